Source: an optimization exercise on an open RTL-to-GDS flow (aim: small area and a short achievable clock period). Production flows keep margins and buffers that such runs may drop. Where RTL was checked, it was by simulation tests only, not by an equivalence proof against the original. Order is by start time. A run may have started before the one above it ended, and the first run may already hold edits. Not every run is shown, and edits may drop behaviour that the tests do not exercise. No functional check of the RTL was part of runs 2 to 7, 14 to 16, 24, 25, 29, 33 and 34. The clock cells of runs 11 to 36 come from the design's own scripts or RTL, not from TritonCTS. The clock input has no modelled driver; a real chip could not lean on it and would need a root buffer or a full tree. Power is estimated from default activity; no workload was simulated.

==> flow/design.v <==
module ram16x8 (data_out, clk, w_mem, address, data_in);
input[3:0] address;
input[7:0] data_in;
input w_mem, clk;
output[7:0] data_out;
reg[7:0] ram_data[15:0];
reg[7:0] data_out;
always@(posedge clk)begin
	if (w_mem == 1'b0)
		data_out <= ram_data[address];
	else
		ram_data[address] <= data_in;
end
endmodule
module cpu(out, in, clk, reset);
parameter DATA_IN=0, REG_C_O=1, ALU_OUT=2, MEM_OUT=3;
input[7:0] in;
input clk, reset;
output[7:0] out;
reg[7:0] reg_a, reg_b, reg_c, instr, write_data, out;
wire[7:0] in, mem_out, alu_out;
wire clk, reset;
wire [3:0] addr;
wire [1:0] sel;
wire ready, w_out, w_reg_a, w_reg_b, w_reg_c, w_mem;
always@(alu_out or in or mem_out or reg_c or sel)begin
	if (sel == DATA_IN)
		write_data = in;
	else if (sel == ALU_OUT)
		write_data = alu_out;
    else if (sel == MEM_OUT)
        write_data = mem_out;
    else
        write_data = reg_c;
end   
always@(posedge clk)begin
	if(reset)begin
		instr <= 0;
		reg_a <= 0;
		reg_b <= 0;
		reg_c <= 0;
		out <= 0;
	end
	else begin
	    instr <= in;
		if(ready | w_reg_c | w_out)begin
			if (w_reg_c)
				reg_c <= write_data;
			else if (w_reg_a)
				reg_a <= write_data;
			else if (w_reg_b)
				reg_b <= write_data;
			else 
				out <= write_data;
		end
	end
end
ram16x8 r1(
	.data_out	(mem_out[7:0]),
	.address	(addr[3:0]),
	.data_in	(write_data[7:0]),
	.w_mem		(w_mem),
	.clk		(clk));
ALU a1(
	.alu_out	(alu_out[7:0]),
	.reg_a		(reg_a[7:0]),
	.reg_b		(reg_b[7:0]),
	.sel_fun	(instr[6:4]));
Control c1(
	.addr		(addr[3:0]),
	.sel		(sel[1:0]),
	.ready		(ready),
	.w_out		(w_out),
	.w_reg_a	(w_reg_a),
	.w_reg_b	(w_reg_b),
	.w_reg_c	(w_reg_c),
	.w_mem		(w_mem),
	.opcode		(instr[7:0]),
	.clk		(clk),
	.reset		(reset));
endmodule
module Control(opcode, clk, reset, addr, sel, ready,
		w_out, w_reg_a, w_reg_b, w_reg_c, w_mem) ;
parameter DATA_IN=0, REG_C_O=1, ALU_OUT=2, MEM_OUT=3;
parameter ST_0=0, ST_1=1, ST_2=2, ST_3=3;
input[7:0] opcode;
input clk, reset;
output[3:0] addr;
output[1:0] sel;
output ready, w_out, w_reg_a, w_reg_b, w_reg_c, w_mem;
reg[3:0] addr;
reg[1:0] sel;
reg ready, w_mem, w_out, w_reg_a, w_reg_b, w_reg_c;
reg[1:0] current_state, next_state;
always@(posedge clk)begin
	if (!reset)
		current_state <= next_state;
	else
		current_state <= ST_1;
	end
always@(current_state or opcode)begin
	case(current_state)
	ST_0:begin
		ready = 1;
		addr = opcode[3:0];
		case (opcode[7:4])
		4'b0000:begin  
				w_out=0; w_reg_a=0; w_reg_b=0; w_reg_c=1; w_mem=0;
				sel=ALU_OUT; next_state=ST_0; 
				end
		4'b0001:begin  
				w_out=0; w_reg_a=0; w_reg_b=0; w_reg_c=1; w_mem=0; 
				sel=ALU_OUT; next_state=ST_0;
				end
		4'b0010:begin  
				w_out=0; w_reg_a=0; w_reg_b=0; w_reg_c=1; w_mem=0; 
				sel=ALU_OUT; next_state=ST_0;
				end
		4'b0011:begin  
				w_out=0; w_reg_a=0; w_reg_b=0; w_reg_c=1; w_mem=0; 
				sel=ALU_OUT; next_state=ST_0;
				end
		4'b0100:begin  
				w_out=0; w_reg_a=0; w_reg_b=0; w_reg_c=1; w_mem=0;
				sel=ALU_OUT; next_state=ST_0;
				end
		4'b0101:begin  
				w_out=0; w_reg_a=0; w_reg_b=0; w_reg_c=1; w_mem=0;
				sel=ALU_OUT; next_state=ST_0;
				end
		4'b0110:begin  
				w_out=0; w_reg_a=1; w_reg_b=0; w_reg_c=0; w_mem=0;
				sel=DATA_IN; next_state=ST_1;
				end
		4'b0111:begin  
				w_out=0; w_reg_a=0; w_reg_b=1; w_reg_c=0; w_mem=0; 
				sel=DATA_IN; next_state=ST_1;
				end
		4'b1000:begin  
				w_out=0; w_reg_a=0; w_reg_b=0; w_reg_c=0; w_mem=1; 
				sel=DATA_IN; next_state=ST_1;
				end
		4'b1001:begin  
				w_out=0; w_reg_a=0; w_reg_b=0; w_reg_c=0; w_mem=1; 
				sel=REG_C_O; next_state=ST_0;
				end
		4'b1010:begin  
				w_out=0; w_reg_a=0; w_reg_b=0; w_reg_c=0; w_mem=0; 
				sel=MEM_OUT; next_state=ST_2;  
				end
		4'b1011:begin  
				w_out=1; w_reg_a=0; w_reg_b=0; w_reg_c=0; w_mem=0;
				sel=REG_C_O; next_state=ST_0;
				end
		4'b1100:begin  
				w_out=1; w_reg_a=0; w_reg_b=0; w_reg_c=0; w_mem=0; 
				sel=MEM_OUT; next_state=ST_3; 
				end
		4'b1101:begin  
				w_out=0; w_reg_a=1; w_reg_b=0; w_reg_c=0; w_mem=0;
				sel=REG_C_O; next_state=ST_0; 
				end
		4'b1110:begin  
				w_out=0; w_reg_a=0; w_reg_b=1; w_reg_c=0; w_mem=0;
				sel=REG_C_O; next_state=ST_0;
				end
		default:begin
				w_out=0; w_reg_a=0; w_reg_b=0; w_reg_c=0; w_mem=1;
				sel=ALU_OUT; next_state=ST_0;
				end
		endcase
	end
	ST_1 : begin
			ready = 0; addr = 0;
			w_out = 0; w_reg_a = 0; w_reg_b = 0; w_reg_c = 0; w_mem = 0;
			sel = DATA_IN; next_state = ST_0;
			end
	ST_2 : begin
			ready = 0; addr = 0;
			w_out = 0; w_reg_a = 0; w_reg_b = 0; w_reg_c = 1; w_mem = 0;
			sel = MEM_OUT; next_state = ST_0;
			end
	ST_3 : begin
			ready = 0; addr = 0;
			w_out = 1; w_reg_a = 0; w_reg_b = 0; w_reg_c = 0; w_mem = 0;
			sel = MEM_OUT; next_state = ST_0;
			end       
	default : begin
			ready = 0; addr = 0;
			w_out = 0; w_reg_a = 0; w_reg_b = 0; w_reg_c = 0; w_mem = 0;
			sel = DATA_IN; next_state = ST_0;
			end
	endcase 
end
endmodule
module ALU(alu_out, reg_a, reg_b, sel_fun) ;
input[7:0]  reg_a, reg_b;
input[2:0] 	sel_fun;
output[7:0] alu_out;
reg[7:0] 	alu_out;
always@(reg_a or reg_b or sel_fun)begin
	case (sel_fun) 
	3'b000 : alu_out = reg_a + reg_b;
	3'b001 : alu_out = reg_a - reg_b;
	3'b010 : alu_out = reg_a + 1;
	3'b011 : alu_out = reg_a - 1;
	3'b100 : alu_out = reg_a + reg_b + 1;
	3'b101 : alu_out = -reg_a;
	default: alu_out = 8'h00;
	endcase
end
endmodule
==> flow/run.sh <==
#!/bin/bash
# synth_recipe.tcl (not shown) runs the flow's synth.tcl, then flattens the netlist and writes it again
# the make line also repeats each setting of config.mk as NAME=value (left out here)
make -C /OpenROAD-flow-scripts/flow DESIGN_CONFIG=/design/flow/config.mk WORK_HOME=/design/flow/orfs CLKGATE_MAP_FILE= SYNTH_SCRIPT=/design/flow/synth_recipe.tcl finish
==> flow/config.mk <==
export PLATFORM = sky130hd
export DESIGN_NAME = cpu
export DESIGN_NICKNAME = cpu
export VERILOG_FILES = /design/flow/design.v
export SDC_FILE = /design/flow/constraint.sdc
export NUM_CORES = 4
export LEC_CHECK = 0
export CAP_MARGIN = 20
export CORE_MARGIN = 2
export CORE_UTILIZATION = 40
export SLEW_MARGIN = 20
==> flow/constraint.sdc <==
create_clock -name core_clock -period 4.0 [get_ports {clk}]
set_input_delay 0.8000 -clock core_clock [delete_from_list [all_inputs] [get_ports {clk}]]
set_output_delay 0.8000 -clock core_clock [all_outputs]
set_load 0.01 [all_outputs]
==> summary.txt, run 1 <==
# nets final=855; fin crit period=3.55 ns; vias per cell=5.60; Synth Net Count=836; CP Launch Type=flip-flop; GRT Util Overall=0.201; Iter 0 DRT Violations=543; # setup viols final=0; deepest clock path buffer count=2; Hold Path End=c1.current_state[0]; Int Pwr=3.18 mW; routed wl met2=10800 um; Synth warnings=4; dpl hpwl=15300 um; Simple-Gate Fraction of Synth Area=0.148; root buffer cell=clkbuf_16; max-slew violations=0; standard-cell rows=54; Post-Syn Area=8890 sq um; initial antenna violation count=0; power share of the combinational group=0.108; residual DRC count=0; post-CTS setup buffers=0; Fin. Hold Viols=0; Critical Path AT=3.68 ns; Synth area leader=edfxtp_1; htree depth=4; Clk pwr share=0.383; Area growth syn-to-layout=12.5%; multiplexer share of the synthesized area=0.0670; WP data required=4.13 ns; critical path type=flip-flop to flip-flop; # resized after CTS=0; Post-synth ARST share=0; worst-case reg-to-reg path depth=12; RSZ-0062 raised after global routing=no; GPL Wtd Cong=0.912; cts bufs inserted=17; RR Startpoint=instr[6]; largest family of logic cells by synthesized area=simple AND/OR/NAND/NOR gates; Non-Filler Instances=1113; Post-synth EDFFs=136; Max-Cap Viols=0; DR top layer=met4; Crit Path Max Fanout=16; drt total wl=22600 um; met1 WL=10400 um; Rel. slew slack=0.368; dpl cells=1081; peak supply drop=0.290 mV; commonest non-fill, non-tap cell in the layout=edfxtp_1; cts-stage hold buffer count=0; initial core utilization=0.408; switching share of power=0.253; grt total ovfl=0; Setup TNS Final=0 ns; Worst-Margin Slew=0.946 ns; sequential fraction of the synthesis area=0.569; Cells after Synth=801; PD cells=426 nW/um^2; Die Footprint=23400 sq um; post-synthesis adder-cell area fraction=0.0369; Die Wd=153 um; Max Freq=282 MHz; CTS tree=built; metal3 WL=1130 um; Clk pin slew, worst setup/hold paths=0.07 ns; HP Class=flip-flop to flip-flop; Clk Latency, worst-skew pair=0.44 ns; Hold WS=0.426 ns; FF/Latch Area=5070 sq um; Synth Register Bits=185; sw power=1.08 mW; largest net degree at the start of global routing=47; num ports=18; ANT nets after route=0; most frequent cells in the layout=edfxtp_1, nor2_1, a21oi_1, nand2_1, dfxtp_1; Critical Path Sink Type=flip-flop; via count=6236; hold depth=1; Netlist cell types=63; r2r setup slk=0.45 ns; syn avg cell area=11.1 sq um; global-route wire length before repair=36000 um; number of global-route vias before repair=6113; drt pass-1 iters=5; top cells by area, synth=edfxtp_1, dfxtp_1, nor2_1; part of the cycle the worst path needs=0.886; Multi-input gate area=3610 sq um; Port-buffer cells=17; Flop pwr share=0.509; Synth Flop Type=edfxtp_1; Synth Area in Compound Gates=0.138; ANT cells=0; number of fill cells=2015; area share of the leading cell type in the synthesized netlist=0.459; XOR/XNOR Fraction of Synth Area=0.0138; P_leak=3.51 nW; share of cells above drive strength 1=0.102; Core Box Area=21800 sq um; r2r endpoint=r1.ram_data[4][7]; Num Clock Sinks=185; Die Span Y=153 um; wire per inst=20.3 um; status=complete, no violations; skew final=0.0131 ns
power by group through the flow:
stage          Sequential (mW)  Clock, mW  Combinational (mW)
3_5_place_dp              2.21          0               0.460
6_report                  2.17       1.63               0.461
5_1_grt                   2.17       1.73               0.508
3_3_place_gp              2.21          0               0.458
4_1_cts                   2.17       1.66               0.462
2_1_floorplan             2.20          0               0.296
critical path, cell delays in order, from the launching register on:
cell	delay, ns
dfxtp_1	0.55
nor2b_1	0.19
a21oi_1	0.15
nor2_1	0.05
a221o_1	0.29
ha_1	0.33
and2_1	0.15
o211ai_1	0.12
a21o_1	0.21
a21bo_2	0.19
o311ai_1	0.32
nor2_1	0.09
nor2_2	0.58
stage by stage:
stage                     setup slack, ns  area, sq um   util  power, mW
after floorplan                     0.581         8890      -       2.49
after CTS                           0.183        10000  0.459       4.29
after detailed placement            0.211         9450  0.433       2.67
after global routing                0.227        10000  0.459       4.42
final                               0.455        10000  0.459       4.26
after global placement              0.339         9450  0.433       2.67
registers in the layout (all words and copies together), names as in the netlist, named ones only:
name,flops
r1.ram_data,128
out,8
r1.data_out,8
reg_a,8
reg_b,8
reg_c,8
instr,7
c1.current_state,2
how the worst max path moves through the flow:
stage          startpoint  depth (start not counted)  slack (ns)                end
6_report         instr[6]                         12        0.45  r1.ram_data[4][7]
3_3_place_gp     instr[6]                         12        0.34  r1.ram_data[0][7]
4_1_cts          instr[6]                         12        0.18  r1.ram_data[4][7]
2_1_floorplan    instr[5]                         13        0.58  r1.ram_data[0][7]
3_5_place_dp     instr[6]                         12        0.21  r1.ram_data[0][7]
5_1_grt          instr[6]                         12        0.23  r1.ram_data[4][7]
cell type report:
| type | count | area share |
|---|---|---|
| sequential | 185 | 0.506 |
| multi-input combinational | 557 | 0.360 |
| clock buffer | 21 | 0.0450 |
| timing repair buffer | 44 | 0.0367 |
| tap | 280 | 0.0350 |
| clock inverter | 11 | 0.0112 |
| inverter | 15 | 0.00562 |
cells by family after synthesis:
group,Yosys count
and+or+nand+nor,273
xor gates and xnor gates,14
DFF,185
muxes,47
buffers and inverters,59
AOI/OAI and AO/OA,198
adders and majority gates,25
cell usage after synthesis (2+ instances only):
master	instances
edfxtp_1	136
nor2_1	120
a21oi_1	82
nand2_1	52
dfxtp_1	49
mux2i_1	37
clkbuf_1	30
o21ai_0	25
nor2b_1	24
ha_1	23
o21ai_1	17
nand3b_1	15
nand2b_1	13
o22ai_1	13
inv_1	12
mux4_2	10
o31ai_1	10
or3_1	10
buf_2	9
nor3_1	8
xor2_1	8
nand3_1	7
xnor2_1	6
a211o_1	5
a311oi_1	5
nand4_1	5
o211ai_1	5
a211oi_1	4
a31oi_1	4
buf_1	4
o21a_1	4
a21o_1	3
a32oi_1	3
and2_1	3
inv_2	3
nor3b_1	3
o221ai_1	3
or2_1	3
a211oi_2	2
and2b_1	2
fa_1	2
metal layers:
layer | vias up | global-route usage
met5 | - | 0
met4 | 0 | 0.0586
met3 | 24 | 0.0369
met2 | 156 | 0.321
met1 | 3066 | 0.281
li1 | 2990 | -
==> run 2: changes to the inputs <==
==> flow/design.v (replaced) <==
module cpu(out, in, clk, reset);
input  [7:0] in;
input        clk, reset;
output [7:0] out;
reg [7:0] out;
reg [7:0] instr, reg_a, reg_b, reg_c, mem_d;
reg [1:0] state;                        
reg [7:0] ram_data [0:15];
wire [3:0] op = instr[7:4];
wire [3:0] a  = instr[3:0];
wire s0 = (state == 2'd0);
wire s2 = (state == 2'd2);
wire s3 = (state == 2'd3);
wire inv_a = (op[2:0] == 3'd5);
wire use_b = ~op[1];                    
wire inv_b = (op[2:0] == 3'd1) | (op[2:0] == 3'd3);
wire cin   = (op[2:0] == 3'd1) | (op[2:0] == 3'd2) | (op[2:0] == 3'd4) | (op[2:0] == 3'd5);
wire [7:0] alu_x = inv_a ? ~reg_a : reg_a;
wire [7:0] alu_y = ({8{use_b & ~inv_a}} & reg_b) ^ {8{inv_b}};
wire [7:0] alu_out = alu_x + alu_y + {7'd0, cin};
wire       mem_we = s0 & op[3] & (op[1:0] == 2'b00 ? ~op[2] : (op[1:0] == 2'b01 ? ~op[2] : (op[2] & op[1] & op[0])));
wire [7:0] mem_wd = ~op[0] ? in : (reg_c & {8{~op[1]}});
wire [3:0] mem_ra = s0 ? a : 4'd0;
integer i;
always @(posedge clk) begin
	for (i = 0; i < 16; i = i + 1)
		if (mem_we && a == i)
			ram_data[i] <= mem_wd;
	if (!mem_we)
		mem_d <= ram_data[mem_ra];
end
always @(posedge clk) begin
	instr <= in;
	if (reset) begin
		reg_a <= 8'd0;
		reg_b <= 8'd0;
		reg_c <= 8'd0;
		out   <= 8'd0;
		state <= 2'd1;
	end else begin
		if (s0) begin
			case (op)
			4'h0, 4'h1, 4'h2, 4'h3, 4'h4, 4'h5: reg_c <= alu_out;
			4'h6: reg_a <= in;
			4'h7: reg_b <= in;
			4'h8: out <= in;
			4'h9: out <= reg_c;
			4'hA: out <= mem_d;
			4'hB: out <= reg_c;
			4'hC: out <= mem_d;
			4'hD: reg_a <= reg_c;
			4'hE: reg_b <= reg_c;
			4'hF: out <= 8'd0;
			endcase
			case (op)
			4'h6, 4'h7, 4'h8: state <= 2'd1;
			4'hA: state <= 2'd2;
			4'hC: state <= 2'd3;
			default: state <= 2'd0;
			endcase
		end else begin
			state <= 2'd0;
			if (s2) reg_c <= mem_d;
			if (s3) out <= mem_d;
		end
	end
end
endmodule
==> summary.txt, run 2 <==
largest net degree at the start of global routing=29 (was 47); Max Freq=304 MHz (was 282 MHz); syn avg cell area=12.3 sq um (was 11.1 sq um); peak supply drop=0.398 mV (was 0.290 mV); area share of the leading cell type in the synthesized netlist=0.507 (was 0.459); Synth area leader=edfxtp_1 (unchanged); max reg flops=128 (unchanged); GRT Util Overall=0.205 (was 0.201); deepest clock path buffer count=2 (unchanged); Hold WS=0.503 ns (was 0.426 ns); Post-Syn Area=8060 sq um (was 8890 sq um); dpl cell area=8390 sq um (was 9450 sq um); wire per inst=22.6 um (was 20.3 um); Worst-Margin Slew=1.02 ns (was 0.946 ns); commonest non-fill, non-tap cell in the layout=edfxtp_1 (unchanged); # nets final=679 (was 855); Cells after Synth=653 (was 801); CP Launch Type=flip-flop (unchanged); drt pass-1 iters=5 (unchanged); drt total wl=21200 um (was 22600 um); global-route wire length before repair=32600 um (was 36000 um); ANT nets after route=0 (unchanged); Rel. slew slack=0.319 (was 0.368); grt total ovfl=0 (unchanged); largest register by flop count=ram_data (was r1.ram_data); Post-synth EDFFs=136 (unchanged); most frequent cells in the layout=edfxtp_1, nor2_1, nand2_1, dfxtp_1, a211oi_1 (was edfxtp_1, nor2_1, a21oi_1, nand2_1, dfxtp_1); Synth Net Count=673 (was 836); Critical Path Sink Type=flip-flop (unchanged); fin crit period=3.29 ns (was 3.55 ns); Iter 0 DRT Violations=594 (was 543); initial antenna violation count=0 (unchanged); Clk Latency, worst-skew pair=0.45 ns (was 0.44 ns); hold depth=2 (was 1); share of cells above drive strength 1=0.112 (was 0.102); status=complete, no violations (unchanged); # setup viols final=0 (unchanged); Die Wd=146 um (was 153 um); CTS tree=built (unchanged); skew final=0.0166 ns (was 0.0131 ns); post-CTS setup buffers=0 (unchanged); post-route cell area=9020 sq um (was 10000 sq um); # resized after CTS=0 (unchanged); P_leak=3.06 nW (was 3.51 nW); r2r endpoint=reg_c[6] (was r1.ram_data[4][7]); worst-case reg-to-reg path depth=9 (was 12); Hold Crit Start=out[1]; WP data required=4.37 ns (was 4.13 ns); residual DRC count=0 (unchanged); Die Span Y=146 um (was 153 um); ANT cells=0 (unchanged); num ports=18 (unchanged); Num Clock Sinks=178 (was 185); top-count cell post-synth=edfxtp_1 (unchanged); worst setup margin=0.707 ns (was 0.455 ns); initial core utilization=0.411 (was 0.408); vias per cell=5.89 (was 5.60); critical path type=flip-flop to flip-flop (unchanged); number of global-route vias before repair=5353 (was 6113); standard-cell rows=51 (was 54); Critical Path AT=3.66 ns (was 3.68 ns); Post-synth ARST share=0 (unchanged); dpl hpwl=14500 um (was 15300 um); Synth Register Bits=178 (was 185); Place WS=0.710 ns (was 0.211 ns); PD cells=466 nW/um^2 (was 426 nW/um^2); root buffer cell=clkbuf_16 (unchanged); part of the cycle the worst path needs=0.823 (was 0.886); max-slew violations=0 (unchanged); Hold Path End=out[1] (was c1.current_state[0]); Setup TNS Final=0 ns (unchanged); r2r setup slk=0.71 ns (was 0.45 ns); Synth Flop Type=edfxtp_1 (unchanged); sequential fraction of the synthesis area=0.611 (was 0.569); Pwr Total=4.20 mW (was 4.26 mW); cts-stage hold buffer count=0 (unchanged); commonest cells in the netlist=edfxtp_1, nor2_1, dfxtp_1, nand2_1, a211oi_1 (was edfxtp_1, nor2_1, a21oi_1); htree depth=4 (unchanged); via count=5523 (was 6236); Crit Path Max Fanout=18 (was 16); Core Box Area=19600 sq um (was 21800 sq um); HP Class=flip-flop to flip-flop (unchanged); Fin. Hold Viols=0 (unchanged); RSZ-0062 raised after global routing=no (unchanged); GPL Wtd Cong=0.941 (was 0.912); Netlist cell types=76 (was 63); top cells by area, synth=edfxtp_1, dfxtp_1, nor2_1 (unchanged); Port-buffer cells=17 (unchanged); RR Startpoint=instr[4] (was instr[6]); Clk pin slew, worst setup/hold paths=0.08 ns (was 0.07 ns); cts bufs inserted=17 (unchanged); Max-Cap Viols=0 (unchanged); Synth warnings=2 (was 4); Area growth syn-to-layout=11.9% (was 12.5%); Die Footprint=21300 sq um (was 23400 sq um)
[run 2: worst max-delay path, cell delays in order, from the launching register on]
cell and delay, ns:
dfxtp_1 0.69, nand3b_1 0.53, xor2_1 0.30, fa_1 0.44, fa_1 0.49, nor2b_4 0.14, o31a_1 0.16, o211ai_1 0.09
a31o_1 0.21, a211oi_1 0.18
[run 2: metrics by stage]
step,instances,util
finish,937,0.460
global route,937,0.460
CTS,937,0.460
detailed placement,905,0.428
global placement,905,0.428
floorplan,653,-
[run 2: cell families after synthesis]
logic type,share of synthesized area
compound gates,0.150
xor+xnor,0.0172
fa+ha+maj,0.0174
buf+inv,0.0374
flops,0.611
mux,0.0354
simple gates,0.132
[run 2: worst max-delay path by stage]
stage                          end     start  slack (ns)  cells past startpoint
after floorplan           reg_c[6]  instr[4]        1.10                     13
after global placement    reg_c[6]  instr[4]        0.81                      9
after detailed placement  reg_c[6]  instr[4]        0.71                      9
after CTS                 reg_c[6]  instr[4]        0.70                      9
after global routing      reg_c[6]  instr[4]        0.47                      9
final                     reg_c[6]  instr[4]        0.71                      9
[run 2: layout make-up]
type,count,area [sq um]
fill,1779,10600
inverter,14,52.6
multi-input combinational,420,2830
timing repair buffer,28,253
clock buffer,17,425
tap,265,332
sequential,178,4920
clock inverter,15,200
[run 2: per-layer routing]
| metal | share of wire | track usage | vias up | wire [um] |
|---|---|---|---|---|
| li1 | - | - | 2542 | - |
| met1 | 0.42 | 0.270 | 2684 | 8830 |
| met2 | 0.47 | 0.321 | 246 | 9930 |
| met3 | 0.074 | 0.0508 | 51 | 1570 |
| met4 | 0.040 | 0.0902 | 0 | 852 |
| met5 | 0 | 0 | - | 0 |
[run 2: where the power goes]
| part | switching [mW] | internal [mW] | leakage [nW] | total [mW] |
|---|---|---|---|---|
| logic | 0.239 | 0.141 | 1.16 | 0.381 |
| clock network | 0.826 | 0.911 | 0.305 | 1.74 |
| registers | 0.0500 | 2.03 | 1.60 | 2.08 |
==> run 3: changes to the inputs <==
--- a/flow/design.v
+++ b/flow/design.v
@@ -3,8 +3,8 @@
 input        clk, reset;
 output [7:0] out;
-reg [7:0] out;
-reg [7:0] instr, reg_a, reg_b, reg_c, mem_d;
-reg [1:0] state;                        
-reg [7:0] ram_data [0:15];
+reg [7:0]   out;
+reg [7:0]   instr, reg_a, reg_b, reg_c, mem_d;
+reg [1:0]   state;                      
+reg [127:0] mem;                        
 wire [3:0] op = instr[7:4];
 wire [3:0] a  = instr[3:0];
@@ -13,20 +13,27 @@
 wire s3 = (state == 2'd3);
 wire inv_a = (op[2:0] == 3'd5);
-wire use_b = ~op[1];                    
-wire inv_b = (op[2:0] == 3'd1) | (op[2:0] == 3'd3);
+wire use_b = ~op[1] & ~inv_a;           
+wire inv_b = op[0] & ~op[2];            
 wire cin   = (op[2:0] == 3'd1) | (op[2:0] == 3'd2) | (op[2:0] == 3'd4) | (op[2:0] == 3'd5);
-wire [7:0] alu_x = inv_a ? ~reg_a : reg_a;
-wire [7:0] alu_y = ({8{use_b & ~inv_a}} & reg_b) ^ {8{inv_b}};
-wire [7:0] alu_out = alu_x + alu_y + {7'd0, cin};
-wire       mem_we = s0 & op[3] & (op[1:0] == 2'b00 ? ~op[2] : (op[1:0] == 2'b01 ? ~op[2] : (op[2] & op[1] & op[0])));
+wire [7:0] alu_x = reg_a ^ {8{inv_a}};
+wire [7:0] alu_y = (reg_b & {8{use_b}}) ^ {8{inv_b}};
+wire [8:0] alu_s = {alu_x, 1'b1} + {alu_y, cin};
+wire [7:0] alu_out = alu_s[8:1];
+wire       mem_wr = s0 & op[3] & ((~op[2] & ~op[1]) | (op[2] & op[1] & op[0]));
 wire [7:0] mem_wd = ~op[0] ? in : (reg_c & {8{~op[1]}});
 wire [3:0] mem_ra = s0 ? a : 4'd0;
+wire [15:0] wsel = {15'd0, mem_wr} << a;
+wire [15:0] rsel = 16'd1 << mem_ra;
+reg [7:0] rd;
 integer i;
+always @(*) begin
+	rd = 8'd0;
+	for (i = 0; i < 16; i = i + 1)
+		rd = rd | (mem[8*i +: 8] & {8{rsel[i]}});
+end
 always @(posedge clk) begin
 	for (i = 0; i < 16; i = i + 1)
-		if (mem_we && a == i)
-			ram_data[i] <= mem_wd;
-	if (!mem_we)
-		mem_d <= ram_data[mem_ra];
+		mem[8*i +: 8] <= (mem_wd & {8{wsel[i]}}) | (mem[8*i +: 8] & {8{~wsel[i]}});
+	mem_d <= (rd & {8{~mem_wr}}) | (mem_d & {8{mem_wr}});
 end
 always @(posedge clk) begin
--- a/flow/config.mk
+++ b/flow/config.mk
@@ -6,6 +6,8 @@
 export NUM_CORES = 4
 export LEC_CHECK = 0
+export ABC_CLOCK_PERIOD_IN_PS = 1500
 export CAP_MARGIN = 20
 export CORE_MARGIN = 2
-export CORE_UTILIZATION = 40
+export CORE_UTILIZATION = 60
+export SETUP_SLACK_MARGIN = 2.2
 export SLEW_MARGIN = 20
==> summary.txt, run 3 <==
grt total ovfl=0 (unchanged); cts-stage hold buffer count=0 (unchanged); WP data required=4.15 ns (was 4.37 ns); commonest non-fill, non-tap cell in the layout=edfxtp_1 (unchanged); status=complete, no violations (unchanged); fin crit period=2.24 ns (was 3.29 ns); met1 WL=8680 um (was 8830 um); dpl hpwl=14000 um (was 14500 um); deepest clock path buffer count=2 (unchanged); commonest cells in the netlist=edfxtp_1, nor2_1, a22oi_1 (was edfxtp_1, nor2_1, dfxtp_1, nand2_1, a211oi_1); Crit Path Max Fanout=7 (was 18); sequential fraction of the synthesis area=0.634 (was 0.611); CP max stage cell=a222oi_1 (was dfxtp_1); Synth Net Count=640 (was 673); ANT nets after route=0 (unchanged); top-count cell post-synth=edfxtp_1 (unchanged); GRT Util Overall=0.340 (was 0.205); r2r setup slk=1.76 ns (was 0.71 ns); residual DRC count=0 (unchanged); Post-synth EDFFs=136 (unchanged); ANT cells=0 (unchanged); Fin. Hold Viols=0 (unchanged); root buffer cell=clkbuf_16 (unchanged); Area growth syn-to-layout=34.3% (was 11.9%); Synth Flop Type=edfxtp_1 (unchanged); Die Span Y=118 um (was 146 um); cts bufs inserted=17 (unchanged); Post-Syn Area=7770 sq um (was 8060 sq um); P_leak=3.80 nW (was 3.06 nW); Synth Register Bits=178 (unchanged); Worst-Margin Slew=0.629 ns (was 1.02 ns); Hold Path End=out[6] (was out[1]); Post-Route Utilization=0.826 (was 0.460); DR top layer=met4 (unchanged); Pwr Total=4.28 mW (was 4.20 mW); wire per inst=27.1 um (was 22.6 um); Crit path buffers/inverters=1 (was 0); Netlist cell types=61 (was 76); largest net degree at the start of global routing=23 (was 29); Clk pin slew, worst setup/hold paths=0.08 ns (about the same); HP Class=flip-flop to flip-flop (unchanged); initial core utilization=0.616 (was 0.411); htree depth=4 (unchanged); Hold WS=0.477 ns (was 0.503 ns); CTS tree=built (unchanged); Rel. slew slack=0.579 (was 0.319); GPL Wtd Cong=0.954 (was 0.941); vias per cell=6.65 (was 5.89); worst-case reg-to-reg path depth=7 (was 9); critical path type=flip-flop to flip-flop (unchanged); dpl cells=789 (was 905); CP Launch Type=flip-flop (unchanged); peak supply drop=0.448 mV (was 0.398 mV); Setup TNS Final=0 ns (unchanged); crit-path cells=inv_2, ha_4, or3b_4, nor2_4, a222oi_1, o2111a_1, nand4_1 (was nand3b_1, xor2_1, fa_1, fa_1, nor2b_4, o31a_1, o211ai_1, a31o_1, a211oi_1); RR Startpoint=state[1] (was instr[4]); syn avg cell area=12.5 sq um (was 12.3 sq um); via count=6146 (was 5523); initial antenna violation count=0 (unchanged); Num Clock Sinks=178 (unchanged); Critical Path Sink Type=flip-flop (unchanged); number of global-route vias before repair=5815 (was 5353); routed wl met2=12500 um (was 9930 um); Port-buffer cells=17 (unchanged); Max Freq=446 MHz (was 304 MHz); Die Wd=118 um (was 146 um); Post-synth ARST share=0 (unchanged); PD cells=411 nW/um^2 (was 466 nW/um^2); Hold Crit Start=out[6] (was out[1]); critical path's largest stage delay=0.58 ns (was 0.69 ns); Synth warnings=1 (was 2); skew final=0.0126 ns (was 0.0166 ns); share of cells above drive strength 1=0.374 (was 0.112); Die Footprint=13900 sq um (was 21300 sq um); num ports=18 (unchanged); Critical Path AT=2.39 ns (was 3.66 ns); drt total wl=25000 um (was 21200 um); Iter 0 DRT Violations=766 (was 594); hold depth=2 (unchanged); # setup viols final=0 (unchanged); RSZ-0062 raised after global routing=yes (was no); Largest delay share family, worst path=compound AO/OA/AOI/OAI gates (was adder cells); global-route wire length before repair=34600 um (was 32600 um); part of the cycle the worst path needs=0.560 (was 0.823); top cells by area, synth=edfxtp_1, dfxtp_1, a22oi_1 (was edfxtp_1, dfxtp_1, nor2_1); metal3 WL=2020 um (was 1570 um); standard-cell rows=41 (was 51); Cells after Synth=620 (was 653); Clk Latency, worst-skew pair=0.44 ns (was 0.45 ns); Non-Filler Instances=924 (was 937); drt pass-1 iters=5 (unchanged); Synth area leader=edfxtp_1 (unchanged); # nets final=759 (was 679); Max-Cap Viols=0 (unchanged); area share of the leading cell type in the synthesized netlist=0.526 (was 0.507); Core Box Area=12600 sq um (was 19600 sq um); most frequent cells in the layout=edfxtp_1, buf_4, nor2_1, a22oi_1, nand2_1 (was edfxtp_1, nor2_1, nand2_1, dfxtp_1, a211oi_1); max-slew violations=0 (unchanged)
[run 3: kinds of logic after synthesis]
group / count (synthesis) / synth area share
compound gates: 154 / 0.144
flops: 178 / 0.634
xor+xnor: 15 / 0.0169
fa+ha+maj: 10 / 0.0171
simple gates: 186 / 0.117
buf+inv: 46 / 0.0287
mux: 31 / 0.0419
[run 3: cell type report]
class / count / area, sq um
Tap cell: 172 / 215
Clock inverter: 14 / 145
Fill cell: 663 / 2190
Clock buffer: 18 / 429
Sequential cell: 178 / 4960
Multi-Input combinational cell: 396 / 3270
Inverter: 16 / 60.1
Timing Repair Buffer: 130 / 1350
[run 3: tightest hold or removal path, stage by stage, from the launching register on]
cell and delay, ns:
dfxtp_2 0.32, nand2b_1 0.06, a21oi_1 0.06
[run 3: per-layer routing]
layer  GRT usage  vias to the layer above
met5           0                        -
met4       0.216                        0
met3      0.0770                      132
met2       0.570                      421
met1       0.394                     2994
li1            -                     2599
[run 3: worst max-delay path by stage]
stage	startpoint	endpoint	slack, ns	depth (start not counted)
2_1_floorplan	state[0]	flip-flop	1.87	7
3_5_place_dp	instr[4]	reg_c[6]	1.20	8
4_1_cts	instr[5]	reg_c[3]	1.87	9
3_3_place_gp	instr[4]	reg_c[6]	1.29	8
5_1_grt	state[1]	flip-flop	1.68	7
6_report	state[1]	flip-flop	1.76	7
[run 3: metrics by stage]
stage	setup slack, ns	cell area (sq um)
detailed placement	1.20	8250
finish	1.76	10400
CTS	1.87	9830
global route	1.68	10400
floorplan	1.87	7980
global placement	1.29	8250
[run 3: power breakdown]
| group | leakage [nW] | total, mW | switching (mW) | internal (mW) |
|---|---|---|---|---|
| Combinational | 1.91 | 0.566 | 0.309 | 0.257 |
| Clock | 0.278 | 1.63 | 0.756 | 0.878 |
| Sequential | 1.61 | 2.08 | 0.0481 | 2.03 |
[run 3: what timing repair did]
action	4_1_cts	5_1_grt
endpoints found under the setup margin	296	190
gates resized for setup	138	53
pin swaps	52	49
setup buffers	62	38
cloned	0	3
==> run 4: changes to the inputs <==
--- a/flow/config.mk
+++ b/flow/config.mk
@@ -6,8 +6,7 @@
 export NUM_CORES = 4
 export LEC_CHECK = 0
-export ABC_CLOCK_PERIOD_IN_PS = 1500
 export CAP_MARGIN = 20
 export CORE_MARGIN = 2
-export CORE_UTILIZATION = 60
+export CORE_UTILIZATION = 40
 export SETUP_SLACK_MARGIN = 2.2
 export SLEW_MARGIN = 20
==> summary.txt, run 4 <==
status=complete, no violations (unchanged); number of fill cells=1525 (was 663); Area growth syn-to-layout=34.2% (was 34.3%); # setup viols final=0 (unchanged); # nets final=751 (was 759); ANT cells=0 (unchanged); Post-synth ARST share=0 (unchanged); PD cells=413 nW/um^2 (was 411 nW/um^2); Die Wd=143 um (was 118 um); Max-Cap Viols=0 (unchanged); Non-Filler Instances=1004 (was 924); GPL Wtd Cong=0.900 (was 0.954); Setup TNS Final=0 ns (unchanged); Synth Register Bits=178 (unchanged); via count=5805 (was 6146); dpl hpwl=14100 um (was 14000 um); Post-synth EDFFs=136 (unchanged); Worst-Margin Slew=0.617 ns (was 0.629 ns); Synth area leader=edfxtp_1 (unchanged); Fin. Hold Viols=0 (unchanged); initial core utilization=0.411 (was 0.616); deepest clock path buffer count=2 (unchanged); number of global-route vias before repair=5847 (was 5815); RR Startpoint=instr[5] (was state[1]); share of cells above drive strength 1=0.378 (was 0.374); commonest cells in the netlist=edfxtp_1, nor2_1, a22oi_1 (unchanged); hold depth=2 (unchanged); cts bufs inserted=17 (unchanged); Iter 0 DRT Violations=639 (was 766); HP Class=flip-flop to flip-flop (unchanged); Clk Latency, worst-skew pair=0.43 ns (was 0.44 ns); top cells by area, synth=edfxtp_1, dfxtp_1, a22oi_1 (unchanged); area share of the leading cell type in the synthesized netlist=0.526 (unchanged); dpl cells=877 (was 789); critical path type=flip-flop to flip-flop (unchanged); Rel. slew slack=0.589 (was 0.579); post-route cell area=10400 sq um (about the same); most frequent cells in the layout=edfxtp_1, buf_4, nor2_1, nand2_1, dfxtp_1 (was edfxtp_1, buf_4, nor2_1, a22oi_1, nand2_1); Hold Crit Start=out[6] (unchanged); peak supply drop=0.315 mV (was 0.448 mV); wire per inst=23.5 um (was 27.1 um); worst-case reg-to-reg path depth=10 (was 7); residual DRC count=0 (unchanged); WP data required=4.36 ns (was 4.15 ns); P_leak=3.71 nW (was 3.80 nW); max-slew violations=0 (unchanged); global-route wire length before repair=35700 um (was 34600 um); Synth Flop Type=edfxtp_1 (unchanged); fin crit period=2.18 ns (was 2.24 ns); dpl cell area=8360 sq um (was 8250 sq um); syn avg cell area=12.5 sq um (unchanged); commonest non-fill, non-tap cell in the layout=edfxtp_1 (unchanged); Port-buffer cells=17 (unchanged); cts-stage hold buffer count=0 (unchanged); CTS tree=built (unchanged); part of the cycle the worst path needs=0.545 (was 0.560); RSZ-0062 raised after global routing=yes (unchanged); htree depth=4 (unchanged); largest net degree at the start of global routing=21 (was 23); CP Launch Point=instr[5] (was state[1]); Die Span Y=143 um (was 118 um); Die Footprint=20500 sq um (was 13900 sq um); Max Freq=459 MHz (was 446 MHz); drt total wl=23600 um (was 25000 um); root buffer cell=clkbuf_16 (unchanged); Critical Path AT=2.54 ns (was 2.39 ns); Core Box Area=18900 sq um (was 12600 sq um); ANT nets after route=0 (unchanged); Crit Path Max Fanout=8 (was 7); Critical Path Sink Type=flip-flop (unchanged); Synth Net Count=640 (unchanged); Post-Syn Area=7770 sq um (unchanged); grt total ovfl=0 (unchanged); CP Launch Type=flip-flop (unchanged); standard-cell rows=50 (was 41); Num Clock Sinks=178 (unchanged); Cells after Synth=620 (unchanged); GRT Util Overall=0.240 (was 0.340); vias per cell=5.78 (was 6.65); top-count cell post-synth=edfxtp_1 (unchanged); Synth warnings=1 (unchanged); Clk pin slew, worst setup/hold paths=0.07 ns (was 0.08 ns); Netlist cell types=61 (unchanged); sequential fraction of the synthesis area=0.634 (unchanged); skew final=0.00967 ns (was 0.0126 ns); initial antenna violation count=0 (unchanged); num ports=18 (unchanged); drt pass-1 iters=5 (unchanged)
-- run 4: cell families (layout without fill, tap and decap cells) --
logic type,Yosys count,after routing,synth area share
buffers and inverters,46,170,0.0287
and+or+nand+nor,186,186,0.117
muxes,31,31,0.0419
AOI/OAI and AO/OA,154,154,0.144
xor gates and xnor gates,15,15,0.0169
DFF,178,178,0.634
adders and majority gates,10,10,0.0171
-- run 4: metal layers --
layer  vias up  share of wire  track usage
met1      2850           0.40        0.307
met2       282           0.48        0.395
met4         0          0.040        0.112
met5         -              0            0
met3        80          0.081       0.0460
li1       2593              -            -
-- run 4: metrics by stage --
stage / util / power, mW / setup WS, ns / hold slack (ns)
2_1_floorplan: - / 2.37 / 1.87 / 0.478
3_3_place_gp: 0.442 / 2.50 / 1.21 / 0.466
3_5_place_dp: 0.442 / 2.50 / 1.17 / 0.494
4_1_cts: 0.540 / 4.27 / 1.83 / 0.500
5_1_grt: 0.552 / 4.44 / 1.74 / 0.505
6_report: 0.552 / 4.30 / 1.82 / 0.496
-- run 4: worst max-delay path: stages (launching register included) --
cell and delay (ns):
dfxtp_4 0.38, nand3b_1 0.20, buf_6 0.17, buf_4 0.14, xnor2_2 0.12, ha_2 0.39
o21ai_1 0.09, nand2b_1 0.07, a21oi_1 0.08, or3_1 0.35, a31oi_1 0.12
-- run 4: final cells by class --
cell class                 instances  area, sq um  share of cell area
sequential                       178         4960               0.476
multi-input combinational        396         3290               0.316
timing repair buffer             122         1180               0.113
clock inverter                    15          178              0.0170
tap                              260          325              0.0312
inverter                          16         60.1             0.00576
clock buffer                      17          425              0.0408
-- run 4: where the power goes --
| group | internal, mW | switching, mW | total (mW) |
|---|---|---|---|
| logic | 0.233 | 0.288 | 0.521 |
| clock network | 0.901 | 0.797 | 1.70 |
| registers | 2.03 | 0.0517 | 2.09 |
-- run 4: path summary, 6_finish.rpt --
| check | slack (ns) | endpoint |
|---|---|---|
| max | 1.82 | reg_c[6] |
| min | 0.50 | out[6] |
| max reg2reg | 1.82 | reg_c[6] |
| min reg2reg | 0.50 | out[6] |
-- run 4: what timing repair did --
item | CTS | global route
gates resized for setup | 141 | 41
setup endpoints to repair | 296 | 168
pin swaps | 50 | 38
setup buffers | 83 | 12
==> run 5: changes to the inputs <==
==> flow/design.v (replaced) <==
module cpu(out, in, clk, reset);
input  [7:0] in;
input        clk, reset;
output [7:0] out;
reg [7:0]   out;
reg [7:0]   reg_a, reg_b, reg_c, mem_d;
reg [127:0] mem;                        
reg [3:0]   op;                         
reg [3:0]   addr;                       
reg         st0, st2, st3;              
reg         mem_wr;                     
reg         inv_a, use_b, inv_b, cin;   
wire go_s1 = st0 & (op == 4'h6 || op == 4'h7 || op == 4'h8);
wire go_s2 = st0 & (op == 4'hA);
wire go_s3 = st0 & (op == 4'hC);
wire nx_s0 = ~reset & ~(go_s1 | go_s2 | go_s3);
wire [2:0] in_f = in[6:4];
always @(posedge clk) begin
	op     <= in[7:4];
	addr   <= in[3:0] & {4{nx_s0}};
	st0    <= nx_s0;
	st2    <= ~reset & go_s2;
	st3    <= ~reset & go_s3;
	mem_wr <= nx_s0 & in[7] & ((~in[6] & ~in[5]) | (in[6] & in[5] & in[4]));
	inv_a  <= (in_f == 3'd5);
	use_b  <= (in_f == 3'd0) | (in_f == 3'd1) | (in_f == 3'd4);
	inv_b  <= (in_f == 3'd1) | (in_f == 3'd3);
	cin    <= (in_f == 3'd1) | (in_f == 3'd2) | (in_f == 3'd4) | (in_f == 3'd5);
end
wire [7:0] alu_x = reg_a ^ {8{inv_a}};
wire [7:0] alu_y = (reg_b & {8{use_b}}) ^ {8{inv_b}};
wire [8:0] alu_s = {alu_x, 1'b1} + {alu_y, cin};
wire [7:0] alu_out = alu_s[8:1];
wire [7:0] mem_wd = ~op[0] ? in : (reg_c & {8{~op[1]}});
wire [15:0] wsel = {15'd0, mem_wr} << addr;
wire [15:0] rsel = 16'd1 << addr;
reg [7:0] rd;
integer i;
always @(*) begin
	rd = 8'd0;
	for (i = 0; i < 16; i = i + 1)
		rd = rd | (mem[8*i +: 8] & {8{rsel[i]}});
end
always @(posedge clk) begin
	for (i = 0; i < 16; i = i + 1)
		if (wsel[i])
			mem[8*i +: 8] <= mem_wd;
	if (!mem_wr)
		mem_d <= rd;
end
always @(posedge clk) begin
	if (reset) begin
		reg_a <= 8'd0;
		reg_b <= 8'd0;
		reg_c <= 8'd0;
		out   <= 8'd0;
	end else begin
		if (st0) begin
			case (op)
			4'h0, 4'h1, 4'h2, 4'h3, 4'h4, 4'h5: reg_c <= alu_out;
			4'h6: reg_a <= in;
			4'h7: reg_b <= in;
			4'h8: out <= in;
			4'h9: out <= reg_c;
			4'hA: out <= mem_d;
			4'hB: out <= reg_c;
			4'hC: out <= mem_d;
			4'hD: reg_a <= reg_c;
			4'hE: reg_b <= reg_c;
			4'hF: out <= 8'd0;
			endcase
		end
		if (st2) reg_c <= mem_d;
		if (st3) out <= mem_d;
	end
end
endmodule
--- a/flow/config.mk
+++ b/flow/config.mk
@@ -9,4 +9,6 @@
 export CORE_MARGIN = 2
 export CORE_UTILIZATION = 40
-export SETUP_SLACK_MARGIN = 2.2
+export CTS_CLUSTER_DIAMETER = 100
+export CTS_CLUSTER_SIZE = 50
+export SETUP_SLACK_MARGIN = 2.3
 export SLEW_MARGIN = 20
==> summary.txt, run 5 <==
power share of the combinational group=0.133 (was 0.121); CP Launch Point=inv_a (was instr[5]); Clk pwr share=0.386 (was 0.394); sw power=1.19 mW (was 1.14 mW); CP endpoint=reg_c[6] (unchanged); worst setup margin=1.79 ns (was 1.82 ns); hold depth=2 (unchanged); Critical Path AT=2.56 ns (was 2.54 ns); grt total ovfl=0 (unchanged); initial core utilization=0.408 (was 0.411); max-slew violations=0 (unchanged); Area growth syn-to-layout=33.5% (was 34.2%); Worst-Margin Slew=0.536 ns (was 0.617 ns); GRT Util Overall=0.232 (was 0.240); Post-synth EDFFs=136 (unchanged); Die Span Y=148 um (was 143 um); Setup TNS Final=0 ns (unchanged); Synth Net Count=702 (was 640); PD cells=408 nW/um^2 (was 413 nW/um^2); num ports=18 (unchanged); global-route wire length before repair=37500 um (was 35700 um); commonest non-fill, non-tap cell in the layout=edfxtp_1 (unchanged); Synth Register Bits=184 (was 178); Rel. slew slack=0.642 (was 0.589); status=complete, no violations (unchanged); dpl cells=947 (was 877); most frequent cells in the layout=edfxtp_1, buf_4, nand2_1, nor2_1, dfxtp_1 (was edfxtp_1, buf_4, nor2_1, nand2_1, dfxtp_1); CTS tree=built (unchanged); drt pass-1 iters=5 (unchanged); CP max stage cell=dfxtp_4 (was ha_2); Die Wd=148 um (was 143 um); r2r endpoint=reg_c[6] (unchanged); ANT nets after route=0 (unchanged); Synth area leader=edfxtp_1 (unchanged); largest register by flop count=mem; Post-synth ARST share=0 (unchanged); drt total wl=26300 um (was 23600 um); Max-Cap Viols=0 (unchanged); most used cell, CP=xor2_1; Die Footprint=21900 sq um (was 20500 sq um); # nets final=794 (was 751); dpl cell area=8760 sq um (was 8360 sq um); share of cells above drive strength 1=0.375 (was 0.378); Post-Route Utilization=0.545 (was 0.552); Netlist cell types=69 (was 61); RSZ-0062 raised after global routing=yes (unchanged); Max Freq=452 MHz (was 459 MHz); Num Clock Sinks=184 (was 178); Pwr Total=4.51 mW (was 4.30 mW); Iter 0 DRT Violations=897 (was 639); Flop pwr share=0.481 (was 0.485); # setup viols final=0 (unchanged); CP Launch Type=flip-flop (unchanged); Post-Syn Area=8280 sq um (was 7770 sq um); Port-buffer cells=17 (unchanged); htree depth=4 (unchanged); switching share of power=0.264 (about the same); dpl hpwl=15600 um (was 14100 um); WP data required=4.34 ns (was 4.36 ns); P_leak=3.96 nW (was 3.71 nW); largest net degree at the start of global routing=29 (was 21); skew final=0.0184 ns (was 0.00967 ns); max reg flops=128; sequential fraction of the synthesis area=0.609 (was 0.634); cts bufs inserted=17 (unchanged); root buffer cell=clkbuf_16 (unchanged); RR Startpoint=inv_a (was instr[5]); Non-Filler Instances=1060 (was 1004); vias per cell=6.17 (was 5.78); commonest cells in the netlist=edfxtp_1, nor2_1, dfxtp_1, nand2_1, a22oi_1 (was edfxtp_1, nor2_1, a22oi_1); Fin. Hold Viols=0 (unchanged); Largest delay share family, worst path=compound AO/OA/AOI/OAI gates (was simple AND/OR/NAND/NOR gates); residual DRC count=0 (unchanged); Hold Crit Start=reg_b[4] (was out[6]); number of global-route vias before repair=6168 (was 5847); worst-case reg-to-reg path depth=7 (was 10); HP Class=flip-flop to flip-flop (unchanged); deepest clock path buffer count=2 (unchanged); fin crit period=2.21 ns (was 2.18 ns); critical path's largest stage delay=0.46 ns (was 0.39 ns); part of the cycle the worst path needs=0.553 (was 0.545); top cells by area, synth=edfxtp_1, dfxtp_1, a22oi_1 (unchanged); peak supply drop=0.273 mV (was 0.315 mV); area share of the leading cell type in the synthesized netlist=0.493 (was 0.526); Crit Path Max Fanout=8 (unchanged); r2r setup slk=1.79 ns (was 1.82 ns); via count=6544 (was 5805); top-count cell post-synth=edfxtp_1 (unchanged); wire per inst=24.8 um (was 23.5 um); Int Pwr=3.32 mW (was 3.17 mW); Crit. path cell count=7 (was 10); Clk Latency, worst-skew pair=0.45 ns (was 0.43 ns); critical path type=flip-flop to flip-flop (unchanged); Cells after Synth=684 (was 620); Core Box Area=20300 sq um (was 18900 sq um); Synth Flop Type=edfxtp_1 (unchanged); crit-path cells=xor2_1, ha_4, nand3_1, o211ai_1, a311oi_2, xor2_1, a2111oi_2 (was nand3b_1, buf_6, buf_4, xnor2_2, ha_2, o21ai_1, nand2b_1, a21oi_1, or3_1, a31oi_1); Crit path buffers/inverters=0 (was 2); Clk pin slew, worst setup/hold paths=0.07 ns (about the same); Place WS=1.20 ns (was 1.17 ns); GPL Wtd Cong=0.931 (was 0.900); Synth warnings=1 (unchanged); post-route cell area=11100 sq um (was 10400 sq um); Critical Path Sink Type=flip-flop (unchanged); Hold WS=0.502 ns (was 0.496 ns); syn avg cell area=12.1 sq um (was 12.5 sq um); initial antenna violation count=1 (was 0); standard-cell rows=52 (was 50)
## run 5: worst reg2reg max path: stages, from the launching register on
cell	delay, ns
dfxtp_4	0.46
xor2_1	0.32
ha_4	0.27
nand3_1	0.08
o211ai_1	0.18
a311oi_2	0.38
xor2_1	0.14
a2111oi_2	0.29
## run 5: logic make-up (layout without fill, tap and decap cells)
logic type	after synthesis	count (layout)	synth area share
AND/OR/NAND/NOR	188	188	0.113
flip-flops	184	184	0.609
AO/OA/AOI/OAI	176	176	0.151
buffers and inverters	65	170	0.0387
multiplexers	39	39	0.0509
XOR/XNOR	24	24	0.0254
adder cells (fa/ha/maj)	8	8	0.0130
other	0	1	0
## run 5: layout make-up
type | instances | area, sq um
Clock buffer | 17 | 425
Timing Repair Buffer | 120 | 1290
Antenna cell | 1 | 2.50
Clock inverter | 15 | 186
Sequential cell | 184 | 5090
Tap cell | 270 | 338
Fill cell | 1625 | 9240
Multi-Input combinational cell | 435 | 3640
Inverter | 18 | 75.1
## run 5: timing repair
item,in CTS,in global routing
setup buffers,49,28
resized for setup,200,72
pin swaps,35,37
cloned,2,1
hold endpoints to repair,0,0
hold buffers,0,0
endpoints found under the setup margin,311,140
## run 5: worst min-delay path by stage
stage                     endpoint  slack [ns]
after floorplan           reg_b[3]        0.48
after global placement    reg_b[4]        0.49
after detailed placement  reg_b[4]        0.49
after CTS                 reg_b[4]        0.50
after global routing      reg_b[4]        0.54
final                     reg_b[4]        0.50
## run 5: routing by layer
| metal | wire length [um] | track usage |
|---|---|---|
| met1 | 10300 | 0.311 |
| met2 | 12100 | 0.357 |
| met3 | 2890 | 0.0648 |
| met4 | 1080 | 0.0943 |
| met5 | 0 | 0 |
## run 5: power groups by stage
stage | clock network [mW] | registers, mW | logic [mW]
final | 1.74 | 2.17 | 0.599
after global routing | 1.83 | 2.17 | 0.629
after CTS | 1.75 | 2.17 | 0.515
after detailed placement | 0 | 2.21 | 0.381
after global placement | 0 | 2.21 | 0.377
after floorplan | 0 | 2.17 | 0.285
==> run 6: changes to the inputs <==
--- a/flow/config.mk
+++ b/flow/config.mk
@@ -9,6 +9,4 @@
 export CORE_MARGIN = 2
 export CORE_UTILIZATION = 40
-export CTS_CLUSTER_DIAMETER = 100
-export CTS_CLUSTER_SIZE = 50
-export SETUP_SLACK_MARGIN = 2.3
+export SETUP_SLACK_MARGIN = 1.5
 export SLEW_MARGIN = 20
==> summary.txt, run 6 <==
status=complete, no violations (unchanged); Post-Syn Area=8280 sq um (unchanged); switching share of power=0.263 (was 0.264); number of fill cells=1825 (was 1625); Cells after Synth=684 (unchanged); peak supply drop=0.252 mV (was 0.273 mV); Setup TNS Final=0 ns (unchanged); HP Class=flip-flop to flip-flop (unchanged); Worst-Margin Slew=1.04 ns (was 0.536 ns); Port-buffer cells=17 (unchanged); Multi-input gate area=2950 sq um (was 3640 sq um); # nets final=717 (was 794); Synth Flop Type=edfxtp_1 (unchanged); fin crit period=2.44 ns (was 2.21 ns); Die Span Y=148 um (unchanged); syn avg cell area=12.1 sq um (unchanged); largest net degree at the start of global routing=26 (was 29); initial antenna violation count=0 (was 1); Max-Cap Viols=0 (unchanged); number of global-route vias before repair=5765 (was 6168); wire per inst=23.2 um (was 24.8 um); most frequent cells in the layout=edfxtp_1, nor2_1, nand2_1, dfxtp_1, a22oi_1 (was edfxtp_1, buf_4, nand2_1, nor2_1, dfxtp_1); GRT Util Overall=0.214 (was 0.232); via count=5945 (was 6544); Core Box Area=20300 sq um (unchanged); Netlist cell types=69 (unchanged); sw power=1.15 mW (was 1.19 mW); Synth area leader=edfxtp_1 (unchanged); max reg flops=128 (unchanged); power share of the combinational group=0.087 (was 0.133); part of the cycle the worst path needs=0.610 (was 0.553); Int Pwr=3.21 mW (was 3.32 mW); RSZ-0062 raised after global routing=yes (unchanged); Flop pwr share=0.499 (was 0.481); Post-synth EDFFs=136 (unchanged); top-count cell post-synth=edfxtp_1 (unchanged); commonest non-fill, non-tap cell in the layout=edfxtp_1 (unchanged); Pwr Total=4.36 mW (was 4.51 mW); Die Wd=148 um (unchanged); Rel. slew slack=0.299 (was 0.642); residual DRC count=0 (unchanged); Max Freq=410 MHz (was 452 MHz); sequential fraction of the synthesis area=0.609 (unchanged); Synth Net Count=702 (unchanged); skew final=0.00940 ns (was 0.0184 ns); GPL Wtd Cong=0.949 (was 0.931); WP data required=4.34 ns (about the same); critical path type=flip-flop to flip-flop (unchanged); post-route cell area=9410 sq um (was 11100 sq um); htree depth=4 (unchanged); Post-synth ARST share=0 (unchanged); Clk pin slew, worst setup/hold paths=0.07 ns (about the same); FF/Latch Area=5050 sq um (was 5090 sq um); Synth warnings=1 (unchanged); share of cells above drive strength 1=0.140 (was 0.375); num ports=18 (unchanged); Num Clock Sinks=184 (unchanged); P_leak=3.23 nW (was 3.96 nW); dpl cell area=8730 sq um (was 8760 sq um); cts bufs inserted=17 (unchanged); Critical Path Sink Type=flip-flop (unchanged); drt pass-1 iters=6 (was 5); commonest cells in the netlist=edfxtp_1, nor2_1, dfxtp_1, nand2_1, a22oi_1 (unchanged); deepest clock path buffer count=2 (unchanged); Synth Register Bits=184 (unchanged); Crit Path Max Fanout=8 (unchanged); root buffer cell=clkbuf_16 (unchanged); Iter 0 DRT Violations=767 (was 897); Critical Path AT=2.78 ns (was 2.56 ns); CTS tree=built (unchanged); global-route wire length before repair=34900 um (was 37500 um); # setup viols final=0 (unchanged); max-slew violations=0 (unchanged); standard-cell rows=52 (unchanged); ANT nets after route=0 (unchanged); vias per cell=6.05 (was 6.17); dpl hpwl=15500 um (was 15600 um); cts-stage hold buffer count=0 (unchanged); Die Footprint=21900 sq um (unchanged); Clk pwr share=0.414 (was 0.386); Clk Latency, worst-skew pair=0.45 ns (about the same); top cells by area, synth=edfxtp_1, dfxtp_1, a22oi_1 (unchanged); Hold WS=0.510 ns (was 0.502 ns); largest register by flop count=mem (unchanged); Fin. Hold Viols=0 (unchanged); ANT cells=0 (was 1); initial core utilization=0.408 (unchanged); drt total wl=22800 um (was 26300 um); Post-Route Utilization=0.463 (was 0.545); PD cells=464 nW/um^2 (was 408 nW/um^2); grt total ovfl=0 (unchanged); area share of the leading cell type in the synthesized netlist=0.493 (unchanged); CP Launch Type=flip-flop (unchanged); Area growth syn-to-layout=13.6% (was 33.5%)
-- run 6: cell counts after synthesis --
Identical to the previous run, type by type.
-- run 6: layer usage --
layer,vias to the layer above,global-route usage,part of all wire
met5,-,0,0
met4,0,0.0857,0.036
met3,70,0.0580,0.095
met2,337,0.329,0.46
met1,2915,0.291,0.41
li1,2623,-,-
-- run 6: path summary, 6_finish.rpt --
check                              start  endpoint  slack, ns  cells after the start
worst max register to register     inv_b  reg_c[6]       1.56                      7
worst max-delay path               inv_b  reg_c[6]       1.56                      7
worst min register to register  reg_b[2]  reg_b[2]       0.51                      2
worst min-delay path            reg_b[2]  reg_b[2]       0.51                      2
-- run 6: metrics by stage --
| stage | setup WS (ns) | cells |
|---|---|---|
| floorplan | 1.80 | 684 |
| global placement | 1.26 | 950 |
| detailed placement | 1.20 | 950 |
| CTS | 1.52 | 982 |
| global route | 1.39 | 982 |
| finish | 1.56 | 982 |
-- run 6: critical path, cell delays in order, from the launching register on --
cell and delay [ns]:
dfxtp_1 0.61, xnor2_1 0.17, ha_1 0.31, a21oi_1 0.23, o211ai_1 0.19, a311oi_1 0.35
xor2_1 0.17, a2111oi_2 0.30
-- run 6: logic make-up after synthesis --
kind of cell	synth area share
and+or+nand+nor	0.113
DFF	0.609
AOI/OAI and AO/OA	0.151
buffers and inverters	0.0387
muxes	0.0509
xor gates and xnor gates	0.0254
adders and majority gates	0.0130
-- run 6: timing repair --
item	CTS	global route
cloned	0	0
setup buffers	0	0
gates resized for setup	1	8
setup endpoints to repair	7	38
-- run 6: power groups by stage --
stage / logic [mW] / registers (mW) / clock network (mW)
2_1_floorplan: 0.277 / 2.17 / 0
3_3_place_gp: 0.364 / 2.21 / 0
3_5_place_dp: 0.371 / 2.22 / 0
4_1_cts: 0.373 / 2.17 / 1.82
5_1_grt: 0.412 / 2.18 / 1.91
6_report: 0.380 / 2.18 / 1.80
-- run 6: cell type report --
cell class                      count  area share
Clock buffer                       17      0.0452
Inverter                           18     0.00718
Timing Repair Buffer               43      0.0388
Sequential cell                   184       0.537
Tap cell                          270      0.0359
Clock inverter                     15      0.0230
Multi-Input combinational cell    435       0.313
==> run 7: changes to the inputs <==
==> flow/design.v (replaced) <==
module cpu(out, in, clk, reset);
input  [7:0] in;
input        clk, reset;
output [7:0] out;
reg [7:0]   out;
reg [7:0]   reg_a, reg_b, reg_c, mem_d;
reg [127:0] mem;                        
reg [3:0]   op;                         
reg [3:0]   addr;                       
reg         st0, st2, st3;              
reg         mem_wr;                     
reg         inv_a, use_b, inv_b, cin;   
wire op_alu = st0 & ~op[3] & ~(op[2] & op[1]);       
wire op_6   = st0 & (op == 4'h6);
wire op_7   = st0 & (op == 4'h7);
wire op_8   = st0 & (op == 4'h8);
wire op_9b  = st0 & (op == 4'h9 || op == 4'hB);
wire op_ac  = st0 & (op == 4'hA || op == 4'hC);
wire op_a   = st0 & (op == 4'hA);
wire op_c   = st0 & (op == 4'hC);
wire op_d   = st0 & (op == 4'hD);
wire op_e   = st0 & (op == 4'hE);
wire nx_s0 = ~reset & ~(op_6 | op_7 | op_8 | op_ac);
wire [2:0] in_f = in[6:4];
always @(posedge clk) begin
	op     <= in[7:4];
	addr   <= in[3:0] & {4{nx_s0}};
	st0    <= nx_s0;
	st2    <= ~reset & op_a;
	st3    <= ~reset & op_c;
	mem_wr <= nx_s0 & in[7] & ((~in[6] & ~in[5]) | (in[6] & in[5] & in[4]));
	inv_a  <= (in_f == 3'd5);
	use_b  <= (in_f == 3'd0) | (in_f == 3'd1) | (in_f == 3'd4);
	inv_b  <= (in_f == 3'd1) | (in_f == 3'd3);
	cin    <= (in_f == 3'd1) | (in_f == 3'd2) | (in_f == 3'd4) | (in_f == 3'd5);
end
wire [7:0] alu_x = reg_a ^ {8{inv_a}};
wire [7:0] alu_y = (reg_b & {8{use_b}}) ^ {8{inv_b}};
reg  [8:0] cg, cp, cgn, cpn;
reg  [7:0] alu_out;
integer k, s;
always @(*) begin
	cg = {alu_x & alu_y, cin};
	cp = {alu_x ^ alu_y, 1'b0};
	for (s = 1; s < 9; s = s * 2) begin
		cgn = cg; cpn = cp;
		for (k = s; k < 9; k = k + 1) begin
			cgn[k] = cg[k] | (cp[k] & cg[k-s]);
			cpn[k] = cp[k] & cp[k-s];
		end
		cg = cgn; cp = cpn;
	end
	alu_out = alu_x ^ alu_y ^ cg[7:0];
end
wire [7:0] mem_wd = (in & {8{~op[0]}}) | (reg_c & {8{op[0] & ~op[1]}});
reg [15:0] wsel, rsel;
reg [7:0]  rd;
integer i;
always @(*) begin
	rd = 8'd0;
	for (i = 0; i < 16; i = i + 1) begin
		rsel[i] = (addr == i);
		wsel[i] = mem_wr & rsel[i];
		rd = rd | (mem[8*i +: 8] & {8{rsel[i]}});
	end
end
always @(posedge clk) begin
	for (i = 0; i < 16; i = i + 1)
		if (wsel[i])
			mem[8*i +: 8] <= mem_wd;
	if (!mem_wr)
		mem_d <= rd;
end
wire nr = ~reset;
wire a_in = nr & op_6, a_c = nr & op_d, a_h = nr & ~(op_6 | op_d);
wire b_in = nr & op_7, b_c = nr & op_e, b_h = nr & ~(op_7 | op_e);
wire c_alu = nr & op_alu, c_d = nr & st2, c_h = nr & ~(op_alu | st2);
wire o_in = nr & op_8, o_c = nr & op_9b, o_d = nr & (op_ac | st3);
wire o_h  = nr & ~(op_8 | op_9b | op_ac | st3 | (st0 & op == 4'hF));
always @(posedge clk) begin
	reg_a <= (in & {8{a_in}}) | (reg_c & {8{a_c}}) | (reg_a & {8{a_h}});
	reg_b <= (in & {8{b_in}}) | (reg_c & {8{b_c}}) | (reg_b & {8{b_h}});
	reg_c <= (alu_out & {8{c_alu}}) | (mem_d & {8{c_d}}) | (reg_c & {8{c_h}});
	out   <= (in & {8{o_in}}) | (reg_c & {8{o_c}}) | (mem_d & {8{o_d}}) | (out & {8{o_h}});
end
endmodule
--- a/flow/config.mk
+++ b/flow/config.mk
@@ -9,4 +9,4 @@
 export CORE_MARGIN = 2
 export CORE_UTILIZATION = 40
-export SETUP_SLACK_MARGIN = 1.5
+export SETUP_SLACK_MARGIN = 2.3
 export SLEW_MARGIN = 20
==> summary.txt, run 7 <==
status=complete, no violations (unchanged); Port-buffer cells=17 (unchanged); drt total wl=25700 um (was 22800 um); Core Box Area=19400 sq um (was 20300 sq um); cts bufs inserted=17 (unchanged); Die Span Y=145 um (was 148 um); residual DRC count=0 (unchanged); CTS tree=built (unchanged); Max-Cap Viols=0 (unchanged); number of fill cells=1475 (was 1825); htree depth=4 (unchanged); Post-Syn Area=7900 sq um (was 8280 sq um); Die Wd=145 um (was 148 um); standard-cell rows=51 (was 52); fin crit period=2.25 ns (was 2.44 ns); critical path type=flip-flop to flip-flop (unchanged); commonest non-fill, non-tap cell in the layout=edfxtp_1 (unchanged); Setup TNS Final=0 ns (unchanged); post-route cell area=11000 sq um (was 9410 sq um); GRT Util Overall=0.234 (was 0.214); deepest clock path buffer count=2 (unchanged); dpl hpwl=14400 um (was 15500 um); Iter 0 DRT Violations=870 (was 767); number of global-route vias before repair=5628 (was 5765); cts-stage hold buffer count=0 (unchanged); r2r setup slk=1.75 ns (was 1.56 ns); P_leak=4.03 nW (was 3.23 nW); Synth Flop Type=edfxtp_1 (unchanged); Num Clock Sinks=184 (unchanged); # nets final=747 (was 717); top-count cell post-synth=edfxtp_1 (unchanged); top cells by area, synth=edfxtp_1, dfxtp_1, a22oi_1 (unchanged); skew final=0.0118 ns (was 0.00940 ns); ANT cells=0 (unchanged); max reg flops=128 (unchanged); Cells after Synth=612 (was 684); Netlist cell types=69 (unchanged); part of the cycle the worst path needs=0.563 (was 0.610); Worst-Margin Slew=0.698 ns (was 1.04 ns); Critical Path AT=2.57 ns (was 2.78 ns); global-route wire length before repair=35400 um (was 34900 um); sequential fraction of the synthesis area=0.639 (was 0.609); via count=6138 (was 5945); Post-synth EDFFs=136 (unchanged); WP data required=4.32 ns (was 4.34 ns); ANT nets after route=0 (unchanged); Critical Path Sink Type=flip-flop (unchanged); GPL Wtd Cong=0.878 (was 0.949); RSZ-0062 raised after global routing=yes (unchanged); grt total ovfl=0 (unchanged); syn avg cell area=12.9 sq um (was 12.1 sq um); drt pass-1 iters=10 (was 6); peak supply drop=0.334 mV (was 0.252 mV); Synth Register Bits=184 (unchanged); area share of the leading cell type in the synthesized netlist=0.517 (was 0.493); max-slew violations=0 (unchanged); share of cells above drive strength 1=0.412 (was 0.140); Crit Path Max Fanout=7 (was 8); commonest cells in the netlist=edfxtp_1, nand2_1, nor2_1 (was edfxtp_1, nor2_1, dfxtp_1, nand2_1, a22oi_1); initial antenna violation count=0 (unchanged); Pwr Total=4.42 mW (was 4.36 mW); largest net degree at the start of global routing=21 (was 26); Max Freq=444 MHz (was 410 MHz); PD cells=403 nW/um^2 (was 464 nW/um^2); largest register by flop count=mem (unchanged); initial core utilization=0.407 (was 0.408); Die Footprint=20900 sq um (was 21900 sq um); Synth Net Count=630 (was 702); Clk Latency, worst-skew pair=0.44 ns (was 0.45 ns); critical path's largest stage delay=0.40 ns (was 0.61 ns); num ports=18 (unchanged); root buffer cell=clkbuf_16 (unchanged); Post-synth ARST share=0 (unchanged); Synth area leader=edfxtp_1 (unchanged); Rel. slew slack=0.534 (was 0.299); Clk pin slew, worst setup/hold paths=0.08 ns (was 0.07 ns); Fin. Hold Viols=0 (unchanged); Synth warnings=1 (unchanged); vias per cell=6.10 (was 6.05); CP max stage cell=dfxtp_4 (was dfxtp_1); dpl cell area=8340 sq um (was 8730 sq um); Area growth syn-to-layout=39.0% (was 13.6%); most frequent cells in the layout=edfxtp_1, buf_4, nand2_1, dfxtp_1, buf_6 (was edfxtp_1, nor2_1, nand2_1, dfxtp_1, a22oi_1); crit-path cells=nand2_4, xnor2_4, fa_2, a21o_1, a221o_1, o41a_1, xnor2_1, o21ai_1 (was xnor2_1, ha_1, a21oi_1, o211ai_1, a311oi_1, xor2_1, a2111oi_2); # setup viols final=0 (unchanged); HP Class=flip-flop to flip-flop (unchanged); wire per inst=25.5 um (was 23.2 um); CP Launch Type=flip-flop (unchanged)
[run 7: cell count changes after synthesis, moves of 6 or more]
cell / delta
a211oi_1: -15
a21oi_1: -8
a221o_1: +8
a222oi_1: +10
a31oi_1: -7
and3_1: +6
clkbuf_1: -6
mux2_2: -8
mux2i_1: -7
nand3b_1: -8
nor2_1: -7
o211ai_1: -14
o21ai_0: -11
[run 7: worst max-delay path: cells and delay by family (launching register included)]
family / cells / cell delay [ns]
simple gates: 1 / 0.08
xor+xnor: 2 / 0.32
fa+ha+maj: 1 / 0.38
flops: 1 / 0.40
compound gates: 4 / 0.95
[run 7: kinds of logic after synthesis]
family | Yosys count | synth area share
DFF | 184 | 0.639
xor gates and xnor gates | 23 | 0.0255
muxes | 25 | 0.0360
AOI/OAI and AO/OA | 145 | 0.146
and+or+nand+nor | 175 | 0.109
buffers and inverters | 52 | 0.0318
adders and majority gates | 8 | 0.0136
[run 7: stage by stage]
stage | util | setup slack, ns | hold WS, ns | instances
3_5_place_dp | 0.430 | 1.17 | 0.467 | 867
5_1_grt | 0.566 | 1.68 | 0.502 | 1007
2_1_floorplan | - | 1.86 | 0.446 | 612
3_3_place_gp | 0.430 | 1.28 | 0.460 | 867
6_report | 0.566 | 1.75 | 0.489 | 1007
4_1_cts | 0.521 | 1.77 | 0.476 | 960
[run 7: final timing paths]
path / end / cells after the start / startpoint
min: out[2] / 1 / out[2]
max: reg_c[7] / 8 / use_b
max reg2reg: reg_c[7] / 8 / use_b
min reg2reg: out[2] / 1 / out[2]
[run 7: power breakdown]
group	switching [mW]	internal, mW
combinational	0.291	0.252
sequential	0.0643	2.09
clock	0.829	0.898
total	1.18	3.24
[run 7: repair_timing]
item / in CTS / in global routing
gates resized for setup: 192 / 95
pin swaps: 35 / 35
buffers inserted: 61 / 44
cloned: 0 / 3
endpoints found under the setup margin: 311 / 225
[run 7: routing by layer]
layer,wire (um),GRT usage
met5,0,0
met4,1010,0.0736
met3,2680,0.0530
met2,12000,0.370
met1,10000,0.322
[run 7: layout make-up]
class                   instances  area (sq um)  share of cell area
multi-input cells             376          3430               0.313
flip-flops and latches        184          5100               0.464
clock buffers                  17           425              0.0387
repair buffers                134          1450               0.132
clock inverters                15           174              0.0158
inverters                      16          68.8             0.00627
well taps                     265           332              0.0302
==> run 8: changes to the inputs <==
==> flow/design.v (replaced) <==
module cpu(out, in, clk, reset);
input  [7:0] in;
input        clk, reset;
output [7:0] out;
reg [7:0]   out;
reg [7:0]   reg_a, reg_b, reg_c, mem_d;
reg [7:0]   alu_p, alu_g;               
reg         alu_c;                      
reg [127:0] mem;                        
reg [3:0]   op;                         
reg [3:0]   addr;                       
reg         st0, st2, st3;              
reg         mem_wr;                     
wire op_alu = st0 & ~op[3] & ~(op[2] & op[1]);       
wire op_6   = st0 & (op == 4'h6);
wire op_7   = st0 & (op == 4'h7);
wire op_8   = st0 & (op == 4'h8);
wire op_9b  = st0 & (op == 4'h9 || op == 4'hB);
wire op_ac  = st0 & (op == 4'hA || op == 4'hC);
wire op_a   = st0 & (op == 4'hA);
wire op_c   = st0 & (op == 4'hC);
wire op_d   = st0 & (op == 4'hD);
wire op_e   = st0 & (op == 4'hE);
wire op_f   = st0 & (op == 4'hF);
wire nx_s0 = ~reset & ~(op_6 | op_7 | op_8 | op_ac);
always @(posedge clk) begin
	op     <= in[7:4];
	addr   <= in[3:0] & {4{nx_s0}};
	st0    <= nx_s0;
	st2    <= ~reset & op_a;
	st3    <= ~reset & op_c;
	mem_wr <= nx_s0 & in[7] & ((~in[6] & ~in[5]) | (in[6] & in[5] & in[4]));
end
wire nr = ~reset;
wire a_in = nr & op_6, a_c = nr & op_d, a_h = nr & ~(op_6 | op_d);
wire b_in = nr & op_7, b_c = nr & op_e, b_h = nr & ~(op_7 | op_e);
wire c_alu = nr & op_alu, c_d = nr & st2, c_h = nr & ~(op_alu | st2);
wire o_in = nr & op_8, o_c = nr & op_9b, o_d = nr & (op_ac | st3);
wire o_h  = nr & ~(op_8 | op_9b | op_ac | st3 | op_f);
wire [7:0] a_nx = (in & {8{a_in}}) | (reg_c & {8{a_c}}) | (reg_a & {8{a_h}});
wire [7:0] b_nx = (in & {8{b_in}}) | (reg_c & {8{b_c}}) | (reg_b & {8{b_h}});
wire [2:0] f = in[6:4];
wire inv_a = f[2] & f[0];
wire use_b = ~f[1] & ~(f[2] & f[0]);
wire inv_b = f[0] & ~f[2];
wire [7:0] a_sel = op_d ? reg_c : reg_a;
wire [7:0] b_sel = op_e ? reg_c : reg_b;
wire [7:0] alu_x = a_sel ^ {8{inv_a}};
wire [7:0] alu_y = (b_sel & {8{use_b}}) ^ {8{inv_b}};
always @(posedge clk) begin
	alu_p <= alu_x ^ alu_y;
	alu_g <= alu_x & alu_y;
	alu_c <= f[2] | (f[1] ^ f[0]);
end
reg  [8:0] cg, cp, cgn, cpn;
integer k, s;
always @(*) begin
	cg = {alu_g, alu_c};
	cp = {alu_p, 1'b0};
	for (s = 1; s < 9; s = s * 2) begin
		cgn = cg; cpn = cp;
		for (k = s; k < 9; k = k + 1) begin
			cgn[k] = cg[k] | (cp[k] & cg[k-s]);
			cpn[k] = cp[k] & cp[k-s];
		end
		cg = cgn; cp = cpn;
	end
end
wire [7:0] alu_out = alu_p ^ cg[7:0];
wire [7:0] mem_wd = (in & {8{~op[0]}}) | (reg_c & {8{op[0] & ~op[1]}});
reg [15:0] wsel, rsel;
reg [7:0]  rd;
integer i;
always @(*) begin
	rd = 8'd0;
	for (i = 0; i < 16; i = i + 1) begin
		rsel[i] = (addr == i);
		wsel[i] = mem_wr & rsel[i];
		rd = rd | (mem[8*i +: 8] & {8{rsel[i]}});
	end
end
always @(posedge clk) begin
	for (i = 0; i < 16; i = i + 1)
		if (wsel[i])
			mem[8*i +: 8] <= mem_wd;
	if (!mem_wr)
		mem_d <= rd;
end
always @(posedge clk) begin
	reg_a <= a_nx;
	reg_b <= b_nx;
	reg_c <= (alu_out & {8{c_alu}}) | (mem_d & {8{c_d}}) | (reg_c & {8{c_h}});
	out   <= (in & {8{o_in}}) | (reg_c & {8{o_c}}) | (mem_d & {8{o_d}}) | (out & {8{o_h}});
end
endmodule
--- a/flow/config.mk
+++ b/flow/config.mk
@@ -9,4 +9,4 @@
 export CORE_MARGIN = 2
 export CORE_UTILIZATION = 40
-export SETUP_SLACK_MARGIN = 2.3
+export SETUP_SLACK_MARGIN = 1.8
 export SLEW_MARGIN = 20
==> summary.txt, run 8 <==
Synth area leader=edfxtp_1 (unchanged); wire per inst=23.4 um (was 25.5 um); share of cells above drive strength 1=0.152 (was 0.412); Netlist cell types=77 (was 69); HP Class=flip-flop to flip-flop (unchanged); Iter 0 DRT Violations=637 (was 870); PD cells=453 nW/um^2 (was 403 nW/um^2); Synth Flop Type=edfxtp_1 (unchanged); peak supply drop=0.307 mV (was 0.334 mV); Hold Path End=reg_a[7] (was out[2]); max reg flops=128 (unchanged); vias per cell=5.99 (was 6.10); hold depth=2 (was 1); max-slew violations=0 (unchanged); commonest non-fill, non-tap cell in the layout=edfxtp_1 (unchanged); standard-cell rows=53 (was 51); deepest clock path buffer count=2 (unchanged); residual DRC count=0 (unchanged); # setup viols final=0 (unchanged); Post-Syn Area=8500 sq um (was 7900 sq um); CP max stage cell=clkdlybuf4s50_1 (was dfxtp_4); Die Footprint=22400 sq um (was 20900 sq um); Post-synth ARST share=0 (unchanged); syn avg cell area=12.7 sq um (was 12.9 sq um); CTS tree=built (unchanged); GRT Util Overall=0.211 (was 0.234); Worst-Margin Slew=0.926 ns (was 0.698 ns); initial antenna violation count=0 (unchanged); P_leak=3.30 nW (was 4.03 nW); Max Freq=459 MHz (was 444 MHz); Clk pin slew, worst setup/hold paths=0.08 ns (about the same); Fin. Hold Viols=0 (unchanged); RSZ-0062 raised after global routing=no (was yes); root buffer cell=clkbuf_16 (unchanged); CP Launch Type=flip-flop (unchanged); Die Wd=150 um (was 145 um); cts bufs inserted=17 (unchanged); Place WS=1.23 ns (was 1.17 ns); Critical Path Sink Type=output pin (was flip-flop); Die Span Y=150 um (was 145 um); via count=5892 (was 6138); Clk Latency, worst-skew pair=0.44 ns (about the same); WP data required=3.20 ns (was 4.32 ns); skew final=0.0181 ns (was 0.0118 ns); Synth Net Count=686 (was 630); critical path's largest stage delay=0.56 ns (was 0.40 ns); RR Startpoint=addr[3] (was use_b); cts-stage hold buffer count=0 (unchanged); area share of the leading cell type in the synthesized netlist=0.481 (was 0.517); Crit Path Max Fanout=2 (was 7); Post-synth EDFFs=136 (unchanged); # nets final=714 (was 747); Critical Path AT=1.38 ns (was 2.57 ns); htree depth=4 (unchanged); Synth warnings=1 (unchanged); Flop pwr share=0.519 (was 0.487); most frequent cells in the layout=edfxtp_1, dfxtp_1, nand2_1, nand3_1, buf_4 (was edfxtp_1, buf_4, nand2_1, dfxtp_1, buf_6); Synth Register Bits=196 (was 184); part of the cycle the worst path needs=0.545 (was 0.563); sequential fraction of the synthesis area=0.622 (was 0.639); worst setup margin=1.82 ns (was 1.75 ns); ANT nets after route=0 (unchanged); power share of the combinational group=0.077 (was 0.123); drt total wl=23000 um (was 25700 um); largest register by flop count=mem (unchanged); Num Clock Sinks=196 (was 184); Cells after Synth=668 (was 612); critical path type=flip-flop to output pin (was flip-flop to flip-flop); sw power=1.19 mW (was 1.18 mW); Largest delay share family, worst path=buffers and inverters (was compound AO/OA/AOI/OAI gates); initial core utilization=0.405 (was 0.407); drt pass-1 iters=5 (was 10); r2r setup slk=1.86 ns (was 1.75 ns); r2r endpoint=mem_d[7] (was reg_c[7]); GPL Wtd Cong=0.878 (about the same); commonest cells in the netlist=edfxtp_1, dfxtp_1, nand2_1 (was edfxtp_1, nand2_1, nor2_1); num ports=18 (unchanged); grt total ovfl=0 (unchanged); number of global-route vias before repair=5662 (was 5628); Hold Crit Start=reg_a[7] (was out[2]); Core Box Area=21000 sq um (was 19400 sq um); Crit path buffers/inverters=1 (was 0); worst-case reg-to-reg path depth=5 (was 8); ANT cells=0 (unchanged); Rel. slew slack=0.380 (was 0.534); Area growth syn-to-layout=14.8% (was 39.0%); Clk pwr share=0.404 (was 0.391); crit-path cells=clkdlybuf4s50_1 (was nand2_4, xnor2_4, fa_2, a21o_1, a221o_1, o41a_1, xnor2_1, o21ai_1); Max-Cap Viols=0 (unchanged); top-count cell post-synth=edfxtp_1 (unchanged); Int Pwr=3.22 mW (was 3.24 mW); switching share of power=0.270 (was 0.268); global-route wire length before repair=35000 um (was 35400 um); fin crit period=2.18 ns (was 2.25 ns); Port-buffer cells=17 (unchanged); Setup TNS Final=0 ns (unchanged); largest net degree at the start of global routing=30 (was 21); status=complete, no violations (unchanged); top cells by area, synth=edfxtp_1, dfxtp_1, mux2i_1 (was edfxtp_1, dfxtp_1, a22oi_1); dpl hpwl=15600 um (was 14400 um)
## run 8: changes by cell type after synthesis, sizes merged, moves of 9 or more
cell / delta
xnor2: -11
nor3: -9
a22o: -9
mux2i: +10
nand2: -11
dfxtp: +12
nor2: -14
nand3: +22
a31oi: +10
a21oi: +15
a222oi: -10
o21ai: +10
## run 8: cell families after synthesis
group,synth area share
and+or+nand+nor,0.122
AOI/OAI and AO/OA,0.142
buffers and inverters,0.0333
xor gates and xnor gates,0.0130
muxes,0.0558
adders and majority gates,0.0118
DFF,0.622
## run 8: worst max-delay path by stage
stage                     slack (ns)  endpoint  cells past startpoint    start
final                           1.82    out[7]                      1   out[7]
after global routing            1.77   mem[67]                      3  addr[3]
after CTS                       1.66  mem_d[7]                      5  addr[3]
after detailed placement        1.23  alu_p[2]                      4    in[4]
after global placement          1.30  alu_p[1]                      4    in[4]
after floorplan                 1.85  mem[101]                      3    in[5]
## run 8: power groups by stage
stage / combinational [mW] / clock, mW / sequential (mW)
4_1_cts: 0.325 / 1.80 / 2.29
5_1_grt: 0.368 / 1.88 / 2.30
3_5_place_dp: 0.317 / 0 / 2.34
3_3_place_gp: 0.313 / 0 / 2.34
2_1_floorplan: 0.224 / 0 / 2.30
6_report: 0.340 / 1.78 / 2.29
## run 8: final cells by class
type	instances	area [sq um]
clock buffer	17	425
clock inverter	15	215
fill	1923	11200
inverter	13	48.8
multi-input combinational	417	2970
sequential	196	5300
tap	275	344
timing repair buffer	51	444
## run 8: what timing repair did
action,in CTS,in global routing
resized for setup,21,12
setup endpoints to repair,204,52
buffers inserted,1,8
## run 8: metal layers
metal | routed length (um) | GRT usage | vias up
li1 | - | - | 2647
met1 | 9980 | 0.284 | 2937
met2 | 10800 | 0.339 | 266
met3 | 1610 | 0.0494 | 42
met4 | 583 | 0.0689 | 0
met5 | 0 | 0 | -
## run 8: per-stage QoR
step | power, mW | util | cell area, sq um | cells | hold slack, ns
floorplan | 2.52 | - | 8500 | 668 | 0.443
global placement | 2.65 | 0.428 | 8970 | 943 | 0.454
global route | 4.55 | 0.465 | 9750 | 984 | 0.484
detailed placement | 2.66 | 0.428 | 8970 | 943 | 0.455
finish | 4.42 | 0.465 | 9750 | 984 | 0.469
CTS | 4.41 | 0.461 | 9650 | 976 | 0.465
==> run 9: changes to the inputs <==
--- a/flow/config.mk
+++ b/flow/config.mk
@@ -9,4 +9,4 @@
 export CORE_MARGIN = 2
 export CORE_UTILIZATION = 40
-export SETUP_SLACK_MARGIN = 1.8
+export SETUP_SLACK_MARGIN = 2.2
 export SLEW_MARGIN = 20
==> summary.txt, run 9 <==
Num Clock Sinks=196 (unchanged); Synth Register Bits=196 (unchanged); RSZ-0062 raised after global routing=yes (was no); cts-stage hold buffer count=0 (unchanged); commonest cells in the netlist=edfxtp_1, dfxtp_1, nand2_1 (unchanged); critical path type=flip-flop to flip-flop (was flip-flop to output pin); Clk Latency, worst-skew pair=0.44 ns (about the same); grt total ovfl=0 (unchanged); global-route wire length before repair=37100 um (was 35000 um); drt total wl=25000 um (was 23000 um); residual DRC count=0 (unchanged); ANT cells=0 (unchanged); status=complete, no violations (unchanged); syn avg cell area=12.7 sq um (unchanged); critical path's largest stage delay=0.54 ns (was 0.56 ns); Cells after Synth=668 (unchanged); Area growth syn-to-layout=22.5% (was 14.8%); initial antenna violation count=0 (unchanged); num ports=18 (unchanged); WP data required=4.17 ns (was 3.20 ns); Netlist cell types=77 (unchanged); Setup TNS Final=0 ns (unchanged); HP Class=flip-flop to flip-flop (unchanged); Die Footprint=22400 sq um (unchanged); Synth area leader=edfxtp_1 (unchanged); largest register by flop count=mem (unchanged); Post-synth ARST share=0 (unchanged); number of fill cells=1811 (was 1923); # nets final=745 (was 714); CP Launch Type=flip-flop (unchanged); most frequent cells in the layout=edfxtp_1, buf_4, dfxtp_1, nand2_1, nand3_1 (was edfxtp_1, dfxtp_1, nand2_1, nand3_1, buf_4); max-slew violations=0 (unchanged); cts bufs inserted=17 (unchanged); Synth Net Count=686 (unchanged); deepest clock path buffer count=2 (unchanged); max reg flops=128 (unchanged); area share of the leading cell type in the synthesized netlist=0.481 (unchanged); share of cells above drive strength 1=0.276 (was 0.152); top cells by area, synth=edfxtp_1, dfxtp_1, mux2i_1 (unchanged); Crit Path Max Fanout=6 (was 2); Rel. slew slack=0.612 (was 0.380); Worst-Margin Slew=0.579 ns (was 0.926 ns); Fin. Hold Viols=0 (unchanged); skew final=0.00867 ns (was 0.0181 ns); PD cells=422 nW/um^2 (was 453 nW/um^2); GRT Util Overall=0.225 (was 0.211); commonest non-fill, non-tap cell in the layout=edfxtp_1 (unchanged); Core Box Area=21000 sq um (unchanged); largest net degree at the start of global routing=35 (was 30); CTS tree=built (unchanged); vias per cell=6.09 (was 5.99); Synth warnings=1 (unchanged); initial core utilization=0.405 (unchanged); wire per inst=24.7 um (was 23.4 um); crit-path cells=buf_6, buf_4, inv_2, a32oi_1, o22ai_1, or4_4 (was clkdlybuf4s50_1); dpl cell area=8950 sq um (was 8970 sq um); root buffer cell=clkbuf_16 (unchanged); dpl hpwl=15300 um (was 15600 um); peak supply drop=0.294 mV (was 0.307 mV); Pwr Total=4.39 mW (was 4.42 mW); Max-Cap Viols=0 (unchanged); Synth Flop Type=edfxtp_1 (unchanged); Clk pin slew, worst setup/hold paths=0.07 ns (was 0.08 ns); Largest delay share family, worst path=simple AND/OR/NAND/NOR gates (was buffers and inverters); # setup viols final=0 (unchanged); standard-cell rows=53 (unchanged); drt pass-1 iters=5 (unchanged); Die Wd=150 um (unchanged); via count=6171 (was 5892); Iter 0 DRT Violations=731 (was 637); post-route cell area=10400 sq um (was 9750 sq um); part of the cycle the worst path needs=0.504 (was 0.545); Post-synth EDFFs=136 (unchanged); Port-buffer cells=17 (unchanged); htree depth=4 (unchanged); Die Span Y=150 um (unchanged); Max Freq=496 MHz (was 459 MHz); Crit path buffers/inverters=3 (was 1); Post-Syn Area=8500 sq um (unchanged); Critical Path AT=2.19 ns (was 1.38 ns); GPL Wtd Cong=0.871 (was 0.878); ANT nets after route=0 (unchanged); number of global-route vias before repair=5984 (was 5662); top-count cell post-synth=edfxtp_1 (unchanged); sequential fraction of the synthesis area=0.622 (unchanged); fin crit period=2.02 ns (was 2.18 ns); P_leak=3.54 nW (was 3.30 nW); Critical Path Sink Type=flip-flop (was output pin); CP max stage cell=or4_4 (was clkdlybuf4s50_1)
## run 9: metal layers
| metal | wire [um] | part of all wire | GRT usage | up-vias |
|---|---|---|---|---|
| li1 | - | - | - | 2722 |
| met5 | 0 | 0 | 0 | - |
| met4 | 734 | 0.029 | 0.0623 | 0 |
| met1 | 10000 | 0.40 | 0.303 | 3022 |
| met2 | 12100 | 0.48 | 0.375 | 371 |
| met3 | 2180 | 0.087 | 0.0424 | 56 |
## run 9: worst paths after layout
kind,from,end,slack [ns],depth (start not counted)
worst max-delay path,addr[2],mem_d[3],1.98,6
worst min-delay path,reg_a[6],reg_a[6],0.47,2
worst max register to register,addr[2],mem_d[3],1.98,6
worst min register to register,reg_a[6],reg_a[6],0.47,2
## run 9: cell families (layout without fill, tap and decap cells)
kind of cell | count (synthesis) | after routing | share of synthesized area
and+or+nand+nor | 191 | 192 | 0.122
AOI/OAI and AO/OA | 168 | 168 | 0.142
adders and majority gates | 8 | 8 | 0.0118
buffers and inverters | 55 | 125 | 0.0333
muxes | 39 | 39 | 0.0558
xor gates and xnor gates | 11 | 11 | 0.0130
DFF | 196 | 196 | 0.622
## run 9: cell type report
class | instances | area [sq um] | area share
Sequential cell | 196 | 5330 | 0.511
Multi-Input combinational cell | 418 | 3300 | 0.317
Inverter | 13 | 52.6 | 0.00505
Tap cell | 275 | 344 | 0.0330
Clock inverter | 13 | 145 | 0.0139
Timing Repair Buffer | 81 | 818 | 0.0786
Clock buffer | 18 | 429 | 0.0412
## run 9: what timing repair did
item | CTS | global route
setup buffers | 23 | 17
setup endpoints to repair | 308 | 110
gates cloned | 3 | 2
pin swaps | 13 | 16
gates resized for setup | 141 | 38
## run 9: stage by stage
step	std cells	util	worst slack, ns	hold slack, ns
finish	1014	0.497	1.98	0.468
global route	1014	0.497	1.97	0.488
CTS	995	0.482	2.05	0.470
detailed placement	938	0.427	1.14	0.460
global placement	938	0.427	1.21	0.451
floorplan	668	-	2.22	0.443
## run 9: worst register-to-register path: cells and delay by family, from the launching register on
family | cells | cell delay (ns)
AND/OR/NAND/NOR | 1 | 0.54
flip-flops | 1 | 0.45
buffers and inverters | 3 | 0.42
AO/OA/AOI/OAI | 2 | 0.35
## run 9: power breakdown
part	leakage, nW	internal, mW	switching, mW
Clock	0.275	0.879	0.801
Sequential	1.75	2.22	0.0671
Combinational	1.51	0.176	0.249
==> run 10: changes to the inputs <==
--- a/flow/design.v
+++ b/flow/design.v
@@ -9,5 +9,5 @@
 reg [127:0] mem;                        
 reg [3:0]   op;                         
-reg [3:0]   addr;                       
+reg [3:0]   a_lo, a_hi;                 
 reg         st0, st2, st3;              
 reg         mem_wr;                     
@@ -26,5 +26,6 @@
 always @(posedge clk) begin
 	op     <= in[7:4];
-	addr   <= in[3:0] & {4{nx_s0}};
+	a_lo   <= nx_s0 ? (4'b0001 << in[1:0]) : 4'b0001;
+	a_hi   <= nx_s0 ? (4'b0001 << in[3:2]) : 4'b0001;
 	st0    <= nx_s0;
 	st2    <= ~reset & op_a;
@@ -75,5 +76,5 @@
 	rd = 8'd0;
 	for (i = 0; i < 16; i = i + 1) begin
-		rsel[i] = (addr == i);
+		rsel[i] = a_hi[i / 4] & a_lo[i % 4];
 		wsel[i] = mem_wr & rsel[i];
 		rd = rd | (mem[8*i +: 8] & {8{rsel[i]}});
==> summary.txt, run 10 <==
WP data required=4.12 ns (was 4.17 ns); Cells after Synth=623 (was 668); cts-stage hold buffer count=0 (unchanged); crit-path cells=buf_12, a222oi_1, inv_1, a222oi_1, o211ai_1 (was buf_6, buf_4, inv_2, a32oi_1, o22ai_1, or4_4); critical path's largest stage delay=0.45 ns (was 0.54 ns); met1 WL=9330 um (was 10000 um); Critical Path Sink Type=flip-flop (unchanged); part of the cycle the worst path needs=0.482 (was 0.504); Netlist cell types=59 (was 77); DR top layer=met4 (unchanged); r2r setup slk=2.07 ns (was 1.98 ns); grt total ovfl=0 (unchanged); Place WS=1.21 ns (was 1.14 ns); number of fill cells=1719 (was 1811); drt total wl=21700 um (was 25000 um); CTS tree=built (unchanged); fin crit period=1.93 ns (was 2.02 ns); Hold Crit Start=out[3] (was reg_a[6]); standard-cell rows=52 (was 53); top-count cell post-synth=edfxtp_1 (unchanged); drt pass-1 iters=6 (was 5); Max-Cap Viols=0 (unchanged); worst-case reg-to-reg path depth=5 (was 6); residual DRC count=0 (unchanged); Crit Path Max Fanout=6 (unchanged); CP Launch Point=a_hi[1] (was addr[2]); cts bufs inserted=17 (unchanged); HP Class=flip-flop to flip-flop (unchanged); most used cell, CP=a222oi_1; Die Span Y=147 um (was 150 um); CP Launch Type=flip-flop (unchanged); CP endpoint=mem_d[4] (was mem_d[3]); RR Startpoint=a_hi[1] (was addr[2]); Post-Syn Area=8150 sq um (was 8500 sq um); most frequent cells in the layout=edfxtp_1, a22oi_1, dfxtp_1, nand2_1, buf_4 (was edfxtp_1, buf_4, dfxtp_1, nand2_1, nand3_1); CP max stage cell=a222oi_1 (was or4_4); initial antenna violation count=0 (unchanged); commonest cells in the netlist=edfxtp_1, dfxtp_1, a22oi_1 (was edfxtp_1, dfxtp_1, nand2_1); metal3 WL=1890 um (was 2180 um); Synth Register Bits=200 (was 196); Synth Net Count=641 (was 686); Rel. slew slack=0.489 (was 0.612); peak supply drop=0.323 mV (was 0.294 mV); Post-synth EDFFs=136 (unchanged); GPL Wtd Cong=0.849 (was 0.871); Critical Path AT=2.05 ns (was 2.19 ns); critical path type=flip-flop to flip-flop (unchanged); sequential fraction of the synthesis area=0.659 (was 0.622); # setup viols final=0 (unchanged); Clk Latency, worst-skew pair=0.44 ns (about the same); dpl cells=874 (was 938); Max Freq=519 MHz (was 496 MHz); number of global-route vias before repair=5378 (was 5984); Clk pin slew, worst setup/hold paths=0.07 ns (about the same); vias per cell=6.04 (was 6.09); Port-buffer cells=17 (unchanged); share of cells above drive strength 1=0.226 (was 0.276); r2r endpoint=mem_d[4] (was mem_d[3]); Non-Filler Instances=938 (was 1014); htree depth=4 (unchanged); via count=5662 (was 6171); Post-synth ARST share=0 (unchanged); Post-Route Utilization=0.487 (was 0.497); num ports=18 (unchanged); status=complete, no violations (unchanged); skew final=0.0118 ns (was 0.00867 ns); Synth Flop Type=edfxtp_1 (unchanged); largest net degree at the start of global routing=30 (was 35); Setup TNS Final=0 ns (unchanged); global-route wire length before repair=32500 um (was 37100 um); routed wl met2=10100 um (was 12100 um); dpl hpwl=13100 um (was 15300 um); Synth warnings=1 (unchanged); Core Box Area=20100 sq um (was 21000 sq um); top cells by area, synth=edfxtp_1, dfxtp_1, a22oi_1 (was edfxtp_1, dfxtp_1, mux2i_1); area share of the leading cell type in the synthesized netlist=0.501 (was 0.481); root buffer cell=clkbuf_16 (unchanged); P_leak=3.43 nW (was 3.54 nW); Worst-Margin Slew=0.766 ns (was 0.579 ns); syn avg cell area=13.1 sq um (was 12.7 sq um); ANT nets after route=0 (unchanged); worst setup margin=2.07 ns (was 1.98 ns); max-slew violations=0 (unchanged); Iter 0 DRT Violations=800 (was 731); Die Footprint=21500 sq um (was 22400 sq um); PD cells=440 nW/um^2 (was 422 nW/um^2); Synth area leader=edfxtp_1 (unchanged); largest register by flop count=mem (unchanged); RSZ-0062 raised after global routing=yes (unchanged); # nets final=673 (was 745); GRT Util Overall=0.202 (was 0.225); initial core utilization=0.405 (about the same); Num Clock Sinks=200 (was 196); commonest non-fill, non-tap cell in the layout=edfxtp_1 (unchanged); Area growth syn-to-layout=20.2% (was 22.5%); wire per inst=23.1 um (was 24.7 um); Fin. Hold Viols=0 (unchanged); max reg flops=128 (unchanged); ANT cells=0 (unchanged); Die Wd=147 um (was 150 um); deepest clock path buffer count=2 (unchanged)
==> run 10: cell types whose count changed after synthesis, moves of 10 or more <==
cell	previous run	this run
a222oi_1	1	20
a22o_1	1	13
mux2i_1	26	16
clkbuf_1	12	31
a22oi_1	29	51
buf_2	15	4
nor2b_1	13	0
and3_1	8	22
nor2_1	36	12
==> run 10: per-layer routing <==
layer	GRT usage	vias to the layer above
li1	-	2547
met1	0.298	2837
met2	0.301	247
met3	0.0360	31
met4	0.0694	0
met5	0	-
==> run 10: where the power goes <==
part / internal, mW / switching (mW)
logic: 0.128 / 0.190
clock network: 0.831 / 0.822
registers: 2.26 / 0.0746
==> run 10: cells by family after synthesis <==
| family | synth area share |
|---|---|
| and+or+nand+nor | 0.0952 |
| AOI/OAI and AO/OA | 0.168 |
| muxes | 0.0197 |
| xor gates and xnor gates | 0.0146 |
| adders and majority gates | 0.0123 |
| buffers and inverters | 0.0319 |
| DFF | 0.659 |
==> run 10: timing repair <==
action,4_1_cts,5_1_grt
endpoints found under the hold margin,0,0
pin swaps,17,27
gates resized for setup,94,51
gates cloned,3,0
setup buffers,10,19
endpoints found under the setup margin,297,113
==> run 10: critical path: cells and delay by family, from the launching register on <==
kind	cells	cell delay (ns)
AO/OA/AOI/OAI	3	1.03
buffers and inverters	2	0.23
flip-flops	1	0.35
==> run 10: how the worst min path moves through the flow <==
stage	endpoint	slack, ns	cells after the start
final	out[3]	0.48	1
after global routing	reg_a[3]	0.49	2
after CTS	reg_a[3]	0.47	2
after detailed placement	reg_a[3]	0.46	2
after global placement	reg_a[2]	0.45	2
after floorplan	reg_a[0]	0.44	2
==> run 10: cell type report <==
class | instances | area, sq um | share of cell area
clock buffer | 17 | 425 | 0.0435
clock inverter | 15 | 156 | 0.0160
inverter | 17 | 63.8 | 0.00652
multi-input combinational | 364 | 2840 | 0.291
sequential | 200 | 5400 | 0.552
tap | 270 | 338 | 0.0345
timing repair buffer | 55 | 562 | 0.0574
==> run 10: per-stage QoR <==
| stage | hold WS [ns] | cell area (sq um) | power, mW |
|---|---|---|---|
| after CTS | 0.472 | 9440 | 4.29 |
| after detailed placement | 0.462 | 8540 | 2.64 |
| final | 0.475 | 9790 | 4.31 |
| after global routing | 0.494 | 9790 | 4.43 |
| after global placement | 0.454 | 8540 | 2.64 |
| after floorplan | 0.443 | 8180 | 2.53 |
==> run 11: changes to the inputs <==
==> flow/flow/run.sh (new file) <==
#!/bin/bash
# Own layout flow: the standard flow (standard.sh) with two changes:
#  - the port buffers are sky130_fd_sc_hd__buf_4 (buffer_ports' default pick
#    is a delay cell);
#  - the clock tree step is flow/cts.tcl: the clock port drives 4 clkbuf_8,
#    which drive 8 clkbuf_16 placed at the centres of k-means clusters of the
#    registers, instead of TritonCTS's H-tree.
# Each step's output goes to a log file of its own in the work folder.
set -euo pipefail
R=$(pwd)/orfs/results/$FLOW_PLATFORM/cpu/base
PB="BUFFER_PORTS_ARGS=-buffer_cell sky130_fd_sc_hd__buf_4"
bash standard.sh "$PB" place > log_1_place.txt 2>&1
RESULTS=$R CTS_NTOP=4 CTS_NLEAF=8 CTS_TOPBUF=sky130_fd_sc_hd__clkbuf_8 \
  CTS_LEAFBUF=sky130_fd_sc_hd__clkbuf_16 SETUP_MARGIN=2.2 \
  openroad -no_init -exit flow/cts.tcl > log_2_cts.txt 2>&1
cp "$R/4_1_cts.odb" "$R/4_cts.odb"
touch "$R/4_cts.sdc"
bash standard.sh "$PB" finish > log_3_finish.txt 2>&1
==> flow/flow/cts.tcl (new file) <==
# Clock tree step of the own flow, in place of ORFS's cts.tcl: the same
# steps, but a shallow two-level clock tree (see mytree.tcl) instead of
# TritonCTS's H-tree.
set P $::env(FLOW_HOME)/platforms/sky130hd
set R $::env(RESULTS)
read_liberty $P/lib/sky130_fd_sc_hd__tt_025C_1v80.lib
read_db $R/3_place.odb
read_sdc $R/3_place.sdc
source $P/setRC.tcl
set_dont_use {sky130_fd_sc_hd__probe_p_8 sky130_fd_sc_hd__probec_p_8 sky130_fd_sc_hd__lpflow_*}

source [file dirname [info script]]/mytree.tcl
build_clock_tree $::env(CTS_NTOP) $::env(CTS_NLEAF) $::env(CTS_TOPBUF) $::env(CTS_LEAFBUF)

set_placement_padding -global -left 0 -right 0
detailed_placement
set_propagated_clock [all_clocks]
estimate_parasitics -placement
report_clock_latency -clock core_clock

repair_timing -setup_margin $::env(SETUP_MARGIN) -verbose
detailed_placement
check_placement -verbose
estimate_parasitics -placement
report_checks -path_delay max -format end -group_path_count 10
report_worst_slack -max
report_worst_slack -min

write_db $R/4_1_cts.odb
write_sdc -no_timestamp $R/4_cts.sdc
==> flow/flow/mytree.tcl (new file) <==
# Build a one-level clock tree: the clock port drives NBUF clock buffers, each
# placed at the centre of a k-means cluster of the clock sinks it drives.
proc kmeans { xs ys nbuf } {
  set n [llength $xs]
  # k-means, seeded by spreading over the sink list sorted by angle around the centre
  set cx 0.0; set cy 0.0
  foreach x $xs y $ys { set cx [expr {$cx + $x}]; set cy [expr {$cy + $y}] }
  set cx [expr {$cx / $n}]; set cy [expr {$cy / $n}]
  set ang {}
  for {set i 0} {$i < $n} {incr i} {
    lappend ang [list $i [expr {atan2([lindex $ys $i] - $cy, [lindex $xs $i] - $cx)}]]
  }
  set ang [lsort -real -index 1 $ang]
  set kx {}; set ky {}
  for {set k 0} {$k < $nbuf} {incr k} {
    set i [lindex [lindex $ang [expr {int(($k + 0.5) * $n / $nbuf)}]] 0]
    lappend kx [expr {($cx + [lindex $xs $i]) / 2.0}]
    lappend ky [expr {($cy + [lindex $ys $i]) / 2.0}]
  }
  set cap [expr {int(ceil(1.15 * $n / $nbuf))}]
  for {set iter 0} {$iter < 30} {incr iter} {
    # balanced assignment: sinks in order of their best distance, capped cluster size
    set cand {}
    for {set i 0} {$i < $n} {incr i} {
      for {set k 0} {$k < $nbuf} {incr k} {
        set d [expr {abs([lindex $xs $i] - [lindex $kx $k]) + abs([lindex $ys $i] - [lindex $ky $k])}]
        lappend cand [list $i $k $d]
      }
    }
    set cand [lsort -real -index 2 $cand]
    set asg [lrepeat $n -1]
    set cnt [lrepeat $nbuf 0]
    foreach c $cand {
      lassign $c i k d
      if {[lindex $asg $i] >= 0} continue
      if {[lindex $cnt $k] >= $cap} continue
      lset asg $i $k
      lset cnt $k [expr {[lindex $cnt $k] + 1}]
    }
    set sx [lrepeat $nbuf 0.0]; set sy [lrepeat $nbuf 0.0]
    for {set i 0} {$i < $n} {incr i} {
      set k [lindex $asg $i]
      lset sx $k [expr {[lindex $sx $k] + [lindex $xs $i]}]
      lset sy $k [expr {[lindex $sy $k] + [lindex $ys $i]}]
    }
    for {set k 0} {$k < $nbuf} {incr k} {
      if {[lindex $cnt $k] > 0} {
        lset kx $k [expr {[lindex $sx $k] / [lindex $cnt $k]}]
        lset ky $k [expr {[lindex $sy $k] / [lindex $cnt $k]}]
      }
    }
  }
  puts "kmeans: $n points, cluster sizes $cnt"
  return [list $asg $kx $ky]
}

# Insert a buffer per cluster of the loads (iterms) of net src.
proc split_net { src loads nbuf bufname prefix } {
  set block [ord::get_db_block]
  set master [[ord::get_db] findMaster $bufname]
  set xs {}; set ys {}
  foreach it $loads {
    set bb [[$it getInst] getBBox]
    lappend xs [expr {([$bb xMin] + [$bb xMax]) / 2.0}]
    lappend ys [expr {([$bb yMin] + [$bb yMax]) / 2.0}]
  }
  lassign [kmeans $xs $ys $nbuf] asg kx ky
  set nets {}; set bufs {}
  for {set k 0} {$k < $nbuf} {incr k} {
    set buf [odb::dbInst_create $block $master "${prefix}_$k"]
    set w [$master getWidth]
    set h [$master getHeight]
    $buf setLocation [expr {int([lindex $kx $k] - $w / 2)}] [expr {int([lindex $ky $k] - $h / 2)}]
    $buf setPlacementStatus PLACED
    set net [odb::dbNet_create $block "${prefix}_net_$k"]
    $net setSigType CLOCK
    [$buf findITerm X] connect $net
    lappend nets $net
    lappend bufs $buf
  }
  set i 0
  foreach it $loads {
    $it disconnect
    $it connect [lindex $nets [lindex $asg $i]]
    incr i
  }
  foreach buf $bufs { [$buf findITerm A] connect $src }
  return $bufs
}

# Clock tree: the clock port drives ntop buffers, which drive nleaf leaf
# buffers in all, which drive the clock sinks (nleaf 0: tops drive the sinks).
proc build_clock_tree { ntop nleaf topbuf leafbuf } {
  set block [ord::get_db_block]
  set clknet [$block findNet clk]
  set sinks [$clknet getITerms]
  if {$nleaf == 0} {
    split_net $clknet $sinks $ntop $topbuf clkbuf_top
    return
  }
  set leaves [split_net $clknet $sinks $nleaf $leafbuf clkbuf_leaf]
  set ins {}
  foreach b $leaves { lappend ins [$b findITerm A] }
  foreach it $ins { $it disconnect }
  set tmp [odb::dbNet_create $block "clk_tmp"]
  foreach it $ins { $it connect $tmp }
  set tops [split_net $clknet $ins $ntop $topbuf clkbuf_top]
  odb::dbNet_destroy $tmp
}
==> flow/standard.sh (new file) <==
#!/bin/bash
# synth_recipe.tcl (not shown) runs the flow's synth.tcl, then flattens the netlist and writes it again
# the make line also repeats each setting of config.mk as NAME=value (left out here)
make -C /OpenROAD-flow-scripts/flow DESIGN_CONFIG=/design/flow/config.mk WORK_HOME=/design/flow/orfs CLKGATE_MAP_FILE= SYNTH_SCRIPT=/design/flow/synth_recipe.tcl "${@:-finish}"
removed: flow/run.sh
==> summary.txt, run 11 <==
status=complete, no violations (unchanged); Synth area leader=edfxtp_1 (unchanged); fin crit period=1.81 ns (was 1.93 ns); # nets final=655 (was 673); Fin. Hold Viols=0 (unchanged); sequential fraction of the synthesis area=0.659 (unchanged); P_leak=3.15 nW (was 3.43 nW); CP max stage cell=dfxtp_4 (was a222oi_1); Post-synth EDFFs=136 (unchanged); Synth Net Count=641 (unchanged); global-route wire length before repair=31700 um (was 32500 um); Synth Register Bits=200 (unchanged); grt total ovfl=0 (unchanged); Die Span Y=147 um (unchanged); Cells after Synth=623 (unchanged); Clk pin slew, worst setup/hold paths=0.11 ns (was 0.07 ns); RSZ-0062 raised after global routing=yes (unchanged); Multi-input gate area=2660 sq um (was 2840 sq um); num ports=18 (unchanged); Synth Flop Type=edfxtp_1 (unchanged); Core Box Area=20100 sq um (unchanged); top cells by area, synth=edfxtp_1, dfxtp_1, a22oi_1 (unchanged); CP Launch Type=flip-flop (unchanged); dpl cells=875 (was 874); # setup viols final=0 (unchanged); Non-Filler Instances=905 (was 938); Setup TNS Final=0 ns (unchanged); Place WS=1.76 ns (was 1.21 ns); Post-Syn Area=8150 sq um (unchanged); skew final=0.0510 ns (was 0.0118 ns); Post-Route Utilization=0.452 (was 0.487); critical path type=flip-flop to flip-flop (unchanged); Synth warnings=1 (unchanged); PD cells=401 nW/um^2 (was 440 nW/um^2); GPL Wtd Cong=0.803 (was 0.849); Area growth syn-to-layout=11.6% (was 20.2%); crit-path cells=buf_12, buf_4, a222oi_1, o22ai_1, a21oi_1, nand3_1 (was buf_12, a222oi_1, inv_1, a222oi_1, o211ai_1); ANT cells=0 (unchanged); FF/Latch Area=5400 sq um (about the same); r2r endpoint=mem_d[2] (was mem_d[4]); Hold Crit Start=reg_a[6] (was out[3]); Worst-Margin Slew=0.709 ns (was 0.766 ns); dpl hpwl=13100 um (about the same); drt total wl=20700 um (was 21700 um); via count=5554 (was 5662); wire per inst=22.9 um (was 23.1 um); residual DRC count=0 (unchanged); syn avg cell area=13.1 sq um (unchanged); vias per cell=6.14 (was 6.04); HP Class=flip-flop to flip-flop (unchanged); Crit Path Max Fanout=5 (was 6); Rel. slew slack=0.527 (was 0.489); worst-case reg-to-reg path depth=6 (was 5); max reg flops=128 (unchanged); Port-buffer cells=17 (unchanged); post-route cell area=9090 sq um (was 9790 sq um); r2r setup slk=2.19 ns (was 2.07 ns); RR Startpoint=a_hi[0] (was a_hi[1]); critical path's largest stage delay=0.37 ns (was 0.45 ns); peak supply drop=0.189 mV (was 0.323 mV); initial core utilization=0.405 (unchanged); worst setup margin=2.19 ns (was 2.07 ns); share of cells above drive strength 1=0.157 (was 0.226); Netlist cell types=59 (unchanged); part of the cycle the worst path needs=0.452 (was 0.482); Critical Path AT=1.82 ns (was 2.05 ns); GRT Util Overall=0.187 (was 0.202); drt pass-1 iters=6 (unchanged); ANT nets after route=0 (unchanged); initial antenna violation count=0 (unchanged); Die Footprint=21500 sq um (unchanged); max-slew violations=0 (unchanged); Die Wd=147 um (unchanged); area share of the leading cell type in the synthesized netlist=0.501 (unchanged); Post-synth ARST share=0 (unchanged); most frequent cells in the layout=edfxtp_1, dfxtp_1, a22oi_1, nand2_1, buf_4 (was edfxtp_1, a22oi_1, dfxtp_1, nand2_1, buf_4); commonest non-fill, non-tap cell in the layout=edfxtp_1 (unchanged); Max-Cap Viols=0 (unchanged); largest register by flop count=mem (unchanged); Max Freq=553 MHz (was 519 MHz); commonest cells in the netlist=edfxtp_1, dfxtp_1, a22oi_1 (unchanged); Critical Path Sink Type=flip-flop (unchanged); number of fill cells=1767 (was 1719); top-count cell post-synth=edfxtp_1 (unchanged); Hold Path End=reg_a[6] (was out[3]); largest net degree at the start of global routing=39 (was 30); standard-cell rows=52 (unchanged); Iter 0 DRT Violations=803 (was 800); dpl cell area=8500 sq um (was 8540 sq um); number of global-route vias before repair=5104 (was 5378); Pwr Total=3.65 mW (was 4.31 mW); Clk Latency, worst-skew pair=0.33 ns (was 0.44 ns); WP data required=4.01 ns (was 4.12 ns); Hold WS=0.476 ns (was 0.475 ns); hold depth=2 (was 1)
==> run 11: cell counts after synthesis <==
No cell type changed its count.
==> run 11: cells by family (layout without fill, tap and decap cells) <==
family / count (synthesis) / after routing / share of synthesized area
flip-flops: 200 / 200 / 0.659
AO/OA/AOI/OAI: 186 / 186 / 0.168
AND/OR/NAND/NOR: 141 / 143 / 0.0952
buffers and inverters: 60 / 70 / 0.0319
multiplexers: 16 / 16 / 0.0197
XOR/XNOR: 12 / 12 / 0.0146
adder cells (fa/ha/maj): 8 / 8 / 0.0123
==> run 11: worst max-delay path: cells and delay by family, from the launching register on <==
kind / cells / cell delay [ns]
AND/OR/NAND/NOR: 1 / 0.18
flip-flops: 1 / 0.37
buffers and inverters: 2 / 0.29
AO/OA/AOI/OAI: 3 / 0.66
==> run 11: layout make-up <==
class	instances	area share
multi-input cells	365	0.292
inverters	17	0.00702
repair buffers	41	0.0420
well taps	270	0.0372
flip-flops and latches	200	0.594
plain buffers	12	0.0281
==> run 11: metal layers <==
| layer | share of wire | track usage | up-vias |
|---|---|---|---|
| met2 | 0.44 | 0.281 | 272 |
| met1 | 0.45 | 0.296 | 2764 |
| met5 | 0 | 0 | - |
| met3 | 0.086 | 0.0177 | 36 |
| met4 | 0.025 | 0.0388 | 0 |
| li1 | - | - | 2482 |
==> run 11: power by group <==
part / switching (mW) / internal, mW / leakage [nW] / total, mW
clock: 0.567 / 0.453 / 0.127 / 1.02
combinational: 0.178 / 0.115 / 1.24 / 0.293
sequential: 0.0730 / 2.26 / 1.78 / 2.33
==> run 11: how the worst max path moves through the flow <==
stage	startpoint	end	slack [ns]	cells past startpoint
floorplan	a_hi[1]	mem[40]	2.07	4
global placement	mem_wr	mem[41]	1.61	2
detailed placement	in[2]	mem[82]	1.76	3
global route	a_hi[0]	mem_d[2]	2.12	6
finish	a_hi[0]	mem_d[2]	2.19	6
==> run 12: changes to the inputs <==
--- a/flow/flow/run.sh
+++ b/flow/flow/run.sh
@@ -12,5 +12,5 @@
 bash standard.sh "$PB" place > log_1_place.txt 2>&1
 RESULTS=$R CTS_NTOP=4 CTS_NLEAF=8 CTS_TOPBUF=sky130_fd_sc_hd__clkbuf_8 \
-  CTS_LEAFBUF=sky130_fd_sc_hd__clkbuf_16 SETUP_MARGIN=2.2 \
+  CTS_LEAFBUF=sky130_fd_sc_hd__clkbuf_16 SETUP_MARGIN=2.5 \
   openroad -no_init -exit flow/cts.tcl > log_2_cts.txt 2>&1
 cp "$R/4_1_cts.odb" "$R/4_cts.odb"
--- a/flow/flow/mytree.tcl
+++ b/flow/flow/mytree.tcl
@@ -1,5 +1,5 @@
 # Build a one-level clock tree: the clock port drives NBUF clock buffers, each
 # placed at the centre of a k-means cluster of the clock sinks it drives.
-proc kmeans { xs ys nbuf } {
+proc kmeans { xs ys nbuf {slack 1.15} } {
   set n [llength $xs]
   # k-means, seeded by spreading over the sink list sorted by angle around the centre
@@ -18,5 +18,5 @@
     lappend ky [expr {($cy + [lindex $ys $i]) / 2.0}]
   }
-  set cap [expr {int(ceil(1.15 * $n / $nbuf))}]
+  set cap [expr {int(ceil($slack * $n / $nbuf))}]
   for {set iter 0} {$iter < 30} {incr iter} {
     # balanced assignment: sinks in order of their best distance, capped cluster size
@@ -56,5 +56,5 @@
 
 # Insert a buffer per cluster of the loads (iterms) of net src.
-proc split_net { src loads nbuf bufname prefix } {
+proc split_net { src loads nbuf bufname prefix {slack 1.15} } {
   set block [ord::get_db_block]
   set master [[ord::get_db] findMaster $bufname]
@@ -65,5 +65,5 @@
     lappend ys [expr {([$bb yMin] + [$bb yMax]) / 2.0}]
   }
-  lassign [kmeans $xs $ys $nbuf] asg kx ky
+  lassign [kmeans $xs $ys $nbuf $slack] asg kx ky
   set nets {}; set bufs {}
   for {set k 0} {$k < $nbuf} {incr k} {
@@ -99,5 +99,5 @@
     return
   }
-  set leaves [split_net $clknet $sinks $nleaf $leafbuf clkbuf_leaf]
+  set leaves [split_net $clknet $sinks $nleaf $leafbuf clkbuf_leaf 1.05]
   set ins {}
   foreach b $leaves { lappend ins [$b findITerm A] }
@@ -105,5 +105,5 @@
   set tmp [odb::dbNet_create $block "clk_tmp"]
   foreach it $ins { $it connect $tmp }
-  set tops [split_net $clknet $ins $ntop $topbuf clkbuf_top]
+  set tops [split_net $clknet $ins $ntop $topbuf clkbuf_top 1.0]
   odb::dbNet_destroy $tmp
 }
--- a/flow/config.mk
+++ b/flow/config.mk
@@ -9,4 +9,4 @@
 export CORE_MARGIN = 2
 export CORE_UTILIZATION = 40
-export SETUP_SLACK_MARGIN = 2.2
+export SETUP_SLACK_MARGIN = 2.5
 export SLEW_MARGIN = 20
==> summary.txt, run 12 <==
status=complete, no violations (unchanged); part of the cycle the worst path needs=0.495 (was 0.452); GPL Wtd Cong=0.795 (was 0.803); standard-cell rows=52 (unchanged); top cells by area, synth=edfxtp_1, dfxtp_1, a22oi_1 (unchanged); max-slew violations=0 (unchanged); CP Launch Point=a_hi[1] (was a_hi[0]); power share of the combinational group=0.101 (was 0.080); sw power=877 uW (was 817 uW); Synth area leader=edfxtp_1 (unchanged); Critical Path AT=2.01 ns (was 1.82 ns); Synth Register Bits=200 (unchanged); top-count cell post-synth=edfxtp_1 (unchanged); WP data required=4.03 ns (was 4.01 ns); Post-synth ARST share=0 (unchanged); Synth warnings=1 (unchanged); RR Startpoint=a_hi[1] (was a_hi[0]); drt pass-1 iters=6 (unchanged); fin crit period=1.98 ns (was 1.81 ns); max reg flops=128 (unchanged); RSZ-0062 raised after global routing=yes (unchanged); Core Box Area=20100 sq um (unchanged); GRT Util Overall=0.190 (was 0.187); residual DRC count=0 (unchanged); worst-case reg-to-reg path depth=5 (was 6); Iter 0 DRT Violations=779 (was 803); vias per cell=6.09 (was 6.14); most used cell, CP=a222oi_1; critical path type=flip-flop to flip-flop (unchanged); global-route wire length before repair=32200 um (was 31700 um); critical path's largest stage delay=0.59 ns (was 0.37 ns); num ports=18 (unchanged); CP max stage cell=a222oi_1 (was dfxtp_4); crit-path cells=buf_12, a222oi_1, inv_1, a222oi_1, o211ai_1 (was buf_12, buf_4, a222oi_1, o22ai_1, a21oi_1, nand3_1); number of global-route vias before repair=5338 (was 5104); Int Pwr=2.88 mW (was 2.83 mW); Crit. path cell count=5 (was 6); Synth Flop Type=edfxtp_1 (unchanged); Hold Crit Start=reg_a[5] (was reg_a[6]); Max Freq=505 MHz (was 553 MHz); r2r setup slk=2.02 ns (was 2.19 ns); commonest non-fill, non-tap cell in the layout=edfxtp_1 (unchanged); Clk pin slew, worst setup/hold paths=0.10 ns (was 0.11 ns); CP Launch Type=flip-flop (unchanged); # nets final=692 (was 655); # setup viols final=0 (unchanged); commonest cells in the netlist=edfxtp_1, dfxtp_1, a22oi_1 (unchanged); Area growth syn-to-layout=20.8% (was 11.6%); Max-Cap Viols=0 (unchanged); grt total ovfl=0 (unchanged); initial antenna violation count=0 (unchanged); Crit Path Max Fanout=6 (was 5); Critical Path Sink Type=flip-flop (unchanged); ANT nets after route=0 (unchanged); skew final=0.0215 ns (was 0.0510 ns); Clk Latency, worst-skew pair=0.31 ns (was 0.33 ns); Synth Net Count=641 (unchanged); Die Footprint=21500 sq um (unchanged); area share of the leading cell type in the synthesized netlist=0.501 (unchanged); sequential fraction of the synthesis area=0.659 (unchanged); syn avg cell area=13.1 sq um (unchanged); Die Span Y=147 um (unchanged); Rel. slew slack=0.555 (was 0.527); peak supply drop=0.272 mV (was 0.189 mV); Flop pwr share=0.622 (was 0.640); wire per inst=23.0 um (was 22.9 um); Die Wd=147 um (unchanged); ANT cells=0 (unchanged); largest net degree at the start of global routing=39 (unchanged); dpl hpwl=13200 um (was 13100 um); Worst-Margin Slew=0.668 ns (was 0.709 ns); P_leak=3.39 nW (was 3.15 nW); Post-synth EDFFs=136 (unchanged); hold depth=2 (unchanged); Netlist cell types=59 (unchanged); Crit path buffers/inverters=2 (unchanged); Setup TNS Final=0 ns (unchanged); Cells after Synth=623 (unchanged); PD cells=382 nW/um^2 (was 401 nW/um^2); initial core utilization=0.405 (unchanged); drt total wl=21600 um (was 20700 um); Clk pwr share=0.277 (was 0.280); Post-Syn Area=8150 sq um (unchanged); HP Class=flip-flop to flip-flop (unchanged); switching share of power=0.233 (was 0.224); Fin. Hold Viols=0 (unchanged); Port-buffer cells=17 (unchanged); Largest delay share family, worst path=compound AO/OA/AOI/OAI gates (unchanged); via count=5736 (was 5554); Post-Route Utilization=0.489 (was 0.452); most frequent cells in the layout=edfxtp_1, buf_4, a22oi_1, dfxtp_1, nand2_1 (was edfxtp_1, dfxtp_1, a22oi_1, nand2_1, buf_4); largest register by flop count=mem (unchanged); share of cells above drive strength 1=0.289 (was 0.157)
## run 12: cell counts after synthesis
No cell type changed its count.
## run 12: cells by family after synthesis
logic type | synth area share
and+or+nand+nor | 0.0952
buffers and inverters | 0.0319
adders and majority gates | 0.0123
DFF | 0.659
xor gates and xnor gates | 0.0146
muxes | 0.0197
AOI/OAI and AO/OA | 0.168
## run 12: layer usage
metal	vias up	GRT usage	wire, um
met3	40	0.0230	1780
met5	-	0	0
met4	0	0.0374	412
met2	295	0.300	10100
li1	2564	-	-
met1	2837	0.285	9380
## run 12: through the flow
| stage | hold WS [ns] | area, sq um | power, mW | std cells | worst slack (ns) |
|---|---|---|---|---|---|
| finish | 0.480 | 9840 | 3.76 | 942 | 2.02 |
| global route | 0.497 | 9840 | 3.88 | 942 | 1.96 |
| detailed placement | 0.459 | 8590 | 2.65 | 872 | 1.77 |
| floorplan | 0.443 | 8400 | 2.55 | 623 | 2.25 |
| global placement | 0.451 | 8590 | 2.65 | 872 | 1.79 |
## run 12: final cells by class
class | count | area (sq um)
fillers | 1737 | 10300
flip-flops and latches | 200 | 5420
multi-input cells | 366 | 2960
repair buffers | 77 | 802
well taps | 270 | 338
plain buffers | 12 | 255
inverters | 17 | 70.1
## run 12: worst paths after layout
kind                            endpoint
worst max register to register  mem_d[7]
worst min register to register  reg_a[5]
worst min-delay path            reg_a[5]
worst max-delay path            mem_d[7]
## run 12: power groups by stage
stage	logic (mW)	clock network, mW	registers, mW
after global routing	0.408	1.13	2.34
after global placement	0.264	0	2.39
final	0.380	1.04	2.34
after floorplan	0.206	0	2.34
after detailed placement	0.268	0	2.39
## run 12: worst register-to-register path, stage by stage, from the launching register on
cell,delay [ns]
dfxtp_4,0.37
buf_12,0.14
a222oi_1,0.37
inv_1,0.08
a222oi_1,0.59
o211ai_1,0.18
==> run 13: changes to the inputs <==
--- a/flow/flow/run.sh
+++ b/flow/flow/run.sh
@@ -12,5 +12,5 @@
 bash standard.sh "$PB" place > log_1_place.txt 2>&1
 RESULTS=$R CTS_NTOP=4 CTS_NLEAF=8 CTS_TOPBUF=sky130_fd_sc_hd__clkbuf_8 \
-  CTS_LEAFBUF=sky130_fd_sc_hd__clkbuf_16 SETUP_MARGIN=2.5 \
+  CTS_LEAFBUF=sky130_fd_sc_hd__clkbuf_16 SETUP_MARGIN=2.8 \
   openroad -no_init -exit flow/cts.tcl > log_2_cts.txt 2>&1
 cp "$R/4_1_cts.odb" "$R/4_cts.odb"
--- a/flow/config.mk
+++ b/flow/config.mk
@@ -9,4 +9,4 @@
 export CORE_MARGIN = 2
 export CORE_UTILIZATION = 40
-export SETUP_SLACK_MARGIN = 2.5
+export SETUP_SLACK_MARGIN = 2.8
 export SLEW_MARGIN = 20
==> summary.txt, run 13 <==
status=complete, no violations (unchanged); Die Wd=147 um (unchanged); Post-synth EDFFs=136 (unchanged); HP Class=flip-flop to flip-flop (unchanged); Die Span Y=147 um (unchanged); RSZ-0062 raised after global routing=yes (unchanged); Clk pin slew, worst setup/hold paths=0.10 ns (about the same); skew final=0.0340 ns (was 0.0215 ns); grt total ovfl=0 (unchanged); met2 usage=0.333 (was 0.300); Core Box Area=20100 sq um (unchanged); max-slew violations=0 (unchanged); Synth warnings=1 (unchanged); largest register by flop count=mem (unchanged); Place WS=1.74 ns (was 1.77 ns); sequential fraction of the synthesis area=0.659 (unchanged); switching share of power=0.239 (was 0.233); wire per inst=25.0 um (was 23.0 um); global-route wire length before repair=35000 um (was 32200 um); num ports=18 (unchanged); peak supply drop=0.344 mV (was 0.272 mV); Critical Path Sink Type=flip-flop (unchanged); # setup viols final=0 (unchanged); power share of the combinational group=0.132 (was 0.101); ANT cells=0 (unchanged); initial core utilization=0.405 (unchanged); Clk pwr share=0.267 (was 0.277); post-route cell area=11000 sq um (was 9840 sq um); Rel. slew slack=0.626 (was 0.555); Hold WS=0.494 ns (was 0.480 ns); top-count cell post-synth=edfxtp_1 (unchanged); sw power=929 uW (was 877 uW); Post-Route Utilization=0.548 (was 0.489); Clk Latency, worst-skew pair=0.32 ns (was 0.31 ns); Netlist cell types=59 (unchanged); Most Crowded Layer GR=met2 (unchanged); GRT Util Overall=0.208 (was 0.190); Synth area leader=edfxtp_1 (unchanged); drt total wl=24700 um (was 21600 um); commonest cells in the netlist=edfxtp_1, dfxtp_1, a22oi_1 (unchanged); Flop pwr share=0.602 (was 0.622); Fin. Hold Viols=0 (unchanged); Synth Flop Type=edfxtp_1 (unchanged); Post-Syn Area=8150 sq um (unchanged); part of the cycle the worst path needs=0.475 (was 0.495); P_leak=3.75 nW (was 3.39 nW); vias per cell=6.19 (was 6.09); Crit Path Max Fanout=6 (unchanged); ANT nets after route=0 (unchanged); CP Launch Type=flip-flop (unchanged); Cells after Synth=623 (unchanged); via count=6124 (was 5736); Port-buffer cells=17 (unchanged); fin crit period=1.90 ns (was 1.98 ns); worst setup margin=2.10 ns (was 2.02 ns); share of cells above drive strength 1=0.435 (was 0.289); Die Footprint=21500 sq um (unchanged); number of global-route vias before repair=5840 (was 5338); dpl cells=871 (was 872); Max-Cap Viols=0 (unchanged); dpl cell area=8780 sq um (was 8590 sq um); Synth Register Bits=200 (unchanged); GPL Wtd Cong=0.857 (was 0.795); syn avg cell area=13.1 sq um (unchanged); top cells by area, synth=edfxtp_1, dfxtp_1, a22oi_1 (unchanged); number of fill cells=1528 (was 1737); met1 Usage GRT=0.294 (was 0.285); initial antenna violation count=0 (unchanged); Setup TNS Final=0 ns (unchanged); drt pass-1 iters=5 (was 6); Area growth syn-to-layout=35.3% (was 20.8%); residual DRC count=0 (unchanged); Synth Net Count=641 (unchanged); PD cells=353 nW/um^2 (was 382 nW/um^2); Post-synth ARST share=0 (unchanged); area share of the leading cell type in the synthesized netlist=0.501 (unchanged); commonest non-fill, non-tap cell in the layout=edfxtp_1 (unchanged); Worst-Margin Slew=0.562 ns (was 0.668 ns); most frequent cells in the layout=edfxtp_1, buf_4, buf_6, a22oi_1, dfxtp_1 (was edfxtp_1, buf_4, a22oi_1, dfxtp_1, nand2_1); Non-Filler Instances=990 (was 942); WP data required=4.04 ns (was 4.03 ns); # nets final=740 (was 692); largest net degree at the start of global routing=28 (was 39); standard-cell rows=52 (unchanged); met3 Use GR=0.0413 (was 0.0230); Critical Path AT=1.94 ns (was 2.01 ns); Int Pwr=2.96 mW (was 2.88 mW); critical path type=flip-flop to flip-flop (unchanged); Max Freq=526 MHz (was 505 MHz); Pwr Total=3.89 mW (was 3.76 mW); max reg flops=128 (unchanged); dpl hpwl=13600 um (was 13200 um); Iter 0 DRT Violations=817 (was 779); r2r setup slk=2.10 ns (was 2.02 ns)
run 13: critical path, cell delays in order, from the launching register on:
cell	delay, ns
dfxtp_4	0.36
buf_12	0.13
buf_8	0.13
a22oi_2	0.18
nand2_2	0.10
a222oi_1	0.57
o21ai_1	0.16
run 13: routing by layer:
metal | up-vias | wire length [um]
met1 | 3076 | 9990
met4 | 0 | 753
li1 | 2662 | -
met2 | 328 | 11700
met5 | - | 0
met3 | 58 | 2270
run 13: path summary, 6_finish.rpt:
| path | from | to | depth (start not counted) |
|---|---|---|---|
| min | reg_a[4] | reg_a[4] | 2 |
| max reg2reg | a_hi[0] | mem_d[1] | 6 |
| max | a_hi[0] | mem_d[1] | 6 |
| min reg2reg | reg_a[4] | reg_a[4] | 2 |
run 13: cells by family after synthesis:
logic type / synth area share
fa+ha+maj: 0.0123
compound gates: 0.168
mux: 0.0197
xor+xnor: 0.0146
flops: 0.659
simple gates: 0.0952
buf+inv: 0.0319
run 13: layout make-up:
type,instances,area (sq um),area share
Inverter,17,134,0.0121
Multi-Input combinational cell,366,3340,0.303
Buffer,12,255,0.0232
Sequential cell,200,5440,0.494
Timing Repair Buffer,125,1520,0.138
Tap cell,270,338,0.0307
run 13: power by group through the flow:
stage / Sequential, mW / Clock, mW / Combinational, mW
after floorplan: 2.34 / 0 / 0.227
after global placement: 2.39 / 0 / 0.283
after detailed placement: 2.39 / 0 / 0.286
after global routing: 2.34 / 1.11 / 0.540
final: 2.34 / 1.04 / 0.513
==> run 14: changes to the inputs <==
==> flow/design.v (replaced) <==
module cpu(out, in, clk, reset);
input  [7:0] in;
input        clk, reset;
output [7:0] out;
reg [7:0]   out;
reg [7:0]   reg_a, reg_b, reg_c, mem_d;
reg [7:0]   alu_p, alu_g;               
reg         alu_c;                      
reg [127:0] mem;                        
reg [3:0]   a_lo, a_hi;                 
reg         c_alu;                      
reg         a_in, b_in, o_in;           
reg         o_c;                        
reg         ld_a, ld_c;                 
reg         a_c, b_c;                   
reg         o_z;                        
reg         mem_wr;                     
reg         st2, st3;                   
wire nx_s0 = ~reset & ~(a_in | b_in | o_in | ld_a | ld_c);
wire [15:0] nop = {15'd0, nx_s0} << in[7:4];
always @(posedge clk) begin
	c_alu  <= nop[0] | nop[1] | nop[2] | nop[3] | nop[4] | nop[5];
	a_in   <= nop[6];
	b_in   <= nop[7];
	o_in   <= nop[8];
	o_c    <= nop[9] | nop[11];
	ld_a   <= nop[10];
	ld_c   <= nop[12];
	a_c    <= nop[13];
	b_c    <= nop[14];
	o_z    <= nop[15];
	mem_wr <= nop[8] | nop[9] | nop[15];
	st2    <= ~reset & ld_a;
	st3    <= ~reset & ld_c;
	a_lo   <= nx_s0 ? (4'b0001 << in[1:0]) : 4'b0001;
	a_hi   <= nx_s0 ? (4'b0001 << in[3:2]) : 4'b0001;
end
wire [2:0] f = in[6:4];
wire inv_a = f[2] & f[0];
wire use_b = ~f[1] & ~(f[2] & f[0]);
wire inv_b = f[0] & ~f[2];
wire [7:0] a_sel = a_c ? reg_c : reg_a;
wire [7:0] b_sel = b_c ? reg_c : reg_b;
wire [7:0] alu_x = a_sel ^ {8{inv_a}};
wire [7:0] alu_y = (b_sel & {8{use_b}}) ^ {8{inv_b}};
always @(posedge clk) begin
	alu_p <= alu_x ^ alu_y;
	alu_g <= alu_x & alu_y;
	alu_c <= f[2] | (f[1] ^ f[0]);
end
reg  [8:0] cg, cp, cgn, cpn;
integer k, s;
always @(*) begin
	cg = {alu_g, alu_c};
	cp = {alu_p, 1'b0};
	for (s = 1; s < 9; s = s * 2) begin
		cgn = cg; cpn = cp;
		for (k = s; k < 9; k = k + 1) begin
			cgn[k] = cg[k] | (cp[k] & cg[k-s]);
			cpn[k] = cp[k] & cp[k-s];
		end
		cg = cgn; cp = cpn;
	end
end
wire [7:0] alu_out = alu_p ^ cg[7:0];
wire [7:0] mem_wd = (in & {8{o_in}}) | (reg_c & {8{o_c}});
reg [15:0] wsel, rsel;
reg [7:0]  rd;
integer i;
always @(*) begin
	rd = 8'd0;
	for (i = 0; i < 16; i = i + 1) begin
		rsel[i] = a_hi[i / 4] & a_lo[i % 4];
		wsel[i] = mem_wr & rsel[i];
		rd = rd | (mem[8*i +: 8] & {8{rsel[i]}});
	end
end
always @(posedge clk) begin
	for (i = 0; i < 16; i = i + 1)
		if (wsel[i])
			mem[8*i +: 8] <= mem_wd;
	if (!mem_wr)
		mem_d <= rd;
end
wire o_d = ld_a | ld_c | st3;
wire a_h = ~(a_in | a_c);
wire b_h = ~(b_in | b_c);
wire c_h = ~(c_alu | st2);
wire o_h = ~(o_in | o_c | o_d | o_z);
always @(posedge clk) begin
	if (reset) begin
		reg_a <= 8'd0;
		reg_b <= 8'd0;
		reg_c <= 8'd0;
		out   <= 8'd0;
	end else begin
		reg_a <= (in & {8{a_in}}) | (reg_c & {8{a_c}}) | (reg_a & {8{a_h}});
		reg_b <= (in & {8{b_in}}) | (reg_c & {8{b_c}}) | (reg_b & {8{b_h}});
		reg_c <= (alu_out & {8{c_alu}}) | (mem_d & {8{st2}}) | (reg_c & {8{c_h}});
		out   <= (in & {8{o_in}}) | (reg_c & {8{o_c}}) | (mem_d & {8{o_d}}) | (out & {8{o_h}});
	end
end
endmodule
--- a/flow/flow/run.sh
+++ b/flow/flow/run.sh
@@ -12,5 +12,5 @@
 bash standard.sh "$PB" place > log_1_place.txt 2>&1
 RESULTS=$R CTS_NTOP=4 CTS_NLEAF=8 CTS_TOPBUF=sky130_fd_sc_hd__clkbuf_8 \
-  CTS_LEAFBUF=sky130_fd_sc_hd__clkbuf_16 SETUP_MARGIN=2.8 \
+  CTS_LEAFBUF=sky130_fd_sc_hd__clkbuf_16 SETUP_MARGIN=2.5 \
   openroad -no_init -exit flow/cts.tcl > log_2_cts.txt 2>&1
 cp "$R/4_1_cts.odb" "$R/4_cts.odb"
--- a/flow/config.mk
+++ b/flow/config.mk
@@ -9,4 +9,4 @@
 export CORE_MARGIN = 2
 export CORE_UTILIZATION = 40
-export SETUP_SLACK_MARGIN = 2.8
+export SETUP_SLACK_MARGIN = 2.5
 export SLEW_MARGIN = 20
==> summary.txt, run 14 <==
Netlist cell types=50 (was 59); Port-buffer cells=17 (unchanged); Hold WS=0.486 ns (was 0.494 ns); top cells by area, synth=edfxtp_1, dfxtp_1, a221oi_1 (was edfxtp_1, dfxtp_1, a22oi_1); Die Footprint=21200 sq um (was 21500 sq um); CP Launch Point=a_hi[1] (was a_hi[0]); Post-Syn Area=8030 sq um (was 8150 sq um); largest register by flop count=mem (unchanged); Critical Path Sink Type=flip-flop (unchanged); wire per inst=24.4 um (was 25.0 um); Setup TNS Final=0 ns (unchanged); Fin. Hold Viols=0 (unchanged); Area growth syn-to-layout=20.2% (was 35.3%); RR Startpoint=a_hi[1] (was a_hi[0]); dpl cells=837 (was 871); sequential fraction of the synthesis area=0.680 (was 0.659); commonest cells in the netlist=edfxtp_1, dfxtp_1, nor2_1 (was edfxtp_1, dfxtp_1, a22oi_1); Synth Register Bits=205 (was 200); Die Span Y=146 um (was 147 um); post-route cell area=9660 sq um (was 11000 sq um); Core Box Area=19600 sq um (was 20100 sq um); standard-cell rows=51 (was 52); max-slew violations=0 (unchanged); worst-case reg-to-reg path depth=5 (was 6); global-route wire length before repair=33000 um (was 35000 um); Rel. slew slack=0.543 (was 0.626); r2r setup slk=2.02 ns (was 2.10 ns); initial core utilization=0.410 (was 0.405); dpl hpwl=13300 um (was 13600 um); Cells after Synth=595 (was 623); # nets final=658 (was 740); PD cells=383 nW/um^2 (was 353 nW/um^2); WP data required=4.04 ns (about the same); share of cells above drive strength 1=0.277 (was 0.435); syn avg cell area=13.5 sq um (was 13.1 sq um); via count=5533 (was 6124); Non-Filler Instances=903 (was 990); status=complete, no violations (unchanged); Post-synth ARST share=0 (unchanged); top-count cell post-synth=edfxtp_1 (unchanged); Synth area leader=edfxtp_1 (unchanged); GRT Util Overall=0.199 (was 0.208); Clk pin slew, worst setup/hold paths=0.10 ns (about the same); ANT nets after route=0 (unchanged); # setup viols final=0 (unchanged); initial antenna violation count=0 (unchanged); max reg flops=128 (unchanged); vias per cell=6.13 (was 6.19); worst setup margin=2.02 ns (was 2.10 ns); Crit Path Max Fanout=6 (unchanged); Max Freq=504 MHz (was 526 MHz); Max-Cap Viols=0 (unchanged); number of global-route vias before repair=5344 (was 5840); Pwr Total=3.70 mW (was 3.89 mW); Post-synth EDFFs=136 (unchanged); grt total ovfl=0 (unchanged); skew final=0.0213 ns (was 0.0340 ns); CP Launch Type=flip-flop (unchanged); RSZ-0062 raised after global routing=yes (unchanged); ANT cells=0 (unchanged); most frequent cells in the layout=edfxtp_1, nor2_1, buf_4, dfxtp_1, a221oi_1 (was edfxtp_1, buf_4, buf_6, a22oi_1, dfxtp_1); r2r endpoint=mem_d[1] (unchanged); peak supply drop=0.213 mV (was 0.344 mV); Clk Latency, worst-skew pair=0.31 ns (was 0.32 ns); fin crit period=1.98 ns (was 1.90 ns); drt total wl=22000 um (was 24700 um); CP max stage cell=or4_1 (was a222oi_1); critical path's largest stage delay=0.48 ns (was 0.57 ns); Iter 0 DRT Violations=750 (was 817); largest net degree at the start of global routing=41 (was 28); Worst-Margin Slew=0.686 ns (was 0.562 ns); Synth Flop Type=edfxtp_1 (unchanged); Critical Path AT=2.03 ns (was 1.94 ns); Synth Net Count=613 (was 641); GPL Wtd Cong=0.870 (was 0.857); Place WS=1.83 ns (was 1.74 ns); CP endpoint=mem_d[1] (unchanged); Synth warnings=1 (unchanged); crit-path cells=buf_4, clkbuf_16, a222oi_1, nor2_1, or4_1 (was buf_12, buf_8, a22oi_2, nand2_2, a222oi_1, o21ai_1); HP Class=flip-flop to flip-flop (unchanged); commonest non-fill, non-tap cell in the layout=edfxtp_1 (unchanged); num ports=18 (unchanged); critical path type=flip-flop to flip-flop (unchanged); P_leak=3.29 nW (was 3.75 nW); dpl cell area=8520 sq um (was 8780 sq um); area share of the leading cell type in the synthesized netlist=0.508 (was 0.501); Post-Route Utilization=0.493 (was 0.548); drt pass-1 iters=5 (unchanged); residual DRC count=0 (unchanged); part of the cycle the worst path needs=0.496 (was 0.475); Die Wd=146 um (was 147 um)
[run 14: cells by family (layout without fill, tap and decap cells)]
group,count (synthesis),in the layout,share of synthesized area
AOI/OAI and AO/OA,153,153,0.147
xor gates and xnor gates,10,10,0.0109
adders and majority gates,8,8,0.0125
buffers and inverters,54,97,0.0262
DFF,205,205,0.680
muxes,16,16,0.0199
and+or+nand+nor,149,149,0.103
[run 14: worst min-delay path by stage]
stage | slack [ns] | to | startpoint | depth (start not counted)
finish | 0.49 | st2 | ld_a | 1
global route | 0.50 | st3 | ld_c | 1
detailed placement | 0.48 | st2 | ld_a | 1
global placement | 0.47 | st2 | ld_a | 1
floorplan | 0.45 | st3 | ld_c | 1
[run 14: layer usage]
layer | vias to the layer above | track usage | routed length, um
met5 | - | 0 | 0
met4 | 0 | 0.0466 | 566
met3 | 40 | 0.0364 | 1870
met2 | 267 | 0.318 | 10300
met1 | 2794 | 0.285 | 9260
li1 | 2432 | - | -
[run 14: critical path: cells and delay by family, from the launching register on]
family / cells / cell delay (ns)
AOI/OAI and AO/OA: 1 / 0.45
buffers and inverters: 2 / 0.31
DFF: 1 / 0.37
and+or+nand+nor: 2 / 0.58
[run 14: layout make-up]
type,instances,area [sq um]
plain buffers,12,255
inverters,12,68.8
well taps,265,332
fillers,1642,9930
flip-flops and latches,205,5540
repair buffers,73,786
multi-input cells,336,2680
[run 14: report_power, final]
part	total [mW]	leakage, nW	switching (mW)	internal, mW
combinational	0.301	1.32	0.168	0.133
sequential	2.36	1.85	0.0792	2.28
clock	1.04	0.127	0.583	0.454
total	3.70	3.29	0.830	2.87
==> run 15: changes to the inputs <==
--- a/flow/flow/run.sh
+++ b/flow/flow/run.sh
@@ -12,5 +12,5 @@
 bash standard.sh "$PB" place > log_1_place.txt 2>&1
 RESULTS=$R CTS_NTOP=4 CTS_NLEAF=8 CTS_TOPBUF=sky130_fd_sc_hd__clkbuf_8 \
-  CTS_LEAFBUF=sky130_fd_sc_hd__clkbuf_16 SETUP_MARGIN=2.5 \
+  CTS_LEAFBUF=sky130_fd_sc_hd__clkbuf_16 SETUP_MARGIN=2.0 \
   openroad -no_init -exit flow/cts.tcl > log_2_cts.txt 2>&1
 cp "$R/4_1_cts.odb" "$R/4_cts.odb"
--- a/flow/config.mk
+++ b/flow/config.mk
@@ -9,4 +9,4 @@
 export CORE_MARGIN = 2
 export CORE_UTILIZATION = 40
-export SETUP_SLACK_MARGIN = 2.5
+export SETUP_SLACK_MARGIN = 2.0
 export SLEW_MARGIN = 20
==> summary.txt, run 15 <==
standard-cell rows=51 (unchanged); Synth area leader=edfxtp_1 (unchanged); Rel. slew slack=0.395 (was 0.543); FF/Latch Area=5470 sq um (was 5540 sq um); max-slew violations=0 (unchanged); Worst-Margin Slew=0.908 ns (was 0.686 ns); top-count cell post-synth=edfxtp_1 (unchanged); Synth Area in Compound Gates=0.147 (unchanged); Netlist cell types=50 (unchanged); Die Wd=146 um (unchanged); # nets final=608 (was 658); most frequent cells in the layout=edfxtp_1, dfxtp_1, nor2_1, a221oi_1 (was edfxtp_1, nor2_1, buf_4, dfxtp_1, a221oi_1); largest family of logic cells by synthesized area=compound AO/OA/AOI/OAI gates (unchanged); Crit path buffers/inverters=1 (was 2); Iter 0 DRT Violations=644 (was 750); Critical Path Sink Type=flip-flop (unchanged); Area growth syn-to-layout=8.93% (was 20.2%); share of cells above drive strength 1=0.100 (was 0.277); critical path type=flip-flop to flip-flop (unchanged); post-synthesis adder-cell area fraction=0.0125 (unchanged); Synth Flop Type=edfxtp_1 (unchanged); Cells after Synth=595 (unchanged); Simple-Gate Fraction of Synth Area=0.103 (unchanged); Synth Net Count=613 (unchanged); dpl cell area=8360 sq um (was 8520 sq um); dpl cells=839 (was 837); drt total wl=19700 um (was 22000 um); ANT nets after route=0 (unchanged); Die Span Y=146 um (unchanged); status=complete, no violations (unchanged); WP data required=4.04 ns (about the same); Post-synth ARST share=0 (unchanged); number of global-route vias before repair=4967 (was 5344); PD cells=414 nW/um^2 (was 383 nW/um^2); Die Footprint=21200 sq um (unchanged); via count=5201 (was 5533); global-route wire length before repair=30300 um (was 33000 um); Max Freq=499 MHz (was 504 MHz); Pwr Total=3.62 mW (was 3.70 mW); largest register by flop count=mem (unchanged); XOR/XNOR Fraction of Synth Area=0.0109 (unchanged); initial antenna violation count=0 (unchanged); dpl hpwl=12900 um (was 13300 um); Post-Syn Area=8030 sq um (unchanged); Port-buffer cells=17 (unchanged); fin crit period=2.00 ns (was 1.98 ns); Max-Cap Viols=0 (unchanged); commonest non-fill, non-tap cell in the layout=edfxtp_1 (unchanged); P_leak=2.86 nW (was 3.29 nW); initial core utilization=0.410 (unchanged); largest net degree at the start of global routing=41 (unchanged); Core Box Area=19600 sq um (unchanged); part of the cycle the worst path needs=0.501 (was 0.496); crit-path cells=buf_8, a222oi_1, o221ai_1, or3_1 (was buf_4, clkbuf_16, a222oi_1, nor2_1, or4_1); Fin. Hold Viols=0 (unchanged); peak supply drop=0.217 mV (was 0.213 mV); drt pass-1 iters=7 (was 5); Hold WS=0.489 ns (was 0.486 ns); multiplexer share of the synthesized area=0.0199 (unchanged); Critical Path AT=2.05 ns (was 2.03 ns); CP Launch Type=flip-flop (unchanged); grt total ovfl=0 (unchanged); commonest cells in the netlist=edfxtp_1, dfxtp_1, nor2_1 (unchanged); max reg flops=128 (unchanged); RSZ-0062 raised after global routing=no (was yes); ANT cells=0 (unchanged); GPL Wtd Cong=0.956 (was 0.870); GRT Util Overall=0.180 (was 0.199); Synth Register Bits=205 (unchanged); # setup viols final=0 (unchanged); skew final=0.0176 ns (was 0.0213 ns); Setup TNS Final=0 ns (unchanged); residual DRC count=0 (unchanged); num ports=18 (unchanged); CP max stage cell=a222oi_1 (was or4_1); Crit Path Max Fanout=34 (was 6); HP Class=flip-flop to flip-flop (unchanged); number of fill cells=1714 (was 1642); Clk Latency, worst-skew pair=0.31 ns (about the same); critical path's largest stage delay=0.58 ns (was 0.48 ns); Synth warnings=1 (unchanged); Largest delay share family, worst path=compound AO/OA/AOI/OAI gates (was simple AND/OR/NAND/NOR gates); Clk pin slew, worst setup/hold paths=0.10 ns (about the same); wire per inst=23.1 um (was 24.4 um); Post-synth EDFFs=136 (unchanged); Multi-input gate area=2440 sq um (was 2680 sq um); syn avg cell area=13.5 sq um (unchanged); post-route cell area=8750 sq um (was 9660 sq um); Non-Filler Instances=853 (was 903); sequential fraction of the synthesis area=0.680 (unchanged); vias per cell=6.10 (was 6.13); area share of the leading cell type in the synthesized netlist=0.508 (unchanged); top cells by area, synth=edfxtp_1, dfxtp_1, a221oi_1 (unchanged)
## run 15: cell count changes in the layout (fill, tap and decap cells not counted), moves of 10 or more
cell | before | now
buf_6 | 20 | 1
dfxtp_4 | 15 | 0
dfxtp_1 | 39 | 64
buf_4 | 40 | 20
dfxtp_2 | 15 | 5
## run 15: power breakdown
part	leakage, nW	total, mW	switching [mW]	internal, mW
registers	1.83	2.35	0.0652	2.29
logic	0.901	0.233	0.145	0.0884
clock network	0.127	1.04	0.583	0.454
total	2.86	3.62	0.793	2.83
## run 15: kinds of logic after synthesis
kind of cell | after synthesis
AOI/OAI and AO/OA | 153
xor gates and xnor gates | 10
adders and majority gates | 8
buffers and inverters | 54
DFF | 205
muxes | 16
and+or+nand+nor | 149
## run 15: layer usage
metal | part of all wire | routed length (um) | vias up | global-route usage
met3 | 0.073 | 1430 | 17 | 0.0213
met1 | 0.44 | 8760 | 2636 | 0.268
met5 | 0 | 0 | - | 0
met2 | 0.47 | 9350 | 223 | 0.294
met4 | 0.0097 | 192 | 0 | 0.0216
li1 | - | - | 2325 | -
## run 15: final cells by class
cell class / instances / share of cell area
sequential: 205 / 0.625
multi-input combinational: 336 / 0.279
tap: 265 / 0.0379
buffer: 12 / 0.0292
timing repair buffer: 23 / 0.0225
inverter: 12 / 0.00644
## run 15: through the flow
stage / utilization / setup slack (ns)
floorplan: - / 2.09
detailed placement: 0.427 / 1.22
global route: 0.447 / 2.00
global placement: 0.427 / 1.52
finish: 0.447 / 2.00
## run 15: final timing paths
check,from,endpoint,slack [ns],cells past startpoint
worst max register to register,a_hi[1],mem_d[5],2.00,4
worst min-delay path,ld_a,st2,0.49,1
worst min register to register,ld_a,st2,0.49,1
worst max-delay path,a_hi[1],mem_d[5],2.00,4
==> run 16: changes to the inputs <==
--- a/flow/flow/run.sh
+++ b/flow/flow/run.sh
@@ -12,5 +12,5 @@
 bash standard.sh "$PB" place > log_1_place.txt 2>&1
 RESULTS=$R CTS_NTOP=4 CTS_NLEAF=8 CTS_TOPBUF=sky130_fd_sc_hd__clkbuf_8 \
-  CTS_LEAFBUF=sky130_fd_sc_hd__clkbuf_16 SETUP_MARGIN=2.0 \
+  CTS_LEAFBUF=sky130_fd_sc_hd__clkbuf_16 SETUP_MARGIN=2.2 \
   openroad -no_init -exit flow/cts.tcl > log_2_cts.txt 2>&1
 cp "$R/4_1_cts.odb" "$R/4_cts.odb"
--- a/flow/config.mk
+++ b/flow/config.mk
@@ -9,4 +9,4 @@
 export CORE_MARGIN = 2
 export CORE_UTILIZATION = 40
-export SETUP_SLACK_MARGIN = 2.0
+export SETUP_SLACK_MARGIN = 2.2
 export SLEW_MARGIN = 20
==> summary.txt, run 16 <==
RR Startpoint=a_hi[1] (unchanged); status=complete, no violations (unchanged); grt total ovfl=0 (unchanged); Most Crowded Layer GR=met2 (unchanged); Die Wd=146 um (unchanged); multiplexer share of the synthesized area=0.0199 (unchanged); Hold Path End=st2 (unchanged); Critical Path Sink Type=flip-flop (unchanged); Setup TNS Final=0 ns (unchanged); num ports=18 (unchanged); most frequent cells in the layout=edfxtp_1, dfxtp_1, nor2_1, a221oi_1, buf_4 (was edfxtp_1, dfxtp_1, nor2_1, a221oi_1); standard-cell rows=51 (unchanged); dpl cell area=8370 sq um (was 8360 sq um); post-synthesis adder-cell area fraction=0.0125 (unchanged); number of fill cells=1756 (was 1714); Non-Filler Instances=863 (was 853); commonest cells in the netlist=edfxtp_1, dfxtp_1, nor2_1 (unchanged); number of global-route vias before repair=5076 (was 4967); # setup viols final=0 (unchanged); Synth Area in Compound Gates=0.147 (unchanged); commonest non-fill, non-tap cell in the layout=edfxtp_1 (unchanged); Fin. Hold Viols=0 (unchanged); Cells after Synth=595 (unchanged); met3 Use GR=0.0213 (unchanged); r2r setup slk=2.09 ns (was 2.00 ns); Synth Flop Type=edfxtp_1 (unchanged); vias per cell=6.08 (was 6.10); Synth area leader=edfxtp_1 (unchanged); XOR/XNOR Fraction of Synth Area=0.0109 (unchanged); met2 usage=0.298 (was 0.294); peak supply drop=0.213 mV (was 0.217 mV); Post-synth EDFFs=136 (unchanged); max reg flops=128 (unchanged); skew final=0.0436 ns (was 0.0176 ns); Clk Latency, worst-skew pair=0.34 ns (was 0.31 ns); GRT Util Overall=0.187 (was 0.180); RSZ-0062 raised after global routing=yes (was no); max-slew violations=0 (unchanged); HP Class=flip-flop to flip-flop (unchanged); # nets final=618 (was 608); met1 Usage GRT=0.281 (was 0.268); Core Box Area=19600 sq um (unchanged); Hold WS=0.485 ns (was 0.489 ns); initial antenna violation count=0 (unchanged); Simple-Gate Fraction of Synth Area=0.103 (unchanged); Port-buffer cells=17 (unchanged); Max Freq=523 MHz (was 499 MHz); Iter 0 DRT Violations=811 (was 644); Area growth syn-to-layout=11.0% (was 8.93%); r2r endpoint=mem_d[5] (unchanged); WP data required=4.05 ns (was 4.04 ns); Crit Path Max Fanout=15 (was 34); sequential fraction of the synthesis area=0.680 (unchanged); top cells by area, synth=edfxtp_1, dfxtp_1, a221oi_1 (unchanged); residual DRC count=0 (unchanged); via count=5248 (was 5201); Max-Cap Viols=0 (unchanged); Hold Crit Start=ld_a (unchanged); initial core utilization=0.410 (unchanged); Worst-Margin Slew=0.846 ns (was 0.908 ns); Netlist cell types=50 (unchanged); drt pass-1 iters=5 (was 7); part of the cycle the worst path needs=0.478 (was 0.501); worst setup margin=2.09 ns (was 2.00 ns); CP Launch Type=flip-flop (unchanged); ANT nets after route=0 (unchanged); Rel. slew slack=0.436 (was 0.395); share of cells above drive strength 1=0.137 (was 0.100); GPL Wtd Cong=0.897 (was 0.956); Die Span Y=146 um (unchanged); PD cells=410 nW/um^2 (was 414 nW/um^2); dpl cells=837 (was 839); largest net degree at the start of global routing=41 (unchanged); wire per inst=23.9 um (was 23.1 um); ANT cells=0 (unchanged); syn avg cell area=13.5 sq um (unchanged); Post-Syn Area=8030 sq um (unchanged); largest register by flop count=mem (unchanged); post-route cell area=8910 sq um (was 8750 sq um); dpl hpwl=13000 um (was 12900 um); drt total wl=20600 um (was 19700 um); top-count cell post-synth=edfxtp_1 (unchanged); hold depth=1 (unchanged); Synth Net Count=613 (unchanged); global-route wire length before repair=31200 um (was 30300 um); FF/Latch Area=5490 sq um (was 5470 sq um); Synth Register Bits=205 (unchanged); Synth warnings=1 (unchanged); Multi-input gate area=2460 sq um (was 2440 sq um); Post-synth ARST share=0 (unchanged); largest family of logic cells by synthesized area=compound AO/OA/AOI/OAI gates (unchanged); Die Footprint=21200 sq um (unchanged); worst-case reg-to-reg path depth=4 (unchanged); fin crit period=1.91 ns (was 2.00 ns); Clk pin slew, worst setup/hold paths=0.10 ns (about the same); Critical Path AT=1.97 ns (was 2.05 ns); area share of the leading cell type in the synthesized netlist=0.508 (unchanged); P_leak=2.93 nW (was 2.86 nW); Place WS=1.38 ns (was 1.22 ns); critical path type=flip-flop to flip-flop (unchanged)
-- run 16: cell counts after synthesis --
Identical to the previous run, type by type.
-- run 16: cell type report --
class,count,area share
Inverter,12,0.00674
Sequential cell,205,0.616
Buffer,12,0.0286
Timing Repair inverter,1,0.000561
Multi-Input combinational cell,336,0.276
Timing Repair Buffer,32,0.0352
Tap cell,265,0.0372
-- run 16: layer usage --
layer	vias up	part of all wire
met5	-	0
li1	2353	-
met1	2621	0.44
met4	0	0.022
met3	32	0.082
met2	242	0.46
-- run 16: worst max-delay path by stage --
stage / start / to / slack (ns) / depth (start not counted)
after floorplan: a_lo[0] / mem[0] / 2.14 / 3
after global placement: a_hi[0] / mem[3] / 1.50 / 2
after detailed placement: a_hi[0] / mem[3] / 1.38 / 2
after global routing: a_hi[1] / mem_d[5] / 2.10 / 4
final: a_hi[1] / mem_d[5] / 2.09 / 4
-- run 16: worst max-delay path, cell delays in order, from the launching register on --
cell and delay [ns]:
dfxtp_4 0.36, buf_12 0.15, a222oi_1 0.53, o22ai_1 0.18, or3_1 0.43
-- run 16: cells by family after synthesis --
group,count (synthesis)
DFF,205
and+or+nand+nor,149
xor gates and xnor gates,10
muxes,16
AOI/OAI and AO/OA,153
adders and majority gates,8
buffers and inverters,54
-- run 16: through the flow --
stage / total power [mW] / util
finish: 3.66 / 0.455
global route: 3.76 / 0.455
detailed placement: 2.62 / 0.427
global placement: 2.61 / 0.427
floorplan: 2.53 / -
-- run 16: report_power, final --
part           internal, mW  total [mW]  switching (mW)  leakage (nW)
combinational        0.0976       0.237           0.140         0.967
sequential             2.29        2.36          0.0764          1.83
clock                 0.454        1.06           0.601         0.127
total                  2.84        3.66           0.818          2.93
==> run 17: changes to the inputs <==
--- a/flow/design.v
+++ b/flow/design.v
@@ -66,14 +66,26 @@
 wire [7:0] mem_wd = (in & {8{o_in}}) | (reg_c & {8{o_c}});
 reg [15:0] wsel, rsel;
-reg [7:0]  rd;
 integer i;
 always @(*) begin
-	rd = 8'd0;
 	for (i = 0; i < 16; i = i + 1) begin
 		rsel[i] = a_hi[i / 4] & a_lo[i % 4];
 		wsel[i] = mem_wr & rsel[i];
-		rd = rd | (mem[8*i +: 8] & {8{rsel[i]}});
 	end
 end
+wire [7:0] rd;
+genvar gb, gp;
+generate
+	for (gb = 0; gb < 8; gb = gb + 1) begin : rdb
+		wire [7:0] u;
+		wire [1:0] v;
+		for (gp = 0; gp < 8; gp = gp + 1) begin : rdp
+			rd_aoi22 t (.y(u[gp]), .a1(rsel[2*gp]), .a2(mem[16*gp + gb]),
+			            .b1(rsel[2*gp+1]), .b2(mem[16*gp + 8 + gb]));
+		end
+		rd_nand4 n0 (.y(v[0]), .a(u[0]), .b(u[1]), .c(u[2]), .d(u[3]));
+		rd_nand4 n1 (.y(v[1]), .a(u[4]), .b(u[5]), .c(u[6]), .d(u[7]));
+		rd_or2   o  (.y(rd[gb]), .a(v[0]), .b(v[1]));
+	end
+endgenerate
 always @(posedge clk) begin
 	for (i = 0; i < 16; i = i + 1)
@@ -102,2 +114,17 @@
 end
 endmodule
+module rd_aoi22(y, a1, a2, b1, b2);
+input  a1, a2, b1, b2;
+output y;
+assign y = ~((a1 & a2) | (b1 & b2));
+endmodule
+module rd_nand4(y, a, b, c, d);
+input  a, b, c, d;
+output y;
+assign y = ~(a & b & c & d);
+endmodule
+module rd_or2(y, a, b);
+input  a, b;
+output y;
+assign y = a | b;
+endmodule
--- a/flow/config.mk
+++ b/flow/config.mk
@@ -11,2 +11,3 @@
 export SETUP_SLACK_MARGIN = 2.2
 export SLEW_MARGIN = 20
+export SYNTH_HIERARCHICAL = 1
==> summary.txt, run 17 <==
status=complete, no violations (unchanged); Rel. slew slack=0.515 (was 0.436); part of the cycle the worst path needs=0.436 (was 0.478); Post-synth EDFFs=136 (unchanged); top cells by area, synth=edfxtp_1, dfxtp_1, a22oi_2 (was edfxtp_1, dfxtp_1, a221oi_1); GRT Util Overall=0.165 (was 0.187); # setup viols final=0 (unchanged); largest net degree at the start of global routing=37 (was 41); commonest cells in the netlist=edfxtp_1, dfxtp_1, a22oi_2 (was edfxtp_1, dfxtp_1, nor2_1); fin crit period=1.74 ns (was 1.91 ns); Fin. Hold Viols=0 (unchanged); RR Startpoint=a_lo[2] (was a_hi[1]); via count=4995 (was 5248); RSZ-0062 raised after global routing=yes (unchanged); dpl cells=848 (was 837); Die Footprint=21900 sq um (was 21200 sq um); CP max stage cell=and3_2 (was a222oi_1); number of global-route vias before repair=4684 (was 5076); drt total wl=18500 um (was 20600 um); GPL Wtd Cong=0.796 (was 0.897); commonest non-fill, non-tap cell in the layout=edfxtp_1 (unchanged); Pwr Total=3.60 mW (was 3.66 mW); Cells after Synth=587 (was 595); initial core utilization=0.408 (was 0.410); ANT cells=0 (unchanged); most frequent cells in the layout=edfxtp_1, dfxtp_1, a22oi_2, nor2_1, a221oi_1 (was edfxtp_1, dfxtp_1, nor2_1, a221oi_1, buf_4); drt pass-1 iters=5 (unchanged); crit-path cells=buf_4, nor2_1, and3_2, nand2_2, nor4b_1 (was buf_12, a222oi_1, o22ai_1, or3_1); Crit Path Max Fanout=36 (was 15); Worst-Margin Slew=0.726 ns (was 0.846 ns); CP Launch Point=reset (was a_hi[1]); Synth warnings=7 (was 1); peak supply drop=0.218 mV (was 0.213 mV); worst-case reg-to-reg path depth=4 (unchanged); Iter 0 DRT Violations=478 (was 811); Port-buffer cells=17 (unchanged); share of cells above drive strength 1=0.177 (was 0.137); Die Span Y=148 um (was 146 um); grt total ovfl=0 (unchanged); P_leak=2.78 nW (was 2.93 nW); Largest delay share family, worst path=simple AND/OR/NAND/NOR gates (was compound AO/OA/AOI/OAI gates); critical path's largest stage delay=0.29 ns (was 0.53 ns); area share of the leading cell type in the synthesized netlist=0.493 (was 0.508); critical path type=input port to flip-flop (was flip-flop to flip-flop); initial antenna violation count=0 (unchanged); Non-Filler Instances=862 (was 863); Synth Register Bits=205 (unchanged); Crit path buffers/inverters=1 (unchanged); Critical Path AT=1.95 ns (was 1.97 ns); CP endpoint=ld_c (was mem_d[5]); WP data required=4.21 ns (was 4.05 ns); Synth Flop Type=edfxtp_1 (unchanged); Max-Cap Viols=0 (unchanged); Setup TNS Final=0 ns (unchanged); top-count cell post-synth=edfxtp_1 (unchanged); max reg flops=128 (unchanged); Die Wd=148 um (was 146 um); Critical Path Sink Type=flip-flop (unchanged); CP Launch Type=input port (was flip-flop); ANT nets after route=0 (unchanged); global-route wire length before repair=28400 um (was 31200 um); Hold Crit Start=ld_a (unchanged); r2r setup slk=2.28 ns (was 2.09 ns); Crit. path cell count=5 (was 4); Area growth syn-to-layout=7.76% (was 11.0%); Max Freq=574 MHz (was 523 MHz); standard-cell rows=52 (was 51); HP Class=flip-flop to flip-flop (unchanged); vias per cell=5.79 (was 6.08); r2r endpoint=mem_d[1] (was mem_d[5]); Synth Net Count=605 (was 613); sequential fraction of the synthesis area=0.659 (was 0.680); Hold WS=0.476 ns (was 0.485 ns); dpl hpwl=12700 um (was 13000 um); Post-synth ARST share=0 (unchanged); Netlist cell types=46 (was 50); skew final=0.0208 ns (was 0.0436 ns); # nets final=612 (was 618); num ports=18 (unchanged); PD cells=403 nW/um^2 (was 410 nW/um^2); wire per inst=21.5 um (was 23.9 um); Core Box Area=20300 sq um (was 19600 sq um); residual DRC count=0 (unchanged); Clk Latency, worst-skew pair=0.31 ns (was 0.34 ns); Post-Syn Area=8290 sq um (was 8030 sq um); largest register by flop count=mem (unchanged); number of fill cells=1842 (was 1756); Clk pin slew, worst setup/hold paths=0.11 ns (was 0.10 ns); Synth area leader=edfxtp_1 (unchanged); syn avg cell area=14.1 sq um (was 13.5 sq um); max-slew violations=0 (unchanged)
run 17: cell count changes in the layout (fill, tap and decap cells not counted), moves of 9 or more:
cell / change
a22oi_1: -21
a22oi_2: +63
o22ai_1: -9
and2_1: +16
nand4_1: +14
a222oi_1: -22
run 17: logic make-up (layout without fill, tap and decap cells):
logic type | after synthesis | after routing | synth area share
compound gates | 146 | 146 | 0.168
xor+xnor | 10 | 10 | 0.0106
fa+ha+maj | 8 | 8 | 0.0121
buf+inv | 31 | 36 | 0.0155
flops | 205 | 205 | 0.659
mux | 16 | 16 | 0.0193
simple gates | 171 | 171 | 0.115
run 17: routing by layer:
metal | wire length [um] | global-route usage | vias to the layer above
met5 | 0 | 0 | -
met4 | 337 | 0.0257 | 0
li1 | - | - | 2295
met3 | 902 | 0.0120 | 19
met1 | 9230 | 0.269 | 2537
met2 | 8020 | 0.246 | 144
run 17: power breakdown:
group	total (mW)	internal (mW)	leakage, nW	switching (mW)
sequential	2.35	2.29	1.71	0.0601
combinational	0.212	0.0903	0.943	0.122
clock	1.04	0.454	0.127	0.586
run 17: worst reg2reg max path, delay by kind of cell, from the launching register on:
| family | cells | cell delay (ns) |
|---|---|---|
| simple gates | 3 | 0.81 |
| compound gates | 1 | 0.28 |
| flops | 1 | 0.39 |
run 17: per-stage QoR:
stage                     instance area [sq um]  utilization  worst slack [ns]
final                                      8930        0.440              2.26
after global routing                       8930        0.440              2.13
after detailed placement                   8660        0.427              1.89
after global placement                     8660        0.427              1.96
after floorplan                            8320            -              2.21
run 17: layout make-up:
cell class	count	area, sq um	area share
Timing Repair Buffer	19	143	0.0160
Tap cell	270	338	0.0378
Multi-Input combinational cell	351	2710	0.304
Sequential cell	205	5470	0.612
Inverter	5	18.8	0.00210
Buffer	12	255	0.0286
run 17: worst min path at each step:
stage                     endpoint  slack, ns  cells after the start
after global placement         st3       0.47                      1
final                          st2       0.48                      1
after floorplan                st3       0.45                      1
after detailed placement       st3       0.48                      1
after global routing           st3       0.51                      1
run 17: Yosys stat by module, one instance, submodules excluded:
| module | cells inside | cell area [sq um] | times used |
|---|---|---|---|
| rd_nand4 | 1 | 6.26 | 16 |
| cpu | 499 | 7340 | 1 |
| rd_or2 | 1 | 6.26 | 8 |
| rd_aoi22 | 1 | 12.5 | 64 |
==> run 18: changes to the inputs <==
--- a/flow/flow/run.sh
+++ b/flow/flow/run.sh
@@ -12,5 +12,5 @@
 bash standard.sh "$PB" place > log_1_place.txt 2>&1
 RESULTS=$R CTS_NTOP=4 CTS_NLEAF=8 CTS_TOPBUF=sky130_fd_sc_hd__clkbuf_8 \
-  CTS_LEAFBUF=sky130_fd_sc_hd__clkbuf_16 SETUP_MARGIN=2.2 \
+  CTS_LEAFBUF=sky130_fd_sc_hd__clkbuf_16 SETUP_MARGIN=2.0 \
   openroad -no_init -exit flow/cts.tcl > log_2_cts.txt 2>&1
 cp "$R/4_1_cts.odb" "$R/4_cts.odb"
--- a/flow/config.mk
+++ b/flow/config.mk
@@ -9,5 +9,5 @@
 export CORE_MARGIN = 2
 export CORE_UTILIZATION = 40
-export SETUP_SLACK_MARGIN = 2.2
+export SETUP_SLACK_MARGIN = 2.0
 export SLEW_MARGIN = 20
 export SYNTH_HIERARCHICAL = 1
==> summary.txt, run 18 <==
GPL Wtd Cong=0.842 (was 0.796); Die Span Y=148 um (unchanged); Place WS=1.91 ns (was 1.89 ns); Pwr Total=3.61 mW (was 3.60 mW); WP data required=4.21 ns (about the same); share of cells above drive strength 1=0.163 (was 0.177); critical path type=input port to flip-flop (unchanged); num ports=18 (unchanged); residual DRC count=0 (unchanged); HP Class=flip-flop to flip-flop (unchanged); worst setup margin=2.18 ns (was 2.26 ns); commonest non-fill, non-tap cell in the layout=edfxtp_1 (unchanged); grt total ovfl=0 (unchanged); Clk pin slew, worst setup/hold paths=0.10 ns (was 0.11 ns); Post-Route Utilization=0.439 (was 0.440); CP Launch Type=input port (unchanged); worst-case reg-to-reg path depth=3 (was 4); Hold Crit Start=ld_c (was ld_a); drt pass-1 iters=5 (unchanged); Max Freq=550 MHz (was 574 MHz); max reg flops=128 (unchanged); wire per inst=21.1 um (was 21.5 um); top cells by area, synth=edfxtp_1, dfxtp_1, a22oi_2 (unchanged); Synth Flop Type=edfxtp_1 (unchanged); Synth warnings=7 (unchanged); Port-buffer cells=17 (unchanged); Area growth syn-to-layout=7.36% (was 7.76%); Synth area leader=edfxtp_1 (unchanged); Rel. slew slack=0.348 (was 0.515); status=complete, no violations (unchanged); commonest cells in the netlist=edfxtp_1, dfxtp_1, a22oi_2 (unchanged); Crit Path Max Fanout=36 (unchanged); initial core utilization=0.408 (unchanged); Critical Path AT=2.03 ns (was 1.95 ns); r2r setup slk=2.18 ns (was 2.28 ns); Synth Register Bits=205 (unchanged); Setup TNS Final=0 ns (unchanged); GRT Util Overall=0.166 (was 0.165); P_leak=2.77 nW (was 2.78 nW); peak supply drop=0.315 mV (was 0.218 mV); top-count cell post-synth=edfxtp_1 (unchanged); area share of the leading cell type in the synthesized netlist=0.493 (unchanged); post-route cell area=8900 sq um (was 8930 sq um); Die Wd=148 um (unchanged); vias per cell=5.73 (was 5.79); sequential fraction of the synthesis area=0.659 (unchanged); part of the cycle the worst path needs=0.455 (was 0.436); Max-Cap Viols=0 (unchanged); Post-synth ARST share=0 (unchanged); max-slew violations=0 (unchanged); largest register by flop count=mem (unchanged); drt total wl=18200 um (was 18500 um); skew final=0.0135 ns (was 0.0208 ns); Post-synth EDFFs=136 (unchanged); syn avg cell area=14.1 sq um (unchanged); standard-cell rows=52 (unchanged); Synth Net Count=605 (unchanged); Post-Syn Area=8290 sq um (unchanged); PD cells=406 nW/um^2 (was 403 nW/um^2); dpl hpwl=12400 um (was 12700 um); number of fill cells=1832 (was 1842); RR Startpoint=a_c (was a_lo[2]); # nets final=610 (was 612); Critical Path Sink Type=flip-flop (unchanged); Cells after Synth=587 (unchanged); most frequent cells in the layout=edfxtp_1, dfxtp_1, a22oi_2, nor2_1, a221oi_1 (unchanged); number of global-route vias before repair=4902 (was 4684); # setup viols final=0 (unchanged); largest net degree at the start of global routing=37 (unchanged); RSZ-0062 raised after global routing=no (was yes); Core Box Area=20300 sq um (unchanged); Clk Latency, worst-skew pair=0.31 ns (about the same); ANT nets after route=0 (unchanged); CP endpoint=ld_c (unchanged); Die Footprint=21900 sq um (unchanged); ANT cells=0 (unchanged); Fin. Hold Viols=0 (unchanged); initial antenna violation count=0 (unchanged); Worst-Margin Slew=0.976 ns (was 0.726 ns); Iter 0 DRT Violations=474 (was 478); r2r endpoint=alu_p[2] (was mem_d[1]); via count=4926 (was 4995); fin crit period=1.82 ns (was 1.74 ns); CP Launch Point=reset (unchanged); dpl cell area=8650 sq um (was 8660 sq um); Netlist cell types=46 (unchanged); global-route wire length before repair=28400 um (unchanged)
[run 18: cell counts after synthesis]
No cell type changed its count.
[run 18: critical path, stage by stage]
cell     delay (ns)
buf_4          0.23
nor2_1         0.17
and3_1         0.33
nand2_2        0.17
nor4b_1        0.30
[run 18: stage by stage]
step,instances,hold slack (ns)
after floorplan,587,0.454
after global placement,848,0.475
after detailed placement,848,0.476
after global routing,860,0.521
final,860,0.495
[run 18: where the power goes]
| part | switching [mW] | total, mW | internal [mW] | leakage (nW) |
|---|---|---|---|---|
| Sequential | 0.0614 | 2.35 | 2.29 | 1.71 |
| Clock | 0.592 | 1.05 | 0.455 | 0.127 |
| Combinational | 0.127 | 0.215 | 0.0887 | 0.935 |
[run 18: worst min-delay path by stage]
stage / to / slack, ns / depth (start not counted)
2_1_floorplan: st3 / 0.45 / 1
3_3_place_gp: st3 / 0.47 / 1
3_5_place_dp: st3 / 0.48 / 1
5_1_grt: st3 / 0.52 / 1
6_report: st3 / 0.49 / 1
[run 18: final cells by class]
type | count | area, sq um | area share
tap | 270 | 338 | 0.0379
buffer | 12 | 255 | 0.0287
inverter | 5 | 18.8 | 0.00211
multi-input combinational | 351 | 2700 | 0.303
sequential | 205 | 5470 | 0.614
timing repair buffer | 17 | 128 | 0.0143
[run 18: logic make-up (layout without fill, tap and decap cells)]
kind of cell	Yosys count	after routing	share of synthesized area
buffers and inverters	31	34	0.0155
adders and majority gates	8	8	0.0121
and+or+nand+nor	171	171	0.115
DFF	205	205	0.659
AOI/OAI and AO/OA	146	146	0.168
xor gates and xnor gates	10	10	0.0106
muxes	16	16	0.0193
[run 18: per-layer routing]
layer	vias up	GRT usage	part of all wire
li1	2295	-	-
met3	40	0.0142	0.047
met5	-	0	0
met1	2454	0.231	0.44
met2	137	0.279	0.48
met4	0	0.0476	0.033
[run 18: modules after synthesis (local to each module, per instance)]
module    copies in the design  cell area, sq um
cpu                          1              7340
rd_or2                       8              6.26
rd_aoi22                    64              12.5
rd_nand4                    16              6.26
==> run 19: changes to the inputs <==
--- a/flow/flow/run.sh
+++ b/flow/flow/run.sh
@@ -12,5 +12,5 @@
 bash standard.sh "$PB" place > log_1_place.txt 2>&1
 RESULTS=$R CTS_NTOP=4 CTS_NLEAF=8 CTS_TOPBUF=sky130_fd_sc_hd__clkbuf_8 \
-  CTS_LEAFBUF=sky130_fd_sc_hd__clkbuf_16 SETUP_MARGIN=2.0 \
+  CTS_LEAFBUF=sky130_fd_sc_hd__clkbuf_16 SETUP_MARGIN=2.4 \
   openroad -no_init -exit flow/cts.tcl > log_2_cts.txt 2>&1
 cp "$R/4_1_cts.odb" "$R/4_cts.odb"
--- a/flow/config.mk
+++ b/flow/config.mk
@@ -9,5 +9,5 @@
 export CORE_MARGIN = 2
 export CORE_UTILIZATION = 40
-export SETUP_SLACK_MARGIN = 2.0
+export SETUP_SLACK_MARGIN = 2.4
 export SLEW_MARGIN = 20
 export SYNTH_HIERARCHICAL = 1
==> summary.txt, run 19 <==
Crit Path Max Fanout=3 (was 36); Synth warnings=7 (unchanged); max reg flops=128 (unchanged); Synth Register Bits=205 (unchanged); share of cells above drive strength 1=0.278 (was 0.163); Post-synth EDFFs=136 (unchanged); commonest non-fill, non-tap cell in the layout=edfxtp_1 (unchanged); area share of the leading cell type in the synthesized netlist=0.493 (unchanged); max-slew violations=0 (unchanged); drt total wl=19000 um (was 18200 um); Worst-Margin Slew=0.725 ns (was 0.976 ns); Setup TNS Final=0 ns (unchanged); Cells after Synth=587 (unchanged); Post-synth ARST share=0 (unchanged); Synth Flop Type=edfxtp_1 (unchanged); status=complete, no violations (unchanged); ANT cells=0 (unchanged); number of fill cells=1836 (was 1832); vias per cell=5.81 (was 5.73); top cells by area, synth=edfxtp_1, dfxtp_1, a22oi_2 (unchanged); Core Box Area=20300 sq um (unchanged); initial core utilization=0.408 (unchanged); FF/Latch Area=5490 sq um (was 5470 sq um); Clk pwr share=0.286 (was 0.290); Int Pwr=2.85 mW (was 2.83 mW); wire per inst=21.9 um (was 21.1 um); Post-Syn Area=8290 sq um (unchanged); drt pass-1 iters=5 (unchanged); Critical Path Sink Type=flip-flop (unchanged); peak supply drop=0.191 mV (was 0.315 mV); Critical Path AT=1.80 ns (was 2.03 ns); sw power=771 uW (was 781 uW); residual DRC count=0 (unchanged); most frequent cells in the layout=edfxtp_1, a22oi_2, dfxtp_1, nor2_1, a221oi_1 (was edfxtp_1, dfxtp_1, a22oi_2, nor2_1, a221oi_1); met1 WL=9620 um (was 8000 um); Die Footprint=21900 sq um (unchanged); fin crit period=1.59 ns (was 1.82 ns); ANT nets after route=0 (unchanged); RSZ-0062 raised after global routing=yes (was no); commonest cells in the netlist=edfxtp_1, dfxtp_1, a22oi_2 (unchanged); largest register by flop count=mem (unchanged); # setup viols final=0 (unchanged); Rel. slew slack=0.516 (was 0.348); Iter 0 DRT Violations=583 (was 474); sequential fraction of the synthesis area=0.659 (unchanged); number of global-route vias before repair=4849 (was 4902); Synth Net Count=605 (unchanged); Clk Latency, worst-skew pair=0.31 ns (about the same); HP Class=flip-flop to flip-flop (unchanged); PD cells=395 nW/um^2 (was 406 nW/um^2); Max-Cap Viols=0 (unchanged); Synth area leader=edfxtp_1 (unchanged); num ports=18 (unchanged); dpl hpwl=12900 um (was 12400 um); critical path's largest stage delay=0.35 ns (was 0.33 ns); DR top layer=met4 (unchanged); skew final=0.0231 ns (was 0.0135 ns); Die Wd=148 um (unchanged); Clk pin slew, worst setup/hold paths=0.10 ns (about the same); Die Span Y=148 um (unchanged); CP max stage cell=dfxtp_2 (was and3_1); Max Freq=629 MHz (was 550 MHz); # nets final=617 (was 610); standard-cell rows=52 (unchanged); WP data required=4.21 ns (about the same); largest net degree at the start of global routing=37 (unchanged); grt total ovfl=0 (unchanged); initial antenna violation count=0 (unchanged); switching share of power=0.213 (was 0.216); Multi-input gate area=2840 sq um (was 2700 sq um); critical path type=flip-flop to flip-flop (was input port to flip-flop); crit-path cells=ha_1, o211ai_1, buf_4, nand3_1, and3b_1, o21a_1 (was buf_4, nor2_1, and3_1, nand2_2, nor4b_1); via count=5041 (was 4926); P_leak=2.86 nW (was 2.77 nW); syn avg cell area=14.1 sq um (unchanged); global-route wire length before repair=29300 um (was 28400 um); metal3 WL=950 um (was 859 um); Area growth syn-to-layout=10.3% (was 7.36%); Flop pwr share=0.651 (about the same); Fin. Hold Viols=0 (unchanged); part of the cycle the worst path needs=0.398 (was 0.455); routed wl met2=8060 um (was 8720 um); Port-buffer cells=17 (unchanged); top-count cell post-synth=edfxtp_1 (unchanged); GRT Util Overall=0.171 (was 0.166); Netlist cell types=46 (unchanged); CP Launch Type=flip-flop (was input port); GPL Wtd Cong=0.748 (was 0.842); Post-Route Utilization=0.450 (was 0.439); power share of the combinational group=0.064 (was 0.060)
-- run 19: final timing paths --
check,from,end,slack [ns],cells after the start
max,alu_p[0],reg_c[3],2.41,6
min reg2reg,ld_c,st3,0.51,1
min,ld_c,st3,0.51,1
max reg2reg,alu_p[0],reg_c[3],2.41,6
-- run 19: cell families (layout without fill, tap and decap cells) --
| group | after synthesis | count (layout) | share of synthesized area |
|---|---|---|---|
| muxes | 16 | 16 | 0.0193 |
| xor gates and xnor gates | 10 | 10 | 0.0106 |
| buffers and inverters | 31 | 41 | 0.0155 |
| AOI/OAI and AO/OA | 146 | 146 | 0.168 |
| DFF | 205 | 205 | 0.659 |
| and+or+nand+nor | 171 | 171 | 0.115 |
| adders and majority gates | 8 | 8 | 0.0121 |
-- run 19: cell type report --
class | count | share of cell area
Sequential cell | 205 | 0.600
Inverter | 5 | 0.00205
Timing Repair Buffer | 24 | 0.0226
Multi-Input combinational cell | 351 | 0.310
Buffer | 12 | 0.0279
Tap cell | 270 | 0.0369
-- run 19: per-stage QoR --
| step | hold WS, ns | instance area, sq um | cells | setup WS [ns] | total power, mW |
|---|---|---|---|---|---|
| final | 0.510 | 9140 | 867 | 2.41 | 3.62 |
| after global placement | 0.478 | 8700 | 848 | 2.04 | 2.61 |
| after global routing | 0.512 | 9140 | 867 | 2.36 | 3.74 |
| after detailed placement | 0.479 | 8700 | 848 | 1.99 | 2.61 |
| after floorplan | 0.454 | 8420 | 587 | 2.27 | 2.53 |
-- run 19: routing by layer --
| layer | track usage | up-vias |
|---|---|---|
| met5 | 0 | - |
| met4 | 0.0290 | 0 |
| met3 | 0.00864 | 21 |
| li1 | - | 2308 |
| met1 | 0.291 | 2569 |
| met2 | 0.243 | 143 |
-- run 19: modules after synthesis (local to each module, per instance) --
module	area, sq um	times used
rd_aoi22	12.5	64
rd_nand4	6.26	16
cpu	7340	1
rd_or2	6.26	8
-- run 19: worst max-delay path, delay by kind of cell, from the launching register on --
family | cells | cell delay [ns]
compound gates | 2 | 0.49
fa+ha+maj | 1 | 0.22
simple gates | 2 | 0.26
flops | 1 | 0.35
buf+inv | 1 | 0.19
-- run 19: power groups by stage --
stage | logic (mW) | registers, mW | clock network, mW
global placement | 0.210 | 2.40 | 0
global route | 0.253 | 2.36 | 1.13
detailed placement | 0.216 | 2.40 | 0
finish | 0.230 | 2.35 | 1.03
floorplan | 0.164 | 2.37 | 0
==> run 20: changes to the inputs <==
--- a/flow/flow/run.sh
+++ b/flow/flow/run.sh
@@ -5,5 +5,6 @@
 #  - the clock tree step is flow/cts.tcl: the clock port drives 4 clkbuf_8,
 #    which drive 8 clkbuf_16 placed at the centres of k-means clusters of the
-#    registers, instead of TritonCTS's H-tree.
+#    registers, instead of TritonCTS's H-tree, followed by the timing repair
+#    and a greedy downsizing pass that keeps the worst slack.
 # Each step's output goes to a log file of its own in the work folder.
 set -euo pipefail
@@ -12,5 +13,5 @@
 bash standard.sh "$PB" place > log_1_place.txt 2>&1
 RESULTS=$R CTS_NTOP=4 CTS_NLEAF=8 CTS_TOPBUF=sky130_fd_sc_hd__clkbuf_8 \
-  CTS_LEAFBUF=sky130_fd_sc_hd__clkbuf_16 SETUP_MARGIN=2.4 \
+  CTS_LEAFBUF=sky130_fd_sc_hd__clkbuf_16 SETUP_MARGIN=2.2 \
   openroad -no_init -exit flow/cts.tcl > log_2_cts.txt 2>&1
 cp "$R/4_1_cts.odb" "$R/4_cts.odb"
--- a/flow/flow/cts.tcl
+++ b/flow/flow/cts.tcl
@@ -1,5 +1,6 @@
 # Clock tree step of the own flow, in place of ORFS's cts.tcl: the same
 # steps, but a shallow two-level clock tree (see mytree.tcl) instead of
-# TritonCTS's H-tree.
+# TritonCTS's H-tree, and a greedy downsizing pass (see downsize.tcl) after
+# the timing repair.
 set P $::env(FLOW_HOME)/platforms/sky130hd
 set R $::env(RESULTS)
@@ -21,4 +22,11 @@
 repair_timing -setup_margin $::env(SETUP_MARGIN) -verbose
 detailed_placement
+estimate_parasitics -placement
+
+# area recovery: smaller drive strengths wherever the worst slack allows
+source [file dirname [info script]]/downsize.tcl
+set ws0 [sta::worst_slack_cmd max]
+downsize_cells [expr {$ws0 - 0.002e-9}] 0.1e-9
+detailed_placement
 check_placement -verbose
 estimate_parasitics -placement
==> flow/flow/downsize.tcl (new file) <==
# Greedy area recovery: try each instance in its family's smallest drive
# strengths, keeping a change only if the worst setup slack stays at or above
# the target and the worst hold slack stays above hold_min.
proc downsize_cells { target hold_min } {
  set block [ord::get_db_block]
  set tried 0; set kept 0; set saved 0.0
  set cands {}
  foreach inst [$block getInsts] {
    set m [[$inst getMaster] getName]
    if {![regexp {^(sky130_fd_sc_hd__\w+?)_(\d+)$} $m -> base drive]} continue
    if {[string match "*clkbuf*" $base] || [string match "*tap*" $base] || [string match "*fill*" $base] || [string match "*decap*" $base] || [string match "*conb*" $base]} continue
    if {[string match "clkbuf_*" [$inst getName]]} continue
    lappend cands [list $inst $base $drive]
  }
  foreach c $cands {
    lassign $c inst base drive
    set name [$inst getName]
    set cur [[$inst getMaster] getName]
    set curarea [expr {[[$inst getMaster] getWidth] * [[$inst getMaster] getHeight]}]
    set opts {}
    foreach lc [get_lib_cells ${base}_*] {
      set ln [get_name $lc]
      if {![regexp {_(\d+)$} $ln -> d]} continue
      if {$ln eq $cur} continue
      set mm [[ord::get_db] findMaster $ln]
      if {$mm eq "NULL"} continue
      set a [expr {[$mm getWidth] * [$mm getHeight]}]
      if {$a < $curarea} { lappend opts [list $ln $a] }
    }
    set opts [lsort -real -index 1 $opts]
    foreach o $opts {
      lassign $o ln a
      incr tried
      replace_cell $name $ln
      set ws [sta::worst_slack_cmd max]
      set hs [sta::worst_slack_cmd min]
      if {$ws >= $target && $hs >= $hold_min} {
        incr kept
        set saved [expr {$saved + ($curarea - $a) / 1e6}]
        break
      } else {
        replace_cell $name $cur
      }
    }
  }
  puts "downsize: tried $tried, kept $kept, saved $saved um2"
}
--- a/flow/config.mk
+++ b/flow/config.mk
@@ -9,5 +9,5 @@
 export CORE_MARGIN = 2
 export CORE_UTILIZATION = 40
-export SETUP_SLACK_MARGIN = 2.4
+export SETUP_SLACK_MARGIN = 2.2
 export SLEW_MARGIN = 20
 export SYNTH_HIERARCHICAL = 1
==> summary.txt, run 20 <==
status=complete, no violations (unchanged); Hold WS=0.479 ns (was 0.510 ns); dpl cells=848 (unchanged); Post-Syn Area=8290 sq um (unchanged); commonest cells in the netlist=edfxtp_1, dfxtp_1, a22oi_2 (unchanged); dpl hpwl=12700 um (was 12900 um); power share of the combinational group=0.054 (was 0.064); skew final=0.0215 ns (was 0.0231 ns); Critical Path Sink Type=flip-flop (unchanged); Iter 0 DRT Violations=466 (was 583); Clk pin slew, worst setup/hold paths=0.11 ns (was 0.10 ns); ANT cells=0 (unchanged); Netlist cell types=46 (unchanged); sw power=765 uW (was 771 uW); Cells after Synth=587 (unchanged); Int Pwr=2.82 mW (was 2.85 mW); Post-Route Utilization=0.422 (was 0.450); grt total ovfl=0 (unchanged); Die Footprint=21900 sq um (unchanged); global-route wire length before repair=28400 um (was 29300 um); via count=5014 (was 5041); Synth Register Bits=205 (unchanged); part of the cycle the worst path needs=0.432 (was 0.398); Post-synth ARST share=0 (unchanged); Synth Net Count=605 (unchanged); Max Freq=579 MHz (was 629 MHz); met1 Usage GRT=0.273 (was 0.291); post-route cell area=8570 sq um (was 9140 sq um); GRT Util Overall=0.166 (was 0.171); Max-Cap Viols=0 (unchanged); Place WS=1.89 ns (was 1.99 ns); most frequent cells in the layout=edfxtp_1, a22oi_1, dfxtp_1, nor2_1, a221oi_1 (was edfxtp_1, a22oi_2, dfxtp_1, nor2_1, a221oi_1); RSZ-0062 raised after global routing=yes (unchanged); # nets final=612 (was 617); Pwr Total=3.58 mW (was 3.62 mW); PD cells=418 nW/um^2 (was 395 nW/um^2); drt pass-1 iters=5 (unchanged); CP Launch Type=input port (was flip-flop); met3 Use GR=0.0120 (was 0.00864); Core Box Area=20300 sq um (unchanged); wire per inst=21.5 um (was 21.9 um); top cells by area, synth=edfxtp_1, dfxtp_1, a22oi_2 (unchanged); commonest non-fill, non-tap cell in the layout=edfxtp_1 (unchanged); Area growth syn-to-layout=3.37% (was 10.3%); Crit Path Max Fanout=18 (was 3); switching share of power=0.213 (about the same); drt total wl=18600 um (was 19000 um); critical path type=input port to flip-flop (was flip-flop to flip-flop); number of global-route vias before repair=4663 (was 4849); HP Class=flip-flop to flip-flop (unchanged); residual DRC count=0 (unchanged); sequential fraction of the synthesis area=0.659 (unchanged); largest net degree at the start of global routing=37 (unchanged); # setup viols final=0 (unchanged); peak supply drop=0.218 mV (was 0.191 mV); share of cells above drive strength 1=0.0507 (was 0.278); Post-synth EDFFs=136 (unchanged); Clk Latency, worst-skew pair=0.31 ns (about the same); worst setup margin=2.27 ns (was 2.41 ns); Die Wd=148 um (unchanged); Non-Filler Instances=862 (was 867); syn avg cell area=14.1 sq um (unchanged); Fin. Hold Viols=0 (unchanged); Flop pwr share=0.655 (was 0.651); vias per cell=5.82 (was 5.81); Synth warnings=7 (unchanged); Die Span Y=148 um (unchanged); initial core utilization=0.408 (unchanged); area share of the leading cell type in the synthesized netlist=0.493 (unchanged); GPL Wtd Cong=0.796 (was 0.748); P_leak=2.70 nW (was 2.86 nW); Most Crowded Layer GR=met1 (unchanged); Port-buffer cells=17 (unchanged); ANT nets after route=0 (unchanged); largest register by flop count=mem (unchanged); initial antenna violation count=0 (unchanged); fin crit period=1.73 ns (was 1.59 ns); Setup TNS Final=0 ns (unchanged); max-slew violations=0 (unchanged); dpl cell area=8660 sq um (was 8700 sq um); Clk pwr share=0.291 (was 0.286); Critical Path AT=1.92 ns (was 1.80 ns); top-count cell post-synth=edfxtp_1 (unchanged); met2 usage=0.245 (was 0.243); standard-cell rows=52 (unchanged); Rel. slew slack=0.501 (was 0.516); num ports=18 (unchanged); max reg flops=128 (unchanged); Synth Flop Type=edfxtp_1 (unchanged); Worst-Margin Slew=0.747 ns (was 0.725 ns); WP data required=4.19 ns (was 4.21 ns); Synth area leader=edfxtp_1 (unchanged)
## run 20: cell counts after synthesis
Identical to the previous run, type by type.
## run 20: power groups by stage
stage | Clock (mW) | Combinational, mW | Sequential [mW]
after floorplan | 0 | 0.153 | 2.37
final | 1.04 | 0.194 | 2.35
after detailed placement | 0 | 0.211 | 2.40
after global placement | 0 | 0.207 | 2.39
after global routing | 1.14 | 0.215 | 2.36
## run 20: cell families (layout without fill, tap and decap cells)
group,Yosys count,after routing,synth area share
flip-flops,205,205,0.659
XOR/XNOR,10,10,0.0106
multiplexers,16,16,0.0193
buffers and inverters,31,36,0.0155
adder cells (fa/ha/maj),8,8,0.0121
AND/OR/NAND/NOR,171,171,0.115
AO/OA/AOI/OAI,146,146,0.168
## run 20: routing by layer
metal	part of all wire	up-vias
met5	0	-
met4	0.016	0
met3	0.057	17
met2	0.43	170
met1	0.49	2535
li1	-	2292
## run 20: layout make-up
cell class                 count  area (sq um)
sequential                   205          5470
inverter                       5          18.8
timing repair buffer          19          90.1
tap                          270           338
multi-input combinational    351          2400
fill                        1895         11700
buffer                        12           255
## run 20: per-module statistics from Yosys, one instance, submodules excluded
| module | flops+latches | area, sq um |
|---|---|---|
| cpu | 205 | 7340 |
| rd_or2 | 0 | 6.26 |
| rd_aoi22 | 0 | 12.5 |
| rd_nand4 | 0 | 6.26 |
## run 20: path summary, 6_finish.rpt
path,to,depth (start not counted),slack [ns],from
setup / recovery,out[5],4,2.27,in[5]
hold / removal,st2,1,0.48,ld_a
setup reg to reg,mem_d[7],4,2.32,a_lo[0]
hold reg to reg,st2,1,0.48,ld_a
## run 20: worst max-delay path, stage by stage
cell and delay [ns]:
clkbuf_2 0.27, a22o_1 0.50, a221oi_1 0.27, nor2_1 0.06
==> run 21: changes to the inputs <==
--- a/flow/flow/run.sh
+++ b/flow/flow/run.sh
@@ -13,5 +13,5 @@
 bash standard.sh "$PB" place > log_1_place.txt 2>&1
 RESULTS=$R CTS_NTOP=4 CTS_NLEAF=8 CTS_TOPBUF=sky130_fd_sc_hd__clkbuf_8 \
-  CTS_LEAFBUF=sky130_fd_sc_hd__clkbuf_16 SETUP_MARGIN=2.2 \
+  CTS_LEAFBUF=sky130_fd_sc_hd__clkbuf_16 SETUP_MARGIN=2.6 \
   openroad -no_init -exit flow/cts.tcl > log_2_cts.txt 2>&1
 cp "$R/4_1_cts.odb" "$R/4_cts.odb"
--- a/flow/config.mk
+++ b/flow/config.mk
@@ -9,5 +9,5 @@
 export CORE_MARGIN = 2
 export CORE_UTILIZATION = 40
-export SETUP_SLACK_MARGIN = 2.2
+export SETUP_SLACK_MARGIN = 2.6
 export SLEW_MARGIN = 20
 export SYNTH_HIERARCHICAL = 1
==> summary.txt, run 21 <==
GRT Util Overall=0.174 (was 0.166); wire per inst=21.7 um (was 21.5 um); status=complete, no violations (unchanged); area share of the leading cell type in the synthesized netlist=0.493 (unchanged); Flop pwr share=0.643 (was 0.655); ANT nets after route=0 (unchanged); Largest delay share family, worst path=simple AND/OR/NAND/NOR gates (was compound AO/OA/AOI/OAI gates); Setup TNS Final=0 ns (unchanged); r2r endpoint=mem_d[2] (was mem_d[7]); Post-Syn Area=8290 sq um (unchanged); Crit. path cell count=4 (unchanged); max reg flops=128 (unchanged); GPL Wtd Cong=0.799 (was 0.796); CP max stage cell=dfxtp_4 (was a22o_1); CP Launch Point=a_hi[0] (was in[5]); Synth area leader=edfxtp_1 (unchanged); vias per cell=5.71 (was 5.82); sw power=794 uW (was 765 uW); Hold WS=0.512 ns (was 0.479 ns); critical path type=flip-flop to flip-flop (was input port to flip-flop); commonest non-fill, non-tap cell in the layout=edfxtp_1 (unchanged); Synth Register Bits=205 (unchanged); Max Freq=625 MHz (was 579 MHz); Max-Cap Viols=0 (unchanged); Fin. Hold Viols=0 (unchanged); r2r setup slk=2.40 ns (was 2.32 ns); P_leak=3.10 nW (was 2.70 nW); crit-path cells=and2_4, a22oi_2, nand4_1, or2_1 (was clkbuf_2, a22o_1, a221oi_1, nor2_1); Synth warnings=7 (unchanged); Core Box Area=20300 sq um (unchanged); Crit path buffers/inverters=0 (was 1); Post-synth EDFFs=136 (unchanged); Die Span Y=148 um (unchanged); Netlist cell types=46 (unchanged); Rel. slew slack=0.625 (was 0.501); Clk Latency, worst-skew pair=0.31 ns (about the same); global-route wire length before repair=29700 um (was 28400 um); RSZ-0062 raised after global routing=yes (unchanged); syn avg cell area=14.1 sq um (unchanged); PD cells=383 nW/um^2 (was 418 nW/um^2); Clk pwr share=0.283 (was 0.291); dpl cell area=8820 sq um (was 8660 sq um); initial antenna violation count=1 (was 0); Non-Filler Instances=905 (was 862); CP endpoint=mem_d[2] (was out[5]); HP Class=flip-flop to flip-flop (unchanged); max-slew violations=0 (unchanged); Critical Path Sink Type=flip-flop (unchanged); Clk pin slew, worst setup/hold paths=0.10 ns (was 0.11 ns); post-route cell area=9560 sq um (was 8570 sq um); switching share of power=0.217 (was 0.213); initial core utilization=0.408 (unchanged); commonest cells in the netlist=edfxtp_1, dfxtp_1, a22oi_2 (unchanged); drt pass-1 iters=5 (unchanged); Die Footprint=21900 sq um (unchanged); number of fill cells=1770 (was 1895); sequential fraction of the synthesis area=0.659 (unchanged); Worst-Margin Slew=0.563 ns (was 0.747 ns); Iter 0 DRT Violations=415 (was 466); drt total wl=19600 um (was 18600 um); # setup viols final=0 (unchanged); grt total ovfl=0 (unchanged); top cells by area, synth=edfxtp_1, dfxtp_1, a22oi_2 (unchanged); RR Startpoint=a_hi[0] (was a_lo[0]); skew final=0.0156 ns (was 0.0215 ns); residual DRC count=0 (unchanged); Crit Path Max Fanout=8 (was 18); share of cells above drive strength 1=0.287 (was 0.0507); peak supply drop=0.219 mV (was 0.218 mV); Int Pwr=2.87 mW (was 2.82 mW); # nets final=655 (was 612); part of the cycle the worst path needs=0.400 (was 0.432); WP data required=4.05 ns (was 4.19 ns); critical path's largest stage delay=0.39 ns (was 0.50 ns); standard-cell rows=52 (unchanged); largest register by flop count=mem (unchanged); num ports=18 (unchanged); fin crit period=1.60 ns (was 1.73 ns); dpl hpwl=12600 um (was 12700 um); number of global-route vias before repair=4967 (was 4663); ANT cells=0 (unchanged); Critical Path AT=1.65 ns (was 1.92 ns); CP Launch Type=flip-flop (was input port); power share of the combinational group=0.074 (was 0.054); top-count cell post-synth=edfxtp_1 (unchanged); worst-case reg-to-reg path depth=4 (unchanged); via count=5166 (was 5014); largest net degree at the start of global routing=28 (was 37); Cells after Synth=587 (unchanged); dpl cells=848 (unchanged); Synth Net Count=605 (unchanged); Synth Flop Type=edfxtp_1 (unchanged); most frequent cells in the layout=edfxtp_1, a22oi_1, nor2_1, dfxtp_1, dfxtp_2 (was edfxtp_1, a22oi_1, dfxtp_1, nor2_1, a221oi_1); Post-synth ARST share=0 (unchanged); Die Wd=148 um (unchanged); Port-buffer cells=17 (unchanged); Area growth syn-to-layout=15.3% (was 3.37%)
==> run 21: how the worst min path moves through the flow <==
| stage | cells after the start | end | start | slack [ns] |
|---|---|---|---|---|
| after floorplan | 1 | st3 | ld_c | 0.45 |
| after global routing | 1 | st3 | ld_c | 0.51 |
| after detailed placement | 1 | st3 | ld_c | 0.49 |
| final | 1 | st3 | ld_c | 0.51 |
| after global placement | 1 | st3 | ld_c | 0.48 |
==> run 21: logic make-up (layout without fill, tap and decap cells) <==
| logic type | Yosys count | count (layout) | synth area share |
|---|---|---|---|
| adders and majority gates | 8 | 8 | 0.0121 |
| xor gates and xnor gates | 10 | 10 | 0.0106 |
| AOI/OAI and AO/OA | 146 | 146 | 0.168 |
| buffers and inverters | 31 | 79 | 0.0155 |
| DFF | 205 | 205 | 0.659 |
| and+or+nand+nor | 171 | 171 | 0.115 |
| muxes | 16 | 16 | 0.0193 |
==> run 21: power by group through the flow <==
| stage | Sequential, mW | Combinational [mW] | Clock, mW |
|---|---|---|---|
| floorplan | 2.37 | 0.174 | 0 |
| global placement | 2.40 | 0.225 | 0 |
| detailed placement | 2.40 | 0.230 | 0 |
| global route | 2.36 | 0.294 | 1.15 |
| finish | 2.36 | 0.271 | 1.04 |
==> run 21: area by class of cell <==
class / count / area, sq um / share of cell area
Sequential cell: 205 / 5520 / 0.578
Buffer: 12 / 255 / 0.0267
Inverter: 5 / 18.8 / 0.00196
Multi-Input combinational cell: 351 / 2840 / 0.297
Timing Repair Buffer: 62 / 592 / 0.0619
Tap cell: 270 / 338 / 0.0353
==> run 21: layer usage <==
layer	share of wire	vias up	GRT usage
met5	0	-	0
met4	0.016	0	0.0271
met3	0.050	19	0.0102
met2	0.49	135	0.290
met1	0.45	2624	0.257
li1	-	2388	-
==> run 21: per-module statistics from Yosys, one instance, submodules excluded <==
module | flip-flops and latches | area [sq um]
cpu | 205 | 7340
rd_aoi22 | 0 | 12.5
rd_or2 | 0 | 6.26
rd_nand4 | 0 | 6.26
==> run 21: per-stage QoR <==
step | setup slack (ns) | total power, mW | utilization
final | 2.40 | 3.66 | 0.471
after detailed placement | 2.02 | 2.63 | 0.434
after floorplan | 2.27 | 2.54 | -
after global routing | 2.36 | 3.81 | 0.471
after global placement | 2.06 | 2.62 | 0.434
==> run 22: changes to the inputs <==
--- a/flow/flow/run.sh
+++ b/flow/flow/run.sh
@@ -13,5 +13,5 @@
 bash standard.sh "$PB" place > log_1_place.txt 2>&1
 RESULTS=$R CTS_NTOP=4 CTS_NLEAF=8 CTS_TOPBUF=sky130_fd_sc_hd__clkbuf_8 \
-  CTS_LEAFBUF=sky130_fd_sc_hd__clkbuf_16 SETUP_MARGIN=2.6 \
+  CTS_LEAFBUF=sky130_fd_sc_hd__clkbuf_16 SETUP_MARGIN=2.4 \
   openroad -no_init -exit flow/cts.tcl > log_2_cts.txt 2>&1
 cp "$R/4_1_cts.odb" "$R/4_cts.odb"
--- a/flow/config.mk
+++ b/flow/config.mk
@@ -9,5 +9,5 @@
 export CORE_MARGIN = 2
 export CORE_UTILIZATION = 40
-export SETUP_SLACK_MARGIN = 2.6
+export SETUP_SLACK_MARGIN = 2.4
 export SLEW_MARGIN = 20
 export SYNTH_HIERARCHICAL = 1
==> summary.txt, run 22 <==
Synth Flop Type=edfxtp_1 (unchanged); area share of the leading cell type in the synthesized netlist=0.493 (unchanged); Clk pin slew, worst setup/hold paths=0.10 ns (about the same); Cells after Synth=587 (unchanged); Netlist cell types=46 (unchanged); critical path's largest stage delay=0.36 ns (was 0.39 ns); peak supply drop=0.191 mV (was 0.219 mV); part of the cycle the worst path needs=0.397 (was 0.400); post-route cell area=8870 sq um (was 9560 sq um); Crit Path Max Fanout=3 (was 8); drt total wl=19100 um (was 19600 um); Crit. path cell count=6 (was 4); Synth Net Count=605 (unchanged); grt total ovfl=0 (unchanged); GPL Wtd Cong=0.748 (was 0.799); Pwr Total=3.60 mW (was 3.66 mW); Iter 0 DRT Violations=592 (was 415); GRT Util Overall=0.172 (was 0.174); Setup TNS Final=0 ns (unchanged); syn avg cell area=14.1 sq um (unchanged); initial antenna violation count=0 (was 1); top cells by area, synth=edfxtp_1, dfxtp_1, a22oi_2 (unchanged); Post-synth EDFFs=136 (unchanged); Max Freq=630 MHz (was 625 MHz); Clk Latency, worst-skew pair=0.31 ns (about the same); CP max stage cell=dfxtp_2 (was dfxtp_4); number of global-route vias before repair=4805 (was 4967); Most Crowded Layer GR=met1 (was met2); num ports=18 (unchanged); Crit path buffers/inverters=1 (was 0); top-count cell post-synth=edfxtp_1 (unchanged); WP data required=4.21 ns (was 4.05 ns); fin crit period=1.59 ns (was 1.60 ns); crit-path cells=ha_1, o211ai_1, buf_4, nand3_1, and3b_1, o21a_1 (was and2_4, a22oi_2, nand4_1, or2_1); vias per cell=5.88 (was 5.71); Rel. slew slack=0.543 (was 0.625); max-slew violations=0 (unchanged); residual DRC count=0 (unchanged); Synth warnings=7 (unchanged); drt pass-1 iters=5 (unchanged); Max-Cap Viols=0 (unchanged); wire per inst=21.9 um (was 21.7 um); status=complete, no violations (unchanged); Worst-Margin Slew=0.685 ns (was 0.563 ns); critical path type=flip-flop to flip-flop (unchanged); commonest non-fill, non-tap cell in the layout=edfxtp_1 (unchanged); RSZ-0062 raised after global routing=yes (unchanged); commonest cells in the netlist=edfxtp_1, dfxtp_1, a22oi_2 (unchanged); dpl cell area=8700 sq um (was 8820 sq um); # setup viols final=0 (unchanged); Post-Syn Area=8290 sq um (unchanged); Synth Register Bits=205 (unchanged); worst-case reg-to-reg path depth=6 (was 4); via count=5114 (was 5166); skew final=0.0259 ns (was 0.0156 ns); Die Span Y=148 um (unchanged); dpl hpwl=12900 um (was 12600 um); Die Wd=148 um (unchanged); global-route wire length before repair=29400 um (was 29700 um); most frequent cells in the layout=edfxtp_1, a22oi_1, dfxtp_1, nor2_1, a221oi_1 (was edfxtp_1, a22oi_1, nor2_1, dfxtp_1, dfxtp_2); PD cells=406 nW/um^2 (was 383 nW/um^2); max reg flops=128 (unchanged); hold depth=1 (unchanged); sequential fraction of the synthesis area=0.659 (unchanged); P_leak=2.85 nW (was 3.10 nW); Port-buffer cells=17 (unchanged); Synth area leader=edfxtp_1 (unchanged); largest net degree at the start of global routing=37 (was 28); ANT cells=0 (unchanged); Post-synth ARST share=0 (unchanged); Core Box Area=20300 sq um (unchanged); Critical Path AT=1.80 ns (was 1.65 ns); Hold WS=0.503 ns (was 0.512 ns); CP Launch Type=flip-flop (unchanged); ANT nets after route=0 (unchanged); Die Footprint=21900 sq um (unchanged); Critical Path Sink Type=flip-flop (unchanged); share of cells above drive strength 1=0.187 (was 0.287); Fin. Hold Viols=0 (unchanged); initial core utilization=0.408 (unchanged); HP Class=flip-flop to flip-flop (unchanged); largest register by flop count=mem (unchanged); standard-cell rows=52 (unchanged); met2 usage=0.240 (was 0.290); met3 Use GR=0.0117 (was 0.0102); # nets final=620 (was 655); Largest delay share family, worst path=compound AO/OA/AOI/OAI gates (was simple AND/OR/NAND/NOR gates); met1 Usage GRT=0.293 (was 0.257); Area growth syn-to-layout=6.99% (was 15.3%)
run 22: cell families (layout without fill, tap and decap cells):
| kind of cell | count (synthesis) | in the layout | share of synthesized area |
|---|---|---|---|
| flip-flops | 205 | 205 | 0.659 |
| AND/OR/NAND/NOR | 171 | 171 | 0.115 |
| AO/OA/AOI/OAI | 146 | 146 | 0.168 |
| buffers and inverters | 31 | 44 | 0.0155 |
| multiplexers | 16 | 16 | 0.0193 |
| XOR/XNOR | 10 | 10 | 0.0106 |
| adder cells (fa/ha/maj) | 8 | 8 | 0.0121 |
run 22: layout make-up:
cell class	count	area, sq um
Buffer	12	255
Sequential cell	205	5490
Multi-Input combinational cell	351	2540
Fill cell	1878	11400
Tap cell	270	338
Timing Repair Buffer	27	225
Inverter	5	18.8
run 22: worst paths after layout:
kind / slack (ns) / endpoint / start
max: 2.41 / reg_c[3] / alu_p[0]
max reg2reg: 2.41 / reg_c[3] / alu_p[0]
min: 0.50 / st3 / ld_c
min reg2reg: 0.50 / st3 / ld_c
run 22: power breakdown:
part | switching [mW] | internal, mW
clock network | 0.573 | 0.454
registers | 0.0639 | 2.29
logic | 0.124 | 0.0938
total | 0.761 | 2.84
run 22: per-module statistics from Yosys (local to each module, per instance):
module | cells inside | cell area, sq um | copies in the design | flip-flops and latches
cpu | 499 | 7340 | 1 | 205
rd_aoi22 | 1 | 12.5 | 64 | 0
rd_nand4 | 1 | 6.26 | 16 | 0
rd_or2 | 1 | 6.26 | 8 | 0
run 22: through the flow:
stage,std cells,utilization,setup WS [ns]
after global placement,848,0.428,2.04
after global routing,870,0.437,2.36
final,870,0.437,2.41
after floorplan,587,-,2.27
after detailed placement,848,0.428,1.99
run 22: metal layers:
| metal | vias to the layer above | part of all wire | wire, um |
|---|---|---|---|
| met5 | - | 0 | 0 |
| met4 | 0 | 0.019 | 356 |
| met3 | 24 | 0.049 | 935 |
| met2 | 155 | 0.43 | 8150 |
| met1 | 2624 | 0.51 | 9660 |
| li1 | 2311 | - | - |
==> run 23: changes to the inputs <==
--- a/flow/design.v
+++ b/flow/design.v
@@ -49,19 +49,44 @@
 	alu_c <= f[2] | (f[1] ^ f[0]);
 end
-reg  [8:0] cg, cp, cgn, cpn;
-integer k, s;
-always @(*) begin
-	cg = {alu_g, alu_c};
-	cp = {alu_p, 1'b0};
-	for (s = 1; s < 9; s = s * 2) begin
-		cgn = cg; cpn = cp;
-		for (k = s; k < 9; k = k + 1) begin
-			cgn[k] = cg[k] | (cp[k] & cg[k-s]);
-			cpn[k] = cp[k] & cp[k-s];
-		end
-		cg = cgn; cp = cpn;
+wire [7:0] g1n, p1n, g2, p2, g3n;
+wire [7:0] alu_out;
+assign g1n[0] = 1'b0;                   
+alu_aoi21 l1g1 (.y(g1n[1]), .a1(alu_p[0]), .a2(alu_c), .b1(alu_g[0]));
+genvar gk;
+generate
+	for (gk = 2; gk < 8; gk = gk + 1) begin : l1
+		alu_aoi21 g (.y(g1n[gk]), .a1(alu_p[gk-1]), .a2(alu_g[gk-2]), .b1(alu_g[gk-1]));
+		alu_nand2 p (.y(p1n[gk]), .a(alu_p[gk-1]), .b(alu_p[gk-2]));
 	end
-end
-wire [7:0] alu_out = alu_p ^ cg[7:0];
+endgenerate
+assign p1n[1:0] = 2'b11;                
+wire alu_c_n;
+alu_inv   l1c  (.y(alu_c_n), .a(alu_c));
+alu_inv   l2g1 (.y(g2[1]), .a(g1n[1]));
+alu_oai21 l2g2 (.y(g2[2]), .a1(p1n[2]), .a2(alu_c_n), .b1(g1n[2]));
+alu_oai21 l2g3 (.y(g2[3]), .a1(p1n[3]), .a2(g1n[1]), .b1(g1n[3]));
+generate
+	for (gk = 4; gk < 8; gk = gk + 1) begin : l2
+		alu_oai21 g (.y(g2[gk]), .a1(p1n[gk]), .a2(g1n[gk-2]), .b1(g1n[gk]));
+		alu_nor2  p (.y(p2[gk]), .a(p1n[gk]), .b(p1n[gk-2]));
+	end
+endgenerate
+assign g2[0] = alu_c;
+assign p2[3:0] = 4'd0;                  
+generate
+	for (gk = 4; gk < 8; gk = gk + 1) begin : l3
+		alu_aoi21 g (.y(g3n[gk]), .a1(p2[gk]), .a2(g2[gk-4]), .b1(g2[gk]));
+	end
+endgenerate
+assign g3n[3:0] = 4'd0;                 
+alu_xor2  s0 (.y(alu_out[0]), .a(alu_p[0]), .b(alu_c));
+alu_xnor2 s1 (.y(alu_out[1]), .a(alu_p[1]), .b(g1n[1]));
+alu_xor2  s2 (.y(alu_out[2]), .a(alu_p[2]), .b(g2[2]));
+alu_xor2  s3 (.y(alu_out[3]), .a(alu_p[3]), .b(g2[3]));
+generate
+	for (gk = 4; gk < 8; gk = gk + 1) begin : sh
+		alu_xnor2 s (.y(alu_out[gk]), .a(alu_p[gk]), .b(g3n[gk]));
+	end
+endgenerate
 wire [7:0] mem_wd = (in & {8{o_in}}) | (reg_c & {8{o_c}});
 reg [15:0] wsel, rsel;
@@ -129,2 +154,37 @@
 assign y = a | b;
 endmodule
+module alu_aoi21(y, a1, a2, b1);
+input  a1, a2, b1;
+output y;
+assign y = ~((a1 & a2) | b1);
+endmodule
+module alu_oai21(y, a1, a2, b1);
+input  a1, a2, b1;
+output y;
+assign y = ~((a1 | a2) & b1);
+endmodule
+module alu_nand2(y, a, b);
+input  a, b;
+output y;
+assign y = ~(a & b);
+endmodule
+module alu_nor2(y, a, b);
+input  a, b;
+output y;
+assign y = ~(a | b);
+endmodule
+module alu_inv(y, a);
+input  a;
+output y;
+assign y = ~a;
+endmodule
+module alu_xor2(y, a, b);
+input  a, b;
+output y;
+assign y = a ^ b;
+endmodule
+module alu_xnor2(y, a, b);
+input  a, b;
+output y;
+assign y = ~(a ^ b);
+endmodule
==> summary.txt, run 23 <==
status=complete, no violations (unchanged); Max-Cap Viols=0 (unchanged); Cells after Synth=580 (was 587); initial core utilization=0.410 (was 0.408); Synth warnings=7 (unchanged); Netlist cell types=40 (was 46); Post-Route Utilization=0.428 (was 0.437); Die Wd=148 um (about the same); top-count cell post-synth=edfxtp_1 (unchanged); Clk pin slew, worst setup/hold paths=0.10 ns (about the same); # nets final=604 (was 620); dpl hpwl=12500 um (was 12900 um); Core Box Area=20400 sq um (was 20300 sq um); Critical Path AT=0.78 ns (was 1.80 ns); critical path's largest stage delay=0.37 ns (was 0.36 ns); Flop pwr share=0.654 (about the same); largest register by flop count=mem (unchanged); worst-case reg-to-reg path depth=4 (was 6); part of the cycle the worst path needs=0.396 (was 0.397); WP data required=3.20 ns (was 4.21 ns); wire per inst=21.6 um (was 21.9 um); top cells by area, synth=edfxtp_1, dfxtp_1, a22oi_2 (unchanged); via count=4820 (was 5114); Critical Path Sink Type=output pin (was flip-flop); residual DRC count=0 (unchanged); Port-buffer cells=17 (unchanged); Crit path buffers/inverters=1 (unchanged); Crit. path cell count=1 (was 6); syn avg cell area=14.4 sq um (was 14.1 sq um); CP Launch Type=flip-flop (unchanged); PD cells=413 nW/um^2 (was 406 nW/um^2); share of cells above drive strength 1=0.164 (was 0.187); drt total wl=18500 um (was 19100 um); number of global-route vias before repair=4820 (was 4805); # setup viols final=0 (unchanged); ANT nets after route=0 (unchanged); commonest cells in the netlist=edfxtp_1, dfxtp_1, a22oi_2 (unchanged); Worst-Margin Slew=0.697 ns (was 0.685 ns); Pwr Total=3.60 mW (about the same); HP Class=flip-flop to flip-flop (unchanged); Die Span Y=148 um (about the same); skew final=0.0155 ns (was 0.0259 ns); Clk pwr share=0.286 (was 0.285); Crit Path Max Fanout=2 (was 3); critical path type=flip-flop to output pin (was flip-flop to flip-flop); Clk Latency, worst-skew pair=0.31 ns (about the same); Synth Net Count=597 (was 605); max reg flops=128 (unchanged); Post-Syn Area=8350 sq um (was 8290 sq um); area share of the leading cell type in the synthesized netlist=0.489 (was 0.493); peak supply drop=0.237 mV (was 0.191 mV); drt pass-1 iters=5 (unchanged); commonest non-fill, non-tap cell in the layout=edfxtp_1 (unchanged); CP max stage cell=dfxtp_4 (was dfxtp_2); hold depth=2 (was 1); initial antenna violation count=0 (unchanged); num ports=18 (unchanged); fin crit period=1.58 ns (was 1.59 ns); grt total ovfl=0 (unchanged); crit-path cells=buf_6 (was ha_1, o211ai_1, buf_4, nand3_1, and3b_1, o21a_1); Rel. slew slack=0.535 (was 0.543); P_leak=2.66 nW (was 2.85 nW); vias per cell=5.64 (was 5.88); Hold WS=0.477 ns (was 0.503 ns); Synth area leader=edfxtp_1 (unchanged); Largest delay share family, worst path=flip-flops (was compound AO/OA/AOI/OAI gates); power share of the combinational group=0.060 (about the same); Fin. Hold Viols=0 (unchanged); ANT cells=0 (unchanged); largest net degree at the start of global routing=36 (was 37); Die Footprint=22000 sq um (was 21900 sq um); Setup TNS Final=0 ns (unchanged); sw power=767 uW (was 761 uW); r2r setup slk=2.44 ns (was 2.41 ns); Area growth syn-to-layout=4.50% (was 6.99%); Synth Register Bits=205 (unchanged); Iter 0 DRT Violations=420 (was 592); switching share of power=0.213 (was 0.211); post-route cell area=8730 sq um (was 8870 sq um); GPL Wtd Cong=0.792 (was 0.748); dpl cell area=8710 sq um (was 8700 sq um); Max Freq=631 MHz (was 630 MHz); RSZ-0062 raised after global routing=yes (unchanged); Post-synth ARST share=0 (unchanged); Synth Flop Type=edfxtp_1 (unchanged); most frequent cells in the layout=edfxtp_1, a22oi_1, dfxtp_1, a21oi_1, nor2_1 (was edfxtp_1, a22oi_1, dfxtp_1, nor2_1, a221oi_1); sequential fraction of the synthesis area=0.654 (was 0.659); standard-cell rows=52 (unchanged); global-route wire length before repair=28900 um (was 29400 um); GRT Util Overall=0.168 (was 0.172); Post-synth EDFFs=136 (unchanged); Int Pwr=2.84 mW (about the same); max-slew violations=0 (unchanged)
[run 23: through the flow]
| stage | setup slack (ns) | std cells |
|---|---|---|
| finish | 2.42 | 855 |
| global route | 2.32 | 855 |
| detailed placement | 2.01 | 840 |
| global placement | 2.06 | 840 |
| floorplan | 2.35 | 580 |
[run 23: kinds of logic after synthesis]
group                      synth area share
AOI/OAI and AO/OA                     0.162
xor gates and xnor gates             0.0178
adders and majority gates            0.0105
buffers and inverters                0.0196
DFF                                   0.654
muxes                                0.0264
and+or+nand+nor                       0.109
[run 23: worst register-to-register path: cells and delay by family, from the launching register on]
kind	cells	cell delay [ns]
flops	1	0.38
compound gates	1	0.24
simple gates	3	0.71
[run 23: routing by layer]
layer	share of wire	GRT usage	vias up
li1	-	-	2255
met1	0.46	0.249	2445
met2	0.48	0.277	99
met3	0.036	0.0117	21
met4	0.022	0.0305	0
met5	0	0	-
[run 23: cell type report]
class                   instances  area, sq um
fillers                      1876        11600
plain buffers                  12          255
repair buffers                 20          159
multi-input cells             344         2470
flip-flops and latches        205         5490
well taps                     270          338
inverters                       4         15.0
[run 23: path summary, 6_finish.rpt]
kind | startpoint | endpoint
max | out[1] | out[1]
min | out[2] | out[2]
min reg2reg | out[2] | out[2]
max reg2reg | a_hi[0] | mem_d[6]
[run 23: modules after synthesis, one instance, submodules excluded]
module / cells inside / cell area [sq um]
alu_oai21: 1 / 5.00
alu_xor2: 1 / 8.76
alu_inv: 1 / 3.75
alu_aoi21: 1 / 8.76
alu_nand2: 1 / 3.75
rd_nand4: 1 / 6.26
alu_xnor2: 1 / 8.76
alu_nor2: 1 / 3.75
rd_aoi22: 1 / 12.5
rd_or2: 1 / 6.26
cpu: 455 / 7160
[run 23: power groups by stage]
stage / combinational (mW) / sequential [mW] / clock [mW]
after floorplan: 0.172 / 2.37 / 0
after detailed placement: 0.229 / 2.40 / 0
final: 0.217 / 2.36 / 1.03
after global routing: 0.240 / 2.37 / 1.13
after global placement: 0.225 / 2.40 / 0
==> run 24: changes to the inputs <==
==> flow/design.v (replaced) <==
module cpu(out, in, clk, reset);
input  [7:0] in;
input        clk, reset;
output [7:0] out;
reg [7:0]   out;
reg [7:0]   reg_a, reg_b, reg_c, mem_d;
reg [7:0]   alu_p, alu_g;               
reg         alu_c;                      
reg [127:0] mem;                        
reg [3:0]   a_lo, a_hi;                 
reg         c_alu;                      
reg         a_in, b_in, o_in;           
reg         o_c;                        
reg         ld_a, ld_c;                 
reg         a_c, b_c;                   
reg         o_z;                        
reg         mem_wr;                     
reg         st2, st3;                   
wire busy = a_in | b_in | o_in | ld_a | ld_c;    
wire [3:0] ih = in[7:4];
wire [15:0] dec = 16'd1 << ih;
wire [10:0] x_nd = ~{dec[0] | dec[1] | dec[2] | dec[3] | dec[4] | dec[5],
                     dec[6], dec[7], dec[8], dec[9] | dec[11], dec[10],
                     dec[12], dec[13], dec[14], dec[15],
                     dec[8] | dec[9] | dec[15]};
wire [10:0] x_nx;
wire [1:0]  st_nx;
wire [3:0]  lo_nd = {~(in[1:0] == 2'd3), ~(in[1:0] == 2'd2), ~(in[1:0] == 2'd1), (in[1:0] == 2'd0)};
wire [3:0]  hi_nd = {~(in[3:2] == 2'd3), ~(in[3:2] == 2'd2), ~(in[3:2] == 2'd1), (in[3:2] == 2'd0)};
wire [3:0]  lo_nx, hi_nx;
genvar gi;
generate
	for (gi = 0; gi < 11; gi = gi + 1) begin : xn
		g_nor3 n (.y(x_nx[gi]), .a(reset), .b(busy), .c(x_nd[gi]));
	end
	for (gi = 0; gi < 4; gi = gi + 1) begin : an
		g_nor3 l (.y(lo_nx[gi]), .a(reset), .b(busy), .c(lo_nd[gi]));
		g_nor3 h (.y(hi_nx[gi]), .a(reset), .b(busy), .c(hi_nd[gi]));
	end
endgenerate
g_nor2 s2n (.y(st_nx[0]), .a(reset), .b(~ld_a));
g_nor2 s3n (.y(st_nx[1]), .a(reset), .b(~ld_c));
always @(posedge clk) begin
	{c_alu, a_in, b_in, o_in, o_c, ld_a, ld_c, a_c, b_c, o_z, mem_wr} <= x_nx;
	{st3, st2} <= st_nx;
	a_lo <= lo_nx;
	a_hi <= hi_nx;
end
wire [2:0] f = in[6:4];
wire sel_t  = ~f[1] & ~f[0];                
wire sel_nt = ~f[2] & ~f[1] & f[0];         
wire sel_a  = f[1] & ~f[0];                 
wire sel_na = f[0] & (f[1] | f[2]);         
wire sel_3  = f[1] & f[0];                  
wire [7:0] a_sel = a_c ? reg_c : reg_a;
wire [7:0] b_sel = b_c ? reg_c : reg_b;
wire [7:0] c_t   = a_sel ^ b_sel;
wire [7:0] c_nt  = ~c_t;
wire [7:0] c_na  = ~a_sel;
wire [7:0] c_ab  = a_sel & b_sel;
wire [7:0] c_anb = a_sel & ~b_sel;
wire [7:0] p_nx, g_nx;
generate
	for (gi = 0; gi < 8; gi = gi + 1) begin : pg
		wire u1, u2, v1, v2;
		g_aoi22 pu1 (.y(u1), .a1(sel_t), .a2(c_t[gi]), .b1(sel_nt), .b2(c_nt[gi]));
		g_aoi22 pu2 (.y(u2), .a1(sel_a), .a2(a_sel[gi]), .b1(sel_na), .b2(c_na[gi]));
		g_nand2 pp  (.y(p_nx[gi]), .a(u1), .b(u2));
		g_aoi22 gv1 (.y(v1), .a1(sel_t), .a2(c_ab[gi]), .b1(sel_nt), .b2(c_anb[gi]));
		g_nand2 gv2 (.y(v2), .a(sel_3), .b(a_sel[gi]));
		g_nand2 gg  (.y(g_nx[gi]), .a(v1), .b(v2));
	end
endgenerate
always @(posedge clk) begin
	alu_p <= p_nx;
	alu_g <= g_nx;
	alu_c <= f[2] | (f[1] ^ f[0]);
end
wire [7:0] g1n, p1n, g2, p2, g3n;
wire [7:0] alu_out;
assign g1n[0] = 1'b0;                   
g_aoi21 l1g1 (.y(g1n[1]), .a1(alu_p[0]), .a2(alu_c), .b1(alu_g[0]));
genvar gk;
generate
	for (gk = 2; gk < 8; gk = gk + 1) begin : l1
		g_aoi21 g (.y(g1n[gk]), .a1(alu_p[gk-1]), .a2(alu_g[gk-2]), .b1(alu_g[gk-1]));
		g_nand2 p (.y(p1n[gk]), .a(alu_p[gk-1]), .b(alu_p[gk-2]));
	end
endgenerate
assign p1n[1:0] = 2'b11;                
wire alu_c_n;
g_inv   l1c  (.y(alu_c_n), .a(alu_c));
g_inv   l2g1 (.y(g2[1]), .a(g1n[1]));
g_oai21 l2g2 (.y(g2[2]), .a1(p1n[2]), .a2(alu_c_n), .b1(g1n[2]));
g_oai21 l2g3 (.y(g2[3]), .a1(p1n[3]), .a2(g1n[1]), .b1(g1n[3]));
generate
	for (gk = 4; gk < 8; gk = gk + 1) begin : l2
		g_oai21 g (.y(g2[gk]), .a1(p1n[gk]), .a2(g1n[gk-2]), .b1(g1n[gk]));
		g_nor2  p (.y(p2[gk]), .a(p1n[gk]), .b(p1n[gk-2]));
	end
endgenerate
assign g2[0] = alu_c;
assign p2[3:0] = 4'd0;                  
generate
	for (gk = 4; gk < 8; gk = gk + 1) begin : l3
		g_aoi21 g (.y(g3n[gk]), .a1(p2[gk]), .a2(g2[gk-4]), .b1(g2[gk]));
	end
endgenerate
assign g3n[3:0] = 4'd0;                 
g_xor2  s0 (.y(alu_out[0]), .a(alu_p[0]), .b(alu_c));
g_xnor2 s1 (.y(alu_out[1]), .a(alu_p[1]), .b(g1n[1]));
g_xor2  s2 (.y(alu_out[2]), .a(alu_p[2]), .b(g2[2]));
g_xor2  s3 (.y(alu_out[3]), .a(alu_p[3]), .b(g2[3]));
generate
	for (gk = 4; gk < 8; gk = gk + 1) begin : sh
		g_xnor2 s (.y(alu_out[gk]), .a(alu_p[gk]), .b(g3n[gk]));
	end
endgenerate
wire [3:0] lo = {a_lo[3:1], ~a_lo[0]};
wire [3:0] hi = {a_hi[3:1], ~a_hi[0]};
wire [7:0] mem_wd = (in & {8{o_in}}) | (reg_c & {8{o_c}});
reg [15:0] wsel, rsel;
integer i;
always @(*) begin
	for (i = 0; i < 16; i = i + 1) begin
		rsel[i] = hi[i / 4] & lo[i % 4];
		wsel[i] = mem_wr & rsel[i];
	end
end
wire [7:0] rd;
genvar gb, gp;
generate
	for (gb = 0; gb < 8; gb = gb + 1) begin : rdb
		wire [7:0] u;
		wire [1:0] v;
		for (gp = 0; gp < 8; gp = gp + 1) begin : rdp
			g_aoi22 t (.y(u[gp]), .a1(rsel[2*gp]), .a2(mem[16*gp + gb]),
			           .b1(rsel[2*gp+1]), .b2(mem[16*gp + 8 + gb]));
		end
		g_nand4 n0 (.y(v[0]), .a(u[0]), .b(u[1]), .c(u[2]), .d(u[3]));
		g_nand4 n1 (.y(v[1]), .a(u[4]), .b(u[5]), .c(u[6]), .d(u[7]));
		g_or2   o  (.y(rd[gb]), .a(v[0]), .b(v[1]));
	end
endgenerate
always @(posedge clk) begin
	for (i = 0; i < 16; i = i + 1)
		if (wsel[i])
			mem[8*i +: 8] <= mem_wd;
	if (!mem_wr)
		mem_d <= rd;
end
wire o_d = ld_a | ld_c | st3;
wire a_h = ~(a_in | a_c);
wire b_h = ~(b_in | b_c);
wire c_h = ~(c_alu | st2);
wire o_h = ~(o_in | o_c | o_d | o_z);
wire [7:0] a_nx, b_nx, c_nx, o_nx;
generate
	for (gi = 0; gi < 8; gi = gi + 1) begin : rw
		wire au, ah, bu, bh, cu, ch, ou, oh;
		g_aoi22 a1 (.y(au), .a1(a_in), .a2(in[gi]), .b1(a_c), .b2(reg_c[gi]));
		g_nand2 a2 (.y(ah), .a(a_h), .b(reg_a[gi]));
		g_aoi21 a3 (.y(a_nx[gi]), .a1(au), .a2(ah), .b1(reset));
		g_aoi22 b1 (.y(bu), .a1(b_in), .a2(in[gi]), .b1(b_c), .b2(reg_c[gi]));
		g_nand2 b2 (.y(bh), .a(b_h), .b(reg_b[gi]));
		g_aoi21 b3 (.y(b_nx[gi]), .a1(bu), .a2(bh), .b1(reset));
		g_aoi22 c1 (.y(cu), .a1(c_alu), .a2(alu_out[gi]), .b1(st2), .b2(mem_d[gi]));
		g_nand2 c2 (.y(ch), .a(c_h), .b(reg_c[gi]));
		g_aoi21 c3 (.y(c_nx[gi]), .a1(cu), .a2(ch), .b1(reset));
		g_aoi22 o1 (.y(ou), .a1(o_in), .a2(in[gi]), .b1(o_c), .b2(reg_c[gi]));
		g_aoi22 o2 (.y(oh), .a1(o_d), .a2(mem_d[gi]), .b1(o_h), .b2(out[gi]));
		g_aoi21 o3 (.y(o_nx[gi]), .a1(ou), .a2(oh), .b1(reset));
	end
endgenerate
always @(posedge clk) begin
	reg_a <= a_nx;
	reg_b <= b_nx;
	reg_c <= c_nx;
	out   <= o_nx;
end
endmodule
module g_aoi22(y, a1, a2, b1, b2);
input  a1, a2, b1, b2;
output y;
assign y = ~((a1 & a2) | (b1 & b2));
endmodule
module g_aoi21(y, a1, a2, b1);
input  a1, a2, b1;
output y;
assign y = ~((a1 & a2) | b1);
endmodule
module g_oai21(y, a1, a2, b1);
input  a1, a2, b1;
output y;
assign y = ~((a1 | a2) & b1);
endmodule
module g_nand2(y, a, b);
input  a, b;
output y;
assign y = ~(a & b);
endmodule
module g_nand4(y, a, b, c, d);
input  a, b, c, d;
output y;
assign y = ~(a & b & c & d);
endmodule
module g_nor2(y, a, b);
input  a, b;
output y;
assign y = ~(a | b);
endmodule
module g_nor3(y, a, b, c);
input  a, b, c;
output y;
assign y = ~(a | b | c);
endmodule
module g_or2(y, a, b);
input  a, b;
output y;
assign y = a | b;
endmodule
module g_inv(y, a);
input  a;
output y;
assign y = ~a;
endmodule
module g_xor2(y, a, b);
input  a, b;
output y;
assign y = a ^ b;
endmodule
module g_xnor2(y, a, b);
input  a, b;
output y;
assign y = ~(a ^ b);
endmodule
--- a/flow/flow/mytree.tcl
+++ b/flow/flow/mytree.tcl
@@ -75,5 +75,7 @@
     set net [odb::dbNet_create $block "${prefix}_net_$k"]
     $net setSigType CLOCK
-    [$buf findITerm X] connect $net
+    set o [$buf findITerm X]
+    if {$o eq "NULL"} { set o [$buf findITerm Y] }
+    $o connect $net
     lappend nets $net
     lappend bufs $buf
==> summary.txt, run 24 <==
commonest cells in the netlist=edfxtp_1, a22oi_2, dfxtp_1 (was edfxtp_1, dfxtp_1, a22oi_2); WP data required=4.19 ns (was 3.20 ns); drt total wl=21800 um (was 18500 um); Rel. slew slack=0.514 (was 0.535); dpl cells=942 (was 840); fin crit period=1.62 ns (was 1.58 ns); Clk Latency, worst-skew pair=0.31 ns (about the same); max reg flops=128 (unchanged); # setup viols final=0 (unchanged); critical path type=flip-flop to flip-flop (was flip-flop to output pin); via count=5580 (was 4820); syn avg cell area=14.1 sq um (was 14.4 sq um); skew final=0.0196 ns (was 0.0155 ns); Cells after Synth=647 (was 580); Post-synth ARST share=0 (unchanged); CP max stage cell=dfxtp_2 (was dfxtp_4); ANT nets after route=0 (unchanged); Synth area leader=edfxtp_1 (unchanged); Crit Path Max Fanout=5 (was 2); top-count cell post-synth=edfxtp_1 (unchanged); grt total ovfl=0 (unchanged); Die Footprint=24100 sq um (was 22000 sq um); Critical Path AT=1.81 ns (was 0.78 ns); Synth Flop Type=edfxtp_1 (unchanged); Place WS=1.69 ns (was 2.01 ns); max-slew violations=0 (unchanged); initial core utilization=0.405 (was 0.410); number of global-route vias before repair=5640 (was 4820); GPL Wtd Cong=0.795 (was 0.792); FF/Latch Area=5500 sq um (was 5490 sq um); P_leak=3.15 nW (was 2.66 nW); Die Wd=155 um (was 148 um); area share of the leading cell type in the synthesized netlist=0.446 (was 0.489); standard-cell rows=55 (was 52); drt pass-1 iters=5 (unchanged); Post-Route Utilization=0.428 (about the same); sequential fraction of the synthesis area=0.597 (was 0.654); PD cells=380 nW/um^2 (was 413 nW/um^2); Port-buffer cells=17 (unchanged); Hold WS=0.473 ns (was 0.477 ns); GRT Util Overall=0.176 (was 0.168); Fin. Hold Viols=0 (unchanged); Die Span Y=155 um (was 148 um); status=complete, no violations (unchanged); residual DRC count=0 (unchanged); commonest non-fill, non-tap cell in the layout=edfxtp_1 (unchanged); Setup TNS Final=0 ns (unchanged); # nets final=720 (was 604); initial antenna violation count=0 (unchanged); Max-Cap Viols=0 (unchanged); num ports=18 (unchanged); Clk pin slew, worst setup/hold paths=0.11 ns (was 0.10 ns); worst setup margin=2.38 ns (was 2.42 ns); Synth Register Bits=205 (unchanged); Synth warnings=7 (unchanged); global-route wire length before repair=33200 um (was 28900 um); critical path's largest stage delay=0.37 ns (about the same); Multi-input gate area=3140 sq um (was 2470 sq um); post-route cell area=9660 sq um (was 8730 sq um); Pwr Total=3.67 mW (was 3.60 mW); RSZ-0062 raised after global routing=yes (unchanged); wire per inst=22.3 um (was 21.6 um); HP Class=flip-flop to flip-flop (unchanged); Netlist cell types=32 (was 40); Synth Net Count=675 (was 597); Iter 0 DRT Violations=465 (was 420); Worst-Margin Slew=0.726 ns (was 0.697 ns); vias per cell=5.72 (was 5.64); part of the cycle the worst path needs=0.405 (was 0.396); Max Freq=617 MHz (was 631 MHz); number of fill cells=2103 (was 1876); top cells by area, synth=edfxtp_1, a22oi_2, dfxtp_1 (was edfxtp_1, dfxtp_1, a22oi_2); largest net degree at the start of global routing=54 (was 36); crit-path cells=buf_4, mux2i_2, inv_2, ha_1, inv_1, a22oi_1, nand2_1 (was buf_6); Core Box Area=22600 sq um (was 20400 sq um); Post-Syn Area=9150 sq um (was 8350 sq um); dpl cell area=9620 sq um (was 8710 sq um); share of cells above drive strength 1=0.236 (was 0.164); peak supply drop=0.322 mV (was 0.237 mV); Area growth syn-to-layout=5.64% (was 4.50%); ANT cells=0 (unchanged); Non-Filler Instances=975 (was 855); CP Launch Type=flip-flop (unchanged); Post-synth EDFFs=136 (unchanged); most frequent cells in the layout=edfxtp_1, a22oi_1, nand2_1, dfxtp_1, a21oi_1 (was edfxtp_1, a22oi_1, dfxtp_1, a21oi_1, nor2_1); Critical Path Sink Type=flip-flop (was output pin); dpl hpwl=14300 um (was 12500 um); largest register by flop count=mem (unchanged)
run 24: cell types whose count changed in the layout (fill, tap and decap cells not counted), sizes merged, moves of 9 or more:
cell    before  now
nor2        30   20
and3        18    9
nor3         7   22
inv          4   27
nand2       20   63
ha           7   18
a22oi       72  127
a221oi      16    0
nor3b       19    0
buf         17   30
run 24: kinds of logic after synthesis:
kind of cell             count (synthesis)  synth area share
AND/OR/NAND/NOR                        173             0.105
multiplexers                            15            0.0164
XOR/XNOR                                11            0.0105
adder cells (fa/ha/maj)                 18            0.0246
buffers and inverters                   36            0.0167
flip-flops                             205             0.597
AO/OA/AOI/OAI                          189             0.230
run 24: worst paths after layout:
check                           startpoint  endpoint  slack [ns]  depth (start not counted)
worst max-delay path                   a_c  alu_p[5]        2.38                          7
worst min-delay path              reg_b[3]  reg_b[3]        0.47                          2
worst max register to register         a_c  alu_p[5]        2.38                          7
worst min register to register    reg_b[3]  reg_b[3]        0.47                          2
run 24: cell type report:
class,count,share of cell area
Tap cell,285,0.0369
Sequential cell,205,0.570
Buffer,12,0.0264
Timing Repair Buffer,38,0.0304
Inverter,29,0.0118
Multi-Input combinational cell,406,0.325
run 24: worst max-delay path: cells and delay by family (launching register included):
family / cells / cell delay (ns)
DFF: 1 / 0.37
adders and majority gates: 1 / 0.31
buffers and inverters: 3 / 0.32
muxes: 1 / 0.26
and+or+nand+nor: 1 / 0.08
AOI/OAI and AO/OA: 1 / 0.16
run 24: layer usage:
layer / track usage / part of all wire
met3: 0.0145 / 0.056
met5: 0 / 0
met2: 0.288 / 0.47
met1: 0.266 / 0.46
met4: 0.0205 / 0.013
run 24: report_power, final:
part / leakage [nW] / switching, mW / total (mW) / internal (mW)
registers: 1.67 / 0.0662 / 2.35 / 2.29
clock network: 0.127 / 0.589 / 1.04 / 0.455
logic: 1.35 / 0.165 / 0.274 / 0.109
total: 3.15 / 0.820 / 3.67 / 2.85
run 24: per-module statistics from Yosys, one instance, submodules excluded, a selection:
module	times used	flops+latches
cpu	1	205
g_aoi22	127	0
g_aoi21	43	0
g_or2	8	0
g_nand4	16	0
g_oai21	6	0
g_inv	2	0
g_nand2	52	0
g_nor2	6	0
==> run 25: changes to the inputs <==
==> flow/flow/run.sh (replaced) <==
#!/bin/bash
# Own layout flow: the standard flow (standard.sh) with two changes:
#  - the port buffers are sky130_fd_sc_hd__buf_4 (buffer_ports' default pick
#    is a delay cell);
#  - the clock tree step is flow/cts.tcl: the clock port drives 4 clkinv_16,
#    which drive 8 clkinv_16 placed at the centres of k-means clusters of the
#    registers, instead of TritonCTS's H-tree, followed by the timing repair
#    and a greedy downsizing pass that keeps the worst slack.
# Each step's output goes to a log file of its own in the work folder.
set -euo pipefail
R=$(pwd)/orfs/results/$FLOW_PLATFORM/cpu/base
PB="BUFFER_PORTS_ARGS=-buffer_cell sky130_fd_sc_hd__buf_4"
bash standard.sh "$PB" place > log_1_place.txt 2>&1
RESULTS=$R CTS_NTOP=4 CTS_NLEAF=8 CTS_TOPBUF=sky130_fd_sc_hd__clkinv_16 \
  CTS_LEAFBUF=sky130_fd_sc_hd__clkinv_16 SETUP_MARGIN=2.5 \
  openroad -no_init -exit flow/cts.tcl > log_2_cts.txt 2>&1
cp "$R/4_1_cts.odb" "$R/4_cts.odb"
touch "$R/4_cts.sdc"
bash standard.sh "$PB" finish > log_3_finish.txt 2>&1
--- a/flow/config.mk
+++ b/flow/config.mk
@@ -9,5 +9,5 @@
 export CORE_MARGIN = 2
 export CORE_UTILIZATION = 40
-export SETUP_SLACK_MARGIN = 2.4
+export SETUP_SLACK_MARGIN = 2.5
 export SLEW_MARGIN = 20
 export SYNTH_HIERARCHICAL = 1
==> summary.txt, run 25 <==
status=complete, no violations (unchanged); ANT cells=0 (unchanged); Hold Crit Start=reg_b[5] (was reg_b[3]); WP data required=4.03 ns (was 4.19 ns); number of global-route vias before repair=5530 (was 5640); wire per inst=22.6 um (was 22.3 um); Post-Route Utilization=0.447 (was 0.428); residual DRC count=0 (unchanged); Place WS=1.83 ns (was 1.69 ns); Post-Syn Area=9150 sq um (unchanged); RR Startpoint=a_c (unchanged); dpl cells=943 (was 942); Post-synth ARST share=0 (unchanged); # setup viols final=0 (unchanged); Clk pin slew, worst setup/hold paths=0.06 ns (was 0.11 ns); num ports=18 (unchanged); switching share of power=0.280 (was 0.223); CP Launch Point=in[4] (was a_c); Most Crowded Layer GR=met2 (unchanged); Clk pwr share=0.283 (was 0.284); peak supply drop=0.262 mV (was 0.322 mV); Setup TNS Final=0 ns (unchanged); Non-Filler Instances=993 (was 975); grt total ovfl=0 (unchanged); Netlist cell types=32 (unchanged); commonest cells in the netlist=edfxtp_1, a22oi_2, dfxtp_1 (unchanged); largest register by flop count=mem (unchanged); Crit Path Max Fanout=6 (was 5); r2r setup slk=2.35 ns (was 2.38 ns); fin crit period=1.69 ns (was 1.62 ns); standard-cell rows=55 (unchanged); Port-buffer cells=17 (unchanged); Die Wd=155 um (unchanged); met3 Use GR=0.0159 (was 0.0145); Synth Net Count=675 (unchanged); max-slew violations=0 (unchanged); commonest non-fill, non-tap cell in the layout=edfxtp_1 (unchanged); skew final=0.0105 ns (was 0.0196 ns); # nets final=738 (was 720); Synth Flop Type=edfxtp_1 (unchanged); Pwr Total=3.70 mW (was 3.67 mW); PD cells=366 nW/um^2 (was 380 nW/um^2); Iter 0 DRT Violations=581 (was 465); Synth warnings=7 (unchanged); Multi-input gate area=3310 sq um (was 3140 sq um); FF/Latch Area=5500 sq um (unchanged); CP endpoint=alu_p[3] (was alu_p[5]); Critical Path AT=1.72 ns (was 1.81 ns); Synth area leader=edfxtp_1 (unchanged); Area growth syn-to-layout=10.3% (was 5.64%); drt pass-1 iters=5 (unchanged); CP Launch Type=input port (was flip-flop); vias per cell=5.72 (about the same); HP Class=flip-flop to flip-flop (unchanged); power share of the combinational group=0.080 (was 0.075); top-count cell post-synth=edfxtp_1 (unchanged); syn avg cell area=14.1 sq um (unchanged); number of fill cells=2098 (was 2103); Rel. slew slack=0.536 (was 0.514); Die Span Y=155 um (unchanged); Core Box Area=22600 sq um (unchanged); sequential fraction of the synthesis area=0.597 (unchanged); Hold WS=0.457 ns (was 0.473 ns); Die Footprint=24100 sq um (unchanged); share of cells above drive strength 1=0.282 (was 0.236); area share of the leading cell type in the synthesized netlist=0.446 (unchanged); global-route wire length before repair=33700 um (was 33200 um); post-route cell area=10100 sq um (was 9660 sq um); critical path type=input port to flip-flop (was flip-flop to flip-flop); top cells by area, synth=edfxtp_1, a22oi_2, dfxtp_1 (unchanged); Post-synth EDFFs=136 (unchanged); max reg flops=128 (unchanged); P_leak=3.29 nW (was 3.15 nW); Fin. Hold Viols=0 (unchanged); Max-Cap Viols=0 (unchanged); Max Freq=593 MHz (was 617 MHz); r2r endpoint=alu_p[6] (was alu_p[5]); most frequent cells in the layout=edfxtp_1, a22oi_1, nand2_1, a22oi_2, dfxtp_1 (was edfxtp_1, a22oi_1, nand2_1, dfxtp_1, a21oi_1); Int Pwr=2.66 mW (was 2.85 mW); GPL Wtd Cong=0.784 (was 0.795); ANT nets after route=0 (unchanged); Clk Latency, worst-skew pair=0.15 ns (was 0.31 ns); Cells after Synth=647 (unchanged); met1 Usage GRT=0.265 (was 0.266); Critical Path Sink Type=flip-flop (unchanged); Flop pwr share=0.637 (was 0.641); via count=5678 (was 5580); largest net degree at the start of global routing=54 (unchanged); drt total wl=22400 um (was 21800 um); worst-case reg-to-reg path depth=7 (unchanged); initial core utilization=0.405 (unchanged); Worst-Margin Slew=0.694 ns (was 0.726 ns); hold depth=2 (unchanged); initial antenna violation count=0 (unchanged); dpl hpwl=14600 um (was 14300 um); met2 usage=0.301 (was 0.288); GRT Util Overall=0.180 (was 0.176); dpl cell area=9670 sq um (was 9620 sq um); RSZ-0062 raised after global routing=yes (unchanged); part of the cycle the worst path needs=0.421 (was 0.405); Synth Register Bits=205 (unchanged); worst setup margin=2.31 ns (was 2.38 ns); sw power=1.03 mW (was 820 uW)
==> run 25: worst max-delay path, cell delays in order <==
cell,delay (ns)
buf_12,0.08
clkinvlp_4,0.10
buf_6,0.14
ha_4,0.21
buf_6,0.16
a22oi_2,0.16
nand2_1,0.07
==> run 25: Yosys stat by module, one instance, submodules excluded, a selection <==
module	flops+latches	cells	copies in the design	cell area, sq um
cpu	205	360	1	6520
g_aoi22	0	1	127	12.5
g_nor3	0	1	19	10.0
g_aoi21	0	1	43	8.76
g_xnor2	0	1	5	8.76
g_xor2	0	1	3	8.76
g_or2	0	1	8	6.26
g_nand4	0	1	16	6.26
g_oai21	0	1	6	5.00
g_nor2	0	1	6	3.75
g_inv	0	1	2	3.75
==> run 25: power groups by stage <==
stage,sequential [mW],clock (mW),combinational (mW)
2_1_floorplan,2.38,0,0.191
3_3_place_gp,2.41,0,0.282
3_5_place_dp,2.41,0,0.287
5_1_grt,2.36,1.17,0.320
6_report,2.35,1.04,0.297
==> run 25: layout make-up <==
type                       instances  share of cell area
multi-input combinational        407               0.328
tap                              285              0.0354
inverter                          41              0.0476
sequential                       205               0.546
timing repair buffer              55              0.0433
==> run 25: kinds of logic (layout without fill, tap and decap cells) <==
family                     Yosys count  count (layout)  share of synthesized area
DFF                                205             205                      0.597
buffers and inverters               36              96                     0.0167
muxes                               15              15                     0.0164
adders and majority gates           18              18                     0.0246
AOI/OAI and AO/OA                  189             190                      0.230
xor gates and xnor gates            11              11                     0.0105
and+or+nand+nor                    173             173                      0.105
==> run 25: per-layer routing <==
layer	share of wire	wire length [um]
met2	0.48	10700
met4	0.017	379
met1	0.46	10200
met5	0	0
met3	0.050	1130
==> run 25: worst min path at each step <==
stage,to,slack [ns]
floorplan,reg_a[0],0.43
global placement,reg_a[5],0.45
detailed placement,reg_a[5],0.45
finish,reg_b[5],0.46
global route,st3,0.48
==> run 26: changes to the inputs <==
==> flow/design.v: back to that of run 23 <==
==> flow/flow/run.sh (replaced) <==
#!/bin/bash
# Own layout flow: the standard flow (standard.sh) with two changes:
#  - the port buffers are sky130_fd_sc_hd__buf_4 (buffer_ports' default pick
#    is a delay cell);
#  - the clock tree step is flow/cts.tcl: the clock port drives 4 clkbuf_8,
#    which drive 8 clkbuf_16 placed at the centres of k-means clusters of the
#    registers, instead of TritonCTS's H-tree, followed by the timing repair
#    and a greedy downsizing pass that keeps the worst slack.
# Each step's output goes to a log file of its own in the work folder.
set -euo pipefail
R=$(pwd)/orfs/results/$FLOW_PLATFORM/cpu/base
PB="BUFFER_PORTS_ARGS=-buffer_cell sky130_fd_sc_hd__buf_4"
bash standard.sh "$PB" place > log_1_place.txt 2>&1
RESULTS=$R CTS_NTOP=4 CTS_NLEAF=8 CTS_TOPBUF=sky130_fd_sc_hd__clkbuf_8 \
  CTS_LEAFBUF=sky130_fd_sc_hd__clkbuf_16 SETUP_MARGIN=2.4 \
  openroad -no_init -exit flow/cts.tcl > log_2_cts.txt 2>&1
cp "$R/4_1_cts.odb" "$R/4_cts.odb"
touch "$R/4_cts.sdc"
bash standard.sh "$PB" finish > log_3_finish.txt 2>&1
--- a/flow/flow/mytree.tcl
+++ b/flow/flow/mytree.tcl
@@ -75,7 +75,5 @@
     set net [odb::dbNet_create $block "${prefix}_net_$k"]
     $net setSigType CLOCK
-    set o [$buf findITerm X]
-    if {$o eq "NULL"} { set o [$buf findITerm Y] }
-    $o connect $net
+    [$buf findITerm X] connect $net
     lappend nets $net
     lappend bufs $buf
--- a/flow/config.mk
+++ b/flow/config.mk
@@ -8,6 +8,6 @@
 export CAP_MARGIN = 20
 export CORE_MARGIN = 2
-export CORE_UTILIZATION = 40
-export SETUP_SLACK_MARGIN = 2.5
+export CORE_UTILIZATION = 55
+export SETUP_SLACK_MARGIN = 2.4
 export SLEW_MARGIN = 20
 export SYNTH_HIERARCHICAL = 1
==> summary.txt, run 26 <==
WP data required=4.05 ns (was 4.03 ns); RR Startpoint=a_lo[2] (was a_c); GPL Wtd Cong=0.835 (was 0.784); status=complete, no violations (unchanged); CP Launch Type=flip-flop (was input port); Multi-input gate area=2500 sq um (was 3310 sq um); Post-Syn Area=8350 sq um (was 9150 sq um); Die Footprint=16200 sq um (was 24100 sq um); Hold Crit Start=out[2] (was reg_b[5]); Synth Register Bits=205 (unchanged); Largest delay share family, worst path=simple AND/OR/NAND/NOR gates (was buffers and inverters); ANT nets after route=0 (unchanged); standard-cell rows=45 (was 55); Fin. Hold Viols=0 (unchanged); via count=4981 (was 5678); post-route cell area=8700 sq um (was 10100 sq um); Synth Area in Compound Gates=0.162 (was 0.230); wire per inst=24.9 um (was 22.6 um); syn avg cell area=14.4 sq um (was 14.1 sq um); Max Freq=613 MHz (was 593 MHz); crit-path cells=and2_4, a22oi_2, nand4_1, or2_1 (was buf_12, clkinvlp_4, buf_6, ha_4, buf_6, a22oi_2, nand2_1); sequential fraction of the synthesis area=0.654 (was 0.597); Clk Latency, worst-skew pair=0.31 ns (was 0.15 ns); fin crit period=1.63 ns (was 1.69 ns); largest net degree at the start of global routing=36 (was 54); num ports=18 (unchanged); max reg flops=128 (unchanged); Simple-Gate Fraction of Synth Area=0.109 (was 0.105); RSZ-0062 raised after global routing=yes (unchanged); Crit path buffers/inverters=0 (was 4); skew final=0.0164 ns (was 0.0105 ns); Critical Path Sink Type=flip-flop (unchanged); largest register by flop count=mem (unchanged); grt total ovfl=0 (unchanged); Worst-Margin Slew=0.752 ns (was 0.694 ns); largest family of logic cells by synthesized area=compound AO/OA/AOI/OAI gates (unchanged); ANT cells=0 (unchanged); Clk pin slew, worst setup/hold paths=0.10 ns (was 0.06 ns); number of fill cells=1225 (was 2098); global-route wire length before repair=29000 um (was 33700 um); Synth Net Count=597 (was 675); Netlist cell types=40 (was 32); CP Launch Point=a_lo[2] (was in[4]); Critical Path AT=1.68 ns (was 1.72 ns); Die Wd=127 um (was 155 um); multiplexer share of the synthesized area=0.0264 (was 0.0164); drt total wl=19500 um (was 22400 um); # setup viols final=0 (unchanged); PD cells=418 nW/um^2 (was 366 nW/um^2); commonest cells in the netlist=edfxtp_1, dfxtp_1, a22oi_2 (was edfxtp_1, a22oi_2, dfxtp_1); Iter 0 DRT Violations=522 (was 581); vias per cell=6.37 (was 5.72); Post-synth ARST share=0 (unchanged); Post-synth EDFFs=136 (unchanged); Port-buffer cells=17 (unchanged); Setup TNS Final=0 ns (unchanged); Area growth syn-to-layout=4.20% (was 10.3%); initial antenna violation count=0 (unchanged); area share of the leading cell type in the synthesized netlist=0.489 (was 0.446); Synth area leader=edfxtp_1 (unchanged); top cells by area, synth=edfxtp_1, dfxtp_1, a22oi_2 (was edfxtp_1, a22oi_2, dfxtp_1); GRT Util Overall=0.237 (was 0.180); Cells after Synth=580 (was 647); residual DRC count=0 (unchanged); XOR/XNOR Fraction of Synth Area=0.0178 (was 0.0105); critical path's largest stage delay=0.38 ns (was 0.21 ns); share of cells above drive strength 1=0.182 (was 0.282); post-synthesis adder-cell area fraction=0.0105 (was 0.0246); top-count cell post-synth=edfxtp_1 (unchanged); part of the cycle the worst path needs=0.408 (was 0.421); Synth warnings=7 (unchanged); peak supply drop=0.336 mV (was 0.262 mV); Max-Cap Viols=0 (unchanged); # nets final=613 (was 738); Die Span Y=127 um (was 155 um); dpl cell area=8610 sq um (was 9670 sq um); Crit Path Max Fanout=8 (was 6); Pwr Total=3.64 mW (was 3.70 mW); CP max stage cell=dfxtp_2 (was ha_4); Synth Flop Type=edfxtp_1 (unchanged); FF/Latch Area=5490 sq um (was 5500 sq um); critical path type=flip-flop to flip-flop (was input port to flip-flop); drt pass-1 iters=8 (was 5); P_leak=2.70 nW (was 3.29 nW); HP Class=flip-flop to flip-flop (unchanged); Core Box Area=15000 sq um (was 22600 sq um); commonest non-fill, non-tap cell in the layout=edfxtp_1 (unchanged); max-slew violations=0 (unchanged); initial core utilization=0.555 (was 0.405); number of global-route vias before repair=4718 (was 5530); dpl hpwl=12700 um (was 14600 um); most frequent cells in the layout=edfxtp_1, a22oi_1, dfxtp_1, a21oi_1, nor2_1 (was edfxtp_1, a22oi_1, nand2_1, a22oi_2, dfxtp_1); Rel. slew slack=0.498 (was 0.536)
==> run 26: cell types whose count changed after synthesis, moves of 8 or more <==
| cell | delta |
|---|---|
| nor3_2 | -19 |
| buf_2 | +9 |
| and3_1 | +9 |
| a22oi_1 | +8 |
| a21oi_2 | -32 |
| inv_1 | -21 |
| clkbuf_1 | +8 |
| a21oi_1 | +25 |
| ha_1 | -11 |
| nor3b_1 | +19 |
| a22oi_2 | -63 |
| a221oi_1 | +16 |
| nand2_1 | -44 |
| nor2_1 | +10 |
==> run 26: routing by layer <==
| metal | wire length, um | track usage | vias up |
|---|---|---|---|
| met4 | 270 | 0.0375 | 0 |
| met5 | 0 | 0 | - |
| met1 | 9410 | 0.376 | 2565 |
| met3 | 925 | 0.0247 | 21 |
| li1 | - | - | 2268 |
| met2 | 8900 | 0.363 | 127 |
==> run 26: final cells by class <==
type,instances,area share
sequential,205,0.631
multi-input combinational,344,0.288
buffer,12,0.0293
tap,188,0.0270
timing repair buffer,29,0.0232
inverter,4,0.00173
==> run 26: worst reg2reg max path: stages, from the launching register on <==
cell and delay (ns):
dfxtp_2 0.38, and2_4 0.19, a22oi_2 0.22, nand4_1 0.25
or2_1 0.33
==> run 26: per-module statistics from Yosys, one instance, submodules excluded <==
module	cells	flip-flops and latches	area, sq um
rd_aoi22	1	0	12.5
alu_xor2	1	0	8.76
cpu	455	205	7160
alu_xnor2	1	0	8.76
alu_nand2	1	0	3.75
rd_nand4	1	0	6.26
alu_aoi21	1	0	8.76
alu_inv	1	0	3.75
alu_nor2	1	0	3.75
alu_oai21	1	0	5.00
rd_or2	1	0	6.26
==> run 26: path summary, 6_finish.rpt <==
kind	end	slack, ns	depth (start not counted)
setup / recovery	mem_d[7]	2.37	4
hold / removal	out[2]	0.47	2
setup reg to reg	mem_d[7]	2.37	4
hold reg to reg	out[2]	0.47	2
==> run 26: logic make-up (layout without fill, tap and decap cells) <==
family	Yosys count	count (layout)
DFF	205	205
and+or+nand+nor	155	155
AOI/OAI and AO/OA	143	143
buffers and inverters	31	45
muxes	22	22
xor gates and xnor gates	17	17
adders and majority gates	7	7
==> run 26: stage by stage <==
stage	instances	setup slack, ns	utilization	hold slack [ns]
floorplan	580	2.35	-	0.474
global placement	759	2.05	0.573	0.460
detailed placement	759	2.00	0.573	0.466
global route	782	2.31	0.579	0.500
finish	782	2.37	0.579	0.471
==> run 26: power by group <==
| group | leakage, nW | switching (mW) | total [mW] | internal, mW |
|---|---|---|---|---|
| logic | 0.910 | 0.145 | 0.237 | 0.0920 |
| registers | 1.66 | 0.0610 | 2.35 | 2.29 |
| clock network | 0.127 | 0.595 | 1.05 | 0.455 |
| total | 2.70 | 0.801 | 3.64 | 2.84 |
==> run 27: changes to the inputs <==
--- a/flow/config.mk
+++ b/flow/config.mk
@@ -8,5 +8,6 @@
 export CAP_MARGIN = 20
 export CORE_MARGIN = 2
-export CORE_UTILIZATION = 55
+export CORE_UTILIZATION = 40
+export PLACE_DENSITY = 0.75
 export SETUP_SLACK_MARGIN = 2.4
 export SLEW_MARGIN = 20
==> summary.txt, run 27 <==
status=complete, no violations (unchanged); Clk pin slew, worst setup/hold paths=0.10 ns (about the same); Iter 0 DRT Violations=577 (was 522); Crit Path Max Fanout=2 (was 8); Setup TNS Final=0 ns (unchanged); GRT Util Overall=0.159 (was 0.237); Place WS=2.05 ns (was 2.00 ns); top-count cell post-synth=edfxtp_1 (unchanged); # nets final=606 (was 613); peak supply drop=0.228 mV (was 0.336 mV); Netlist cell types=40 (unchanged); Post-synth EDFFs=136 (unchanged); grt total ovfl=0 (unchanged); initial antenna violation count=0 (unchanged); Synth Flop Type=edfxtp_1 (unchanged); residual DRC count=0 (unchanged); Critical Path Sink Type=output pin (was flip-flop); number of global-route vias before repair=4877 (was 4718); initial core utilization=0.410 (was 0.555); largest family of logic cells by synthesized area=compound AO/OA/AOI/OAI gates (unchanged); syn avg cell area=14.4 sq um (unchanged); ANT cells=0 (unchanged); Max-Cap Viols=0 (unchanged); Post-synth ARST share=0 (unchanged); Multi-input gate area=2420 sq um (was 2500 sq um); wire per inst=21.3 um (was 24.9 um); power share of the combinational group=0.059 (was 0.065); skew final=0.0317 ns (was 0.0164 ns); CP max stage cell=dfxtp_4 (was dfxtp_2); via count=4964 (was 4981); Die Span Y=148 um (was 127 um); crit-path cells=buf_6 (was and2_4, a22oi_2, nand4_1, or2_1); Non-Filler Instances=857 (was 782); vias per cell=5.79 (was 6.37); FF/Latch Area=5500 sq um (was 5490 sq um); Die Wd=148 um (was 127 um); area share of the leading cell type in the synthesized netlist=0.489 (unchanged); top cells by area, synth=edfxtp_1, dfxtp_1, a22oi_2 (unchanged); ANT nets after route=0 (unchanged); Hold WS=0.498 ns (was 0.471 ns); CP Launch Type=flip-flop (unchanged); Cells after Synth=580 (unchanged); Die Footprint=22000 sq um (was 16200 sq um); Flop pwr share=0.657 (was 0.647); dpl hpwl=12200 um (was 12700 um); most frequent cells in the layout=edfxtp_1, a22oi_1, dfxtp_1, a21oi_1, nor2_1 (unchanged); critical path type=flip-flop to output pin (was flip-flop to flip-flop); max reg flops=128 (unchanged); multiplexer share of the synthesized area=0.0264 (unchanged); Clk Latency, worst-skew pair=0.32 ns (was 0.31 ns); RSZ-0062 raised after global routing=yes (unchanged); fin crit period=1.60 ns (was 1.63 ns); share of cells above drive strength 1=0.145 (was 0.182); CP Launch Point=out[4] (was a_lo[2]); num ports=18 (unchanged); number of fill cells=1827 (was 1225); Synth Area in Compound Gates=0.162 (unchanged); XOR/XNOR Fraction of Synth Area=0.0178 (unchanged); global-route wire length before repair=27500 um (was 29000 um); GPL Wtd Cong=0.847 (was 0.835); Max Freq=626 MHz (was 613 MHz); Simple-Gate Fraction of Synth Area=0.109 (unchanged); r2r setup slk=2.43 ns (was 2.37 ns); # setup viols final=0 (unchanged); Synth Net Count=597 (unchanged); Port-buffer cells=17 (unchanged); Fin. Hold Viols=0 (unchanged); worst setup margin=2.40 ns (was 2.37 ns); largest register by flop count=mem (unchanged); Synth Register Bits=205 (unchanged); largest net degree at the start of global routing=36 (unchanged); WP data required=3.20 ns (was 4.05 ns); drt pass-1 iters=8 (unchanged); Synth warnings=7 (unchanged); drt total wl=18200 um (was 19500 um); sw power=752 uW (was 801 uW); switching share of power=0.210 (was 0.220); Clk pwr share=0.283 (was 0.288); post-synthesis adder-cell area fraction=0.0105 (unchanged); Area growth syn-to-layout=4.36% (was 4.20%); RR Startpoint=a_hi[2] (was a_lo[2]); Critical Path AT=0.80 ns (was 1.68 ns); Rel. slew slack=0.564 (was 0.498); standard-cell rows=52 (was 45); Crit path buffers/inverters=1 (was 0); max-slew violations=0 (unchanged); Hold Crit Start=out[1] (was out[2]); Int Pwr=2.83 mW (was 2.84 mW); Worst-Margin Slew=0.653 ns (was 0.752 ns); commonest cells in the netlist=edfxtp_1, dfxtp_1, a22oi_2 (unchanged); Post-Syn Area=8350 sq um (unchanged); dpl cells=840 (was 759); commonest non-fill, non-tap cell in the layout=edfxtp_1 (unchanged); part of the cycle the worst path needs=0.399 (was 0.408); Largest delay share family, worst path=flip-flops (was simple AND/OR/NAND/NOR gates); sequential fraction of the synthesis area=0.654 (unchanged); PD cells=411 nW/um^2 (was 418 nW/um^2); critical path's largest stage delay=0.37 ns (was 0.38 ns); P_leak=2.67 nW (was 2.70 nW); HP Class=flip-flop to flip-flop (unchanged); Core Box Area=20400 sq um (was 15000 sq um); Synth area leader=edfxtp_1 (unchanged)
-- run 27: changes by cell type in the layout (fill, tap and decap cells not counted), sizes merged --
cell    before  now
buf         26   21
clkbuf      15   13
-- run 27: final timing paths --
kind / endpoint / cells past startpoint
setup / recovery: out[4] / 1
hold / removal: out[1] / 2
setup reg to reg: mem_d[7] / 4
hold reg to reg: out[1] / 2
-- run 27: final cells by class --
cell class | instances | area share
Sequential cell | 205 | 0.631
Buffer | 12 | 0.0293
Timing Repair Buffer | 22 | 0.0212
Tap cell | 270 | 0.0388
Inverter | 4 | 0.00172
Multi-Input combinational cell | 344 | 0.278
-- run 27: per-module statistics from Yosys (local to each module, per instance) --
module | area [sq um] | cells inside | copies in the design
cpu | 7160 | 455 | 1
rd_aoi22 | 12.5 | 1 | 64
alu_aoi21 | 8.76 | 1 | 11
alu_xnor2 | 8.76 | 1 | 5
alu_xor2 | 8.76 | 1 | 3
rd_nand4 | 6.26 | 1 | 16
rd_or2 | 6.26 | 1 | 8
alu_oai21 | 5.00 | 1 | 6
alu_inv | 3.75 | 1 | 2
alu_nand2 | 3.75 | 1 | 6
alu_nor2 | 3.75 | 1 | 4
-- run 27: stage by stage --
step	power, mW	utilization	area, sq um
2_1_floorplan	2.55	-	8430
3_3_place_gp	2.62	0.428	8710
3_5_place_dp	2.63	0.428	8710
5_1_grt	3.70	0.428	8710
6_report	3.59	0.428	8710
-- run 27: cells by family after synthesis --
kind of cell / count (synthesis)
simple gates: 155
buf+inv: 31
mux: 22
fa+ha+maj: 7
compound gates: 143
xor+xnor: 17
flops: 205
-- run 27: metal layers --
metal / GRT usage / wire, um
met2: 0.270 / 8840
met3: 0.0163 / 953
met4: 0.0362 / 446
met1: 0.223 / 8000
met5: 0 / 0
-- run 27: tightest hold or removal path: stages, from the launching register on --
cell	delay (ns)
dfxtp_2	0.35
nand3_1	0.07
a21oi_1	0.05
-- run 27: power groups by stage --
| stage | registers [mW] | logic [mW] | clock network, mW |
|---|---|---|---|
| 2_1_floorplan | 2.37 | 0.172 | 0 |
| 3_3_place_gp | 2.40 | 0.217 | 0 |
| 3_5_place_dp | 2.41 | 0.223 | 0 |
| 5_1_grt | 2.36 | 0.233 | 1.11 |
| 6_report | 2.36 | 0.212 | 1.02 |
==> run 28: changes to the inputs <==
--- a/flow/flow/run.sh
+++ b/flow/flow/run.sh
@@ -13,5 +13,5 @@
 bash standard.sh "$PB" place > log_1_place.txt 2>&1
 RESULTS=$R CTS_NTOP=4 CTS_NLEAF=8 CTS_TOPBUF=sky130_fd_sc_hd__clkbuf_8 \
-  CTS_LEAFBUF=sky130_fd_sc_hd__clkbuf_16 SETUP_MARGIN=2.4 \
+  CTS_LEAFBUF=sky130_fd_sc_hd__clkbuf_16 SETUP_MARGIN=2.3 \
   openroad -no_init -exit flow/cts.tcl > log_2_cts.txt 2>&1
 cp "$R/4_1_cts.odb" "$R/4_cts.odb"
--- a/flow/config.mk
+++ b/flow/config.mk
@@ -9,6 +9,5 @@
 export CORE_MARGIN = 2
 export CORE_UTILIZATION = 40
-export PLACE_DENSITY = 0.75
-export SETUP_SLACK_MARGIN = 2.4
+export SETUP_SLACK_MARGIN = 2.3
 export SLEW_MARGIN = 20
 export SYNTH_HIERARCHICAL = 1
==> summary.txt, run 28 <==
status=complete, no violations (unchanged); # nets final=601 (was 606); Clk Latency, worst-skew pair=0.30 ns (was 0.32 ns); Port-buffer cells=17 (unchanged); most frequent cells in the layout=edfxtp_1, a22oi_1, dfxtp_1, a21oi_1, nor2_1 (unchanged); fin crit period=1.67 ns (was 1.60 ns); Die Span Y=148 um (unchanged); Iter 0 DRT Violations=454 (was 577); Non-Filler Instances=852 (was 857); area share of the leading cell type in the synthesized netlist=0.489 (unchanged); max-slew violations=0 (unchanged); commonest cells in the netlist=edfxtp_1, dfxtp_1, a22oi_2 (unchanged); standard-cell rows=52 (unchanged); initial antenna violation count=0 (unchanged); Multi-input gate area=2390 sq um (was 2420 sq um); dpl hpwl=12400 um (was 12200 um); Critical Path AT=0.87 ns (was 0.80 ns); skew final=0.0214 ns (was 0.0317 ns); crit-path cells=buf_1 (was buf_6); Largest delay share family, worst path=flip-flops (unchanged); drt pass-1 iters=5 (was 8); PD cells=420 nW/um^2 (was 411 nW/um^2); Hold WS=0.470 ns (was 0.498 ns); Netlist cell types=40 (unchanged); Max Freq=599 MHz (was 626 MHz); num ports=18 (unchanged); drt total wl=18300 um (was 18200 um); Area growth syn-to-layout=2.29% (was 4.36%); ANT nets after route=0 (unchanged); Synth Flop Type=edfxtp_1 (unchanged); Synth Net Count=597 (unchanged); vias per cell=5.60 (was 5.79); Synth warnings=7 (unchanged); Cells after Synth=580 (unchanged); syn avg cell area=14.4 sq um (unchanged); Rel. slew slack=0.548 (was 0.564); WP data required=3.20 ns (about the same); Clk pin slew, worst setup/hold paths=0.09 ns (was 0.10 ns); ANT cells=0 (unchanged); Die Wd=148 um (unchanged); Fin. Hold Viols=0 (unchanged); Core Box Area=20400 sq um (unchanged); critical path's largest stage delay=0.39 ns (was 0.37 ns); global-route wire length before repair=28400 um (was 27500 um); largest net degree at the start of global routing=36 (unchanged); part of the cycle the worst path needs=0.417 (was 0.399); Synth area leader=edfxtp_1 (unchanged); critical path type=flip-flop to output pin (unchanged); P_leak=2.58 nW (was 2.67 nW); Post-synth ARST share=0 (unchanged); grt total ovfl=0 (unchanged); Die Footprint=22000 sq um (unchanged); Synth Register Bits=205 (unchanged); top-count cell post-synth=edfxtp_1 (unchanged); Crit path buffers/inverters=1 (unchanged); GRT Util Overall=0.165 (was 0.159); Critical Path Sink Type=output pin (unchanged); Place WS=1.97 ns (was 2.05 ns); Worst-Margin Slew=0.678 ns (was 0.653 ns); via count=4767 (was 4964); worst-case reg-to-reg path depth=4 (unchanged); Max-Cap Viols=0 (unchanged); initial core utilization=0.410 (unchanged); peak supply drop=0.219 mV (was 0.228 mV); # setup viols final=0 (unchanged); commonest non-fill, non-tap cell in the layout=edfxtp_1 (unchanged); HP Class=flip-flop to flip-flop (unchanged); hold depth=2 (unchanged); CP max stage cell=dfxtp_1 (was dfxtp_4); Setup TNS Final=0 ns (unchanged); share of cells above drive strength 1=0.0876 (was 0.145); Crit Path Max Fanout=2 (unchanged); FF/Latch Area=5470 sq um (was 5500 sq um); GPL Wtd Cong=0.860 (was 0.847); number of global-route vias before repair=4838 (was 4877); wire per inst=21.5 um (was 21.3 um); Post-synth EDFFs=136 (unchanged); number of fill cells=1916 (was 1827); Crit. path cell count=1 (unchanged); top cells by area, synth=edfxtp_1, dfxtp_1, a22oi_2 (unchanged); residual DRC count=0 (unchanged); CP Launch Type=flip-flop (unchanged); dpl cells=840 (unchanged); RSZ-0062 raised after global routing=yes (unchanged); worst setup margin=2.33 ns (was 2.40 ns); largest register by flop count=mem (unchanged); sequential fraction of the synthesis area=0.654 (unchanged); max reg flops=128 (unchanged); Post-Syn Area=8350 sq um (unchanged)
[run 28: modules after synthesis, one instance, submodules excluded]
module	cell area, sq um	flops+latches	cells	times used
alu_xnor2	8.76	0	1	5
rd_or2	6.26	0	1	8
cpu	7160	205	455	1
alu_aoi21	8.76	0	1	11
rd_nand4	6.26	0	1	16
alu_nand2	3.75	0	1	6
alu_inv	3.75	0	1	2
alu_oai21	5.00	0	1	6
alu_xor2	8.76	0	1	3
rd_aoi22	12.5	0	1	64
alu_nor2	3.75	0	1	4
[run 28: cell families after synthesis]
kind of cell | after synthesis | share of synthesized area
flip-flops | 205 | 0.654
AND/OR/NAND/NOR | 155 | 0.109
AO/OA/AOI/OAI | 143 | 0.162
buffers and inverters | 31 | 0.0196
multiplexers | 22 | 0.0264
XOR/XNOR | 17 | 0.0178
adder cells (fa/ha/maj) | 7 | 0.0105
[run 28: final timing paths]
| check | startpoint | end | slack [ns] |
|---|---|---|---|
| max | out[1] | out[1] | 2.33 |
| min | out[2] | out[2] | 0.47 |
| max reg2reg | a_hi[3] | mem_d[1] | 2.34 |
| min reg2reg | out[2] | out[2] | 0.47 |
[run 28: cell type report]
type,count,share of cell area
inverter,4,0.00176
sequential,205,0.640
buffer,12,0.0299
multi-input combinational,344,0.279
tap,270,0.0395
timing repair buffer,17,0.00937
[run 28: power breakdown]
part	switching [mW]	internal, mW
Clock	0.576	0.454
Combinational	0.125	0.0781
Sequential	0.0610	2.29
Total	0.762	2.82
[run 28: per-layer routing]
layer	vias to the layer above	global-route usage	share of wire
li1	2244	-	-
met3	17	0.0123	0.042
met5	-	0	0
met4	0	0.0305	0.017
met1	2392	0.245	0.47
met2	114	0.271	0.47
[run 28: metrics by stage]
| step | instance area (sq um) | power (mW) | utilization |
|---|---|---|---|
| 6_report | 8540 | 3.59 | 0.419 |
| 5_1_grt | 8540 | 3.72 | 0.419 |
| 3_5_place_dp | 8680 | 2.63 | 0.426 |
| 3_3_place_gp | 8680 | 2.62 | 0.426 |
| 2_1_floorplan | 8370 | 2.54 | - |
==> run 29: changes to the inputs <==
--- a/flow/design.v
+++ b/flow/design.v
@@ -113,8 +113,17 @@
 	end
 endgenerate
-always @(posedge clk) begin
-	for (i = 0; i < 16; i = i + 1)
-		if (wsel[i])
-			mem[8*i +: 8] <= mem_wd;
+wire [15:0] nwsel = ~wsel;
+wire [127:0] mem_nx;
+genvar gw, gm;
+generate
+	for (gw = 0; gw < 16; gw = gw + 1) begin : mw
+		for (gm = 0; gm < 8; gm = gm + 1) begin : mb
+			mem_ao22 m (.y(mem_nx[8*gw + gm]), .a1(wsel[gw]), .a2(mem_wd[gm]),
+			            .b1(nwsel[gw]), .b2(mem[8*gw + gm]));
+		end
+	end
+endgenerate
+always @(posedge clk) begin
+	mem <= mem_nx;
 	if (!mem_wr)
 		mem_d <= rd;
@@ -189,2 +198,7 @@
 assign y = ~(a ^ b);
 endmodule
+module mem_ao22(y, a1, a2, b1, b2);
+input  a1, a2, b1, b2;
+output y;
+assign y = (a1 & a2) | (b1 & b2);
+endmodule
--- a/flow/flow/run.sh
+++ b/flow/flow/run.sh
@@ -13,5 +13,5 @@
 bash standard.sh "$PB" place > log_1_place.txt 2>&1
 RESULTS=$R CTS_NTOP=4 CTS_NLEAF=8 CTS_TOPBUF=sky130_fd_sc_hd__clkbuf_8 \
-  CTS_LEAFBUF=sky130_fd_sc_hd__clkbuf_16 SETUP_MARGIN=2.3 \
+  CTS_LEAFBUF=sky130_fd_sc_hd__clkbuf_16 SETUP_MARGIN=2.4 \
   openroad -no_init -exit flow/cts.tcl > log_2_cts.txt 2>&1
 cp "$R/4_1_cts.odb" "$R/4_cts.odb"
--- a/flow/config.mk
+++ b/flow/config.mk
@@ -9,5 +9,5 @@
 export CORE_MARGIN = 2
 export CORE_UTILIZATION = 40
-export SETUP_SLACK_MARGIN = 2.3
+export SETUP_SLACK_MARGIN = 2.4
 export SLEW_MARGIN = 20
 export SYNTH_HIERARCHICAL = 1
==> summary.txt, run 29 <==
Largest delay share family, worst path=flip-flops (unchanged); Synth Net Count=742 (was 597); max reg flops=128 (unchanged); Fin. Hold Viols=0 (unchanged); Max Freq=600 MHz (was 599 MHz); Post-synth ARST share=0 (unchanged); standard-cell rows=52 (unchanged); Setup TNS Final=0 ns (unchanged); largest register by flop count=mem (unchanged); Non-Filler Instances=1002 (was 852); num ports=18 (unchanged); critical path's largest stage delay=0.61 ns (was 0.39 ns); worst setup margin=2.33 ns (about the same); Max-Cap Viols=0 (unchanged); status=complete, no violations (unchanged); Cells after Synth=725 (was 580); global-route wire length before repair=33900 um (was 28400 um); part of the cycle the worst path needs=0.416 (was 0.417); residual DRC count=0 (unchanged); Synth Flop Type=dfxtp_1 (was edfxtp_1); Hold WS=0.465 ns (was 0.470 ns); Post-Syn Area=8240 sq um (was 8350 sq um); ANT cells=0 (unchanged); Iter 0 DRT Violations=444 (was 454); Die Footprint=21800 sq um (was 22000 sq um); fin crit period=1.67 ns (about the same); Place WS=1.99 ns (was 1.97 ns); Die Span Y=147 um (was 148 um); HP Class=flip-flop to flip-flop (unchanged); peak supply drop=0.268 mV (was 0.219 mV); drt total wl=21300 um (was 18300 um); Synth Register Bits=205 (unchanged); critical path type=flip-flop to flip-flop (was flip-flop to output pin); post-route cell area=8680 sq um (was 8540 sq um); Synth area leader=dfxtp_1 (was edfxtp_1); via count=5991 (was 4767); drt pass-1 iters=7 (was 5); dpl cell area=8600 sq um (was 8680 sq um); Critical Path Sink Type=flip-flop (was output pin); PD cells=388 nW/um^2 (was 420 nW/um^2); grt total ovfl=0 (unchanged); vias per cell=5.98 (was 5.60); number of global-route vias before repair=6029 (was 4838); max-slew violations=0 (unchanged); ANT nets after route=0 (unchanged); area share of the leading cell type in the synthesized netlist=0.479 (was 0.489); sequential fraction of the synthesis area=0.508 (was 0.654); CP max stage cell=dfxtp_2 (was dfxtp_1); Rel. slew slack=0.549 (was 0.548); Area growth syn-to-layout=5.42% (was 2.29%); Critical Path AT=1.91 ns (was 0.87 ns); skew final=0.0227 ns (was 0.0214 ns); dpl hpwl=14800 um (was 12400 um); top cells by area, synth=dfxtp_1, a22o_1, a22oi_2 (was edfxtp_1, dfxtp_1, a22oi_2); largest net degree at the start of global routing=36 (unchanged); # setup viols final=0 (unchanged); most frequent cells in the layout=dfxtp_1, a22o_1, a22oi_1, a21oi_1, nor2_1 (was edfxtp_1, a22oi_1, dfxtp_1, a21oi_1, nor2_1); P_leak=3.20 nW (was 2.58 nW); syn avg cell area=11.4 sq um (was 14.4 sq um); Clk Latency, worst-skew pair=0.31 ns (was 0.30 ns); Core Box Area=20200 sq um (was 20400 sq um); # nets final=751 (was 601); Clk pin slew, worst setup/hold paths=0.10 ns (was 0.09 ns); dpl cells=984 (was 840); Worst-Margin Slew=0.676 ns (was 0.678 ns); initial core utilization=0.407 (was 0.410); commonest cells in the netlist=dfxtp_1, a22o_1, a22oi_2 (was edfxtp_1, dfxtp_1, a22oi_2); share of cells above drive strength 1=0.135 (was 0.0876); Synth warnings=7 (unchanged); GRT Util Overall=0.190 (was 0.165); Crit Path Max Fanout=17 (was 2); Die Wd=147 um (was 148 um); crit-path cells=nand3_1, inv_1, a22o_1 (was buf_1); CP Launch Type=flip-flop (unchanged); Port-buffer cells=17 (unchanged); RSZ-0062 raised after global routing=yes (unchanged); WP data required=4.25 ns (was 3.20 ns); commonest non-fill, non-tap cell in the layout=dfxtp_1 (was edfxtp_1); initial antenna violation count=0 (unchanged); Post-synth EDFFs=8 (was 136); wire per inst=21.2 um (was 21.5 um); Netlist cell types=41 (was 40); GPL Wtd Cong=0.850 (was 0.860); Crit path buffers/inverters=1 (unchanged); top-count cell post-synth=dfxtp_1 (was edfxtp_1)
run 29: final cells by class:
cell class / count / area [sq um]
Buffer: 12 / 255
Tap cell: 270 / 338
Multi-Input combinational cell: 472 / 3650
Fill cell: 1898 / 11600
Inverter: 20 / 75.1
Timing Repair Buffer: 23 / 140
Sequential cell: 205 / 4220
run 29: logic make-up after synthesis:
logic type | after synthesis | share of synthesized area
AO/OA/AOI/OAI | 271 | 0.301
buffers and inverters | 48 | 0.0278
multiplexers | 22 | 0.0267
AND/OR/NAND/NOR | 155 | 0.108
flip-flops | 205 | 0.508
adder cells (fa/ha/maj) | 7 | 0.0106
XOR/XNOR | 17 | 0.0181
run 29: path summary, 6_finish.rpt:
path	to	startpoint	slack (ns)	cells past startpoint
min reg2reg	out[2]	out[2]	0.46	2
min	out[2]	out[2]	0.46	2
max reg2reg	mem[21]	mem_wr	2.33	3
max	mem[21]	mem_wr	2.33	3
run 29: per-module statistics from Yosys, one instance, submodules excluded, excerpt:
module | flops+latches | cells | area (sq um)
alu_nand2 | 0 | 1 | 3.75
rd_nand4 | 0 | 1 | 6.26
alu_xor2 | 0 | 1 | 8.76
cpu | 205 | 472 | 5920
mem_ao22 | 0 | 1 | 8.76
alu_xnor2 | 0 | 1 | 8.76
alu_aoi21 | 0 | 1 | 8.76
alu_nor2 | 0 | 1 | 3.75
rd_aoi22 | 0 | 1 | 12.5
alu_oai21 | 0 | 1 | 5.00
alu_inv | 0 | 1 | 3.75
run 29: metrics by stage:
| step | total power [mW] | utilization |
|---|---|---|
| 6_report | 3.37 | 0.429 |
| 5_1_grt | 3.49 | 0.429 |
| 3_5_place_dp | 2.37 | 0.425 |
| 3_3_place_gp | 2.36 | 0.425 |
| 2_1_floorplan | 2.31 | - |
run 29: layer usage:
| metal | wire, um | part of all wire | global-route usage | up-vias |
|---|---|---|---|---|
| met5 | 0 | 0 | 0 | - |
| met2 | 10200 | 0.48 | 0.326 | 171 |
| li1 | - | - | - | 2821 |
| met4 | 589 | 0.028 | 0.0534 | 0 |
| met1 | 9550 | 0.45 | 0.257 | 2971 |
| met3 | 952 | 0.045 | 0.0167 | 28 |
run 29: power by group:
part	leakage, nW	internal, mW	switching (mW)
logic	1.37	0.0639	0.105
registers	1.70	2.09	0.0588
clock network	0.127	0.455	0.596
total	3.20	2.61	0.759
run 29: worst reg2reg max path: stages (launching register included):
cell	delay [ns]
dfxtp_2	0.61
nand3_1	0.42
inv_1	0.38
a22o_1	0.20
==> run 30: changes to the inputs <==
--- a/flow/design.v
+++ b/flow/design.v
@@ -113,17 +113,8 @@
 	end
 endgenerate
-wire [15:0] nwsel = ~wsel;
-wire [127:0] mem_nx;
-genvar gw, gm;
-generate
-	for (gw = 0; gw < 16; gw = gw + 1) begin : mw
-		for (gm = 0; gm < 8; gm = gm + 1) begin : mb
-			mem_ao22 m (.y(mem_nx[8*gw + gm]), .a1(wsel[gw]), .a2(mem_wd[gm]),
-			            .b1(nwsel[gw]), .b2(mem[8*gw + gm]));
-		end
-	end
-endgenerate
 always @(posedge clk) begin
-	mem <= mem_nx;
+	for (i = 0; i < 16; i = i + 1)
+		if (wsel[i])
+			mem[8*i +: 8] <= mem_wd;
 	if (!mem_wr)
 		mem_d <= rd;
@@ -198,7 +189,2 @@
 assign y = ~(a ^ b);
 endmodule
-module mem_ao22(y, a1, a2, b1, b2);
-input  a1, a2, b1, b2;
-output y;
-assign y = (a1 & a2) | (b1 & b2);
-endmodule
--- a/flow/flow/run.sh
+++ b/flow/flow/run.sh
@@ -1,4 +1,4 @@
 #!/bin/bash
-# Own layout flow: the standard flow (standard.sh) with two changes:
+# Own layout flow: the standard flow (standard.sh) with these changes:
 #  - the port buffers are sky130_fd_sc_hd__buf_4 (buffer_ports' default pick
 #    is a delay cell);
@@ -6,5 +6,7 @@
 #    which drive 8 clkbuf_16 placed at the centres of k-means clusters of the
 #    registers, instead of TritonCTS's H-tree, followed by the timing repair
-#    and a greedy downsizing pass that keeps the worst slack.
+#    and a greedy downsizing pass that keeps the worst slack;
+#  - after global routing, flow/grt_post.tcl runs the downsizing pass again
+#    on the global-routing parasitics (nets rerouted incrementally).
 # Each step's output goes to a log file of its own in the work folder.
 set -euo pipefail
@@ -17,3 +19,3 @@
 cp "$R/4_1_cts.odb" "$R/4_cts.odb"
 touch "$R/4_cts.sdc"
-bash standard.sh "$PB" finish > log_3_finish.txt 2>&1
+OWN_FLOW_DIR=$(pwd)/flow bash standard.sh "$PB" "POST_GLOBAL_ROUTE_TCL=$(pwd)/flow/grt_post.tcl" finish > log_3_finish.txt 2>&1
==> flow/flow/grt_post.tcl (new file) <==
# POST_GLOBAL_ROUTE hook of the own flow: a second greedy downsizing pass on
# the global-routing parasitics, keeping the worst setup slack, with the
# changed nets routed again incrementally before the detailed router runs.
source $::env(OWN_FLOW_DIR)/downsize.tcl
global_route -start_incremental
set ws0 [sta::worst_slack_cmd max]
puts "post-grt downsize: worst slack before [expr {$ws0 * 1e9}]"
downsize_cells [expr {$ws0 - 0.002e-9}] 0.1e-9
detailed_placement
global_route -end_incremental
estimate_parasitics -global_routing
puts "post-grt downsize: worst slack after [expr {[sta::worst_slack_cmd max] * 1e9}]"
check_placement -verbose
write_guides $::env(RESULTS_DIR)/route.guide
==> summary.txt, run 30 <==
status=complete, no violations (unchanged); FF/Latch Area=5490 sq um (was 4220 sq um); Synth warnings=7 (unchanged); Core Box Area=20400 sq um (was 20200 sq um); Synth area leader=edfxtp_1 (was dfxtp_1); Non-Filler Instances=855 (was 1002); Hold WS=0.470 ns (was 0.465 ns); Place WS=2.01 ns (was 1.99 ns); post-route cell area=8520 sq um (was 8680 sq um); Post-Route Utilization=0.419 (was 0.429); share of cells above drive strength 1=0.0803 (was 0.135); largest register by flop count=mem (unchanged); Die Span Y=148 um (was 147 um); Synth Flop Type=edfxtp_1 (was dfxtp_1); PD cells=421 nW/um^2 (was 388 nW/um^2); initial core utilization=0.410 (was 0.407); top-count cell post-synth=edfxtp_1 (was dfxtp_1); Max Freq=524 MHz (was 600 MHz); worst-case reg-to-reg path depth=4 (was 3); grt total ovfl=0 (unchanged); Post-synth ARST share=0 (unchanged); GPL Wtd Cong=0.792 (was 0.850); via count=4808 (was 5991); Port-buffer cells=17 (unchanged); commonest non-fill, non-tap cell in the layout=edfxtp_1 (was dfxtp_1); standard-cell rows=52 (unchanged); # nets final=604 (was 751); wire per inst=21.6 um (was 21.2 um); Rel. slew slack=0.314 (was 0.549); commonest cells in the netlist=edfxtp_1, dfxtp_1, a22oi_2 (was dfxtp_1, a22o_1, a22oi_2); Clk Latency, worst-skew pair=0.31 ns (about the same); dpl cell area=8710 sq um (was 8600 sq um); Post-Syn Area=8350 sq um (was 8240 sq um); largest net degree at the start of global routing=36 (unchanged); CP Launch Point=in[5] (was mem_wr); global-route wire length before repair=28900 um (was 33900 um); ANT cells=0 (unchanged); most frequent cells in the layout=edfxtp_1, a22oi_1, dfxtp_1, a21oi_1, nor2_1 (was dfxtp_1, a22o_1, a22oi_1, a21oi_1, nor2_1); Setup TNS Final=0 ns (unchanged); Post-synth EDFFs=136 (was 8); Synth Net Count=597 (was 742); Multi-input gate area=2320 sq um (was 3650 sq um); max reg flops=128 (unchanged); skew final=0.0172 ns (was 0.0227 ns); num ports=18 (unchanged); number of global-route vias before repair=4820 (was 6029); Worst-Margin Slew=1.02 ns (was 0.676 ns); r2r setup slk=2.31 ns (was 2.33 ns); Critical Path Sink Type=flip-flop (unchanged); r2r endpoint=mem_d[3] (was mem[21]); dpl hpwl=12500 um (was 14800 um); Cells after Synth=580 (was 725); CP endpoint=out[5] (was mem[21]); HP Class=flip-flop to flip-flop (unchanged); number of fill cells=1914 (was 1898); RR Startpoint=a_lo[2] (was mem_wr); area share of the leading cell type in the synthesized netlist=0.489 (was 0.479); dpl cells=840 (was 984); # setup viols final=0 (unchanged); Area growth syn-to-layout=2.08% (was 5.42%); ANT nets after route=0 (unchanged); Crit Path Max Fanout=18 (was 17); sequential fraction of the synthesis area=0.654 (was 0.508); WP data required=4.23 ns (was 4.25 ns); Clk pin slew, worst setup/hold paths=0.10 ns (about the same); Critical Path AT=2.13 ns (was 1.91 ns); part of the cycle the worst path needs=0.477 (was 0.416); Netlist cell types=40 (was 41); Fin. Hold Viols=0 (unchanged); drt total wl=18500 um (was 21300 um); Synth Register Bits=205 (unchanged); Max-Cap Viols=0 (unchanged); Iter 0 DRT Violations=397 (was 444); drt pass-1 iters=7 (unchanged); syn avg cell area=14.4 sq um (was 11.4 sq um); Die Wd=148 um (was 147 um); Die Footprint=22000 sq um (was 21800 sq um); initial antenna violation count=0 (unchanged); P_leak=2.58 nW (was 3.20 nW); vias per cell=5.62 (was 5.98); worst setup margin=2.09 ns (was 2.33 ns); GRT Util Overall=0.168 (was 0.190); CP Launch Type=input port (was flip-flop); top cells by area, synth=edfxtp_1, dfxtp_1, a22oi_2 (was dfxtp_1, a22o_1, a22oi_2); max-slew violations=0 (unchanged); Pwr Total=3.59 mW (was 3.37 mW); fin crit period=1.91 ns (was 1.67 ns); critical path type=input port to flip-flop (was flip-flop to flip-flop); residual DRC count=0 (unchanged); peak supply drop=0.236 mV (was 0.268 mV)
[run 30: changes by cell type in the layout (fill, tap and decap cells not counted), sizes merged]
cell,previous run,this run
buf,20,17
nand3,26,10
and3,2,18
dfxtp,197,69
inv,20,4
edfxtp,8,136
a22o,136,8
[run 30: worst min path at each step]
stage | cells past startpoint | start | end
finish | 2 | out[7] | out[7]
floorplan | 2 | reg_c[7] | reg_c[7]
global placement | 2 | out[3] | out[3]
detailed placement | 2 | out[7] | out[7]
[run 30: logic make-up after synthesis]
logic type	share of synthesized area
compound gates	0.162
xor+xnor	0.0178
fa+ha+maj	0.0105
buf+inv	0.0196
flops	0.654
mux	0.0264
simple gates	0.109
[run 30: report_power, final]
part | total, mW | internal (mW) | switching [mW] | leakage [nW]
clock network | 1.03 | 0.454 | 0.579 | 0.127
logic | 0.201 | 0.0769 | 0.124 | 0.791
registers | 2.35 | 2.29 | 0.0610 | 1.66
[run 30: critical path: stages]
cell and delay, ns:
buf_1 0.63, a22o_2 0.49, a21oi_1 0.07, a21oi_1 0.14
[run 30: cell type report]
class | instances | share of cell area
Inverter | 4 | 0.00176
Sequential cell | 205 | 0.644
Multi-Input combinational cell | 344 | 0.273
Buffer | 12 | 0.0299
Tap cell | 270 | 0.0396
Timing Repair Buffer | 20 | 0.0119
[run 30: per-module statistics from Yosys, one instance, submodules excluded, a selection]
module	flip-flops and latches	cell area, sq um	cells	copies in the design
alu_aoi21	0	8.76	1	11
rd_or2	0	6.26	1	8
alu_oai21	0	5.00	1	6
alu_nand2	0	3.75	1	6
alu_inv	0	3.75	1	2
alu_nor2	0	3.75	1	4
[run 30: per-layer routing]
metal / track usage / vias to the layer above / share of wire
met4: 0.0305 / 0 / 0.021
met3: 0.0117 / 20 / 0.029
li1: - / 2255 / -
met2: 0.277 / 84 / 0.48
met1: 0.249 / 2449 / 0.47
met5: 0 / - / 0
==> run 31: changes to the inputs <==
==> flow/flow/run.sh (replaced) <==
#!/bin/bash
# Own layout flow: the standard flow (standard.sh) with two changes:
#  - the port buffers are sky130_fd_sc_hd__buf_4 (buffer_ports' default pick
#    is a delay cell);
#  - the clock tree step is flow/cts.tcl: the clock port drives 4 clkbuf_8,
#    which drive 8 clkbuf_16 placed at the centres of k-means clusters of the
#    registers, instead of TritonCTS's H-tree, followed by the timing repair
#    and a greedy downsizing pass that keeps the worst slack.
# Each step's output goes to a log file of its own in the work folder.
set -euo pipefail
R=$(pwd)/orfs/results/$FLOW_PLATFORM/cpu/base
PB="BUFFER_PORTS_ARGS=-buffer_cell sky130_fd_sc_hd__buf_4"
bash standard.sh "$PB" place > log_1_place.txt 2>&1
RESULTS=$R CTS_NTOP=4 CTS_NLEAF=8 CTS_TOPBUF=sky130_fd_sc_hd__clkbuf_8 \
  CTS_LEAFBUF=sky130_fd_sc_hd__clkbuf_16 SETUP_MARGIN=2.4 \
  openroad -no_init -exit flow/cts.tcl > log_2_cts.txt 2>&1
cp "$R/4_1_cts.odb" "$R/4_cts.odb"
touch "$R/4_cts.sdc"
bash standard.sh "$PB" finish > log_3_finish.txt 2>&1
--- a/flow/config.mk
+++ b/flow/config.mk
@@ -8,5 +8,5 @@
 export CAP_MARGIN = 20
 export CORE_MARGIN = 2
-export CORE_UTILIZATION = 40
+export CORE_UTILIZATION = 35
 export SETUP_SLACK_MARGIN = 2.4
 export SLEW_MARGIN = 20
removed: flow/flow/grt_post.tcl
==> summary.txt, run 31 <==
num ports=18 (unchanged); dpl cells=889 (was 840); Crit Path Max Fanout=2 (was 18); residual DRC count=0 (unchanged); syn avg cell area=14.4 sq um (unchanged); HP Class=flip-flop to flip-flop (unchanged); skew final=0.0229 ns (was 0.0172 ns); Fin. Hold Viols=0 (unchanged); share of cells above drive strength 1=0.156 (was 0.0803); max-slew violations=0 (unchanged); drt pass-1 iters=5 (was 7); Largest delay share family, worst path=flip-flops (was compound AO/OA/AOI/OAI gates); largest register by flop count=mem (unchanged); initial antenna violation count=0 (unchanged); Non-Filler Instances=908 (was 855); top-count cell post-synth=edfxtp_1 (unchanged); ANT nets after route=0 (unchanged); dpl cell area=8770 sq um (was 8710 sq um); max reg flops=128 (unchanged); Synth Net Count=597 (unchanged); Max Freq=623 MHz (was 524 MHz); Cells after Synth=580 (unchanged); commonest cells in the netlist=edfxtp_1, dfxtp_1, a22oi_2 (unchanged); critical path type=flip-flop to output pin (was input port to flip-flop); Flop pwr share=0.651 (was 0.656); Iter 0 DRT Violations=502 (was 397); crit-path cells=buf_6 (was buf_1, a22o_2, a21oi_1, a21oi_1); Die Wd=158 um (was 148 um); RSZ-0062 raised after global routing=yes; initial core utilization=0.356 (was 0.410); global-route wire length before repair=29300 um (was 28900 um); Clk Latency, worst-skew pair=0.31 ns (about the same); ANT cells=0 (unchanged); Die Span Y=158 um (was 148 um); Synth area leader=edfxtp_1 (unchanged); Max-Cap Viols=0 (unchanged); most frequent cells in the layout=edfxtp_1, a22oi_1, dfxtp_1, a21oi_1, nor2_1 (unchanged); largest net degree at the start of global routing=36 (unchanged); area share of the leading cell type in the synthesized netlist=0.489 (unchanged); Clk pwr share=0.287 (was 0.288); power share of the combinational group=0.062 (was 0.056); switching share of power=0.216 (was 0.213); dpl hpwl=13100 um (was 12500 um); Die Footprint=25100 sq um (was 22000 sq um); post-route cell area=8830 sq um (was 8520 sq um); commonest non-fill, non-tap cell in the layout=edfxtp_1 (unchanged); P_leak=2.68 nW (was 2.58 nW); number of fill cells=2241 (was 1914); Crit path buffers/inverters=1 (unchanged); part of the cycle the worst path needs=0.401 (was 0.477); Post-synth EDFFs=136 (unchanged); Critical Path Sink Type=output pin (was flip-flop); wire per inst=21.5 um (was 21.6 um); Clk pin slew, worst setup/hold paths=0.10 ns (about the same); critical path's largest stage delay=0.37 ns (was 0.63 ns); Post-Syn Area=8350 sq um (unchanged); grt total ovfl=0 (unchanged); Setup TNS Final=0 ns (unchanged); Core Box Area=23500 sq um (was 20400 sq um); sequential fraction of the synthesis area=0.654 (unchanged); peak supply drop=0.199 mV (was 0.236 mV); fin crit period=1.60 ns (was 1.91 ns); Port-buffer cells=17 (unchanged); CP Launch Type=flip-flop (was input port); WP data required=3.20 ns (was 4.23 ns); # setup viols final=0 (unchanged); status=complete, no violations (unchanged); # nets final=608 (was 604); Synth Flop Type=edfxtp_1 (unchanged); Area growth syn-to-layout=5.80% (was 2.08%); drt total wl=19500 um (was 18500 um); Critical Path AT=0.80 ns (was 2.13 ns); Post-Route Utilization=0.376 (was 0.419); vias per cell=5.50 (was 5.62); CP max stage cell=dfxtp_4 (was buf_1); standard-cell rows=56 (was 52); Synth warnings=7 (unchanged); Worst-Margin Slew=0.687 ns (was 1.02 ns); Post-synth ARST share=0 (unchanged); PD cells=409 nW/um^2 (was 421 nW/um^2); top cells by area, synth=edfxtp_1, dfxtp_1, a22oi_2 (unchanged); via count=4997 (was 4808); Rel. slew slack=0.541 (was 0.314); sw power=781 uW (was 764 uW); number of global-route vias before repair=4886 (was 4820); GPL Wtd Cong=0.814 (was 0.792); Netlist cell types=40 (unchanged); GRT Util Overall=0.153 (was 0.168); Int Pwr=2.84 mW (was 2.82 mW); Synth Register Bits=205 (unchanged)
-- run 31: stage by stage --
stage	total power, mW	hold WS [ns]	worst slack, ns
finish	3.62	0.496	2.40
global route	3.73	0.515	2.37
detailed placement	2.64	0.501	2.01
global placement	2.63	0.490	2.07
floorplan	2.55	0.474	2.35
-- run 31: final timing paths --
path / startpoint / to / slack [ns] / cells after the start
min reg2reg: out[0] / out[0] / 0.50 / 2
min: out[0] / out[0] / 0.50 / 2
max reg2reg: a_lo[0] / mem_d[4] / 2.40 / 5
max: out[5] / out[5] / 2.40 / 1
-- run 31: power groups by stage --
| stage | registers, mW | logic (mW) | clock network, mW |
|---|---|---|---|
| 2_1_floorplan | 2.37 | 0.172 | 0 |
| 3_3_place_gp | 2.41 | 0.224 | 0 |
| 3_5_place_dp | 2.41 | 0.231 | 0 |
| 5_1_grt | 2.36 | 0.244 | 1.13 |
| 6_report | 2.36 | 0.223 | 1.04 |
-- run 31: layout make-up --
type | count | area (sq um) | area share
buffer | 12 | 255 | 0.0289
multi-input combinational | 344 | 2450 | 0.278
sequential | 205 | 5510 | 0.624
tap | 319 | 399 | 0.0452
timing repair buffer | 24 | 200 | 0.0227
inverter | 4 | 15.0 | 0.00170
-- run 31: routing by layer --
metal  track usage  up-vias  part of all wire
met5             0        -                 0
met4        0.0360        0             0.027
met3        0.0166       29             0.055
met2         0.247      149              0.47
met1         0.222     2565              0.45
li1              -     2254                 -
-- run 31: cells by family (layout without fill, tap and decap cells) --
logic type / Yosys count / after routing / synth area share
DFF: 205 / 205 / 0.654
buffers and inverters: 31 / 40 / 0.0196
adders and majority gates: 7 / 7 / 0.0105
xor gates and xnor gates: 17 / 17 / 0.0178
and+or+nand+nor: 155 / 155 / 0.109
AOI/OAI and AO/OA: 143 / 143 / 0.162
muxes: 22 / 22 / 0.0264
-- run 31: modules after synthesis (local to each module, per instance) --
module | cells inside | flops+latches | area [sq um] | times used
cpu | 455 | 205 | 7160 | 1
rd_aoi22 | 1 | 0 | 12.5 | 64
alu_aoi21 | 1 | 0 | 8.76 | 11
alu_xnor2 | 1 | 0 | 8.76 | 5
alu_xor2 | 1 | 0 | 8.76 | 3
rd_nand4 | 1 | 0 | 6.26 | 16
rd_or2 | 1 | 0 | 6.26 | 8
alu_oai21 | 1 | 0 | 5.00 | 6
alu_inv | 1 | 0 | 3.75 | 2
alu_nand2 | 1 | 0 | 3.75 | 6
alu_nor2 | 1 | 0 | 3.75 | 4
==> run 32: changes to the inputs <==
--- a/flow/flow/run.sh
+++ b/flow/flow/run.sh
@@ -13,5 +13,5 @@
 bash standard.sh "$PB" place > log_1_place.txt 2>&1
 RESULTS=$R CTS_NTOP=4 CTS_NLEAF=8 CTS_TOPBUF=sky130_fd_sc_hd__clkbuf_8 \
-  CTS_LEAFBUF=sky130_fd_sc_hd__clkbuf_16 SETUP_MARGIN=2.4 \
+  CTS_LEAFBUF=sky130_fd_sc_hd__clkbuf_16 SETUP_MARGIN=2.45 \
   openroad -no_init -exit flow/cts.tcl > log_2_cts.txt 2>&1
 cp "$R/4_1_cts.odb" "$R/4_cts.odb"
--- a/flow/config.mk
+++ b/flow/config.mk
@@ -8,6 +8,6 @@
 export CAP_MARGIN = 20
 export CORE_MARGIN = 2
-export CORE_UTILIZATION = 35
-export SETUP_SLACK_MARGIN = 2.4
+export CORE_UTILIZATION = 40
+export SETUP_SLACK_MARGIN = 2.45
 export SLEW_MARGIN = 20
 export SYNTH_HIERARCHICAL = 1
==> summary.txt, run 32 <==
status=complete, no violations (unchanged); Critical Path AT=0.80 ns (about the same); wire per inst=22.4 um (was 21.5 um); critical path type=flip-flop to output pin (unchanged); Crit Path Max Fanout=2 (unchanged); Largest delay share family, worst path=flip-flops (unchanged); number of fill cells=1856 (was 2241); GRT Util Overall=0.175 (was 0.153); initial antenna violation count=0 (unchanged); RR Startpoint=a_lo[0] (unchanged); CP Launch Type=flip-flop (unchanged); Cells after Synth=580 (unchanged); Core Box Area=20400 sq um (was 23500 sq um); top-count cell post-synth=edfxtp_1 (unchanged); GPL Wtd Cong=0.830 (was 0.814); Clk pin slew, worst setup/hold paths=0.10 ns (about the same); Post-synth EDFFs=136 (unchanged); Fin. Hold Viols=0 (unchanged); Max-Cap Viols=0 (unchanged); Max Freq=626 MHz (was 623 MHz); HP Class=flip-flop to flip-flop (unchanged); max reg flops=128 (unchanged); area share of the leading cell type in the synthesized netlist=0.489 (unchanged); most frequent cells in the layout=edfxtp_1, a22oi_1, dfxtp_1, a21oi_1, nor2_1 (unchanged); Synth warnings=7 (unchanged); FF/Latch Area=5500 sq um (was 5510 sq um); peak supply drop=0.231 mV (was 0.199 mV); global-route wire length before repair=29900 um (was 29300 um); Synth area leader=edfxtp_1 (unchanged); number of global-route vias before repair=4884 (was 4886); Synth Register Bits=205 (unchanged); top cells by area, synth=edfxtp_1, dfxtp_1, a22oi_2 (unchanged); grt total ovfl=0 (unchanged); Port-buffer cells=17 (unchanged); Netlist cell types=40 (unchanged); Post-synth ARST share=0 (unchanged); via count=4917 (was 4997); Synth Flop Type=edfxtp_1 (unchanged); drt pass-1 iters=5 (unchanged); Critical Path Sink Type=output pin (unchanged); # nets final=609 (was 608); part of the cycle the worst path needs=0.399 (was 0.401); num ports=18 (unchanged); largest register by flop count=mem (unchanged); sequential fraction of the synthesis area=0.654 (unchanged); WP data required=3.20 ns (about the same); crit-path cells=buf_6 (unchanged); Crit path buffers/inverters=1 (unchanged); residual DRC count=0 (unchanged); ANT nets after route=0 (unchanged); CP Launch Point=out[3] (was out[5]); # setup viols final=0 (unchanged); Die Wd=148 um (was 158 um); skew final=0.0203 ns (was 0.0229 ns); initial core utilization=0.410 (was 0.356); drt total wl=19300 um (was 19500 um); commonest non-fill, non-tap cell in the layout=edfxtp_1 (unchanged); vias per cell=5.72 (was 5.50); largest net degree at the start of global routing=36 (unchanged); Setup TNS Final=0 ns (unchanged); Synth Net Count=597 (unchanged); Area growth syn-to-layout=5.63% (was 5.80%); Clk Latency, worst-skew pair=0.30 ns (was 0.31 ns); Die Span Y=148 um (was 158 um); Post-Syn Area=8350 sq um (unchanged); Post-Route Utilization=0.433 (was 0.376); Multi-input gate area=2510 sq um (was 2450 sq um); critical path's largest stage delay=0.37 ns (about the same); Iter 0 DRT Violations=452 (was 502); RSZ-0062 raised after global routing=yes (unchanged); share of cells above drive strength 1=0.190 (was 0.156); P_leak=2.70 nW (was 2.68 nW); Worst-Margin Slew=0.717 ns (was 0.687 ns); Hold Crit Start=out[7] (was out[0]); syn avg cell area=14.4 sq um (unchanged); Rel. slew slack=0.520 (was 0.541); Die Footprint=22000 sq um (was 25100 sq um); PD cells=409 nW/um^2 (about the same); standard-cell rows=52 (was 56); ANT cells=0 (unchanged); CP max stage cell=dfxtp_4 (unchanged); max-slew violations=0 (unchanged); commonest cells in the netlist=edfxtp_1, dfxtp_1, a22oi_2 (unchanged); fin crit period=1.60 ns (about the same); dpl hpwl=13000 um (was 13100 um)
==> run 32: cell counts after synthesis <==
Identical to the previous run, type by type.
==> run 32: report_power, final <==
group	internal, mW	total, mW	switching (mW)
Clock	0.454	1.03	0.571
Combinational	0.0937	0.224	0.130
Sequential	2.29	2.36	0.0651
==> run 32: cells by family after synthesis <==
logic type / share of synthesized area
xor gates and xnor gates: 0.0178
adders and majority gates: 0.0105
buffers and inverters: 0.0196
muxes: 0.0264
DFF: 0.654
and+or+nand+nor: 0.109
AOI/OAI and AO/OA: 0.162
==> run 32: layer usage <==
layer / GRT usage / wire, um / vias up
met5: 0 / 0 / -
li1: - / - / 2257
met1: 0.269 / 9180 / 2521
met2: 0.280 / 8960 / 123
met4: 0.0243 / 310 / 0
met3: 0.0113 / 821 / 16
==> run 32: path summary, 6_finish.rpt <==
check                           slack (ns)  depth (start not counted)  endpoint
worst min register to register        0.48                          2    out[7]
worst max-delay path                  2.40                          1    out[3]
worst min-delay path                  0.48                          2    out[7]
worst max register to register        2.48                          4  mem_d[7]
==> run 32: stage by stage <==
| stage | cell area (sq um) | power [mW] | std cells | setup slack [ns] | hold slack (ns) |
|---|---|---|---|---|---|
| after global routing | 8820 | 3.73 | 860 | 2.37 | 0.493 |
| after global placement | 8720 | 2.63 | 840 | 2.14 | 0.464 |
| final | 8820 | 3.61 | 860 | 2.40 | 0.485 |
| after floorplan | 8460 | 2.55 | 580 | 2.35 | 0.481 |
| after detailed placement | 8720 | 2.64 | 840 | 2.11 | 0.465 |
==> run 32: Yosys stat by module, one instance, submodules excluded, a selection <==
module     flops+latches  area (sq um)  times used
alu_xnor2              0          8.76           5
alu_xor2               0          8.76           3
alu_aoi21              0          8.76          11
rd_aoi22               0          12.5          64
rd_nand4               0          6.26          16
cpu                  205          7160           1
alu_inv                0          3.75           2
alu_nor2               0          3.75           4
==> run 32: cell type report <==
cell class                 instances  share of cell area
sequential                       205               0.624
buffer                            12              0.0289
multi-input combinational        344               0.284
tap                              270              0.0383
inverter                           4             0.00170
timing repair buffer              25              0.0233
==> run 33: changes to the inputs <==
==> flow/design.v (replaced) <==
module cpu(out, in, clk, reset);
input  [7:0] in;
input        clk, reset;
output [7:0] out;
reg [7:0]   out;
reg [7:0]   reg_a, reg_b, reg_c, mem_d;
reg [7:0]   alu_p, alu_g;               
reg         alu_c;                      
reg [127:0] mem;                        
reg [3:0]   a_lo, a_hi;                 
reg         c_alu;                      
reg         a_in, b_in, o_in;           
reg         o_c;                        
reg         ld_a, ld_c;                 
reg         a_c, b_c;                   
reg         o_z;                        
reg         mem_wr;                     
reg         st2, st3;                   
wire busy = a_in | b_in | o_in | ld_a | ld_c;    
wire [3:0] ih = in[7:4];
wire [15:0] dec = 16'd1 << ih;
wire [10:0] x_nd = ~{dec[0] | dec[1] | dec[2] | dec[3] | dec[4] | dec[5],
                     dec[6], dec[7], dec[8], dec[9] | dec[11], dec[10],
                     dec[12], dec[13], dec[14], dec[15],
                     dec[8] | dec[9] | dec[15]};
wire [10:0] x_nx;
wire [1:0]  st_nx;
wire [3:0]  lo_nd = {~(in[1:0] == 2'd3), ~(in[1:0] == 2'd2), ~(in[1:0] == 2'd1), (in[1:0] == 2'd0)};
wire [3:0]  hi_nd = {~(in[3:2] == 2'd3), ~(in[3:2] == 2'd2), ~(in[3:2] == 2'd1), (in[3:2] == 2'd0)};
wire [3:0]  lo_nx, hi_nx;
genvar gi;
generate
	for (gi = 0; gi < 11; gi = gi + 1) begin : xn
		g_nor3 n (.y(x_nx[gi]), .a(reset), .b(busy), .c(x_nd[gi]));
	end
	for (gi = 0; gi < 4; gi = gi + 1) begin : an
		g_nor3 l (.y(lo_nx[gi]), .a(reset), .b(busy), .c(lo_nd[gi]));
		g_nor3 h (.y(hi_nx[gi]), .a(reset), .b(busy), .c(hi_nd[gi]));
	end
endgenerate
g_nor2 s2n (.y(st_nx[0]), .a(reset), .b(~ld_a));
g_nor2 s3n (.y(st_nx[1]), .a(reset), .b(~ld_c));
always @(posedge clk) begin
	{c_alu, a_in, b_in, o_in, o_c, ld_a, ld_c, a_c, b_c, o_z, mem_wr} <= x_nx;
	{st3, st2} <= st_nx;
	a_lo <= lo_nx;
	a_hi <= hi_nx;
end
wire [2:0] f = in[6:4];
wire inv_a = f[2] & f[0];
wire use_b = ~f[1] & ~(f[2] & f[0]);
wire inv_b = f[0] & ~f[2];
wire [7:0] a_sel = a_c ? reg_c : reg_a;
wire [7:0] b_sel = b_c ? reg_c : reg_b;
wire [7:0] alu_x = a_sel ^ {8{inv_a}};
wire [7:0] alu_y = (b_sel & {8{use_b}}) ^ {8{inv_b}};
wire [7:0] p_nx, g_nx;
generate
	for (gi = 0; gi < 8; gi = gi + 1) begin : pg
		g_xor2 p (.y(p_nx[gi]), .a(alu_x[gi]), .b(alu_y[gi]));
		g_and2 g (.y(g_nx[gi]), .a(alu_x[gi]), .b(alu_y[gi]));
	end
endgenerate
wire c_nx;
g_cin cn (.y(c_nx), .f(f));
always @(posedge clk) begin
	alu_p <= p_nx;
	alu_g <= g_nx;
	alu_c <= c_nx;
end
wire [7:0] g1n, p1n, g2, p2, g3n;
wire [7:0] alu_out;
assign g1n[0] = 1'b0;                   
g_aoi21 l1g1 (.y(g1n[1]), .a1(alu_p[0]), .a2(alu_c), .b1(alu_g[0]));
genvar gk;
generate
	for (gk = 2; gk < 8; gk = gk + 1) begin : l1
		g_aoi21 g (.y(g1n[gk]), .a1(alu_p[gk-1]), .a2(alu_g[gk-2]), .b1(alu_g[gk-1]));
		g_nand2 p (.y(p1n[gk]), .a(alu_p[gk-1]), .b(alu_p[gk-2]));
	end
endgenerate
assign p1n[1:0] = 2'b11;                
wire alu_c_n;
g_inv   l1c  (.y(alu_c_n), .a(alu_c));
g_inv   l2g1 (.y(g2[1]), .a(g1n[1]));
g_oai21 l2g2 (.y(g2[2]), .a1(p1n[2]), .a2(alu_c_n), .b1(g1n[2]));
g_oai21 l2g3 (.y(g2[3]), .a1(p1n[3]), .a2(g1n[1]), .b1(g1n[3]));
generate
	for (gk = 4; gk < 8; gk = gk + 1) begin : l2
		g_oai21 g (.y(g2[gk]), .a1(p1n[gk]), .a2(g1n[gk-2]), .b1(g1n[gk]));
		g_nor2  p (.y(p2[gk]), .a(p1n[gk]), .b(p1n[gk-2]));
	end
endgenerate
assign g2[0] = alu_c;
assign p2[3:0] = 4'd0;                  
generate
	for (gk = 4; gk < 8; gk = gk + 1) begin : l3
		g_aoi21 g (.y(g3n[gk]), .a1(p2[gk]), .a2(g2[gk-4]), .b1(g2[gk]));
	end
endgenerate
assign g3n[3:0] = 4'd0;                 
g_xor2  s0 (.y(alu_out[0]), .a(alu_p[0]), .b(alu_c));
g_xnor2 s1 (.y(alu_out[1]), .a(alu_p[1]), .b(g1n[1]));
g_xor2  s2 (.y(alu_out[2]), .a(alu_p[2]), .b(g2[2]));
g_xor2  s3 (.y(alu_out[3]), .a(alu_p[3]), .b(g2[3]));
generate
	for (gk = 4; gk < 8; gk = gk + 1) begin : sh
		g_xnor2 s (.y(alu_out[gk]), .a(alu_p[gk]), .b(g3n[gk]));
	end
endgenerate
wire [3:0] lo = {a_lo[3:1], ~a_lo[0]};
wire [3:0] hi = {a_hi[3:1], ~a_hi[0]};
wire [7:0] mem_wd = (in & {8{o_in}}) | (reg_c & {8{o_c}});
reg [15:0] wsel, rsel;
integer i;
always @(*) begin
	for (i = 0; i < 16; i = i + 1) begin
		rsel[i] = hi[i / 4] & lo[i % 4];
		wsel[i] = mem_wr & rsel[i];
	end
end
wire [7:0] rd;
genvar gb, gp;
generate
	for (gb = 0; gb < 8; gb = gb + 1) begin : rdb
		wire [7:0] u;
		wire [1:0] v;
		for (gp = 0; gp < 8; gp = gp + 1) begin : rdp
			g_aoi22 t (.y(u[gp]), .a1(rsel[2*gp]), .a2(mem[16*gp + gb]),
			            .b1(rsel[2*gp+1]), .b2(mem[16*gp + 8 + gb]));
		end
		g_nand4 n0 (.y(v[0]), .a(u[0]), .b(u[1]), .c(u[2]), .d(u[3]));
		g_nand4 n1 (.y(v[1]), .a(u[4]), .b(u[5]), .c(u[6]), .d(u[7]));
		g_or2   o  (.y(rd[gb]), .a(v[0]), .b(v[1]));
	end
endgenerate
always @(posedge clk) begin
	for (i = 0; i < 16; i = i + 1)
		if (wsel[i])
			mem[8*i +: 8] <= mem_wd;
	if (!mem_wr)
		mem_d <= rd;
end
wire o_d = ld_a | ld_c | st3;
wire a_h = ~(a_in | a_c);
wire b_h = ~(b_in | b_c);
wire c_h = ~(c_alu | st2);
wire o_h = ~(o_in | o_c | o_d | o_z);
always @(posedge clk) begin
	if (reset) begin
		reg_a <= 8'd0;
		reg_b <= 8'd0;
		reg_c <= 8'd0;
		out   <= 8'd0;
	end else begin
		reg_a <= (in & {8{a_in}}) | (reg_c & {8{a_c}}) | (reg_a & {8{a_h}});
		reg_b <= (in & {8{b_in}}) | (reg_c & {8{b_c}}) | (reg_b & {8{b_h}});
		reg_c <= (alu_out & {8{c_alu}}) | (mem_d & {8{st2}}) | (reg_c & {8{c_h}});
		out   <= (in & {8{o_in}}) | (reg_c & {8{o_c}}) | (mem_d & {8{o_d}}) | (out & {8{o_h}});
	end
end
endmodule
module g_aoi22(y, a1, a2, b1, b2);
input  a1, a2, b1, b2;
output y;
assign y = ~((a1 & a2) | (b1 & b2));
endmodule
module g_nand4(y, a, b, c, d);
input  a, b, c, d;
output y;
assign y = ~(a & b & c & d);
endmodule
module g_or2(y, a, b);
input  a, b;
output y;
assign y = a | b;
endmodule
module g_aoi21(y, a1, a2, b1);
input  a1, a2, b1;
output y;
assign y = ~((a1 & a2) | b1);
endmodule
module g_oai21(y, a1, a2, b1);
input  a1, a2, b1;
output y;
assign y = ~((a1 | a2) & b1);
endmodule
module g_nand2(y, a, b);
input  a, b;
output y;
assign y = ~(a & b);
endmodule
module g_nor2(y, a, b);
input  a, b;
output y;
assign y = ~(a | b);
endmodule
module g_inv(y, a);
input  a;
output y;
assign y = ~a;
endmodule
module g_xor2(y, a, b);
input  a, b;
output y;
assign y = a ^ b;
endmodule
module g_xnor2(y, a, b);
input  a, b;
output y;
assign y = ~(a ^ b);
endmodule
module g_nor3(y, a, b, c);
input  a, b, c;
output y;
assign y = ~(a | b | c);
endmodule
module g_and2(y, a, b);
input  a, b;
output y;
assign y = a & b;
endmodule
module g_cin(y, f);
input  [2:0] f;
output y;
assign y = f[2] | (f[1] ^ f[0]);
endmodule
==> flow/flow/run.sh (replaced) <==
#!/bin/bash
# Own layout flow: the standard flow (standard.sh) with two changes:
#  - the port buffers are sky130_fd_sc_hd__buf_4 (buffer_ports' default pick
#    is a delay cell);
#  - the clock tree step is flow/cts.tcl: the clock port drives 4 inv_12,
#    which drive 8 inv_16 placed at the centres of k-means clusters of the
#    registers, instead of TritonCTS's H-tree, followed by the timing repair
#    and a greedy downsizing pass that keeps the worst slack.
# Each step's output goes to a log file of its own in the work folder.
set -euo pipefail
R=$(pwd)/orfs/results/$FLOW_PLATFORM/cpu/base
PB="BUFFER_PORTS_ARGS=-buffer_cell sky130_fd_sc_hd__buf_4"
bash standard.sh "$PB" place > log_1_place.txt 2>&1
RESULTS=$R CTS_NTOP=4 CTS_NLEAF=8 CTS_TOPBUF=sky130_fd_sc_hd__inv_12 \
  CTS_LEAFBUF=sky130_fd_sc_hd__inv_16 SETUP_MARGIN=2.55 \
  openroad -no_init -exit flow/cts.tcl > log_2_cts.txt 2>&1
cp "$R/4_1_cts.odb" "$R/4_cts.odb"
touch "$R/4_cts.sdc"
bash standard.sh "$PB" finish > log_3_finish.txt 2>&1
--- a/flow/flow/mytree.tcl
+++ b/flow/flow/mytree.tcl
@@ -75,5 +75,7 @@
     set net [odb::dbNet_create $block "${prefix}_net_$k"]
     $net setSigType CLOCK
-    [$buf findITerm X] connect $net
+    set o [$buf findITerm X]
+    if {$o eq "NULL"} { set o [$buf findITerm Y] }
+    $o connect $net
     lappend nets $net
     lappend bufs $buf
--- a/flow/config.mk
+++ b/flow/config.mk
@@ -9,5 +9,5 @@
 export CORE_MARGIN = 2
 export CORE_UTILIZATION = 40
-export SETUP_SLACK_MARGIN = 2.45
+export SETUP_SLACK_MARGIN = 2.55
 export SLEW_MARGIN = 20
 export SYNTH_HIERARCHICAL = 1
==> summary.txt, run 33 <==
status=complete, no violations (unchanged); P_leak=3.18 nW (was 2.70 nW); ANT cells=0 (unchanged); global-route wire length before repair=33100 um (was 29900 um); standard-cell rows=53 (was 52); peak supply drop=0.173 mV (was 0.231 mV); Post-Syn Area=8560 sq um (was 8350 sq um); Die Footprint=22600 sq um (was 22000 sq um); dpl cells=870 (was 840); wire per inst=23.6 um (was 22.4 um); Post-Route Utilization=0.473 (was 0.433); Fin. Hold Viols=0 (unchanged); Crit Path Max Fanout=7 (was 2); Synth Net Count=614 (was 597); area share of the leading cell type in the synthesized netlist=0.477 (was 0.489); Port-buffer cells=17 (unchanged); # nets final=676 (was 609); Post-synth ARST share=0 (unchanged); Setup TNS Final=0 ns (unchanged); Place WS=2.00 ns (was 2.11 ns); Synth area leader=edfxtp_1 (unchanged); share of cells above drive strength 1=0.316 (was 0.190); Synth Register Bits=205 (unchanged); grt total ovfl=0 (unchanged); post-synthesis adder-cell area fraction=0 (was 0.0105); largest register by flop count=mem (unchanged); residual DRC count=0 (unchanged); met1 WL=9850 um (was 9180 um); vias per cell=5.82 (was 5.72); metal3 WL=1330 um (was 821 um); Die Wd=150 um (was 148 um); part of the cycle the worst path needs=0.409 (was 0.399); sequential fraction of the synthesis area=0.639 (was 0.654); Synth warnings=7 (unchanged); drt total wl=22200 um (was 19300 um); dpl hpwl=13100 um (was 13000 um); Simple-Gate Fraction of Synth Area=0.124 (was 0.109); Critical Path Sink Type=flip-flop (was output pin); Synth Area in Compound Gates=0.164 (was 0.162); Die Span Y=150 um (was 148 um); drt pass-1 iters=6 (was 5); top-count cell post-synth=edfxtp_1 (unchanged); number of global-route vias before repair=5339 (was 4884); Rel. slew slack=0.637 (was 0.520); top cells by area, synth=edfxtp_1, dfxtp_1, a22oi_2 (unchanged); GPL Wtd Cong=0.792 (was 0.830); Core Box Area=21000 sq um (was 20400 sq um); critical path type=flip-flop to flip-flop (was flip-flop to output pin); multiplexer share of the synthesized area=0.0281 (was 0.0264); skew final=0.0232 ns (was 0.0203 ns); Max-Cap Viols=0 (unchanged); Critical Path AT=1.52 ns (was 0.80 ns); largest net degree at the start of global routing=55 (was 36); DR top layer=met4 (unchanged); fin crit period=1.64 ns (was 1.60 ns); Hold WS=0.499 ns (was 0.485 ns); Synth Flop Type=edfxtp_1 (unchanged); num ports=18 (unchanged); Cells after Synth=604 (was 580); syn avg cell area=14.2 sq um (was 14.4 sq um); max reg flops=128 (unchanged); via count=5465 (was 4917); Netlist cell types=38 (was 40); Clk pin slew, worst setup/hold paths=0.09 ns (was 0.10 ns); largest family of logic cells by synthesized area=compound AO/OA/AOI/OAI gates (unchanged); XOR/XNOR Fraction of Synth Area=0.0256 (was 0.0178); Non-Filler Instances=939 (was 860); Max Freq=611 MHz (was 626 MHz); HP Class=flip-flop to flip-flop (unchanged); CP max stage cell=dfxtp_4 (unchanged); initial core utilization=0.407 (was 0.410); WP data required=3.89 ns (was 3.20 ns); initial antenna violation count=0 (unchanged); commonest cells in the netlist=edfxtp_1, dfxtp_1, a22oi_2 (unchanged); PD cells=368 nW/um^2 (was 409 nW/um^2); max-slew violations=0 (unchanged); crit-path cells=and2_4, a22oi_2, nand4_1, or2_1 (was buf_6); critical path's largest stage delay=0.38 ns (was 0.37 ns); CP Launch Type=flip-flop (unchanged); # setup viols final=0 (unchanged); Post-synth EDFFs=136 (unchanged); Clk Latency, worst-skew pair=0.14 ns (was 0.30 ns); Worst-Margin Slew=0.543 ns (was 0.717 ns); commonest non-fill, non-tap cell in the layout=edfxtp_1 (unchanged); post-route cell area=9940 sq um (was 8820 sq um); Area growth syn-to-layout=16.1% (was 5.63%); GRT Util Overall=0.194 (was 0.175); Pwr Total=3.66 mW (was 3.61 mW); routed wl met2=10600 um (was 8960 um); RSZ-0062 raised after global routing=yes (unchanged); r2r setup slk=2.36 ns (was 2.48 ns); dpl cell area=8970 sq um (was 8720 sq um); most frequent cells in the layout=edfxtp_1, a22oi_1, dfxtp_1, nor2_1, a22oi_2 (was edfxtp_1, a22oi_1, dfxtp_1, a21oi_1, nor2_1); Iter 0 DRT Violations=519 (was 452); worst setup margin=2.36 ns (was 2.40 ns); ANT nets after route=0 (unchanged)
[run 33: cell types whose count changed in the layout (fill, tap and decap cells not counted), sizes merged, moves of 12 or more]
| cell | before | now |
|---|---|---|
| a21oi | 36 | 19 |
| nor3 | 7 | 22 |
| nor2 | 30 | 42 |
| inv | 4 | 17 |
| buf | 24 | 49 |
[run 33: routing by layer]
layer  GRT usage  up-vias
li1            -     2454
met1       0.284     2817
met2       0.310      165
met3      0.0273       29
met4      0.0387        0
met5           0        -
[run 33: path summary, 6_finish.rpt]
check,start,end,cells after the start
worst min register to register,ld_c,st3,2
worst max register to register,a_hi[3],mem_d[1],4
worst max-delay path,a_hi[3],mem_d[1],4
worst min-delay path,ld_c,st3,2
[run 33: Yosys stat by module, one instance, submodules excluded, excerpt]
module	area, sq um	cells inside
cpu	7040	441
g_cin	15.0	2
g_aoi22	12.5	1
g_nor3	10.0	1
g_xnor2	8.76	1
g_aoi21	8.76	1
g_and2	6.26	1
g_oai21	5.00	1
g_nor2	3.75	1
[run 33: kinds of logic (layout without fill, tap and decap cells)]
| family | count (synthesis) | count (layout) |
|---|---|---|
| and+or+nand+nor | 179 | 179 |
| DFF | 205 | 205 |
| xor gates and xnor gates | 25 | 25 |
| AOI/OAI and AO/OA | 139 | 142 |
| buffers and inverters | 32 | 89 |
| muxes | 24 | 24 |
[run 33: area by class of cell]
cell class                      instances  area [sq um]
Multi-Input combinational cell        370          3040
Inverter                               18           249
Tap cell                              275           344
Sequential cell                       205          5520
Timing Repair Buffer                   71           792
Fill cell                            1817         11100
[run 33: worst max-delay path: cells and delay by family (launching register included)]
family / cells / cell delay (ns)
and+or+nand+nor: 3 / 0.80
AOI/OAI and AO/OA: 1 / 0.19
DFF: 1 / 0.38
[run 33: where the power goes]
| group | internal [mW] | switching [mW] | leakage [nW] | total [mW] |
|---|---|---|---|---|
| clock network | 0.207 | 0.777 | 0.107 | 0.984 |
| logic | 0.139 | 0.163 | 1.32 | 0.301 |
| registers | 2.29 | 0.0781 | 1.75 | 2.37 |
==> run 34: changes to the inputs <==
==> flow/flow/run.sh (replaced) <==
#!/bin/bash
# Own layout flow: the standard flow (standard.sh) with two changes:
#  - the port buffers are sky130_fd_sc_hd__buf_4 (buffer_ports' default pick
#    is a delay cell);
#  - the clock tree step is flow/cts.tcl: the clock port drives 4 clkbuf_8,
#    which drive 8 clkbuf_16 placed at the centres of k-means clusters of the
#    registers, instead of TritonCTS's H-tree, followed by the timing repair
#    and a greedy downsizing pass that keeps the worst slack.
# Each step's output goes to a log file of its own in the work folder.
set -euo pipefail
R=$(pwd)/orfs/results/$FLOW_PLATFORM/cpu/base
PB="BUFFER_PORTS_ARGS=-buffer_cell sky130_fd_sc_hd__buf_4"
bash standard.sh "$PB" place > log_1_place.txt 2>&1
RESULTS=$R CTS_NTOP=4 CTS_NLEAF=8 CTS_TOPBUF=sky130_fd_sc_hd__clkbuf_8 \
  CTS_LEAFBUF=sky130_fd_sc_hd__clkbuf_16 SETUP_MARGIN=2.4 \
  openroad -no_init -exit flow/cts.tcl > log_2_cts.txt 2>&1
cp "$R/4_1_cts.odb" "$R/4_cts.odb"
touch "$R/4_cts.sdc"
bash standard.sh "$PB" finish > log_3_finish.txt 2>&1
--- a/flow/config.mk
+++ b/flow/config.mk
@@ -9,5 +9,5 @@
 export CORE_MARGIN = 2
 export CORE_UTILIZATION = 40
-export SETUP_SLACK_MARGIN = 2.55
+export SETUP_SLACK_MARGIN = 2.4
 export SLEW_MARGIN = 20
 export SYNTH_HIERARCHICAL = 1
==> summary.txt, run 34 <==
status=complete, no violations (unchanged); Synth warnings=7 (unchanged); Max-Cap Viols=0 (unchanged); ANT nets after route=0 (unchanged); CP Launch Point=a_lo[0] (was a_hi[3]); Netlist cell types=38 (unchanged); RR Startpoint=a_lo[0] (was a_hi[3]); peak supply drop=0.247 mV (was 0.173 mV); max reg flops=128 (unchanged); Rel. slew slack=0.444 (was 0.637); Crit Path Max Fanout=8 (was 7); Crit. path cell count=4 (unchanged); Largest delay share family, worst path=simple AND/OR/NAND/NOR gates (unchanged); Port-buffer cells=17 (unchanged); wire per inst=22.0 um (was 23.6 um); CP endpoint=mem_d[4] (was mem_d[1]); max-slew violations=0 (unchanged); residual DRC count=0 (unchanged); post-route cell area=9070 sq um (was 9940 sq um); most frequent cells in the layout=edfxtp_1, a22oi_1, dfxtp_1, nor2_1, nand2_1 (was edfxtp_1, a22oi_1, dfxtp_1, nor2_1, a22oi_2); Setup TNS Final=0 ns (unchanged); Core Box Area=21000 sq um (unchanged); commonest cells in the netlist=edfxtp_1, dfxtp_1, a22oi_2 (unchanged); via count=5028 (was 5465); Cells after Synth=604 (unchanged); Post-synth EDFFs=136 (unchanged); largest register by flop count=mem (unchanged); crit-path cells=nor2b_4, a22oi_1, nand4_1, or2_1 (was and2_4, a22oi_2, nand4_1, or2_1); global-route wire length before repair=30200 um (was 33100 um); r2r setup slk=2.39 ns (was 2.36 ns); P_leak=3.03 nW (was 3.18 nW); Die Footprint=22600 sq um (unchanged); top-count cell post-synth=edfxtp_1 (unchanged); share of cells above drive strength 1=0.182 (was 0.316); critical path's largest stage delay=0.48 ns (was 0.38 ns); largest net degree at the start of global routing=55 (unchanged); ANT cells=0 (unchanged); Die Span Y=150 um (unchanged); Hold WS=0.474 ns (was 0.499 ns); part of the cycle the worst path needs=0.403 (was 0.409); grt total ovfl=0 (unchanged); Worst-Margin Slew=0.830 ns (was 0.543 ns); # nets final=629 (was 676); Synth area leader=edfxtp_1 (unchanged); PD cells=395 nW/um^2 (was 368 nW/um^2); critical path type=flip-flop to flip-flop (unchanged); # setup viols final=0 (unchanged); Die Wd=150 um (unchanged); sequential fraction of the synthesis area=0.639 (unchanged); number of global-route vias before repair=4933 (was 5339); Crit path buffers/inverters=0 (unchanged); commonest non-fill, non-tap cell in the layout=edfxtp_1 (unchanged); initial antenna violation count=0 (unchanged); Post-Syn Area=8560 sq um (unchanged); initial core utilization=0.407 (unchanged); WP data required=4.07 ns (was 3.89 ns); Max Freq=620 MHz (was 611 MHz); worst-case reg-to-reg path depth=4 (unchanged); drt pass-1 iters=4 (was 6); skew final=0.0218 ns (was 0.0232 ns); Synth Net Count=614 (unchanged); fin crit period=1.61 ns (was 1.64 ns); area share of the leading cell type in the synthesized netlist=0.477 (unchanged); dpl hpwl=13300 um (was 13100 um); GPL Wtd Cong=0.789 (was 0.792); Area growth syn-to-layout=5.92% (was 16.1%); Synth Register Bits=205 (unchanged); num ports=18 (unchanged); standard-cell rows=53 (unchanged); top cells by area, synth=edfxtp_1, dfxtp_1, a22oi_2 (unchanged); drt total wl=19700 um (was 22200 um); RSZ-0062 raised after global routing=yes (unchanged); Fin. Hold Viols=0 (unchanged); CP max stage cell=dfxtp_4 (unchanged); r2r endpoint=mem_d[4] (was mem_d[1]); HP Class=flip-flop to flip-flop (unchanged); Synth Flop Type=edfxtp_1 (unchanged); GRT Util Overall=0.176 (was 0.194); Critical Path Sink Type=flip-flop (unchanged); vias per cell=5.64 (was 5.82); Clk Latency, worst-skew pair=0.31 ns (was 0.14 ns); Critical Path AT=1.68 ns (was 1.52 ns); Post-synth ARST share=0 (unchanged); Clk pin slew, worst setup/hold paths=0.10 ns (was 0.09 ns); Iter 0 DRT Violations=437 (was 519); dpl cell area=8900 sq um (was 8970 sq um); syn avg cell area=14.2 sq um (unchanged); CP Launch Type=flip-flop (unchanged)
## run 34: worst min path at each step
stage | cells after the start | endpoint | from
2_1_floorplan | 1 | out[7] | mem_d[7]
3_3_place_gp | 2 | st3 | ld_c
3_5_place_dp | 2 | st3 | ld_c
5_1_grt | 2 | st2 | ld_a
6_report | 2 | st2 | ld_a
## run 34: worst register-to-register path, delay by kind of cell (launching register included)
family	cells	cell delay, ns
DFF	1	0.48
and+or+nand+nor	3	0.66
AOI/OAI and AO/OA	1	0.24
## run 34: cells by family after synthesis
family / after synthesis / synth area share
mux: 24 / 0.0281
xor+xnor: 25 / 0.0256
flops: 205 / 0.639
buf+inv: 32 / 0.0206
compound gates: 139 / 0.164
simple gates: 179 / 0.124
## run 34: metal layers
layer	GRT usage	vias up	share of wire
met2	0.277	122	0.46
li1	-	2346	-
met4	0.0226	0	0.015
met1	0.271	2540	0.48
met5	0	-	0
met3	0.0185	20	0.043
## run 34: report_power, final
part           internal (mW)  switching (mW)  leakage, nW
logic                 0.0820           0.133        0.951
clock network          0.454           0.574        0.127
registers               2.28          0.0638         1.96
## run 34: per-stage QoR
stage	worst slack (ns)	utilization	power [mW]	cells
6_report	2.39	0.431	3.59	892
5_1_grt	2.31	0.431	3.72	892
3_5_place_dp	1.63	0.423	2.58	870
3_3_place_gp	1.78	0.423	2.58	870
2_1_floorplan	2.40	-	2.50	604
## run 34: area by class of cell
type                            instances  area, sq um
Fill cell                            1894        12000
Sequential cell                       205         5510
Multi-Input combinational cell        367         2690
Tap cell                              275          344
Buffer                                 12          255
Timing Repair Buffer                   27          241
Inverter                                6         23.8
## run 34: modules after synthesis, one instance, submodules excluded, excerpt
module   flip-flops and latches  area, sq um  cells
g_inv                         0         3.75      1
g_nand4                       0         6.26      1
g_nand2                       0         3.75      1
g_cin                         0         15.0      2
g_and2                        0         6.26      1
g_nor3                        0         10.0      1
g_oai21                       0         5.00      1
g_aoi22                       0         12.5      1
g_aoi21                       0         8.76      1
g_xnor2                       0         8.76      1
cpu                         205         7040    441
==> run 35: changes to the inputs <==
==> flow/design.v: back to that of run 23 <==
--- a/flow/flow/run.sh
+++ b/flow/flow/run.sh
@@ -13,5 +13,5 @@
 bash standard.sh "$PB" place > log_1_place.txt 2>&1
 RESULTS=$R CTS_NTOP=4 CTS_NLEAF=8 CTS_TOPBUF=sky130_fd_sc_hd__clkbuf_8 \
-  CTS_LEAFBUF=sky130_fd_sc_hd__clkbuf_16 SETUP_MARGIN=2.4 \
+  CTS_LEAFBUF=sky130_fd_sc_hd__clkbuf_16 SETUP_MARGIN=2.5 \
   openroad -no_init -exit flow/cts.tcl > log_2_cts.txt 2>&1
 cp "$R/4_1_cts.odb" "$R/4_cts.odb"
--- a/flow/flow/mytree.tcl
+++ b/flow/flow/mytree.tcl
@@ -75,7 +75,5 @@
     set net [odb::dbNet_create $block "${prefix}_net_$k"]
     $net setSigType CLOCK
-    set o [$buf findITerm X]
-    if {$o eq "NULL"} { set o [$buf findITerm Y] }
-    $o connect $net
+    [$buf findITerm X] connect $net
     lappend nets $net
     lappend bufs $buf
==> summary.txt, run 35 <==
Critical Path Sink Type=flip-flop (unchanged); skew final=0.0155 ns (was 0.0218 ns); metal3 WL=705 um (was 843 um); critical path type=flip-flop to flip-flop (unchanged); drt total wl=18500 um (was 19700 um); vias per cell=5.63 (was 5.64); critical path's largest stage delay=0.39 ns (was 0.48 ns); Synth Flop Type=edfxtp_1 (unchanged); Core Box Area=20400 sq um (was 21000 sq um); fin crit period=1.59 ns (was 1.61 ns); area share of the leading cell type in the synthesized netlist=0.489 (was 0.477); PD cells=412 nW/um^2 (was 395 nW/um^2); crit-path cells=and2_4, a22oi_1, nand4_1, or2_1 (was nor2b_4, a22oi_1, nand4_1, or2_1); Rel. slew slack=0.547 (was 0.444); residual DRC count=0 (unchanged); number of fill cells=1876 (was 1894); RSZ-0062 raised after global routing=yes (unchanged); syn avg cell area=14.4 sq um (was 14.2 sq um); Non-Filler Instances=856 (was 892); # nets final=605 (was 629); commonest non-fill, non-tap cell in the layout=edfxtp_1 (unchanged); num ports=18 (unchanged); Netlist cell types=40 (was 38); Setup TNS Final=0 ns (unchanged); wire per inst=21.6 um (was 22.0 um); DR top layer=met4 (unchanged); Critical Path AT=1.65 ns (was 1.68 ns); Place WS=2.01 ns (was 1.63 ns); GPL Wtd Cong=0.792 (was 0.789); Cells after Synth=580 (was 604); sequential fraction of the synthesis area=0.654 (was 0.639); WP data required=4.06 ns (was 4.07 ns); commonest cells in the netlist=edfxtp_1, dfxtp_1, a22oi_2 (unchanged); part of the cycle the worst path needs=0.398 (was 0.403); Iter 0 DRT Violations=427 (was 437); Worst-Margin Slew=0.679 ns (was 0.830 ns); Multi-input gate area=2480 sq um (was 2690 sq um); global-route wire length before repair=29000 um (was 30200 um); Synth Register Bits=205 (unchanged); Area growth syn-to-layout=4.73% (was 5.92%); max-slew violations=0 (unchanged); routed wl met2=8830 um (was 9050 um); Synth area leader=edfxtp_1 (unchanged); Die Span Y=148 um (was 150 um); initial antenna violation count=0 (unchanged); Crit Path Max Fanout=8 (unchanged); met1 WL=8530 um (was 9480 um); Max-Cap Viols=0 (unchanged); most frequent cells in the layout=edfxtp_1, a22oi_1, dfxtp_1, a21oi_1, nor2_1 (was edfxtp_1, a22oi_1, dfxtp_1, nor2_1, nand2_1); initial core utilization=0.410 (was 0.407); Die Wd=148 um (was 150 um); P_leak=2.66 nW (was 3.03 nW); Fin. Hold Viols=0 (unchanged); status=complete, no violations (unchanged); GRT Util Overall=0.168 (was 0.176); dpl hpwl=12500 um (was 13300 um); standard-cell rows=52 (was 53); largest net degree at the start of global routing=36 (was 55); largest register by flop count=mem (unchanged); share of cells above drive strength 1=0.169 (was 0.182); Post-Syn Area=8350 sq um (was 8560 sq um); ANT cells=0 (unchanged); drt pass-1 iters=5 (was 4); HP Class=flip-flop to flip-flop (unchanged); grt total ovfl=0 (unchanged); Port-buffer cells=17 (unchanged); number of global-route vias before repair=4820 (was 4933); Crit path buffers/inverters=0 (unchanged); top-count cell post-synth=edfxtp_1 (unchanged); Die Footprint=22000 sq um (was 22600 sq um); # setup viols final=0 (unchanged); Post-Route Utilization=0.429 (was 0.431); worst setup margin=2.41 ns (was 2.39 ns); CP Launch Type=flip-flop (unchanged); FF/Latch Area=5490 sq um (was 5510 sq um); Clk Latency, worst-skew pair=0.30 ns (was 0.31 ns); Synth warnings=7 (unchanged); CP max stage cell=dfxtp_1 (was dfxtp_4); Post-synth EDFFs=136 (unchanged); peak supply drop=0.235 mV (was 0.247 mV); via count=4823 (was 5028); Largest delay share family, worst path=simple AND/OR/NAND/NOR gates (unchanged); Clk pin slew, worst setup/hold paths=0.10 ns (about the same); top cells by area, synth=edfxtp_1, dfxtp_1, a22oi_2 (unchanged); Post-synth ARST share=0 (unchanged); Synth Net Count=597 (was 614); Max Freq=629 MHz (was 620 MHz); max reg flops=128 (unchanged); dpl cells=840 (was 870); ANT nets after route=0 (unchanged)
==> run 35: cell count changes after synthesis, sizes merged, moves of 5 or more <==
cell | before | now
a21oi | 19 | 36
a41oi | 8 | 0
and3 | 9 | 18
ha | 0 | 7
nand2 | 25 | 20
nand3 | 5 | 10
nor2 | 42 | 30
nor2b | 9 | 2
nor3 | 22 | 7
o2bb2ai | 8 | 0
xor2 | 19 | 10
==> run 35: modules after synthesis, one instance, submodules excluded <==
module | cells | times used
alu_xnor2 | 1 | 5
alu_xor2 | 1 | 3
alu_oai21 | 1 | 6
rd_or2 | 1 | 8
alu_nand2 | 1 | 6
rd_aoi22 | 1 | 64
alu_inv | 1 | 2
alu_nor2 | 1 | 4
alu_aoi21 | 1 | 11
rd_nand4 | 1 | 16
cpu | 455 | 1
==> run 35: final cells by class <==
cell class	count	area share
flip-flops and latches	205	0.628
multi-input cells	344	0.284
well taps	270	0.0386
plain buffers	12	0.0292
repair buffers	21	0.0186
inverters	4	0.00172
==> run 35: tightest hold or removal path, stage by stage (launching register included) <==
cell and delay, ns:
dfxtp_2 0.34, nand3_1 0.06, a21oi_1 0.05
==> run 35: metrics by stage <==
step                      hold WS [ns]  instance area, sq um  power (mW)
after floorplan                  0.474                  8430        2.55
after global placement           0.462                  8710        2.63
after detailed placement         0.466                  8710        2.63
after global routing             0.502                  8750        3.73
final                            0.479                  8750        3.60
==> run 35: cells by family after synthesis <==
family                     share of synthesized area
AOI/OAI and AO/OA                              0.162
xor gates and xnor gates                      0.0178
adders and majority gates                     0.0105
buffers and inverters                         0.0196
DFF                                            0.654
muxes                                         0.0264
and+or+nand+nor                                0.109
==> run 35: worst paths after layout <==
path                            startpoint  endpoint  slack (ns)  depth (start not counted)
worst min-delay path                out[2]    out[2]        0.48                          2
worst min register to register      out[2]    out[2]        0.48                          2
worst max-delay path               a_hi[3]  mem_d[1]        2.41                          4
worst max register to register     a_hi[3]  mem_d[1]        2.41                          4
==> run 35: power by group <==
part / leakage (nW) / internal (mW) / total, mW / switching (mW)
sequential: 1.66 / 2.29 / 2.36 / 0.0641
combinational: 0.873 / 0.0903 / 0.218 / 0.128
clock: 0.127 / 0.454 / 1.03 / 0.575
total: 2.66 / 2.84 / 3.60 / 0.767
==> run 35: metal layers <==
layer	vias to the layer above	global-route usage
met4	0	0.0305
met5	-	0
li1	2255	-
met1	2440	0.249
met2	108	0.278
met3	20	0.0113
==> run 36: changes to the inputs <==
==> flow/flow/run.sh (replaced) <==
#!/bin/bash
# Own layout flow: the standard flow (standard.sh) with two changes:
#  - the port buffers are sky130_fd_sc_hd__buf_4 (buffer_ports' default pick
#    is a delay cell);
#  - the clock tree step is flow/cts.tcl: the clock port drives 4 clkbuf_16,
#    which drive 12 clkbuf_16 placed at the centres of k-means clusters of the
#    registers, instead of TritonCTS's H-tree, followed by the timing repair
#    and a greedy downsizing pass that keeps the worst slack.
# Each step's output goes to a log file of its own in the work folder.
set -euo pipefail
R=$(pwd)/orfs/results/$FLOW_PLATFORM/cpu/base
PB="BUFFER_PORTS_ARGS=-buffer_cell sky130_fd_sc_hd__buf_4"
bash standard.sh "$PB" place > log_1_place.txt 2>&1
RESULTS=$R CTS_NTOP=4 CTS_NLEAF=12 CTS_TOPBUF=sky130_fd_sc_hd__clkbuf_16 \
  CTS_LEAFBUF=sky130_fd_sc_hd__clkbuf_16 SETUP_MARGIN=2.4 \
  openroad -no_init -exit flow/cts.tcl > log_2_cts.txt 2>&1
cp "$R/4_1_cts.odb" "$R/4_cts.odb"
touch "$R/4_cts.sdc"
bash standard.sh "$PB" finish > log_3_finish.txt 2>&1
==> summary.txt, run 36 <==
status=complete, no violations (unchanged); largest register by flop count=mem (unchanged); r2r endpoint=mem_d[6] (was mem_d[1]); Synth area leader=edfxtp_1 (unchanged); critical path type=flip-flop to flip-flop (unchanged); dpl cell area=8710 sq um (unchanged); Critical Path Sink Type=flip-flop (unchanged); hold depth=2 (unchanged); part of the cycle the worst path needs=0.395 (was 0.398); crit-path cells=and2_4, a22oi_1, nand4_1, or2_1 (unchanged); HP Class=flip-flop to flip-flop (unchanged); area share of the leading cell type in the synthesized netlist=0.489 (unchanged); Synth Register Bits=205 (unchanged); CP Launch Point=a_lo[2] (was a_hi[3]); peak supply drop=0.217 mV (was 0.235 mV); Place WS=2.01 ns (unchanged); Clk Latency, worst-skew pair=0.29 ns (was 0.30 ns); via count=4816 (was 4823); initial antenna violation count=0 (unchanged); RR Startpoint=a_lo[2] (was a_hi[3]); Port-buffer cells=17 (unchanged); P_leak=2.72 nW (was 2.66 nW); initial core utilization=0.410 (unchanged); Post-Syn Area=8350 sq um (unchanged); Core Box Area=20400 sq um (unchanged); largest net degree at the start of global routing=36 (unchanged); Post-synth EDFFs=136 (unchanged); max-slew violations=0 (unchanged); global-route wire length before repair=29300 um (was 29000 um); ANT nets after route=0 (unchanged); drt pass-1 iters=5 (unchanged); post-route cell area=8840 sq um (was 8750 sq um); drt total wl=18700 um (was 18500 um); Netlist cell types=40 (unchanged); Hold Path End=out[7] (was out[2]); CP max stage cell=dfxtp_2 (was dfxtp_1); Crit path buffers/inverters=0 (unchanged); Worst-Margin Slew=0.675 ns (was 0.679 ns); sequential fraction of the synthesis area=0.654 (unchanged); Setup TNS Final=0 ns (unchanged); Largest delay share family, worst path=simple AND/OR/NAND/NOR gates (unchanged); PD cells=442 nW/um^2 (was 412 nW/um^2); most frequent cells in the layout=edfxtp_1, a22oi_1, dfxtp_1, a21oi_1, nor2_1 (unchanged); standard-cell rows=52 (unchanged); residual DRC count=0 (unchanged); skew final=0.0185 ns (was 0.0155 ns); CP Launch Type=flip-flop (unchanged); Post-synth ARST share=0 (unchanged); Iter 0 DRT Violations=344 (was 427); dpl hpwl=12500 um (unchanged); GPL Wtd Cong=0.792 (unchanged); RSZ-0062 raised after global routing=yes (unchanged); r2r setup slk=2.42 ns (was 2.41 ns); Die Footprint=22000 sq um (unchanged); # nets final=606 (was 605); grt total ovfl=0 (unchanged); share of cells above drive strength 1=0.160 (was 0.169); Cells after Synth=580 (unchanged); WP data required=4.04 ns (was 4.06 ns); Hold Crit Start=out[7] (was out[2]); GRT Util Overall=0.171 (was 0.168); Synth warnings=7 (unchanged); Critical Path AT=1.62 ns (was 1.65 ns); Max-Cap Viols=0 (unchanged); num ports=18 (unchanged); worst-case reg-to-reg path depth=4 (unchanged); syn avg cell area=14.4 sq um (unchanged); Clk pin slew, worst setup/hold paths=0.07 ns (was 0.10 ns); Die Span Y=148 um (unchanged); commonest non-fill, non-tap cell in the layout=edfxtp_1 (unchanged); ANT cells=0 (unchanged); Die Wd=148 um (unchanged); Max Freq=633 MHz (was 629 MHz); max reg flops=128 (unchanged); wire per inst=21.8 um (was 21.6 um); Synth Net Count=597 (unchanged); Crit Path Max Fanout=8 (unchanged); critical path's largest stage delay=0.37 ns (was 0.39 ns); Rel. slew slack=0.549 (was 0.547); Synth Flop Type=edfxtp_1 (unchanged); number of global-route vias before repair=4856 (was 4820); # setup viols final=0 (unchanged); top-count cell post-synth=edfxtp_1 (unchanged); commonest cells in the netlist=edfxtp_1, dfxtp_1, a22oi_2 (unchanged); top cells by area, synth=edfxtp_1, dfxtp_1, a22oi_2 (unchanged); fin crit period=1.58 ns (was 1.59 ns); worst setup margin=2.42 ns (was 2.41 ns); vias per cell=5.62 (was 5.63); Fin. Hold Viols=0 (unchanged); Area growth syn-to-layout=5.90% (was 4.73%)
## run 36: cell counts after synthesis
No cell type changed its count.
## run 36: metal layers
layer | global-route usage | vias up | part of all wire
li1 | - | 2262 | -
met1 | 0.250 | 2436 | 0.47
met2 | 0.282 | 92 | 0.48
met3 | 0.0129 | 26 | 0.035
met4 | 0.0324 | 0 | 0.022
met5 | 0 | - | 0
## run 36: through the flow
| step | std cells | hold slack [ns] | power (mW) | util |
|---|---|---|---|---|
| 6_report | 857 | 0.476 | 3.91 | 0.434 |
| 5_1_grt | 857 | 0.501 | 4.05 | 0.434 |
| 3_5_place_dp | 840 | 0.466 | 2.63 | 0.428 |
| 3_3_place_gp | 840 | 0.462 | 2.63 | 0.428 |
| 2_1_floorplan | 580 | 0.474 | 2.55 | - |
## run 36: worst max path at each step
stage                     endpoint  depth (start not counted)  slack (ns)
final                     mem_d[6]                          4        2.42
after global routing          a_in                          4        2.36
after detailed placement    out[4]                          4        2.01
after global placement      out[5]                          4        2.06
after floorplan           alu_p[3]                          5        2.35
## run 36: report_power, final
part           total [mW]  leakage (nW)  internal (mW)  switching, mW
clock network        1.34         0.197          0.713          0.627
registers            2.36          1.66           2.29         0.0636
logic               0.214         0.860         0.0868          0.127
total                3.91          2.72           3.09          0.818
## run 36: kinds of logic (layout without fill, tap and decap cells)
family,Yosys count,in the layout,share of synthesized area
AO/OA/AOI/OAI,143,143,0.162
XOR/XNOR,17,17,0.0178
adder cells (fa/ha/maj),7,7,0.0105
buffers and inverters,31,38,0.0196
flip-flops,205,205,0.654
multiplexers,22,22,0.0264
AND/OR/NAND/NOR,155,155,0.109
## run 36: worst reg2reg max path, delay by kind of cell, from the launching register on
kind	cells	cell delay, ns
compound gates	1	0.26
flops	1	0.37
simple gates	3	0.72
## run 36: final cells by class
cell class                 instances  area, sq um
fill                            1859        11500
sequential                       205         5480
multi-input combinational        344         2490
buffer                            16          400
tap                              270          338
timing repair buffer              18          118
inverter                           4         15.0
## run 36: per-module statistics from Yosys (local to each module, per instance), a selection
module	cell area, sq um	cells inside
cpu	7160	455
rd_aoi22	12.5	1
alu_xor2	8.76	1
alu_aoi21	8.76	1
alu_xnor2	8.76	1
rd_or2	6.26	1
alu_oai21	5.00	1
alu_inv	3.75	1
alu_nor2	3.75	1
alu_nand2	3.75	1

==> static timing again, ports no longer ideal <==
How much do the figures lean on ideal ports? The routed layouts below were timed once more, with nothing changed but the port constraints.
Step 1 (the two cells are an assumption about what drives the block):
set clk [get_ports {clk}]
set_driving_cell -lib_cell sky130_fd_sc_hd__clkbuf_16 $clk
set_driving_cell -lib_cell sky130_fd_sc_hd__buf_2 [delete_from_list [all_inputs] $clk]
Step 2 adds t to the input delays and takes it off the output delays; t is the mean of the earliest and latest rising clock arrival at the registers after step 1. Input paths then give back, and output paths get back, about the clock's delay inside the block.
Three values: ideal ports, drivers, drivers and shift; two values: the first two.
run	t (ns)	setup slack, ns	clock arrival spread, ns	pins driven straight from the clock port
run 1	0.475	0.455 / 0.455 / 0.455	0.014 / 0.013	1
run 2	0.481	0.707 / 0.707 / 0.707	0.017 / 0.017	1
run 3	0.474	1.759 / 1.759 / 1.698	0.013 / 0.013	1
run 4	0.476	1.819 / 1.819 / 1.819	0.012 / 0.012	1
run 5	0.488	1.787 / 1.787 / 1.787	0.018 / 0.019	1
run 6	0.487	1.561 / 1.561 / 1.329	0.013 / 0.013	1
run 7	0.485	1.746 / 1.746 / 1.746	0.016 / 0.016	1
run 8	0.483	1.820 / 1.771 / 1.465	0.019 / 0.019	1
run 9	0.481	1.983 / 1.983 / 1.845	0.010 / 0.010	1
run 10	0.481	2.074 / 2.074 / 1.764	0.015 / 0.015	1
run 11	0.376	2.191 / 2.191 / 1.938	0.051 / 0.051	4
run 12	0.376	2.022 / 2.022 / 2.022	0.021 / 0.022	4
run 13	0.373	2.099 / 2.099 / 2.043	0.034 / 0.034	4
run 14	0.380	2.017 / 2.017 / 2.017	0.022 / 0.022	4
run 15	0.370	1.998 / 1.998 / 1.805	0.021 / 0.021	4
run 16	0.392	2.087 / 2.087 / 1.978	0.045 / 0.045	4
run 17	0.373	2.256 / 2.251 / 1.935	0.023 / 0.022	4
run 18	0.373	2.181 / 2.183 / 1.852	0.016 / 0.017	4
run 19	0.374	2.410 / 2.335 / 2.154	0.023 / 0.023	4
run 20	0.372	2.272 / 2.239 / 1.948	0.023 / 0.023	4
run 21	0.378	2.401 / 2.339 / 2.176	0.015 / 0.016	4
run 22	0.376	2.412 / 2.339 / 2.106	0.026 / 0.026	4
run 23	0.378	2.416 / 2.339 / 2.137	0.022 / 0.022	4
run 24	0.379	2.380 / 2.309 / 2.037	0.020 / 0.020	4
run 25	0.360	2.315 / 2.320 / 2.109	0.011 / 0.010	4
run 26	0.385	2.369 / 2.330 / 2.077	0.017 / 0.017	4
run 27	0.378	2.403 / 2.325 / 2.151	0.035 / 0.034	4
run 28	0.369	2.331 / 2.257 / 2.104	0.022 / 0.022	4
run 29	0.371	2.335 / 2.334 / 2.100	0.024 / 0.024	4
run 30	0.378	2.091 / 2.143 / 1.765	0.022 / 0.022	4
run 31	0.377	2.395 / 2.318 / 2.115	0.025 / 0.025	4
run 32	0.376	2.403 / 2.322 / 2.139	0.021 / 0.021	4
run 33	0.289	2.365 / 2.368 / 2.271	0.024 / 0.025	4
run 34	0.370	2.386 / 2.329 / 2.068	0.023 / 0.023	4
run 35	0.379	2.410 / 2.336 / 2.150	0.021 / 0.021	4
run 36	0.371	2.419 / 2.328 / 2.159	0.019 / 0.019	4
After both steps setup and hold are still met in every run listed. The setup slack of run 8, which loses most, moves by -0.049 ns with the drivers and by -0.355 ns with both steps.
